Source: an optimization exercise on an open RTL-to-GDS flow (aim: small area, a short achievable clock period and few clock cycles per item). Production flows keep margins and buffers that such runs may drop. RTL that was checked went through simulation tests only; none was proved equivalent to the original. Runs are listed by start time; runs that overlapped did not see each other's results, and the first one shown may already differ from the original design. The series may have gaps, and a smaller design here may also do less where the tests do not look. The RTL of runs 2, 4 to 7, 9 to 13, 15, 16, 18 to 20 and 26 was laid out without a check of its function.

==> flow/design.v <==
module Montgomery(
	input		   i_clk,
	input		   i_rst,
	input 		   i_start,
	input  [255:0] i_a, 
	input  [255:0] i_b,
	input  [255:0] i_n,
	output [255:0] o_res,
	output 		   done
);
localparam S_IDLE = 0;
localparam S_COMPUTE = 1;
logic [257:0] res_r, res_w;
logic state_r, state_w;
logic done_flag_r, done_flag_w;
logic multiplyer_r, multiplyer_w;
logic [257:0] w1, w2, w3, w4;
logic [7:0] count_r, count_w;
assign o_res = res_r[255:0];
assign done = done_flag_r;
always_comb begin
	res_w = res_r;
	state_w = state_r;
	done_flag_w = done_flag_r;
	multiplyer_w = multiplyer_r; 
	count_w = count_r;
	w1 = 258'b0;
	w2 = 258'b0;
	w3 = 258'b0;
	w4 = 258'b0;
	case (state_r)
        S_IDLE : begin
            if (i_start) begin
				state_w = S_COMPUTE;
				res_w = 258'b0;
				done_flag_w = 1'b0;
				multiplyer_w = i_a[0];
				count_w = 7'b0;
			end
			else begin 
				done_flag_w = 1'b0;	
			end
        end 
        S_COMPUTE: begin
			multiplyer_w = i_a[count_r];
			w1 = multiplyer_w ? {1'b0, i_b} : 258'b0;
			w2 = w1 + res_r;
			w3 = w2[0] ? (w2 + {1'b0, i_n}) : w2;
			w4 = w3 >> 1;
			if (count_r == 8'd255) begin
				if (w4 >= {1'b0, i_n}) begin
					res_w = w4 - {1'b0, i_n};
				end
				else begin
					res_w = w4;
				end
				state_w = S_IDLE;
				done_flag_w = 1'b1;
			end
			else begin
				res_w = w4;
				count_w = count_r + 1;
			end
        end
	endcase
end
always_ff @(posedge i_clk or posedge i_rst) begin
	if (i_rst) begin
		state_r <= S_IDLE;
		res_r <= 258'b0;
		done_flag_r <= 1'b0;
		multiplyer_r <= 1'b0;
		count_r <= 8'b0;
	end
	else begin
		state_r <= state_w;
		res_r <= res_w;
		done_flag_r <= done_flag_w;
		multiplyer_r <= multiplyer_w;
		count_r <= count_w;
	end
end
endmodule
module ModuloProduct(
	input          i_clk,
	input          i_rst,
	input          i_start,
	input  [255:0] i_a, 
	input  [255:0] i_n,
	output         o_finished,
	output [255:0] o_result
);
logic state_r, state_w;
logic [7:0] count_r, count_w;
logic [256:0] res_r, res_w;
logic done_r, done_w;
logic [256:0] w1;
localparam S_IDLE = 0;
localparam S_CALC = 1;
assign o_result = res_r[255:0];
assign o_finished = done_r;
always_comb begin
	state_w = state_r;
	count_w = count_r;
	done_w = done_r;
	res_w = res_r;
	w1 = res_r << 1;
	case(state_r)
		S_IDLE: begin
			done_w = 1'b0;
			if (i_start) begin
				state_w = S_CALC;
				res_w = {1'b0,i_a};
				count_w = 8'b0;
				done_w = 1'b0;
			end
		end
		S_CALC: begin
			res_w = (w1 > i_n) ? (w1 - i_n) : w1;
			if (count_r == 8'd255) begin
				state_w = S_IDLE;
				done_w = 1'b1;
			end
			else begin
				count_w = count_r + 1;
			end
		end
	endcase
end
always_ff @(posedge i_clk or posedge i_rst) begin
	if (i_rst) begin
		state_r <= S_IDLE;
		res_r <= 257'b0;
		count_r <= 8'b0;
		done_r <= 1'b0;
	end
	else begin
		res_r <= res_w;
		state_r <= state_w;
		count_r <= count_w;
		done_r <= done_w;
	end
end
endmodule
module Rsa256Core (
	input          i_clk,
	input          i_rst,
	input          i_start,
	input  [255:0] i_a,  
	input  [255:0] i_d,  
	input  [255:0] i_n,
	output [255:0] o_a_pow_d,  
	output         o_finished
);
logic calc_product_r, calc_product_w;
logic [255:0] multiplyer_r, multiplyer_w;
logic [255:0] multiply_result_w, result_w, result_r;
logic MT1_done, MT2_done;
logic [1:0] state_r, state_w;
logic [8:0] count_r, count_w;
logic shift_finish;
logic [255:0] shift_res;
logic done_flag_r, done_flag_w;
logic calc_mont1_r, calc_mont1_w, calc_mont2_r, calc_mont2_w;
logic multiply_r, multiply_w;
logic [255:0] square_result_w;
logic [255:0] init_a_w, init_a_r;
localparam S_IDLE = 0;
localparam S_PREP = 1;
localparam S_CALC = 2;
localparam S_WAIT = 3;
Montgomery mont1( .i_clk(i_clk), .i_rst(i_rst), .i_start(calc_mont1_w), .i_a(multiplyer_r), .i_b(result_r), .i_n(i_n), .o_res(multiply_result_w), .done(MT1_done));
Montgomery mont2( .i_clk(i_clk), .i_rst(i_rst), .i_start(calc_mont2_w), .i_a(result_r), .i_b(result_r), .i_n(i_n), .o_res(square_result_w), .done(MT2_done));
ModuloProduct MP(.i_clk(i_clk), .i_rst(i_rst), .i_start(calc_product_w),  .i_a(init_a_w), .i_n(i_n), .o_finished(shift_finish), .o_result(shift_res));
assign o_a_pow_d = result_r;
assign o_finished = done_flag_r;
always_comb begin
	state_w = state_r;
	calc_product_w = calc_product_r;
	count_w = count_r;
	multiply_w = multiply_r;
	multiplyer_w = multiplyer_r;
	calc_mont1_w = calc_mont1_r;
	calc_mont2_w = calc_mont2_r;
	result_w = result_r;
	init_a_w = init_a_r;
	done_flag_w = done_flag_r;
	case(state_r)
		S_IDLE : begin
			done_flag_w = 1'b0;
			if (i_start) begin
				calc_product_w = 1'b1;
				state_w = S_PREP;
				done_flag_w = 1'b0;
				count_w = 9'd0;
				calc_mont1_w = 1'b0;
				calc_mont2_w = 1'b0;
				multiply_w = 1'b0;
				multiplyer_w = 256'd1;
				init_a_w = i_a;
				result_w = 256'b0;
			end
		end	
		S_PREP : begin
			if (shift_finish) begin
				result_w = shift_res;
				state_w = S_CALC;
				calc_product_w = 1'b0;
			end
		end	
		S_CALC : begin
			if(count_r == 9'd256) begin
				state_w = S_IDLE;
				done_flag_w = 1'b1;
				result_w = multiplyer_r; 
			end
			else begin
				count_w = count_r + 1;
				if (i_d[count_r]) begin
					state_w = S_WAIT;
					calc_mont1_w = 1'b1;
					calc_mont2_w = 1'b1;
					multiply_w = 1'b1;
				end
				else begin
					state_w = S_WAIT;
					calc_mont2_w = 1'b1;
					calc_mont1_w = 1'b0;
					multiply_w = 1'b0;
				end
			end
		end
		S_WAIT : begin
			if (multiply_r & MT1_done & MT2_done) begin
				calc_mont1_w = 1'b0;
				calc_mont2_w = 1'b0;
				result_w = square_result_w;
				multiplyer_w = multiply_result_w;
				state_w = S_CALC;
			end
			else if (~multiply_r & MT2_done) begin
				calc_mont2_w = 1'b0;
				result_w = square_result_w;
				state_w = S_CALC;
			end	
		end
	endcase
end
always_ff @(posedge i_clk or posedge i_rst) begin
	if (i_rst) begin
		state_r <= S_IDLE;
		result_r <= 257'b0;
		done_flag_r <= 1'b0;
		multiplyer_r <= 256'd1;
		calc_mont1_r <= 1'b0;
		calc_mont2_r <= 1'b0;
		calc_product_r <= 1'b0;
		count_r <= 9'd0;
		multiply_r <= 1'b0;
		init_a_r <= 256'b0;
		done_flag_r <= 1'b0;
	end
	else begin
		state_r <= state_w;
		result_r <= result_w;
		done_flag_r <= done_flag_w;
		multiplyer_r <= multiplyer_w;
		calc_mont1_r <= calc_mont1_w;
		calc_mont2_r <= calc_mont2_w;
		calc_product_r <= calc_product_w;
		count_r <= count_w;
		multiply_r <= multiply_w;
		init_a_r <= init_a_w;
	end
end
endmodule
module Rsa256Wrapper (
    input         avm_rst,
    input         avm_clk,
    output  [4:0] avm_address,  
    output        avm_read,
    input  [31:0] avm_readdata,
    output        avm_write,
    output [31:0] avm_writedata,
    input         avm_waitrequest
);
localparam RX_BASE     = 0*4;
localparam TX_BASE     = 1*4;
localparam STATUS_BASE = 2*4;
localparam TX_OK_BIT   = 6;
localparam RX_OK_BIT   = 7;
localparam RSA_DATA_LEN = 32;  
localparam S_RX_IDLE        = 0;
localparam S_TX_IDLE        = 1;
localparam S_GET_KEY        = 2;
localparam S_GET_DATA       = 3;
localparam S_WAIT_CALCULATE = 4;
localparam S_SEND_DATA      = 5;
localparam T_KEY  = 1'b0;
localparam T_DATA = 1'b1;
logic [255:0] n_r, n_w, d_r, d_w, enc_r, enc_w, dec_r, dec_w;  
logic [2:0] state_r, state_w;
logic [6:0] bytes_counter_r, bytes_counter_w;
logic [4:0] avm_address_r, avm_address_w;
logic avm_read_r, avm_read_w, avm_write_r, avm_write_w;
logic rx_type_r, rx_type_w;
logic rsa_start_r, rsa_start_w;
logic rsa_finished;
logic [255:0] rsa_dec;
assign avm_address = avm_address_r;
assign avm_read = avm_read_r;
assign avm_write = avm_write_r;
assign avm_writedata = dec_r[247-:8];
Rsa256Core rsa256_core(
    .i_clk(avm_clk),
    .i_rst(avm_rst),
    .i_start(rsa_start_r),
    .i_a(enc_r),
    .i_d(d_r),
    .i_n(n_r),
    .o_a_pow_d(rsa_dec),
    .o_finished(rsa_finished)
);
task StartRead;
    input [4:0] addr;
    begin
        avm_read_w = 1;
        avm_write_w = 0;
        avm_address_w = addr;
    end
endtask
task StartWrite;
    input [4:0] addr;
    begin
        avm_read_w = 0;
        avm_write_w = 1;
        avm_address_w = addr;
    end
endtask
always_comb begin
    n_w = n_r;
    d_w = d_r;
    enc_w = enc_r;
    dec_w = dec_r;
    avm_address_w = avm_address_r;
    avm_read_w = avm_read_r;
	avm_write_w = avm_write_r;
    state_w = state_r;
    rsa_start_w = rsa_start_r;
    bytes_counter_w = bytes_counter_r;
    rx_type_w = rx_type_r;
     case (state_r)
        S_RX_IDLE : begin
            StartRead(STATUS_BASE);
            if (!avm_waitrequest) begin
                if (avm_readdata[RX_OK_BIT]) begin
                    StartRead(RX_BASE);
                    if (rx_type_r == T_KEY)
                        state_w = S_GET_KEY;
                    else
                        state_w = S_GET_DATA;
                end
                else begin
                    state_w = S_RX_IDLE;
                end
            end
            else begin
                state_w = S_RX_IDLE;
            end
        end
        S_GET_KEY: begin
            if (!avm_waitrequest) begin
                    avm_read_w = 0;  
                    if (bytes_counter_r < RSA_DATA_LEN) begin
                        n_w = n_r << 8;
                        n_w[7:0] = avm_readdata[7:0];
                        bytes_counter_w = bytes_counter_r + 1'b1;
                        state_w = S_RX_IDLE;
                    end
                    else if (bytes_counter_r < 2 * RSA_DATA_LEN) begin  
                        d_w = d_r << 8;
                        d_w[7:0] = avm_readdata[7:0];
                        bytes_counter_w = bytes_counter_r + 1'b1;
                        state_w = S_RX_IDLE;
                    end
                    if (bytes_counter_r == (2 * RSA_DATA_LEN - 1)) begin
                        rx_type_w = T_DATA;
                        state_w = S_RX_IDLE;
                        bytes_counter_w = 0;
                    end
            end
            else begin
                state_w = S_GET_KEY;
            end
        end
        S_GET_DATA: begin
            if (!avm_waitrequest) begin
                avm_read_w = 0;
                if (bytes_counter_r < RSA_DATA_LEN) begin
                    enc_w = enc_r << 8;
                    enc_w[7:0] = avm_readdata[7:0];
                    bytes_counter_w = bytes_counter_r + 1'b1;
                    state_w = S_RX_IDLE;
                end
                if (bytes_counter_r == RSA_DATA_LEN - 1) begin
                    bytes_counter_w = 0;
                    rsa_start_w = 1'b1;  
                    state_w = S_WAIT_CALCULATE;
                end
            end
        end
        S_WAIT_CALCULATE : begin
            rsa_start_w = 1'b0;  
            if (rsa_finished) begin
                dec_w = rsa_dec;
                state_w = S_TX_IDLE;
            end
            else begin
                state_w = S_WAIT_CALCULATE;
            end
        end
        S_TX_IDLE: begin
            StartRead(STATUS_BASE);
            if (!avm_waitrequest) begin
                if (avm_readdata[TX_OK_BIT]) begin
                    StartWrite(TX_BASE);
                    state_w = S_SEND_DATA;
                end
                else begin
                    state_w = S_TX_IDLE;
                end
            end
            else begin
                state_w = S_TX_IDLE;
            end
        end
        S_SEND_DATA : begin
            if (!avm_waitrequest) begin
                avm_write_w = 0;
                if (bytes_counter_r < RSA_DATA_LEN - 2) begin
                    bytes_counter_w = bytes_counter_r + 1'b1;
                    dec_w = dec_r << 8;
                    state_w = S_TX_IDLE;
                end
                else if (bytes_counter_r == RSA_DATA_LEN - 2) begin  
                    bytes_counter_w = 0;
                    state_w = S_RX_IDLE;
                end
                else begin
                    state_w = S_SEND_DATA;
                end
            end
            else begin
                state_w = S_SEND_DATA;
            end
        end
    endcase
end
always_ff @(posedge avm_clk or posedge avm_rst) begin
    if (avm_rst) begin
        n_r <= 0;
        d_r <= 0;
        enc_r <= 0;
        dec_r <= 0;
        avm_address_r <= STATUS_BASE;
        avm_read_r <= 1;
        avm_write_r <= 0;
        state_r <= S_RX_IDLE;
        bytes_counter_r <= 0;
        rsa_start_r <= 0;
        rx_type_r <= T_KEY;
    end else begin
        n_r <= n_w;
        d_r <= d_w;
        enc_r <= enc_w;
        dec_r <= dec_w;
        avm_address_r <= avm_address_w;
        avm_read_r <= avm_read_w;
        avm_write_r <= avm_write_w;
        state_r <= state_w;
        bytes_counter_r <= bytes_counter_w;
        rsa_start_r <= rsa_start_w;
        rx_type_r <= rx_type_w;
    end
end
endmodule
==> flow/run.sh <==
#!/bin/bash
# synth_recipe.tcl (not shown) runs the flow's synth.tcl, then flattens the netlist and writes it again
# the make line also repeats each setting of config.mk as NAME=value (left out here)
make -C /OpenROAD-flow-scripts/flow DESIGN_CONFIG=/design/flow/config.mk WORK_HOME=/design/flow/orfs CLKGATE_MAP_FILE= SYNTH_SCRIPT=/design/flow/synth_recipe.tcl finish
==> flow/config.mk <==
export PLATFORM = sky130hd
export DESIGN_NAME = Rsa256Wrapper
export DESIGN_NICKNAME = Rsa256Wrapper
export VERILOG_FILES = /design/flow/design.v
export SDC_FILE = /design/flow/constraint.sdc
export NUM_CORES = 8
export LEC_CHECK = 0
export CAP_MARGIN = 20
export CORE_MARGIN = 2
export CORE_UTILIZATION = 40
export SETUP_SLACK_MARGIN = 1.0
export SLEW_MARGIN = 20
==> flow/constraint.sdc <==
create_clock -name core_clock -period 22.0 [get_ports {avm_clk}]
set_input_delay 4.4000 -clock core_clock [delete_from_list [all_inputs] [get_ports {avm_clk}]]
set_output_delay 4.4000 -clock core_clock [all_outputs]
set_load 0.01 [all_outputs]
==> metrics.md, run 1 <==
| Metric | Value |
|---|---|
| Status | no timing/DRC/antenna violations |
| CP max stage delay | between 1000 and 1500 ps |
| Kind of critical path | register to register |
| Clock Latency Late Sink | roughly 1100 ps |
| Initial Utilization | 40.1% |
| Worst relative slew slack | 6.13% |
| Post-layout min period | 21030 ps |
| Input/output buffers | 22 |
| Most frequent CP cell | buf_4 |
| CTS Buffer Depth | 4 |
| RSZ-0062 raised after global routing | false |
| Synthesized instance count | 32600 |
| Detailed Route WL | roughly 1400 mm |
| Core Rows | 288 |
| HPWL after DPL | 1180 mm |
| Vias in the first global route | 243000 |
| Die width | 790 um |
| Root Buffer | clkbuf_16 |
| Area contributors post-synth | dfrtp_1 (26%), ha_1 (9.1%), nand2_1 (8.1%) |
| Die area | 0.624 mm2 |
| Initial antenna violation count | 145 |
| Setup TNS | 0 ps |
| Post-synthesis async set-or-reset flop share | 100% |
| Clk slew on worst S/H paths | about 60 ps |
| Slew @ Worst Pin | 1390 ps |
| Overall Global Routing Usage | between 40% and 50% |
| Yosys synthesis warning count | 4 |
| Die height | a little under 800 um |
| I/O Pins | 74 |
| Fin area | 0.271 mm2 |
| Synth area leader | dfrtp_1 |
| WHS Endpoint | rsa256_core.init_a_r[50] |
| Via count | around 260k |
| Crit-path leading delay family | compound AO/OA/AOI/OAI gates |
| Max Fanout on Critical Path | 48 |
| Layout cells sized above 1 | 9.58% |
| DP Area | 0.259 mm2 |
| Hold violation count in the final report | 0 |
| Final setup viols | 0 |
| Area share of the leading cell type in the synthesized netlist | 26.5% |
| Hold Path Depth | 2 |
| Synthesized area | 0.247 mm2 |
| Hold buffers post-CTS | 0 |
| Final Util | 44.0% |
| Post-Syn Area per Cell | around 7.6 um2 |
| # DRC | 0 |
| Clk_skew | 99.1 ps |
| Reg2reg setup slack | 970 ps |
| First-pass GRT wire length | 1930 mm |
| H-tree level count | 5 |
| CP max-delay cell | o21ai_0 |
| TritonCTS Buffers | 329 |
| Worst min-delay path class | register to register |
| Violation count after the first detailed-routing iteration | 34900 |
| Register area share after synthesis | around a quarter |
| Required time worst endpoint | 22970 ps |
| Grt ovf | 0 |
| Gpl congestion | 1.10 |
| Clk sink count | 2618 |
| Register-to-Register Path Depth | 67 |
| Reg2reg start | rsa256_core.mont1.count_r[0] |
| FF+latch count, synth | 2618 |
| Post-detailed-route count of antenna-violating nets | 0 |
| Avg WL per Cell | 34.9 um |
| Via/cell ratio | 6.51 |
| Fin nets | 33800 |
| Max-Cap Viols | 0 |
| Post-synth top cells | nand2_1 (5348), a21oi_1 (3703), nor2_1 (2873), o21ai_0 (2775), dfrtp_1 (2615) |
| CTS tree | done |
| Pre-antenna DRT Iters | 13 |
| Bufs and invs on worst path | 13 |
| Max Fclk | approximately 48 MHz |
| Ys flop type | dfrtp_1 |
| Worst R2R End | rsa256_core.mont1.res_r[148] |
| Largest net degree at the start of global routing | 182 |
| WP data arrival | 22000 ps |
| Area grow syn2layout | 9.62% |
| Slew Viols, Final | 0 |
| Fin crit share | 95.6% |
| Number of enable flip-flop cells after synthesis | 0 |
| Top-count cell post-synth | nand2_1 |
| Crit end category | register |
| Core footprint | 0.615 mm2 |
| Crit start category | register |
| Cell variety after synth | 128 |
| Worst Min Path Start | rsa256_core.init_a_r[50] |
[layout make-up]
type,count,area [um2]
antenna,112,280
clock buffer,446,9280
clock inverter,149,2100
fill,63500,344000
inverter,914,3470
multi-input combinational,26900,170000
sequential,2618,65600
tap,8120,10200
timing repair buffer,1172,9730
[how the worst max path moves through the flow]
stage | start | end | slack [ps] | cells past startpoint
after floorplan | avm_rst | avm_address_r[2] | -18810 | 1
after global placement | rsa256_core.mont1.count_r[0] | rsa256_core.mont1.res_r[148] | 1540 | 67
after detailed placement | rsa256_core.mont1.count_r[0] | rsa256_core.mont1.res_r[255] | 1480 | 67
after CTS | rsa256_core.mont1.count_r[0] | rsa256_core.mont1.res_r[148] | 1450 | 67
after global routing | rsa256_core.mont2.count_r[2] | rsa256_core.mont2.res_r[119] | 1060 | 67
final | rsa256_core.mont1.count_r[0] | rsa256_core.mont1.res_r[148] | 970 | 67
[what timing repair did]
item	CTS	global route
endpoints found under the setup margin	0	168
gates resized for setup	0	4
buffers inserted	0	3
[worst register-to-register path, delay by kind of cell (launching register included)]
family / cells / cell delay [ps]
XOR/XNOR: 2 / 240
adder cells (fa/ha/maj): 3 / 1110
AO/OA/AOI/OAI: 22 / 8160
multiplexers: 5 / 3110
AND/OR/NAND/NOR: 22 / 4760
flip-flops: 1 / 820
buffers and inverters: 13 / 2770
[placed cells by master (no fill, tap or decap), types with 150 or more instances in the layout]
master,n
a222oi_1,256
nand3_1,371
ha_1,1795
clkbuf_16,329
nor2_1,2866
dfrtp_1,2601
o21a_1,275
a21boi_0,150
a21o_1,776
xor2_1,654
and2_1,569
nand2_1,5343
buf_4,1079
xnor2_1,1123
o21bai_1,561
nand4_1,947
nor3_1,393
mux4_2,253
o21ai_0,2761
inv_1,903
o31ai_1,412
mux2_2,808
a31oi_1,632
o21ai_1,194
nand2b_1,175
a21oi_1,3693
[sequential cells by signal (all words and copies together) (netlist names), 9 cells and up]
name and flops:
dec_r 248, rsa256_core.result_r 256, rsa256_core.multiplyer_r 256, d_r 256, rsa256_core.MP.res_r 256, enc_r 256
rsa256_core.count_r 9, rsa256_core.init_a_r 256, rsa256_core.mont2.res_r 258, rsa256_core.mont1.res_r 258, n_r 256
[layer usage]
layer  part of all wire [%]  vias to the layer above  routed length, um  track usage (%)
li1                       -                   116000                  -                -
met1                     41                   130000             578000             56.6
met2                     41                    13800             585000             63.5
met3                    9.9                     2973             140000             11.0
met4                    7.7                       66             108000             27.2
met5                  0.048                        -                682                0
[through the flow]
step / instances / worst slack (ps) / hold WS (ps)
after floorplan: 32600 / -18810 / 439
after global placement: 39800 / 1540 / 452
after detailed placement: 39800 / 1480 / 457
after CTS: 40400 / 1450 / 472
after global routing: 40400 / 1060 / 485
final: 40500 / 970 / 469
[cell families after synthesis]
family | after synthesis | share of synthesized area [%]
AO/OA/AOI/OAI | 10700 | 26.3
AND/OR/NAND/NOR | 11400 | 20.4
flip-flops | 2618 | 26.5
adder cells (fa/ha/maj) | 1808 | 9.18
multiplexers | 1145 | 6.34
buffers and inverters | 3022 | 4.87
other | 1 | 0.00152
XOR/XNOR | 1779 | 6.32
Testbench counts, summed over its fixed seeds: cycles 1,597,456, items 24.
Power of run 1 is not shown: the default activity estimate is doubtful for this run.
==> run 2, diff against run 1 <==
==> flow/design.v (replaced) <==
module Rsa256Core #(
	parameter R  = 4,
	parameter WB = 257,           
	parameter WS = 258            
)(
	input  [WS-1:0] i_sc,
	input  [WS-1:0] i_ss,
	input           i_cin,
	input  [R-1:0]  i_a,
	input  [WB-1:0] i_b,
	input  [255:0]  i_n,
	output [WS-1:0] o_sc,
	output [WS-1:0] o_ss,
	output          o_cin
);
localparam W = WS + R;        
function automatic [R-1:0] ninv(input [R-1:0] n);
	reg [R-1:0] x;
	integer i;
	begin
		x = 1;
		for (i = 0; i < 6; i = i + 1) x = x * (2 - n * x);
		ninv = -x;
	end
endfunction
wire [R-1:0] np = ninv(i_n[R-1:0]);
wire [R-1:0] ab_lo = i_a * i_b[R-1:0];
wire [R-1:0] t_lo = i_sc[R-1:0] + i_ss[R-1:0] + {{(R-1){1'b0}}, i_cin} + ab_lo;
wire [R-1:0] q    = t_lo * np;
wire [(R+2)*W-1:0] rows1;
assign rows1[0 +: W] = {{R{1'b0}}, i_sc};
assign rows1[W +: W] = {{R{1'b0}}, i_ss};
genvar j;
generate for (j = 0; j < R; j = j + 1) begin : g_pp
	assign rows1[(j+2)*W +: W] = i_a[j] ? ({{(W-WB){1'b0}}, i_b} << j) : {W{1'b0}};
end endgenerate
wire [W-1:0] u1, v1;
CsaTree #(.W(W), .N(R+2), .CIN(1)) tree1 (.rows(rows1), .cin(i_cin), .o_s(u1), .o_c(v1));
wire [(R+2)*W-1:0] rows2;
assign rows2[0 +: W] = u1;
assign rows2[W +: W] = v1;
generate for (j = 0; j < R; j = j + 1) begin : g_qn
	assign rows2[(j+2)*W +: W] = q[j] ? ({{(W-256){1'b0}}, i_n} << j) : {W{1'b0}};
end endgenerate
wire [W-1:0] u, v;
CsaTree #(.W(W), .N(R+2), .CIN(0)) tree2 (.rows(rows2), .cin(1'b0), .o_s(u), .o_c(v));
assign o_sc  = u[W-1:R];
assign o_ss  = v[W-1:R];
assign o_cin = |(u[R-1:0] | v[R-1:0]);
endmodule
module CsaTree #(
	parameter W   = 8,
	parameter N   = 3,
	parameter CIN = 0
)(
	input  [N*W-1:0] rows,
	input            cin,
	output [W-1:0]   o_s,
	output [W-1:0]   o_c
);
function automatic integer nrows(input integer n, input integer l);
	integer k, i;
	begin
		k = n;
		for (i = 0; i < l; i = i + 1) k = (k / 3) * 2 + (k % 3);
		nrows = k;
	end
endfunction
function automatic integer nlevels(input integer n);
	integer k, l, i;
	begin
		k = n;
		l = 0;
		for (i = 0; i < 32; i = i + 1) if (k > 2) begin k = (k / 3) * 2 + (k % 3); l = l + 1; end
		nlevels = l;
	end
endfunction
localparam L = nlevels(N);
wire [(L+1)*N*W-1:0] r;
genvar i, g;
generate
	assign r[0 +: N*W] = rows;
	for (i = 0; i < L; i = i + 1) begin : g_lvl
		localparam NI = nrows(N, i);
		localparam NG = NI / 3;
		for (g = 0; g < NG; g = g + 1) begin : g_grp
			wire [W-1:0] c;
			CsaRow #(.W(W)) row (
				.x(r[(i*N + 3*g)*W +: W]),
				.y(r[(i*N + 3*g + 1)*W +: W]),
				.z(r[(i*N + 3*g + 2)*W +: W]),
				.s(r[((i+1)*N + 2*g)*W +: W]),
				.c(c)
			);
			if (CIN && i == 0 && g == 0) begin : g_cin
				assign r[((i+1)*N + 2*g + 1)*W +: W] = {c[W-2:0], cin};
			end else begin : g_nocin
				assign r[((i+1)*N + 2*g + 1)*W +: W] = {c[W-2:0], 1'b0};
			end
		end
		for (g = 3 * NG; g < NI; g = g + 1) begin : g_pass
			assign r[((i+1)*N + 2*NG + g - 3*NG)*W +: W] = r[(i*N + g)*W +: W];
		end
		for (g = NI - NG; g < N; g = g + 1) begin : g_fill
			assign r[((i+1)*N + g)*W +: W] = {W{1'b0}};
		end
	end
endgenerate
assign o_s = r[(L*N)*W +: W];
assign o_c = r[(L*N + 1)*W +: W];
endmodule
module CsaRow #(
	parameter W = 8
)(
	input  [W-1:0] x,
	input  [W-1:0] y,
	input  [W-1:0] z,
	output [W-1:0] s,
	output [W-1:0] c
);
assign s = x ^ y ^ z;
assign c = (x & y) | (x & z) | (y & z);
endmodule
module Rsa256Wrapper (
    input         avm_rst,
    input         avm_clk,
    output  [4:0] avm_address,
    output        avm_read,
    input  [31:0] avm_readdata,
    output        avm_write,
    output [31:0] avm_writedata,
    input         avm_waitrequest
);
localparam R  = 4;                  
localparam M  = (258 + R - 1) / R;  
localparam K  = R * M;              
localparam WX = K;                  
localparam RX_BASE     = 5'd0;
localparam TX_BASE     = 5'd4;
localparam STATUS_BASE = 5'd8;
localparam S_RXS   = 0;    
localparam S_RXD   = 1;    
localparam S_WAIT  = 2;    
localparam S_DBLA  = 3;    
localparam S_DBLB  = 4;    
localparam S_SCAN  = 5;    
localparam S_MONT  = 6;    
localparam S_CONV  = 7;    
localparam S_FINAL = 8;    
localparam S_FINA  = 9;    
localparam S_FINB  = 10;   
localparam S_TXS   = 11;   
localparam S_TXD   = 12;   
localparam NS      = 13;
localparam OP_SQR = 2'd0;
localparam OP_MUL = 2'd1;
localparam OP_FIN = 2'd2;
logic [NS-1:0] st;
logic         rd_r, wr_r;
logic [4:0]   addr_r;
logic [8:0]   cnt;
logic [8:0]   bitcnt;
logic         keyed, started, mulflag;
logic [1:0]   op;
logic         shp, shk;       
logic [255:0] N, D, Cm;
logic [256:0] X;
logic [7:0]   txb, rxb;
logic [R-1:0] ad;
logic [257:0] Sc, Ss;
logic         cin;
assign avm_address   = addr_r;
assign avm_read      = rd_r;
assign avm_write     = wr_r;
assign avm_writedata = {24'd0, txb};
wire done = !avm_waitrequest;
wire [256:0] B = (op == OP_MUL) ? {1'b0, Cm} :
                 (op == OP_SQR) ? X : 257'd1;
wire [257:0] t_sc, t_ss;
wire         t_cin;
Rsa256Core #(.R(R), .WB(257), .WS(258)) step (
    .i_sc(Sc), .i_ss(Ss), .i_cin(cin), .i_a(ad), .i_b(B), .i_n(N),
    .o_sc(t_sc), .o_ss(t_ss), .o_cin(t_cin)
);
wire [257:0] sum = Sc + Ss + {257'd0, cin};
wire         ge  = ~sum[257];
logic [256:0] X_next;
always_comb begin
    X_next = X;
    if (shp) X_next = {1'b0, X[247:0], rxb};
    if (st[S_CONV]) X_next = sum[256:0];
    if (st[S_DBLB] || st[S_FINB]) X_next = ge ? sum[256:0] : Sc[256:0];
end
wire [WX-1:0] Xp = {{(WX-257){1'b0}}, X};
wire [6:0]    didx = st[S_MONT] ? cnt[6:0] + 7'd1 : 7'd0;
logic [R-1:0] xdig;
always_comb begin
    xdig = '0;
    for (int i = 0; i < M; i++)
        if (didx == i) xdig = Xp[i*R +: R];
end
always_ff @(posedge avm_clk) begin
    X   <= X_next;
    rxb <= avm_readdata[7:0];
    ad  <= st[S_CONV] ? sum[R-1:0] : xdig;
    if (shp || st[S_FINB]) txb <= X_next[247:240];
    if (st[S_MONT]) begin
        Sc  <= t_sc;
        Ss  <= t_ss;
        cin <= t_cin;
    end else if (st[S_DBLA]) begin
        Sc  <= {1'b0, X[255:0], 1'b0};
        Ss  <= ~{2'b0, N};
        cin <= 1'b1;
    end else if (st[S_FINA]) begin
        Sc  <= {1'b0, X};
        Ss  <= ~{2'b0, N};
        cin <= 1'b1;
    end else begin
        Sc  <= 258'd0;
        Ss  <= 258'd0;
        cin <= st[S_FINAL] && !started;
    end
    if (shk) begin
        D <= {D[247:0], X[255:248]};
        N <= {N[247:0], D[255:248]};
    end else if (st[S_SCAN] && bitcnt != 9'd256) begin
        D <= {D[254:0], D[255]};
    end
    if (st[S_SCAN] && !started)
        Cm <= X[255:0];
end
always_ff @(posedge avm_clk or posedge avm_rst) begin
    if (avm_rst) begin
        st      <= 1 << S_RXS;
        rd_r    <= 1'b1;
        wr_r    <= 1'b0;
        addr_r  <= STATUS_BASE;
        cnt     <= 9'd0;
        bitcnt  <= 9'd0;
        keyed   <= 1'b0;
        started <= 1'b0;
        mulflag <= 1'b0;
        op      <= OP_SQR;
        shp     <= 1'b0;
        shk     <= 1'b0;
    end else begin
        shp <= (st[S_RXD] || st[S_TXD]) && done;
        shk <= st[S_RXD] && done && !keyed;
        if (st[S_RXS] && done && avm_readdata[7]) begin
            addr_r <= RX_BASE;
            st     <= 1 << S_RXD;
        end
        if (st[S_RXD] && done) begin
            cnt <= cnt + 9'd1;
            if (cnt == (keyed ? 9'd31 : 9'd95)) begin
                rd_r  <= 1'b0;
                keyed <= 1'b1;
                cnt   <= 9'd0;
                st    <= 1 << S_WAIT;
            end else begin
                addr_r <= STATUS_BASE;
                st     <= 1 << S_RXS;
            end
        end
        if (st[S_WAIT]) st <= 1 << S_DBLA;
        if (st[S_DBLA]) st <= 1 << S_DBLB;
        if (st[S_DBLB]) begin
            cnt <= cnt + 9'd1;
            if (cnt == K - 1) begin
                cnt     <= 9'd0;
                bitcnt  <= 9'd0;
                started <= 1'b0;
                st      <= 1 << S_SCAN;
            end else begin
                st      <= 1 << S_DBLA;
            end
        end
        if (st[S_SCAN]) begin
            if (bitcnt == 9'd256) begin
                st <= 1 << S_FINAL;
            end else begin
                bitcnt <= bitcnt + 9'd1;
                if (!started) begin
                    started <= D[255];
                end else begin
                    mulflag <= D[255];
                    op      <= OP_SQR;
                    cnt     <= 9'd0;
                    st      <= 1 << S_MONT;
                end
            end
        end
        if (st[S_MONT]) begin
            cnt <= cnt + 9'd1;
            if (cnt == M - 1) begin
                cnt <= 9'd0;
                st  <= 1 << S_CONV;
            end
        end
        if (st[S_CONV]) begin
            if (op == OP_SQR && mulflag) begin
                op <= OP_MUL;
                st <= 1 << S_MONT;
            end else if (op == OP_FIN) begin
                st <= 1 << S_FINA;
            end else begin
                st <= 1 << S_SCAN;
            end
        end
        if (st[S_FINAL]) begin
            op <= OP_FIN;
            st <= started ? (1 << S_MONT) : (1 << S_CONV);
        end
        if (st[S_FINA]) st <= 1 << S_FINB;
        if (st[S_FINB]) begin
            rd_r   <= 1'b1;
            addr_r <= STATUS_BASE;
            cnt    <= 9'd0;
            st     <= 1 << S_TXS;
        end
        if (st[S_TXS] && done && avm_readdata[6]) begin
            rd_r   <= 1'b0;
            wr_r   <= 1'b1;
            addr_r <= TX_BASE;
            st     <= 1 << S_TXD;
        end
        if (st[S_TXD] && done) begin
            wr_r   <= 1'b0;
            rd_r   <= 1'b1;
            addr_r <= STATUS_BASE;
            cnt    <= cnt + 9'd1;
            if (cnt == 9'd30) begin
                cnt <= 9'd0;
                st  <= 1 << S_RXS;
            end else begin
                st  <= 1 << S_TXS;
            end
        end
    end
end
endmodule
--- a/flow/config.mk
+++ b/flow/config.mk
@@ -12 +12,2 @@
 export SLEW_MARGIN = 20
+export SYNTH_HIERARCHICAL = 1
==> run 2 against run 1 <==
Net effect:
- worst hold slack worse by 25 ps
- global-route usage down 17 points
- register-to-register slack better by 9300 ps
- routed wire length down 66%
- core utilization down 0.67 points
- critical path depth down 30
- highest routed layer unchanged
==> metrics.md, run 2 <==
| Metric | Value |
|---|---|
| Status | no timing/DRC/antenna violations |
| CTS tree | done |
| Die area | 0.361 mm2 (-42%) |
| Most frequent CP cell | ha_1 |
| Main combinational cell family by area after synthesis | adder cells |
| Crit start category | register |
| Gates resized, CTS repair | 0 (unchanged) |
| Worst Min Path Start | D[251] |
| Routed wl met3 | 37.7 mm (-73%) |
| Reg2reg start | N[1] |
| RSZ-0062 raised after global routing | false |
| Register-to-Register Path Depth | 37 (-45%) |
| Area share of the leading cell type in the synthesized netlist | 29.5% (+3.0 points) |
| Pre-antenna DRT Iters | 9 (-4) |
| Fillers | 33900 (-47%) |
| FF+latch count, synth | 1607 (-39%) |
| Clk slew on worst S/H paths | 60 ps (about the same) |
| Synthesized area | 0.143 mm2 (-42%) |
| Largest net degree at the start of global routing | 192 (+5.5%) |
| Synth area leader | fa_1 |
| Kind of critical path | register to register |
| CTS Buffer Depth | 4 (unchanged) |
| Synthesized instance count | 13500 (-59%) |
| Avg WL per Cell | 26.9 um (-23%) |
| Overall Global Routing Usage | 26.5% (-17 points) |
| I/O Pins | 74 (unchanged) |
| CP max-delay cell | buf_4 |
| Vias in the first global route | 109000 (-55%) |
| Synth Area in Adders | 32.0% (+23 points) |
| TritonCTS Buffers | 205 (-38%) |
| Top-count cell post-synth | fa_1 |
| Regs by FF count | Sc: 258 flops, Ss: 258 flops, X: 257 flops |
| Ys flop type | edfxtp_1 |
| Post-synthesis compound-gate area fraction | 12.8% (-14 points) |
| Post-Syn Area per Cell | 10.6 um2 (+39%) |
| Input/output buffers | 25 (+14%) |
| Max-Cap Viols | 0 (unchanged) |
| Area grow syn2layout | 8.03% |
| Clk sink count | 1607 (-39%) |
| First-pass GRT wire length | 732 mm (-62%) |
| Post-synthesis async set-or-reset flop share | 2.80% (-97 points) |
| Register area share after synthesis | 29.9% (+3.4 points) |
| Setup TNS | 0 ps (unchanged) |
| # DRC | 0 (unchanged) |
| Root Buffer | clkbuf_16 |
| Final setup viols | 0 (unchanged) |
| Reg area | 0.0427 mm2 (-35%) |
| Initial antenna violation count | 27 (-81%) |
| WP data arrival | 12480 ps (-9520 ps) |
| CP max stage delay | 770 ps (-270 ps) |
| Gpl congestion | 1.00 (-9.1%) |
| Clk_skew | 103 ps (+3.71 ps) |
| Footprint of the multi-input gates | 0.0963 mm2 (-43%) |
| Cell variety after synth | 102 (-20%) |
| Initial Utilization | 40.1% (about the same) |
| HPWL after DPL | 353 mm (-70%) |
| Core Rows | 219 (-24%) |
| Slew @ Worst Pin | 1320 ps (-74.1 ps) |
| Post-layout min period | 11740 ps (-9290 ps) |
| Max Fclk | 85.2 MHz (+79%) |
| WHS Endpoint | N[3] |
| Simple-gate share of the synthesized area | 16.4% (-4.0 points) |
| Yosys synthesis warning count | 8 (+4) |
| Violation count after the first detailed-routing iteration | 10600 (-70%) |
| Layout cells sized above 1 | 6.61% (-3.0 points) |
| H-tree level count | 4 (-1) |
| Die height | 601 um (-24%) |
| Die width | 601 um (-24%) |
| Mux cell area share after synthesis | 4.15% (-2.2 points) |
| Fin crit share | 53.4% (-42 points) |
| Post-CTS setup buffers | 0 (unchanged) |
| Met2 routed WL | 214 mm (-63%) |
| Via/cell ratio | 5.89 (-9.4%) |
| Post-synth top cells | fa_1 (2104), and2_1 (1575), nand2_1 (1463), edfxtp_1 (1025), nor2_1 (887) |
| Detailed Route WL | 483 mm (-66%) |
| Slew Viols, Final | 0 (unchanged) |
| Via count | 106000 (-60%) |
| Number of enable flip-flop cells after synthesis | 1025 (+1025) |
| Hold buffers post-CTS | 0 (unchanged) |
| Required time worst endpoint | 22740 ps (-230 ps) |
| Crit end category | register |
| Worst min-delay path class | register to register |
| Reg2reg setup slack | 10260 ps (+9290 ps) |
| Clock Latency Late Sink | 970 ps (-120 ps) |
| Area contributors post-synth | fa_1 (30%), edfxtp_1 (22%), dfxtp_1 (7.5%) |
| Fin nets | 15500 (-54%) |
| Core footprint | 0.355 mm2 (-42%) |
| Worst relative slew slack | 12.1% (+6.0 points) |
| Worst R2R End | Sc[254] |
| M1 WL | 209 mm (-64%) |
| Commonest non-fill, non-tap cells in the layout | fa_1 (2104), and2_1 (1574), nand2_1 (1461) |
| XOR/XNOR Fraction of Synth Area | 1.77% (-4.6 points) |
| Post-detailed-route count of antenna-violating nets | 0 (unchanged) |
| Worst hold slack | 444 ps (-24.9 ps) |
| DR top layer | met5 |
| Max Fanout on Critical Path | 56 (+17%) |
| Leading cell type in the layout, fill and taps excluded | fa_1 |
| Hold violation count in the final report | 0 (unchanged) |
| Hold Path Depth | 0 (-2) |
| Grt ovf | 0 (unchanged) |
run 2: worst max-delay path, delay by kind of cell, from the launching register on:
family                   cells  cell delay (ps)
buffers and inverters        6             2490
AO/OA/AOI/OAI                3              700
XOR/XNOR                     2              290
adder cells (fa/ha/maj)     18             5670
flip-flops                   1              580
AND/OR/NAND/NOR              8             1680
run 2: cell families (layout without fill, tap and decap cells):
group / Yosys count / after routing
and+or+nand+nor: 4706 / 4706
AOI/OAI and AO/OA: 2913 / 2913
adders and majority gates: 2386 / 2386
DFF: 1607 / 1607
buffers and inverters: 1037 / 688
muxes: 558 / 558
xor gates and xnor gates: 282 / 282
other: 5 / 110
run 2: per-layer routing:
layer	global-route usage (%)	vias to the layer above
met1	37.0	55000
met5	0	-
met2	40.5	4308
met4	11.1	2
met3	4.91	897
li1	-	45900
run 2: through the flow:
step           worst slack, ps  util [%]  area (um2)  cells
2_1_floorplan             8640         -      143000  13600
3_3_place_gp             10360      41.4      147000  17600
3_5_place_dp             10290      41.4      147000  17600
4_1_cts                  10270      43.3      154000  18000
5_1_grt                   9620      43.3      154000  18000
6_report                 10260      43.3      154000  18000
run 2: how the worst max path moves through the flow:
stage	from	end	cells after the start
floorplan	shk	D[0]	4
global placement	N[1]	Sc[254]	37
detailed placement	N[1]	Sc[254]	36
CTS	N[1]	Sc[254]	36
global route	N[1]	Sc[254]	36
finish	N[1]	Sc[254]	37
run 2: cell type report:
class | instances | share of cell area [%]
antenna | 19 | 0.0309
clock buffer | 270 | 3.69
clock inverter | 111 | 0.783
inverter | 107 | 0.261
multi-input combinational | 10900 | 62.5
sequential | 1607 | 27.7
tap | 4751 | 3.86
timing repair buffer | 200 | 1.11
Power of run 2 is not shown: the default activity estimate is doubtful for this run.
==> run 3, diff against run 2 <==
==> flow/design.v (replaced) <==
module Rsa256Core #(
	parameter R  = 4,
	parameter WB = 257,           
	parameter WS = 258            
)(
	input  [WS-1:0] i_sc,
	input  [WS-1:0] i_ss,
	input           i_cin,
	input  [R-1:0]  i_a,
	input  [WB-1:0] i_b,
	input  [255:0]  i_n,
	output [WS-1:0] o_sc,
	output [WS-1:0] o_ss,
	output          o_cin
);
localparam W = WS + R;        
function automatic [R-1:0] ninv(input [R-1:0] n);
	reg [R-1:0] x;
	integer i;
	begin
		x = 1;
		for (i = 0; i < 6; i = i + 1) x = x * (2 - n * x);
		ninv = -x;
	end
endfunction
wire [R-1:0] np = ninv(i_n[R-1:0]);
wire [R-1:0] ab_lo = i_a * i_b[R-1:0];
wire [R-1:0] t_lo = i_sc[R-1:0] + i_ss[R-1:0] + {{(R-1){1'b0}}, i_cin} + ab_lo;
wire [R-1:0] q    = t_lo * np;
wire [(R+2)*W-1:0] rows1;
assign rows1[0 +: W] = {{R{1'b0}}, i_sc};
assign rows1[W +: W] = {{R{1'b0}}, i_ss};
genvar j;
generate for (j = 0; j < R; j = j + 1) begin : g_pp
	assign rows1[(j+2)*W +: W] = i_a[j] ? ({{(W-WB){1'b0}}, i_b} << j) : {W{1'b0}};
end endgenerate
wire [W-1:0] u1, v1;
CsaTree #(.W(W), .N(R+2), .CIN(1)) tree1 (.rows(rows1), .cin(i_cin), .o_s(u1), .o_c(v1));
wire [(R+2)*W-1:0] rows2;
assign rows2[0 +: W] = u1;
assign rows2[W +: W] = v1;
generate for (j = 0; j < R; j = j + 1) begin : g_qn
	assign rows2[(j+2)*W +: W] = q[j] ? ({{(W-256){1'b0}}, i_n} << j) : {W{1'b0}};
end endgenerate
wire [W-1:0] u, v;
CsaTree #(.W(W), .N(R+2), .CIN(0)) tree2 (.rows(rows2), .cin(1'b0), .o_s(u), .o_c(v));
assign o_sc  = u[W-1:R];
assign o_ss  = v[W-1:R];
assign o_cin = |(u[R-1:0] | v[R-1:0]);
endmodule
module CsaTree #(
	parameter W   = 8,
	parameter N   = 3,
	parameter CIN = 0
)(
	input  [N*W-1:0] rows,
	input            cin,
	output [W-1:0]   o_s,
	output [W-1:0]   o_c
);
function automatic integer nrows(input integer n, input integer l);
	integer k, i;
	begin
		k = n;
		for (i = 0; i < l; i = i + 1) k = (k / 3) * 2 + (k % 3);
		nrows = k;
	end
endfunction
function automatic integer nlevels(input integer n);
	integer k, l, i;
	begin
		k = n;
		l = 0;
		for (i = 0; i < 32; i = i + 1) if (k > 2) begin k = (k / 3) * 2 + (k % 3); l = l + 1; end
		nlevels = l;
	end
endfunction
localparam L = nlevels(N);
wire [(L+1)*N*W-1:0] r;
genvar i, g;
generate
	assign r[0 +: N*W] = rows;
	for (i = 0; i < L; i = i + 1) begin : g_lvl
		localparam NI = nrows(N, i);
		localparam NG = NI / 3;
		for (g = 0; g < NG; g = g + 1) begin : g_grp
			wire [W-1:0] x = r[(i*N + 3*g)*W +: W];
			wire [W-1:0] y = r[(i*N + 3*g + 1)*W +: W];
			wire [W-1:0] z = r[(i*N + 3*g + 2)*W +: W];
			wire [W-1:0] c = (x & y) | (x & z) | (y & z);
			assign r[((i+1)*N + 2*g)*W +: W] = x ^ y ^ z;
			if (CIN && i == 0 && g == 0) begin : g_cin
				assign r[((i+1)*N + 2*g + 1)*W +: W] = {c[W-2:0], cin};
			end else begin : g_nocin
				assign r[((i+1)*N + 2*g + 1)*W +: W] = {c[W-2:0], 1'b0};
			end
		end
		for (g = 3 * NG; g < NI; g = g + 1) begin : g_pass
			assign r[((i+1)*N + 2*NG + g - 3*NG)*W +: W] = r[(i*N + g)*W +: W];
		end
		for (g = NI - NG; g < N; g = g + 1) begin : g_fill
			assign r[((i+1)*N + g)*W +: W] = {W{1'b0}};
		end
	end
endgenerate
assign o_s = r[(L*N)*W +: W];
assign o_c = r[(L*N + 1)*W +: W];
endmodule
module Rsa256Wrapper (
    input         avm_rst,
    input         avm_clk,
    output  [4:0] avm_address,
    output        avm_read,
    input  [31:0] avm_readdata,
    output        avm_write,
    output [31:0] avm_writedata,
    input         avm_waitrequest
);
localparam R = 4;                  
localparam M = (258 + R - 1) / R;  
localparam K = R * M;              
localparam RX_BASE     = 5'd0;
localparam TX_BASE     = 5'd4;
localparam STATUS_BASE = 5'd8;
localparam S_RXS  = 4'd0;    
localparam S_RXD  = 4'd1;    
localparam S_DBL  = 4'd2;    
localparam S_SCAN = 4'd3;    
localparam S_MONT = 4'd4;    
localparam S_CONV = 4'd5;    
localparam S_FINAL= 4'd6;    
localparam S_FIN  = 4'd7;    
localparam S_TXS  = 4'd8;    
localparam S_TXD  = 4'd9;    
localparam OP_SQR = 2'd0;
localparam OP_MUL = 2'd1;
localparam OP_FIN = 2'd2;
logic [3:0]   state;
logic         rd_r, wr_r;
logic [4:0]   addr_r;
logic [8:0]   cnt;
logic [8:0]   bitcnt;
logic         keyed, started, mulflag;
logic [1:0]   op;
logic [255:0] N, D, Cm;
logic [256:0] X, A;
logic [257:0] Sc, Ss;
logic         cin;
assign avm_address   = addr_r;
assign avm_read      = rd_r;
assign avm_write     = wr_r;
assign avm_writedata = {24'd0, X[247:240]};
wire done = !avm_waitrequest;
wire [256:0] B = (op == OP_MUL) ? {1'b0, Cm} :
                 (op == OP_SQR) ? X : 257'd1;
wire [257:0] t_sc, t_ss;
wire         t_cin;
Rsa256Core #(.R(R), .WB(257), .WS(258)) step (
    .i_sc(Sc), .i_ss(Ss), .i_cin(cin), .i_a(A[R-1:0]), .i_b(B), .i_n(N),
    .o_sc(t_sc), .o_ss(t_ss), .o_cin(t_cin)
);
wire         conv = (state == S_CONV);
wire         dbl  = (state == S_DBL);
wire [258:0] opP  = conv ? {1'b0, Sc} : dbl ? {2'b0, X[255:0], 1'b0} : {2'b0, X};
wire [258:0] opQ  = conv ? {1'b0, Ss} : ~{3'b0, N};
wire [258:0] sum  = opP + opQ + {258'd0, conv ? cin : 1'b1};
wire         ge   = ~sum[258];    
wire         shift_in = (state == S_RXD || state == S_TXD) && done;
logic [256:0] X_next;
always_comb begin
    X_next = X;
    case (state)
        S_RXD, S_TXD: if (done) X_next = {1'b0, X[247:0], avm_readdata[7:0]};
        S_DBL:   X_next = ge ? sum[256:0] : {X[255:0], 1'b0};
        S_CONV:  X_next = sum[256:0];
        S_FIN:   if (ge) X_next = sum[256:0];
        default: ;
    endcase
end
always_ff @(posedge avm_clk) begin
    X <= X_next;
    A <= (state == S_MONT) ? (A >> R) : X_next;
    if (state == S_MONT) begin
        Sc  <= t_sc;
        Ss  <= t_ss;
        cin <= t_cin;
    end else begin
        Sc  <= 258'd0;
        Ss  <= 258'd0;
        cin <= (state == S_FINAL) && !started;
    end
    if (state == S_RXD && done && !keyed) begin
        D <= {D[247:0], X[255:248]};
        N <= {N[247:0], D[255:248]};
    end else if (state == S_SCAN && bitcnt != 9'd256) begin
        D <= {D[254:0], D[255]};
    end
    if (state == S_SCAN && !started)
        Cm <= X[255:0];
end
always_ff @(posedge avm_clk or posedge avm_rst) begin
    if (avm_rst) begin
        state   <= S_RXS;
        rd_r    <= 1'b1;
        wr_r    <= 1'b0;
        addr_r  <= STATUS_BASE;
        cnt     <= 9'd0;
        bitcnt  <= 9'd0;
        keyed   <= 1'b0;
        started <= 1'b0;
        mulflag <= 1'b0;
        op      <= OP_SQR;
    end else begin
        case (state)
            S_RXS: if (done && avm_readdata[7]) begin
                addr_r <= RX_BASE;
                state  <= S_RXD;
            end
            S_RXD: if (done) begin
                cnt <= cnt + 9'd1;
                if (cnt == (keyed ? 9'd31 : 9'd95)) begin
                    rd_r  <= 1'b0;
                    keyed <= 1'b1;
                    cnt   <= 9'd0;
                    state <= S_DBL;
                end else begin
                    addr_r <= STATUS_BASE;
                    state  <= S_RXS;
                end
            end
            S_DBL: begin
                cnt <= cnt + 9'd1;
                if (cnt == K - 1) begin
                    cnt     <= 9'd0;
                    bitcnt  <= 9'd0;
                    started <= 1'b0;
                    state   <= S_SCAN;
                end
            end
            S_SCAN: begin
                if (bitcnt == 9'd256) begin
                    state <= S_FINAL;
                end else begin
                    bitcnt <= bitcnt + 9'd1;
                    if (!started) begin
                        started <= D[255];
                    end else begin
                        mulflag <= D[255];
                        op      <= OP_SQR;
                        cnt     <= 9'd0;
                        state   <= S_MONT;
                    end
                end
            end
            S_MONT: begin
                cnt <= cnt + 9'd1;
                if (cnt == M - 1) begin
                    cnt   <= 9'd0;
                    state <= S_CONV;
                end
            end
            S_CONV: begin
                if (op == OP_SQR && mulflag) begin
                    op    <= OP_MUL;
                    state <= S_MONT;
                end else if (op == OP_FIN) begin
                    state <= S_FIN;
                end else begin
                    state <= S_SCAN;
                end
            end
            S_FINAL: begin
                op <= OP_FIN;
                state <= started ? S_MONT : S_CONV;
            end
            S_FIN: begin
                rd_r   <= 1'b1;
                addr_r <= STATUS_BASE;
                cnt    <= 9'd0;
                state  <= S_TXS;
            end
            S_TXS: if (done && avm_readdata[6]) begin
                rd_r   <= 1'b0;
                wr_r   <= 1'b1;
                addr_r <= TX_BASE;
                state  <= S_TXD;
            end
            S_TXD: if (done) begin
                wr_r   <= 1'b0;
                rd_r   <= 1'b1;
                addr_r <= STATUS_BASE;
                cnt    <= cnt + 9'd1;
                if (cnt == 9'd30) begin
                    cnt   <= 9'd0;
                    state <= S_RXS;
                end else begin
                    state <= S_TXS;
                end
            end
            default: state <= S_RXS;
        endcase
    end
end
endmodule
--- a/flow/config.mk
+++ b/flow/config.mk
@@ -12,2 +12 @@
 export SLEW_MARGIN = 20
-export SYNTH_HIERARCHICAL = 1
==> run 3 against run 2 <==
Net effect:
- sequential cell count increased by 223
- area after synthesis increased by 11%
- clock-buffer cell count increased by 31
- clock skew increased by 2.1 ps
- critical path depth decreased by 13
- global-route usage increased by 0.32 points
- synthesized cell count increased by 32%
- still clean on timing, DRC and antenna
- largest cell class unchanged
- core utilization decreased by 0.24 points
- maximum frequency increased by 7.3%
- sequential share of layout area decreased by 1.6 points
- routed wire length increased by 12%
==> metrics.md, run 3 <==
| Metric | Value |
|---|---|
| Status | no timing/DRC/antenna violations |
| Largest net degree at the start of global routing | 218 (+14%) |
| Most frequent CP cell | buf_4 |
| Bufs and invs on worst path | 7 (+1) |
| Core Rows | 231 (+5.5%) |
| Register area share after synthesis | 28.0% (-1.9 points) |
| Via/cell ratio | 5.64 (-4.2%) |
| Grt ovf | 0 (unchanged) |
| Synthesized area | 0.159 mm2 (+11%) |
| H-tree level count | 4 (unchanged) |
| Crit-path leading delay family | buffers and inverters |
| Clk sink count | 1830 (+14%) |
| Avg WL per Cell | 24.0 um (-10%) |
| Regs by FF count | Sc: 258 flops, Ss: 258 flops |
| Clock Latency Late Sink | 990 ps (+20 ps) |
| Crit end category | register |
| Fin nets | 19500 (+26%) |
| Initial antenna violation count | 20 (-26%) |
| Crit start category | register |
| CTS tree | done |
| Max-Cap Viols | 0 (unchanged) |
| Clk slew on worst S/H paths | 70 ps (about the same) |
| Required time worst endpoint | 22790 ps (+50 ps) |
| DR top layer | met5 |
| I/O Pins | 74 (unchanged) |
| Layout cells sized above 1 | 4.98% (-1.6 points) |
| Synth area leader | fa_1 |
| Area share of the leading cell type in the synthesized netlist | 25.9% (-3.6 points) |
| Gpl congestion | 1.01 (+0.87%) |
| Post-Syn Area per Cell | 8.91 um2 (-16%) |
| WP data arrival | 11730 ps (-750 ps) |
| Clk_skew | 105 ps (+2.08 ps) |
| FF+latch count, synth | 1830 (+14%) |
| Worst hold slack | 431 ps (-12.4 ps) |
| Setup TNS | 0 ps (unchanged) |
| M1 WL | 232 mm (+11%) |
| Fin crit share | 49.7% (-3.6 points) |
| # DRC | 0 (unchanged) |
| Die width | 634 um (+5.5%) |
| Slew Viols, Final | 0 (unchanged) |
| Vias in the first global route | 129000 (+18%) |
| Area grow syn2layout | 7.39% |
| CTS Buffer Depth | 4 (unchanged) |
| Initial Utilization | 40.1% (about the same) |
| Core footprint | 0.395 mm2 (+11%) |
| Met2 routed WL | 241 mm (+13%) |
| Overall Global Routing Usage | 26.9% (+0.32 points) |
| Final setup viols | 0 (unchanged) |
| Yosys synthesis warning count | 2 (-6) |
| Input/output buffers | 22 (-12%) |
| Commonest non-fill, non-tap cells in the layout | nand2_1 (3467), fa_1 (2056), inv_1 (1925) |
| RSZ-0062 raised after global routing | false |
| Synthesized instance count | 17800 (+32%) |
| Post-detailed-route count of antenna-violating nets | 0 (unchanged) |
| Cell variety after synth | 100 (-2.0%) |
| Worst relative slew slack | 13.9% (+1.8 points) |
| Worst min-delay path class | register to register |
| CP max-delay cell | buf_4 |
| Die height | 634 um (+5.5%) |
| Violation count after the first detailed-routing iteration | 12800 (+21%) |
| Routed wl met3 | 43.3 mm (+15%) |
| Root Buffer | clkbuf_16 |
| Pre-antenna DRT Iters | 9 (unchanged) |
| Gates resized, CTS repair | 0 (unchanged) |
| Ys flop type | dfxtp_1 |
| Post-synthesis async set-or-reset flop share | 1.69% (-1.1 points) |
| Hold violation count in the final report | 0 (unchanged) |
| HPWL after DPL | 393 mm (+11%) |
| Number of enable flip-flop cells after synthesis | 768 (-25%) |
| Kind of critical path | register to register |
| Max Fanout on Critical Path | 75 (+34%) |
| Post-layout min period | 10940 ps (-800 ps) |
| Via count | 127000 (+20%) |
| Max Fclk | 91.4 MHz (+7.3%) |
| Post-synth top cells | nand2_1 (3478), fa_1 (2056), inv_1 (1926), and2_1 (1052), dfxtp_1 (1031) |
| Leading cell type in the layout, fill and taps excluded | nand2_1 |
| Top-count cell post-synth | nand2_1 |
| First-pass GRT wire length | 827 mm (+13%) |
| Crit path cell chain | inv_1, nor2_1, buf_4, nand2_4, buf_4, buf_4, a31oi_1, ha_1, nand2_1, nor4_2, nand4_1, a211oi_1, o21ai_0, buf_4, nand2b_1, o221ai_2, o211ai_1, nand2_4, buf_4, nor2_4, buf_4, a221o_1, a211o_1, mux2_2 |
| Detailed Route WL | 543 mm (+12%) |
| Slew @ Worst Pin | 1280 ps (-34.7 ps) |
| CP max stage delay | 910 ps (+140 ps) |
| Hold buffers post-CTS | 0 (unchanged) |
| Die area | 0.402 mm2 (+11%) |
| Post-CTS setup buffers | 0 (unchanged) |
| TritonCTS Buffers | 220 (+7.3%) |
| Area contributors post-synth | fa_1 (26%), edfxtp_1 (15%), dfxtp_1 (13%) |
==> run 3: changes by cell type after synthesis, sizes merged, moves of 75 or more <==
cell    delta
a21boi   -217
and2     -524
clkbuf   +152
a31oi    +129
a21oi    +101
o21ai     +75
a221oi   -148
edfxtp   -257
and3     +326
nor2     +103
dfxtp    +494
inv     +1825
nand2   +2015
==> run 3: worst paths after layout <==
path	from	end	slack, ps	depth (start not counted)
setup / recovery	state[0]	A[216]	11060	24
hold / removal	A[250]	A[246]	430	2
setup reg to reg	state[0]	A[216]	11060	24
hold reg to reg	A[250]	A[246]	430	2
max in group asynchronous	avm_rst	op[0]	17670	3
min in group asynchronous	avm_rst	bitcnt[0]	3900	3
==> run 3: worst register-to-register path: stages (launching register included) <==
cell      delay (ps)
dfrtp_1          740
inv_1            370
nor2_1            70
buf_4            220
nand2_4          600
buf_4            670
buf_4            740
a31oi_1          340
ha_1             540
nand2_1          190
nor4_2           880
nand4_1          350
a211oi_1         320
o21ai_0          150
buf_4            200
nand2b_1         180
o221ai_2         470
o211ai_1         460
nand2_4          560
buf_4            920
nor2_4           390
buf_4            450
a221o_1          440
a211o_1          280
mux2_2           260
==> run 3: stage by stage <==
step | utilization, % | cell area (um2) | instances | setup slack [ps]
floorplan | - | 159000 | 17800 | 8770
global placement | 41.2 | 163000 | 22100 | 11540
detailed placement | 41.2 | 163000 | 22100 | 11580
CTS | 43.1 | 170000 | 22600 | 11490
global route | 43.1 | 170000 | 22600 | 10880
finish | 43.1 | 170000 | 22600 | 11060
==> run 3: cell type report <==
cell class | count | area [um2]
clock buffer | 301 | 6230
inverter | 1931 | 7260
clock inverter | 113 | 1260
sequential | 1830 | 44500
timing repair buffer | 202 | 1790
multi-input combinational | 12900 | 103000
fill | 39000 | 225000
tap | 5242 | 6560
antenna | 8 | 20.0
==> run 3: cell families after synthesis <==
logic type	Yosys count	share of synthesized area [%]
compound gates	2996	11.6
xor+xnor	287	1.58
fa+ha+maj	2359	28.3
buf+inv	3073	7.47
flops	1830	28.0
mux	525	3.49
other cells	1	0.00236
simple gates	6739	19.5
==> run 3: layer usage <==
layer	up-vias	global-route usage, %
li1	56800	-
met1	64200	37.2
met2	5277	41.7
met3	1100	4.37
met4	18	11.3
met5	-	0
Testbench counts for the RTL of run 3, summed over its fixed seeds: cycles 626,740, items 24.
Power of run 3 is not shown: the default activity estimate is doubtful for this run.
==> run 4, diff against run 3 <==
==> flow/design.v (replaced) <==
module Rsa256Core #(
	parameter R  = 6,
	parameter WB = 257,           
	parameter WS = 258            
)(
	input  [WS-1:0] i_scf,
	input  [WS-1:0] i_ssf,
	input           i_cin,
	input  [R-1:0]  i_a,          
	input  [R-1:0]  i_abnp,       
	input  [R-1:0]  i_np,         
	input  [WB-1:0] i_b,
	input  [255:0]  i_n,
	output [WS-1:0] o_scf,
	output [WS-1:0] o_ssf,
	output          o_cin
);
localparam W = WS + R;        
wire [R-1:0] sc_lo = ~i_scf[R-1:0];
wire [R-1:0] ss_lo = ~i_ssf[R-1:0];
wire [(2*R+2)*R-1:0] qrows;
genvar j;
generate for (j = 0; j < R; j = j + 1) begin : g_qpp
	assign qrows[j*R +: R]     = sc_lo[j] ? (i_np << j) : {R{1'b0}};
	assign qrows[(R+j)*R +: R] = ss_lo[j] ? (i_np << j) : {R{1'b0}};
end endgenerate
assign qrows[2*R*R +: R]     = i_cin ? i_np : {R{1'b0}};
assign qrows[(2*R+1)*R +: R] = i_abnp;
wire [R-1:0] qs, qc, q;
CsaTree #(.W(R), .N(2*R+2), .CIN(0), .FILL(0)) qtree (.rows(qrows), .cin(1'b0), .o_s(qs), .o_c(qc));
BkAdd #(.W(R)) qadd (.a(qs), .b(qc), .ci(1'b0), .s(q), .co());
wire [(R+2)*W-1:0] rows1;
assign rows1[0 +: W] = {{R{1'b1}}, i_scf};
assign rows1[W +: W] = {{R{1'b1}}, i_ssf};
generate for (j = 0; j < R; j = j + 1) begin : g_pp
	wire [WB-1:0] pp = ~(i_b & {WB{i_a[j]}});
	if (j == 0) begin : g0
		assign rows1[(j+2)*W +: W] = {{(W-WB){1'b1}}, pp};
	end else begin : gj
		assign rows1[(j+2)*W +: W] = {{(W-WB-j){1'b1}}, pp, {j{1'b1}}};
	end
end endgenerate
wire [W-1:0] u1, v1;
CsaTree #(.W(W), .N(R+2), .CIN(1), .FILL(1)) tree1 (.rows(rows1), .cin(~i_cin), .o_s(u1), .o_c(v1));
wire [(R+2)*W-1:0] rows2;
generate for (j = 0; j < R; j = j + 1) begin : g_qn
	wire [255:0] pp = ~(i_n & {256{q[j]}});
	if (j == 0) begin : g0
		assign rows2[j*W +: W] = {{(W-256){1'b1}}, pp};
	end else begin : gj
		assign rows2[j*W +: W] = {{(W-256-j){1'b1}}, pp, {j{1'b1}}};
	end
end endgenerate
assign rows2[R*W +: W]     = u1;
assign rows2[(R+1)*W +: W] = v1;
wire [W-1:0] u, v;
CsaTree #(.W(W), .N(R+2), .CIN(0), .FILL(1)) tree2 (.rows(rows2), .cin(1'b1), .o_s(u), .o_c(v));
assign o_scf = u[W-1:R];
assign o_ssf = v[W-1:R];
assign o_cin = ~&{u[R-1:0], v[R-1:0]};
endmodule
module CsaTree #(
	parameter W    = 8,
	parameter N    = 3,
	parameter CIN  = 0,
	parameter FILL = 0
)(
	input  [N*W-1:0] rows,
	input            cin,
	output [W-1:0]   o_s,
	output [W-1:0]   o_c
);
function automatic integer nrows(input integer n, input integer l);
	integer k, i;
	begin
		k = n;
		for (i = 0; i < l; i = i + 1) k = (k / 3) * 2 + (k % 3);
		nrows = k;
	end
endfunction
function automatic integer nlevels(input integer n);
	integer k, l, i;
	begin
		k = n;
		l = 0;
		for (i = 0; i < 32; i = i + 1) if (k > 2) begin k = (k / 3) * 2 + (k % 3); l = l + 1; end
		nlevels = l;
	end
endfunction
localparam L = nlevels(N);
wire [(L+1)*N*W-1:0] r;
genvar i, g;
generate
	assign r[0 +: N*W] = rows;
	for (i = 0; i < L; i = i + 1) begin : g_lvl
		localparam NI = nrows(N, i);
		localparam NG = NI / 3;
		for (g = 0; g < NI - 3 * NG; g = g + 1) begin : g_pass
			assign r[((i+1)*N + g)*W +: W] = r[(i*N + 3*NG + g)*W +: W];
		end
		for (g = 0; g < NG; g = g + 1) begin : g_grp
			wire [W-1:0] c;
			CsaRow #(.W(W)) row (
				.x(r[(i*N + 3*g)*W +: W]),
				.y(r[(i*N + 3*g + 1)*W +: W]),
				.z(r[(i*N + 3*g + 2)*W +: W]),
				.s(r[((i+1)*N + NI - 3*NG + 2*g)*W +: W]),
				.c(c)
			);
			if (CIN && i == 0 && g == 0) begin : g_cin
				assign r[((i+1)*N + NI - 3*NG + 2*g + 1)*W +: W] = {c[W-2:0], cin};
			end else begin : g_nocin
				assign r[((i+1)*N + NI - 3*NG + 2*g + 1)*W +: W] = {c[W-2:0], FILL[0]};
			end
		end
		for (g = NI - NG; g < N; g = g + 1) begin : g_fill
			assign r[((i+1)*N + g)*W +: W] = {W{1'b0}};
		end
	end
endgenerate
assign o_s = r[(L*N)*W +: W];
assign o_c = r[(L*N + 1)*W +: W];
endmodule
module CsaRow #(
	parameter W = 8
)(
	input  [W-1:0] x,
	input  [W-1:0] y,
	input  [W-1:0] z,
	output [W-1:0] s,
	output [W-1:0] c
);
assign s = x ^ y ^ z;
assign c = (x & y) | (x & z) | (y & z);
endmodule
module BkAdd #(
	parameter W = 8
)(
	input  [W-1:0] a,
	input  [W-1:0] b,
	input          ci,
	output [W-1:0] s,
	output         co
);
localparam L = $clog2(W + 1);
wire [(2*L)*(W+1)-1:0] g;
wire [(2*L)*(W+1)-1:0] p;
assign g[0 +: W+1] = {a & b, ci};
assign p[0 +: W+1] = {a ^ b, 1'b0};
genvar lv, j;
generate
	for (lv = 0; lv < L; lv = lv + 1) begin : up
		for (j = 0; j <= W; j = j + 1) begin : b
			if ((j + 1) % (2 << lv) == 0) begin : op
				assign g[(lv+1)*(W+1) + j] = g[lv*(W+1) + j] | (p[lv*(W+1) + j] & g[lv*(W+1) + j - (1 << lv)]);
				assign p[(lv+1)*(W+1) + j] = p[lv*(W+1) + j] & p[lv*(W+1) + j - (1 << lv)];
			end else begin : pass
				assign g[(lv+1)*(W+1) + j] = g[lv*(W+1) + j];
				assign p[(lv+1)*(W+1) + j] = p[lv*(W+1) + j];
			end
		end
	end
	for (lv = L - 2; lv >= 0; lv = lv - 1) begin : dn
		for (j = 0; j <= W; j = j + 1) begin : b
			if ((j + 1) % (2 << lv) == (1 << lv) && j + 1 > (2 << lv)) begin : op
				assign g[(2*L-1-lv)*(W+1) + j] = g[(2*L-2-lv)*(W+1) + j] | (p[(2*L-2-lv)*(W+1) + j] & g[(2*L-2-lv)*(W+1) + j - (1 << lv)]);
				assign p[(2*L-1-lv)*(W+1) + j] = p[(2*L-2-lv)*(W+1) + j] & p[(2*L-2-lv)*(W+1) + j - (1 << lv)];
			end else begin : pass
				assign g[(2*L-1-lv)*(W+1) + j] = g[(2*L-2-lv)*(W+1) + j];
				assign p[(2*L-1-lv)*(W+1) + j] = p[(2*L-2-lv)*(W+1) + j];
			end
		end
	end
endgenerate
wire [W:0] c = g[(2*L-1)*(W+1) +: W+1];
assign s  = p[W:1] ^ c[W-1:0];
assign co = c[W];
endmodule
module MulLo #(
	parameter W = 6
)(
	input  [W-1:0] a,
	input  [W-1:0] b,
	output [W-1:0] p
);
wire [(W+1)*W-1:0] rows;
genvar j;
generate for (j = 0; j < W; j = j + 1) begin : g_pp
	assign rows[j*W +: W] = a[j] ? (b << j) : {W{1'b0}};
end endgenerate
assign rows[W*W +: W] = {W{1'b0}};
wire [W-1:0] s, c;
CsaTree #(.W(W), .N(W+1), .CIN(0), .FILL(0)) tree (.rows(rows), .cin(1'b0), .o_s(s), .o_c(c));
BkAdd #(.W(W)) add (.a(s), .b(c), .ci(1'b0), .s(p), .co());
endmodule
module Rsa256Wrapper (
    input         avm_rst,
    input         avm_clk,
    output  [4:0] avm_address,
    output        avm_read,
    input  [31:0] avm_readdata,
    output        avm_write,
    output [31:0] avm_writedata,
    input         avm_waitrequest
);
localparam R  = 6;                  
localparam M  = (258 + R - 1) / R;  
localparam K  = R * M;              
localparam RX_BASE     = 5'd0;
localparam TX_BASE     = 5'd4;
localparam STATUS_BASE = 5'd8;
localparam S_RXS   = 0;    
localparam S_RXD   = 1;    
localparam S_WAIT  = 2;    
localparam S_DBLA  = 3;    
localparam S_DBLB  = 4;    
localparam S_SCAN  = 5;    
localparam S_MONT  = 6;    
localparam S_CONV  = 7;    
localparam S_FINAL = 8;    
localparam S_FINA  = 9;    
localparam S_FINB  = 10;   
localparam S_TXS   = 11;   
localparam S_TXD   = 12;   
localparam NS      = 13;
logic [NS-1:0] st;
logic         rd_r, wr_r;
logic [4:0]   addr_r;
logic [8:0]   cnt;
logic [8:0]   bitcnt;
logic         keyed, started, mulflag;
logic         op_sqr, op_mul, op_fin;    
logic         shp, shk;                  
logic [255:0] N, D;
logic [K-1:0] Cm;                        
logic [256:0] X;
logic [7:0]   txb, rxb;
logic [R-1:0] ad, abnp, np, npp;
logic [257:0] Scf, Ssf;                  
logic         cin;
assign avm_address   = addr_r;
assign avm_read      = rd_r;
assign avm_write     = wr_r;
assign avm_writedata = {24'd0, txb};
wire done = !avm_waitrequest;
wire [257:0] t_scf, t_ssf;
wire         t_cin;
Rsa256Core #(.R(R), .WB(257), .WS(258)) step (
    .i_scf(Scf), .i_ssf(Ssf), .i_cin(cin), .i_a(ad), .i_abnp(abnp), .i_np(np),
    .i_b(X), .i_n(N),
    .o_scf(t_scf), .o_ssf(t_ssf), .o_cin(t_cin)
);
wire [257:0] nsum;
BkAdd #(.W(258)) add (.a(Scf), .b(Ssf), .ci(~cin), .s(nsum), .co());
wire [257:0] sum = ~nsum;
wire         ge  = ~sum[257];
logic [256:0] X_next;
always_comb begin
    X_next = X;
    if (shp) X_next = {1'b0, X[247:0], rxb};
    if (st[S_CONV]) X_next = sum[256:0];
    if (st[S_DBLB] || st[S_FINB]) X_next = ge ? sum[256:0] : ~Scf[256:0];
end
wire [K-1:0]  Xp = {{(K-257){1'b0}}, X};
wire [6:0]    didx = cnt[6:0] + 7'd1;
logic [R-1:0] xdig;
always_comb begin
    xdig = '0;
    for (int i = 1; i < M; i++)
        if (didx == i) xdig = Xp[i*R +: R];
end
logic [R-1:0] ad_next;
always_comb begin
    ad_next = '0;
    if (st[S_MONT] && op_sqr) ad_next = xdig;
    if (st[S_MONT] && op_mul) ad_next = Cm[2*R-1:R];
    if (st[S_CONV])  ad_next = Cm[R-1:0];
    if (st[S_SCAN])  ad_next = X[R-1:0];
    if (st[S_FINAL]) ad_next = {{(R-1){1'b0}}, 1'b1};
end
wire [R-1:0] b_lo = st[S_CONV] ? sum[R-1:0] : X[R-1:0];
wire [R-1:0] bnp, abnp_next;
MulLo #(.W(R)) mul_bnp (.a(b_lo), .b(np), .p(bnp));
MulLo #(.W(R)) mul_abnp (.a(ad_next), .b(bnp), .p(abnp_next));
wire [R-1:0] n_lo = N[R-1:0];
wire [4:0]   nj = cnt[4:0];
always_ff @(posedge avm_clk) begin
    X    <= X_next;
    rxb  <= avm_readdata[7:0];
    ad   <= ad_next;
    abnp <= abnp_next;
    if (shp || st[S_FINB]) txb <= X_next[247:240];
    if (st[S_MONT]) begin
        Scf <= t_scf;
        Ssf <= t_ssf;
        cin <= t_cin;
    end else if (st[S_DBLA]) begin
        Scf <= ~{1'b0, X[255:0], 1'b0};
        Ssf <= {2'b0, N};
        cin <= 1'b1;
    end else if (st[S_FINA]) begin
        Scf <= ~{1'b0, X};
        Ssf <= {2'b0, N};
        cin <= 1'b1;
    end else begin
        Scf <= '1;
        Ssf <= '1;
        cin <= st[S_FINAL] && !started;
    end
    if (shk) begin
        D <= {D[247:0], X[255:248]};
        N <= {N[247:0], D[255:248]};
    end else if (st[S_SCAN] && bitcnt != 9'd256) begin
        D <= {D[254:0], D[255]};
    end
    if (st[S_SCAN] && !started)
        Cm <= Xp;
    else if (st[S_MONT] && op_mul)
        Cm <= {Cm[R-1:0], Cm[K-1:R]};
    if (st[S_DBLA] && cnt == 9'd0) begin
        np  <= {{(R-1){1'b0}}, 1'b1};
        npp <= n_lo;
    end else if (st[S_DBLB] && cnt < R && !npp[nj]) begin
        np[nj] <= 1'b1;
        npp    <= npp + (n_lo << nj);
    end
end
always_ff @(posedge avm_clk or posedge avm_rst) begin
    if (avm_rst) begin
        st      <= 1 << S_RXS;
        rd_r    <= 1'b1;
        wr_r    <= 1'b0;
        addr_r  <= STATUS_BASE;
        cnt     <= 9'd0;
        bitcnt  <= 9'd0;
        keyed   <= 1'b0;
        started <= 1'b0;
        mulflag <= 1'b0;
        op_sqr  <= 1'b0;
        op_mul  <= 1'b0;
        op_fin  <= 1'b0;
        shp     <= 1'b0;
        shk     <= 1'b0;
    end else begin
        shp <= (st[S_RXD] || st[S_TXD]) && done;
        shk <= st[S_RXD] && done && !keyed;
        if (st[S_RXS] && done && avm_readdata[7]) begin
            addr_r <= RX_BASE;
            st     <= 1 << S_RXD;
        end
        if (st[S_RXD] && done) begin
            cnt <= cnt + 9'd1;
            if (cnt == (keyed ? 9'd31 : 9'd95)) begin
                rd_r  <= 1'b0;
                keyed <= 1'b1;
                cnt   <= 9'd0;
                st    <= 1 << S_WAIT;
            end else begin
                addr_r <= STATUS_BASE;
                st     <= 1 << S_RXS;
            end
        end
        if (st[S_WAIT]) st <= 1 << S_DBLA;
        if (st[S_DBLA]) st <= 1 << S_DBLB;
        if (st[S_DBLB]) begin
            cnt <= cnt + 9'd1;
            if (cnt == K - 1) begin
                cnt     <= 9'd0;
                bitcnt  <= 9'd0;
                started <= 1'b0;
                st      <= 1 << S_SCAN;
            end else begin
                st      <= 1 << S_DBLA;
            end
        end
        if (st[S_SCAN]) begin
            if (bitcnt == 9'd256) begin
                st <= 1 << S_FINAL;
            end else begin
                bitcnt <= bitcnt + 9'd1;
                if (!started) begin
                    started <= D[255];
                end else begin
                    mulflag <= D[255];
                    op_sqr  <= 1'b1;
                    op_mul  <= 1'b0;
                    op_fin  <= 1'b0;
                    cnt     <= 9'd0;
                    st      <= 1 << S_MONT;
                end
            end
        end
        if (st[S_MONT]) begin
            cnt <= cnt + 9'd1;
            if (cnt == M - 1) begin
                cnt <= 9'd0;
                st  <= 1 << S_CONV;
            end
        end
        if (st[S_CONV]) begin
            if (op_sqr && mulflag) begin
                op_sqr <= 1'b0;
                op_mul <= 1'b1;
                st     <= 1 << S_MONT;
            end else if (op_fin) begin
                st <= 1 << S_FINA;
            end else begin
                st <= 1 << S_SCAN;
            end
        end
        if (st[S_FINAL]) begin
            op_sqr <= 1'b0;
            op_mul <= 1'b0;
            op_fin <= 1'b1;
            st     <= started ? (1 << S_MONT) : (1 << S_CONV);
        end
        if (st[S_FINA]) st <= 1 << S_FINB;
        if (st[S_FINB]) begin
            rd_r   <= 1'b1;
            addr_r <= STATUS_BASE;
            cnt    <= 9'd0;
            st     <= 1 << S_TXS;
        end
        if (st[S_TXS] && done && avm_readdata[6]) begin
            rd_r   <= 1'b0;
            wr_r   <= 1'b1;
            addr_r <= TX_BASE;
            st     <= 1 << S_TXD;
        end
        if (st[S_TXD] && done) begin
            wr_r   <= 1'b0;
            rd_r   <= 1'b1;
            addr_r <= STATUS_BASE;
            cnt    <= cnt + 9'd1;
            if (cnt == 9'd30) begin
                cnt <= 9'd0;
                st  <= 1 << S_RXS;
            end else begin
                st  <= 1 << S_TXS;
            end
        end
    end
end
endmodule
==> flow/flow/run.sh (new file) <==
#!/bin/bash
# Standard synthesis, then the standard ORFS layout steps with repair_timing
# aiming at a shorter period than the constraint (which stays as it is).
set -euo pipefail
MARGIN=16.5
bash standard.sh synth > synth.log 2>&1
bash standard.sh SETUP_SLACK_MARGIN=$MARGIN floorplan place cts route finish > layout.log 2>&1
==> flow/standard.sh (new file) <==
#!/bin/bash
# synth_recipe.tcl (not shown) runs the flow's synth.tcl, then flattens the netlist and writes it again
# the make line also repeats each setting of config.mk as NAME=value (left out here)
make -C /OpenROAD-flow-scripts/flow DESIGN_CONFIG=/design/flow/config.mk WORK_HOME=/design/flow/orfs CLKGATE_MAP_FILE= SYNTH_SCRIPT=/design/flow/synth_recipe.tcl "${@:-finish}"
--- a/flow/config.mk
+++ b/flow/config.mk
@@ -12 +12,2 @@
 export SLEW_MARGIN = 20
+export SYNTH_HIERARCHICAL = 1
removed: flow/run.sh
==> run 4 against run 3 <==
Net effect:
- design area is 11% higher
- maximum frequency increased by 39%
- sequential cell count decreased by 200
- largest cell class unchanged
==> metrics.md, run 4 <==
| Metric | Value |
|---|---|
| Worst R2R End | Scf[120] |
| RSZ-0062 raised after global routing | true |
| Clk slew on worst S/H paths | 60 ps (about the same) |
| Post-Syn Area per Cell | 11.2 um2 (+26%) |
| HPWL after DPL | 338 mm (-14%) |
| Layout cells sized above 1 | 22.3% (+17 points) |
| Fin crit share | 35.7% (-14 points) |
| Detailed Route WL | 557 mm (+2.6%) |
| I/O Pins | 74 (unchanged) |
| Final setup viols | 0 (unchanged) |
| Pre-antenna DRT Iters | 6 (-3) |
| Fillers | 36200 (-7.3%) |
| Root Buffer | clkbuf_16 |
| Core footprint | 0.403 mm2 (+1.9%) |
| Vias in the first global route | 123000 (-4.5%) |
| # DRC | 0 (unchanged) |
| Status | no timing/DRC/antenna violations |
| Crit path capture | Scf[120] |
| Worst Slack Setup Final | 14140 ps (+3080 ps) |
| Crit start category | register |
| Leading cell type in the layout, fill and taps excluded | nand2_1 |
| Setup TNS | 0 ps (unchanged) |
| Synthesized instance count | 14400 (-19%) |
| Slew Viols, Final | 0 (unchanged) |
| Yosys synthesis warning count | 7 (+5) |
| Clk_skew | 63.3 ps (-41.6 ps) |
| Worst hold slack | 447 ps (+15.2 ps) |
| Worst relative slew slack | 16.7% (+2.8 points) |
| Reg2reg start | np[1] |
| Fin nets | 18400 (-5.6%) |
| Max-Cap Viols | 0 (unchanged) |
| Input/output buffers | 25 (+14%) |
| TritonCTS Buffers | 204 (-7.3%) |
| Required time worst endpoint | 22770 ps (-20 ps) |
| Core Rows | 233 (+0.87%) |
| Area grow syn2layout | 16.7% |
| Synthesized area | 0.162 mm2 (+2.1%) |
| Commonest non-fill, non-tap cells in the layout | nand2_1 (3873), fa_1 (2878), edfxtp_1 (1032) |
| Grt ovf | 0 (unchanged) |
| Die height | 640 um (+1.0%) |
| First-pass GRT wire length | 813 mm (-1.7%) |
| Crit end category | register |
| CTS Buffer Depth | 4 (unchanged) |
| Via count | 117000 (-8.0%) |
| Clk sink count | 1630 (-11%) |
| Regs by FF count | Cm: 258 flops, Scf: 258 flops, Ssf: 258 flops |
| Largest net degree at the start of global routing | 195 (-11%) |
| H-tree level count | 4 (unchanged) |
| Slew @ Worst Pin | 1240 ps (-45.6 ps) |
| Overall Global Routing Usage | 26.5% (-0.38 points) |
| Max Fanout on Critical Path | 6 (-92%) |
| Reg2reg setup slack | 14140 ps (+3080 ps) |
| Hold violation count in the final report | 0 (unchanged) |
| Via/cell ratio | 5.79 (+2.5%) |
| Initial antenna violation count | 22 (+10%) |
| Clock Latency Late Sink | 960 ps (-30 ps) |
| Initial Utilization | 40.2% (+0.067 points) |
| CP startpoint | np[1] |
| Gpl congestion | 0.892 (-12%) |
| Max Fclk | 127 MHz (+39%) |
| Register-to-Register Path Depth | 26 (+8.3%) |
| Violation count after the first detailed-routing iteration | 13200 (+2.5%) |
| Die width | 640 um (+1.0%) |
| Post-detailed-route count of antenna-violating nets | 0 (unchanged) |
| DP Area | 0.169 mm2 (+3.6%) |
| DP Worst Slack | 12660 ps (+1080 ps) |
| Avg WL per Cell | 27.5 um (+14%) |
| Die area | 0.410 mm2 (+2.1%) |
| Worst min-delay path class | register to register |
| Fin area | 0.189 mm2 (+11%) |
| Post-layout min period | 7860 ps (-3080 ps) |
| WP data arrival | 8630 ps (-3100 ps) |
| CTS tree | done |
| Kind of critical path | register to register |
==> run 4: cell count changes in the layout (fill, tap and decap cells not counted), sizes merged, moves of 293 or more <==
cell,change
dfxtp,-479
fa,+1387
buf,+376
and2,-982
a31oi,-293
inv,-1392
a21oi,-388
and3,-587
nand2,+831
nor2,-598
mux2i,-294
==> run 4: worst min path at each step <==
stage	startpoint	end	slack, ps	cells past startpoint
after CTS	D[254]	N[6]	450	0
after detailed placement	D[254]	N[6]	430	0
final	D[254]	N[6]	450	0
after floorplan	D[248]	N[0]	420	0
after global routing	D[253]	N[5]	460	0
after global placement	D[253]	N[5]	430	0
==> run 4: repair_timing <==
item,4_1_cts,5_1_grt
setup buffers,163,80
pin swaps,168,416
hold buffers,0,0
gates cloned,105,53
endpoints found under the setup margin,815,807
gates resized for setup,1004,986
==> run 4: critical path, cell delays in order (launching register included) <==
cell     delay (ps)
dfxtp_4         380
buf_6           130
nor2b_4         120
fa_1            520
fa_1            440
fa_2            550
fa_1            430
fa_2            550
fa_2            450
ha_2            200
a21o_1          180
a31oi_2         180
fa_2            490
buf_6           160
inv_16          100
buf_6           120
buf_16          160
buf_12          120
buf_16          120
buf_12          100
nand2_2          50
fa_2            540
fa_1            430
fa_2            570
fa_2            430
nand2_1         100
o21ai_1          90
==> run 4: per-layer routing <==
layer	global-route usage (%)	share of wire (%)	wire length [um]	vias up
met2	39.8	44	246000	6425
li1	-	-	-	47800
met4	11.7	5.6	31100	14
met3	6.12	11	59500	1250
met1	36.6	39	220000	61700
met5	0.142	0.024	136	-
==> run 4: area by class of cell <==
type | instances | area (um2) | share of cell area (%)
antenna | 13 | 32.5 | 0.0172
clock buffer | 258 | 5450 | 2.88
clock inverter | 119 | 1290 | 0.683
inverter | 545 | 2120 | 1.12
multi-input combinational | 11700 | 120000 | 63.7
sequential | 1630 | 43300 | 22.9
tap | 5405 | 6760 | 3.58
timing repair buffer | 609 | 9460 | 5.01
timing repair inverter | 12 | 236 | 0.125
==> run 4: metrics by stage <==
step           std cells  utilization [%]
6_report           20300             46.9
5_1_grt            20200             46.9
4_1_cts            20100             45.4
3_5_place_dp       19500             41.9
3_3_place_gp       19500             41.9
2_1_floorplan      14600                -
Power of run 4 is left out: the tool's default activity adds up to more than one toggle a clock period on the data nets, which glitch-free logic cannot reach.
==> run 5, diff against run 4 <==
--- a/flow/design.v
+++ b/flow/design.v
@@ -2,4 +2,5 @@
 	parameter R  = 6,
-	parameter WB = 257,           
-	parameter WS = 258            
+	parameter NT = 262,           
+	parameter WB = 263,           
+	parameter WS = 264            
 )(
@@ -9,6 +10,5 @@
 	input  [R-1:0]  i_a,          
-	input  [R-1:0]  i_abnp,       
-	input  [R-1:0]  i_np,         
+	input  [R-1:0]  i_ab,         
 	input  [WB-1:0] i_b,
-	input  [255:0]  i_n,
+	input  [NT-1:0] i_nt,
 	output [WS-1:0] o_scf,
@@ -18,15 +18,6 @@
 localparam W = WS + R;        
-wire [R-1:0] sc_lo = ~i_scf[R-1:0];
-wire [R-1:0] ss_lo = ~i_ssf[R-1:0];
-wire [(2*R+2)*R-1:0] qrows;
-genvar j;
-generate for (j = 0; j < R; j = j + 1) begin : g_qpp
-	assign qrows[j*R +: R]     = sc_lo[j] ? (i_np << j) : {R{1'b0}};
-	assign qrows[(R+j)*R +: R] = ss_lo[j] ? (i_np << j) : {R{1'b0}};
-end endgenerate
-assign qrows[2*R*R +: R]     = i_cin ? i_np : {R{1'b0}};
-assign qrows[(2*R+1)*R +: R] = i_abnp;
-wire [R-1:0] qs, qc, q;
-CsaTree #(.W(R), .N(2*R+2), .CIN(0), .FILL(0)) qtree (.rows(qrows), .cin(1'b0), .o_s(qs), .o_c(qc));
-BkAdd #(.W(R)) qadd (.a(qs), .b(qc), .ci(1'b0), .s(q), .co());
+wire [R-1:0] q0s, q0c, q;
+wire [3*R-1:0] q0rows = {~i_scf[R-1:0], ~i_ssf[R-1:0], i_ab};
+CsaTree #(.W(R), .N(3), .CIN(1), .FILL(0)) qtree (.rows(q0rows), .cin(i_cin), .o_s(q0s), .o_c(q0c));
+BkAdd #(.W(R)) qadd (.a(q0s), .b(q0c), .ci(1'b0), .s(q), .co());
 wire [(R+2)*W-1:0] rows1;
@@ -34,2 +25,3 @@
 assign rows1[W +: W] = {{R{1'b1}}, i_ssf};
+genvar j;
 generate for (j = 0; j < R; j = j + 1) begin : g_pp
@@ -46,7 +38,7 @@
 generate for (j = 0; j < R; j = j + 1) begin : g_qn
-	wire [255:0] pp = ~(i_n & {256{q[j]}});
+	wire [NT-1:0] pp = ~(i_nt & {NT{q[j]}});
 	if (j == 0) begin : g0
-		assign rows2[j*W +: W] = {{(W-256){1'b1}}, pp};
+		assign rows2[j*W +: W] = {{(W-NT){1'b1}}, pp};
 	end else begin : gj
-		assign rows2[j*W +: W] = {{(W-256-j){1'b1}}, pp, {j{1'b1}}};
+		assign rows2[j*W +: W] = {{(W-NT-j){1'b1}}, pp, {j{1'b1}}};
 	end
@@ -205,5 +197,8 @@
 );
-localparam R  = 6;                  
-localparam M  = (258 + R - 1) / R;  
-localparam K  = R * M;              
+localparam R  = 6;                           
+localparam NT = 256 + R;                     
+localparam WB = NT + 1;                      
+localparam WS = NT + 2;                      
+localparam M  = (WS + R - 1) / R;            
+localparam K  = R * M;                       
 localparam RX_BASE     = 5'd0;
@@ -214,13 +209,14 @@
 localparam S_WAIT  = 2;    
-localparam S_DBLA  = 3;    
-localparam S_DBLB  = 4;    
-localparam S_SCAN  = 5;    
-localparam S_MONT  = 6;    
-localparam S_CONV  = 7;    
-localparam S_FINAL = 8;    
-localparam S_FINA  = 9;    
-localparam S_FINB  = 10;   
-localparam S_TXS   = 11;   
-localparam S_TXD   = 12;   
-localparam NS      = 13;
+localparam S_NT0   = 3;    
+localparam S_NTA   = 4;    
+localparam S_NTB   = 5;    
+localparam S_DBLA  = 6;    
+localparam S_DBLB  = 7;    
+localparam S_SCAN  = 8;    
+localparam S_MONT  = 9;    
+localparam S_CONV  = 10;   
+localparam S_FINAL = 11;   
+localparam S_TXS   = 12;   
+localparam S_TXD   = 13;   
+localparam NS      = 14;
 logic [NS-1:0] st;
@@ -230,3 +226,3 @@
 logic [8:0]   bitcnt;
-logic         keyed, started, mulflag;
+logic         keyed, started, mulflag, fr;
 logic         op_sqr, op_mul, op_fin;    
@@ -234,7 +230,8 @@
 logic [255:0] N, D;
+logic [256:0] Q;                         
 logic [K-1:0] Cm;                        
-logic [256:0] X;
+logic [WB-1:0] X;
 logic [7:0]   txb, rxb;
-logic [R-1:0] ad, abnp, np, npp;
-logic [257:0] Scf, Ssf;                  
+logic [R-1:0] ad, ab;
+logic [WS-1:0] Scf, Ssf;                 
 logic         cin;
@@ -245,21 +242,22 @@
 wire done = !avm_waitrequest;
-wire [257:0] t_scf, t_ssf;
-wire         t_cin;
-Rsa256Core #(.R(R), .WB(257), .WS(258)) step (
-    .i_scf(Scf), .i_ssf(Ssf), .i_cin(cin), .i_a(ad), .i_abnp(abnp), .i_np(np),
-    .i_b(X), .i_n(N),
+wire [NT-1:0] Nt = {Q[NT-R:0], {(R-1){1'b1}}};
+wire [WS-1:0] t_scf, t_ssf;
+wire          t_cin;
+Rsa256Core #(.R(R), .NT(NT), .WB(WB), .WS(WS)) step (
+    .i_scf(Scf), .i_ssf(Ssf), .i_cin(cin), .i_a(ad), .i_ab(ab),
+    .i_b(X), .i_nt(Nt),
     .o_scf(t_scf), .o_ssf(t_ssf), .o_cin(t_cin)
 );
-wire [257:0] nsum;
-BkAdd #(.W(258)) add (.a(Scf), .b(Ssf), .ci(~cin), .s(nsum), .co());
-wire [257:0] sum = ~nsum;
-wire         ge  = ~sum[257];
-logic [256:0] X_next;
+wire [WS-1:0] nsum;
+BkAdd #(.W(WS)) add (.a(Scf), .b(Ssf), .ci(~cin), .s(nsum), .co());
+wire [WS-1:0] sum = ~nsum;
+wire          ge  = ~sum[WS-1];
+logic [WB-1:0] X_next;
 always_comb begin
     X_next = X;
-    if (shp) X_next = {1'b0, X[247:0], rxb};
-    if (st[S_CONV]) X_next = sum[256:0];
-    if (st[S_DBLB] || st[S_FINB]) X_next = ge ? sum[256:0] : ~Scf[256:0];
+    if (shp) X_next = {{(WB-256){1'b0}}, X[247:0], rxb};
+    if (st[S_CONV]) X_next = sum[WB-1:0];
+    if (st[S_DBLB]) X_next = ge ? sum[WB-1:0] : ~Scf[WB-1:0];
 end
-wire [K-1:0]  Xp = {{(K-257){1'b0}}, X};
+wire [K-1:0]  Xp = {{(K-WB){1'b0}}, X};
 wire [6:0]    didx = cnt[6:0] + 7'd1;
@@ -271,2 +269,3 @@
 end
+wire conv_mul = op_sqr && mulflag;       
 logic [R-1:0] ad_next;
@@ -276,3 +275,3 @@
     if (st[S_MONT] && op_mul) ad_next = Cm[2*R-1:R];
-    if (st[S_CONV])  ad_next = Cm[R-1:0];
+    if (st[S_CONV])  ad_next = conv_mul ? Cm[R-1:0] : sum[R-1:0];
     if (st[S_SCAN])  ad_next = X[R-1:0];
@@ -281,13 +280,11 @@
 wire [R-1:0] b_lo = st[S_CONV] ? sum[R-1:0] : X[R-1:0];
-wire [R-1:0] bnp, abnp_next;
-MulLo #(.W(R)) mul_bnp (.a(b_lo), .b(np), .p(bnp));
-MulLo #(.W(R)) mul_abnp (.a(ad_next), .b(bnp), .p(abnp_next));
-wire [R-1:0] n_lo = N[R-1:0];
-wire [4:0]   nj = cnt[4:0];
+wire [R-1:0] ab_next;
+MulLo #(.W(R)) mul_ab (.a(ad_next), .b(b_lo), .p(ab_next));
+wire ntlast = (cnt == R - 1);
 always_ff @(posedge avm_clk) begin
-    X    <= X_next;
-    rxb  <= avm_readdata[7:0];
-    ad   <= ad_next;
-    abnp <= abnp_next;
-    if (shp || st[S_FINB]) txb <= X_next[247:240];
+    X   <= X_next;
+    rxb <= avm_readdata[7:0];
+    ad  <= ad_next;
+    ab  <= ab_next;
+    if (shp || (st[S_DBLB] && fr)) txb <= X_next[R+247 -: 8];
     if (st[S_MONT]) begin
@@ -297,9 +294,9 @@
     end else if (st[S_DBLA]) begin
-        Scf <= ~{1'b0, X[255:0], 1'b0};
-        Ssf <= {2'b0, N};
-        cin <= 1'b1;
-    end else if (st[S_FINA]) begin
-        Scf <= ~{1'b0, X};
-        Ssf <= {2'b0, N};
+        Scf <= ~{X[WS-2:0], 1'b0};
+        Ssf <= fr ? {{(WS-256-R){1'b0}}, N, {R{1'b0}}} : {{(WS-256){1'b0}}, N};
         cin <= 1'b1;
+    end else if (st[S_NTA]) begin
+        Scf <= ~{{(WS-257){1'b0}}, Q};
+        Ssf <= Q[0] ? '1 : ~{{(WS-256){1'b0}}, N};
+        cin <= 1'b0;
     end else begin
@@ -309,2 +306,6 @@
     end
+    if (st[S_NT0])
+        Q <= {2'b0, N[255:1]};
+    else if (st[S_NTB])
+        Q <= ntlast ? sum[256:0] : {1'b0, sum[256:1]};
     if (shk) begin
@@ -312,3 +313,3 @@
         N <= {N[247:0], D[255:248]};
-    end else if (st[S_SCAN] && bitcnt != 9'd256) begin
+    end else if ((st[S_SCAN] || (st[S_CONV] && !conv_mul && !op_fin)) && bitcnt != 9'd256) begin
         D <= {D[254:0], D[255]};
@@ -319,9 +320,2 @@
         Cm <= {Cm[R-1:0], Cm[K-1:R]};
-    if (st[S_DBLA] && cnt == 9'd0) begin
-        np  <= {{(R-1){1'b0}}, 1'b1};
-        npp <= n_lo;
-    end else if (st[S_DBLB] && cnt < R && !npp[nj]) begin
-        np[nj] <= 1'b1;
-        npp    <= npp + (n_lo << nj);
-    end
 end
@@ -338,2 +332,3 @@
         mulflag <= 1'b0;
+        fr      <= 1'b0;
         op_sqr  <= 1'b0;
@@ -362,3 +357,18 @@
         end
-        if (st[S_WAIT]) st <= 1 << S_DBLA;
+        if (st[S_WAIT]) begin
+            cnt <= 9'd1;
+            st  <= 1 << S_NT0;
+        end
+        if (st[S_NT0]) st <= 1 << S_NTA;
+        if (st[S_NTA]) st <= 1 << S_NTB;
+        if (st[S_NTB]) begin
+            cnt <= cnt + 9'd1;
+            if (ntlast) begin
+                cnt <= 9'd0;
+                fr  <= 1'b0;
+                st  <= 1 << S_DBLA;
+            end else begin
+                st  <= 1 << S_NTA;
+            end
+        end
         if (st[S_DBLA]) st <= 1 << S_DBLB;
@@ -366,3 +376,8 @@
             cnt <= cnt + 9'd1;
-            if (cnt == K - 1) begin
+            if (fr && cnt == R - 1) begin
+                cnt    <= 9'd0;
+                rd_r   <= 1'b1;
+                addr_r <= STATUS_BASE;
+                st     <= 1 << S_TXS;
+            end else if (!fr && cnt == K - 1) begin
                 cnt     <= 9'd0;
@@ -400,3 +415,3 @@
         if (st[S_CONV]) begin
-            if (op_sqr && mulflag) begin
+            if (conv_mul) begin
                 op_sqr <= 1'b0;
@@ -405,5 +420,12 @@
             end else if (op_fin) begin
-                st <= 1 << S_FINA;
+                fr <= 1'b1;
+                st <= 1 << S_DBLA;
+            end else if (bitcnt == 9'd256) begin
+                st <= 1 << S_FINAL;
             end else begin
-                st <= 1 << S_SCAN;
+                bitcnt  <= bitcnt + 9'd1;
+                mulflag <= D[255];
+                op_sqr  <= 1'b1;
+                op_mul  <= 1'b0;
+                st      <= 1 << S_MONT;
             end
@@ -416,9 +438,2 @@
         end
-        if (st[S_FINA]) st <= 1 << S_FINB;
-        if (st[S_FINB]) begin
-            rd_r   <= 1'b1;
-            addr_r <= STATUS_BASE;
-            cnt    <= 9'd0;
-            st     <= 1 << S_TXS;
-        end
         if (st[S_TXS] && done && avm_readdata[6]) begin
==> run 5 against run 4 <==
Net effect:
- clock skew is 63 ps higher
- worst hold slack worse by 38 ps
- maximum frequency up 23%
- final cell count up 11%
- sequential share of layout area up 1.9 points
- global-route usage up 3.1 points
- now fails the layout checks on slew limit
- first-iteration DRC count increased by 31%
- via count increased by 18%
- design area up 9.7%
==> metrics.md, run 5 <==
| Metric | Value |
|---|---|
| Slew @ Worst Pin | 1750 ps (+516 ps) |
| M1 WL | 255 mm (+16%) |
| Leading cell type in the layout, fill and taps excluded | nand2_1 |
| Layout check failures | slew limit |
| Post-Syn Area per Cell | 11.1 um2 (-1.3%) |
| I/O Pins | 74 (unchanged) |
| Avg WL per Cell | 30.3 um (+10%) |
| Violation count after the first detailed-routing iteration | 17300 (+31%) |
| CTS Buffer Depth | 4 (unchanged) |
| Clk sink count | 1901 (+17%) |
| Hold violation count in the final report | 0 (unchanged) |
| TritonCTS Buffers | 237 (+16%) |
| Regs by FF count | Cm: 264 flops, Scf: 264 flops, Ssf: 264 flops |
| Via count | 138000 (+18%) |
| Clk slew on worst S/H paths | 70 ps (about the same) |
| Synthesized area | 0.178 mm2 (+10%) |
| Max Fanout on Critical Path | 7 (+1) |
| Root Buffer | clkbuf_16 |
| H-tree level count | 4 (unchanged) |
| Synthesized instance count | 16100 (+12%) |
| Max-Cap Viols | 0 (unchanged) |
| Clock Latency Late Sink | 1040 ps (+80 ps) |
| Area grow syn2layout | 16.3% |
| Pre-antenna DRT Iters | 14 (+8) |
| Post-detailed-route count of antenna-violating nets | 0 (unchanged) |
| Post-layout min period | 6390 ps (-1470 ps) |
| # DRC | 0 (unchanged) |
| Clk_skew | 126 ps (+63.1 ps) |
| Detailed Route WL | 682 mm (+22%) |
| Grt ovf | 0 (unchanged) |
| Kind of critical path | register to register |
| Input/output buffers | 25 (unchanged) |
| Met2 routed WL | 296 mm (+20%) |
| DR top layer | met5 |
| First-pass GRT wire length | 987 mm (+21%) |
| Die width | 672 um (+4.9%) |
| Status | complete, but fails checks |
| Worst min-delay path class | register to register |
| Initial Utilization | 40.1% (-0.088 points) |
| Initial antenna violation count | 27 (+23%) |
| Required time worst endpoint | 22940 ps (+170 ps) |
| Core footprint | 0.444 mm2 (+10%) |
| Die height | 672 um (+4.9%) |
| Vias in the first global route | 143000 (+16%) |
| WP data arrival | 7330 ps (-1300 ps) |
| Routed wl met3 | 87.9 mm (+48%) |
| Crit start category | register |
| Final setup viols | 0 (unchanged) |
| Die area | 0.451 mm2 (+10%) |
| Core Rows | 245 (+5.2%) |
| CTS tree | done |
| Setup TNS | 0 ps (unchanged) |
| Worst relative slew slack | -17.0% (-34 points) |
| Via/cell ratio | 6.13 (+6.0%) |
| Fin crit share | 29.1% (-6.7 points) |
| Layout cells sized above 1 | 16.1% (-6.1 points) |
| Commonest non-fill, non-tap cells in the layout | nand2_1 (4931), fa_1 (2878), edfxtp_1 (1293) |
| HPWL after DPL | 413 mm (+22%) |
| Crit end category | register |
| Largest net degree at the start of global routing | 143 (-27%) |
| RSZ-0062 raised after global routing | true |
| Max Fclk | 156 MHz (+23%) |
| Gpl congestion | 0.909 (+1.9%) |
| Fin nets | 20100 (+8.9%) |
| Fillers | 40200 (+11%) |
| Overall Global Routing Usage | 29.6% (+3.1 points) |
| Yosys synthesis warning count | 7 (unchanged) |
| Slew Viols, Final | 78 (+78) |
## run 5: what timing repair did
| item | CTS | global route |
|---|---|---|
| gates resized for setup | 1620 | 511 |
| cloned | 131 | 30 |
| endpoints found under the setup margin | 913 | 859 |
| setup buffers | 292 | 98 |
| hold buffers | 0 | 0 |
| pin swaps | 1136 | 265 |
## run 5: area by class of cell
class	count	area [um2]	area share (%)
flip-flops and latches	1901	51300	24.8
clock inverters	138	1550	0.746
inverters	277	1160	0.558
repair buffers	819	12100	5.83
diodes	11	27.5	0.0133
repair inverters	19	415	0.200
multi-input cells	13100	127000	61.2
clock buffers	304	6450	3.11
well taps	5928	7420	3.58
## run 5: path summary, 6_finish.rpt
| path | startpoint | to | slack [ps] | cells after the start |
|---|---|---|---|---|
| worst max-delay path | cnt[0] | ab[5] | 15610 | 22 |
| worst max register to register | cnt[0] | ab[5] | 15610 | 22 |
| max in group asynchronous | avm_rst | cnt[2] | 17320 | 3 |
| worst min register to register | Cm[123] | Cm[117] | 410 | 2 |
| min in group asynchronous | avm_rst | addr_r[0] | 3980 | 3 |
| worst min-delay path | Cm[123] | Cm[117] | 410 | 2 |
## run 5: per-layer routing
layer  vias to the layer above  GRT usage (%)
met2                      9144           44.1
met4                        12           15.0
li1                      54900              -
met5                         -              0
met1                     71800           38.9
met3                      1937           9.21
## run 5: worst max-delay path, cell delays in order (launching register included)
cell       delay, ps
dfrtp_4          540
ha_4             210
buf_6            120
buf_6            110
a311oi_4         360
a31oi_4          120
a2111oi_4        390
buf_6            180
o31ai_1           90
a22oi_2          310
o211ai_1         150
o211ai_1         500
a21oi_2          200
and2_4           200
fa_1             490
fa_1             430
fa_1             520
fa_1             460
ha_4             180
a21o_1           150
a31oi_2          170
fa_1             440
inv_1             70
## run 5: stage by stage
step                instances  cell area [um2]  utilization, %  hold slack, ps  setup slack (ps)
CTS                     22300           204000            45.8             428             15660
finish                  22500           207000            46.6             409             15610
global route            22500           207000            46.6             463             15560
global placement        21500           184000            41.4             434             13810
detailed placement      21500           184000            41.4             438             13770
floorplan               16300           179000               -             422             16370
Power of run 5 is left out for the same reason.
==> run 6, diff against run 5 <==
--- a/flow/design.v
+++ b/flow/design.v
@@ -177,3 +177,3 @@
 );
-wire [(W+1)*W-1:0] rows;
+wire [W*W-1:0] rows;
 genvar j;
@@ -182,5 +182,4 @@
 end endgenerate
-assign rows[W*W +: W] = {W{1'b0}};
 wire [W-1:0] s, c;
-CsaTree #(.W(W), .N(W+1), .CIN(0), .FILL(0)) tree (.rows(rows), .cin(1'b0), .o_s(s), .o_c(c));
+CsaTree #(.W(W), .N(W), .CIN(0), .FILL(0)) tree (.rows(rows), .cin(1'b0), .o_s(s), .o_c(c));
 BkAdd #(.W(W)) add (.a(s), .b(c), .ci(1'b0), .s(p), .co());
@@ -222,4 +221,6 @@
 logic [NS-1:0] st;
-logic         rd_r, wr_r;
+logic         rd_r, wr_r;            
 logic [4:0]   addr_r;
+logic         rd_n, wr_n;
+logic [4:0]   addr_n;
 logic [8:0]   cnt;
@@ -234,3 +235,3 @@
 logic [7:0]   txb, rxb;
-logic [R-1:0] ad, ab;
+logic [R-1:0] ad, ab, dn;               
 logic [WS-1:0] Scf, Ssf;                 
@@ -262,3 +263,3 @@
 wire [K-1:0]  Xp = {{(K-WB){1'b0}}, X};
-wire [6:0]    didx = cnt[6:0] + 7'd1;
+wire [6:0]    didx = cnt[6:0] + 7'd2;
 logic [R-1:0] xdig;
@@ -266,5 +267,6 @@
     xdig = '0;
-    for (int i = 1; i < M; i++)
+    for (int i = 2; i < M; i++)
         if (didx == i) xdig = Xp[i*R +: R];
 end
+wire [R-1:0] dn_next = st[S_MONT] ? xdig : st[S_CONV] ? sum[2*R-1:R] : X[2*R-1:R];
 wire conv_mul = op_sqr && mulflag;       
@@ -273,3 +275,3 @@
     ad_next = '0;
-    if (st[S_MONT] && op_sqr) ad_next = xdig;
+    if (st[S_MONT] && op_sqr) ad_next = dn;
     if (st[S_MONT] && op_mul) ad_next = Cm[2*R-1:R];
@@ -288,2 +290,3 @@
     ab  <= ab_next;
+    dn  <= dn_next;
     if (shp || (st[S_DBLB] && fr)) txb <= X_next[R+247 -: 8];
@@ -321,2 +324,31 @@
 end
+always_comb begin
+    rd_n   = rd_r;
+    wr_n   = wr_r;
+    addr_n = addr_r;
+    if (st[S_RXS] && done && avm_readdata[7]) addr_n = RX_BASE;
+    if (st[S_RXD] && done) begin
+        if (cnt == (keyed ? 9'd31 : 9'd95)) rd_n = 1'b0;
+        else addr_n = STATUS_BASE;
+    end
+    if (st[S_DBLB] && fr && cnt == R - 1) begin
+        rd_n   = 1'b1;
+        addr_n = STATUS_BASE;
+    end
+    if (st[S_TXS] && done && avm_readdata[6]) begin
+        rd_n   = 1'b0;
+        wr_n   = 1'b1;
+        addr_n = TX_BASE;
+    end
+    if (st[S_TXD] && done) begin
+        rd_n   = 1'b1;
+        wr_n   = 1'b0;
+        addr_n = STATUS_BASE;
+    end
+end
+always_ff @(posedge avm_clk) begin
+    rd_r   <= avm_rst ? 1'b1 : rd_n;
+    wr_r   <= avm_rst ? 1'b0 : wr_n;
+    addr_r <= avm_rst ? STATUS_BASE : addr_n;
+end
 always_ff @(posedge avm_clk or posedge avm_rst) begin
@@ -324,5 +356,2 @@
         st      <= 1 << S_RXS;
-        rd_r    <= 1'b1;
-        wr_r    <= 1'b0;
-        addr_r  <= STATUS_BASE;
         cnt     <= 9'd0;
@@ -342,3 +371,2 @@
         if (st[S_RXS] && done && avm_readdata[7]) begin
-            addr_r <= RX_BASE;
             st     <= 1 << S_RXD;
@@ -348,3 +376,2 @@
             if (cnt == (keyed ? 9'd31 : 9'd95)) begin
-                rd_r  <= 1'b0;
                 keyed <= 1'b1;
@@ -353,3 +380,2 @@
             end else begin
-                addr_r <= STATUS_BASE;
                 st     <= 1 << S_RXS;
@@ -378,4 +404,2 @@
                 cnt    <= 9'd0;
-                rd_r   <= 1'b1;
-                addr_r <= STATUS_BASE;
                 st     <= 1 << S_TXS;
@@ -439,5 +463,2 @@
         if (st[S_TXS] && done && avm_readdata[6]) begin
-            rd_r   <= 1'b0;
-            wr_r   <= 1'b1;
-            addr_r <= TX_BASE;
             st     <= 1 << S_TXD;
@@ -445,5 +466,2 @@
         if (st[S_TXD] && done) begin
-            wr_r   <= 1'b0;
-            rd_r   <= 1'b1;
-            addr_r <= STATUS_BASE;
             cnt    <= cnt + 9'd1;
==> flow/flow/run.sh (replaced) <==
#!/bin/bash
# Standard synthesis, then the standard ORFS layout steps with repair_timing
# aiming at a shorter period than the constraint (which stays as it is).
set -euo pipefail
MARGIN=16
bash standard.sh synth > synth.log 2>&1
bash standard.sh SETUP_SLACK_MARGIN=$MARGIN SKIP_BUFFER_REMOVAL=1 floorplan place cts route finish > layout.log 2>&1
==> run 6 against run 5 <==
Net effect:
- now clean on timing, DRC and antenna
- via count is 4.6% lower
- critical path depth is 16 lower
- first-iteration DRC count is 13% lower
- final cell count is 2.2% lower
- setup slack better by 400 ps
- critical endpoint is now st[3]
- largest cell class unchanged
==> metrics.md, run 6 <==
| Metric | Value |
|---|---|
| Layout cells sized above 1 | 6.42% (-9.7 points) |
| Root Buffer | clkbuf_16 |
| Clk slew on worst S/H paths | 60 ps (about the same) |
| Slew Viols, Final | 0 (-100%) |
| Final setup viols | 0 (unchanged) |
| Post-Syn Area per Cell | 11.1 um2 (about the same) |
| Crit end category | register |
| Max-Cap Viols | 0 (unchanged) |
| Fin crit share | 27.2% (-1.8 points) |
| Via count | 131000 (-4.6%) |
| Die height | 673 um (+0.27%) |
| Slew @ Worst Pin | 1270 ps (-489 ps) |
| Worst min-delay path class | register to register |
| Global-route track usage on met2 | 41.6% (-2.5 points) |
| Required time worst endpoint | 22910 ps (-30 ps) |
| RSZ-0062 raised after global routing | true |
| Global routing usage on met1 | 35.9% (-3.0 points) |
| Footprint of the multi-input gates | 0.123 mm2 (-3.1%) |
| Clk sink count | 1907 (+0.32%) |
| Post-detailed-route count of antenna-violating nets | 0 (unchanged) |
| HPWL after DPL | 408 mm (-1.3%) |
| Hold violation count in the final report | 0 (unchanged) |
| Hold buffers post-CTS | 0 (unchanged) |
| Yosys synthesis warning count | 7 (unchanged) |
| Core footprint | 0.446 mm2 (+0.28%) |
| Core Rows | 245 (unchanged) |
| First-pass GRT wire length | 914 mm (-7.4%) |
| Initial antenna violation count | 25 (-7.4%) |
| Area grow syn2layout | 8.33% |
| H-tree level count | 4 (unchanged) |
| TritonCTS Buffers | 232 (-2.1%) |
| Die area | 0.453 mm2 (+0.55%) |
| Worst relative slew slack | 15.7% (+33 points) |
| Crit start category | input port |
| Vias in the first global route | 139000 (-2.9%) |
| Fillers | 41700 (+3.6%) |
| Max Fclk | 167 MHz (+6.7%) |
| Clock Latency Late Sink | 1030 ps (about the same) |
| Grt ovf | 0 (unchanged) |
| # DRC | 0 (unchanged) |
| Gpl congestion | 0.924 (+1.6%) |
| Most Used Layer, Global Route | met2 |
| Synthesized instance count | 16200 (+0.58%) |
| Kind of critical path | input port to register |
| Crit path cell chain | clkdlybuf4s50_1, nand2_1, o21ai_1, or4_1, nor3_1, and4b_1 |
| Setup TNS | 0 ps (unchanged) |
| Status | no timing/DRC/antenna violations |
| M3 GR Usage | 6.25% (-3.0 points) |
| Pre-antenna DRT Iters | 7 (-7) |
| Overall Global Routing Usage | 26.7% (-2.9 points) |
| Fin nets | 19600 (-2.5%) |
| CTS Buffer Depth | 4 (unchanged) |
| Largest net degree at the start of global routing | 197 (+38%) |
| CTS tree | done |
| Reg area | 0.0514 mm2 (about the same) |
| Clk_skew | 83.6 ps (-42.7 ps) |
| I/O Pins | 74 (unchanged) |
| Commonest non-fill, non-tap cells in the layout | nand2_1 (5175), fa_1 (3407), edfxtp_1 (1293) |
| Avg WL per Cell | 27.7 um (-8.6%) |
| Violation count after the first detailed-routing iteration | 15100 (-13%) |
| WP data arrival | 6910 ps (-420 ps) |
| Via/cell ratio | 5.98 (-2.4%) |
| Max Fanout on Critical Path | 6 (-1) |
| Post-layout min period | 5990 ps (-401 ps) |
| Detailed Route WL | 610 mm (-11%) |
| CP max-delay cell | clkdlybuf4s50_1 |
| Initial Utilization | 40.2% (+0.11 points) |
| Input/output buffers | 25 (unchanged) |
| Synthesized area | 0.179 mm2 (+0.55%) |
| Leading cell type in the layout, fill and taps excluded | nand2_1 |
| Regs by FF count | Cm: 264 flops, Scf: 264 flops, Ssf: 264 flops |
| CP max stage delay | 810 ps (+270 ps) |
| Die width | 673 um (+0.27%) |
==> run 6: final cells by class <==
type,instances,share of cell area (%)
Sequential cell,1907,26.5
Clock inverter,147,0.894
Tap cell,5928,3.82
Antenna cell,10,0.0129
Timing Repair inverter,7,0.0464
Timing Repair Buffer,275,1.62
Clock buffer,292,3.25
Inverter,261,0.546
Multi-Input combinational cell,13200,63.3
==> run 6: worst paths after layout <==
kind                            cells after the start            start  slack (ps)      to
worst min register to register                      0           D[248]         410    N[0]
worst max register to register                     18          Scf[56]       16010  X[113]
max in group asynchronous                           2          avm_rst       16850   st[9]
worst min-delay path                                0           D[248]         410    N[0]
worst max-delay path                                6  avm_readdata[6]       16010   st[3]
min in group asynchronous                           2          avm_rst        4460   st[2]
==> run 6: critical path: cells and delay by family <==
family	cells	cell delay, ps
AO/OA/AOI/OAI	1	240
buffers and inverters	1	810
AND/OR/NAND/NOR	4	1440
==> run 6: what timing repair did <==
action	4_1_cts	5_1_grt
pin swaps	6	3
endpoints found under the setup margin	834	429
gates cloned	13	8
setup buffers	20	11
resized for setup	159	40
==> run 6: per-layer routing <==
layer | wire length (um) | vias up
met2 | 277000 | 7358
met1 | 241000 | 68900
li1 | - | 53900
met5 | 237 | -
met4 | 29400 | 8
met3 | 61900 | 1328
==> run 6: through the flow <==
stage                     util, %  cells  instance area, um2  hold slack, ps  setup slack [ps]
after CTS                    43.4  22000              194000             394             16010
after floorplan                 -  16400              180000             422             16020
after global routing         43.6  22000              194000             406             15970
final                        43.6  22000              194000             411             16010
after detailed placement     41.4  21500              185000             418             14400
after global placement       41.4  21500              185000             418             14440
Power of run 6 is left out for the same reason.
==> run 7, diff against run 6 <==
--- a/flow/design.v
+++ b/flow/design.v
@@ -196,3 +196,3 @@
 );
-localparam R  = 6;                           
+localparam R  = 8;                           
 localparam NT = 256 + R;                     
==> run 7 against run 6 <==
Net effect:
- still clean on timing, DRC and antenna
- clock-buffer cell count is 3 lower
- setup slack worse by 300 ps
- first-iteration DRC count is 35% higher
- critical path type is now register to register
- largest cell class unchanged
==> metrics.md, run 7 <==
| Metric | Value |
|---|---|
| Root Buffer | clkbuf_16 |
| Die height | 728 um (+8.1%) |
| TritonCTS Buffers | 220 (-5.2%) |
| Crit start category | register |
| Hold violation count in the final report | 0 (unchanged) |
| Post-Place Cells | 24900 (+16%) |
| Die area | 0.530 mm2 (+17%) |
| Detailed Route WL | 788 mm (+29%) |
| Crit path cell chain | ha_2, nand4_1, or4_4, nor3_4, o2111ai_4, nand4_2, buf_12, a211oi_4, buf_6, o21ai_4, a41oi_4, o31ai_4, a31oi_2, a211o_1, fa_2, inv_16, buf_16, buf_16, buf_16, mux2i_2, a22oi_2, o21ai_1 |
| Finished Layout Cells | 25900 (+18%) |
| Core Rows | 265 (+8.2%) |
| H-tree level count | 4 (unchanged) |
| Max FFs per register | 272 |
| Bufs and invs on worst path | 6 (+5) |
| Hold buffers post-CTS | 0 (unchanged) |
| Reg area | 0.0519 mm2 (+0.99%) |
| Most frequent CP cell | buf_16 |
| Avg WL per Cell | 30.4 um (+9.8%) |
| Fillers | 47500 (+14%) |
| RSZ-0062 raised after global routing | true |
| First-pass GRT wire length | 1130 mm (+24%) |
| Layout cells sized above 1 | 13.8% (+7.4 points) |
| Post-Syn Area per Cell | 10.9 um2 (-1.2%) |
| Largest Register | Cm |
| Fin nets | 23600 (+21%) |
| Area grow syn2layout | 12.0% |
| Post-layout min period | 6290 ps (+303 ps) |
| Regs by FF count | Cm: 272 flops, Scf: 266 flops, Ssf: 266 flops |
| Yosys synthesis warning count | 7 (unchanged) |
| Synthesized area | 0.210 mm2 (+17%) |
| Via/cell ratio | 6.10 (+1.9%) |
| CTS tree | done |
| Leading cell type in the layout, fill and taps excluded | nand2_1 |
| Slew @ Worst Pin | 1250 ps (-13.3 ps) |
| Worst relative slew slack | 14.4% (-1.3 points) |
| Crit end category | register |
| Gpl congestion | 0.918 (-0.57%) |
| Worst min-delay path class | register to register |
| Die width | 728 um (+8.1%) |
| Clk sink count | 1927 (+1.0%) |
| Clk_skew | 72.0 ps (-11.6 ps) |
| Required time worst endpoint | 22680 ps (-230 ps) |
| WP data arrival | 6970 ps (+60 ps) |
| Pre-antenna DRT Iters | 7 (unchanged) |
| CTS Buffer Depth | 4 (unchanged) |
| Input/output buffers | 25 (unchanged) |
| Core footprint | 0.522 mm2 (+17%) |
| Final Util | 45.1% (+1.5 points) |
| Crit-path leading delay family | compound AO/OA/AOI/OAI gates |
| Final setup viols | 0 (unchanged) |
| CP max stage delay | 670 ps (-140 ps) |
| Synthesized instance count | 19200 (+18%) |
| Footprint of the multi-input gates | 0.155 mm2 (+26%) |
| Violation count after the first detailed-routing iteration | 20300 (+35%) |
| Clock Latency Late Sink | 1000 ps (-30 ps) |
| Status | no timing/DRC/antenna violations |
| Max Fclk | 159 MHz (-4.8%) |
| I/O Pins | 74 (unchanged) |
| Largest net degree at the start of global routing | 199 (+1.0%) |
| Initial antenna violation count | 37 (+48%) |
| Fin crit share | 28.6% (+1.4 points) |
| Kind of critical path | register to register |
| Via count | 158000 (+20%) |
| Max-Cap Viols | 0 (unchanged) |
| Max Fanout on Critical Path | 6 (unchanged) |
| Clk slew on worst S/H paths | 70 ps (about the same) |
| Setup TNS | 0 ps (unchanged) |
| HPWL after DPL | 490 mm (+20%) |
| Initial Utilization | 40.2% (about the same) |
| Vias in the first global route | 164000 (+19%) |
| Overall Global Routing Usage | 28.9% (+2.2 points) |
| # DRC | 0 (unchanged) |
| Slew Viols, Final | 0 (unchanged) |
| CP max-delay cell | fa_2 |
| Grt ovf | 0 (unchanged) |
| Post-detailed-route count of antenna-violating nets | 0 (unchanged) |
| Commonest non-fill, non-tap cells in the layout | nand2_1 (6120), fa_1 (3761), edfxtp_1 (1297) |
[run 7: final timing paths]
kind / slack [ps] / cells after the start / endpoint / from
worst max-delay path: 15710 / 22 / X[88] / Scf[62]
worst min-delay path: 450 / 0 / N[3] / D[251]
worst max register to register: 15710 / 22 / X[88] / Scf[62]
worst min register to register: 450 / 0 / N[3] / D[251]
max in group asynchronous: 17320 / 3 / shk / avm_rst
min in group asynchronous: 4190 / 3 / st[10] / avm_rst
[run 7: metal layers]
| layer | share of wire [%] | up-vias | track usage [%] |
|---|---|---|---|
| li1 | - | 62000 | - |
| met2 | 44 | 10500 | 43.7 |
| met1 | 38 | 83300 | 38.7 |
| met3 | 13 | 1937 | 8.23 |
| met4 | 5.6 | 28 | 13.0 |
| met5 | 0.027 | - | 0 |
[run 7: layout make-up]
cell class,instances,area share (%)
repair buffers,764,4.67
clock inverters,123,0.545
inverters,277,0.479
clock buffers,289,2.58
diodes,29,0.0309
flip-flops and latches,1927,22.1
well taps,6942,3.70
multi-input cells,15500,65.9
repair inverters,7,0.0282
[run 7: timing repair]
action	CTS	global route
pin swaps	1124	1420
resized for setup	897	1006
setup buffers	253	130
setup endpoints to repair	914	807
cloned	94	35
[run 7: metrics by stage]
stage	hold WS (ps)	cell area, um2	setup slack [ps]
floorplan	422	211000	16000
global placement	429	215000	13110
detailed placement	437	215000	13040
CTS	451	230000	15810
global route	463	235000	15690
finish	453	235000	15710
Power of run 7 is left out for the same reason.
==> run 8, diff against run 7 <==
--- a/flow/design.v
+++ b/flow/design.v
@@ -136,3 +136,11 @@
 );
-localparam L = $clog2(W + 1);
+function automatic integer clog2(input integer x);
+	integer n, i;
+	begin
+		n = 0;
+		for (i = 0; i < 31; i = i + 1) if ((1 << i) < x) n = i + 1;
+		clog2 = n;
+	end
+endfunction
+localparam L = clog2(W + 1);
 wire [(2*L)*(W+1)-1:0] g;
@@ -196,3 +204,3 @@
 );
-localparam R  = 8;                           
+localparam R  = 6;                           
 localparam NT = 256 + R;                     
==> flow/flow/run.sh (replaced) <==
#!/bin/bash
# Standard synthesis, then the standard ORFS layout steps with repair_timing
# aiming at a shorter period than the constraint (which stays as it is), and
# port buffers of a plain buffer cell.
set -euo pipefail
MARGIN=16.1
bash standard.sh synth > synth.log 2>&1
bash standard.sh SETUP_SLACK_MARGIN=$MARGIN SKIP_BUFFER_REMOVAL=1 \
    "BUFFER_PORTS_ARGS=-inputs -outputs -buffer_cell sky130_fd_sc_hd__buf_4" \
    floorplan place cts route finish > layout.log 2>&1
==> run 8 against run 7 <==
Net effect:
- design area is 17% lower
- non-clock buffer count is 473 lower
- sequential cell count is 20 lower
- final cell count is 15% lower
- sequential share of layout area is 4.4 points higher
- global-route usage is 2.0 points lower
- via count is 16% lower
- register-to-register slack better by 450 ps
- synthesized cell count is 16% lower
- area after synthesis is 15% lower
- critical path type is now register to primary output
- largest cell class unchanged
- highest routed layer unchanged
==> metrics.md, run 8 <==
| Metric | Value |
|---|---|
| # DRC | 0 (unchanged) |
| Global routing usage on met1 | 35.9% (-2.8 points) |
| Violation count after the first detailed-routing iteration | 14600 (-28%) |
| Hold buffers post-CTS | 0 (unchanged) |
| Core Rows | 245 (-7.5%) |
| Clk slew on worst S/H paths | 60 ps (about the same) |
| Max-Cap Viols | 0 (unchanged) |
| Max Fanout on Critical Path | 1 (-5) |
| Required time worst endpoint | 17600 ps (-5080 ps) |
| Register-to-Register Path Depth | 10 (-55%) |
| Crit start category | register |
| Post-Syn Area per Cell | 11.1 um2 (+1.2%) |
| Critical Path Stages | 1 (-95%) |
| Clock Latency Late Sink | 1010 ps (about the same) |
| Fin nets | 19600 (-17%) |
| Input/output buffers | 25 (unchanged) |
| Final setup viols | 0 (unchanged) |
| HPWL after DPL | 403 mm (-18%) |
| Setup TNS | 0 ps (unchanged) |
| Slew Viols, Final | 0 (unchanged) |
| H-tree level count | 4 (unchanged) |
| Die width | 673 um (-7.5%) |
| Pre-antenna DRT Iters | 9 (+2) |
| CP max-delay cell | edfxtp_1 |
| Crit path cell chain | buf_6 |
| Grt ovf | 0 (unchanged) |
| Die height | 673 um (-7.5%) |
| Kind of critical path | register to primary output |
| Vias in the first global route | 139000 (-16%) |
| Clk_skew | 94.5 ps (+22.5 ps) |
| CP max stage delay | 420 ps (-250 ps) |
| Initial Utilization | 40.2% (about the same) |
| Leading cell type in the layout, fill and taps excluded | nand2_1 |
| I/O Pins | 74 (unchanged) |
| Regs by FF count | Cm: 264 flops, Scf: 264 flops, Ssf: 264 flops |
| Bufs and invs on worst path | 1 (-5) |
| Yosys synthesis warning count | 7 (unchanged) |
| Crit-path leading delay family | flip-flops |
| Synthesized area | 0.179 mm2 (-15%) |
| Hold Path Depth | 2 (+2) |
| Worst hold slack | 432 ps (-20.9 ps) |
| Global-route track usage on met2 | 42.3% (-1.4 points) |
| Status | no timing/DRC/antenna violations |
| Post-detailed-route count of antenna-violating nets | 0 (unchanged) |
| Layout cells sized above 1 | 6.64% (-7.2 points) |
| Root Buffer | clkbuf_16 |
| Synthesized instance count | 16200 (-16%) |
| Clk sink count | 1907 (-1.0%) |
| Slew @ Worst Pin | 1260 ps (+6.53 ps) |
| CTS Buffer Depth | 4 (unchanged) |
| Hold violation count in the final report | 0 (unchanged) |
| Commonest non-fill, non-tap cells in the layout | nand2_1 (5173), fa_1 (3406), edfxtp_1 (1293) |
| Overall Global Routing Usage | 26.9% (-2.0 points) |
| TritonCTS Buffers | 229 (+4.1%) |
| Detailed Route WL | 615 mm (-22%) |
| Core footprint | 0.446 mm2 (-15%) |
| Initial antenna violation count | 19 (-49%) |
| Fin crit share | 27.1% (-1.5 points) |
| Fillers | 41700 (-12%) |
| Post-layout min period | 5960 ps (-332 ps) |
| Max Fclk | 168 MHz (+5.6%) |
| Worst min-delay path class | register to register |
| CTS tree | done |
| RSZ-0062 raised after global routing | true |
| First-pass GRT wire length | 921 mm (-19%) |
| Most Used Layer, Global Route | met2 |
| Worst relative slew slack | 16.1% (+1.7 points) |
| Gpl congestion | 0.931 (+1.4%) |
| WP data arrival | 1560 ps (-5410 ps) |
| Die area | 0.453 mm2 (-14%) |
| Via/cell ratio | 6.00 (-1.5%) |
| Final Util | 43.6% (-1.5 points) |
| Area grow syn2layout | 8.40% |
| Largest net degree at the start of global routing | 179 (-10%) |
| Via count | 132000 (-16%) |
| M3 GR Usage | 6.72% (-1.5 points) |
| Avg WL per Cell | 28.0 um (-8.1%) |
| Crit end category | primary output |
-- run 8: path summary, 6_finish.rpt --
kind | end | from | slack, ps
hold / removal | addr_r[1] | addr_r[1] | 430
setup reg to reg | Scf[114] | ad[0] | 16160
hold reg to reg | addr_r[1] | addr_r[1] | 430
min in group asynchronous | st[12] | avm_rst | 3730
max in group asynchronous | shk | avm_rst | 17530
setup / recovery | avm_writedata[1] | txb[1] | 16040
-- run 8: final cells by class --
class	count	area, um2	area share, %
Multi-Input combinational cell	13200	123000	63.3
Timing Repair Buffer	291	3380	1.74
Tap cell	5928	7420	3.82
Clock buffer	279	6070	3.12
Inverter	261	1050	0.541
Sequential cell	1907	51400	26.5
Clock inverter	143	1810	0.929
Timing Repair inverter	10	130	0.0670
Antenna cell	10	25.0	0.0129
-- run 8: repair_timing --
item                                    4_1_cts  5_1_grt
cloned                                       20        3
pin swaps                                     8        9
buffers inserted                             26       21
endpoints found under the setup margin      858      716
gates resized for setup                     126       53
endpoints found under the hold margin         0        0
-- run 8: through the flow --
stage               setup slack (ps)  cells  instance area [um2]
detailed placement             13920  21500               185000
global route                   16010  22000               194000
global placement               14000  21500               185000
finish                         16040  22000               194000
CTS                            15950  22000               194000
floorplan                      16130  16400               180000
-- run 8: per-layer routing --
| layer | routed length [um] | share of wire, % |
|---|---|---|
| met2 | 282000 | 46 |
| met4 | 27600 | 4.5 |
| met1 | 241000 | 39 |
| met3 | 63900 | 10 |
| met5 | 285 | 0.046 |
Testbench counts for the RTL of run 8, summed over its fixed seeds: cycles 433,459, items 24.
Power of run 8 is left out for the same reason.
==> run 9, diff against run 8 <==
--- a/flow/design.v
+++ b/flow/design.v
@@ -10,3 +10,3 @@
 	input  [R-1:0]  i_a,          
-	input  [R-1:0]  i_ab,         
+	input  [R-1:0]  i_q,          
 	input  [WB-1:0] i_b,
@@ -18,33 +18,19 @@
 localparam W = WS + R;        
-wire [R-1:0] q0s, q0c, q;
-wire [3*R-1:0] q0rows = {~i_scf[R-1:0], ~i_ssf[R-1:0], i_ab};
-CsaTree #(.W(R), .N(3), .CIN(1), .FILL(0)) qtree (.rows(q0rows), .cin(i_cin), .o_s(q0s), .o_c(q0c));
-BkAdd #(.W(R)) qadd (.a(q0s), .b(q0c), .ci(1'b0), .s(q), .co());
-wire [(R+2)*W-1:0] rows1;
-assign rows1[0 +: W] = {{R{1'b1}}, i_scf};
-assign rows1[W +: W] = {{R{1'b1}}, i_ssf};
+wire [(2*R+2)*W-1:0] rows;
+assign rows[0 +: W] = {{R{1'b1}}, i_scf};
+assign rows[W +: W] = {{R{1'b1}}, i_ssf};
 genvar j;
 generate for (j = 0; j < R; j = j + 1) begin : g_pp
-	wire [WB-1:0] pp = ~(i_b & {WB{i_a[j]}});
+	wire [WB-1:0] pb = ~(i_b & {WB{i_a[j]}});
+	wire [NT-1:0] pn = ~(i_nt & {NT{i_q[j]}});
 	if (j == 0) begin : g0
-		assign rows1[(j+2)*W +: W] = {{(W-WB){1'b1}}, pp};
+		assign rows[(2*j+2)*W +: W] = {{(W-WB){1'b1}}, pb};
+		assign rows[(2*j+3)*W +: W] = {{(W-NT){1'b1}}, pn};
 	end else begin : gj
-		assign rows1[(j+2)*W +: W] = {{(W-WB-j){1'b1}}, pp, {j{1'b1}}};
+		assign rows[(2*j+2)*W +: W] = {{(W-WB-j){1'b1}}, pb, {j{1'b1}}};
+		assign rows[(2*j+3)*W +: W] = {{(W-NT-j){1'b1}}, pn, {j{1'b1}}};
 	end
 end endgenerate
-wire [W-1:0] u1, v1;
-CsaTree #(.W(W), .N(R+2), .CIN(1), .FILL(1)) tree1 (.rows(rows1), .cin(~i_cin), .o_s(u1), .o_c(v1));
-wire [(R+2)*W-1:0] rows2;
-generate for (j = 0; j < R; j = j + 1) begin : g_qn
-	wire [NT-1:0] pp = ~(i_nt & {NT{q[j]}});
-	if (j == 0) begin : g0
-		assign rows2[j*W +: W] = {{(W-NT){1'b1}}, pp};
-	end else begin : gj
-		assign rows2[j*W +: W] = {{(W-NT-j){1'b1}}, pp, {j{1'b1}}};
-	end
-end endgenerate
-assign rows2[R*W +: W]     = u1;
-assign rows2[(R+1)*W +: W] = v1;
 wire [W-1:0] u, v;
-CsaTree #(.W(W), .N(R+2), .CIN(0), .FILL(1)) tree2 (.rows(rows2), .cin(1'b1), .o_s(u), .o_c(v));
+CsaTree #(.W(W), .N(2*R+2), .CIN(1), .FILL(1)) tree (.rows(rows), .cin(~i_cin), .o_s(u), .o_c(v));
 assign o_scf = u[W-1:R];
@@ -53,2 +39,31 @@
 endmodule
+module Rsa256QNext #(
+	parameter R = 6
+)(
+	input  [2*R-1:0] i_sc,        
+	input  [2*R-1:0] i_ss,
+	input            i_cin,
+	input  [2*R-1:0] i_pa,        
+	input  [R-1:0]   i_q,         
+	input  [R-1:0]   i_hp,        
+	input  [R-1:0]   i_pb,        
+	output [R-1:0]   o_q
+);
+wire [2*R-1:0] vs, vc;
+CsaTree #(.W(2*R), .N(3), .CIN(1), .FILL(0)) vtree (.rows({i_sc, i_ss, i_pa}), .cin(i_cin), .o_s(vs), .o_c(vc));
+wire clo;
+BkAdd #(.W(R)) vlo (.a(vs[R-1:0]), .b(vc[R-1:0]), .ci(1'b0), .s(), .co(clo));
+wire [(R+2)*R-1:0] rows;
+assign rows[0 +: R] = vs[2*R-1:R];
+assign rows[R +: R] = vc[2*R-1:R];
+genvar j;
+generate for (j = 0; j < R; j = j + 1) begin : g_pp
+	assign rows[(j+2)*R +: R] = i_q[j] ? (i_hp << j) : {R{1'b0}};
+end endgenerate
+wire [R-1:0] hs, hc;
+CsaTree #(.W(R), .N(R+2), .CIN(1), .FILL(0)) htree (.rows(rows), .cin(clo), .o_s(hs), .o_c(hc));
+wire [R-1:0] ts, tc;
+CsaTree #(.W(R), .N(3), .CIN(0), .FILL(0)) ttree (.rows({hs, hc, i_pb}), .cin(1'b0), .o_s(ts), .o_c(tc));
+BkAdd #(.W(R)) tadd (.a(ts), .b(tc), .ci(1'b0), .s(o_q), .co());
+endmodule
 module CsaTree #(
@@ -179,16 +194,17 @@
 module MulLo #(
-	parameter W = 6
+	parameter WA = 6,
+	parameter WP = 6
 )(
-	input  [W-1:0] a,
-	input  [W-1:0] b,
-	output [W-1:0] p
+	input  [WA-1:0] a,
+	input  [WP-1:0] b,
+	output [WP-1:0] p
 );
-wire [W*W-1:0] rows;
+wire [WA*WP-1:0] rows;
 genvar j;
-generate for (j = 0; j < W; j = j + 1) begin : g_pp
-	assign rows[j*W +: W] = a[j] ? (b << j) : {W{1'b0}};
+generate for (j = 0; j < WA; j = j + 1) begin : g_pp
+	assign rows[j*WP +: WP] = a[j] ? (b << j) : {WP{1'b0}};
 end endgenerate
-wire [W-1:0] s, c;
-CsaTree #(.W(W), .N(W), .CIN(0), .FILL(0)) tree (.rows(rows), .cin(1'b0), .o_s(s), .o_c(c));
-BkAdd #(.W(W)) add (.a(s), .b(c), .ci(1'b0), .s(p), .co());
+wire [WP-1:0] s, c;
+CsaTree #(.W(WP), .N(WA), .CIN(0), .FILL(0)) tree (.rows(rows), .cin(1'b0), .o_s(s), .o_c(c));
+BkAdd #(.W(WP)) add (.a(s), .b(c), .ci(1'b0), .s(p), .co());
 endmodule
@@ -204,3 +220,3 @@
 );
-localparam R  = 6;                           
+localparam R  = 8;                           
 localparam NT = 256 + R;                     
@@ -228,4 +244,12 @@
 localparam NS      = 14;
+localparam O_PRE1 = 0;     
+localparam O_PRE2 = 1;     
+localparam O_SQR  = 2;     
+localparam O_MUL1 = 3;     
+localparam O_MUL3 = 4;     
+localparam O_FIN  = 5;     
+localparam NO     = 6;
 logic [NS-1:0] st;
-logic         rd_r, wr_r;            
+logic [NO-1:0] op;
+logic         rd_r, wr_r;                
 logic [4:0]   addr_r;
@@ -234,5 +258,6 @@
 logic [8:0]   cnt;
-logic [8:0]   bitcnt;
-logic         keyed, started, mulflag, fr;
-logic         op_sqr, op_mul, op_fin;    
+logic [8:0]   bitcnt;                    
+logic         keyed, started, fr;
+logic         sq2;                       
+logic [1:0]   mulp;                      
 logic         shp, shk;                  
@@ -241,5 +266,7 @@
 logic [K-1:0] Cm;                        
+logic [K-1:0] C3;                        
 logic [WB-1:0] X;
 logic [7:0]   txb, rxb;
-logic [R-1:0] ad, ab, dn;               
+logic [R-1:0] ad, q, dn, hp;             
+logic [2*R-1:0] pa;                      
 logic [WS-1:0] Scf, Ssf;                 
@@ -252,2 +279,6 @@
 wire [NT-1:0] Nt = {Q[NT-R:0], {(R-1){1'b1}}};
+wire a_x  = op[O_PRE1] || op[O_SQR];
+wire a_cm = op[O_MUL1];
+wire a_c3 = op[O_PRE2] || op[O_MUL3];
+wire d_c3 = op[O_PRE1] || op[O_PRE2];
 wire [WS-1:0] t_scf, t_ssf;
@@ -255,3 +286,3 @@
 Rsa256Core #(.R(R), .NT(NT), .WB(WB), .WS(WS)) step (
-    .i_scf(Scf), .i_ssf(Ssf), .i_cin(cin), .i_a(ad), .i_ab(ab),
+    .i_scf(Scf), .i_ssf(Ssf), .i_cin(cin), .i_a(ad), .i_q(q),
     .i_b(X), .i_nt(Nt),
@@ -263,2 +294,3 @@
 wire          ge  = ~sum[WS-1];
+wire conv_x = st[S_CONV] && !d_c3;       
 logic [WB-1:0] X_next;
@@ -266,6 +298,32 @@
     X_next = X;
-    if (shp) X_next = {{(WB-256){1'b0}}, X[247:0], rxb};
-    if (st[S_CONV]) X_next = sum[WB-1:0];
+    if (shp) X_next = {X[WB-9:0], rxb};
+    if (conv_x) X_next = sum[WB-1:0];
     if (st[S_DBLB]) X_next = ge ? sum[WB-1:0] : ~Scf[WB-1:0];
 end
+wire more  = bitcnt != 9'd256;           
+wire win3  = D[255] && D[254] && bitcnt != 9'd255;
+logic [NO-1:0] op_next;
+always_comb begin
+    op_next = op;
+    if (st[S_SCAN] && more && D[255]) op_next = 1 << O_PRE1;
+    if (st[S_FINAL]) op_next = 1 << O_FIN;
+    if (st[S_CONV]) begin
+        if (op[O_PRE1])                        op_next = 1 << O_PRE2;
+        else if (op[O_SQR] && sq2)             op_next = 1 << O_SQR;
+        else if (op[O_SQR] && mulp == 2'd1)    op_next = 1 << O_MUL1;
+        else if (op[O_SQR] && mulp == 2'd3)    op_next = 1 << O_MUL3;
+        else                                   op_next = 1 << O_SQR;
+    end
+end
+wire decide = st[S_CONV] && !op[O_PRE1] && !op[O_FIN] &&
+              !(op[O_SQR] && (sq2 || mulp != 2'd0));
+wire [WB-1:0] X_new = conv_x ? sum[WB-1:0] : X;
+wire [K-1:0]  C3_new = (st[S_CONV] && d_c3) ? {{(K-WB){1'b0}}, sum[WB-1:0]} : C3;
+logic [R-1:0] ad_first;
+always_comb begin
+    ad_first = X_new[R-1:0];
+    if (op_next[O_MUL1]) ad_first = Cm[R-1:0];
+    if (op_next[O_MUL3] || op_next[O_PRE2]) ad_first = C3_new[R-1:0];
+    if (op_next[O_FIN]) ad_first = {{(R-1){1'b0}}, 1'b1};
+end
 wire [K-1:0]  Xp = {{(K-WB){1'b0}}, X};
@@ -278,17 +336,18 @@
 end
-wire [R-1:0] dn_next = st[S_MONT] ? xdig : st[S_CONV] ? sum[2*R-1:R] : X[2*R-1:R];
-wire conv_mul = op_sqr && mulflag;       
-logic [R-1:0] ad_next;
-always_comb begin
-    ad_next = '0;
-    if (st[S_MONT] && op_sqr) ad_next = dn;
-    if (st[S_MONT] && op_mul) ad_next = Cm[2*R-1:R];
-    if (st[S_CONV])  ad_next = conv_mul ? Cm[R-1:0] : sum[R-1:0];
-    if (st[S_SCAN])  ad_next = X[R-1:0];
-    if (st[S_FINAL]) ad_next = {{(R-1){1'b0}}, 1'b1};
-end
-wire [R-1:0] b_lo = st[S_CONV] ? sum[R-1:0] : X[R-1:0];
-wire [R-1:0] ab_next;
-MulLo #(.W(R)) mul_ab (.a(ad_next), .b(b_lo), .p(ab_next));
+wire [R-1:0] dn_next = st[S_MONT] ? xdig : X_new[2*R-1:R];
+wire [R-1:0]   ad_mont = a_x ? dn : a_cm ? Cm[2*R-1:R] : a_c3 ? C3[2*R-1:R] : {R{1'b0}};
+wire [R-1:0]   ad_next = st[S_MONT] ? ad_mont : ad_first;
+wire [2*R-1:0] pm, pg;
+MulLo #(.WA(R), .WP(2*R)) mul_pm (.a(ad_mont), .b(X[2*R-1:0]), .p(pm));
+MulLo #(.WA(R), .WP(2*R)) mul_pg (.a(ad_first), .b(X_new[2*R-1:0]), .p(pg));
+wire [R-1:0] q_mont;
+Rsa256QNext #(.R(R)) qnext (
+    .i_sc(~Scf[2*R-1:0]), .i_ss(~Ssf[2*R-1:0]), .i_cin(cin), .i_pa(pa), .i_q(q),
+    .i_hp(hp), .i_pb(pm[R-1:0]), .o_q(q_mont)
+);
+wire [2*R-1:0] pa_next = st[S_MONT] ? pm : pg;
+wire [R-1:0]   q_next  = st[S_MONT] ? q_mont : pg[R-1:0];
 wire ntlast = (cnt == R - 1);
+wire rot1 = (st[S_SCAN] && more) || (decide && more && !win3);
+wire rot2 = decide && more && win3;
 always_ff @(posedge avm_clk) begin
@@ -297,4 +356,6 @@
     ad  <= ad_next;
-    ab  <= ab_next;
+    pa  <= pa_next;
+    q   <= q_next;
     dn  <= dn_next;
+    hp  <= Q[R:1] + 1'b1;
     if (shp || (st[S_DBLB] && fr)) txb <= X_next[R+247 -: 8];
@@ -305,3 +366,3 @@
     end else if (st[S_DBLA]) begin
-        Scf <= ~{X[WS-2:0], 1'b0};
+        Scf <= ~{X[WS-2:256] & {(WS-257){fr}}, X[255:0], 1'b0};
         Ssf <= fr ? {{(WS-256-R){1'b0}}, N, {R{1'b0}}} : {{(WS-256){1'b0}}, N};
@@ -324,4 +385,6 @@
         N <= {N[247:0], D[255:248]};
-    end else if ((st[S_SCAN] || (st[S_CONV] && !conv_mul && !op_fin)) && bitcnt != 9'd256) begin
+    end else if (rot1) begin
         D <= {D[254:0], D[255]};
+    end else if (rot2) begin
+        D <= {D[253:0], D[255:254]};
     end
@@ -329,4 +392,8 @@
         Cm <= Xp;
-    else if (st[S_MONT] && op_mul)
+    else if (st[S_MONT] && a_cm)
         Cm <= {Cm[R-1:0], Cm[K-1:R]};
+    if (st[S_CONV] && d_c3)
+        C3 <= C3_new;
+    else if (st[S_MONT] && a_c3)
+        C3 <= {C3[R-1:0], C3[K-1:R]};
 end
@@ -364,2 +431,3 @@
         st      <= 1 << S_RXS;
+        op      <= 1 << O_SQR;
         cnt     <= 9'd0;
@@ -368,7 +436,5 @@
         started <= 1'b0;
-        mulflag <= 1'b0;
         fr      <= 1'b0;
-        op_sqr  <= 1'b0;
-        op_mul  <= 1'b0;
-        op_fin  <= 1'b0;
+        sq2     <= 1'b0;
+        mulp    <= 2'd0;
         shp     <= 1'b0;
@@ -378,5 +444,4 @@
         shk <= st[S_RXD] && done && !keyed;
-        if (st[S_RXS] && done && avm_readdata[7]) begin
-            st     <= 1 << S_RXD;
-        end
+        op  <= op_next;
+        if (st[S_RXS] && done && avm_readdata[7]) st <= 1 << S_RXD;
         if (st[S_RXD] && done) begin
@@ -388,3 +453,3 @@
             end else begin
-                st     <= 1 << S_RXS;
+                st    <= 1 << S_RXS;
             end
@@ -411,4 +476,4 @@
             if (fr && cnt == R - 1) begin
-                cnt    <= 9'd0;
-                st     <= 1 << S_TXS;
+                cnt <= 9'd0;
+                st  <= 1 << S_TXS;
             end else if (!fr && cnt == K - 1) begin
@@ -423,3 +488,3 @@
         if (st[S_SCAN]) begin
-            if (bitcnt == 9'd256) begin
+            if (!more) begin
                 st <= 1 << S_FINAL;
@@ -427,9 +492,4 @@
                 bitcnt <= bitcnt + 9'd1;
-                if (!started) begin
-                    started <= D[255];
-                end else begin
-                    mulflag <= D[255];
-                    op_sqr  <= 1'b1;
-                    op_mul  <= 1'b0;
-                    op_fin  <= 1'b0;
+                if (D[255]) begin
+                    started <= 1'b1;
                     cnt     <= 9'd0;
@@ -447,30 +507,28 @@
         if (st[S_CONV]) begin
-            if (conv_mul) begin
-                op_sqr <= 1'b0;
-                op_mul <= 1'b1;
-                st     <= 1 << S_MONT;
-            end else if (op_fin) begin
+            if (op[O_FIN]) begin
                 fr <= 1'b1;
                 st <= 1 << S_DBLA;
-            end else if (bitcnt == 9'd256) begin
+            end else if (decide && !more) begin
                 st <= 1 << S_FINAL;
             end else begin
-                bitcnt  <= bitcnt + 9'd1;
-                mulflag <= D[255];
-                op_sqr  <= 1'b1;
-                op_mul  <= 1'b0;
-                st      <= 1 << S_MONT;
+                st <= 1 << S_MONT;
+            end
+            if (op[O_SQR] && sq2) sq2 <= 1'b0;
+            else if (op[O_SQR]) mulp <= 2'd0;
+            if (decide && more) begin
+                if (win3) begin
+                    bitcnt <= bitcnt + 9'd2;
+                    sq2    <= 1'b1;
+                    mulp   <= 2'd3;
+                end else begin
+                    bitcnt <= bitcnt + 9'd1;
+                    sq2    <= 1'b0;
+                    mulp   <= D[255] ? 2'd1 : 2'd0;
+                end
             end
         end
-        if (st[S_FINAL]) begin
-            op_sqr <= 1'b0;
-            op_mul <= 1'b0;
-            op_fin <= 1'b1;
-            st     <= started ? (1 << S_MONT) : (1 << S_CONV);
-        end
-        if (st[S_TXS] && done && avm_readdata[6]) begin
-            st     <= 1 << S_TXD;
-        end
+        if (st[S_FINAL]) st <= started ? (1 << S_MONT) : (1 << S_CONV);
+        if (st[S_TXS] && done && avm_readdata[6]) st <= 1 << S_TXD;
         if (st[S_TXD] && done) begin
-            cnt    <= cnt + 9'd1;
+            cnt <= cnt + 9'd1;
             if (cnt == 9'd30) begin
==> run 9 against run 8 <==
Net effect:
- area after synthesis is 30% higher
- clock skew is 15 ps lower
- critical path depth rose by 24
- design area increased by 29%
- die area is 30% higher
- final cell count up 31%
- critical endpoint is now pa[14]
- setup slack got worse by 890 ps
- worst hold slack gained 24 ps
- non-clock buffer count up 156
==> metrics.md, run 9 <==
| Metric | Value |
|---|---|
| Commonest non-fill, non-tap cells in the layout | nand2_1 (6810), fa_1 (4804), edfxtp_1 (1569) |
| CTS tree | done |
| Layout cells sized above 1 | 6.76% (+0.12 points) |
| Worst hold slack | 457 ps (+24.4 ps) |
| Worst relative slew slack | 12.5% (-3.6 points) |
| Die area | 0.589 mm2 (+30%) |
| Clk slew on worst S/H paths | 60 ps (about the same) |
| HPWL after DPL | 566 mm (+41%) |
| Post-detailed-route count of antenna-violating nets | 0 (unchanged) |
| Initial Utilization | 40.1% (-0.094 points) |
| Synthesized instance count | 21700 (+34%) |
| CTS Buffer Depth | 4 (unchanged) |
| Gpl congestion | 0.920 (-1.2%) |
| Fillers | 54800 (+31%) |
| Clk_skew | 79.3 ps (-15.2 ps) |
| Largest net degree at the start of global routing | 185 (+3.4%) |
| Initial antenna violation count | 26 (+7) |
| Via count | 172000 (+31%) |
| Fin nets | 26000 (+33%) |
| Slew Viols, Final | 0 (unchanged) |
| Input/output buffers | 25 (unchanged) |
| Leading cell type in the layout, fill and taps excluded | nand2_1 |
| Core Rows | 280 (+14%) |
| RSZ-0062 raised after global routing | true |
| Regs by FF count | C3: 272 flops, Cm: 272 flops |
| Violation count after the first detailed-routing iteration | 20200 (+38%) |
| Kind of critical path | register to register |
| Worst min-delay path class | register to register |
| Max Fclk | 146 MHz (-13%) |
| Grt ovf | 0 (unchanged) |
| Slew @ Worst Pin | 1310 ps (+54.6 ps) |
| # DRC | 0 (unchanged) |
| Post-layout min period | 6850 ps (+891 ps) |
| Post-Syn Area per Cell | 10.8 um2 (-2.8%) |
| Overall Global Routing Usage | 27.1% (+0.15 points) |
| I/O Pins | 74 (unchanged) |
| Status | no timing/DRC/antenna violations |
| WP data arrival | 7710 ps (+6150 ps) |
| TritonCTS Buffers | 272 (+19%) |
| Area grow syn2layout | 7.65% |
| Synthesized area | 0.233 mm2 (+30%) |
| Die width | 767 um (+14%) |
| Vias in the first global route | 182000 (+32%) |
| Crit end category | register |
| Pre-antenna DRT Iters | 8 (-1) |
| Final setup viols | 0 (unchanged) |
| Fin crit share | 31.1% (+4.0 points) |
| Clk sink count | 2228 (+17%) |
| Hold violation count in the final report | 0 (unchanged) |
| H-tree level count | 5 (+1) |
| Avg WL per Cell | 28.1 um (+0.42%) |
| Max-Cap Viols | 0 (unchanged) |
| Required time worst endpoint | 22850 ps (+5250 ps) |
| Die height | 767 um (+14%) |
| Root Buffer | clkbuf_16 |
| Detailed Route WL | 809 mm (+32%) |
| Clock Latency Late Sink | 1020 ps (about the same) |
| Via/cell ratio | 5.99 (-0.32%) |
| Core footprint | 0.581 mm2 (+30%) |
| Yosys synthesis warning count | 7 (unchanged) |
| Max Fanout on Critical Path | 7 (+6) |
| Crit start category | register |
| Setup TNS | 0 ps (unchanged) |
| First-pass GRT wire length | 1210 mm (+31%) |
## run 9: layout make-up
cell class	count	area, um2	share of cell area (%)
Antenna cell	14	35.0	0.0140
Timing Repair inverter	3	45.0	0.0180
Clock inverter	134	1420	0.568
Tap cell	7755	9700	3.87
Sequential cell	2228	60700	24.2
Clock buffer	360	7660	3.05
Multi-Input combinational cell	17600	166000	66.1
Timing Repair Buffer	447	4350	1.73
Inverter	323	1250	0.497
## run 9: stage by stage
step	cells	area, um2	util, %	setup WS, ps
final	28800	251000	43.2	15150
after global routing	28800	251000	43.2	14950
after CTS	28800	250000	43.0	15130
after detailed placement	28200	239000	41.2	13630
after global placement	28200	239000	41.2	13650
after floorplan	22000	234000	-	15640
## run 9: what timing repair did
action / CTS / global route
buffers inserted: 79 / 23
endpoints found under the hold margin: 0 / 0
endpoints found under the setup margin: 854 / 470
pin swaps: 80 / 43
hold buffers: 0 / 0
cloned: 11 / 8
gates resized for setup: 180 / 102
## run 9: final timing paths
kind	from	end	slack, ps	depth (start not counted)
setup reg to reg	Scf[0]	pa[14]	15150	25
min in group asynchronous	avm_rst	st[1]	3560	2
hold reg to reg	Cm[268]	Cm[268]	460	2
setup / recovery	Scf[0]	pa[14]	15150	25
max in group asynchronous	avm_rst	st[9]	17790	2
hold / removal	Cm[268]	Cm[268]	460	2
## run 9: critical path, stage by stage (launching register included)
cell	delay, ps
dfxtp_2	330
inv_2	40
fa_2	410
nand2b_4	170
nand2b_1	90
a21oi_1	90
fa_1	480
xnor2_4	180
buf_4	190
nor2_1	190
nor3_2	80
a211oi_4	370
and2_1	220
fa_1	440
fa_1	560
fa_1	450
fa_1	570
ha_4	220
a21o_1	200
a21o_1	170
a21oi_2	130
o21ai_2	100
o31a_1	280
fa_2	380
xor2_2	160
mux2_4	270
## run 9: metal layers
metal  global-route usage, %  wire, um  share of wire, %  vias up
met5                 0.00812       287             0.035        -
met4                    11.3     41500               5.1       18
met2                    42.2    366000                45    10500
met1                    36.6    314000                39    90600
li1                        -         -                 -    69600
met3                    6.19     87000                11     1776
Power of run 9 is left out for the same reason.
==> run 10, diff against run 9 <==
--- a/flow/design.v
+++ b/flow/design.v
@@ -151,2 +151,17 @@
 );
+wire [W-1:0] p;
+wire [W:0]   c;
+BkCarry #(.W(W)) carry (.a(a), .b(b), .ci(ci), .p(p), .c(c));
+assign s  = p ^ c[W-1:0];
+assign co = c[W];
+endmodule
+module BkCarry #(
+	parameter W = 8
+)(
+	input  [W-1:0] a,
+	input  [W-1:0] b,
+	input          ci,
+	output [W-1:0] p,
+	output [W:0]   c
+);
 function automatic integer clog2(input integer x);
@@ -161,5 +176,5 @@
 wire [(2*L)*(W+1)-1:0] g;
-wire [(2*L)*(W+1)-1:0] p;
-assign g[0 +: W+1] = {a & b, ci};
-assign p[0 +: W+1] = {a ^ b, 1'b0};
+wire [(2*L)*(W+1)-1:0] pp;
+assign g[0 +: W+1]  = {a & b, ci};
+assign pp[0 +: W+1] = {a ^ b, 1'b0};
 genvar lv, j;
@@ -169,7 +184,7 @@
 			if ((j + 1) % (2 << lv) == 0) begin : op
-				assign g[(lv+1)*(W+1) + j] = g[lv*(W+1) + j] | (p[lv*(W+1) + j] & g[lv*(W+1) + j - (1 << lv)]);
-				assign p[(lv+1)*(W+1) + j] = p[lv*(W+1) + j] & p[lv*(W+1) + j - (1 << lv)];
+				assign g[(lv+1)*(W+1) + j]  = g[lv*(W+1) + j] | (pp[lv*(W+1) + j] & g[lv*(W+1) + j - (1 << lv)]);
+				assign pp[(lv+1)*(W+1) + j] = pp[lv*(W+1) + j] & pp[lv*(W+1) + j - (1 << lv)];
 			end else begin : pass
-				assign g[(lv+1)*(W+1) + j] = g[lv*(W+1) + j];
-				assign p[(lv+1)*(W+1) + j] = p[lv*(W+1) + j];
+				assign g[(lv+1)*(W+1) + j]  = g[lv*(W+1) + j];
+				assign pp[(lv+1)*(W+1) + j] = pp[lv*(W+1) + j];
 			end
@@ -180,7 +195,7 @@
 			if ((j + 1) % (2 << lv) == (1 << lv) && j + 1 > (2 << lv)) begin : op
-				assign g[(2*L-1-lv)*(W+1) + j] = g[(2*L-2-lv)*(W+1) + j] | (p[(2*L-2-lv)*(W+1) + j] & g[(2*L-2-lv)*(W+1) + j - (1 << lv)]);
-				assign p[(2*L-1-lv)*(W+1) + j] = p[(2*L-2-lv)*(W+1) + j] & p[(2*L-2-lv)*(W+1) + j - (1 << lv)];
+				assign g[(2*L-1-lv)*(W+1) + j]  = g[(2*L-2-lv)*(W+1) + j] | (pp[(2*L-2-lv)*(W+1) + j] & g[(2*L-2-lv)*(W+1) + j - (1 << lv)]);
+				assign pp[(2*L-1-lv)*(W+1) + j] = pp[(2*L-2-lv)*(W+1) + j] & pp[(2*L-2-lv)*(W+1) + j - (1 << lv)];
 			end else begin : pass
-				assign g[(2*L-1-lv)*(W+1) + j] = g[(2*L-2-lv)*(W+1) + j];
-				assign p[(2*L-1-lv)*(W+1) + j] = p[(2*L-2-lv)*(W+1) + j];
+				assign g[(2*L-1-lv)*(W+1) + j]  = g[(2*L-2-lv)*(W+1) + j];
+				assign pp[(2*L-1-lv)*(W+1) + j] = pp[(2*L-2-lv)*(W+1) + j];
 			end
@@ -189,5 +204,4 @@
 endgenerate
-wire [W:0] c = g[(2*L-1)*(W+1) +: W+1];
-assign s  = p[W:1] ^ c[W-1:0];
-assign co = c[W];
+assign c = g[(2*L-1)*(W+1) +: W+1];
+assign p = pp[W:1];
 endmodule
@@ -365,4 +379,5 @@
         cin <= t_cin;
-    end else if (st[S_DBLA]) begin
-        Scf <= ~{X[WS-2:256] & {(WS-257){fr}}, X[255:0], 1'b0};
+    end else if (st[S_DBLA] || st[S_DBLB]) begin
+        Scf <= st[S_DBLA] ? ~{X[WS-2:256] & {(WS-257){fr}}, X[255:0], 1'b0}
+                          : {ge ? nsum[WS-2:0] : Scf[WS-2:0], 1'b1};
         Ssf <= fr ? {{(WS-256-R){1'b0}}, N, {R{1'b0}}} : {{(WS-256){1'b0}}, N};
@@ -483,4 +498,2 @@
                 st      <= 1 << S_SCAN;
-            end else begin
-                st      <= 1 << S_DBLA;
             end
--- a/flow/config.mk
+++ b/flow/config.mk
@@ -11,3 +11,3 @@
 export SETUP_SLACK_MARGIN = 1.0
-export SLEW_MARGIN = 20
+export SLEW_MARGIN = 45
 export SYNTH_HIERARCHICAL = 1
==> run 10 against run 9 <==
Net effect:
- area after synthesis grew 0.60%
- sequential cell count is the same
- clock skew grew 34 ps
- critical path type unchanged
- largest cell class unchanged
==> metrics.md, run 10 <==
| Metric | Value |
|---|---|
| Final setup viols | 0 (unchanged) |
| Max Fclk | 155 MHz (+6.0%) |
| Hold violation count in the final report | 0 (unchanged) |
| Reg area | 0.0607 mm2 (about the same) |
| Clock Latency Late Sink | 1020 ps (about the same) |
| Crit start category | register |
| Post-detailed-route count of antenna-violating nets | 0 (unchanged) |
| Largest net degree at the start of global routing | 213 (+15%) |
| H-tree level count | 5 (unchanged) |
| CP max-delay cell | fa_1 |
| Post-layout min period | 6460 ps (-391 ps) |
| Synthesized area | 0.234 mm2 (+0.60%) |
| RSZ-0062 raised after global routing | true |
| Required time worst endpoint | 22860 ps (about the same) |
| Status | no timing/DRC/antenna violations |
| Clk_skew | 113 ps (+33.6 ps) |
| Via/cell ratio | 5.95 (-0.63%) |
| Grt ovf | 0 (unchanged) |
| Post-Syn Area per Cell | 10.3 um2 (-4.4%) |
| Clk sink count | 2228 (unchanged) |
| Setup TNS | 0 ps (unchanged) |
| Global-route track usage on met2 | 42.1% (-0.088 points) |
| Most Used Layer, Global Route | met2 |
| Initial Utilization | 40.1% (about the same) |
| Fin nets | 27200 (+4.6%) |
| Regs by FF count | C3: 272 flops, Cm: 272 flops |
| Max Fanout on Critical Path | 3 (-4) |
| Initial antenna violation count | 28 (+7.7%) |
| Detailed Route WL | 839 mm (+3.7%) |
| WP data arrival | 7320 ps (-390 ps) |
| Slew Viols, Final | 0 (unchanged) |
| Core footprint | 0.585 mm2 (+0.66%) |
| Worst min-delay path class | register to register |
| TritonCTS Buffers | 281 (+3.3%) |
| Area grow syn2layout | 9.64% |
| Kind of critical path | register to register |
| Footprint of the multi-input gates | 0.169 mm2 (+1.8%) |
| First-pass GRT wire length | 1240 mm (+3.0%) |
| Overall Global Routing Usage | 27.9% (+0.76 points) |
| Max-Cap Viols | 0 (unchanged) |
| Crit end category | register |
| Leading cell type in the layout, fill and taps excluded | nand2_1 |
| CP max stage delay | 530 ps (-40 ps) |
| Die area | 0.592 mm2 (+0.60%) |
| Yosys synthesis warning count | 7 (unchanged) |
| Worst relative slew slack | 28.5% (+16 points) |
| Via count | 180000 (+4.2%) |
| CTS Buffer Depth | 4 (unchanged) |
| Pre-antenna DRT Iters | 19 (+11) |
| Root Buffer | clkbuf_16 |
| Vias in the first global route | 184000 (+1.1%) |
| Die width | 770 um (+0.30%) |
| M3 GR Usage | 7.05% (+0.86 points) |
| Die height | 770 um (+0.30%) |
| Violation count after the first detailed-routing iteration | 22800 (+13%) |
| Gpl congestion | 0.984 (+6.9%) |
| Global routing usage on met1 | 38.5% (+1.9 points) |
| I/O Pins | 74 (unchanged) |
| Avg WL per Cell | 27.8 um (-1.0%) |
| Synthesized instance count | 22800 (+5.2%) |
| Commonest non-fill, non-tap cells in the layout | nand2_1 (7365), fa_1 (4660), edfxtp_1 (1569) |
| HPWL after DPL | 608 mm (+7.3%) |
| # DRC | 0 (unchanged) |
| Slew @ Worst Pin | 1070 ps (-248 ps) |
| Core Rows | 281 (+0.36%) |
| Clk slew on worst S/H paths | 60 ps (about the same) |
| Fin crit share | 29.4% (-1.8 points) |
| Fillers | 54900 (+0.21%) |
| Layout cells sized above 1 | 7.03% (+0.27 points) |
| Input/output buffers | 25 (unchanged) |
| CTS tree | done |
==> run 10: critical path: cells and delay by family, from the launching register on <==
family | cells | cell delay, ps
fa+ha+maj | 6 | 2540
compound gates | 12 | 2060
simple gates | 4 | 460
flops | 1 | 350
buf+inv | 3 | 330
xor+xnor | 2 | 320
mux | 1 | 280
==> run 10: what timing repair did <==
| item | 4_1_cts | 5_1_grt |
|---|---|---|
| setup buffers | 63 | 131 |
| hold buffers | 0 | 0 |
| resized for setup | 215 | 565 |
| cloned | 17 | 23 |
| endpoints found under the setup margin | 744 | 496 |
| pin swaps | 72 | 169 |
==> run 10: layout make-up <==
cell class	instances	share of cell area (%)
Sequential cell	2228	23.6
Inverter	126	0.188
Clock buffer	351	2.95
Tap cell	7782	3.79
Antenna cell	20	0.0195
Clock inverter	162	0.698
Timing Repair Buffer	696	3.07
Multi-Input combinational cell	18800	65.7
==> run 10: worst paths after layout <==
check / slack (ps) / from / end / cells after the start
worst min register to register: 460 / addr_r[0] / addr_r[0] / 1
worst min-delay path: 460 / addr_r[0] / addr_r[0] / 1
worst max-delay path: 15540 / Ssf[0] / pa[15] / 28
min in group asynchronous: 3610 / avm_rst / shp / 2
max in group asynchronous: 17880 / avm_rst / shk / 2
worst max register to register: 15540 / Ssf[0] / pa[15] / 28
==> run 10: metal layers <==
metal | wire, um | up-vias
li1 | - | 73400
met1 | 331000 | 93500
met2 | 370000 | 11000
met3 | 98700 | 1750
met4 | 38900 | 26
met5 | 320 | -
==> run 10: stage by stage <==
stage / setup slack (ps) / std cells / instance area [um2] / utilization (%) / hold WS (ps)
after floorplan: 15980 / 23100 / 236000 / - / 434
after global placement: 12980 / 29300 / 241000 / 41.2 / 446
final: 15540 / 30200 / 257000 / 44.0 / 461
after global routing: 15380 / 30200 / 257000 / 44.0 / 482
after CTS: 15410 / 30000 / 254000 / 43.4 / 462
after detailed placement: 13970 / 29400 / 242000 / 41.4 / 446
Power of run 10 is left out for the same reason.
==> run 11, diff against run 10 <==
--- a/flow/design.v
+++ b/flow/design.v
@@ -54,3 +54,3 @@
 wire clo;
-BkAdd #(.W(R)) vlo (.a(vs[R-1:0]), .b(vc[R-1:0]), .ci(1'b0), .s(), .co(clo));
+KsAdd #(.W(R)) vlo (.a(vs[R-1:0]), .b(vc[R-1:0]), .ci(1'b0), .s(), .co(clo));
 wire [(R+2)*R-1:0] rows;
@@ -66,3 +66,3 @@
 CsaTree #(.W(R), .N(3), .CIN(0), .FILL(0)) ttree (.rows({hs, hc, i_pb}), .cin(1'b0), .o_s(ts), .o_c(tc));
-BkAdd #(.W(R)) tadd (.a(ts), .b(tc), .ci(1'b0), .s(o_q), .co());
+KsAdd #(.W(R)) tadd (.a(ts), .b(tc), .ci(1'b0), .s(o_q), .co());
 endmodule
@@ -207,2 +207,56 @@
 endmodule
+module KsAdd #(
+	parameter W = 8
+)(
+	input  [W-1:0] a,
+	input  [W-1:0] b,
+	input          ci,
+	output [W-1:0] s,
+	output         co
+);
+wire [W-1:0] p;
+wire [W:0]   c;
+KsCarry #(.W(W)) carry (.a(a), .b(b), .ci(ci), .p(p), .c(c));
+assign s  = p ^ c[W-1:0];
+assign co = c[W];
+endmodule
+module KsCarry #(
+	parameter W = 8
+)(
+	input  [W-1:0] a,
+	input  [W-1:0] b,
+	input          ci,
+	output [W-1:0] p,
+	output [W:0]   c
+);
+function automatic integer clog2(input integer x);
+	integer n, i;
+	begin
+		n = 0;
+		for (i = 0; i < 31; i = i + 1) if ((1 << i) < x) n = i + 1;
+		clog2 = n;
+	end
+endfunction
+localparam L = clog2(W + 1);
+wire [(L+1)*(W+1)-1:0] g;
+wire [(L+1)*(W+1)-1:0] pp;
+assign g[0 +: W+1]  = {a & b, ci};
+assign pp[0 +: W+1] = {a ^ b, 1'b0};
+genvar lv, j;
+generate
+	for (lv = 0; lv < L; lv = lv + 1) begin : lvl
+		for (j = 0; j <= W; j = j + 1) begin : b
+			if (j >= (1 << lv)) begin : op
+				assign g[(lv+1)*(W+1) + j]  = g[lv*(W+1) + j] | (pp[lv*(W+1) + j] & g[lv*(W+1) + j - (1 << lv)]);
+				assign pp[(lv+1)*(W+1) + j] = pp[lv*(W+1) + j] & pp[lv*(W+1) + j - (1 << lv)];
+			end else begin : pass
+				assign g[(lv+1)*(W+1) + j]  = g[lv*(W+1) + j];
+				assign pp[(lv+1)*(W+1) + j] = pp[lv*(W+1) + j];
+			end
+		end
+	end
+endgenerate
+assign c = g[L*(W+1) +: W+1];
+assign p = pp[W:1];
+endmodule
 module MulLo #(
@@ -222,3 +276,3 @@
 CsaTree #(.W(WP), .N(WA), .CIN(0), .FILL(0)) tree (.rows(rows), .cin(1'b0), .o_s(s), .o_c(c));
-BkAdd #(.W(WP)) add (.a(s), .b(c), .ci(1'b0), .s(p), .co());
+KsAdd #(.W(WP)) add (.a(s), .b(c), .ci(1'b0), .s(p), .co());
 endmodule
@@ -307,2 +361,5 @@
 wire [WS-1:0] sum = ~nsum;
+wire [2*R-1:0] nlo;
+KsAdd #(.W(2*R)) addlo (.a(Scf[2*R-1:0]), .b(Ssf[2*R-1:0]), .ci(~cin), .s(nlo), .co());
+wire [2*R-1:0] sum_lo = ~nlo;
 wire          ge  = ~sum[WS-1];
@@ -318,2 +375,8 @@
 wire win3  = D[255] && D[254] && bitcnt != 9'd255;
+wire [NO-1:0] op_conv = op[O_PRE1]                     ? (1 << O_PRE2) :
+                        (op[O_SQR] && sq2)             ? (1 << O_SQR)  :
+                        (op[O_SQR] && mulp == 2'd1)    ? (1 << O_MUL1) :
+                        (op[O_SQR] && mulp == 2'd3)    ? (1 << O_MUL3) :
+                                                         (1 << O_SQR);
+logic [NO-1:0] cn;                       
 logic [NO-1:0] op_next;
@@ -323,9 +386,3 @@
     if (st[S_FINAL]) op_next = 1 << O_FIN;
-    if (st[S_CONV]) begin
-        if (op[O_PRE1])                        op_next = 1 << O_PRE2;
-        else if (op[O_SQR] && sq2)             op_next = 1 << O_SQR;
-        else if (op[O_SQR] && mulp == 2'd1)    op_next = 1 << O_MUL1;
-        else if (op[O_SQR] && mulp == 2'd3)    op_next = 1 << O_MUL3;
-        else                                   op_next = 1 << O_SQR;
-    end
+    if (st[S_CONV]) op_next = cn;
 end
@@ -333,10 +390,12 @@
               !(op[O_SQR] && (sq2 || mulp != 2'd0));
-wire [WB-1:0] X_new = conv_x ? sum[WB-1:0] : X;
-wire [K-1:0]  C3_new = (st[S_CONV] && d_c3) ? {{(K-WB){1'b0}}, sum[WB-1:0]} : C3;
+wire [WB-1:0]  X_new  = conv_x ? sum[WB-1:0] : X;
+wire [2*R-1:0] X_new2 = conv_x ? sum_lo : X[2*R-1:0];
+wire [K-1:0]   C3_new = (st[S_CONV] && d_c3) ? {{(K-WB){1'b0}}, sum[WB-1:0]} : C3;
+wire [R-1:0]   C3_new1 = (st[S_CONV] && d_c3) ? sum_lo[R-1:0] : C3[R-1:0];
 logic [R-1:0] ad_first;
 always_comb begin
-    ad_first = X_new[R-1:0];
-    if (op_next[O_MUL1]) ad_first = Cm[R-1:0];
-    if (op_next[O_MUL3] || op_next[O_PRE2]) ad_first = C3_new[R-1:0];
-    if (op_next[O_FIN]) ad_first = {{(R-1){1'b0}}, 1'b1};
+    ad_first = X_new2[R-1:0];
+    if (st[S_CONV] && cn[O_MUL1]) ad_first = Cm[R-1:0];
+    if (st[S_CONV] && (cn[O_MUL3] || cn[O_PRE2])) ad_first = C3_new1;
+    if (st[S_FINAL]) ad_first = {{(R-1){1'b0}}, 1'b1};
 end
@@ -350,3 +409,3 @@
 end
-wire [R-1:0] dn_next = st[S_MONT] ? xdig : X_new[2*R-1:R];
+wire [R-1:0] dn_next = st[S_MONT] ? xdig : X_new2[2*R-1:R];
 wire [R-1:0]   ad_mont = a_x ? dn : a_cm ? Cm[2*R-1:R] : a_c3 ? C3[2*R-1:R] : {R{1'b0}};
@@ -355,3 +414,3 @@
 MulLo #(.WA(R), .WP(2*R)) mul_pm (.a(ad_mont), .b(X[2*R-1:0]), .p(pm));
-MulLo #(.WA(R), .WP(2*R)) mul_pg (.a(ad_first), .b(X_new[2*R-1:0]), .p(pg));
+MulLo #(.WA(R), .WP(2*R)) mul_pg (.a(ad_first), .b(X_new2), .p(pg));
 wire [R-1:0] q_mont;
@@ -370,2 +429,3 @@
     ad  <= ad_next;
+    cn  <= op_conv;
     pa  <= pa_next;
==> run 11 against run 10 <==
Net effect:
- die area grew 0.39%
- critical path depth shrank 27
- core utilization grew 0.10 points
- setup slack gained 350 ps
- synthesized cell count grew 0.90%
- final cell count grew 0.77%
- via count grew 0.94%
- critical endpoint is now avm_address[2]
==> metrics.md, run 11 <==
| Metric | Value |
|---|---|
| Status | no timing/DRC/antenna violations |
| Initial antenna violation count | 40 (+43%) |
| Bufs and invs on worst path | 1 (-2) |
| DP Worst Slack | 12660 ps (-1310 ps) |
| Post-layout min period | 6110 ps (-351 ps) |
| Hold violation count in the final report | 0 (unchanged) |
| Input/output buffers | 25 (unchanged) |
| Violation count after the first detailed-routing iteration | 21500 (-5.8%) |
| Clk slew on worst S/H paths | 70 ps (about the same) |
| RSZ-0062 raised after global routing | true |
| Max-Cap Viols | 0 (unchanged) |
| Post-detailed-route count of antenna-violating nets | 0 (unchanged) |
| Die area | 0.595 mm2 (+0.39%) |
| First-pass GRT wire length | 1260 mm (+1.2%) |
| Max Fclk | 164 MHz (+5.8%) |
| Avg WL per Cell | 27.8 um (about the same) |
| Fillers | 55000 (+0.18%) |
| Leading cell type in the layout, fill and taps excluded | nand2_1 |
| Required time worst endpoint | 17600 ps (-5260 ps) |
| Initial Utilization | 40.2% (+0.085 points) |
| Die width | 771 um (+0.19%) |
| Post-Syn Area per Cell | 10.2 um2 (-0.51%) |
| Worst Slack Setup Final | 15890 ps (+351 ps) |
| CP max stage delay | 530 ps (about the same) |
| Slew @ Worst Pin | 954 ps (-112 ps) |
| Via count | 181000 (+0.94%) |
| Gpl congestion | 0.944 (-4.1%) |
| Hold Path Depth | 2 (+1) |
| Vias in the first global route | 189000 (+2.4%) |
| Post-Place Cells | 29600 (+0.81%) |
| Max Fanout on Critical Path | 2 (-1) |
| Footprint of the multi-input gates | 0.169 mm2 (+0.36%) |
| Core footprint | 0.586 mm2 (+0.18%) |
| TritonCTS Buffers | 279 (-0.71%) |
| HPWL after DPL | 607 mm (-0.20%) |
| H-tree level count | 5 (unchanged) |
| Commonest non-fill, non-tap cells in the layout | nand2_1 (7420), fa_1 (4659), edfxtp_1 (1562) |
| Root Buffer | clkbuf_16 |
| Layout cells sized above 1 | 7.02% (-0.0074 points) |
| CTS Buffer Depth | 4 (unchanged) |
| Yosys synthesis warning count | 7 (unchanged) |
| Critical Path Stages | 1 (-96%) |
| Overall Global Routing Usage | 28.1% (+0.21 points) |
| CTS tree | done |
| Pre-antenna DRT Iters | 10 (-9) |
| # DRC | 0 (unchanged) |
| Crit end category | primary output |
| Reg area | 0.0607 mm2 (+0.11%) |
| Worst min-delay path class | register to register |
| Synthesized instance count | 23000 (+0.90%) |
| Largest net degree at the start of global routing | 244 (+15%) |
| Finished Layout Cells | 30400 (+0.77%) |
| Crit path cell chain | buf_6 |
| Final setup viols | 0 (unchanged) |
| Crit-path leading delay family | flip-flops |
| Area grow syn2layout | 9.66% (about the same) |
| Grt ovf | 0 (unchanged) |
| Clk_skew | 94.6 ps (-18.3 ps) |
| Register-to-Register Path Depth | 22 (-21%) |
| Synthesized area | 0.235 mm2 (+0.39%) |
| Fin crit share | 27.8% (-1.6 points) |
| Worst hold slack | 445 ps (-16.2 ps) |
| Regs by FF count | C3: 272 flops, Cm: 272 flops |
| CP max-delay cell | dfxtp_4 |
| Detailed Route WL | 846 mm (+0.77%) |
| Slew Viols, Final | 0 (unchanged) |
| Core Rows | 281 (unchanged) |
| Setup TNS | 0 ps (unchanged) |
| Fin nets | 27400 (+0.89%) |
| I/O Pins | 74 (unchanged) |
| Via/cell ratio | 5.96 (+0.17%) |
| Die height | 771 um (+0.19%) |
| Clock Latency Late Sink | 1020 ps (about the same) |
| Kind of critical path | register to primary output |
| Worst relative slew slack | 36.4% (+7.9 points) |
| WP data arrival | 1710 ps (-5610 ps) |
| Crit start category | register |
| Clk sink count | 2232 (+0.18%) |
## run 11: path summary, 6_finish.rpt
check,slack (ps),from,endpoint
worst max-delay path,15890,addr_r[2],avm_address[2]
worst min-delay path,450,cn[2],op[2]
worst max register to register,15900,Scf[4],pa[15]
worst min register to register,450,cn[2],op[2]
max in group asynchronous,17930,avm_rst,op[3]
min in group asynchronous,3530,avm_rst,cnt[7]
## run 11: what timing repair did
action                     CTS  global route
pin swaps                  113           158
cloned                      15            13
buffers inserted           103            83
hold buffers                 0             0
resized for setup          279           279
setup endpoints to repair  743           315
## run 11: per-stage QoR
stage	instance area, um2	util, %
floorplan	237000	-
global placement	241000	41.2
detailed placement	244000	41.6
CTS	256000	43.6
global route	258000	44.1
finish	258000	44.1
## run 11: per-layer routing
metal | vias up | part of all wire, % | GRT usage [%] | wire length (um)
met4 | 30 | 4.8 | 11.9 | 41000
met2 | 11200 | 44 | 42.5 | 374000
li1 | 74000 | - | - | -
met3 | 1859 | 12 | 7.18 | 97800
met5 | - | 0.021 | 0 | 181
met1 | 94300 | 39 | 38.4 | 333000
## run 11: final cells by class
cell class	instances	share of cell area, %
Sequential cell	2232	23.5
Clock buffer	348	2.88
Inverter	118	0.179
Clock inverter	161	0.685
Antenna cell	29	0.0281
Timing Repair Buffer	722	3.27
Multi-Input combinational cell	19000	65.6
Tap cell	7782	3.77
Power of run 11 is left out for the same reason.
==> run 12, diff against run 11 <==
--- a/flow/config.mk
+++ b/flow/config.mk
@@ -10,2 +10,4 @@
 export CORE_UTILIZATION = 40
+export CTS_CLUSTER_DIAMETER = 100
+export CTS_CLUSTER_SIZE = 24
 export SETUP_SLACK_MARGIN = 1.0
==> run 12 against run 11 <==
Net effect:
- still clean
- critical path depth up 20
- sequential cell count unchanged
- routed wire length shrank 0.61%
- global-route usage down 0.14 points
- non-clock buffer count fell by 17
- setup slack got worse by 70 ps
- clock-buffer cell count shrank 161
- synthesized cell count is the same
- via count fell by 0.80%
- area after synthesis stayed put
- sequential share of layout area is 0.44 points higher
- critical path type is now register to register
==> metrics.md, run 12 <==
| Metric | Value |
|---|---|
| Register-to-Register Path Depth | 21 (-4.5%) |
| Root Buffer | clkbuf_16 |
| Detailed Route WL | 840 mm (-0.61%) |
| Crit start category | register |
| Clock Latency Late Sink | 980 ps (-40 ps) |
| Worst hold slack | 418 ps (-27.0 ps) |
| Worst min-delay path class | register to register |
| Via/cell ratio | 5.96 (+0.10%) |
| Commonest non-fill, non-tap cells in the layout | nand2_1 (7421), fa_1 (4659), edfxtp_1 (1562) |
| Final setup viols | 0 (unchanged) |
| H-tree level count | 4 (-1) |
| Reg2reg setup slack | 15820 ps (-80 ps) |
| Via count | 180000 (-0.80%) |
| CP startpoint | Ssf[0] |
| Max-Cap Viols | 0 (unchanged) |
| Yosys synthesis warning count | 7 (unchanged) |
| CTS Buffer Depth | 4 (unchanged) |
| I/O Pins | 74 (unchanged) |
| Post-Syn Area per Cell | 10.2 um2 (unchanged) |
| Worst R2R End | pa[12] |
| Overall Global Routing Usage | 27.9% (-0.14 points) |
| Die area | 0.595 mm2 (unchanged) |
| Die height | 771 um (unchanged) |
| Clk sink count | 2232 (unchanged) |
| Reg2reg start | Ssf[0] |
| Setup TNS | 0 ps (unchanged) |
| Slew @ Worst Pin | 956 ps (+2.35 ps) |
| RSZ-0062 raised after global routing | true |
| Initial Utilization | 40.2% (unchanged) |
| Clk_skew | 90.0 ps (-4.58 ps) |
| # DRC | 0 (unchanged) |
| Max Fanout on Critical Path | 4 (+2) |
| Initial antenna violation count | 39 (-2.5%) |
| Grt ovf | 0 (unchanged) |
| WP data arrival | 7000 ps (+5290 ps) |
| Kind of critical path | register to register |
| Status | no timing/DRC/antenna violations |
| Hold Path Depth | 2 (unchanged) |
| Leading cell type in the layout, fill and taps excluded | nand2_1 |
| WHS Endpoint | op[2] |
| Violation count after the first detailed-routing iteration | 21500 (+0.25%) |
| Layout cells sized above 1 | 6.03% (-0.99 points) |
| Largest net degree at the start of global routing | 244 (unchanged) |
| Area grow syn2layout | 7.62% |
| Fin crit share | 28.1% (+0.32 points) |
| Synthesized instance count | 23000 (unchanged) |
| Fin nets | 27300 (-0.57%) |
| Pre-antenna DRT Iters | 6 (-4) |
| First-pass GRT wire length | 1250 mm (-0.56%) |
| Max Fclk | 162 MHz (-1.1%) |
| Core Rows | 281 (unchanged) |
| Regs by FF count | C3: 272 flops, Cm: 272 flops |
| Gpl congestion | 0.944 (unchanged) |
| Worst relative slew slack | 36.3% (-0.16 points) |
| Vias in the first global route | 187000 (-0.92%) |
| Clk slew on worst S/H paths | 110 ps (+40 ps) |
| CTS tree | done |
| Synthesized area | 0.235 mm2 (unchanged) |
| Input/output buffers | 25 (unchanged) |
| Die width | 771 um (unchanged) |
| Avg WL per Cell | 27.9 um (+0.29%) |
| Post-detailed-route count of antenna-violating nets | 0 (unchanged) |
| Hold violation count in the final report | 0 (unchanged) |
| Worst Min Path Start | cn[2] |
| Slew Viols, Final | 0 (unchanged) |
| Required time worst endpoint | 22820 ps (+5220 ps) |
| Core footprint | 0.586 mm2 (unchanged) |
| Post-layout min period | 6180 ps (+70.2 ps) |
| HPWL after DPL | 607 mm (unchanged) |
| TritonCTS Buffers | 140 (-50%) |
| Crit end category | register |
-- run 12: worst max-delay path by stage --
stage                     end  slack, ps  cells after the start
6_report               pa[12]      15820                     21
5_1_grt                pa[12]      15730                     21
4_1_cts        avm_address[3]      15910                      1
3_5_place_dp         Scf[140]      12660                     24
3_3_place_gp         Scf[140]      12690                     24
2_1_floorplan            q[6]      16100                     24
-- run 12: layout make-up --
cell class	instances	area (um2)
well taps	7782	9740
flip-flops and latches	2232	60700
inverters	118	462
clock buffers	187	3790
multi-input cells	19000	169000
clock inverters	65	861
diodes	29	72.6
fillers	55500	332000
repair buffers	705	8240
-- run 12: layer usage --
metal  vias up  share of wire [%]  global-route usage [%]
li1      73600                  -                       -
met1     93800                 39                    38.3
met2     10700                 44                    42.4
met3      1812                 11                    6.97
met4        30                5.0                    11.6
met5         -              0.027                       0
-- run 12: timing repair --
item / CTS / global route
buffers inserted: 101 / 72
hold buffers: 0 / 0
gates resized for setup: 288 / 217
endpoints found under the setup margin: 721 / 303
gates cloned: 13 / 12
pin swaps: 118 / 129
-- run 12: metrics by stage --
stage | utilization [%] | cell area (um2) | instances | worst slack (ps)
final | 43.2 | 253000 | 30200 | 15820
after global routing | 43.2 | 253000 | 30100 | 15730
after CTS | 42.9 | 251000 | 30000 | 15910
after detailed placement | 41.6 | 244000 | 29600 | 12660
after global placement | 41.2 | 241000 | 29500 | 12690
after floorplan | - | 237000 | 23300 | 16100
-- run 12: critical path, stage by stage (launching register included) --
cell      delay (ps)
dfxtp_4          360
ha_4             240
a21o_4           230
a311oi_4         420
nor2_4            90
a21o_4           240
a21o_1           210
xor2_4           280
a21oi_4          120
buf_12           160
and2_4           130
fa_1             490
fa_1             440
fa_1             500
fa_1             560
ha_4             220
a21o_1           170
a211o_1          320
a211oi_2         300
nor2_1           100
xor2_1           190
mux2_4           270
Power of run 12 is left out for the same reason.
==> run 13, diff against run 12 <==
--- a/flow/design.v
+++ b/flow/design.v
@@ -288,3 +288,3 @@
 );
-localparam R  = 8;                           
+localparam R  = 10;                           
 localparam NT = 256 + R;                     
--- a/flow/config.mk
+++ b/flow/config.mk
@@ -10,4 +10,2 @@
 export CORE_UTILIZATION = 40
-export CTS_CLUSTER_DIAMETER = 100
-export CTS_CLUSTER_SIZE = 24
 export SETUP_SLACK_MARGIN = 1.0
==> run 13 against run 12 <==
Net effect:
- sequential share of layout area shrank 3.4 points
- area after synthesis rose by 16%
- die area grew 16%
- sequential cell count rose by 14
- global-route usage rose by 0.91 points
- via count grew 14%
- synthesized cell count rose by 9.8%
- routed wire length rose by 20%
==> metrics.md, run 13 <==
| Metric | Value |
|---|---|
| Status | no timing/DRC/antenna violations |
| Crit path cell chain | ha_4, a21o_4, nand4_1, buf_4, a21oi_4, o41ai_4, o21bai_1, xor2_1, a21oi_4, and2_1, fa_1, fa_1, fa_1, fa_1, fa_1, ha_4, a21oi_2, o21bai_1, a41o_1, a21oi_2, o31ai_2, xor2_2, mux2_2 |
| Synthesized area | 0.273 mm2 (+16%) |
| Commonest non-fill, non-tap cells in the layout | nand2_1 (7509), fa_1 (5985), edfxtp_1 (1568) |
| Post-Place Cells | 33300 (+12%) |
| Register-to-Register Path Depth | 23 (+9.5%) |
| Worst relative slew slack | 34.8% (-1.5 points) |
| Initial Utilization | 40.1% (-0.044 points) |
| Vias in the first global route | 215000 (+15%) |
| Max Fanout on Critical Path | 6 (+2) |
| Kind of critical path | register to register |
| Crit start category | register |
| Core Rows | 303 (+7.8%) |
| First-pass GRT wire length | 1480 mm (+18%) |
| I/O Pins | 74 (unchanged) |
| Slew Viols, Final | 0 (unchanged) |
| H-tree level count | 5 (+1) |
| Hold Path Depth | 2 (unchanged) |
| Setup TNS | 0 ps (unchanged) |
| Die height | 831 um (+7.7%) |
| Worst min-delay path class | register to register |
| Gpl congestion | 0.973 (+3.1%) |
| Post-detailed-route count of antenna-violating nets | 0 (unchanged) |
| Avg WL per Cell | 29.6 um (+6.2%) |
| Clk slew on worst S/H paths | 70 ps (-40 ps) |
| Footprint of the multi-input gates | 0.204 mm2 (+20%) |
| Clk_skew | 119 ps (+28.9 ps) |
| Layout cells sized above 1 | 9.21% (+3.2 points) |
| Fin nets | 31300 (+15%) |
| Hold violation count in the final report | 0 (unchanged) |
| # DRC | 0 (unchanged) |
| Die width | 831 um (+7.7%) |
| Final setup viols | 0 (unchanged) |
| Violation count after the first detailed-routing iteration | 24000 (+11%) |
| Synthesized instance count | 25200 (+9.8%) |
| RSZ-0062 raised after global routing | true |
| Crit end category | register |
| WP data arrival | 7560 ps (+560 ps) |
| TritonCTS Buffers | 283 (+100%) |
| Via count | 205000 (+14%) |
| Slew @ Worst Pin | 978 ps (+22.0 ps) |
| CP max stage delay | 560 ps (about the same) |
| Input/output buffers | 25 (unchanged) |
| Largest net degree at the start of global routing | 143 (-41%) |
| Finished Layout Cells | 34100 (+13%) |
| Detailed Route WL | 1010 mm (+20%) |
| CP max-delay cell | fa_1 |
| Reg area | 0.0611 mm2 (+0.62%) |
| Overall Global Routing Usage | 28.8% (+0.91 points) |
| Initial antenna violation count | 49 (+26%) |
| Max-Cap Viols | 0 (unchanged) |
| Required time worst endpoint | 22970 ps (+150 ps) |
| Crit-path leading delay family | adder cells |
| Core footprint | 0.681 mm2 (+16%) |
| Most frequent CP cell | fa_1 |
| Hold buffers post-CTS | 0 (unchanged) |
| Regs by FF count | C3: 270 flops, Cm: 270 flops |
| Yosys synthesis warning count | 7 (unchanged) |
| Leading cell type in the layout, fill and taps excluded | nand2_1 |
| Fin crit share | 29.9% (+1.8 points) |
| Clk sink count | 2246 (+0.63%) |
| CTS tree | done |
| HPWL after DPL | 733 mm (+21%) |
| Grt ovf | 0 (unchanged) |
| Die area | 0.690 mm2 (+16%) |
| Fillers | 63400 (+14%) |
| Post-layout min period | 6590 ps (+406 ps) |
| Area grow syn2layout | 8.54% |
| Critical Path Stages | 23 (+9.5%) |
| Max Fclk | 152 MHz (-6.2%) |
| Pre-antenna DRT Iters | 7 (+1) |
| Bufs and invs on worst path | 1 (unchanged) |
| Root Buffer | clkbuf_16 |
| Via/cell ratio | 6.00 (+0.57%) |
| Post-Syn Area per Cell | 10.8 um2 (+5.8%) |
| CTS Buffer Depth | 4 (unchanged) |
| Clock Latency Late Sink | 1040 ps (+60 ps) |
run 13: repair_timing:
action | 4_1_cts | 5_1_grt
gates cloned | 28 | 10
pin swaps | 131 | 91
buffers inserted | 122 | 59
resized for setup | 322 | 135
setup endpoints to repair | 791 | 315
run 13: layout make-up:
cell class	count	share of cell area, %
sequential	2246	20.6
multi-input combinational	21300	68.7
clock inverter	136	0.469
timing repair buffer	924	3.58
clock buffer	379	2.61
antenna	39	0.0329
inverter	133	0.174
tap	8997	3.80
run 13: stage by stage:
stage	util, %	setup slack, ps	cell area (um2)	hold slack, ps
floorplan	-	15800	276000	362
global placement	41.0	12410	279000	400
detailed placement	41.4	12720	282000	414
CTS	43.2	15470	294000	420
global route	43.6	15270	297000	452
finish	43.6	15410	297000	423
run 13: routing by layer:
layer | vias to the layer above | part of all wire [%] | GRT usage (%)
li1 | 81500 | - | -
met1 | 108000 | 38 | 38.4
met2 | 12900 | 44 | 43.8
met3 | 2439 | 12 | 8.31
met4 | 40 | 5.4 | 13.0
met5 | - | 0.065 | 0
run 13: path summary, 6_finish.rpt:
path / end / start / slack (ps)
worst max-delay path: pa[19] / Ssf[0] / 15410
worst min-delay path: op[2] / cn[2] / 420
worst max register to register: pa[19] / Ssf[0] / 15410
worst min register to register: op[2] / cn[2] / 420
max in group asynchronous: st[3] / avm_rst / 17860
min in group asynchronous: fr / avm_rst / 3580
run 13: tightest hold or removal path, cell delays in order, from the launching register on:
cell	delay [ps]
dfxtp_1	300
nand2_1	50
o21ai_0	70
Power of run 13 is left out for the same reason.
==> run 14, diff against run 13 <==
--- a/flow/design.v
+++ b/flow/design.v
@@ -288,3 +288,3 @@
 );
-localparam R  = 10;                           
+localparam R  = 8;                           
 localparam NT = 256 + R;                     
@@ -475,5 +475,5 @@
 always_comb begin
-    rd_n   = rd_r;
-    wr_n   = wr_r;
-    addr_n = addr_r;
+    rd_n   = st[S_RXS] || st[S_RXD] || st[S_TXS];
+    wr_n   = st[S_TXD];
+    addr_n = st[S_RXD] ? RX_BASE : st[S_TXD] ? TX_BASE : STATUS_BASE;
     if (st[S_RXS] && done && avm_readdata[7]) addr_n = RX_BASE;
==> run 14 against run 13 <==
Net effect:
- design area decreased by 14%
- die area decreased by 14%
- still clean on timing, DRC and antenna
- highest routed layer unchanged
- critical endpoint is now q[7]
- sequential cell count down 17
- final cell count shrank 11%
- maximum frequency up 8.5%
- first-iteration DRC count shrank 8.4%
==> metrics.md, run 14 <==
| Metric | Value |
|---|---|
| Status | no timing/DRC/antenna violations |
| H-tree level count | 5 (unchanged) |
| CTS Buffer Depth | 4 (unchanged) |
| Largest net degree at the start of global routing | 187 (+31%) |
| # DRC | 0 (unchanged) |
| DP Area | 0.243 mm2 (-14%) |
| Post-layout min period | 6070 ps (-514 ps) |
| Hold buffers post-CTS | 0 (unchanged) |
| WP data arrival | 7000 ps (-560 ps) |
| Synthesized area | 0.235 mm2 (-14%) |
| Fin crit share | 27.6% (-2.3 points) |
| First-pass GRT wire length | 1270 mm (-14%) |
| Slew Viols, Final | 0 (unchanged) |
| Max-Cap Viols | 0 (unchanged) |
| Via/cell ratio | 5.99 (-0.20%) |
| Fin area | 0.257 mm2 (-14%) |
| Worst min-delay path class | register to register |
| Final setup viols | 0 (unchanged) |
| Required time worst endpoint | 22920 ps (-50 ps) |
| Reg2reg setup slack | 15930 ps (+510 ps) |
| Violation count after the first detailed-routing iteration | 22000 (-8.4%) |
| Initial antenna violation count | 26 (-47%) |
| Max Fanout on Critical Path | 8 (+2) |
| Setup TNS | 0 ps (unchanged) |
| Hold violation count in the final report | 0 (unchanged) |
| TritonCTS Buffers | 280 (-1.1%) |
| Overall Global Routing Usage | 28.5% (-0.35 points) |
| Kind of critical path | register to register |
| Grt ovf | 0 (unchanged) |
| Initial Utilization | 40.2% (about the same) |
| Reg2reg start | op[1] |
| CTS tree | done |
| Via count | 181000 (-12%) |
| Post-detailed-route count of antenna-violating nets | 0 (unchanged) |
| Worst Min Path Start | cn[2] |
| Crit end category | register |
| Die height | 771 um (-7.2%) |
| HPWL after DPL | 609 mm (-17%) |
| Clock Latency Late Sink | 1000 ps (-40 ps) |
| Synthesized instance count | 22900 (-9.3%) |
| Root Buffer | clkbuf_16 |
| Regs by FF count | C3: 272 flops, Cm: 272 flops |
| Max Fclk | 165 MHz (+8.5%) |
| Die area | 0.594 mm2 (-14%) |
| Slew @ Worst Pin | 904 ps (-74.5 ps) |
| Leading cell type in the layout, fill and taps excluded | nand2_1 |
| Core Rows | 281 (-7.3%) |
| Clk sink count | 2229 (-0.76%) |
| Clk_skew | 63.6 ps (-55.3 ps) |
| Crit start category | register |
| Post-Syn Area per Cell | 10.3 um2 (-5.0%) |
| Layout cells sized above 1 | 6.48% (-2.7 points) |
| Worst relative slew slack | 39.1% (+4.3 points) |
| Hold Path Depth | 2 (unchanged) |
| RSZ-0062 raised after global routing | true |
| Worst R2R End | q[7] |
| Yosys synthesis warning count | 7 (unchanged) |
| Commonest non-fill, non-tap cells in the layout | nand2_1 (7357), fa_1 (4655), edfxtp_1 (1562) |
| Pre-antenna DRT Iters | 6 (-1) |
| CP startpoint | op[1] |
| Die width | 771 um (-7.2%) |
| Core footprint | 0.586 mm2 (-14%) |
| Avg WL per Cell | 28.2 um (-4.6%) |
| Clk slew on worst S/H paths | 60 ps (about the same) |
| Fin nets | 27200 (-13%) |
| Area grow syn2layout | 9.03% |
| Detailed Route WL | 854 mm (-16%) |
| Vias in the first global route | 188000 (-13%) |
| WHS Endpoint | op[2] |
| Register-to-Register Path Depth | 23 (unchanged) |
| Input/output buffers | 22 (-12%) |
| I/O Pins | 74 (unchanged) |
| Gpl congestion | 0.953 (-2.1%) |
[run 14: worst max path at each step]
stage / end / cells past startpoint
6_report: q[7] / 23
5_1_grt: q[7] / 23
4_1_cts: avm_writedata[4] / 1
3_5_place_dp: Scf[79] / 22
3_3_place_gp: Scf[35] / 22
2_1_floorplan: pa[15] / 22
[run 14: final cells by class]
class,count,area (um2)
fillers,55100,329000
multi-input cells,18900,169000
flip-flops and latches,2229,60700
well taps,7782,9740
clock buffers,362,7590
repair buffers,636,7370
clock inverters,150,1490
inverters,119,457
diodes,17,42.5
[run 14: worst max-delay path, cell delays in order, from the launching register on]
cell and delay [ps]:
dfrtp_2 440, nor2_4 110, nor2_4 80, a22oi_2 120, o21ai_1 90, buf_4 170
and2_4 160, fa_1 560, fa_1 440, fa_1 540, fa_1 420, ha_2 210
or2_1 220, a311oi_2 300, nor2_2 110, a21o_1 230, xor2_4 300, fa_2 570
ha_4 330, nand2_4 50, o31ai_4 230, xor2_1 170, nand2_1 60, nand2_1 70
[run 14: per-layer routing]
metal / vias to the layer above / GRT usage (%) / routed length (um)
met3: 1997 / 6.92 / 98400
li1: 73600 / - / -
met2: 11200 / 43.3 / 375000
met5: - / 0 / 131
met1: 94100 / 38.8 / 333000
met4: 20 / 12.8 / 46800
[run 14: repair_timing]
action,in CTS,in global routing
gates cloned,17,3
buffers inserted,101,31
pin swaps,112,53
resized for setup,262,128
setup endpoints to repair,673,280
[run 14: per-stage QoR]
stage	hold WS [ps]	setup slack, ps	util (%)	instances
after floorplan	362	16110	-	23200
after global placement	404	13170	41.2	29400
after detailed placement	405	13350	41.5	29500
after CTS	417	15870	43.5	30200
after global routing	436	15740	43.8	30200
final	419	15930	43.8	30200
Testbench counts for the RTL of run 14, summed over its fixed seeds: cycles 300,019, items 24.
Power of run 14 is left out for the same reason.
==> run 15, diff against run 14 <==
--- a/flow/design.v
+++ b/flow/design.v
@@ -288,3 +288,3 @@
 );
-localparam R  = 8;                           
+localparam R  = 10;                           
 localparam NT = 256 + R;                     
@@ -311,3 +311,4 @@
 localparam S_TXD   = 13;   
-localparam NS      = 14;
+localparam S_PREP  = 14;   
+localparam NS      = 15;
 localparam O_PRE1 = 0;     
@@ -361,5 +362,2 @@
 wire [WS-1:0] sum = ~nsum;
-wire [2*R-1:0] nlo;
-KsAdd #(.W(2*R)) addlo (.a(Scf[2*R-1:0]), .b(Ssf[2*R-1:0]), .ci(~cin), .s(nlo), .co());
-wire [2*R-1:0] sum_lo = ~nlo;
 wire          ge  = ~sum[WS-1];
@@ -391,11 +389,9 @@
 wire [WB-1:0]  X_new  = conv_x ? sum[WB-1:0] : X;
-wire [2*R-1:0] X_new2 = conv_x ? sum_lo : X[2*R-1:0];
 wire [K-1:0]   C3_new = (st[S_CONV] && d_c3) ? {{(K-WB){1'b0}}, sum[WB-1:0]} : C3;
-wire [R-1:0]   C3_new1 = (st[S_CONV] && d_c3) ? sum_lo[R-1:0] : C3[R-1:0];
 logic [R-1:0] ad_first;
 always_comb begin
-    ad_first = X_new2[R-1:0];
-    if (st[S_CONV] && cn[O_MUL1]) ad_first = Cm[R-1:0];
-    if (st[S_CONV] && (cn[O_MUL3] || cn[O_PRE2])) ad_first = C3_new1;
-    if (st[S_FINAL]) ad_first = {{(R-1){1'b0}}, 1'b1};
+    ad_first = X[R-1:0];
+    if (a_cm) ad_first = Cm[R-1:0];
+    if (a_c3) ad_first = C3[R-1:0];
+    if (op[O_FIN]) ad_first = {{(R-1){1'b0}}, 1'b1};
 end
@@ -409,3 +405,3 @@
 end
-wire [R-1:0] dn_next = st[S_MONT] ? xdig : X_new2[2*R-1:R];
+wire [R-1:0] dn_next = st[S_MONT] ? xdig : X[2*R-1:R];
 wire [R-1:0]   ad_mont = a_x ? dn : a_cm ? Cm[2*R-1:R] : a_c3 ? C3[2*R-1:R] : {R{1'b0}};
@@ -414,3 +410,3 @@
 MulLo #(.WA(R), .WP(2*R)) mul_pm (.a(ad_mont), .b(X[2*R-1:0]), .p(pm));
-MulLo #(.WA(R), .WP(2*R)) mul_pg (.a(ad_first), .b(X_new2), .p(pg));
+MulLo #(.WA(R), .WP(2*R)) mul_pg (.a(ad_first), .b(X[2*R-1:0]), .p(pg));
 wire [R-1:0] q_mont;
@@ -568,3 +564,3 @@
                     cnt     <= 9'd0;
-                    st      <= 1 << S_MONT;
+                    st      <= 1 << S_PREP;
                 end
@@ -586,3 +582,3 @@
             end else begin
-                st <= 1 << S_MONT;
+                st <= 1 << S_PREP;
             end
@@ -602,3 +598,4 @@
         end
-        if (st[S_FINAL]) st <= started ? (1 << S_MONT) : (1 << S_CONV);
+        if (st[S_FINAL]) st <= started ? (1 << S_PREP) : (1 << S_CONV);
+        if (st[S_PREP]) st <= 1 << S_MONT;
         if (st[S_TXS] && done && avm_readdata[6]) st <= 1 << S_TXD;
==> run 15 against run 14 <==
Net effect:
- synthesized cell count up 12%
- register-to-register slack worse by 220 ps
- die area up 16%
- via count up 13%
- critical path depth unchanged
- setup slack worse by 220 ps
- routed wire length up 15%
- worst hold slack better by 45 ps
- clock skew up 21 ps
- critical path type unchanged
- highest routed layer unchanged
==> metrics.md, run 15 <==
| Metric | Value |
|---|---|
| Detailed Route WL | 986 mm (+15%) |
| Pre-antenna DRT Iters | 6 (unchanged) |
| Post-detailed-route count of antenna-violating nets | 0 (unchanged) |
| Worst min-delay path class | register to register |
| Slew Viols, Final | 0 (unchanged) |
| Core Rows | 302 (+7.5%) |
| Root Buffer | clkbuf_16 |
| Status | no timing/DRC/antenna violations |
| Initial Utilization | 40.2% (about the same) |
| Most frequent CP cell | fa_1 |
| Reg2reg start | op[0] |
| Gpl congestion | 1.00 (+5.2%) |
| Max Fanout on Critical Path | 14 (+6) |
| Violation count after the first detailed-routing iteration | 24900 (+13%) |
| Synthesized area | 0.272 mm2 (+16%) |
| TritonCTS Buffers | 282 (+0.71%) |
| Setup TNS | 0 ps (unchanged) |
| Max Fclk | 159 MHz (-3.6%) |
| Yosys synthesis warning count | 7 (unchanged) |
| First-pass GRT wire length | 1460 mm (+15%) |
| Clk sink count | 2244 (+0.67%) |
| Global routing usage on met1 | 38.0% (-0.78 points) |
| Global-route track usage on met2 | 42.8% (-0.49 points) |
| # DRC | 0 (unchanged) |
| HPWL after DPL | 712 mm (+17%) |
| CTS Buffer Depth | 4 (unchanged) |
| Avg WL per Cell | 28.7 um (+1.5%) |
| I/O Pins | 74 (unchanged) |
| Register-to-Register Path Depth | 23 (unchanged) |
| Die width | 829 um (+7.5%) |
| Bufs and invs on worst path | 3 (+2) |
| DP Area | 0.280 mm2 (+15%) |
| Largest net degree at the start of global routing | 207 (+11%) |
| Crit path cell chain | or2_4, buf_4, nand2_2, o21ai_4, buf_12, buf_4, and2_1, fa_2, fa_2, fa_1, fa_1, fa_1, ha_4, xor2_4, fa_1, ha_4, o21ai_4, nor2_2, a41oi_2, a31oi_2, xor2_1, nand2_1, nand2_1 |
| RSZ-0062 raised after global routing | true |
| Vias in the first global route | 215000 (+14%) |
| Fin nets | 31500 (+16%) |
| Required time worst endpoint | 22970 ps (+50 ps) |
| Most Used Layer, Global Route | met2 |
| Die height | 829 um (+7.5%) |
| Layout cells sized above 1 | 7.17% (+0.69 points) |
| CP max-delay cell | fa_2 |
| Synthesized instance count | 25700 (+12%) |
| Post-Syn Area per Cell | 10.6 um2 (+3.1%) |
| Area grow syn2layout | 7.89% |
| WP data arrival | 7260 ps (+260 ps) |
| Initial antenna violation count | 37 (+42%) |
| Overall Global Routing Usage | 28.3% (-0.21 points) |
| Kind of critical path | register to register |
| Slew @ Worst Pin | 953 ps (+49.4 ps) |
| Input/output buffers | 22 (unchanged) |
| Max-Cap Viols | 0 (unchanged) |
| Commonest non-fill, non-tap cells in the layout | nand2_1 (8288), fa_1 (5992), edfxtp_1 (1568) |
| Core footprint | 0.677 mm2 (+16%) |
| CP max stage delay | 540 ps (-30 ps) |
| H-tree level count | 5 (unchanged) |
| Worst Min Path Start | Cm[268] |
| Clk slew on worst S/H paths | 60 ps (about the same) |
| Critical Path Stages | 23 (unchanged) |
| Regs by FF count | C3: 270 flops, Cm: 270 flops |
| Hold Path Depth | 2 (unchanged) |
| Clk_skew | 84.6 ps (+21.0 ps) |
| Crit end category | register |
| Via count | 205000 (+13%) |
| Worst relative slew slack | 36.4% (-2.7 points) |
| Grt ovf | 0 (unchanged) |
| Clock Latency Late Sink | 1050 ps (+50 ps) |
| Fin area | 0.294 mm2 (+14%) |
| Hold buffers post-CTS | 0 (unchanged) |
| Hold violation count in the final report | 0 (unchanged) |
| Post-layout min period | 6300 ps (+225 ps) |
| Via/cell ratio | 5.96 (-0.50%) |
| Fin crit share | 28.6% (+1.0 points) |
| Crit start category | register |
| CTS tree | done |
| Die area | 0.687 mm2 (+16%) |
| Final setup viols | 0 (unchanged) |
| Leading cell type in the layout, fill and taps excluded | nand2_1 |
| M3 GR Usage | 7.03% (+0.10 points) |
| Worst hold slack | 464 ps (+45.0 ps) |
| Crit-path leading delay family | adder cells |
| CP startpoint | op[0] |
run 15: cell types whose count changed in the layout (fill, tap and decap cells not counted), moves of 24 or more:
cell,delta
fa_1,+1337
nand2_1,+931
nand2_2,+210
and2_1,+147
o21ai_0,+147
conb_1,+145
o21ai_1,-132
buf_4,+92
a21oi_1,+62
a221oi_1,-53
dfxtp_1,+36
buf_6,+28
diode_2,+25
nor2_1,-24
run 15: metal layers:
layer	vias up	part of all wire [%]
met5	-	0.020
li1	81900	-
met1	107000	38
met2	13000	44
met4	28	6.2
met3	2440	11
run 15: path summary, 6_finish.rpt:
path / end / slack, ps
min in group asynchronous: bitcnt[6] / 3500
max reg2reg: q[8] / 15700
max in group asynchronous: st[9] / 17980
min reg2reg: Cm[268] / 460
min: Cm[268] / 460
max: q[8] / 15700
run 15: area by class of cell:
class | count | area [um2]
Sequential cell | 2244 | 61000
Clock inverter | 143 | 1590
Antenna cell | 42 | 105
Multi-Input combinational cell | 21700 | 202000
Inverter | 134 | 518
Clock buffer | 375 | 7670
Fill cell | 63700 | 384000
Tap cell | 8968 | 11200
Timing Repair Buffer | 795 | 9300
run 15: worst reg2reg max path: stages (launching register included):
cell	delay, ps
dfrtp_2	410
or2_4	310
buf_4	170
nand2_2	100
o21ai_4	70
buf_12	150
buf_4	160
and2_1	160
fa_2	540
fa_2	440
fa_1	520
fa_1	510
fa_1	520
ha_4	290
xor2_4	160
fa_1	500
ha_4	310
o21ai_4	70
nor2_2	120
a41oi_2	180
a31oi_2	270
xor2_1	170
nand2_1	70
nand2_1	70
run 15: through the flow:
stage | std cells | util, % | setup slack (ps)
after floorplan | 26100 | - | 15940
after global placement | 33500 | 40.9 | 12960
after detailed placement | 33600 | 41.3 | 13410
after CTS | 34200 | 43.0 | 15680
after global routing | 34400 | 43.3 | 15500
final | 34400 | 43.4 | 15700
run 15: repair_timing:
action / in CTS / in global routing
setup buffers: 84 / 43
endpoints found under the setup margin: 842 / 361
cloned: 22 / 8
gates resized for setup: 217 / 128
pin swaps: 65 / 94
Power of run 15 is left out for the same reason.
==> run 16, diff against run 15 <==
--- a/flow/design.v
+++ b/flow/design.v
@@ -33,4 +33,18 @@
 end endgenerate
+function automatic [1023:0] row_ranges(input integer dummy);
+	reg [1023:0] t;
+	integer k;
+	begin
+		t = 0;
+		t[0 +: 32]  = {WS[15:0], 16'd0};
+		t[32 +: 32] = {WS[15:0], 16'd0};
+		for (k = 0; k < R; k = k + 1) begin
+			t[(2*k+2)*32 +: 32] = {16'(k + WB), 16'(k)};
+			t[(2*k+3)*32 +: 32] = {16'(k + NT), 16'(k)};
+		end
+		row_ranges = t;
+	end
+endfunction
 wire [W-1:0] u, v;
-CsaTree #(.W(W), .N(2*R+2), .CIN(1), .FILL(1)) tree (.rows(rows), .cin(~i_cin), .o_s(u), .o_c(v));
+CsaTree #(.W(W), .N(2*R+2), .CIN(1), .FILL(1), .RANGE(row_ranges(0))) tree (.rows(rows), .cin(~i_cin), .o_s(u), .o_c(v));
 assign o_scf = u[W-1:R];
@@ -72,3 +86,4 @@
 	parameter CIN  = 0,
-	parameter FILL = 0
+	parameter FILL = 0,
+	parameter [1023:0] RANGE = 0  
 )(
@@ -97,2 +112,38 @@
 localparam L = nlevels(N);
+function automatic integer imin(input integer a, input integer b);
+	imin = a < b ? a : b;
+endfunction
+function automatic integer imax(input integer a, input integer b);
+	imax = a > b ? a : b;
+endfunction
+function automatic [8191:0] ranges(input integer dummy);
+	reg [8191:0] t;
+	integer i, k, g, ni, ng, lo, hi, a;
+	begin
+		t = 0;
+		for (k = 0; k < N; k = k + 1)
+			if (RANGE == 0) t[k*32 +: 32] = {16'(W), 16'd0};
+			else t[k*32 +: 32] = RANGE[k*32 +: 32];
+		for (i = 0; i < L; i = i + 1) begin
+			ni = nrows(N, i);
+			ng = ni / 3;
+			for (g = 0; g < ni - 3 * ng; g = g + 1)
+				t[((i+1)*N + g)*32 +: 32] = t[(i*N + 3*ng + g)*32 +: 32];
+			for (g = 0; g < ng; g = g + 1) begin
+				lo = W;
+				hi = 0;
+				for (k = 0; k < 3; k = k + 1) begin
+					a = i*N + 3*g + k;
+					lo = imin(lo, t[a*32 +: 16]);
+					hi = imax(hi, t[a*32 + 16 +: 16]);
+				end
+				t[((i+1)*N + ni - 3*ng + 2*g)*32 +: 32] = {16'(hi), 16'(lo)};
+				t[((i+1)*N + ni - 3*ng + 2*g + 1)*32 +: 32] =
+					{16'(imin(hi + 1, W)), 16'((CIN && i == 0 && g == 0) ? 0 : lo + 1)};
+			end
+		end
+		ranges = t;
+	end
+endfunction
+localparam [8191:0] RT = ranges(0);
 wire [(L+1)*N*W-1:0] r;
@@ -108,4 +159,6 @@
 		for (g = 0; g < NG; g = g + 1) begin : g_grp
+			localparam integer RLO = RT[((i+1)*N + NI - 3*NG + 2*g)*32 +: 16];
+			localparam integer RHI = RT[((i+1)*N + NI - 3*NG + 2*g)*32 + 16 +: 16];
 			wire [W-1:0] c;
-			CsaRow #(.W(W)) row (
+			CsaRow #(.W(W), .LO(RLO), .HI(RHI), .FILL(FILL)) row (
 				.x(r[(i*N + 3*g)*W +: W]),
@@ -131,3 +184,6 @@
 module CsaRow #(
-	parameter W = 8
+	parameter W    = 8,
+	parameter LO   = 0,         
+	parameter HI   = 8,
+	parameter FILL = 0
 )(
@@ -139,4 +195,12 @@
 );
-assign s = x ^ y ^ z;
-assign c = (x & y) | (x & z) | (y & z);
+genvar i;
+generate for (i = 0; i < W; i = i + 1) begin : b
+	if (i >= LO && i < HI) begin : fa
+		assign s[i] = x[i] ^ y[i] ^ z[i];
+		assign c[i] = (x[i] & y[i]) | (x[i] & z[i]) | (y[i] & z[i]);
+	end else begin : k
+		assign s[i] = FILL[0];
+		assign c[i] = FILL[0];
+	end
+end endgenerate
 endmodule
@@ -288,3 +352,3 @@
 );
-localparam R  = 10;                           
+localparam R  = 12;                           
 localparam NT = 256 + R;                     
@@ -405,4 +469,5 @@
 end
-wire [R-1:0] dn_next = st[S_MONT] ? xdig : X[2*R-1:R];
-wire [R-1:0]   ad_mont = a_x ? dn : a_cm ? Cm[2*R-1:R] : a_c3 ? C3[2*R-1:R] : {R{1'b0}};
+wire [R-1:0] dn_next = st[S_MONT] ? (a_x ? xdig : a_cm ? Cm[3*R-1:2*R] : a_c3 ? C3[3*R-1:2*R] : {R{1'b0}})
+                                  : (a_x ? X[2*R-1:R] : a_cm ? Cm[2*R-1:R] : a_c3 ? C3[2*R-1:R] : {R{1'b0}});
+wire [R-1:0]   ad_mont = dn;
 wire [R-1:0]   ad_next = st[S_MONT] ? ad_mont : ad_first;
==> run 16 against run 15 <==
Net effect:
- highest routed layer unchanged
- global-route usage is 1.2 points higher
- critical endpoint is now pa[23]
- area after synthesis up 13%
- first-iteration DRC count grew 19%
- via count up 13%
==> metrics.md, run 16 <==
| Metric | Value |
|---|---|
| Status | no timing/DRC/antenna violations |
| Clk slew on worst S/H paths | 70 ps (about the same) |
| Die width | 879 um (+6.1%) |
| Max-Cap Viols | 0 (unchanged) |
| Synthesized area | 0.306 mm2 (+13%) |
| DP Worst Slack | 12780 ps (-630 ps) |
| Leading cell type in the layout, fill and taps excluded | nand2_1 |
| Avg WL per Cell | 29.9 um (+4.3%) |
| Final setup viols | 0 (unchanged) |
| Hold violation count in the final report | 0 (unchanged) |
| Max Fanout on Critical Path | 5 (-9) |
| CP max-delay cell | fa_1 |
| Layout cells sized above 1 | 7.81% (+0.64 points) |
| Initial antenna violation count | 59 (+59%) |
| Slew @ Worst Pin | 970 ps (+17.3 ps) |
| Crit path cell chain | buf_12, buf_12, mux2i_4, nor2_4, buf_12, a211o_4, buf_4, and2_4, fa_2, fa_1, fa_2, fa_1, fa_1, ha_4, and4_4, a22oi_2, nand2_1, a221o_1, nand2_2, o21ai_4, xor2_2, mux2_2 |
| Slew Viols, Final | 0 (unchanged) |
| Input/output buffers | 22 (unchanged) |
| I/O Pins | 74 (unchanged) |
| Initial Utilization | 40.1% (-0.060 points) |
| Yosys synthesis warning count | 7 (unchanged) |
| Grt ovf | 0 (unchanged) |
| Regs by FF count | C3: 276 flops, Cm: 276 flops |
| Clk sink count | 2274 (+1.3%) |
| # DRC | 0 (unchanged) |
| Fin nets | 35900 (+14%) |
| Root Buffer | clkbuf_16 |
| Die area | 0.773 mm2 (+13%) |
| Worst Slack Setup Final | 15820 ps (+113 ps) |
| Post-Syn Area per Cell | 10.6 um2 (+0.26%) |
| Gpl congestion | 0.975 (-2.7%) |
| Core footprint | 0.764 mm2 (+13%) |
| Kind of critical path | register to register |
| CTS Buffer Depth | 4 (unchanged) |
| Via/cell ratio | 5.98 (+0.39%) |
| Synthesized instance count | 28800 (+12%) |
| Post-detailed-route count of antenna-violating nets | 0 (unchanged) |
| DP Area | 0.316 mm2 (+13%) |
| Vias in the first global route | 244000 (+14%) |
| Setup TNS | 0 ps (unchanged) |
| Required time worst endpoint | 22880 ps (-90 ps) |
| Violation count after the first detailed-routing iteration | 29500 (+19%) |
| Detailed Route WL | 1160 mm (+18%) |
| CP max stage delay | 580 ps (+40 ps) |
| Overall Global Routing Usage | 29.5% (+1.2 points) |
| Crit end category | register |
| Fin crit share | 28.1% (-0.51 points) |
| Area grow syn2layout | 8.56% |
| Fillers | 71400 (+12%) |
| HPWL after DPL | 851 mm (+19%) |
| Hold buffers post-CTS | 0 (unchanged) |
| Crit start category | register |
| TritonCTS Buffers | 286 (+1.4%) |
| Bufs and invs on worst path | 4 (+1) |
| Die height | 879 um (+6.1%) |
| Via count | 232000 (+13%) |
| Pre-antenna DRT Iters | 8 (+2) |
| Clock Latency Late Sink | 1070 ps (+20 ps) |
| Commonest non-fill, non-tap cells in the layout | nand2_1 (9687), fa_1 (7214), edfxtp_1 (1574) |
| H-tree level count | 5 (unchanged) |
| Core Rows | 321 (+6.3%) |
| Post-layout min period | 6190 ps (-113 ps) |
| Worst relative slew slack | 34.6% (-1.8 points) |
| Max Fclk | 162 MHz (+1.8%) |
| Worst min-delay path class | register to register |
| Crit-path leading delay family | adder cells |
| First-pass GRT wire length | 1690 mm (+16%) |
| WP data arrival | 7060 ps (-200 ps) |
| Clk_skew | 113 ps (+28.7 ps) |
| Largest net degree at the start of global routing | 136 (-34%) |
| Fin area | 0.333 mm2 (+13%) |
| RSZ-0062 raised after global routing | true |
| CTS tree | done |
==> run 16: repair_timing <==
item | 4_1_cts | 5_1_grt
setup buffers | 132 | 89
pin swaps | 123 | 157
resized for setup | 481 | 270
endpoints found under the setup margin | 997 | 420
cloned | 29 | 18
==> run 16: final timing paths <==
check                         from      to  slack [ps]  cells past startpoint
setup / recovery              X[0]  pa[23]       15820                     22
hold reg to reg              cn[2]   op[2]         420                      2
max in group asynchronous  avm_rst   op[3]       17850                      3
hold / removal               cn[2]   op[2]         420                      2
min in group asynchronous  avm_rst  cnt[4]        3590                      3
setup reg to reg              X[0]  pa[23]       15820                     22
==> run 16: metrics by stage <==
step           utilization [%]  hold WS, ps  cells
4_1_cts                   43.1          420  38600
2_1_floorplan                -          342  29300
3_5_place_dp              41.3          413  37900
5_1_grt                   43.6          449  38800
6_report                  43.6          419  38800
3_3_place_gp              40.8          401  37600
==> run 16: worst reg2reg max path, stage by stage (launching register included) <==
cell and delay (ps):
edfxtp_1 480, buf_12 190, buf_12 150, mux2i_4 200
nor2_4 80, buf_12 150, a211o_4 370, buf_4 160
and2_4 150, fa_2 530, fa_1 450, fa_2 560
fa_1 440, fa_1 580, ha_4 230, and4_4 170
a22oi_2 170, nand2_1 100, a221o_1 340, nand2_2 80
o21ai_4 80, xor2_2 170, mux2_2 270
==> run 16: layer usage <==
metal  track usage [%]  part of all wire (%)
met1              39.4                    38
met3              7.40                    12
met4              15.3                   6.7
met5                 0                 0.026
met2              44.6                    44
==> run 16: layout make-up <==
type / count / area (um2) / share of cell area, %
timing repair buffer: 1150 / 13800 / 4.14
inverter: 150 / 581 / 0.175
tap: 10200 / 12700 / 3.83
clock inverter: 136 / 1420 / 0.427
antenna: 52 / 130 / 0.0391
multi-input combinational: 24500 / 234000 / 70.5
sequential: 2274 / 61700 / 18.6
clock buffer: 388 / 7930 / 2.38
Power of run 16 is left out for the same reason.
==> run 17, diff against run 16 <==
--- a/flow/design.v
+++ b/flow/design.v
@@ -352,3 +352,3 @@
 );
-localparam R  = 12;                           
+localparam R  = 10;                           
 localparam NT = 256 + R;                     
==> run 17 against run 16 <==
Net effect:
- worst hold slack worse by 40 ps
- sequential share of layout area is 2.3 points higher
- routed wire length shrank 11%
- area after synthesis down 12%
- synthesized cell count fell by 11%
- final cell count fell by 12%
- maximum frequency increased by 3.7%
- sequential cell count shrank 30
- clock skew is 6.3 ps lower
- still clean
- register-to-register slack better by 290 ps
- clock-buffer cell count fell by 14
- die area decreased by 12%
==> metrics.md, run 17 <==
| Metric | Value |
|---|---|
| Status | no timing/DRC/antenna violations |
| Reg2reg setup slack | 16100 ps (+290 ps) |
| Slew Viols, Final | 0 (unchanged) |
| Die width | 827 um (-5.9%) |
| Initial antenna violation count | 47 (-20%) |
| Hold Path Depth | 2 (unchanged) |
| Crit-path leading delay family | flip-flops |
| H-tree level count | 5 (unchanged) |
| CTS tree | done |
| DP Worst Slack | 13290 ps (+508 ps) |
| Bufs and invs on worst path | 1 (-3) |
| Grt ovf | 0 (unchanged) |
| Fin nets | 31300 (-13%) |
| Input/output buffers | 22 (unchanged) |
| Initial Utilization | 40.1% (about the same) |
| CTS Buffer Depth | 4 (unchanged) |
| Crit path cell chain | buf_6 |
| # DRC | 0 (unchanged) |
| Largest net degree at the start of global routing | 168 (+24%) |
| Gpl congestion | 0.975 (about the same) |
| Worst relative slew slack | 37.0% (+2.4 points) |
| Critical Path Stages | 1 (-95%) |
| Layout cells sized above 1 | 7.78% (-0.030 points) |
| Yosys synthesis warning count | 7 (unchanged) |
| Max Fanout on Critical Path | 1 (-4) |
| Worst min-delay path class | register to register |
| Post-layout min period | 5960 ps (-223 ps) |
| First-pass GRT wire length | 1500 mm (-11%) |
| Slew @ Worst Pin | 944 ps (-26.1 ps) |
| Crit end category | primary output |
| TritonCTS Buffers | 282 (-1.4%) |
| CP max-delay cell | edfxtp_1 |
| Finished Layout Cells | 34300 (-12%) |
| Required time worst endpoint | 17600 ps (-5280 ps) |
| Worst Slack Setup Final | 16040 ps (+223 ps) |
| Leading cell type in the layout, fill and taps excluded | nand2_1 |
| Max Fclk | 168 MHz (+3.7%) |
| Detailed Route WL | 1030 mm (-11%) |
| Hold violation count in the final report | 0 (unchanged) |
| Clk slew on worst S/H paths | 70 ps (about the same) |
| Core Rows | 302 (-5.9%) |
| Commonest non-fill, non-tap cells in the layout | nand2_1 (8359), fa_1 (5875), edfxtp_1 (1568) |
| Clk sink count | 2244 (-1.3%) |
| DR top layer | met5 |
| Pre-antenna DRT Iters | 9 (+1) |
| Clk_skew | 107 ps (-6.31 ps) |
| Core footprint | 0.676 mm2 (-12%) |
| CP max stage delay | 380 ps (-200 ps) |
| Max-Cap Viols | 0 (unchanged) |
| Post-detailed-route count of antenna-violating nets | 0 (unchanged) |
| Post-Syn Area per Cell | 10.5 um2 (-0.86%) |
| Overall Global Routing Usage | 29.7% (+0.22 points) |
| Avg WL per Cell | 30.1 um (+0.66%) |
| Met2 routed WL | 449 mm (-12%) |
| Setup TNS | 0 ps (unchanged) |
| I/O Pins | 74 (unchanged) |
| Die area | 0.684 mm2 (-12%) |
| HPWL after DPL | 731 mm (-14%) |
| Regs by FF count | C3: 270 flops, Cm: 270 flops |
| M1 WL | 388 mm (-11%) |
| Clock Latency Late Sink | 1060 ps (about the same) |
| Fin crit share | 27.1% (-1.0 points) |
| Routed wl met3 | 126 mm (-8.0%) |
| Register-to-Register Path Depth | 17 (-23%) |
| Via/cell ratio | 6.01 (+0.49%) |
| Synthesized area | 0.271 mm2 (-12%) |
| Root Buffer | clkbuf_16 |
| Crit start category | register |
| RSZ-0062 raised after global routing | true |
| Die height | 827 um (-5.9%) |
| Violation count after the first detailed-routing iteration | 26300 (-11%) |
| Kind of critical path | register to primary output |
| Area grow syn2layout | 7.98% |
| Hold buffers post-CTS | 0 (unchanged) |
| Final setup viols | 0 (unchanged) |
| Via count | 206000 (-11%) |
| Synthesized instance count | 25700 (-11%) |
| WP data arrival | 1560 ps (-5500 ps) |
| Vias in the first global route | 215000 (-12%) |
| Post-Place Cells | 33500 (-12%) |
==> run 17: layout make-up <==
cell class | count | area, um2
Fill cell | 63500 | 383000
Multi-Input combinational cell | 21500 | 199000
Tap cell | 8968 | 11200
Timing Repair Buffer | 904 | 11200
Sequential cell | 2244 | 61000
Clock inverter | 141 | 1540
Inverter | 128 | 490
Antenna cell | 51 | 128
Clock buffer | 374 | 7660
==> run 17: routing by layer <==
metal / global-route usage, % / up-vias
met5: 0 / -
met3: 8.06 / 2725
met1: 39.4 / 107000
met4: 15.8 / 36
li1: - / 82000
met2: 44.5 / 13800
==> run 17: final timing paths <==
path / startpoint / end
setup / recovery: txb[0] / avm_writedata[0]
setup reg to reg: Scf[134] / txb[2]
min in group asynchronous: avm_rst / shp
hold / removal: cn[3] / op[3]
max in group asynchronous: avm_rst / op[4]
hold reg to reg: cn[3] / op[3]
==> run 17: what timing repair did <==
action	in CTS	in global routing
cloned	33	18
pin swaps	58	93
endpoints found under the setup margin	834	345
setup buffers	92	38
resized for setup	305	250
==> run 17: metrics by stage <==
step	hold slack, ps	instance area (um2)	util [%]
final	379	292000	43.3
after detailed placement	414	277000	41.1
after floorplan	345	272000	-
after CTS	381	290000	42.9
after global placement	403	275000	40.7
after global routing	439	292000	43.3
Testbench counts for the RTL of run 17, summed over its fixed seeds: cycles 250,615, items 24.
Power of run 17 is left out for the same reason.
==> run 18, diff against run 17 <==
--- a/flow/design.v
+++ b/flow/design.v
@@ -59,6 +59,8 @@
 	input            i_cin,
-	input  [2*R-1:0] i_pa,        
+	input  [2*R-1:0] i_pas,       
+	input  [2*R-1:0] i_pac,
 	input  [R-1:0]   i_q,         
 	input  [R-1:0]   i_hp,        
-	input  [R-1:0]   i_pb,        
+	input  [R-1:0]   i_pbs,       
+	input  [R-1:0]   i_pbc,
 	output [R-1:0]   o_q
@@ -66,3 +68,3 @@
 wire [2*R-1:0] vs, vc;
-CsaTree #(.W(2*R), .N(3), .CIN(1), .FILL(0)) vtree (.rows({i_sc, i_ss, i_pa}), .cin(i_cin), .o_s(vs), .o_c(vc));
+CsaTree #(.W(2*R), .N(4), .CIN(1), .FILL(0)) vtree (.rows({i_sc, i_ss, i_pas, i_pac}), .cin(i_cin), .o_s(vs), .o_c(vc));
 wire clo;
@@ -79,3 +81,3 @@
 wire [R-1:0] ts, tc;
-CsaTree #(.W(R), .N(3), .CIN(0), .FILL(0)) ttree (.rows({hs, hc, i_pb}), .cin(1'b0), .o_s(ts), .o_c(tc));
+CsaTree #(.W(R), .N(4), .CIN(0), .FILL(0)) ttree (.rows({hs, hc, i_pbs, i_pbc}), .cin(1'b0), .o_s(ts), .o_c(tc));
 KsAdd #(.W(R)) tadd (.a(ts), .b(tc), .ci(1'b0), .s(o_q), .co());
@@ -342,2 +344,18 @@
 endmodule
+module MulCs #(
+	parameter WA = 6,
+	parameter WP = 6
+)(
+	input  [WA-1:0] a,
+	input  [WP-1:0] b,
+	output [WP-1:0] s,
+	output [WP-1:0] c
+);
+wire [WA*WP-1:0] rows;
+genvar j;
+generate for (j = 0; j < WA; j = j + 1) begin : g_pp
+	assign rows[j*WP +: WP] = a[j] ? (b << j) : {WP{1'b0}};
+end endgenerate
+CsaTree #(.W(WP), .N(WA), .CIN(0), .FILL(0)) tree (.rows(rows), .cin(1'b0), .o_s(s), .o_c(c));
+endmodule
 module Rsa256Wrapper (
@@ -375,4 +393,3 @@
 localparam S_TXD   = 13;   
-localparam S_PREP  = 14;   
-localparam NS      = 15;
+localparam NS      = 14;
 localparam O_PRE1 = 0;     
@@ -403,3 +420,3 @@
 logic [R-1:0] ad, q, dn, hp;             
-logic [2*R-1:0] pa;                      
+logic [2*R-1:0] pas, pac;                
 logic [WS-1:0] Scf, Ssf;                 
@@ -426,2 +443,5 @@
 wire [WS-1:0] sum = ~nsum;
+wire [2*R-1:0] nlo;
+KsAdd #(.W(2*R)) addlo (.a(Scf[2*R-1:0]), .b(Ssf[2*R-1:0]), .ci(~cin), .s(nlo), .co());
+wire [2*R-1:0] sum_lo = ~nlo;
 wire          ge  = ~sum[WS-1];
@@ -454,9 +474,10 @@
 wire [K-1:0]   C3_new = (st[S_CONV] && d_c3) ? {{(K-WB){1'b0}}, sum[WB-1:0]} : C3;
-logic [R-1:0] ad_first;
-always_comb begin
-    ad_first = X[R-1:0];
-    if (a_cm) ad_first = Cm[R-1:0];
-    if (a_c3) ad_first = C3[R-1:0];
-    if (op[O_FIN]) ad_first = {{(R-1){1'b0}}, 1'b1};
-end
+wire [2*R-1:0] X_new2 = conv_x ? sum_lo : X[2*R-1:0];
+wire [2*R-1:0] C3_new2 = (st[S_CONV] && d_c3) ? sum_lo : C3[2*R-1:0];
+wire nx_cm  = st[S_CONV] && cn[O_MUL1];
+wire nx_c3  = st[S_CONV] && (cn[O_MUL3] || cn[O_PRE2]);
+wire nx_fin = st[S_FINAL];
+wire [2*R-1:0] a_first = nx_cm ? Cm[2*R-1:0] : nx_c3 ? C3_new2 :
+                         nx_fin ? {{(2*R-1){1'b0}}, 1'b1} : X_new2;
+wire [R-1:0] ad_first = a_first[R-1:0];
 wire [K-1:0]  Xp = {{(K-WB){1'b0}}, X};
@@ -470,15 +491,15 @@
 wire [R-1:0] dn_next = st[S_MONT] ? (a_x ? xdig : a_cm ? Cm[3*R-1:2*R] : a_c3 ? C3[3*R-1:2*R] : {R{1'b0}})
-                                  : (a_x ? X[2*R-1:R] : a_cm ? Cm[2*R-1:R] : a_c3 ? C3[2*R-1:R] : {R{1'b0}});
+                                  : a_first[2*R-1:R];
 wire [R-1:0]   ad_mont = dn;
 wire [R-1:0]   ad_next = st[S_MONT] ? ad_mont : ad_first;
-wire [2*R-1:0] pm, pg;
-MulLo #(.WA(R), .WP(2*R)) mul_pm (.a(ad_mont), .b(X[2*R-1:0]), .p(pm));
-MulLo #(.WA(R), .WP(2*R)) mul_pg (.a(ad_first), .b(X[2*R-1:0]), .p(pg));
-wire [R-1:0] q_mont;
+wire [2*R-1:0] pms, pmc, pgs, pgc;
+MulCs #(.WA(R), .WP(2*R)) mul_pm (.a(ad_mont), .b(X[2*R-1:0]), .s(pms), .c(pmc));
+MulCs #(.WA(R), .WP(2*R)) mul_pg (.a(ad_first), .b(X_new2), .s(pgs), .c(pgc));
+wire [R-1:0] q_mont, q_first;
 Rsa256QNext #(.R(R)) qnext (
-    .i_sc(~Scf[2*R-1:0]), .i_ss(~Ssf[2*R-1:0]), .i_cin(cin), .i_pa(pa), .i_q(q),
-    .i_hp(hp), .i_pb(pm[R-1:0]), .o_q(q_mont)
+    .i_sc(~Scf[2*R-1:0]), .i_ss(~Ssf[2*R-1:0]), .i_cin(cin), .i_pas(pas), .i_pac(pac), .i_q(q),
+    .i_hp(hp), .i_pbs(pms[R-1:0]), .i_pbc(pmc[R-1:0]), .o_q(q_mont)
 );
-wire [2*R-1:0] pa_next = st[S_MONT] ? pm : pg;
-wire [R-1:0]   q_next  = st[S_MONT] ? q_mont : pg[R-1:0];
+KsAdd #(.W(R)) qfirst (.a(pgs[R-1:0]), .b(pgc[R-1:0]), .ci(1'b0), .s(q_first), .co());
+wire [R-1:0]   q_next  = st[S_MONT] ? q_mont : q_first;
 wire ntlast = (cnt == R - 1);
@@ -491,3 +512,4 @@
     cn  <= op_conv;
-    pa  <= pa_next;
+    pas <= st[S_MONT] ? pms : pgs;
+    pac <= st[S_MONT] ? pmc : pgc;
     q   <= q_next;
@@ -629,3 +651,3 @@
                     cnt     <= 9'd0;
-                    st      <= 1 << S_PREP;
+                    st      <= 1 << S_MONT;
                 end
@@ -647,3 +669,3 @@
             end else begin
-                st <= 1 << S_PREP;
+                st <= 1 << S_MONT;
             end
@@ -663,4 +685,3 @@
         end
-        if (st[S_FINAL]) st <= started ? (1 << S_PREP) : (1 << S_CONV);
-        if (st[S_PREP]) st <= 1 << S_MONT;
+        if (st[S_FINAL]) st <= started ? (1 << S_MONT) : (1 << S_CONV);
         if (st[S_TXS] && done && avm_readdata[6]) st <= 1 << S_TXD;
==> run 18 against run 17 <==
Net effect:
- core utilization fell by 0.27 points
- first-iteration DRC count down 4.2%
- non-clock buffer count shrank 99
- sequential share of layout area rose by 0.24 points
- routed wire length shrank 5.0%
- still clean on timing, DRC and antenna
- global-route usage is 1.4 points lower
- design area is 0.51% lower
- sequential cell count grew 19
- highest routed layer unchanged
- setup slack got worse by 250 ps
- synthesized cell count down 3.4%
==> metrics.md, run 18 <==
| Metric | Value |
|---|---|
| CTS Buffer Depth | 4 (unchanged) |
| Pre-antenna DRT Iters | 13 (+4) |
| Post-Syn Area per Cell | 10.9 um2 (+3.8%) |
| Most frequent CP cell | fa_1 |
| Clk sink count | 2263 (+0.85%) |
| Via/cell ratio | 6.00 (-0.18%) |
| First-pass GRT wire length | 1440 mm (-4.1%) |
| DP Worst Slack | 14630 ps (+1340 ps) |
| Setup TNS | 0 ps (unchanged) |
| Slew Viols, Final | 0 (unchanged) |
| RSZ-0062 raised after global routing | true |
| Reg2reg setup slack | 15790 ps (-310 ps) |
| Yosys synthesis warning count | 7 (unchanged) |
| Worst min-delay path class | register to register |
| Core footprint | 0.676 mm2 (+0.11%) |
| # DRC | 0 (unchanged) |
| Post-layout min period | 6210 ps (+250 ps) |
| CP max stage delay | 630 ps (+250 ps) |
| Root Buffer | clkbuf_16 |
| Status | no timing/DRC/antenna violations |
| Hold violation count in the final report | 0 (unchanged) |
| Max-Cap Viols | 0 (unchanged) |
| Post-detailed-route count of antenna-violating nets | 0 (unchanged) |
| WHS Endpoint | op[2] |
| Clock Latency Late Sink | 1000 ps (-60 ps) |
| Worst Slack Setup Final | 15790 ps (-250 ps) |
| Overall Global Routing Usage | 28.3% (-1.4 points) |
| CP max-delay cell | fa_2 |
| Initial antenna violation count | 45 (-4.3%) |
| Hold Path Depth | 2 (unchanged) |
| Via count | 200000 (-2.9%) |
| Largest net degree at the start of global routing | 150 (-11%) |
| Worst relative slew slack | 39.4% (+2.3 points) |
| Synthesized area | 0.272 mm2 (+0.26%) |
| Bufs and invs on worst path | 1 (unchanged) |
| I/O Pins | 74 (unchanged) |
| Crit path cell chain | ha_4, a21o_1, a21oi_4, nand2_2, a21o_4, a31o_4, xor2_4, o21ai_4, buf_12, and2_1, fa_1, fa_1, fa_1, fa_1, fa_2, ha_4, nand2_1, nor2_1, a211oi_1, o21ai_1, xor2_1, mux2_2 |
| Worst Min Path Start | cn[2] |
| Clk_skew | 73.4 ps (-33.6 ps) |
| Vias in the first global route | 208000 (-3.2%) |
| Commonest non-fill, non-tap cells in the layout | nand2_1 (7451), fa_1 (5890), edfxtp_1 (1568) |
| Slew @ Worst Pin | 909 ps (-35.2 ps) |
| Final setup viols | 0 (unchanged) |
| Fin nets | 30400 (-2.8%) |
| CTS tree | done |
| Max Fanout on Critical Path | 10 (+9) |
| Input/output buffers | 22 (unchanged) |
| Crit end category | register |
| Crit-path leading delay family | adder cells |
| H-tree level count | 5 (unchanged) |
| Area grow syn2layout | 7.15% |
| TritonCTS Buffers | 276 (-2.1%) |
| Crit start category | register |
| Die area | 0.686 mm2 (+0.26%) |
| Initial Utilization | 40.2% (+0.059 points) |
| Core Rows | 302 (unchanged) |
| Die width | 828 um (+0.13%) |
| Leading cell type in the layout, fill and taps excluded | nand2_1 |
| Required time worst endpoint | 22840 ps (+5240 ps) |
| Layout cells sized above 1 | 9.82% (+2.0 points) |
| Clk slew on worst S/H paths | 60 ps (about the same) |
| Reg2reg start | Scf[2] |
| Violation count after the first detailed-routing iteration | 25200 (-4.2%) |
| Hold buffers post-CTS | 0 (unchanged) |
| Worst R2R End | q[9] |
| Detailed Route WL | 980 mm (-5.0%) |
| WP data arrival | 7050 ps (+5490 ps) |
| Grt ovf | 0 (unchanged) |
| Avg WL per Cell | 29.4 um (-2.4%) |
| Kind of critical path | register to register |
| Register-to-Register Path Depth | 22 (+5) |
| HPWL after DPL | 718 mm (-1.8%) |
| Synthesized instance count | 24800 (-3.4%) |
| Max Fclk | 161 MHz (-4.0%) |
| Regs by FF count | C3: 270 flops, Cm: 270 flops |
| Die height | 828 um (+0.13%) |
| Fin crit share | 28.2% (+1.1 points) |
| Gpl congestion | 0.997 (+2.3%) |
-- run 18: tightest hold or removal path, cell delays in order (launching register included) --
cell     delay, ps
dfxtp_1        290
nand2_1         50
o21ai_0         70
-- run 18: stage by stage --
step           hold WS, ps  cells  utilization [%]  area (um2)
6_report               370  33300             43.0      291000
2_1_floorplan          355  25100                -      273000
3_5_place_dp           407  32600             41.1      278000
5_1_grt                401  33300             43.0      291000
4_1_cts                379  33200             42.8      289000
3_3_place_gp           406  32500             40.7      276000
-- run 18: repair_timing --
item / 4_1_cts / 5_1_grt
pin swaps: 119 / 45
setup buffers: 79 / 30
gates resized for setup: 243 / 83
gates cloned: 13 / 10
endpoints found under the setup margin: 900 / 441
-- run 18: how the worst max path moves through the flow --
| stage | start | end | slack [ps] | cells after the start |
|---|---|---|---|---|
| global route | Ssf[2] | q[4] | 15650 | 20 |
| detailed placement | ad[4] | Scf[239] | 14630 | 12 |
| finish | Scf[2] | q[9] | 15790 | 22 |
| CTS | Ssf[14] | q[8] | 15850 | 17 |
| floorplan | Scf[2] | q[9] | 16100 | 21 |
| global placement | Scf[90] | Scf[67] | 14160 | 20 |
-- run 18: final cells by class --
type                       count  area [um2]
fill                       63400      385000
multi-input combinational  20600      199000
sequential                  2263       61400
tap                         8968       11200
timing repair buffer         805        9010
clock buffer                 373        7720
clock inverter               130        1450
inverter                     220         838
antenna                       30        75.1
-- run 18: layer usage --
metal | part of all wire (%) | GRT usage (%) | up-vias | wire [um]
li1 | - | - | 79400 | -
met1 | 38 | 38.3 | 105000 | 376000
met2 | 44 | 42.7 | 13000 | 433000
met3 | 12 | 7.47 | 2156 | 118000
met4 | 5.5 | 12.8 | 24 | 53800
met5 | 0.021 | 0.0560 | - | 209
Power of run 18 is left out for the same reason.
==> run 19, diff against run 18 <==
--- a/flow/design.v
+++ b/flow/design.v
@@ -59,8 +59,6 @@
 	input            i_cin,
-	input  [2*R-1:0] i_pas,       
-	input  [2*R-1:0] i_pac,
+	input  [2*R-1:0] i_pa,        
 	input  [R-1:0]   i_q,         
 	input  [R-1:0]   i_hp,        
-	input  [R-1:0]   i_pbs,       
-	input  [R-1:0]   i_pbc,
+	input  [R-1:0]   i_pb,        
 	output [R-1:0]   o_q
@@ -68,3 +66,3 @@
 wire [2*R-1:0] vs, vc;
-CsaTree #(.W(2*R), .N(4), .CIN(1), .FILL(0)) vtree (.rows({i_sc, i_ss, i_pas, i_pac}), .cin(i_cin), .o_s(vs), .o_c(vc));
+CsaTree #(.W(2*R), .N(3), .CIN(1), .FILL(0)) vtree (.rows({i_sc, i_ss, i_pa}), .cin(i_cin), .o_s(vs), .o_c(vc));
 wire clo;
@@ -81,3 +79,3 @@
 wire [R-1:0] ts, tc;
-CsaTree #(.W(R), .N(4), .CIN(0), .FILL(0)) ttree (.rows({hs, hc, i_pbs, i_pbc}), .cin(1'b0), .o_s(ts), .o_c(tc));
+CsaTree #(.W(R), .N(3), .CIN(0), .FILL(0)) ttree (.rows({hs, hc, i_pb}), .cin(1'b0), .o_s(ts), .o_c(tc));
 KsAdd #(.W(R)) tadd (.a(ts), .b(tc), .ci(1'b0), .s(o_q), .co());
@@ -344,18 +342,2 @@
 endmodule
-module MulCs #(
-	parameter WA = 6,
-	parameter WP = 6
-)(
-	input  [WA-1:0] a,
-	input  [WP-1:0] b,
-	output [WP-1:0] s,
-	output [WP-1:0] c
-);
-wire [WA*WP-1:0] rows;
-genvar j;
-generate for (j = 0; j < WA; j = j + 1) begin : g_pp
-	assign rows[j*WP +: WP] = a[j] ? (b << j) : {WP{1'b0}};
-end endgenerate
-CsaTree #(.W(WP), .N(WA), .CIN(0), .FILL(0)) tree (.rows(rows), .cin(1'b0), .o_s(s), .o_c(c));
-endmodule
 module Rsa256Wrapper (
@@ -393,3 +375,4 @@
 localparam S_TXD   = 13;   
-localparam NS      = 14;
+localparam S_PREP  = 14;   
+localparam NS      = 15;
 localparam O_PRE1 = 0;     
@@ -420,3 +403,3 @@
 logic [R-1:0] ad, q, dn, hp;             
-logic [2*R-1:0] pas, pac;                
+logic [2*R-1:0] pa;                      
 logic [WS-1:0] Scf, Ssf;                 
@@ -443,5 +426,2 @@
 wire [WS-1:0] sum = ~nsum;
-wire [2*R-1:0] nlo;
-KsAdd #(.W(2*R)) addlo (.a(Scf[2*R-1:0]), .b(Ssf[2*R-1:0]), .ci(~cin), .s(nlo), .co());
-wire [2*R-1:0] sum_lo = ~nlo;
 wire          ge  = ~sum[WS-1];
@@ -474,10 +454,9 @@
 wire [K-1:0]   C3_new = (st[S_CONV] && d_c3) ? {{(K-WB){1'b0}}, sum[WB-1:0]} : C3;
-wire [2*R-1:0] X_new2 = conv_x ? sum_lo : X[2*R-1:0];
-wire [2*R-1:0] C3_new2 = (st[S_CONV] && d_c3) ? sum_lo : C3[2*R-1:0];
-wire nx_cm  = st[S_CONV] && cn[O_MUL1];
-wire nx_c3  = st[S_CONV] && (cn[O_MUL3] || cn[O_PRE2]);
-wire nx_fin = st[S_FINAL];
-wire [2*R-1:0] a_first = nx_cm ? Cm[2*R-1:0] : nx_c3 ? C3_new2 :
-                         nx_fin ? {{(2*R-1){1'b0}}, 1'b1} : X_new2;
-wire [R-1:0] ad_first = a_first[R-1:0];
+logic [R-1:0] ad_first;
+always_comb begin
+    ad_first = X[R-1:0];
+    if (a_cm) ad_first = Cm[R-1:0];
+    if (a_c3) ad_first = C3[R-1:0];
+    if (op[O_FIN]) ad_first = {{(R-1){1'b0}}, 1'b1};
+end
 wire [K-1:0]  Xp = {{(K-WB){1'b0}}, X};
@@ -491,15 +470,15 @@
 wire [R-1:0] dn_next = st[S_MONT] ? (a_x ? xdig : a_cm ? Cm[3*R-1:2*R] : a_c3 ? C3[3*R-1:2*R] : {R{1'b0}})
-                                  : a_first[2*R-1:R];
+                                  : (a_x ? X[2*R-1:R] : a_cm ? Cm[2*R-1:R] : a_c3 ? C3[2*R-1:R] : {R{1'b0}});
 wire [R-1:0]   ad_mont = dn;
 wire [R-1:0]   ad_next = st[S_MONT] ? ad_mont : ad_first;
-wire [2*R-1:0] pms, pmc, pgs, pgc;
-MulCs #(.WA(R), .WP(2*R)) mul_pm (.a(ad_mont), .b(X[2*R-1:0]), .s(pms), .c(pmc));
-MulCs #(.WA(R), .WP(2*R)) mul_pg (.a(ad_first), .b(X_new2), .s(pgs), .c(pgc));
-wire [R-1:0] q_mont, q_first;
+wire [2*R-1:0] pm, pg;
+MulLo #(.WA(R), .WP(2*R)) mul_pm (.a(ad_mont), .b(X[2*R-1:0]), .p(pm));
+MulLo #(.WA(R), .WP(2*R)) mul_pg (.a(ad_first), .b(X[2*R-1:0]), .p(pg));
+wire [R-1:0] q_mont;
 Rsa256QNext #(.R(R)) qnext (
-    .i_sc(~Scf[2*R-1:0]), .i_ss(~Ssf[2*R-1:0]), .i_cin(cin), .i_pas(pas), .i_pac(pac), .i_q(q),
-    .i_hp(hp), .i_pbs(pms[R-1:0]), .i_pbc(pmc[R-1:0]), .o_q(q_mont)
+    .i_sc(~Scf[2*R-1:0]), .i_ss(~Ssf[2*R-1:0]), .i_cin(cin), .i_pa(pa), .i_q(q),
+    .i_hp(hp), .i_pb(pm[R-1:0]), .o_q(q_mont)
 );
-KsAdd #(.W(R)) qfirst (.a(pgs[R-1:0]), .b(pgc[R-1:0]), .ci(1'b0), .s(q_first), .co());
-wire [R-1:0]   q_next  = st[S_MONT] ? q_mont : q_first;
+wire [2*R-1:0] pa_next = st[S_MONT] ? pm : pg;
+wire [R-1:0]   q_next  = st[S_MONT] ? q_mont : pg[R-1:0];
 wire ntlast = (cnt == R - 1);
@@ -512,4 +491,3 @@
     cn  <= op_conv;
-    pas <= st[S_MONT] ? pms : pgs;
-    pac <= st[S_MONT] ? pmc : pgc;
+    pa  <= pa_next;
     q   <= q_next;
@@ -517,3 +495,3 @@
     hp  <= Q[R:1] + 1'b1;
-    if (shp || (st[S_DBLB] && fr)) txb <= X_next[R+247 -: 8];
+    txb <= (st[S_TXS] || st[S_TXD] || (st[S_DBLB] && fr)) ? X_next[R+247 -: 8] : 8'd0;
     if (st[S_MONT]) begin
@@ -651,3 +629,3 @@
                     cnt     <= 9'd0;
-                    st      <= 1 << S_MONT;
+                    st      <= 1 << S_PREP;
                 end
@@ -669,3 +647,3 @@
             end else begin
-                st <= 1 << S_MONT;
+                st <= 1 << S_PREP;
             end
@@ -685,3 +663,4 @@
         end
-        if (st[S_FINAL]) st <= started ? (1 << S_MONT) : (1 << S_CONV);
+        if (st[S_FINAL]) st <= started ? (1 << S_PREP) : (1 << S_CONV);
+        if (st[S_PREP]) st <= 1 << S_MONT;
         if (st[S_TXS] && done && avm_readdata[6]) st <= 1 << S_TXD;
--- a/flow/config.mk
+++ b/flow/config.mk
@@ -10,2 +10,4 @@
 export CORE_UTILIZATION = 40
+export CTS_CLUSTER_DIAMETER = 100
+export CTS_CLUSTER_SIZE = 18
 export SETUP_SLACK_MARGIN = 1.0
==> run 19 against run 18 <==
Net effect:
- clock skew grew 17 ps
- setup slack gained 230 ps
- synthesized cell count grew 3.5%
- critical path depth shrank 3
- routed wire length grew 2.8%
- clock-buffer cell count shrank 120
- register-to-register slack gained 230 ps
- maximum frequency grew 3.9%
- largest cell class unchanged
==> metrics.md, run 19 <==
| Metric | Value |
|---|---|
| Slew Viols, Final | 0 (unchanged) |
| Setup TNS | 0 ps (unchanged) |
| Die area | 0.683 mm2 (-0.36%) |
| Hold Path Depth | 2 (unchanged) |
| Yosys synthesis warning count | 7 (unchanged) |
| Reg2reg start | Scf[144] |
| Post-detailed-route count of antenna-violating nets | 0 (unchanged) |
| Commonest non-fill, non-tap cells in the layout | nand2_1 (8348), fa_1 (5868), edfxtp_1 (1560) |
| Layout cells sized above 1 | 6.81% (-3.0 points) |
| Input/output buffers | 22 (unchanged) |
| Slew @ Worst Pin | 952 ps (+43.1 ps) |
| Post-Syn Area per Cell | 10.5 um2 (-3.8%) |
| Clk_skew | 90.2 ps (+16.8 ps) |
| Via/cell ratio | 6.00 (about the same) |
| H-tree level count | 4 (-1) |
| Area grow syn2layout | 6.21% |
| Leading cell type in the layout, fill and taps excluded | nand2_1 |
| Reg2reg setup slack | 16020 ps (+230 ps) |
| Worst hold slack | 365 ps (-5.01 ps) |
| Clk sink count | 2244 (-0.84%) |
| Worst R2R End | txb[0] |
| Die width | 827 um (-0.18%) |
| Crit start category | register |
| CTS tree | done |
| Required time worst endpoint | 22790 ps (-50 ps) |
| Detailed Route WL | 1010 mm (+2.8%) |
| Initial Utilization | 40.1% (-0.077 points) |
| Regs by FF count | C3: 270 flops, Cm: 270 flops |
| Max-Cap Viols | 0 (unchanged) |
| First-pass GRT wire length | 1480 mm (+2.7%) |
| I/O Pins | 74 (unchanged) |
| Final Util | 42.6% (-0.46 points) |
| Clock Latency Late Sink | 1010 ps (about the same) |
| RSZ-0062 raised after global routing | true |
| Crit end category | register |
| Fin crit share | 27.2% (-1.1 points) |
| Die height | 827 um (-0.18%) |
| TritonCTS Buffers | 164 (-41%) |
| Largest net degree at the start of global routing | 201 (+34%) |
| CP startpoint | Scf[144] |
| Fin nets | 31100 (+2.4%) |
| Status | no timing/DRC/antenna violations |
| M3 GR Usage | 7.84% (+0.36 points) |
| Worst Min Path Start | cn[3] |
| Kind of critical path | register to register |
| # DRC | 0 (unchanged) |
| Violation count after the first detailed-routing iteration | 26700 (+5.8%) |
| Global routing usage on met1 | 38.5% (+0.16 points) |
| Register-to-Register Path Depth | 19 (-14%) |
| Max Fclk | 167 MHz (+3.9%) |
| Most Used Layer, Global Route | met2 |
| Final setup viols | 0 (unchanged) |
| Core footprint | 0.675 mm2 (-0.17%) |
| Hold violation count in the final report | 0 (unchanged) |
| Gpl congestion | 0.968 (-2.9%) |
| Post-layout min period | 5980 ps (-231 ps) |
| HPWL after DPL | 722 mm (+0.62%) |
| Worst min-delay path class | register to register |
| Core Rows | 302 (unchanged) |
| Synthesized instance count | 25700 (+3.5%) |
| WHS Endpoint | op[3] |
| Clk slew on worst S/H paths | 90 ps (+30 ps) |
| Vias in the first global route | 213000 (+2.5%) |
| CTS Buffer Depth | 4 (unchanged) |
| Synthesized area | 0.271 mm2 (-0.36%) |
| Pre-antenna DRT Iters | 6 (-7) |
| Root Buffer | clkbuf_16 |
| WP data arrival | 6770 ps (-280 ps) |
| Avg WL per Cell | 29.6 um (+0.77%) |
| Via count | 204000 (+2.0%) |
| Grt ovf | 0 (unchanged) |
| Global-route track usage on met2 | 44.2% (+1.5 points) |
| Overall Global Routing Usage | 29.1% (+0.85 points) |
| Worst relative slew slack | 36.5% (-2.9 points) |
| Max Fanout on Critical Path | 5 (-5) |
| Fillers | 64000 (+0.82%) |
| Initial antenna violation count | 47 (+4.4%) |
run 19: final cells by class:
cell class                      count  area, um2  area share [%]
Tap cell                         8968      11200            3.90
Clock buffer                      253       4520            1.57
Clock inverter                     45        579           0.202
Inverter                          127        487           0.169
Sequential cell                  2244      60900            21.2
Antenna cell                       39       97.6          0.0340
Multi-Input combinational cell  21500     199000            69.3
Timing Repair Buffer              863      10400            3.62
run 19: worst max path at each step:
stage / end / cells past startpoint
2_1_floorplan: cnt[6] / 8
3_3_place_gp: Scf[198] / 20
3_5_place_dp: Scf[213] / 22
4_1_cts: pa[13] / 20
5_1_grt: q[9] / 21
6_report: txb[0] / 19
run 19: timing repair:
| item | in CTS | in global routing |
|---|---|---|
| endpoints found under the hold margin | 0 | 0 |
| endpoints found under the setup margin | 865 | 268 |
| buffers inserted | 89 | 45 |
| cloned | 29 | 8 |
| pin swaps | 72 | 104 |
| hold buffers | 0 | 0 |
| gates resized for setup | 270 | 187 |
run 19: routing by layer:
metal | wire length (um) | share of wire [%]
met5 | 177 | 0.018
met4 | 65900 | 6.5
met3 | 118000 | 12
met2 | 444000 | 44
met1 | 379000 | 38
run 19: stage by stage:
step,worst slack [ps],area (um2),cells
6_report,16020,287000,34000
5_1_grt,15890,287000,34000
4_1_cts,16060,285000,33900
3_5_place_dp,14340,277000,33500
3_3_place_gp,13510,274000,33300
2_1_floorplan,15960,272000,26000
run 19: worst max-delay path, cell delays in order, from the launching register on:
cell      delay, ps
dfxtp_1         470
ha_1            320
a21oi_1         200
o211ai_1        210
o221ai_1        470
a21oi_1         180
a211o_2         490
a22oi_1         290
nand4_1         230
a31o_2          340
a21o_1          230
a41o_1          310
xor2_4          190
buf_12          190
buf_16          170
buf_4           140
mux2i_1         170
and2_1          210
o21bai_1        180
a21boi_0        760
Power of run 19 is left out for the same reason.
==> run 20, diff against run 19 <==
--- a/flow/config.mk
+++ b/flow/config.mk
@@ -10,4 +10,2 @@
 export CORE_UTILIZATION = 40
-export CTS_CLUSTER_DIAMETER = 100
-export CTS_CLUSTER_SIZE = 18
 export SETUP_SLACK_MARGIN = 1.0
==> run 20 against run 19 <==
Net effect:
- register-to-register slack better by 20 ps
- clock-buffer cell count is 114 higher
- setup slack gained 20 ps
- global-route usage grew 0.15 points
==> metrics.md, run 20 <==
| Metric | Value |
|---|---|
| WP data arrival | 6810 ps (+40 ps) |
| Initial Utilization | 40.1% (unchanged) |
| Die area | 0.683 mm2 (unchanged) |
| Synthesized area | 0.271 mm2 (unchanged) |
| Max Fclk | 168 MHz (+0.34%) |
| Worst hold slack | 367 ps (+1.26 ps) |
| Worst relative slew slack | 39.1% (+2.7 points) |
| RSZ-0062 raised after global routing | true |
| Worst min-delay path class | register to register |
| Post-Syn Area per Cell | 10.5 um2 (unchanged) |
| CP max stage delay | 580 ps (-180 ps) |
| First-pass GRT wire length | 1480 mm (+0.50%) |
| Crit path cell chain | buf_6, mux2i_4, nor2_4, a211o_4, buf_6, and2_1, fa_1, fa_2, fa_1, fa_1, fa_1, ha_4, nand2_1, o21ai_2, a311o_1, o2111a_1, o22a_1, xor2_1, mux2_2 |
| Leading cell type in the layout, fill and taps excluded | nand2_1 |
| Slew Viols, Final | 0 (unchanged) |
| Largest net degree at the start of global routing | 201 (unchanged) |
| Avg WL per Cell | 29.6 um (about the same) |
| Area grow syn2layout | 7.63% |
| Required time worst endpoint | 22850 ps (+60 ps) |
| H-tree level count | 5 (+1) |
| Fin area | 0.291 mm2 (+1.3%) |
| Crit start category | register |
| Regs by FF count | C3: 270 flops, Cm: 270 flops |
| DP Worst Slack | 14340 ps (unchanged) |
| # DRC | 0 (unchanged) |
| Vias in the first global route | 214000 (+0.57%) |
| Setup TNS | 0 ps (unchanged) |
| Crit end category | register |
| Core footprint | 0.675 mm2 (unchanged) |
| Fin crit share | 27.1% (-0.091 points) |
| Hold buffers post-CTS | 0 (unchanged) |
| CTS Buffer Depth | 4 (unchanged) |
| I/O Pins | 74 (unchanged) |
| Fillers | 63600 (-0.58%) |
| Initial antenna violation count | 48 (+2.1%) |
| Max Fanout on Critical Path | 4 (-1) |
| Crit-path leading delay family | adder cells |
| Clock Latency Late Sink | 1030 ps (+20 ps) |
| Layout cells sized above 1 | 7.45% (+0.64 points) |
| Grt ovf | 0 (unchanged) |
| Commonest non-fill, non-tap cells in the layout | nand2_1 (8348), fa_1 (5878), edfxtp_1 (1560) |
| Post-layout min period | 5960 ps (-20.0 ps) |
| Die height | 827 um (unchanged) |
| Root Buffer | clkbuf_16 |
| Clk_skew | 103 ps (+12.8 ps) |
| CTS tree | done |
| Fin nets | 31200 (+0.36%) |
| Clk sink count | 2244 (unchanged) |
| Input/output buffers | 22 (unchanged) |
| DP Area | 0.277 mm2 (unchanged) |
| Max-Cap Viols | 0 (unchanged) |
| Status | no timing/DRC/antenna violations |
| Most frequent CP cell | fa_1 |
| Kind of critical path | register to register |
| Post-detailed-route count of antenna-violating nets | 0 (unchanged) |
| Yosys synthesis warning count | 7 (unchanged) |
| Pre-antenna DRT Iters | 7 (+1) |
| Detailed Route WL | 1010 mm (+0.69%) |
| Bufs and invs on worst path | 2 (-1) |
| TritonCTS Buffers | 279 (+70%) |
| Clk slew on worst S/H paths | 60 ps (-30 ps) |
| Hold violation count in the final report | 0 (unchanged) |
| Final setup viols | 0 (unchanged) |
| Synthesized instance count | 25700 (unchanged) |
| Slew @ Worst Pin | 903 ps (-48.9 ps) |
| Gpl congestion | 0.968 (unchanged) |
| Die width | 827 um (unchanged) |
| Overall Global Routing Usage | 29.3% (+0.15 points) |
| Core Rows | 302 (unchanged) |
| CP max-delay cell | fa_2 |
| Worst Slack Setup Final | 16040 ps (+20.0 ps) |
| Violation count after the first detailed-routing iteration | 26300 (-1.6%) |
| Via count | 206000 (+0.77%) |
| HPWL after DPL | 722 mm (unchanged) |
| Via/cell ratio | 6.01 (+0.15%) |
-- run 20: metal layers --
metal | GRT usage, % | up-vias | wire length, um
li1 | - | 81900 | -
met1 | 38.5 | 107000 | 379000
met2 | 44.3 | 13800 | 446000
met3 | 8.05 | 2709 | 122000
met4 | 15.5 | 43 | 67200
met5 | 0 | - | 534
-- run 20: cell type report --
class / count / area [um2] / share of cell area, %
Multi-Input combinational cell: 21500 / 199000 / 68.4
Sequential cell: 2244 / 60900 / 20.9
Tap cell: 8968 / 11200 / 3.85
Timing Repair Buffer: 859 / 10400 / 3.59
Clock buffer: 367 / 7650 / 2.63
Clock inverter: 143 / 1310 / 0.451
Inverter: 127 / 487 / 0.167
Antenna cell: 39 / 97.6 / 0.0335
-- run 20: timing repair --
item                                   CTS  global route
buffers inserted                        72            59
gates resized for setup                243           198
setup endpoints to repair              872           335
endpoints found under the hold margin    0             0
gates cloned                            28            13
pin swaps                               53            92
-- run 20: tightest hold or removal path, delay by kind of cell, from the launching register on --
family           cells  cell delay [ps]
flip-flops           1              310
AO/OA/AOI/OAI        1               60
AND/OR/NAND/NOR      1               40
-- run 20: path summary, 6_finish.rpt --
check / start / endpoint / slack [ps] / depth (start not counted)
max: op[3] / pa[18] / 16040 / 19
min: cn[3] / op[3] / 370 / 2
max reg2reg: op[3] / pa[18] / 16040 / 19
min reg2reg: cn[3] / op[3] / 370 / 2
max in group asynchronous: avm_rst / shp / 17850 / 2
min in group asynchronous: avm_rst / st[13] / 3620 / 2
-- run 20: per-stage QoR --
stage          utilization [%]  instances
4_1_cts                   42.7      34100
5_1_grt                   43.1      34200
2_1_floorplan                -      26000
3_3_place_gp              40.6      33300
3_5_place_dp              41.0      33500
6_report                  43.1      34200
Power of run 20 is left out for the same reason.
==> run 21, diff against run 20 <==
--- a/flow/design.v
+++ b/flow/design.v
@@ -495,3 +495,3 @@
     hp  <= Q[R:1] + 1'b1;
-    txb <= (st[S_TXS] || st[S_TXD] || (st[S_DBLB] && fr)) ? X_next[R+247 -: 8] : 8'd0;
+    if (shp || (st[S_DBLB] && fr)) txb <= X_next[R+247 -: 8];
     if (st[S_MONT]) begin
--- a/flow/config.mk
+++ b/flow/config.mk
@@ -9,3 +9,3 @@
 export CORE_MARGIN = 2
-export CORE_UTILIZATION = 40
+export CORE_UTILIZATION = 55
 export SETUP_SLACK_MARGIN = 1.0
==> run 21 against run 20 <==
Net effect:
- area after synthesis is 0.10% higher
- critical endpoint is now avm_writedata[4]
- routed wire length decreased by 0.16%
- clock skew is 38 ps lower
- critical path type is now register to primary output
- global-route usage is 11 points higher
==> metrics.md, run 21 <==
| Metric | Value |
|---|---|
| Status | no timing/DRC/antenna violations |
| Worst relative slew slack | 33.4% (-5.7 points) |
| Max Fclk | 165 MHz (-1.9%) |
| CP max stage delay | 530 ps (-50 ps) |
| Post-Place Cells | 30900 (-7.5%) |
| Hold violation count in the final report | 0 (unchanged) |
| RSZ-0062 raised after global routing | true |
| WP data arrival | 1680 ps (-5130 ps) |
| Post-Syn Area per Cell | 10.5 um2 (+0.12%) |
| Core Rows | 257 (-15%) |
| Worst min-delay path class | register to register |
| Slew @ Worst Pin | 995 ps (+91.8 ps) |
| Reg area | 0.0610 mm2 (+0.14%) |
| Die width | 706 um (-15%) |
| Largest net degree at the start of global routing | 169 (-16%) |
| Crit end category | primary output |
| Grt ovf | 0 (unchanged) |
| Commonest non-fill, non-tap cells in the layout | nand2_1 (8356), fa_1 (5868), edfxtp_1 (1568) |
| Vias in the first global route | 213000 (-0.41%) |
| Input/output buffers | 22 (unchanged) |
| Fin crit share | 27.6% (+0.52 points) |
| Setup TNS | 0 ps (unchanged) |
| Clk sink count | 2244 (unchanged) |
| Clk_skew | 64.9 ps (-38.0 ps) |
| Final setup viols | 0 (unchanged) |
| I/O Pins | 74 (unchanged) |
| Kind of critical path | register to primary output |
| Die area | 0.498 mm2 (-27%) |
| Post-detailed-route count of antenna-violating nets | 0 (unchanged) |
| Yosys synthesis warning count | 7 (unchanged) |
| Initial antenna violation count | 56 (+17%) |
| TritonCTS Buffers | 281 (+0.72%) |
| Crit start category | register |
| Overall Global Routing Usage | 40.7% (+11 points) |
| Detailed Route WL | 1010 mm (-0.16%) |
| # DRC | 0 (unchanged) |
| First-pass GRT wire length | 1480 mm (about the same) |
| Max-Cap Viols | 0 (unchanged) |
| Area grow syn2layout | 6.40% |
| Fillers | 41800 (-34%) |
| Clk slew on worst S/H paths | 60 ps (about the same) |
| Synthesized area | 0.271 mm2 (+0.10%) |
| Violation count after the first detailed-routing iteration | 26600 (+1.1%) |
| Pre-antenna DRT Iters | 9 (+2) |
| Fin nets | 31200 (-0.054%) |
| Clock Latency Late Sink | 980 ps (-50 ps) |
| H-tree level count | 5 (unchanged) |
| Bufs and invs on worst path | 1 (-1) |
| Crit-path leading delay family | flip-flops |
| Initial Utilization | 55.3% (+15 points) |
| Layout cells sized above 1 | 7.54% (+0.097 points) |
| Core footprint | 0.490 mm2 (-27%) |
| HPWL after DPL | 728 mm (+0.81%) |
| Finished Layout Cells | 31700 (-7.4%) |
| Avg WL per Cell | 31.9 um (+7.8%) |
| CP max-delay cell | edfxtp_1 |
| Crit path cell chain | buf_6 |
| Root Buffer | clkbuf_16 |
| Via/cell ratio | 6.51 (+8.4%) |
| Via count | 206000 (+0.40%) |
| Synthesized instance count | 25700 (-0.019%) |
| Die height | 706 um (-15%) |
| Slew Viols, Final | 0 (unchanged) |
| Max Fanout on Critical Path | 1 (-3) |
| Final Util | 58.8% (+16 points) |
| Footprint of the multi-input gates | 0.199 mm2 (+0.14%) |
| Post-layout min period | 6080 ps (+115 ps) |
| Gpl congestion | 0.977 (+0.94%) |
| Required time worst endpoint | 17600 ps (-5250 ps) |
| CTS Buffer Depth | 4 (unchanged) |
| CTS tree | done |
| Regs by FF count | C3: 270 flops, Cm: 270 flops |
| Leading cell type in the layout, fill and taps excluded | nand2_1 |
-- run 21: final timing paths --
kind / slack (ps) / depth (start not counted) / end / from
worst min-delay path: 420 / 2 / op[2] / cn[2]
worst min register to register: 420 / 2 / op[2] / cn[2]
worst max-delay path: 15920 / 1 / avm_writedata[4] / txb[4]
worst max register to register: 16000 / 18 / txb[2] / Scf[131]
min in group asynchronous: 3650 / 2 / started / avm_rst
max in group asynchronous: 17860 / 2 / op[3] / avm_rst
-- run 21: cell type report --
cell class,instances,share of cell area (%)
Inverter,128,0.171
Timing Repair Buffer,843,3.47
Antenna cell,30,0.0260
Sequential cell,2244,21.2
Clock inverter,136,0.489
Multi-Input combinational cell,21500,69.2
Clock buffer,375,2.68
Tap cell,6475,2.81
-- run 21: through the flow --
stage               setup WS (ps)  area [um2]  hold slack (ps)
global placement            12150      271000              402
floorplan                   16110      272000              345
global route                15920      288000              458
finish                      15920      288000              417
CTS                         15870      286000              421
detailed placement          12780      274000              414
-- run 21: metal layers --
| layer | GRT usage [%] | routed length [um] | vias to the layer above |
|---|---|---|---|
| met3 | 10.7 | 125000 | 2634 |
| met4 | 20.6 | 61500 | 56 |
| met1 | 56.8 | 390000 | 108000 |
| met5 | 0.202 | 378 | - |
| met2 | 59.1 | 436000 | 14000 |
| li1 | - | - | 81900 |
-- run 21: repair_timing --
item	in CTS	in global routing
pin swaps	48	111
buffers inserted	83	49
gates cloned	24	5
endpoints found under the setup margin	800	323
hold buffers	0	0
gates resized for setup	294	236
Testbench counts for the RTL of run 21, summed over its fixed seeds: cycles 250,615, items 24.
Power of run 21 is left out for the same reason.
==> run 22, diff against run 21 <==
--- a/flow/config.mk
+++ b/flow/config.mk
@@ -10,2 +10,4 @@
 export CORE_UTILIZATION = 55
+export CTS_CLUSTER_DIAMETER = 100
+export CTS_CLUSTER_SIZE = 18
 export SETUP_SLACK_MARGIN = 1.0
==> run 22 against run 21 <==
Net effect:
- core utilization fell by 0.74 points
- maximum frequency barely moved
- critical path depth did not move
- critical path type unchanged
- largest cell class unchanged
==> metrics.md, run 22 <==
| Metric | Value |
|---|---|
| Synthesized instance count | 25700 (unchanged) |
| Setup TNS | 0 ps (unchanged) |
| Vias in the first global route | 212000 (-0.53%) |
| CP max-delay cell | edfxtp_1 |
| Core footprint | 0.490 mm2 (unchanged) |
| Regs by FF count | C3: 270 flops, Cm: 270 flops |
| Footprint of the multi-input gates | 0.199 mm2 (about the same) |
| Crit-path leading delay family | flip-flops |
| Fillers | 42200 (+0.96%) |
| Worst relative slew slack | 34.5% (+1.0 points) |
| TritonCTS Buffers | 164 (-42%) |
| Commonest non-fill, non-tap cells in the layout | nand2_1 (8358), fa_1 (5863), edfxtp_1 (1568) |
| Violation count after the first detailed-routing iteration | 26600 (+0.11%) |
| Synthesized area | 0.271 mm2 (unchanged) |
| Grt ovf | 0 (unchanged) |
| Input/output buffers | 22 (unchanged) |
| Leading cell type in the layout, fill and taps excluded | nand2_1 |
| Die width | 706 um (unchanged) |
| Detailed Route WL | 1010 mm (about the same) |
| CP max stage delay | 540 ps (about the same) |
| Yosys synthesis warning count | 7 (unchanged) |
| Via count | 206000 (-0.13%) |
| First-pass GRT wire length | 1480 mm (-0.42%) |
| Reg area | 0.0610 mm2 (about the same) |
| Kind of critical path | register to primary output |
| Clk_skew | 100 ps (+35.1 ps) |
| Die area | 0.498 mm2 (unchanged) |
| Pre-antenna DRT Iters | 7 (-2) |
| HPWL after DPL | 728 mm (unchanged) |
| I/O Pins | 74 (unchanged) |
| Hold buffers post-CTS | 0 (unchanged) |
| Post-detailed-route count of antenna-violating nets | 0 (unchanged) |
| Initial Utilization | 55.3% (unchanged) |
| Gpl congestion | 0.977 (unchanged) |
| Crit start category | register |
| Overall Global Routing Usage | 40.5% (-0.15 points) |
| Slew Viols, Final | 0 (unchanged) |
| Fin nets | 31100 (-0.31%) |
| CTS Buffer Depth | 4 (unchanged) |
| Via/cell ratio | 6.54 (+0.43%) |
| H-tree level count | 4 (-1) |
| Clk sink count | 2244 (unchanged) |
| Fin crit share | 27.6% (about the same) |
| Worst hold slack | 433 ps (+15.8 ps) |
| Clock Latency Late Sink | 1000 ps (+20 ps) |
| Final setup viols | 0 (unchanged) |
| Required time worst endpoint | 17600 ps (about the same) |
| Root Buffer | clkbuf_16 |
| Die height | 706 um (unchanged) |
| Max Fclk | 165 MHz (about the same) |
| Core Rows | 257 (unchanged) |
| Crit path cell chain | buf_6 |
| Clk slew on worst S/H paths | 90 ps (+30 ps) |
| Worst min-delay path class | register to register |
| Avg WL per Cell | 32.1 um (+0.53%) |
| Bufs and invs on worst path | 1 (unchanged) |
| Status | no timing/DRC/antenna violations |
| RSZ-0062 raised after global routing | true |
| Initial antenna violation count | 55 (-1.8%) |
| Max Fanout on Critical Path | 1 (unchanged) |
| # DRC | 0 (unchanged) |
| WP data arrival | 1670 ps (about the same) |
| CTS tree | done |
| Hold violation count in the final report | 0 (unchanged) |
| Post-Syn Area per Cell | 10.5 um2 (unchanged) |
| Largest net degree at the start of global routing | 169 (unchanged) |
| Post-layout min period | 6070 ps (-4.50 ps) |
| Layout cells sized above 1 | 6.99% (-0.55 points) |
| Max-Cap Viols | 0 (unchanged) |
| Slew @ Worst Pin | 980 ps (-15.4 ps) |
| Area grow syn2layout | 5.06% |
| Crit end category | primary output |
-- run 22: metal layers --
| layer | GRT usage, % | up-vias | share of wire (%) |
|---|---|---|---|
| met2 | 59.0 | 14100 | 43 |
| met4 | 20.1 | 46 | 6.1 |
| li1 | - | 81600 | - |
| met1 | 56.7 | 108000 | 38 |
| met5 | 0.202 | - | 0.030 |
| met3 | 10.6 | 2560 | 12 |
-- run 22: path summary, 6_finish.rpt --
path	start	end	slack, ps	cells after the start
setup / recovery	txb[6]	avm_writedata[6]	15930	1
hold / removal	cn[2]	op[2]	430	2
setup reg to reg	X[7]	pa[17]	15950	20
hold reg to reg	cn[2]	op[2]	430	2
max in group asynchronous	avm_rst	op[5]	17850	2
min in group asynchronous	avm_rst	cnt[6]	3640	2
-- run 22: area by class of cell --
class | instances | share of cell area, %
inverter | 128 | 0.173
clock inverter | 46 | 0.204
antenna | 44 | 0.0387
multi-input combinational | 21500 | 70.1
tap | 6475 | 2.85
timing repair buffer | 863 | 3.59
clock buffer | 254 | 1.62
sequential | 2244 | 21.4
-- run 22: per-stage QoR --
step,utilization [%],worst slack [ps],std cells,instance area [um2]
after CTS,57.5,15880,31400,282000
after detailed placement,55.9,12780,30900,274000
after global routing,58.1,15870,31500,284000
after global placement,55.4,12150,30800,271000
after floorplan,-,16110,26000,272000
final,58.1,15930,31500,285000
-- run 22: timing repair --
item,in CTS,in global routing
hold endpoints to repair,0,0
resized for setup,300,254
cloned,27,6
endpoints found under the setup margin,802,413
buffers inserted,92,56
pin swaps,45,133
Power of run 22 is left out for the same reason.
==> run 23, diff against run 22 <==
--- a/flow/flow/run.sh
+++ b/flow/flow/run.sh
@@ -7,3 +7,3 @@
 bash standard.sh synth > synth.log 2>&1
-bash standard.sh SETUP_SLACK_MARGIN=$MARGIN SKIP_BUFFER_REMOVAL=1 \
+bash standard.sh SETUP_SLACK_MARGIN=$MARGIN \
     "BUFFER_PORTS_ARGS=-inputs -outputs -buffer_cell sky130_fd_sc_hd__buf_4" \
--- a/flow/config.mk
+++ b/flow/config.mk
@@ -9,5 +9,3 @@
 export CORE_MARGIN = 2
-export CORE_UTILIZATION = 55
-export CTS_CLUSTER_DIAMETER = 100
-export CTS_CLUSTER_SIZE = 18
+export CORE_UTILIZATION = 40
 export SETUP_SLACK_MARGIN = 1.0
==> run 23 against run 22 <==
Net effect:
- final cell count up 8.7%
- design area grew 2.8%
- setup slack better by 110 ps
- area after synthesis did not move
- critical endpoint is now avm_writedata[0]
- routed wire length up 1.9%
- still clean on timing, DRC and antenna
- sequential share of layout area is 0.58 points lower
- maximum frequency up 1.8%
- first-iteration DRC count decreased by 1.1%
- register-to-register slack gained 150 ps
- largest cell class unchanged
==> metrics.md, run 23 <==
| Metric | Value |
|---|---|
| Status | no timing/DRC/antenna violations |
| Vias in the first global route | 215000 (+1.2%) |
| Post-layout min period | 5960 ps (-109 ps) |
| Crit-path leading delay family | flip-flops |
| First-pass GRT wire length | 1500 mm (+1.5%) |
| Worst relative slew slack | 37.0% (+2.6 points) |
| Violation count after the first detailed-routing iteration | 26300 (-1.1%) |
| RSZ-0062 raised after global routing | true |
| Layout cells sized above 1 | 7.78% (+0.79 points) |
| Register-to-Register Path Depth | 17 (-15%) |
| Post-detailed-route count of antenna-violating nets | 0 (unchanged) |
| Slew Viols, Final | 0 (unchanged) |
| Overall Global Routing Usage | 29.7% (-11 points) |
| # DRC | 0 (unchanged) |
| Fin nets | 31300 (+0.51%) |
| Final setup viols | 0 (unchanged) |
| Clk_skew | 107 ps (+7.00 ps) |
| Root Buffer | clkbuf_16 |
| Reg2reg start | Scf[134] |
| Bufs and invs on worst path | 1 (unchanged) |
| Synthesized area | 0.271 mm2 (unchanged) |
| Worst R2R End | txb[2] |
| Die width | 827 um (+17%) |
| Required time worst endpoint | 17600 ps (about the same) |
| WP data arrival | 1560 ps (-110 ps) |
| Worst min-delay path class | register to register |
| Post-Syn Area per Cell | 10.5 um2 (unchanged) |
| Setup TNS | 0 ps (unchanged) |
| Commonest non-fill, non-tap cells in the layout | nand2_1 (8359), fa_1 (5875), edfxtp_1 (1568) |
| HPWL after DPL | 731 mm (+0.36%) |
| Synthesized instance count | 25700 (unchanged) |
| I/O Pins | 74 (unchanged) |
| Area grow syn2layout | 7.98% |
| Largest net degree at the start of global routing | 168 (-0.59%) |
| Fillers | 63500 (+50%) |
| Crit path cell chain | buf_6 |
| H-tree level count | 5 (+1) |
| Clock Latency Late Sink | 1060 ps (+60 ps) |
| Kind of critical path | register to primary output |
| CP max stage delay | 380 ps (-160 ps) |
| Via/cell ratio | 6.01 (-8.1%) |
| WHS Endpoint | op[3] |
| Max-Cap Viols | 0 (unchanged) |
| Max Fanout on Critical Path | 1 (unchanged) |
| Die height | 827 um (+17%) |
| Die area | 0.684 mm2 (+37%) |
| Core Rows | 302 (+18%) |
| Leading cell type in the layout, fill and taps excluded | nand2_1 |
| Via count | 206000 (-0.089%) |
| Slew @ Worst Pin | 944 ps (-35.4 ps) |
| Input/output buffers | 22 (unchanged) |
| Detailed Route WL | 1030 mm (+1.9%) |
| Grt ovf | 0 (unchanged) |
| CTS Buffer Depth | 4 (unchanged) |
| CP max-delay cell | edfxtp_1 |
| Footprint of the multi-input gates | 0.199 mm2 (about the same) |
| Avg WL per Cell | 30.1 um (-6.3%) |
| Hold violation count in the final report | 0 (unchanged) |
| Yosys synthesis warning count | 7 (unchanged) |
| CTS tree | done |
| Crit start category | register |
| Worst Min Path Start | cn[3] |
| Gpl congestion | 0.975 (-0.26%) |
| Core footprint | 0.676 mm2 (+38%) |
| Crit end category | primary output |
| Clk sink count | 2244 (unchanged) |
| Pre-antenna DRT Iters | 9 (+2) |
| TritonCTS Buffers | 282 (+72%) |
| Regs by FF count | C3: 270 flops, Cm: 270 flops |
| Reg area | 0.0610 mm2 (about the same) |
| Fin crit share | 27.1% (-0.50 points) |
| Max Fclk | 168 MHz (+1.8%) |
| Initial Utilization | 40.1% (-15 points) |
| Initial antenna violation count | 47 (-15%) |
| Hold Path Depth | 2 (unchanged) |
| Clk slew on worst S/H paths | 70 ps (-20 ps) |
| Reg2reg setup slack | 16100 ps (+150 ps) |
==> run 23: layer usage <==
layer	share of wire [%]	track usage, %	vias up
met5	0.028	0	-
li1	-	-	82000
met1	38	39.4	107000
met3	12	8.06	2725
met2	44	44.5	13800
met4	6.7	15.8	36
==> run 23: tightest hold or removal path, cell delays in order, from the launching register on <==
cell     delay [ps]
dfxtp_1         300
nand2_1          40
o21ai_0          60
==> run 23: worst max-delay path by stage <==
stage | cells past startpoint | end | from | slack, ps
after detailed placement | 21 | Scf[223] | Scf[72] | 13290
after CTS | 1 | avm_writedata[0] | txb[0] | 15990
after floorplan | 20 | q[9] | X[6] | 16110
final | 1 | avm_writedata[0] | txb[0] | 16040
after global routing | 19 | pa[18] | op[1] | 16000
after global placement | 21 | Scf[131] | Scf[124] | 12320
==> run 23: stage by stage <==
stage | instances | worst slack [ps] | cell area, um2 | hold WS, ps | util (%)
finish | 34300 | 16040 | 292000 | 379 | 43.3
global route | 34200 | 16000 | 292000 | 439 | 43.3
CTS | 34100 | 15990 | 290000 | 381 | 42.9
detailed placement | 33500 | 13290 | 277000 | 414 | 41.1
global placement | 33300 | 12320 | 275000 | 403 | 40.7
floorplan | 26000 | 16110 | 272000 | 345 | -
==> run 23: area by class of cell <==
cell class	count	share of cell area, %
Antenna cell	51	0.0436
Clock buffer	374	2.62
Clock inverter	141	0.527
Inverter	128	0.168
Multi-Input combinational cell	21500	68.1
Sequential cell	2244	20.9
Tap cell	8968	3.84
Timing Repair Buffer	904	3.81
==> run 23: timing repair <==
item / CTS / global route
buffers inserted: 92 / 38
pin swaps: 58 / 93
endpoints found under the setup margin: 834 / 345
gates cloned: 33 / 18
resized for setup: 305 / 250
hold buffers: 0 / 0
Power of run 23 is left out for the same reason.
==> run 24, diff against run 23 <==
--- a/flow/flow/run.sh
+++ b/flow/flow/run.sh
@@ -5,5 +5,5 @@
 set -euo pipefail
-MARGIN=16.1
+MARGIN=15.9
 bash standard.sh synth > synth.log 2>&1
-bash standard.sh SETUP_SLACK_MARGIN=$MARGIN \
+bash standard.sh SETUP_SLACK_MARGIN=$MARGIN SKIP_BUFFER_REMOVAL=1 \
     "BUFFER_PORTS_ARGS=-inputs -outputs -buffer_cell sky130_fd_sc_hd__buf_4" \
==> run 24 against run 23 <==
Net effect:
- die area is the same
- synthesized cell count is the same
- still clean on timing, DRC and antenna
- critical path type is now register to register
- area after synthesis is the same
- highest routed layer unchanged
==> metrics.md, run 24 <==
| Metric | Value |
|---|---|
| CTS Buffer Depth | 4 (unchanged) |
| Commonest non-fill, non-tap cells in the layout | nand2_1 (8361), fa_1 (5886), edfxtp_1 (1568) |
| Die area | 0.684 mm2 (unchanged) |
| Slew @ Worst Pin | 985 ps (+40.8 ps) |
| Max Fclk | 164 MHz (-2.2%) |
| Slew Viols, Final | 0 (unchanged) |
| Largest net degree at the start of global routing | 187 (+11%) |
| Max Fanout on Critical Path | 14 (+13) |
| Regs by FF count | C3: 270 flops, Cm: 270 flops |
| Fin nets | 31200 (-0.35%) |
| Fin crit share | 27.7% (+0.61 points) |
| Final setup viols | 0 (unchanged) |
| Gpl congestion | 0.973 (-0.21%) |
| Clk_skew | 105 ps (-1.82 ps) |
| WP data arrival | 6950 ps (+5390 ps) |
| Worst min-delay path class | register to register |
| Hold Path Depth | 2 (unchanged) |
| First-pass GRT wire length | 1480 mm (-1.3%) |
| Die height | 827 um (unchanged) |
| Reg2reg setup slack | 15900 ps (-200 ps) |
| Core footprint | 0.676 mm2 (unchanged) |
| Area grow syn2layout | 6.98% |
| Worst R2R End | pa[18] |
| Initial Utilization | 40.1% (unchanged) |
| I/O Pins | 74 (unchanged) |
| Register-to-Register Path Depth | 19 (+2) |
| Overall Global Routing Usage | 29.2% (-0.45 points) |
| WHS Endpoint | op[3] |
| Max-Cap Viols | 0 (unchanged) |
| CTS tree | done |
| Via count | 205000 (-0.26%) |
| Post-detailed-route count of antenna-violating nets | 0 (unchanged) |
| Kind of critical path | register to register |
| Crit start category | register |
| Via/cell ratio | 6.02 (+0.10%) |
| Required time worst endpoint | 22860 ps (+5260 ps) |
| Core Rows | 302 (unchanged) |
| Detailed Route WL | 1020 mm (-1.3%) |
| HPWL after DPL | 727 mm (-0.54%) |
| H-tree level count | 5 (unchanged) |
| Root Buffer | clkbuf_16 |
| Setup TNS | 0 ps (unchanged) |
| Layout cells sized above 1 | 6.88% (-0.90 points) |
| Clk sink count | 2244 (unchanged) |
| TritonCTS Buffers | 282 (unchanged) |
| Input/output buffers | 22 (unchanged) |
| Hold violation count in the final report | 0 (unchanged) |
| Die width | 827 um (unchanged) |
| Vias in the first global route | 214000 (-0.36%) |
| Clk slew on worst S/H paths | 60 ps (about the same) |
| Reg2reg start | op[3] |
| Crit end category | register |
| Leading cell type in the layout, fill and taps excluded | nand2_1 |
| RSZ-0062 raised after global routing | true |
| # DRC | 0 (unchanged) |
| Synthesized area | 0.271 mm2 (unchanged) |
| Hold buffers post-CTS | 0 (unchanged) |
| Avg WL per Cell | 29.8 um (-0.99%) |
| Clock Latency Late Sink | 1050 ps (about the same) |
| Grt ovf | 0 (unchanged) |
| Post-layout min period | 6100 ps (+134 ps) |
| Synthesized instance count | 25700 (unchanged) |
| Initial antenna violation count | 42 (-11%) |
| Status | no timing/DRC/antenna violations |
| Post-Syn Area per Cell | 10.5 um2 (unchanged) |
| Worst Min Path Start | cn[3] |
| Worst relative slew slack | 34.3% (-2.7 points) |
| Yosys synthesis warning count | 7 (unchanged) |
| Violation count after the first detailed-routing iteration | 26400 (+0.44%) |
| Pre-antenna DRT Iters | 9 (unchanged) |
==> run 24: cell types whose count changed in the layout (fill, tap and decap cells not counted), moves of 16 or more <==
cell      delta
buf_12      -24
mux2i_2     -49
dfxtp_1     +16
mux2i_1     +54
clkbuf_1    -18
buf_6       -39
ha_1        +22
o21ai_0     +43
o21ai_1     -43
==> run 24: area by class of cell <==
type                       count  area [um2]
fill                       63700      386000
inverter                     128         490
sequential                  2244       61000
tap                         8968       11200
clock inverter               159        1750
timing repair buffer         792        9110
clock buffer                 356        7640
antenna                       38        95.1
multi-input combinational  21500      198000
==> run 24: metal layers <==
layer,vias to the layer above,track usage (%),routed length [um]
met2,13800,44.3,448000
met4,42,14.9,64300
met3,2615,7.26,118000
met5,-,0,310
li1,81700,-,-
met1,107000,39.1,387000
==> run 24: through the flow <==
stage | utilization, % | cell area, um2 | hold WS (ps) | worst slack, ps | std cells
final | 42.9 | 290000 | 412 | 15900 | 34100
after global routing | 42.9 | 290000 | 415 | 15710 | 34100
after CTS | 42.6 | 288000 | 400 | 15900 | 34000
after detailed placement | 41.0 | 277000 | 414 | 13720 | 33400
after global placement | 40.7 | 275000 | 400 | 13060 | 33300
after floorplan | - | 272000 | 345 | 15950 | 26000
==> run 24: timing repair <==
| item | 4_1_cts | 5_1_grt |
|---|---|---|
| hold endpoints to repair | 0 | 0 |
| gates cloned | 14 | 17 |
| pin swaps | 18 | 13 |
| setup endpoints to repair | 819 | 259 |
| gates resized for setup | 135 | 86 |
| buffers inserted | 49 | 29 |
==> run 24: worst max path at each step <==
stage / startpoint / to / cells after the start
after detailed placement: Scf[4] / Scf[131] / 22
after global routing: op[3] / pa[18] / 18
after floorplan: op[3] / pa[18] / 18
after CTS: ad[0] / Scf[97] / 13
final: op[3] / pa[18] / 19
after global placement: Scf[124] / Scf[131] / 19
==> run 24: worst max-delay path, cell delays in order, from the launching register on <==
cell and delay, ps:
dfrtp_2 430, buf_12 180, mux2i_1 210, o211ai_1 110
buf_4 170, buf_8 160, and2_1 180, fa_1 470
fa_1 520, fa_1 600, fa_1 450, fa_1 600
ha_4 230, a21oi_2 180, o21ai_4 120, a311o_1 400
o2111a_1 270, o22a_1 180, xor2_1 200, mux2_2 290
Power of run 24 is left out for the same reason.
==> run 25, diff against run 24 <==
--- a/flow/design.v
+++ b/flow/design.v
@@ -388,2 +388,4 @@
 logic [4:0]   addr_r;
+logic         rd_q;                      
+logic [4:0]   addr_q;                    
 logic         rd_n, wr_n;
@@ -406,2 +408,4 @@
 logic         cin;
+assign rd_r          = ~rd_q;
+assign addr_r        = addr_q ^ STATUS_BASE;
 assign avm_address   = addr_r;
@@ -559,6 +563,12 @@
 end
-always_ff @(posedge avm_clk) begin
-    rd_r   <= avm_rst ? 1'b1 : rd_n;
-    wr_r   <= avm_rst ? 1'b0 : wr_n;
-    addr_r <= avm_rst ? STATUS_BASE : addr_n;
+always_ff @(posedge avm_clk or posedge avm_rst) begin
+    if (avm_rst) begin
+        rd_q   <= 1'b0;
+        wr_r   <= 1'b0;
+        addr_q <= 5'd0;
+    end else begin
+        rd_q   <= ~rd_n;
+        wr_r   <= wr_n;
+        addr_q <= addr_n ^ STATUS_BASE;
+    end
 end
--- a/flow/flow/run.sh
+++ b/flow/flow/run.sh
@@ -5,3 +5,3 @@
 set -euo pipefail
-MARGIN=15.9
+MARGIN=16.1
 bash standard.sh synth > synth.log 2>&1
==> run 25 against run 24 <==
Net effect:
- still clean
- maximum frequency fell by 0.65%
- die area barely moved
- clock skew fell by 17 ps
- sequential cell count did not move
- clock-buffer cell count rose by 16
- final cell count fell by 0.84%
==> metrics.md, run 25 <==
| Metric | Value |
|---|---|
| Setup TNS | 0 ps (unchanged) |
| Initial Utilization | 40.1% (about the same) |
| Final setup viols | 0 (unchanged) |
| # DRC | 0 (unchanged) |
| Hold buffers post-CTS | 0 (unchanged) |
| Reg2reg setup slack | 16100 ps (+200 ps) |
| Root Buffer | clkbuf_16 |
| I/O Pins | 74 (unchanged) |
| Commonest non-fill, non-tap cells in the layout | nand2_1 (8303), fa_1 (5876), edfxtp_1 (1568) |
| Clk_skew | 88.2 ps (-17.1 ps) |
| Fin crit share | 27.9% (+0.18 points) |
| Kind of critical path | register to primary output |
| Fin nets | 30900 (-0.89%) |
| Area grow syn2layout | 7.40% |
| H-tree level count | 5 (unchanged) |
| Violation count after the first detailed-routing iteration | 26600 (+0.50%) |
| Post-layout min period | 6140 ps (+40.0 ps) |
| Die area | 0.684 mm2 (about the same) |
| RSZ-0062 raised after global routing | true |
| Clk sink count | 2244 (unchanged) |
| Status | no timing/DRC/antenna violations |
| Die height | 827 um (about the same) |
| Layout cells sized above 1 | 8.40% (+1.5 points) |
| Synthesized area | 0.271 mm2 (about the same) |
| Required time worst endpoint | 17600 ps (-5260 ps) |
| Largest net degree at the start of global routing | 180 (-3.7%) |
| Max Fanout on Critical Path | 1 (-13) |
| DP Worst Slack | 13750 ps (+34.6 ps) |
| WP data arrival | 1740 ps (-5210 ps) |
| Leading cell type in the layout, fill and taps excluded | nand2_1 |
| Initial antenna violation count | 42 (unchanged) |
| Input/output buffers | 22 (unchanged) |
| CTS Buffer Depth | 4 (unchanged) |
| Die width | 827 um (about the same) |
| Max-Cap Viols | 0 (unchanged) |
| Detailed Route WL | 981 mm (-3.6%) |
| Overall Global Routing Usage | 28.3% (-0.90 points) |
| Yosys synthesis warning count | 7 (unchanged) |
| Slew Viols, Final | 0 (unchanged) |
| Gpl congestion | 0.970 (-0.33%) |
| Crit start category | register |
| Regs by FF count | C3: 270 flops, Cm: 270 flops |
| Slew @ Worst Pin | 969 ps (-15.8 ps) |
| Worst Slack Setup Final | 15860 ps (-40.0 ps) |
| Via count | 202000 (-1.5%) |
| First-pass GRT wire length | 1440 mm (-2.5%) |
| Via/cell ratio | 5.97 (-0.71%) |
| Clk slew on worst S/H paths | 60 ps (about the same) |
| Core footprint | 0.676 mm2 (unchanged) |
| Core Rows | 302 (unchanged) |
| Worst relative slew slack | 35.2% (+0.83 points) |
| Max Fclk | 163 MHz (-0.65%) |
| Crit end category | primary output |
| Avg WL per Cell | 29.0 um (-2.8%) |
| Hold violation count in the final report | 0 (unchanged) |
| Post-detailed-route count of antenna-violating nets | 0 (unchanged) |
| Grt ovf | 0 (unchanged) |
| CTS tree | done |
| Synthesized instance count | 25400 (-1.3%) |
| Post-Syn Area per Cell | 10.7 um2 (+1.3%) |
| HPWL after DPL | 713 mm (-1.8%) |
| Fillers | 63300 (-0.54%) |
| TritonCTS Buffers | 283 (+0.35%) |
| Vias in the first global route | 210000 (-1.9%) |
| Pre-antenna DRT Iters | 7 (-2) |
| Worst min-delay path class | register to register |
| Clock Latency Late Sink | 1040 ps (about the same) |
==> run 25: cell types whose count changed in the layout (fill, tap and decap cells not counted), moves of 19 or more <==
cell | previous run | this run
a21o_1 | 454 | 507
a22oi_1 | 257 | 2
a21oi_1 | 544 | 745
o211ai_1 | 29 | 48
nor2_1 | 683 | 436
diode_2 | 38 | 17
xor2_1 | 310 | 290
a221oi_1 | 242 | 277
mux2_2 | 29 | 288
nand2_1 | 8361 | 8303
o21ai_0 | 1453 | 1171
==> run 25: layout make-up <==
class | count | area (um2) | share of cell area, %
Timing Repair Buffer | 799 | 9230 | 3.17
Clock buffer | 372 | 7810 | 2.69
Tap cell | 8968 | 11200 | 3.86
Antenna cell | 17 | 42.5 | 0.0146
Sequential cell | 2244 | 61000 | 21.0
Multi-Input combinational cell | 21200 | 199000 | 68.5
Clock inverter | 153 | 1810 | 0.622
Inverter | 131 | 495 | 0.170
==> run 25: final timing paths <==
path | from | depth (start not counted) | endpoint
max | rd_q | 2 | avm_read
min | cn[2] | 2 | op[2]
max reg2reg | op[3] | 18 | pa[18]
min reg2reg | cn[2] | 2 | op[2]
max in group asynchronous | avm_rst | 3 | fr
min in group asynchronous | avm_rst | 3 | cnt[2]
==> run 25: worst max-delay path, stage by stage (launching register included) <==
cell     delay, ps
dfrtp_2        550
inv_2           60
buf_6          120
==> run 25: what timing repair did <==
item                       4_1_cts  5_1_grt
resized for setup              206      177
cloned                          14       13
setup endpoints to repair      838      274
pin swaps                       24       91
buffers inserted                52       57
==> run 25: stage by stage <==
step	hold WS (ps)	instance area (um2)	util, %	std cells
5_1_grt	460	291000	43.0	33800
3_3_place_gp	401	275000	40.6	33000
4_1_cts	419	288000	42.7	33700
2_1_floorplan	345	272000	-	25700
6_report	418	291000	43.1	33900
3_5_place_dp	410	277000	41.0	33100
==> run 25: metal layers <==
| layer | global-route usage [%] | up-vias | routed length (um) |
|---|---|---|---|
| met5 | 0 | - | 156 |
| met4 | 13.9 | 22 | 57900 |
| met3 | 7.07 | 2109 | 116000 |
| met2 | 41.9 | 13200 | 425000 |
| met1 | 39.0 | 106000 | 382000 |
| li1 | - | 80800 | - |
Testbench counts for the RTL of run 25, summed over its fixed seeds: cycles 250,615, items 24.
Power of run 25 is left out for the same reason.
==> run 26, diff against run 25 <==
--- a/flow/design.v
+++ b/flow/design.v
@@ -352,3 +352,3 @@
 );
-localparam R  = 10;                           
+localparam R  = 11;                           
 localparam NT = 256 + R;                     
==> run 26 against run 25 <==
Net effect:
- setup slack worse by 200 ps
- routed wire length is 7.1% higher
- worst hold slack better by 5.6 ps
- core utilization is 0.29 points higher
- clock skew is 20 ps higher
- maximum frequency is 3.2% lower
- highest routed layer unchanged
- synthesized cell count is 5.2% higher
- critical path depth is 20 higher
- sequential cell count is 19 higher
- sequential share of layout area is 1.2 points lower
- still clean
- via count is 6.1% higher
- area after synthesis is 6.4% higher
==> metrics.md, run 26 <==
| Metric | Value |
|---|---|
| Fin nets | 32900 (+6.6%) |
| I/O Pins | 74 (unchanged) |
| Worst Slack Setup Final | 15660 ps (-203 ps) |
| Input/output buffers | 22 (unchanged) |
| WP data arrival | 7190 ps (+5450 ps) |
| Most Used Layer, Global Route | met2 |
| Root Buffer | clkbuf_16 |
| Setup TNS | 0 ps (unchanged) |
| Post-detailed-route count of antenna-violating nets | 0 (unchanged) |
| Final Util | 43.3% (+0.29 points) |
| Regs by FF count | C3: 275 flops, Cm: 275 flops |
| Via count | 215000 (+6.1%) |
| Area grow syn2layout | 7.91% |
| Crit start category | register |
| Layout cells sized above 1 | 7.97% (-0.43 points) |
| Core footprint | 0.718 mm2 (+6.2%) |
| Hold buffers post-CTS | 0 (unchanged) |
| Pre-antenna DRT Iters | 7 (unchanged) |
| Register-to-Register Path Depth | 22 (+4) |
| Violation count after the first detailed-routing iteration | 27000 (+1.8%) |
| Clk_skew | 108 ps (+19.7 ps) |
| Avg WL per Cell | 29.3 um (+1.2%) |
| First-pass GRT wire length | 1540 mm (+6.5%) |
| Initial antenna violation count | 52 (+24%) |
| Via/cell ratio | 5.99 (+0.35%) |
| Fillers | 67000 (+5.8%) |
| DP Worst Slack | 12570 ps (-1180 ps) |
| Global routing usage on met1 | 38.0% (-1.0 points) |
| Clock Latency Late Sink | 1020 ps (-20 ps) |
| Grt ovf | 0 (unchanged) |
| # DRC | 0 (unchanged) |
| Slew @ Worst Pin | 928 ps (-41.2 ps) |
| M3 GR Usage | 7.08% (about the same) |
| Clk sink count | 2263 (+0.85%) |
| HPWL after DPL | 767 mm (+7.5%) |
| Overall Global Routing Usage | 28.3% (-0.043 points) |
| Leading cell type in the layout, fill and taps excluded | nand2_1 |
| CP startpoint | X[2] |
| Hold violation count in the final report | 0 (unchanged) |
| Synthesized instance count | 26700 (+5.2%) |
| Worst relative slew slack | 38.1% (+3.0 points) |
| TritonCTS Buffers | 280 (-1.1%) |
| Reg2reg setup slack | 15660 ps (-440 ps) |
| Die area | 0.727 mm2 (+6.4%) |
| Fin crit share | 28.8% (+0.92 points) |
| Crit path capture | pa[19] |
| Detailed Route WL | 1050 mm (+7.1%) |
| Required time worst endpoint | 22850 ps (+5250 ps) |
| Reg area | 0.0615 mm2 (+0.76%) |
| Yosys synthesis warning count | 7 (unchanged) |
| Die width | 853 um (+3.1%) |
| Worst R2R End | pa[19] |
| Core Rows | 311 (+3.0%) |
| H-tree level count | 5 (unchanged) |
| Kind of critical path | register to register |
| Clk slew on worst S/H paths | 70 ps (about the same) |
| Crit end category | register |
| Status | no timing/DRC/antenna violations |
| Vias in the first global route | 224000 (+6.9%) |
| Footprint of the multi-input gates | 0.216 mm2 (+8.4%) |
| Final setup viols | 0 (unchanged) |
| CTS Buffer Depth | 4 (unchanged) |
| Initial Utilization | 40.2% (+0.082 points) |
| RSZ-0062 raised after global routing | true |
| Gpl congestion | 0.955 (-1.5%) |
| Global-route track usage on met2 | 42.8% (+0.88 points) |
| Post-layout min period | 6340 ps (+203 ps) |
| Max Fclk | 158 MHz (-3.2%) |
| Synthesized area | 0.288 mm2 (+6.4%) |
| Largest net degree at the start of global routing | 144 (-20%) |
| Commonest non-fill, non-tap cells in the layout | nand2_1 (8310), fa_1 (6538), edfxtp_1 (1571) |
| Slew Viols, Final | 0 (unchanged) |
| Reg2reg start | X[2] |
| Die height | 853 um (+3.1%) |
| CTS tree | done |
| Post-Syn Area per Cell | 10.8 um2 (+1.2%) |
| Max Fanout on Critical Path | 8 (+7) |
| Max-Cap Viols | 0 (unchanged) |
| Worst min-delay path class | register to register |
[run 26: stage by stage]
stage          std cells  hold WS (ps)  cell area, um2
2_1_floorplan      27100           345          290000
3_3_place_gp       34800           399          292000
3_5_place_dp       35000           410          296000
4_1_cts            35600           424          308000
5_1_grt            35800           464          311000
6_report           35800           424          311000
[run 26: timing repair]
item / in CTS / in global routing
gates cloned: 21 / 15
buffers inserted: 95 / 77
endpoints found under the setup margin: 878 / 347
pin swaps: 111 / 117
resized for setup: 373 / 162
[run 26: metal layers]
metal | vias to the layer above | share of wire (%)
met3 | 2429 | 11
li1 | 85200 | -
met1 | 113000 | 38
met4 | 34 | 6.3
met2 | 13600 | 44
met5 | - | 0.021
[run 26: final cells by class]
type                       count  area share, %
clock buffer                 375           2.44
inverter                     147          0.180
antenna                       37         0.0298
timing repair buffer         940           3.71
sequential                  2263           19.8
clock inverter               139          0.589
multi-input combinational  22400           69.4
tap                         9546           3.84
[run 26: critical path, stage by stage, from the launching register on]
cell and delay (ps):
edfxtp_1 430, buf_12 160, buf_4 140, buf_12 150, mux2i_4 170, a211oi_4 80, buf_6 170, buf_12 150
and2_4 160, fa_1 470, fa_1 470, fa_1 540, fa_1 430, fa_1 530, ha_4 220, and2_4 170
a2111o_1 410, a41o_4 280, a21boi_4 190, nor3b_4 80, a221o_1 320, xor2_1 180, mux2_2 270
[run 26: worst min-delay path by stage]
stage	to	startpoint	slack [ps]	cells past startpoint
global route	op[2]	cn[2]	460	2
detailed placement	op[2]	cn[2]	410	2
floorplan	cn[1]	op[0]	350	0
finish	op[2]	cn[2]	420	2
CTS	op[2]	cn[2]	420	2
global placement	op[2]	cn[2]	400	2
Power of run 26 is left out for the same reason.

==> port drivers added, routing unchanged <==
How much do the figures lean on ideal ports? The routed layouts below were timed once more, with nothing changed but the port constraints.
Step 1: set_driving_cell puts a clkbuf_16 on avm_clk and a buf_2 on each other input, an assumption about the parent block.
Step 2, shift: input delay + t, output delay - t, t = (earliest + latest rising clock arrival at the registers) / 2. This alone moves slack from input paths to output paths.
Three values: ideal ports, drivers, drivers and shift; two values: the first two.
| run | t (ns) | setup WS [ns] | worst setup path after step 2 | latest minus earliest clock arrival (ns) | cell pins on the clock port's net |
|---|---|---|---|---|---|
| run 1 | 1.179 | 0.970 / 0.970 / 0.970 | register to register | 0.100 / 0.099 | 1 |
| run 2 | 1.017 | 10.256 / 10.256 / 10.256 | register to register | 0.103 / 0.102 | 1 |
| run 3 | 1.046 | 11.057 / 11.057 / 11.057 | register to register | 0.105 / 0.105 | 1 |
| run 4 | 1.059 | 14.139 / 14.139 / 14.139 | register to register | 0.063 / 0.063 | 1 |
| run 5 | 1.102 | 15.609 / 15.562 / 15.282 | input to register | 0.126 / 0.127 | 1 |
| run 6 | 1.093 | 16.010 / 15.912 / 14.991 | input to register | 0.088 / 0.088 | 1 |
| run 7 | 1.082 | 15.706 / 15.706 / 14.904 | input to register | 0.072 / 0.072 | 1 |
| run 8 | 1.089 | 16.038 / 15.914 / 15.303 | input to register | 0.098 / 0.098 | 1 |
| run 9 | 1.107 | 15.147 / 15.147 / 15.147 | register to register | 0.080 / 0.080 | 1 |
| run 10 | 1.092 | 15.538 / 15.538 / 15.408 | input to register | 0.114 / 0.114 | 1 |
| run 11 | 1.100 | 15.890 / 15.766 / 15.216 | input to register | 0.094 / 0.094 | 1 |
| run 12 | 1.075 | 15.820 / 15.772 / 15.248 | input to register | 0.090 / 0.090 | 1 |
| run 13 | 1.103 | 15.413 / 15.413 / 15.276 | input to register | 0.119 / 0.119 | 1 |
| run 14 | 1.115 | 15.927 / 15.811 / 15.466 | input to register | 0.067 / 0.067 | 1 |
| run 15 | 1.136 | 15.702 / 15.702 / 15.588 | input to register | 0.090 / 0.091 | 1 |
| run 16 | 1.149 | 15.815 / 15.771 / 15.593 | input to register | 0.114 / 0.113 | 1 |
| run 17 | 1.155 | 16.038 / 15.886 / 15.334 | input to register | 0.107 / 0.107 | 1 |
| run 18 | 1.100 | 15.789 / 15.789 / 15.580 | input to register | 0.074 / 0.074 | 1 |
| run 19 | 1.091 | 16.020 / 16.020 / 15.352 | input to register | 0.091 / 0.091 | 1 |
| run 20 | 1.103 | 16.040 / 16.021 / 15.320 | input to register | 0.104 / 0.103 | 1 |
| run 21 | 1.070 | 15.924 / 15.798 / 15.417 | input to register | 0.065 / 0.065 | 1 |
| run 22 | 1.092 | 15.929 / 15.788 / 15.355 | input to register | 0.101 / 0.100 | 1 |
| run 23 | 1.155 | 16.038 / 15.886 / 15.334 | input to register | 0.107 / 0.107 | 1 |
| run 24 | 1.126 | 15.904 / 15.901 / 15.213 | input to register | 0.106 / 0.107 | 1 |
| run 25 | 1.117 | 15.864 / 15.737 / 15.654 | input to register | 0.089 / 0.089 | 1 |
| run 26 | 1.100 | 15.661 / 15.661 / 15.458 | input to register | 0.108 / 0.108 | 1 |
The setup slack of run 6, which loses most, moves by -0.098 ns with the drivers and by -1.019 ns with both steps.
